What follows belongs to an exercise in optimizing a design on an open flow for small area and a short achievable clock period; a production flow would make more cautious choices. At most, simulation tests tie the RTL to the original design; equivalence was not proved. Runs are listed by start time; runs that overlapped did not see each other's results, and the first one shown may already differ from the original design. The series may have gaps, and a smaller design here may also do less where the tests do not look. The RTL of runs 2 to 6, 8, 12 to 16, 26 to 30, 37, 40, 48 to 50 and 52 was laid out without a check of its function. Power is estimated from default activity; no workload was simulated.

**design/flow/design.v**
```verilog
`timescale 1ns / 1ps
module fulladder(input wire a,b,c, output wire sum,carry);
    assign sum = a ^ b ^ c;
    assign carry = (a & b) | (b & c) | (c & a);
endmodule
module compressor_7_to_3(
    input  wire w0,w1,w2,w3,w4,w5,w6,
    output wire sum, c0, c1
);
    wire s1,s2,s3,s4,d1,d2,d3,d4;
    fulladder fa1(.a(w0), .b(w1), .c(w2), .sum(s1), .carry(d1));
    fulladder fa2(.a(w3), .b(w4), .c(w5), .sum(s2), .carry(d2));
    fulladder fa3(.a(s1), .b(s2), .c(w6), .sum(s3), .carry(d3));
    fulladder fa4(.a(d1), .b(d2), .c(d3), .sum(s4), .carry(d4));
    assign sum = s3;
    assign c0  = s4;
    assign c1  = d4;
endmodule
module array_7_to_3_compressor(
    input  wire [31:0] p0,p1,p2,p3,p4,p5,p6,
    output wire [31:0] psum, pc0, pc1
);
    genvar j;
    generate
        for(j=0; j<32; j=j+1) begin
            compressor_7_to_3 C(
                p0[j], p1[j], p2[j], p3[j], p4[j], p5[j], p6[j],
                psum[j], pc0[j], pc1[j]
            );
        end
    endgenerate
endmodule
module array_3_to_2_compressor(
    input  wire [31:0] a,b,c,
    output wire [31:0] sum, carry
);
    assign sum   = a ^ b ^ c;
    assign carry = ((a & b) | (b & c) | (c & a)) << 1;
endmodule
module han_carlson_adder(
    input  wire [31:0] a,
    input  wire [31:0] b,
    output wire [31:0] sum,
    output wire carry_out
);
    wire [31:0] g, p;
    assign g = a & b;
    assign p = a ^ b;
    wire [31:0] g1, p1;
    assign g1[0] = g[0];
    assign p1[0] = p[0];
    genvar i;
    generate
        for(i=1;i<32;i=i+1) begin
            assign g1[i] = g[i] | (p[i] & g[i-1]);
            assign p1[i] = p[i] & p[i-1];
        end
    endgenerate
    wire [31:0] g2, p2;
    assign g2[0] = g1[0];
    assign p2[0] = p1[0];
    assign g2[1] = g1[1];
    assign p2[1] = p1[1];
    generate
        for(i=2;i<32;i=i+1) begin
            assign g2[i] = g1[i] | (p1[i] & g1[i-2]);
            assign p2[i] = p1[i] & p1[i-2];
        end
    endgenerate
    wire [31:0] g3, p3;
    assign g3[0] = g2[0];
    assign p3[0] = p2[0];
    assign g3[1] = g2[1];
    assign p3[1] = p2[1];
    assign g3[2] = g2[2];
    assign p3[2] = p2[2];
    assign g3[3] = g2[3];
    assign p3[3] = p2[3];
    generate
        for(i=4;i<32;i=i+1) begin
            assign g3[i] = g2[i] | (p2[i] & g2[i-4]);
            assign p3[i] = p2[i] & p2[i-4];
        end
    endgenerate
    wire [31:0] g4, p4;
    assign g4[0] = g3[0];
    assign p4[0] = p3[0];
    assign g4[1] = g3[1];
    assign p4[1] = p3[1];
    assign g4[2] = g3[2];
    assign p4[2] = p3[2];
    assign g4[3] = g3[3];
    assign p4[3] = p3[3];
    assign g4[4] = g3[4];
    assign p4[4] = p3[4];
    assign g4[5] = g3[5];
    assign p4[5] = p3[5];
    assign g4[6] = g3[6];
    assign p4[6] = p3[6];
    assign g4[7] = g3[7];
    assign p4[7] = p3[7];
    generate
        for(i=8;i<32;i=i+1) begin
            assign g4[i] = g3[i] | (p3[i] & g3[i-8]);
            assign p4[i] = p3[i] & p3[i-8];
        end
    endgenerate
    wire [31:0] g5, p5;
    assign g5[0]  = g4[0];  assign p5[0]  = p4[0];
    assign g5[1]  = g4[1];  assign p5[1]  = p4[1];
    assign g5[2]  = g4[2];  assign p5[2]  = p4[2];
    assign g5[3]  = g4[3];  assign p5[3]  = p4[3];
    assign g5[4]  = g4[4];  assign p5[4]  = p4[4];
    assign g5[5]  = g4[5];  assign p5[5]  = p4[5];
    assign g5[6]  = g4[6];  assign p5[6]  = p4[6];
    assign g5[7]  = g4[7];  assign p5[7]  = p4[7];
    assign g5[8]  = g4[8];  assign p5[8]  = p4[8];
    assign g5[9]  = g4[9];  assign p5[9]  = p4[9];
    assign g5[10] = g4[10]; assign p5[10] = p4[10];
    assign g5[11] = g4[11]; assign p5[11] = p4[11];
    assign g5[12] = g4[12]; assign p5[12] = p4[12];
    assign g5[13] = g4[13]; assign p5[13] = p4[13];
    assign g5[14] = g4[14]; assign p5[14] = p4[14];
    assign g5[15] = g4[15]; assign p5[15] = p4[15];
    generate
        for(i=16;i<32;i=i+1) begin
            assign g5[i] = g4[i] | (p4[i] & g4[i-16]);
            assign p5[i] = p4[i] & p4[i-16];
        end
    endgenerate
    wire [31:0] carry_in; 
    assign carry_in[0] = 1'b0;
    assign carry_in[1]  = g[0];
    assign carry_in[2]  = g1[1];
    assign carry_in[3]  = g2[2];
    assign carry_in[4]  = g3[3];
    generate
        for(i=5;i<32;i=i+1) begin
            assign carry_in[i] = g5[i-1];
        end
    endgenerate
    generate
        for(i=0;i<32;i=i+1) begin
            assign sum[i] = p[i] ^ carry_in[i];
        end
    endgenerate
    assign carry_out = g5[31];
endmodule
module piped_wallace_mult(
    input wire clock, reset,
    input wire [15:0] x,y,
    output reg [31:0] prod
);
    genvar i,j;
    wire [31:0] pp[0:15];
    generate
        for(i=0; i<16; i=i+1) begin : PP_GEN
            for(j=0; j<32; j=j+1) begin : COL
                assign pp[i][j] = (j>=i && j<i+16) ? (x[j-i] & y[i]) : 1'b0;
            end
        end
    endgenerate
    wire [31:0] s0,s1,c0_0,c1_0,c02_0,c12_0;
    array_7_to_3_compressor A0(pp[0],pp[1],pp[2],pp[3],pp[4],pp[5],pp[6], s0, c0_0, c02_0);
    array_7_to_3_compressor A1(pp[7],pp[8],pp[9],pp[10],pp[11],pp[12],pp[13], s1, c1_0, c12_0);
    wire [31:0] c0  = c0_0  << 1;
    wire [31:0] c1  = c1_0  << 1;
    wire [31:0] c02 = c02_0 << 2;
    wire [31:0] c12 = c12_0 << 2;
    reg [31:0] rs0,rs1,rc0,rc1,rc02,rc12, rpp14,rpp15;
    always @(posedge clock or posedge reset)
        if(reset) begin
            rs0<=0; rs1<=0; rc0<=0; rc1<=0; rc02<=0; rc12<=0;
            rpp14<=0; rpp15<=0;
        end else begin
            rs0<=s0; rs1<=s1; rc0<=c0; rc1<=c1; rc02<=c02; rc12<=c12;
            rpp14<=pp[14]; rpp15<=pp[15];
        end
    wire [31:0] sum1,carry_1,carry_2;
    array_7_to_3_compressor A2(
        rs0,rs1,rc0,rc1,rc02,rc12,rpp14,
        sum1, carry_1, carry_2
    );
    wire [31:0] carry1 = carry_1 << 1;
    wire [31:0] carry2 = carry_2 << 2;
    reg [31:0] rsum1,rcarry1,rcarry2,rlast;
    always @(posedge clock or posedge reset)
        if(reset) begin
            rsum1<=0; rcarry1<=0; rcarry2<=0; rlast<=0;
        end else begin
            rsum1<=sum1; rcarry1<=carry1; rcarry2<=carry2;
            rlast<=rpp15;
        end
    wire [31:0] psum_1, pcarry_1, final_sum_pre, final_carry_pre;
    array_3_to_2_compressor C0(rsum1, rcarry1, rcarry2, psum_1, pcarry_1);
    array_3_to_2_compressor C1(rlast, psum_1, pcarry_1, final_sum_pre, final_carry_pre);
    reg [31:0] rsum, rcarry;
    always @(posedge clock or posedge reset)
        if(reset) begin
            rsum<=0; rcarry<=0;
        end else begin
            rsum<=final_sum_pre;
            rcarry<=final_carry_pre;
        end
    wire [31:0] final_sum;
    wire cout;
    han_carlson_adder HC(rsum, rcarry, final_sum, cout);
    always @(posedge clock or posedge reset)
        if(reset)
            prod <= 0;
        else
            prod <= final_sum;
endmodule
```
**design/flow/run.sh**
```bash
#!/bin/bash
# synth_recipe.tcl (not shown) runs the flow's synth.tcl, then flattens the netlist and writes it again
# the make line also repeats each setting of config.mk as NAME=value (left out here)
make -C /OpenROAD-flow-scripts/flow DESIGN_CONFIG=/design/flow/config.mk WORK_HOME=/design/flow/orfs CLKGATE_MAP_FILE= SYNTH_SCRIPT=/design/flow/synth_recipe.tcl finish
```
**design/flow/config.mk**
```make
export PLATFORM = sky130hd
export DESIGN_NAME = piped_wallace_mult
export DESIGN_NICKNAME = piped_wallace_mult
export VERILOG_FILES = /design/flow/design.v
export SDC_FILE = /design/flow/constraint.sdc
export NUM_CORES = 4
export LEC_CHECK = 0
export CAP_MARGIN = 20
export CORE_MARGIN = 2
export CORE_UTILIZATION = 40
export SLEW_MARGIN = 20
```
**design/flow/constraint.sdc**
```tcl
create_clock -name core_clock -period 2.8 [get_ports {clock}]
set_input_delay 0.5600 -clock core_clock [delete_from_list [all_inputs] [get_ports {clock}]]
set_output_delay 0.5600 -clock core_clock [all_outputs]
set_load 0.01 [all_outputs]
```
==> impl_metrics.yaml, run 1 <==
sta:
  worst_pin_slew_ns: 0.720
  period_minus_slack_ns: 2.56
  drv_slew: 0
  max_freq_mhz: 390
  hold_viol_final: 0
  setup_viol: 0
  min_period_over_period: 0.915
  relSlewSlack: 0.518
  rsz0062_at_grt: "no"
  fin_skew_ns: 0.0242
  tns_ns: 0
worst_setup_path:
  critPathRequiredTime_ns: 3.20
  crit_arrival_ns: 2.96
  crit_fanout: 4
  startpoint: "rcarry[5]"
  crit_type: "reg2reg"
  startpoint_type: "flop"
  critPathCaptureType: "flop"
  reg2reg_from: "rcarry[5]"
layout:
  multiInputGateArea_um2: 8040
  seq_area_um2: 8430
  fillCellCount: 3750
  layout_commonest_cell: "dfrtp_1"
  num_antenna_cells: 0
  fin_nets: 1796
  drive_above_1_share: 0.100
  syn_to_final_growth_pct: 18.8
  final_cell_mix: "337 x dfrtp_1, 211 x and2_1, 211 x inv_1"
synthesis:
  ys_seq_area_frac: 0.484
  synth-main-ff-cell: "dfrtp_1"
  ys_warn_count: 1
  ys_types: 56
  avgSynthCellArea_um2: 13.2
  synthArstFlopShare: 1.00
  synth_nets: 1665
  synth_edf_count: 0
  ys_ff_latch: 337
  syn-instance-count: 1324
  syn_area_um2: 17400
clocking:
  hold_buffers: 0
  cts_sinks: 337
  cts_max_level: 2
  cts_buffers: 36
  post_cts_buffers: 0
  path_clk_slew_ns: 0.06
  clockBufferDepth: 3
  cts_resized: 0
  clk_root_buffer_cell: "clkbuf_16"
  clk_latency_ns: 0.53
  cts_tree: "done"
outcome:
  status: "complete, no violations"
floorplan:
  rows: 76
  die_x_um: 213
  start_util: 0.404
  dieArea_um2: 45200
  die_h_um: 213
  io_pins: 66
  fp.coreArea_um2: 43100
global_routing:
  antenna_found_initial: 0
  grtUsageTotal: 0.166
  grt_pass1_wl_um: 57800
  grt_pass1_vias: 10600
  grt_max_degree: 65
  overflow: 0
hold_path:
  hp-class: "reg2reg"
  hp-start: "rpp15[25]"
pwr:
  p_per_area_nw_per_um2: 881
  power.switching_mw: 6.06
  power.share.switching: 0.332
  leakage_nw: 10.4
  combPwrFrac: 0.357
  finalPower_mw: 18.2
  p_seq_frac: 0.372
  max-vdd-ir-drop_mv: 0.396
  clkPwrFrac: 0.271
  internal_power_mw: 12.2
route:
  drc: 0
  wl_per_cell_um: 16.7
  antenna_left: 0
  via_count: 9375
  vias_per_cell: 4.54
  wl_um: 34400
  drt_iter0_markers: 590
  drtPass1Iterations: 5
placed_design:
  io_buffers: 65
  post-dp-hpwl_um: 26000
  gp_congestion: 0.834
run:
  cap_violations: 0
[stage by stage]
step,hold WS (ns),area [um2],instances,utilization,worst slack (ns)
2_1_floorplan,0.331,17400,1324,-,-2.26
3_3_place_gp,0.333,19500,2002,0.452,-0.161
3_5_place_dp,0.335,19500,2002,0.452,-0.210
4_1_cts,0.348,20700,2064,0.481,0.178
5_1_grt,0.356,20700,2064,0.481,0.0923
6_report,0.344,20700,2064,0.481,0.238
[path summary, 6_finish.rpt]
path | to | slack [ns] | cells past startpoint
max | prod[27] | 0.24 | 8
min | C1.a[25] | 0.34 | 0
max reg2reg | prod[27] | 0.24 | 8
min reg2reg | C1.a[25] | 0.34 | 0
max in group asynchronous | prod[24] | 1.56 | 3
min in group asynchronous | C0.b[5] | 0.49 | 2
[power by group through the flow]
stage                     logic [mW]  registers, mW  clock network (mW)
final                           6.51           6.79                4.93
after global routing            7.47           6.92                5.30
after CTS                       6.66           6.80                5.07
after detailed placement        6.59           6.89                   0
after global placement          6.43           6.87                   0
after floorplan                 4.28           6.84                   0
[cells in the mapped netlist, types with 3 or more instances]
cell type | number | area share
a21o_1 | 7 | 0.0030
a21oi_1 | 22 | 0.0063
a31oi_1 | 3 | 0.0011
and2_1 | 211 | 0.076
clkbuf_1 | 35 | 0.0075
dfrtp_1 | 337 | 0.48
fa_1 | 203 | 0.23
ha_1 | 104 | 0.075
inv_1 | 212 | 0.046
nand2_1 | 61 | 0.013
nand3_1 | 11 | 0.0032
nor2_1 | 20 | 0.0043
nor2b_1 | 5 | 0.0018
nor3_1 | 4 | 0.0011
o211ai_1 | 5 | 0.0022
o21ai_0 | 10 | 0.0029
o21bai_1 | 4 | 0.0017
o31ai_1 | 3 | 0.0013
xnor2_1 | 17 | 0.0085
xor2_1 | 4 | 0.0020
[worst max-delay path: stages, from the launching register on]
cell and delay (ns):
dfrtp_1 0.37, ha_1 0.24, fa_1 0.47, a21o_1 0.21
a221oi_2 0.37, nor3_4 0.13, o211ai_4 0.26, nand2_2 0.09
o311ai_2 0.29
[cell families (layout without fill, tap and decap cells)]
kind of cell    count (synthesis)  in the layout  synth area share
compound gates                 79             79            0.0345
xor+xnor                       21             21            0.0106
fa+ha+maj                     307            307             0.308
buf+inv                       251            406            0.0544
flops                         337            337             0.484
mux                             2              2           0.00122
simple gates                  327            327             0.107
[area by class of cell]
class | count | share of cell area
clock buffers | 48 | 0.0496
clock inverters | 14 | 0.0103
inverters | 212 | 0.0386
multi-input cells | 736 | 0.389
flip-flops and latches | 337 | 0.407
well taps | 585 | 0.0354
repair buffers | 132 | 0.0702
[registers in the layout (all words and copies together) (netlist names)]
name,flops
rcarry,27
prod,32
rsum1,30
A2.genblk1.C.fa1.b,22
C1.a,16
A2.genblk1.C.fa2.b,17
C0.b,27
rpp15,16
rs0,22
C0.c,24
A2.genblk1.C.fa2.a,20
A2.genblk1.C.fa1.c,20
A2.genblk1.C.fa2.c,17
A2.genblk1.C.fa3.c,16
rsum,31
[per-layer routing]
layer,up-vias,global-route usage,wire length (um)
li1,4281,-,-
met1,4860,0.246,16800
met2,174,0.256,15600
met3,60,0.0240,1240
met4,0,0.0497,741
met5,-,0,0
## Run 2: large edit since run 1, in outline
design/flow/design.v: 213 -> 449 lines; modules unchanged: 0
  piped_wallace_mult: edited, 65 -> 449 lines, shown in part
  removed: fulladder, compressor_7_to_3, array_7_to_3_compressor, array_3_to_2_compressor, han_carlson_adder
  code outside the modules changed too, not shown
==> module piped_wallace_mult, changes in run 2, first 39 of 509 lines <==
@@ -1,65 +1,449 @@
 module piped_wallace_mult(
     input wire clock, reset,
-    input wire [15:0] x,y,
+    input wire [15:0] x, y,
     output reg [31:0] prod
 );
-    genvar i,j;
-    wire [31:0] pp[0:15];
-    generate
-        for(i=0; i<16; i=i+1) begin : PP_GEN
-            for(j=0; j<32; j=j+1) begin : COL
-                assign pp[i][j] = (j>=i && j<i+16) ? (x[j-i] & y[i]) : 1'b0;
-            end
+    reg [40:0] r1;
+    reg [114:0] r2;
+    reg [62:0] r3;
+    reg v1, v2, v3;
+    wire p1 = ((r1[0] & r1[16])) ^ r1[18];
+    wire p2 = ((r1[1] & r1[16]) | (r1[0] & r1[17])) ^ r1[18];
+    wire p3 = ((r1[2] & r1[16]) | (r1[1] & r1[17])) ^ r1[18];
+    wire p4 = ((r1[3] & r1[16]) | (r1[2] & r1[17])) ^ r1[18];
+    wire p5 = ((r1[4] & r1[16]) | (r1[3] & r1[17])) ^ r1[18];
+    wire p6 = ((r1[5] & r1[16]) | (r1[4] & r1[17])) ^ r1[18];
+    wire p7 = ((r1[6] & r1[16]) | (r1[5] & r1[17])) ^ r1[18];
+    wire p8 = ((r1[7] & r1[16]) | (r1[6] & r1[17])) ^ r1[18];
+    wire p9 = ((r1[8] & r1[16]) | (r1[7] & r1[17])) ^ r1[18];
+    wire p10 = ((r1[9] & r1[16]) | (r1[8] & r1[17])) ^ r1[18];
+    wire p11 = ((r1[10] & r1[16]) | (r1[9] & r1[17])) ^ r1[18];
+    wire p12 = ((r1[11] & r1[16]) | (r1[10] & r1[17])) ^ r1[18];
+    wire p13 = ((r1[12] & r1[16]) | (r1[11] & r1[17])) ^ r1[18];
+    wire p14 = ((r1[13] & r1[16]) | (r1[12] & r1[17])) ^ r1[18];
+    wire p15 = ((r1[14] & r1[16]) | (r1[13] & r1[17])) ^ r1[18];
+    wire p16 = ((r1[15] & r1[16]) | (r1[14] & r1[17])) ^ r1[18];
+    wire p17 = ((r1[15] & r1[17])) ^ r1[18];
+    wire p18 = ~r1[18];
+    wire p19 = ((r1[0] & r1[19])) ^ r1[21];
+    wire p20 = ((r1[1] & r1[19]) | (r1[0] & r1[20])) ^ r1[21];
+    wire p21 = ((r1[2] & r1[19]) | (r1[1] & r1[20])) ^ r1[21];
==> impl_metrics.yaml, run 2 <==
sta:
  fin_skew_ns: 0.0184
  rsz0062_at_grt: "yes"
  hold_viol_final: 0
  relSlewSlack: 0.573
  period_minus_slack_ns: 2.67
  max_freq_mhz: 374
  min_period_over_period: 0.955
  hold_ws_ns: 0.325
  setup_viol: 0
  worst_pin_slew_ns: 0.639
  drv_slew: 0
global_routing:
  met1_usage: 0.228
  grt_pass1_vias: 7923
  grt_max_degree: 36
  met3_usage: 0.0280
  antenna_found_initial: 0
  grtUsageTotal: 0.160
  overflow: 0
  grt_pass1_wl_um: 42300
  busiest_layer: "met2"
  grt_use_met2: 0.251
clocking:
  cts_buffers: 27
  clockBufferDepth: 3
  clk_latency_ns: 0.52
  post_cts_buffers: 0
  clk_root_buffer_cell: "clkbuf_16"
  cts_max_level: 1
  cts_tree: "done"
  path_clk_slew_ns: 0.06
  cts_sinks: 253
route:
  drtPass1Iterations: 5
  vias_per_cell: 4.88
  drc: 0
  antenna_left: 0
  drt_iter0_markers: 402
  wl_per_cell_um: 16.4
  via_count: 7631
  wl_um: 25600
layout:
  layout_commonest_cell: "dfxtp_1"
  drive_above_1_share: 0.0950
  final_cell_mix: "218 x dfxtp_1, 127 x xnor2_1, 120 x a22oi_1"
  largest-register: "r2"
  largest_reg_flops: 115
  num_antenna_cells: 0
  reg.largest.list: "r2: 115 flops, r3: 63 flops, r1: 40 flops"
  fillCellCount: 2792
  fin_nets: 1342
  syn_to_final_growth_pct: 17.0
  final_core_util: 0.475
worst_setup_path:
  reg2reg_slack_ns: 0.13
  crit_arrival_ns: 3.12
  crit_type: "reg2reg"
  reg2reg_from: "r3[1]"
  critPathRequiredTime_ns: 3.25
  startpoint: "r3[1]"
  crit_fanout: 4
  critPathCaptureType: "flop"
  cp_top_family: "compound AO/OA/AOI/OAI gates"
  critPathBufInv: 0
  startpoint_type: "flop"
  slowest_delay_ns: 0.36
  cp_cell_sequence: "ha_1 > fa_2 > a21o_1 > a31oi_2 > o31a_2 > a21oi_2 > a31oi_4 > o21ai_2 > a31o_1 > a311oi_2 > mux2i_1"
  cpMaxStageDelayCell: "fa_2"
floorplan:
  fp.coreArea_um2: 30500
  die_x_um: 180
  io_pins: 66
  die_h_um: 180
  start_util: 0.406
  dieArea_um2: 32400
  rows: 64
synthesis:
  avgSynthCellArea_um2: 11.4
  syn_area_um2: 12400
  ys_warn_count: 1
  synth-main-ff-cell: "dfxtp_1"
  synth_xor_area_frac: 0.118
  synth_edf_count: 0
  yosys.area.top_type: "dfxtp_1"
  synthTopCellsByCount: "218 x dfxtp_1, 127 x xnor2_1, 120 x a22oi_1, 109 x fa_1, 88 x clkbuf_1"
  synthArstFlopShare: 0.138
  synthMuxAreaShare: 0.00242
  synth-simple-area-share: 0.0646
  synth_top_area_frac: 0.352
  syn-instance-count: 1090
  synth_nets: 1284
  synth_area_leaders: "dfxtp_1 35%, fa_1 18%, xnor2_1 9.0%"
  synth_top_family_by_area: "adder cells"
  ys_types: 52
  yosysMostFrequentCell: "dfxtp_1"
  ys_ff_latch: 253
  synth_fa_ha_area_frac: 0.228
  ys_seq_area_frac: 0.423
  synth_compound_area_frac: 0.117
outcome:
  status: "complete, no violations"
pwr:
  p_per_area_nw_per_um2: 1060
  max-vdd-ir-drop_mv: 0.516
  leakage_nw: 6.07
placed_design:
  gp_congestion: 0.859
  io_buffers: 65
  post-dp-hpwl_um: 19600
hold_path:
  hp-class: "reg2reg"
  hp-start: "r2[5]"
run:
  cap_violations: 0
-- run 2: worst register-to-register path: stages (launching register included) --
cell      delay (ns)
dfxtp_1         0.30
ha_1            0.22
fa_2            0.36
a21o_1          0.22
a31oi_2         0.23
o31a_2          0.19
a21oi_2         0.11
a31oi_4         0.20
o21ai_2         0.11
a31o_1          0.24
a311oi_2        0.22
mux2i_1         0.21
-- run 2: area by class of cell --
class	instances	area, um2	share of cell area
Clock inverter	14	126	0.00872
Tap cell	396	495	0.0342
Inverter	65	244	0.0168
Clock buffer	35	757	0.0522
Timing Repair Buffer	118	1050	0.0723
Multi-Input combinational cell	683	6580	0.454
Sequential cell	253	5240	0.362
-- run 2: through the flow --
step / cell area (um2) / setup slack (ns) / std cells / total power [mW] / TNS [ns]
detailed placement: 13600 / -0.0428 / 1515 / 12.0 / -0.0436
global route: 14500 / -0.0390 / 1564 / 16.7 / -0.0627
floorplan: 12400 / 0.235 / 1090 / 9.96 / 0
CTS: 14500 / 0.0381 / 1564 / 15.5 / 0
global placement: 13600 / -0.000595 / 1515 / 11.9 / -0.000595
finish: 14500 / 0.127 / 1564 / 15.4 / 0
-- run 2: logic make-up after synthesis --
family	after synthesis
flip-flops	253
AO/OA/AOI/OAI	203
XOR/XNOR	167
adder cells (fa/ha/maj)	160
buffers and inverters	154
AND/OR/NAND/NOR	149
multiplexers	3
other	1
-- run 2: metal layers --
metal / part of all wire / wire [um]
met2: 0.43 / 11100
met1: 0.48 / 12400
met4: 0.025 / 629
met3: 0.059 / 1530
met5: 0 / 0
-- run 2: where the power goes --
group / internal [mW] / switching [mW]
combinational: 3.14 / 3.45
sequential: 4.83 / 0.530
clock: 2.01 / 1.41
total: 9.99 / 5.39
-- run 2: repair_timing --
action                     in CTS  in global routing
gates resized for setup         3                  1
setup endpoints to repair       2                  4
cloned                          0                  0
hold buffers                    0                  0
pin swaps                       1                  2
-- run 2: final timing paths --
| kind | endpoint | cells past startpoint |
|---|---|---|
| max in group asynchronous | v3 | 3 |
| worst max-delay path | prod[29] | 11 |
| worst min register to register | r3[4] | 0 |
| worst min-delay path | r3[4] | 0 |
| worst max register to register | prod[29] | 11 |
| min in group asynchronous | prod[5] | 3 |
--- run 3: outline of the changes from run 2 ---
design/flow/design.v: 449 -> 465 lines; modules unchanged: 0
  piped_wallace_mult: edited, 449 -> 465 lines, shown in part
==> module piped_wallace_mult as of run 3, first 39 of 465 lines <==
module piped_wallace_mult(
    input wire clock, reset,
    input wire [15:0] x, y,
    output reg [31:0] prod
);
    reg [31:0] r1;
    reg [148:0] r2;
    reg [91:0] r3;
    reg v1, v2, v3;
    wire e1 = r1[16] ^ 1'b0;
    wire e2 = (r1[17] & ~r1[16] & ~1'b0) | (~r1[17] & r1[16] & 1'b0);
    wire e3 = r1[18] ^ r1[17];
    wire e4 = (r1[19] & ~r1[18] & ~r1[17]) | (~r1[19] & r1[18] & r1[17]);
    wire e5 = r1[20] ^ r1[19];
    wire e6 = (r1[21] & ~r1[20] & ~r1[19]) | (~r1[21] & r1[20] & r1[19]);
    wire e7 = r1[22] ^ r1[21];
    wire e8 = (r1[23] & ~r1[22] & ~r1[21]) | (~r1[23] & r1[22] & r1[21]);
    wire e9 = r1[24] ^ r1[23];
    wire e10 = (r1[25] & ~r1[24] & ~r1[23]) | (~r1[25] & r1[24] & r1[23]);
    wire e11 = r1[26] ^ r1[25];
    wire e12 = (r1[27] & ~r1[26] & ~r1[25]) | (~r1[27] & r1[26] & r1[25]);
    wire e13 = r1[28] ^ r1[27];
    wire e14 = (r1[29] & ~r1[28] & ~r1[27]) | (~r1[29] & r1[28] & r1[27]);
    wire e15 = r1[30] ^ r1[29];
    wire e16 = (r1[31] & ~r1[30] & ~r1[29]) | (~r1[31] & r1[30] & r1[29]);
    wire e17 = 1'b0 ^ r1[31];
    wire p18 = ((r1[0] & e1)) ^ r1[17];
    wire p19 = ((r1[1] & e1) | (r1[0] & e2)) ^ r1[17];
    wire p20 = ((r1[2] & e1) | (r1[1] & e2)) ^ r1[17];
    wire p21 = ((r1[3] & e1) | (r1[2] & e2)) ^ r1[17];
    wire p22 = ((r1[4] & e1) | (r1[3] & e2)) ^ r1[17];
    wire p23 = ((r1[5] & e1) | (r1[4] & e2)) ^ r1[17];
    wire p24 = ((r1[6] & e1) | (r1[5] & e2)) ^ r1[17];
    wire p25 = ((r1[7] & e1) | (r1[6] & e2)) ^ r1[17];
    wire p26 = ((r1[8] & e1) | (r1[7] & e2)) ^ r1[17];
    wire p27 = ((r1[9] & e1) | (r1[8] & e2)) ^ r1[17];
    wire p28 = ((r1[10] & e1) | (r1[9] & e2)) ^ r1[17];
    wire p29 = ((r1[11] & e1) | (r1[10] & e2)) ^ r1[17];
    wire p30 = ((r1[12] & e1) | (r1[11] & e2)) ^ r1[17];
==> impl_metrics.yaml, run 3 <==
layout:
  largest_reg_flops: 149
  fillCellCount: 3675
  num_antenna_cells: 0
  final_cell_mix: "272 x dfxtp_1, 219 x nand2_1, 216 x inv_1"
  largest-register: "r2"
  fin_nets: 2002
  syn_to_final_growth_pct: 17.2
  drive_above_1_share: 0.0944
  layout_commonest_cell: "dfxtp_1"
  reg.largest.list: "r2: 149 flops, r3: 92 flops"
run:
  cap_violations: 0
synthesis:
  ys_warn_count: 1
  synth_nets: 1959
  avgSynthCellArea_um2: 8.90
  yosys.area.top_type: "dfxtp_1"
  synth_area_leaders: "dfxtp_1 35%, fa_1 14%, dfrtp_1 5.6%"
  synth_top_area_frac: 0.348
  syn_area_um2: 15700
  ys_types: 66
  synth_edf_count: 0
  yosysMostFrequentCell: "dfxtp_1"
  syn-instance-count: 1766
  ys_seq_area_frac: 0.403
  synthTopCellsByCount: "273 x dfxtp_1, 219 x nand2_1, 216 x inv_1, 168 x nor2_1, 142 x a21oi_1"
  synth-main-ff-cell: "dfxtp_1"
  ys_ff_latch: 308
  synthArstFlopShare: 0.114
sta:
  period_minus_slack_ns: 2.68
  relSlewSlack: 0.315
  min_period_over_period: 0.957
  drv_slew: 0
  tns_ns: 0
  worst_pin_slew_ns: 1.02
  setup_viol: 0
  max_freq_mhz: 373
  hold_viol_final: 0
  fin_skew_ns: 0.0275
  rsz0062_at_grt: "yes"
floorplan:
  dieArea_um2: 40900
  start_util: 0.406
  die_h_um: 202
  die_x_um: 202
  fp.coreArea_um2: 38700
  rows: 72
  io_pins: 66
pwr:
  internal_power_mw: 13.0
  power.switching_mw: 8.55
  power.share.switching: 0.397
  max-vdd-ir-drop_mv: 0.600
  combPwrFrac: 0.508
  p_seq_frac: 0.275
  finalPower_mw: 21.6
  p_per_area_nw_per_um2: 1170
  leakage_nw: 8.19
  clkPwrFrac: 0.217
outcome:
  status: "complete, no violations"
worst_setup_path:
  startpoint_type: "flop"
  critPathRequiredTime_ns: 3.19
  reg2reg_slack_ns: 0.12
  critPathBufInv: 0
  slowest_delay_ns: 0.52
  startpoint: "r3[8]"
  crit_fanout: 4
  critPathCaptureType: "flop"
  cpMaxStageDelayCell: "fa_1"
  cp_top_family: "simple AND/OR/NAND/NOR gates"
  reg2reg_from: "r3[8]"
  cp_cell_sequence: "fa_1 > ha_4 > o21ai_1 > o21bai_2 > nand4_2 > a21oi_4 > or2_4 > nor2_1 > or4_1"
  crit_arrival_ns: 3.07
  crit_type: "reg2reg"
clocking:
  cts_max_level: 2
  cts_sinks: 308
  path_clk_slew_ns: 0.06
  cts_buffers: 35
  clockBufferDepth: 3
  clk_latency_ns: 0.54
  clk_root_buffer_cell: "clkbuf_16"
  cts_tree: "done"
  hold_buffers: 0
hold_path:
  hp-class: "reg2reg"
  hp-start: "r2[4]"
route:
  wl_um: 41500
  via_count: 12100
  drc: 0
  antenna_left: 0
  drtPass1Iterations: 5
  wl_per_cell_um: 17.7
  vias_per_cell: 5.16
  drt_iter0_markers: 842
placed_design:
  io_buffers: 65
  gp_congestion: 0.904
  post-dp-hpwl_um: 31200
global_routing:
  grt_pass1_wl_um: 66300
  grt_pass1_vias: 12100
  overflow: 0
  antenna_found_initial: 0
  grt_max_degree: 42
  grtUsageTotal: 0.205
run 3: metal layers:
layer / track usage / wire length, um
met2: 0.330 / 18700
met1: 0.282 / 19100
met3: 0.0268 / 2300
met5: 0 / 0
met4: 0.0751 / 1360
run 3: final timing paths:
path	to	cells after the start
max reg2reg	prod[25]	9
max in group asynchronous	prod[23]	3
min reg2reg	r3[4]	0
max	prod[25]	9
min in group asynchronous	prod[0]	3
min	r3[4]	0
run 3: repair_timing:
| action | CTS | global route |
|---|---|---|
| setup endpoints to repair | 0 | 11 |
| gates resized for setup | 0 | 27 |
| setup buffers | 0 | 1 |
run 3: worst register-to-register path: stages, from the launching register on:
cell      delay (ns)
dfxtp_1         0.32
fa_1            0.52
ha_4            0.30
o21ai_1         0.07
o21bai_2        0.19
nand4_2         0.19
a21oi_4         0.26
or2_4           0.17
nor2_1          0.04
or4_1           0.49
run 3: through the flow:
stage                     hold slack, ns  utilization  setup WS, ns  cell area [um2]  cells
final                              0.321        0.476         0.121            18400   2351
after global routing               0.323        0.476       -0.0204            18400   2351
after CTS                          0.321        0.472        0.0145            18300   2350
after detailed placement           0.312        0.441        0.0290            17100   2289
after global placement             0.314        0.441        0.0555            17100   2289
after floorplan                    0.310            -         0.251            15700   1766
run 3: cell type report:
cell class | instances | area (um2) | area share
sequential | 308 | 6340 | 0.344
clock inverter | 14 | 190 | 0.0103
inverter | 217 | 815 | 0.0442
clock buffer | 47 | 1000 | 0.0544
timing repair buffer | 145 | 1250 | 0.0679
multi-input combinational | 1102 | 8180 | 0.444
tap | 518 | 648 | 0.0352
run 3: kinds of logic (layout without fill, tap and decap cells):
logic type | Yosys count | after routing | share of synthesized area
XOR/XNOR | 55 | 55 | 0.0306
AO/OA/AOI/OAI | 389 | 389 | 0.162
AND/OR/NAND/NOR | 482 | 482 | 0.130
buffers and inverters | 356 | 423 | 0.0859
other | 1 | 1 | 0.000238
multiplexers | 1 | 1 | 0.000637
adder cells (fa/ha/maj) | 174 | 174 | 0.188
flip-flops | 308 | 308 | 0.403
run 3: power groups by stage:
stage          Sequential (mW)  Combinational (mW)  Clock (mW)
2_1_floorplan             5.93                7.16           0
3_3_place_gp              6.00                10.5           0
3_5_place_dp              6.03                10.5           0
4_1_cts                   5.94                10.5        4.78
5_1_grt                   6.03                12.3        4.97
6_report                  5.92                11.0        4.68
==> run 4, diff against run 3 <==
==> design/flow/design.v: back to that of run 2 <==
--- a/design/flow/config.mk
+++ b/design/flow/config.mk
@@ -6,6 +6,8 @@
 export NUM_CORES = 4
 export LEC_CHECK = 0
+export ABC_CLOCK_PERIOD_IN_PS = 1500
 export CAP_MARGIN = 20
 export CORE_MARGIN = 2
 export CORE_UTILIZATION = 40
+export SETUP_SLACK_MARGIN = 1.2
 export SLEW_MARGIN = 20
==> impl_metrics.yaml, run 4 <==
global_routing:
  met1_usage: 0.260
  antenna_found_initial: 0
  grt_max_degree: 40
  grt_pass1_vias: 8116
  grtUsageTotal: 0.175
  grt_use_met2: 0.268
  met3_usage: 0.0276
  overflow: 0
  busiest_layer: "met2"
  grt_pass1_wl_um: 45500
synthesis:
  synth_top_area_frac: 0.352
  syn_area_um2: 12400
  yosys.area.top_type: "dfxtp_1"
  avgSynthCellArea_um2: 11.4
  ys_warn_count: 1
  yosysMostFrequentCell: "dfxtp_1"
  synth_nets: 1284
  ys_types: 52
  synthTopCellsByCount: "218 x dfxtp_1, 127 x xnor2_1, 120 x a22oi_1, 109 x fa_1, 88 x clkbuf_1"
  syn-instance-count: 1090
  synthArstFlopShare: 0.138
  synth_area_leaders: "dfxtp_1 35%, fa_1 18%, xnor2_1 9.0%"
  ys_ff_latch: 253
  synth-main-ff-cell: "dfxtp_1"
  ys_seq_area_frac: 0.423
  synth_edf_count: 0
layout:
  multiInputGateArea_um2: 7600
  reg.largest.list: "r2: 115 flops, r3: 63 flops, r1: 40 flops"
  syn_to_final_growth_pct: 33.8
  layout_commonest_cell: "dfxtp_1"
  fin_nets: 1416
  seq_area_um2: 5360
  num_antenna_cells: 0
  largest-register: "r2"
  final_core_util: 0.543
  final_cell_mix: "177 x dfxtp_1, 101 x xnor2_1, 82 x a22oi_2"
  stdcell_area_um2: 16600
  fillCellCount: 2544
  drive_above_1_share: 0.386
  largest_reg_flops: 115
sta:
  max_freq_mhz: 408
  hold_viol_final: 0
  setup_viol: 0
  hold_ws_ns: 0.341
  tns_ns: 0
  period_minus_slack_ns: 2.45
  fin_skew_ns: 0.0116
  drv_slew: 0
  min_period_over_period: 0.875
  rsz0062_at_grt: "yes"
clocking:
  clk_root_buffer_cell: "clkbuf_16"
  clk_latency_ns: 0.53
  clockBufferDepth: 3
  cts_max_level: 1
  cts_buffers: 27
  cts_tree: "done"
  cts_sinks: 253
  path_clk_slew_ns: 0.06
pwr:
  leakage_nw: 6.81
  p_per_area_nw_per_um2: 1030
  max-vdd-ir-drop_mv: 0.549
route:
  drtPass1Iterations: 4
  antenna_left: 0
  wl_per_cell_um: 17.4
  drc: 0
  wl_um: 28600
  drt_iter0_markers: 550
  vias_per_cell: 4.85
  via_count: 7938
run:
  cap_violations: 0
placed_design:
  placed_area_um2: 14200
  io_buffers: 65
  post-dp-hpwl_um: 20100
  gp_congestion: 0.820
worst_setup_path:
  critPathCaptureType: "flop"
  crit_type: "reg2reg"
  critPathRequiredTime_ns: 3.24
  cp_cell_sequence: "ha_1 > or2_2 > a21oi_2 > o31a_4 > a21oi_4 > a31oi_4 > o21ai_2 > a31o_1 > a311oi_2 > mux2i_1"
  startpoint_type: "flop"
  crit_arrival_ns: 2.89
  reg2reg_from: "r3[11]"
  startpoint: "r3[11]"
  crit_fanout: 5
  slowest_delay_ns: 0.37
  cpMaxStageDelayCell: "ha_1"
floorplan:
  die_h_um: 180
  die_x_um: 180
  rows: 64
  dieArea_um2: 32400
  fp.coreArea_um2: 30500
  io_pins: 66
  start_util: 0.406
hold_path:
  hp-class: "reg2reg"
  hp-start: "r2[5]"
outcome:
  status: "complete, no violations"
[run 4: cell types whose count changed after synthesis, moves of 86 or more]
| cell | delta |
|---|---|
| a22oi_1 | +111 |
| nand2_1 | -178 |
| inv_1 | -153 |
| nor2_1 | -152 |
| xnor2_1 | +86 |
| a21oi_1 | -116 |
[run 4: kinds of logic after synthesis]
| family | after synthesis | synth area share |
|---|---|---|
| XOR/XNOR | 167 | 0.118 |
| buffers and inverters | 154 | 0.0467 |
| flip-flops | 253 | 0.423 |
| AO/OA/AOI/OAI | 203 | 0.117 |
| adder cells (fa/ha/maj) | 160 | 0.228 |
| AND/OR/NAND/NOR | 149 | 0.0646 |
| multiplexers | 3 | 0.00242 |
| other | 1 | 0.000303 |
[run 4: what timing repair did]
item,CTS,global route
cloned,4,0
setup buffers,45,24
endpoints found under the hold margin,0,0
setup endpoints to repair,129,125
pin swaps,94,96
resized for setup,292,92
hold buffers,0,0
[run 4: layer usage]
layer  wire [um]  part of all wire
met5           0                 0
met2       12700              0.45
met1       13900              0.49
met3        1420             0.050
met4         536             0.019
[run 4: layout make-up]
type,count,share of cell area
Clock buffer,38,0.0489
Clock inverter,11,0.00868
Timing Repair Buffer,192,0.116
Multi-Input combinational cell,683,0.459
Inverter,65,0.0149
Sequential cell,253,0.323
Tap cell,396,0.0299
[run 4: path summary, 6_finish.rpt]
check                                end  slack, ns  depth (start not counted)
worst max register to register  prod[29]       0.35                         10
max in group asynchronous       prod[26]       2.06                          3
min in group asynchronous       prod[15]       0.43                          3
worst max-delay path            prod[29]       0.35                         10
worst min-delay path               r3[4]       0.34                          0
worst min register to register     r3[4]       0.34                          0
[run 4: metrics by stage]
stage | setup slack (ns) | std cells | power (mW)
floorplan | 0.455 | 1090 | 10.5
global placement | 0.250 | 1516 | 12.4
detailed placement | 0.204 | 1516 | 12.5
CTS | 0.345 | 1614 | 16.5
global route | 0.264 | 1638 | 18.5
finish | 0.351 | 1638 | 17.1
[run 4: report_power, final]
group          leakage, nW  switching (mW)  total, mW  internal [mW]
Clock                0.462            1.41       3.70           2.29
Sequential            2.29           0.606       5.44           4.84
Combinational         4.06            3.94       7.92           3.99
Total                 6.81            5.95       17.1           11.1
[run 4: critical path: cells and delay by family (launching register included)]
family          cells  cell delay [ns]
fa+ha+maj           1             0.37
simple gates        1             0.33
mux                 1             0.21
flops               1             0.30
compound gates      7             1.16
==> run 5, diff against run 4 <==
--- a/design/flow/config.mk
+++ b/design/flow/config.mk
@@ -10,4 +10,4 @@
 export CORE_MARGIN = 2
 export CORE_UTILIZATION = 40
-export SETUP_SLACK_MARGIN = 1.2
+export SETUP_SLACK_MARGIN = 0.8
 export SLEW_MARGIN = 20
==> impl_metrics.yaml, run 5 <==
outcome:
  status: "complete, no violations"
layout:
  num_antenna_cells: 0
  stdcell_area_um2: 15700
  reg.largest.list: "r2: 115 flops, r3: 63 flops, r1: 40 flops"
  finalNonFillerCells: 1613
  final_cell_mix: "177 x dfxtp_1, 117 x xnor2_1, 107 x fa_1"
  layout_commonest_cell: "dfxtp_1"
  largest_reg_flops: 115
  drive_above_1_share: 0.235
  final_core_util: 0.513
  syn_to_final_growth_pct: 26.5
  fin_nets: 1392
  fillCellCount: 2625
  largest-register: "r2"
placed_design:
  io_buffers: 65
  post-dp-hpwl_um: 19700
  placed_area_um2: 13700
  place_ws_ns: 0.175
  place_inst: 1515
  gp_congestion: 0.841
clocking:
  clockBufferDepth: 3
  clk_root_buffer_cell: "clkbuf_16"
  clk_latency_ns: 0.53
  cts_tree: "done"
  hold_buffers: 0
  cts_buffers: 26
  cts_sinks: 253
  path_clk_slew_ns: 0.06
  cts_max_level: 1
route:
  antenna_left: 0
  drc: 0
  via_count: 7891
  wl_um: 27200
  vias_per_cell: 4.89
  drtPass1Iterations: 6
  wl_per_cell_um: 16.9
  drt_iter0_markers: 533
worst_setup_path:
  cpMaxStageDelayCell: "fa_2"
  crit_fanout: 3
  endpoint: "prod[9]"
  reg2reg_slack_ns: 0.28
  cp_common_cell: "buf_4"
  critPathCaptureType: "flop"
  critPathRequiredTime_ns: 3.20
  critPathBufInv: 8
  reg2reg_from: "r3[1]"
  cp_top_family: "buffers and inverters"
  startpoint_type: "flop"
  cp_cell_sequence: "ha_4 > fa_2 > a21o_1 > a31oi_2 > buf_4 > buf_4 > buf_4 > buf_4 > buf_4 > buf_4 > buf_4 > buf_4 > nor2_2 > a21o_1 > xnor2_1 > nor2b_1"
  r2r_end: "prod[9]"
  crit_type: "reg2reg"
  cp.depth: 16
  crit_arrival_ns: 2.91
  slowest_delay_ns: 0.34
  startpoint: "r3[1]"
  rr_worst_depth: 16
sta:
  rsz0062_at_grt: "yes"
  max_freq_mhz: 397
  period_minus_slack_ns: 2.52
  tns_ns: 0
  setup_viol: 0
  worst_pin_slew_ns: 0.672
  fin_skew_ns: 0.0217
  drv_slew: 0
  hold_ws_ns: 0.326
  min_period_over_period: 0.899
  hold_viol_final: 0
  relSlewSlack: 0.552
  setup_ws_ns: 0.284
pwr:
  clkPwrFrac: 0.210
  internal_power_mw: 11.0
  power.share.switching: 0.348
  leakage_nw: 6.52
  finalPower_mw: 16.9
  p_seq_frac: 0.321
  power.switching_mw: 5.90
  p_per_area_nw_per_um2: 1080
  combPwrFrac: 0.469
  max-vdd-ir-drop_mv: 0.526
synthesis:
  synth-main-ff-cell: "dfxtp_1"
  synth_area_leaders: "dfxtp_1 35%, fa_1 18%, xnor2_1 9.0%"
  syn-instance-count: 1090
  ys_seq_area_frac: 0.423
  synth_nets: 1284
  synthTopCellsByCount: "218 x dfxtp_1, 127 x xnor2_1, 120 x a22oi_1, 109 x fa_1, 88 x clkbuf_1"
  syn_area_um2: 12400
  avgSynthCellArea_um2: 11.4
  yosysMostFrequentCell: "dfxtp_1"
  synth_edf_count: 0
  ys_types: 52
  yosys.area.top_type: "dfxtp_1"
  synth_top_area_frac: 0.352
  ys_warn_count: 1
  synthArstFlopShare: 0.138
  ys_ff_latch: 253
floorplan:
  dieArea_um2: 32400
  io_pins: 66
  die_h_um: 180
  start_util: 0.406
  fp.coreArea_um2: 30500
  rows: 64
  die_x_um: 180
global_routing:
  antenna_found_initial: 0
  grt_pass1_wl_um: 43500
  grtUsageTotal: 0.165
  grt_pass1_vias: 7988
  overflow: 0
  grt_max_degree: 36
hold_path:
  hold_depth: 0
  hp-class: "reg2reg"
run:
  cap_violations: 0
## run 5: cell type report
type	instances	area [um2]	area share
inverters	65	248	0.0158
clock buffers	37	764	0.0488
well taps	396	495	0.0316
repair buffers	169	1570	0.100
multi-input cells	683	7120	0.455
clock inverters	10	133	0.00847
flip-flops and latches	253	5330	0.340
## run 5: power groups by stage
stage	clock network [mW]	logic, mW	registers (mW)
floorplan	0	4.85	5.39
global placement	0	6.70	5.44
detailed placement	0	6.75	5.48
CTS	3.64	7.22	5.43
global route	3.82	8.83	5.57
finish	3.56	7.94	5.44
## run 5: worst min path at each step
stage	startpoint	to	slack [ns]
2_1_floorplan	r2[2]	r3[2]	0.31
3_3_place_gp	r2[5]	r3[4]	0.32
3_5_place_dp	r2[5]	r3[4]	0.31
4_1_cts	r2[5]	r3[4]	0.33
5_1_grt	r2[5]	r3[4]	0.34
6_report	r2[5]	r3[4]	0.33
## run 5: kinds of logic (layout without fill, tap and decap cells)
logic type | count (synthesis) | count (layout) | synth area share
flip-flops | 253 | 253 | 0.423
AO/OA/AOI/OAI | 203 | 203 | 0.117
XOR/XNOR | 167 | 167 | 0.118
adder cells (fa/ha/maj) | 160 | 160 | 0.228
buffers and inverters | 154 | 281 | 0.0467
AND/OR/NAND/NOR | 149 | 149 | 0.0646
multiplexers | 3 | 3 | 0.00242
other | 1 | 1 | 0.000303
## run 5: timing repair
| action | CTS | global route |
|---|---|---|
| buffers inserted | 27 | 24 |
| setup endpoints to repair | 59 | 50 |
| pin swaps | 25 | 69 |
| gates resized for setup | 78 | 92 |
## run 5: metal layers
| layer | track usage | part of all wire | vias up |
|---|---|---|---|
| li1 | - | - | 3818 |
| met5 | 0 | 0 | - |
| met1 | 0.240 | 0.48 | 3824 |
| met2 | 0.258 | 0.45 | 217 |
| met4 | 0.0377 | 0.015 | 0 |
| met3 | 0.0267 | 0.058 | 32 |
==> run 6, diff against run 5 <==
--- a/design/flow/design.v
+++ b/design/flow/design.v
@@ -432,11 +432,328 @@
     wire s423 = r2[113] ^ r2[114] ^ c364;
     wire c424 = (r2[113] & r2[114]) | (r2[113] & c364) | (r2[114] & c364);
-    wire [1:0] lo425 = {r2[0]} + {r2[1]};
-    wire [30:0] hi426 = {r3[61], r3[59], r3[57], r3[55], r3[53], r3[51], r3[49], r3[47], r3[45], r3[43], r3[41], r3[39], r3[37], r3[35], r3[33], r3[31], r3[29], r3[27], r3[25], r3[23], r3[21], r3[19], r3[17], r3[15], r3[13], r3[11], r3[9], r3[7], r3[5], r3[3], r3[2]} + {r3[62], r3[60], r3[58], r3[56], r3[54], r3[52], r3[50], r3[48], r3[46], r3[44], r3[42], r3[40], r3[38], r3[36], r3[34], r3[32], r3[30], r3[28], r3[26], r3[24], r3[22], r3[20], r3[18], r3[16], r3[14], r3[12], r3[10], r3[8], r3[6], r3[4], 1'b0} + r3[1];
-    wire [31:0] result = {hi426, r3[0]};
+    wire g425 = r2[0] & r2[1];
+    wire q426 = r2[0] ^ r2[1];
+    wire g427 = r3[3] & r3[4];
+    wire q428 = r3[3] ^ r3[4];
+    wire g429 = r3[5] & r3[6];
+    wire q430 = r3[5] ^ r3[6];
+    wire g431 = r3[7] & r3[8];
+    wire q432 = r3[7] ^ r3[8];
+    wire g433 = r3[9] & r3[10];
+    wire q434 = r3[9] ^ r3[10];
+    wire g435 = r3[11] & r3[12];
+    wire q436 = r3[11] ^ r3[12];
+    wire g437 = r3[13] & r3[14];
+    wire q438 = r3[13] ^ r3[14];
+    wire g439 = r3[15] & r3[16];
+    wire q440 = r3[15] ^ r3[16];
+    wire g441 = r3[17] & r3[18];
+    wire q442 = r3[17] ^ r3[18];
+    wire g443 = r3[19] & r3[20];
+    wire q444 = r3[19] ^ r3[20];
+    wire g445 = r3[21] & r3[22];
+    wire q446 = r3[21] ^ r3[22];
+    wire g447 = r3[23] & r3[24];
+    wire q448 = r3[23] ^ r3[24];
+    wire g449 = r3[25] & r3[26];
+    wire q450 = r3[25] ^ r3[26];
+    wire g451 = r3[27] & r3[28];
+    wire q452 = r3[27] ^ r3[28];
+    wire g453 = r3[29] & r3[30];
+    wire q454 = r3[29] ^ r3[30];
+    wire g455 = r3[31] & r3[32];
+    wire q456 = r3[31] ^ r3[32];
+    wire g457 = r3[33] & r3[34];
+    wire q458 = r3[33] ^ r3[34];
+    wire g459 = r3[35] & r3[36];
+    wire q460 = r3[35] ^ r3[36];
+    wire g461 = r3[37] & r3[38];
+    wire q462 = r3[37] ^ r3[38];
+    wire g463 = r3[39] & r3[40];
+    wire q464 = r3[39] ^ r3[40];
+    wire g465 = r3[41] & r3[42];
+    wire q466 = r3[41] ^ r3[42];
+    wire g467 = r3[43] & r3[44];
+    wire q468 = r3[43] ^ r3[44];
+    wire g469 = r3[45] & r3[46];
+    wire q470 = r3[45] ^ r3[46];
+    wire g471 = r3[47] & r3[48];
+    wire q472 = r3[47] ^ r3[48];
+    wire g473 = r3[49] & r3[50];
+    wire q474 = r3[49] ^ r3[50];
+    wire g475 = r3[51] & r3[52];
+    wire q476 = r3[51] ^ r3[52];
+    wire g477 = r3[53] & r3[54];
+    wire q478 = r3[53] ^ r3[54];
+    wire g479 = r3[55] & r3[56];
+    wire q480 = r3[55] ^ r3[56];
+    wire g481 = r3[57] & r3[58];
+    wire q482 = r3[57] ^ r3[58];
+    wire g483 = r3[59] & r3[60];
+    wire q484 = r3[59] ^ r3[60];
+    wire g485 = r3[61] & r3[62];
+    wire q486 = r3[61] ^ r3[62];
+    wire t487 = r3[2] & r3[1];
+    wire u488 = q428 & r3[2];
+    wire t489 = g429 | (q430 & g427);
+    wire u490 = q430 & q428;
+    wire t491 = g431 | (q432 & g429);
+    wire u492 = q432 & q430;
+    wire t493 = g433 | (q434 & g431);
+    wire u494 = q434 & q432;
+    wire t495 = g435 | (q436 & g433);
+    wire u496 = q436 & q434;
+    wire t497 = g437 | (q438 & g435);
+    wire u498 = q438 & q436;
+    wire t499 = g439 | (q440 & g437);
+    wire u500 = q440 & q438;
+    wire t501 = g441 | (q442 & g439);
+    wire u502 = q442 & q440;
+    wire t503 = g443 | (q444 & g441);
+    wire u504 = q444 & q442;
+    wire t505 = g445 | (q446 & g443);
+    wire u506 = q446 & q444;
+    wire t507 = g447 | (q448 & g445);
+    wire u508 = q448 & q446;
+    wire t509 = g449 | (q450 & g447);
+    wire u510 = q450 & q448;
+    wire t511 = g451 | (q452 & g449);
+    wire u512 = q452 & q450;
+    wire t513 = g453 | (q454 & g451);
+    wire u514 = q454 & q452;
+    wire t515 = g455 | (q456 & g453);
+    wire u516 = q456 & q454;
+    wire t517 = g457 | (q458 & g455);
+    wire u518 = q458 & q456;
+    wire t519 = g459 | (q460 & g457);
+    wire u520 = q460 & q458;
+    wire t521 = g461 | (q462 & g459);
+    wire u522 = q462 & q460;
+    wire t523 = g463 | (q464 & g461);
+    wire u524 = q464 & q462;
+    wire t525 = g465 | (q466 & g463);
+    wire u526 = q466 & q464;
+    wire t527 = g467 | (q468 & g465);
+    wire u528 = q468 & q466;
+    wire t529 = g469 | (q470 & g467);
+    wire u530 = q470 & q468;
+    wire t531 = g471 | (q472 & g469);
+    wire u532 = q472 & q470;
+    wire t533 = g473 | (q474 & g471);
+    wire u534 = q474 & q472;
+    wire t535 = g475 | (q476 & g473);
+    wire u536 = q476 & q474;
+    wire t537 = g477 | (q478 & g475);
+    wire u538 = q478 & q476;
+    wire t539 = g479 | (q480 & g477);
+    wire u540 = q480 & q478;
+    wire t541 = g481 | (q482 & g479);
+    wire u542 = q482 & q480;
+    wire t543 = g483 | (q484 & g481);
+    wire u544 = q484 & q482;
+    wire t545 = g485 | (q486 & g483);
+    wire u546 = q486 & q484;
+    wire t547 = g427 | (u488 & r3[1]);
+    wire t548 = t489 | (u490 & t487);
+    wire t549 = t491 | (u492 & g427);
+    wire u550 = u492 & u488;
+    wire t551 = t493 | (u494 & t489);
+    wire u552 = u494 & u490;
+    wire t553 = t495 | (u496 & t491);
+    wire u554 = u496 & u492;
+    wire t555 = t497 | (u498 & t493);
+    wire u556 = u498 & u494;
+    wire t557 = t499 | (u500 & t495);
+    wire u558 = u500 & u496;
+    wire t559 = t501 | (u502 & t497);
+    wire u560 = u502 & u498;
+    wire t561 = t503 | (u504 & t499);
+    wire u562 = u504 & u500;
+    wire t563 = t505 | (u506 & t501);
+    wire u564 = u506 & u502;
+    wire t565 = t507 | (u508 & t503);
+    wire u566 = u508 & u504;
+    wire t567 = t509 | (u510 & t505);
+    wire u568 = u510 & u506;
+    wire t569 = t511 | (u512 & t507);
+    wire u570 = u512 & u508;
+    wire t571 = t513 | (u514 & t509);
+    wire u572 = u514 & u510;
+    wire t573 = t515 | (u516 & t511);
+    wire u574 = u516 & u512;
+    wire t575 = t517 | (u518 & t513);
+    wire u576 = u518 & u514;
+    wire t577 = t519 | (u520 & t515);
+    wire u578 = u520 & u516;
+    wire t579 = t521 | (u522 & t517);
+    wire u580 = u522 & u518;
+    wire t581 = t523 | (u524 & t519);
+    wire u582 = u524 & u520;
+    wire t583 = t525 | (u526 & t521);
+    wire u584 = u526 & u522;
+    wire t585 = t527 | (u528 & t523);
+    wire u586 = u528 & u524;
+    wire t587 = t529 | (u530 & t525);
+    wire u588 = u530 & u526;
+    wire t589 = t531 | (u532 & t527);
+    wire u590 = u532 & u528;
+    wire t591 = t533 | (u534 & t529);
+    wire u592 = u534 & u530;
+    wire t593 = t535 | (u536 & t531);
+    wire u594 = u536 & u532;
+    wire t595 = t537 | (u538 & t533);
+    wire u596 = u538 & u534;
+    wire t597 = t539 | (u540 & t535);
+    wire u598 = u540 & u536;
+    wire t599 = t541 | (u542 & t537);
+    wire u600 = u542 & u538;
+    wire t601 = t543 | (u544 & t539);
+    wire u602 = u544 & u540;
+    wire t603 = t545 | (u546 & t541);
+    wire u604 = u546 & u542;
+    wire t605 = t549 | (u550 & r3[1]);
+    wire t606 = t551 | (u552 & t487);
+    wire t607 = t553 | (u554 & t547);
+    wire t608 = t555 | (u556 & t548);
+    wire t609 = t557 | (u558 & t549);
+    wire u610 = u558 & u550;
+    wire t611 = t559 | (u560 & t551);
+    wire u612 = u560 & u552;
+    wire t613 = t561 | (u562 & t553);
+    wire u614 = u562 & u554;
+    wire t615 = t563 | (u564 & t555);
+    wire u616 = u564 & u556;
+    wire t617 = t565 | (u566 & t557);
+    wire u618 = u566 & u558;
+    wire t619 = t567 | (u568 & t559);
+    wire u620 = u568 & u560;
+    wire t621 = t569 | (u570 & t561);
+    wire u622 = u570 & u562;
+    wire t623 = t571 | (u572 & t563);
+    wire u624 = u572 & u564;
+    wire t625 = t573 | (u574 & t565);
+    wire u626 = u574 & u566;
+    wire t627 = t575 | (u576 & t567);
+    wire u628 = u576 & u568;
+    wire t629 = t577 | (u578 & t569);
+    wire u630 = u578 & u570;
+    wire t631 = t579 | (u580 & t571);
+    wire u632 = u580 & u572;
+    wire t633 = t581 | (u582 & t573);
+    wire u634 = u582 & u574;
+    wire t635 = t583 | (u584 & t575);
+    wire u636 = u584 & u576;
+    wire t637 = t585 | (u586 & t577);
+    wire u638 = u586 & u578;
+    wire t639 = t587 | (u588 & t579);
+    wire u640 = u588 & u580;
+    wire t641 = t589 | (u590 & t581);
+    wire u642 = u590 & u582;
+    wire t643 = t591 | (u592 & t583);
+    wire u644 = u592 & u584;
+    wire t645 = t593 | (u594 & t585);
+    wire u646 = u594 & u586;
+    wire t647 = t595 | (u596 & t587);
+    wire u648 = u596 & u588;
+    wire t649 = t597 | (u598 & t589);
+    wire u650 = u598 & u590;
+    wire t651 = t599 | (u600 & t591);
+    wire u652 = u600 & u592;
+    wire t653 = t601 | (u602 & t593);
+    wire u654 = u602 & u594;
+    wire t655 = t603 | (u604 & t595);
+    wire u656 = u604 & u596;
+    wire t657 = t609 | (u610 & r3[1]);
+    wire t658 = t611 | (u612 & t487);
+    wire t659 = t613 | (u614 & t547);
+    wire t660 = t615 | (u616 & t548);
+    wire t661 = t617 | (u618 & t605);
+    wire t662 = t619 | (u620 & t606);
+    wire t663 = t621 | (u622 & t607);
+    wire t664 = t623 | (u624 & t608);
+    wire t665 = t625 | (u626 & t609);
+    wire u666 = u626 & u610;
+    wire t667 = t627 | (u628 & t611);
+    wire u668 = u628 & u612;
+    wire t669 = t629 | (u630 & t613);
+    wire u670 = u630 & u614;
+    wire t671 = t631 | (u632 & t615);
+    wire u672 = u632 & u616;
+    wire t673 = t633 | (u634 & t617);
+    wire u674 = u634 & u618;
+    wire t675 = t635 | (u636 & t619);
+    wire u676 = u636 & u620;
+    wire t677 = t637 | (u638 & t621);
+    wire u678 = u638 & u622;
+    wire t679 = t639 | (u640 & t623);
+    wire u680 = u640 & u624;
+    wire t681 = t641 | (u642 & t625);
+    wire u682 = u642 & u626;
+    wire t683 = t643 | (u644 & t627);
+    wire u684 = u644 & u628;
+    wire t685 = t645 | (u646 & t629);
+    wire u686 = u646 & u630;
+    wire t687 = t647 | (u648 & t631);
+    wire u688 = u648 & u632;
+    wire t689 = t649 | (u650 & t633);
+    wire u690 = u650 & u634;
+    wire t691 = t651 | (u652 & t635);
+    wire u692 = u652 & u636;
+    wire t693 = t653 | (u654 & t637);
+    wire u694 = u654 & u638;
+    wire t695 = t655 | (u656 & t639);
+    wire u696 = u656 & u640;
+    wire t697 = t665 | (u666 & r3[1]);
+    wire t698 = t667 | (u668 & t487);
+    wire t699 = t669 | (u670 & t547);
+    wire t700 = t671 | (u672 & t548);
+    wire t701 = t673 | (u674 & t605);
+    wire t702 = t675 | (u676 & t606);
+    wire t703 = t677 | (u678 & t607);
+    wire t704 = t679 | (u680 & t608);
+    wire t705 = t681 | (u682 & t657);
+    wire t706 = t683 | (u684 & t658);
+    wire t707 = t685 | (u686 & t659);
+    wire t708 = t687 | (u688 & t660);
+    wire t709 = t689 | (u690 & t661);
+    wire t710 = t691 | (u692 & t662);
+    wire t711 = t693 | (u694 & t663);
+    wire t712 = t695 | (u696 & t664);
+    wire z713 = r3[2] ^ r3[1];
+    wire z714 = q428 ^ t487;
+    wire z715 = q430 ^ t547;
+    wire z716 = q432 ^ t548;
+    wire z717 = q434 ^ t605;
+    wire z718 = q436 ^ t606;
+    wire z719 = q438 ^ t607;
+    wire z720 = q440 ^ t608;
+    wire z721 = q442 ^ t657;
+    wire z722 = q444 ^ t658;
+    wire z723 = q446 ^ t659;
+    wire z724 = q448 ^ t660;
+    wire z725 = q450 ^ t661;
+    wire z726 = q452 ^ t662;
+    wire z727 = q454 ^ t663;
+    wire z728 = q456 ^ t664;
+    wire z729 = q458 ^ t697;
+    wire z730 = q460 ^ t698;
+    wire z731 = q462 ^ t699;
+    wire z732 = q464 ^ t700;
+    wire z733 = q466 ^ t701;
+    wire z734 = q468 ^ t702;
+    wire z735 = q470 ^ t703;
+    wire z736 = q472 ^ t704;
+    wire z737 = q474 ^ t705;
+    wire z738 = q476 ^ t706;
+    wire z739 = q478 ^ t707;
+    wire z740 = q480 ^ t708;
+    wire z741 = q482 ^ t709;
+    wire z742 = q484 ^ t710;
+    wire z743 = q486 ^ t711;
+    wire [31:0] result = {z743, z742, z741, z740, z739, z738, z737, z736, z735, z734, z733, z732, z731, z730, z729, z728, z727, z726, z725, z724, z723, z722, z721, z720, z719, z718, z717, z716, z715, z714, z713, r3[0]};
     always @(posedge clock) begin
         r1 <= {(1'b0 ^ y[15]), y[15], ((y[15] & ~y[14] & ~y[13]) | (~y[15] & y[14] & y[13])), (y[14] ^ y[13]), y[13], ((y[13] & ~y[12] & ~y[11]) | (~y[13] & y[12] & y[11])), (y[12] ^ y[11]), y[11], ((y[11] & ~y[10] & ~y[9]) | (~y[11] & y[10] & y[9])), (y[10] ^ y[9]), y[9], ((y[9] & ~y[8] & ~y[7]) | (~y[9] & y[8] & y[7])), (y[8] ^ y[7]), y[7], ((y[7] & ~y[6] & ~y[5]) | (~y[7] & y[6] & y[5])), (y[6] ^ y[5]), y[5], ((y[5] & ~y[4] & ~y[3]) | (~y[5] & y[4] & y[3])), (y[4] ^ y[3]), y[3], ((y[3] & ~y[2] & ~y[1]) | (~y[3] & y[2] & y[1])), (y[2] ^ y[1]), y[1], ((y[1] & ~y[0] & ~1'b0) | (~y[1] & y[0] & 1'b0)), (y[0] ^ 1'b0), x[15], x[14], x[13], x[12], x[11], x[10], x[9], x[8], x[7], x[6], x[5], x[4], x[3], x[2], x[1], x[0]};
         r2 <= {p160, p144, p159, p143, p158, p142, p126, c310, p157, p141, s309, c308, p156, s307, c306, c304, s305, s303, c302, c300, s301, s299, c298, c296, s297, s295, c294, c292, s293, s291, c290, c288, s289, s287, c286, c284, s285, s283, c282, c280, s281, s279, c278, c276, s277, s275, c274, c272, s273, s271, c270, c268, s269, s267, c266, c264, s265, s263, c262, c260, s261, s259, c258, c256, s257, s255, c254, c252, s253, s251, c250, c248, s249, s247, c246, c244, s245, s243, c242, c240, s241, s239, c238, c236, s237, s235, c234, c232, p73, s233, s231, c230, p56, p40, s229, c228, p55, p39, p23, s227, p38, p22, p6, p37, p21, p5, r1[24], p20, p4, p19, p3, r1[21], p2, p1, r1[18]};
-        r3 <= {s423, c422, s421, c420, s419, c418, s417, c416, s415, c414, s413, c412, s411, c410, s409, c408, s407, c406, s405, c404, s403, c402, s401, c400, s399, c398, s397, c396, s395, c394, s393, c392, s391, c390, s389, c388, s387, c386, s385, c384, s383, c382, s381, c380, s379, c378, s377, c376, s375, c374, s373, c372, s371, c370, s369, c368, s367, c366, r2[5], s365, r2[2], lo425[1], lo425[0]};
+        r3 <= {s423, c422, s421, c420, s419, c418, s417, c416, s415, c414, s413, c412, s411, c410, s409, c408, s407, c406, s405, c404, s403, c402, s401, c400, s399, c398, s397, c396, s395, c394, s393, c392, s391, c390, s389, c388, s387, c386, s385, c384, s383, c382, s381, c380, s379, c378, s377, c376, s375, c374, s373, c372, s371, c370, s369, c368, s367, c366, r2[5], s365, r2[2], g425, q426};
     end
     always @(posedge clock or posedge reset)
--- a/design/flow/config.mk
+++ b/design/flow/config.mk
@@ -10,4 +10,4 @@
 export CORE_MARGIN = 2
 export CORE_UTILIZATION = 40
-export SETUP_SLACK_MARGIN = 0.8
+export SETUP_SLACK_MARGIN = 1.0
 export SLEW_MARGIN = 20
==> impl_metrics.yaml, run 6 <==
outcome:
  status: "complete, no violations"
worst_setup_path:
  critPathCaptureType: "flop"
  crit_type: "reg2reg"
  crit_fanout: 6
  reg2reg_from: "r3[26]"
  startpoint_type: "flop"
  startpoint: "r3[26]"
  critPathRequiredTime_ns: 3.22
  crit_arrival_ns: 2.62
route:
  drc: 0
  wl_met3_um: 1750
  drt_iter0_markers: 523
  wl_met1_um: 13800
  via_count: 8350
  routed.top_layer: "met4"
  antenna_left: 0
  wl_met2_um: 13400
  drtPass1Iterations: 5
  wl_um: 29900
  vias_per_cell: 5.09
  wl_per_cell_um: 18.2
layout:
  stdcell_area_um2: 16300
  syn_to_final_growth_pct: 30.2
  layout_commonest_cell: "dfxtp_1"
  reg.largest.list: "r2: 115 flops, r3: 63 flops, r1: 40 flops"
  largest-register: "r2"
  final_cell_mix: "177 x dfxtp_1, 110 x xnor2_1, 75 x fa_1"
  fin_nets: 1415
  largest_reg_flops: 115
  drive_above_1_share: 0.307
  num_antenna_cells: 0
global_routing:
  grtUsageTotal: 0.181
  antenna_found_initial: 1
  grt_max_degree: 36
  overflow: 0
  grt_pass1_vias: 8768
  grt_pass1_wl_um: 47600
floorplan:
  fp.coreArea_um2: 30700
  die_h_um: 181
  io_pins: 66
  dieArea_um2: 32800
  start_util: 0.408
  rows: 64
  die_x_um: 181
synthesis:
  yosys.area.top_type: "dfxtp_1"
  ys_warn_count: 1
  synth_top_area_frac: 0.348
  synthArstFlopShare: 0.138
  ys_seq_area_frac: 0.418
  avgSynthCellArea_um2: 11.2
  synth-main-ff-cell: "dfxtp_1"
  ys_types: 57
  syn-instance-count: 1116
  yosysMostFrequentCell: "dfxtp_1"
  synth_area_leaders: "dfxtp_1 35%, fa_1 17%, xnor2_1 8.7%"
  synthTopCellsByCount: "218 x dfxtp_1, 125 x xnor2_1, 121 x a22oi_1, 108 x fa_1, 90 x clkbuf_1"
  ys_ff_latch: 253
  synth_nets: 1309
  syn_area_um2: 12500
  synth_edf_count: 0
pwr:
  max-vdd-ir-drop_mv: 0.469
  leakage_nw: 6.63
  p_per_area_nw_per_um2: 1070
sta:
  fin_skew_ns: 0.00782
  setup_viol: 0
  hold_viol_final: 0
  min_period_over_period: 0.786
  hold_ws_ns: 0.334
  rsz0062_at_grt: "yes"
  max_freq_mhz: 455
  period_minus_slack_ns: 2.20
  drv_slew: 0
  tns_ns: 0
  setup_ws_ns: 0.600
placed_design:
  place_ws_ns: 0.403
  placed_area_um2: 14000
  gp_congestion: 0.873
  post-dp-hpwl_um: 21000
  io_buffers: 65
hold_path:
  hp-class: "reg2reg"
  hp-start: "r2[5]"
clocking:
  clk_latency_ns: 0.54
  path_clk_slew_ns: 0.06
  cts_buffers: 27
  cts_tree: "done"
  clk_root_buffer_cell: "clkbuf_16"
  clockBufferDepth: 3
  cts_max_level: 1
  cts_sinks: 253
run:
  cap_violations: 0
[run 6: changes by cell type in the layout (fill, tap and decap cells not counted), moves of 14 or more]
cell             previous run  this run
dlygate4sd2_1               1        32
a22oi_2                    33        57
fa_1                      107        75
a22oi_1                    87        64
and2_1                     35        13
buf_6                      16        30
buf_4                      82        60
clkdlybuf4s50_1            60        33
fa_2                        2        33
[run 6: area by class of cell]
cell class / count / area (um2)
flip-flops and latches: 253 / 5360
clock buffers: 34 / 753
fillers: 2642 / 14400
multi-input cells: 711 / 7660
well taps: 396 / 495
inverters: 61 / 233
clock inverters: 16 / 185
repair buffers: 168 / 1650
[run 6: logic make-up (layout without fill, tap and decap cells)]
kind of cell	Yosys count	after routing	synth area share
fa+ha+maj	159	159	0.223
mux	10	10	0.00798
flops	253	253	0.418
compound gates	226	226	0.132
other cells	1	1	0.000299
simple gates	155	155	0.0617
xor+xnor	160	160	0.112
buf+inv	152	279	0.0455
[run 6: path summary, 6_finish.rpt]
kind	to	slack, ns	depth (start not counted)
worst max-delay path	prod[24]	0.60	8
min in group asynchronous	prod[0]	0.41	3
worst max register to register	prod[24]	0.60	8
worst min-delay path	r3[4]	0.33	0
max in group asynchronous	prod[26]	2.08	3
worst min register to register	r3[4]	0.33	0
[run 6: where the power goes]
group          switching (mW)  internal (mW)  leakage [nW]
Clock                    1.47           2.20         0.454
Sequential              0.686           4.83          2.30
Combinational            4.37           4.01          3.88
[run 6: worst max-delay path, cell delays in order (launching register included)]
cell and delay (ns):
dfxtp_1 0.30, ha_2 0.41, and3_1 0.28, nand3_1 0.17, or2_1 0.33, o211ai_2 0.25
buf_4 0.16, a21oi_4 0.05, mux2i_1 0.12
[run 6: timing repair]
| item | CTS | global route |
|---|---|---|
| setup buffers | 38 | 18 |
| resized for setup | 222 | 76 |
| setup endpoints to repair | 121 | 77 |
| hold buffers | 0 | 0 |
| cloned | 0 | 2 |
| pin swaps | 83 | 58 |
[run 6: metal layers]
metal | GRT usage | vias to the layer above
met4 | 0.0592 | 0
met1 | 0.253 | 4070
li1 | - | 3964
met2 | 0.288 | 259
met3 | 0.0288 | 57
met5 | 0 | -
[run 6: metrics by stage]
stage	power [mW]	instances	utilization
after detailed placement	12.6	1531	0.454
after global routing	18.9	1639	0.531
after CTS	16.9	1619	0.513
after floorplan	10.6	1116	-
final	17.6	1639	0.531
after global placement	12.5	1531	0.454
==> run 7, diff against run 6 <==
--- a/design/flow/design.v
+++ b/design/flow/design.v
@@ -495,261 +495,164 @@
     wire q486 = r3[61] ^ r3[62];
     wire t487 = r3[2] & r3[1];
-    wire u488 = q428 & r3[2];
-    wire t489 = g429 | (q430 & g427);
-    wire u490 = q430 & q428;
-    wire t491 = g431 | (q432 & g429);
-    wire u492 = q432 & q430;
-    wire t493 = g433 | (q434 & g431);
-    wire u494 = q434 & q432;
-    wire t495 = g435 | (q436 & g433);
-    wire u496 = q436 & q434;
-    wire t497 = g437 | (q438 & g435);
-    wire u498 = q438 & q436;
-    wire t499 = g439 | (q440 & g437);
-    wire u500 = q440 & q438;
-    wire t501 = g441 | (q442 & g439);
-    wire u502 = q442 & q440;
-    wire t503 = g443 | (q444 & g441);
-    wire u504 = q444 & q442;
-    wire t505 = g445 | (q446 & g443);
-    wire u506 = q446 & q444;
-    wire t507 = g447 | (q448 & g445);
-    wire u508 = q448 & q446;
-    wire t509 = g449 | (q450 & g447);
-    wire u510 = q450 & q448;
-    wire t511 = g451 | (q452 & g449);
-    wire u512 = q452 & q450;
-    wire t513 = g453 | (q454 & g451);
-    wire u514 = q454 & q452;
-    wire t515 = g455 | (q456 & g453);
-    wire u516 = q456 & q454;
-    wire t517 = g457 | (q458 & g455);
-    wire u518 = q458 & q456;
-    wire t519 = g459 | (q460 & g457);
-    wire u520 = q460 & q458;
-    wire t521 = g461 | (q462 & g459);
-    wire u522 = q462 & q460;
-    wire t523 = g463 | (q464 & g461);
-    wire u524 = q464 & q462;
-    wire t525 = g465 | (q466 & g463);
-    wire u526 = q466 & q464;
-    wire t527 = g467 | (q468 & g465);
-    wire u528 = q468 & q466;
-    wire t529 = g469 | (q470 & g467);
-    wire u530 = q470 & q468;
-    wire t531 = g471 | (q472 & g469);
-    wire u532 = q472 & q470;
-    wire t533 = g473 | (q474 & g471);
-    wire u534 = q474 & q472;
-    wire t535 = g475 | (q476 & g473);
-    wire u536 = q476 & q474;
-    wire t537 = g477 | (q478 & g475);
-    wire u538 = q478 & q476;
-    wire t539 = g479 | (q480 & g477);
-    wire u540 = q480 & q478;
-    wire t541 = g481 | (q482 & g479);
-    wire u542 = q482 & q480;
-    wire t543 = g483 | (q484 & g481);
-    wire u544 = q484 & q482;
-    wire t545 = g485 | (q486 & g483);
-    wire u546 = q486 & q484;
-    wire t547 = g427 | (u488 & r3[1]);
-    wire t548 = t489 | (u490 & t487);
-    wire t549 = t491 | (u492 & g427);
-    wire u550 = u492 & u488;
-    wire t551 = t493 | (u494 & t489);
-    wire u552 = u494 & u490;
-    wire t553 = t495 | (u496 & t491);
-    wire u554 = u496 & u492;
-    wire t555 = t497 | (u498 & t493);
-    wire u556 = u498 & u494;
-    wire t557 = t499 | (u500 & t495);
-    wire u558 = u500 & u496;
-    wire t559 = t501 | (u502 & t497);
-    wire u560 = u502 & u498;
-    wire t561 = t503 | (u504 & t499);
-    wire u562 = u504 & u500;
-    wire t563 = t505 | (u506 & t501);
-    wire u564 = u506 & u502;
-    wire t565 = t507 | (u508 & t503);
-    wire u566 = u508 & u504;
-    wire t567 = t509 | (u510 & t505);
-    wire u568 = u510 & u506;
-    wire t569 = t511 | (u512 & t507);
-    wire u570 = u512 & u508;
-    wire t571 = t513 | (u514 & t509);
-    wire u572 = u514 & u510;
-    wire t573 = t515 | (u516 & t511);
-    wire u574 = u516 & u512;
-    wire t575 = t517 | (u518 & t513);
-    wire u576 = u518 & u514;
-    wire t577 = t519 | (u520 & t515);
-    wire u578 = u520 & u516;
-    wire t579 = t521 | (u522 & t517);
-    wire u580 = u522 & u518;
-    wire t581 = t523 | (u524 & t519);
-    wire u582 = u524 & u520;
-    wire t583 = t525 | (u526 & t521);
-    wire u584 = u526 & u522;
-    wire t585 = t527 | (u528 & t523);
-    wire u586 = u528 & u524;
-    wire t587 = t529 | (u530 & t525);
-    wire u588 = u530 & u526;
-    wire t589 = t531 | (u532 & t527);
-    wire u590 = u532 & u528;
-    wire t591 = t533 | (u534 & t529);
-    wire u592 = u534 & u530;
-    wire t593 = t535 | (u536 & t531);
-    wire u594 = u536 & u532;
-    wire t595 = t537 | (u538 & t533);
-    wire u596 = u538 & u534;
-    wire t597 = t539 | (u540 & t535);
-    wire u598 = u540 & u536;
-    wire t599 = t541 | (u542 & t537);
-    wire u600 = u542 & u538;
-    wire t601 = t543 | (u544 & t539);
-    wire u602 = u544 & u540;
-    wire t603 = t545 | (u546 & t541);
-    wire u604 = u546 & u542;
-    wire t605 = t549 | (u550 & r3[1]);
-    wire t606 = t551 | (u552 & t487);
-    wire t607 = t553 | (u554 & t547);
-    wire t608 = t555 | (u556 & t548);
-    wire t609 = t557 | (u558 & t549);
-    wire u610 = u558 & u550;
-    wire t611 = t559 | (u560 & t551);
-    wire u612 = u560 & u552;
-    wire t613 = t561 | (u562 & t553);
-    wire u614 = u562 & u554;
-    wire t615 = t563 | (u564 & t555);
-    wire u616 = u564 & u556;
-    wire t617 = t565 | (u566 & t557);
-    wire u618 = u566 & u558;
-    wire t619 = t567 | (u568 & t559);
-    wire u620 = u568 & u560;
-    wire t621 = t569 | (u570 & t561);
-    wire u622 = u570 & u562;
-    wire t623 = t571 | (u572 & t563);
-    wire u624 = u572 & u564;
-    wire t625 = t573 | (u574 & t565);
-    wire u626 = u574 & u566;
-    wire t627 = t575 | (u576 & t567);
-    wire u628 = u576 & u568;
-    wire t629 = t577 | (u578 & t569);
-    wire u630 = u578 & u570;
-    wire t631 = t579 | (u580 & t571);
-    wire u632 = u580 & u572;
-    wire t633 = t581 | (u582 & t573);
-    wire u634 = u582 & u574;
-    wire t635 = t583 | (u584 & t575);
-    wire u636 = u584 & u576;
-    wire t637 = t585 | (u586 & t577);
-    wire u638 = u586 & u578;
-    wire t639 = t587 | (u588 & t579);
-    wire u640 = u588 & u580;
-    wire t641 = t589 | (u590 & t581);
-    wire u642 = u590 & u582;
-    wire t643 = t591 | (u592 & t583);
-    wire u644 = u592 & u584;
-    wire t645 = t593 | (u594 & t585);
-    wire u646 = u594 & u586;
-    wire t647 = t595 | (u596 & t587);
-    wire u648 = u596 & u588;
-    wire t649 = t597 | (u598 & t589);
-    wire u650 = u598 & u590;
-    wire t651 = t599 | (u600 & t591);
-    wire u652 = u600 & u592;
-    wire t653 = t601 | (u602 & t593);
-    wire u654 = u602 & u594;
-    wire t655 = t603 | (u604 & t595);
-    wire u656 = u604 & u596;
-    wire t657 = t609 | (u610 & r3[1]);
-    wire t658 = t611 | (u612 & t487);
-    wire t659 = t613 | (u614 & t547);
-    wire t660 = t615 | (u616 & t548);
-    wire t661 = t617 | (u618 & t605);
-    wire t662 = t619 | (u620 & t606);
-    wire t663 = t621 | (u622 & t607);
-    wire t664 = t623 | (u624 & t608);
-    wire t665 = t625 | (u626 & t609);
-    wire u666 = u626 & u610;
-    wire t667 = t627 | (u628 & t611);
-    wire u668 = u628 & u612;
-    wire t669 = t629 | (u630 & t613);
-    wire u670 = u630 & u614;
-    wire t671 = t631 | (u632 & t615);
-    wire u672 = u632 & u616;
-    wire t673 = t633 | (u634 & t617);
-    wire u674 = u634 & u618;
-    wire t675 = t635 | (u636 & t619);
-    wire u676 = u636 & u620;
-    wire t677 = t637 | (u638 & t621);
-    wire u678 = u638 & u622;
-    wire t679 = t639 | (u640 & t623);
-    wire u680 = u640 & u624;
-    wire t681 = t641 | (u642 & t625);
-    wire u682 = u642 & u626;
-    wire t683 = t643 | (u644 & t627);
-    wire u684 = u644 & u628;
-    wire t685 = t645 | (u646 & t629);
-    wire u686 = u646 & u630;
-    wire t687 = t647 | (u648 & t631);
-    wire u688 = u648 & u632;
-    wire t689 = t649 | (u650 & t633);
-    wire u690 = u650 & u634;
-    wire t691 = t651 | (u652 & t635);
-    wire u692 = u652 & u636;
-    wire t693 = t653 | (u654 & t637);
-    wire u694 = u654 & u638;
-    wire t695 = t655 | (u656 & t639);
-    wire u696 = u656 & u640;
-    wire t697 = t665 | (u666 & r3[1]);
-    wire t698 = t667 | (u668 & t487);
-    wire t699 = t669 | (u670 & t547);
-    wire t700 = t671 | (u672 & t548);
-    wire t701 = t673 | (u674 & t605);
-    wire t702 = t675 | (u676 & t606);
-    wire t703 = t677 | (u678 & t607);
-    wire t704 = t679 | (u680 & t608);
-    wire t705 = t681 | (u682 & t657);
-    wire t706 = t683 | (u684 & t658);
-    wire t707 = t685 | (u686 & t659);
-    wire t708 = t687 | (u688 & t660);
-    wire t709 = t689 | (u690 & t661);
-    wire t710 = t691 | (u692 & t662);
-    wire t711 = t693 | (u694 & t663);
-    wire t712 = t695 | (u696 & t664);
-    wire z713 = r3[2] ^ r3[1];
-    wire z714 = q428 ^ t487;
-    wire z715 = q430 ^ t547;
-    wire z716 = q432 ^ t548;
-    wire z717 = q434 ^ t605;
-    wire z718 = q436 ^ t606;
-    wire z719 = q438 ^ t607;
-    wire z720 = q440 ^ t608;
-    wire z721 = q442 ^ t657;
-    wire z722 = q444 ^ t658;
-    wire z723 = q446 ^ t659;
-    wire z724 = q448 ^ t660;
-    wire z725 = q450 ^ t661;
-    wire z726 = q452 ^ t662;
-    wire z727 = q454 ^ t663;
-    wire z728 = q456 ^ t664;
-    wire z729 = q458 ^ t697;
-    wire z730 = q460 ^ t698;
-    wire z731 = q462 ^ t699;
-    wire z732 = q464 ^ t700;
-    wire z733 = q466 ^ t701;
-    wire z734 = q468 ^ t702;
-    wire z735 = q470 ^ t703;
-    wire z736 = q472 ^ t704;
-    wire z737 = q474 ^ t705;
-    wire z738 = q476 ^ t706;
-    wire z739 = q478 ^ t707;
-    wire z740 = q480 ^ t708;
-    wire z741 = q482 ^ t709;
-    wire z742 = q484 ^ t710;
-    wire z743 = q486 ^ t711;
-    wire [31:0] result = {z743, z742, z741, z740, z739, z738, z737, z736, z735, z734, z733, z732, z731, z730, z729, z728, z727, z726, z725, z724, z723, z722, z721, z720, z719, z718, z717, z716, z715, z714, z713, r3[0]};
+    wire t488 = g429 | (q430 & g427);
+    wire u489 = q430 & q428;
+    wire t490 = g433 | (q434 & g431);
+    wire u491 = q434 & q432;
+    wire t492 = g437 | (q438 & g435);
+    wire u493 = q438 & q436;
+    wire t494 = g441 | (q442 & g439);
+    wire u495 = q442 & q440;
+    wire t496 = g445 | (q446 & g443);
+    wire u497 = q446 & q444;
+    wire t498 = g449 | (q450 & g447);
+    wire u499 = q450 & q448;
+    wire t500 = g453 | (q454 & g451);
+    wire u501 = q454 & q452;
+    wire t502 = g457 | (q458 & g455);
+    wire u503 = q458 & q456;
+    wire t504 = g461 | (q462 & g459);
+    wire u505 = q462 & q460;
+    wire t506 = g465 | (q466 & g463);
+    wire u507 = q466 & q464;
+    wire t508 = g469 | (q470 & g467);
+    wire u509 = q470 & q468;
+    wire t510 = g473 | (q474 & g471);
+    wire u511 = q474 & q472;
+    wire t512 = g477 | (q478 & g475);
+    wire u513 = q478 & q476;
+    wire t514 = g481 | (q482 & g479);
+    wire u515 = q482 & q480;
+    wire t516 = g485 | (q486 & g483);
+    wire u517 = q486 & q484;
+    wire t518 = g427 | (q428 & t487);
+    wire t519 = t488 | (u489 & t487);
+    wire t520 = g435 | (q436 & t490);
+    wire u521 = q436 & u491;
+    wire t522 = t492 | (u493 & t490);
+    wire u523 = u493 & u491;
+    wire t524 = g443 | (q444 & t494);
+    wire u525 = q444 & u495;
+    wire t526 = t496 | (u497 & t494);
+    wire u527 = u497 & u495;
+    wire t528 = g451 | (q452 & t498);
+    wire u529 = q452 & u499;
+    wire t530 = t500 | (u501 & t498);
+    wire u531 = u501 & u499;
+    wire t532 = g459 | (q460 & t502);
+    wire u533 = q460 & u503;
+    wire t534 = t504 | (u505 & t502);
+    wire u535 = u505 & u503;
+    wire t536 = g467 | (q468 & t506);
+    wire u537 = q468 & u507;
+    wire t538 = t508 | (u509 & t506);
+    wire u539 = u509 & u507;
+    wire t540 = g475 | (q476 & t510);
+    wire u541 = q476 & u511;
+    wire t542 = t512 | (u513 & t510);
+    wire u543 = u513 & u511;
+    wire t544 = g483 | (q484 & t514);
+    wire u545 = q484 & u515;
+    wire t546 = t516 | (u517 & t514);
+    wire u547 = u517 & u515;
+    wire t548 = g431 | (q432 & t519);
+    wire t549 = t490 | (u491 & t519);
+    wire t550 = t520 | (u521 & t519);
+    wire t551 = t522 | (u523 & t519);
+    wire t552 = g447 | (q448 & t526);
+    wire u553 = q448 & u527;
+    wire t554 = t498 | (u499 & t526);
+    wire u555 = u499 & u527;
+    wire t556 = t528 | (u529 & t526);
+    wire u557 = u529 & u527;
+    wire t558 = t530 | (u531 & t526);
+    wire u559 = u531 & u527;
+    wire t560 = g463 | (q464 & t534);
+    wire u561 = q464 & u535;
+    wire t562 = t506 | (u507 & t534);
+    wire u563 = u507 & u535;
+    wire t564 = t536 | (u537 & t534);
+    wire u565 = u537 & u535;
+    wire t566 = t538 | (u539 & t534);
+    wire u567 = u539 & u535;
+    wire t568 = g479 | (q480 & t542);
+    wire u569 = q480 & u543;
+    wire t570 = t514 | (u515 & t542);
+    wire u571 = u515 & u543;
+    wire t572 = t544 | (u545 & t542);
+    wire u573 = u545 & u543;
+    wire t574 = t546 | (u547 & t542);
+    wire u575 = u547 & u543;
+    wire t576 = g439 | (q440 & t551);
+    wire t577 = t494 | (u495 & t551);
+    wire t578 = t524 | (u525 & t551);
+    wire t579 = t526 | (u527 & t551);
+    wire t580 = t552 | (u553 & t551);
+    wire t581 = t554 | (u555 & t551);
+    wire t582 = t556 | (u557 & t551);
+    wire t583 = t558 | (u559 & t551);
+    wire t584 = g471 | (q472 & t566);
+    wire u585 = q472 & u567;
+    wire t586 = t510 | (u511 & t566);
+    wire u587 = u511 & u567;
+    wire t588 = t540 | (u541 & t566);
+    wire u589 = u541 & u567;
+    wire t590 = t542 | (u543 & t566);
+    wire u591 = u543 & u567;
+    wire t592 = t568 | (u569 & t566);
+    wire u593 = u569 & u567;
+    wire t594 = t570 | (u571 & t566);
+    wire u595 = u571 & u567;
+    wire t596 = t572 | (u573 & t566);
+    wire u597 = u573 & u567;
+    wire t598 = t574 | (u575 & t566);
+    wire u599 = u575 & u567;
+    wire t600 = g455 | (q456 & t583);
+    wire t601 = t502 | (u503 & t583);
+    wire t602 = t532 | (u533 & t583);
+    wire t603 = t534 | (u535 & t583);
+    wire t604 = t560 | (u561 & t583);
+    wire t605 = t562 | (u563 & t583);
+    wire t606 = t564 | (u565 & t583);
+    wire t607 = t566 | (u567 & t583);
+    wire t608 = t584 | (u585 & t583);
+    wire t609 = t586 | (u587 & t583);
+    wire t610 = t588 | (u589 & t583);
+    wire t611 = t590 | (u591 & t583);
+    wire t612 = t592 | (u593 & t583);
+    wire t613 = t594 | (u595 & t583);
+    wire t614 = t596 | (u597 & t583);
+    wire t615 = t598 | (u599 & t583);
+    wire z616 = r3[2] ^ r3[1];
+    wire z617 = q428 ^ t487;
+    wire z618 = q430 ^ t518;
+    wire z619 = q432 ^ t519;
+    wire z620 = q434 ^ t548;
+    wire z621 = q436 ^ t549;
+    wire z622 = q438 ^ t550;
+    wire z623 = q440 ^ t551;
+    wire z624 = q442 ^ t576;
+    wire z625 = q444 ^ t577;
+    wire z626 = q446 ^ t578;
+    wire z627 = q448 ^ t579;
+    wire z628 = q450 ^ t580;
+    wire z629 = q452 ^ t581;
+    wire z630 = q454 ^ t582;
+    wire z631 = q456 ^ t583;
+    wire z632 = q458 ^ t600;
+    wire z633 = q460 ^ t601;
+    wire z634 = q462 ^ t602;
+    wire z635 = q464 ^ t603;
+    wire z636 = q466 ^ t604;
+    wire z637 = q468 ^ t605;
+    wire z638 = q470 ^ t606;
+    wire z639 = q472 ^ t607;
+    wire z640 = q474 ^ t608;
+    wire z641 = q476 ^ t609;
+    wire z642 = q478 ^ t610;
+    wire z643 = q480 ^ t611;
+    wire z644 = q482 ^ t612;
+    wire z645 = q484 ^ t613;
+    wire z646 = q486 ^ t614;
+    wire [31:0] result = {z646, z645, z644, z643, z642, z641, z640, z639, z638, z637, z636, z635, z634, z633, z632, z631, z630, z629, z628, z627, z626, z625, z624, z623, z622, z621, z620, z619, z618, z617, z616, r3[0]};
     always @(posedge clock) begin
         r1 <= {(1'b0 ^ y[15]), y[15], ((y[15] & ~y[14] & ~y[13]) | (~y[15] & y[14] & y[13])), (y[14] ^ y[13]), y[13], ((y[13] & ~y[12] & ~y[11]) | (~y[13] & y[12] & y[11])), (y[12] ^ y[11]), y[11], ((y[11] & ~y[10] & ~y[9]) | (~y[11] & y[10] & y[9])), (y[10] ^ y[9]), y[9], ((y[9] & ~y[8] & ~y[7]) | (~y[9] & y[8] & y[7])), (y[8] ^ y[7]), y[7], ((y[7] & ~y[6] & ~y[5]) | (~y[7] & y[6] & y[5])), (y[6] ^ y[5]), y[5], ((y[5] & ~y[4] & ~y[3]) | (~y[5] & y[4] & y[3])), (y[4] ^ y[3]), y[3], ((y[3] & ~y[2] & ~y[1]) | (~y[3] & y[2] & y[1])), (y[2] ^ y[1]), y[1], ((y[1] & ~y[0] & ~1'b0) | (~y[1] & y[0] & 1'b0)), (y[0] ^ 1'b0), x[15], x[14], x[13], x[12], x[11], x[10], x[9], x[8], x[7], x[6], x[5], x[4], x[3], x[2], x[1], x[0]};
==> impl_metrics.yaml, run 7 <==
sta:
  hold_viol_final: 0
  drv_slew: 0
  fin_skew_ns: 0.0108
  hold_ws_ns: 0.334
  rsz0062_at_grt: "yes"
  period_minus_slack_ns: 2.07
  setup_viol: 0
  min_period_over_period: 0.740
  max_freq_mhz: 482
  tns_ns: 0
global_routing:
  grtUsageTotal: 0.180
  antenna_found_initial: 0
  grt_pass1_wl_um: 45200
  overflow: 0
  grt_max_degree: 36
  grt_pass1_vias: 8178
synthesis:
  synth_top_area_frac: 0.356
  avgSynthCellArea_um2: 11.7
  synthArstFlopShare: 0.138
  yosysMostFrequentCell: "dfxtp_1"
  yosys.area.top_type: "dfxtp_1"
  ys_warn_count: 1
  ys_types: 59
  ys_seq_area_frac: 0.428
  synth_area_leaders: "dfxtp_1 36%, fa_1 18%, xnor2_1 8.7%"
  syn-instance-count: 1049
  synth-main-ff-cell: "dfxtp_1"
  syn_area_um2: 12200
  synth_edf_count: 0
  synthTopCellsByCount: "218 x dfxtp_1, 122 x xnor2_1, 120 x a22oi_1, 112 x fa_1, 75 x clkbuf_1"
  synth_nets: 1246
  ys_ff_latch: 253
clocking:
  clk_root_buffer_cell: "clkbuf_16"
  cts_tree: "done"
  cts_max_level: 1
  clockBufferDepth: 3
  cts_buffers: 27
  cts_sinks: 253
  hold_buffers: 0
  path_clk_slew_ns: 0.06
  clk_latency_ns: 0.52
route:
  antenna_left: 0
  drc: 0
  drt_iter0_markers: 430
  drtPass1Iterations: 4
  vias_per_cell: 4.86
  wl_per_cell_um: 17.4
  wl_um: 27800
  via_count: 7744
worst_setup_path:
  crit_arrival_ns: 2.47
  startpoint: "r1[12]"
  endpoint: "r2[70]"
  startpoint_type: "flop"
  reg2reg_from: "r1[12]"
  critPathRequiredTime_ns: 3.20
  critPathCaptureType: "flop"
  crit_fanout: 12
  r2r_end: "r2[70]"
  reg2reg_slack_ns: 0.73
  crit_type: "reg2reg"
  rr_worst_depth: 6
layout:
  layout_commonest_cell: "dfxtp_1"
  final_core_util: 0.533
  largest-register: "r2"
  reg.largest.list: "r2: 115 flops, r3: 63 flops, r1: 40 flops"
  fillCellCount: 2548
  num_antenna_cells: 0
  largest_reg_flops: 115
  finalNonFillerCells: 1592
  fin_nets: 1374
  final_cell_mix: "162 x dfxtp_1, 101 x xnor2_1, 80 x fa_1"
  syn_to_final_growth_pct: 32.0
  stdcell_area_um2: 16200
  drive_above_1_share: 0.347
floorplan:
  start_util: 0.403
  die_h_um: 179
  die_x_um: 179
  rows: 64
  dieArea_um2: 32000
  io_pins: 66
  fp.coreArea_um2: 30300
pwr:
  p_per_area_nw_per_um2: 1020
  leakage_nw: 6.61
  max-vdd-ir-drop_mv: 0.499
hold_path:
  hold_end: "r3[2]"
  hp-start: "r2[2]"
  hold_depth: 0
  hp-class: "reg2reg"
placed_design:
  placed_area_um2: 13800
  place_inst: 1478
  io_buffers: 65
  post-dp-hpwl_um: 20200
  gp_congestion: 0.857
run:
  cap_violations: 0
outcome:
  status: "complete, no violations"
==> run 7: cell types whose count changed in the layout (fill, tap and decap cells not counted), moves of 7 or more <==
cell and change:
and3_1 -7, buf_4 +10, dfxtp_1 -15, dfxtp_2 +13, ha_2 -9, inv_1 +10, mux2i_1 -8, nand2_1 -18
nand2b_1 -8, xnor2_1 -9
==> run 7: metrics by stage <==
| stage | power (mW) | worst slack [ns] |
|---|---|---|
| 2_1_floorplan | 10.1 | 0.821 |
| 3_3_place_gp | 11.7 | 0.481 |
| 3_5_place_dp | 11.8 | 0.425 |
| 4_1_cts | 16.1 | 0.707 |
| 5_1_grt | 17.9 | 0.643 |
| 6_report | 16.5 | 0.727 |
==> run 7: logic make-up (layout without fill, tap and decap cells) <==
logic type      count (synthesis)  count (layout)  share of synthesized area
flops                         253             253                      0.428
other cells                     1               1                   0.000306
mux                             3               3                    0.00286
compound gates                190             190                      0.119
simple gates                  123             123                     0.0513
fa+ha+maj                     163             163                      0.235
buf+inv                       155             302                     0.0481
xor+xnor                      161             161                      0.115
==> run 7: critical path, cell delays in order (launching register included) <==
cell     delay, ns
dfxtp_2       0.33
buf_12        0.15
a22oi_2       0.15
xor2_1        0.30
fa_2          0.52
inv_2         0.07
fa_2          0.43
==> run 7: layout make-up <==
cell class              instances  area (um2)  share of cell area
multi-input cells             641        7380               0.456
flip-flops and latches        253        5390               0.333
repair buffers                182        1750               0.108
clock buffers                  37         773              0.0478
well taps                     396         495              0.0307
inverters                      72         270              0.0167
clock inverters                11         115             0.00712
==> run 7: timing repair <==
item	4_1_cts	5_1_grt
buffers inserted	49	16
gates resized for setup	229	74
gates cloned	1	0
pin swaps	103	67
endpoints found under the setup margin	120	71
==> run 7: layer usage <==
layer / global-route usage / wire length (um) / share of wire / vias up
met3: 0.0282 / 1500 / 0.054 / 44
met1: 0.262 / 13300 / 0.48 / 3784
met5: 0 / 0 / 0 / -
met4: 0.0400 / 511 / 0.018 / 0
li1: - / - / - / 3729
met2: 0.282 / 12500 / 0.45 / 187
==> run 7: power breakdown <==
group | total, mW | switching (mW) | internal (mW)
combinational | 7.46 | 3.67 | 3.79
clock | 3.48 | 1.37 | 2.11
sequential | 5.57 | 0.710 | 4.86
total | 16.5 | 5.75 | 10.8
--- run 8: outline of the changes from run 7 ---
design/flow/design.v: 669 -> 665 lines; modules unchanged: 0
  piped_wallace_mult: edited, 669 -> 665 lines, not shown
--- a/design/flow/config.mk
+++ b/design/flow/config.mk
@@ -10,4 +10,4 @@
 export CORE_MARGIN = 2
 export CORE_UTILIZATION = 40
-export SETUP_SLACK_MARGIN = 1.0
+export SETUP_SLACK_MARGIN = 1.2
 export SLEW_MARGIN = 20
==> impl_metrics.yaml, run 8 <==
pwr:
  leakage_nw: 9.86
  p_per_area_nw_per_um2: 844
  max-vdd-ir-drop_mv: 0.419
hold_path:
  hp-class: "in2reg"
route:
  antenna_left: 0
  drc: 0
  wl_per_cell_um: 19.3
  drt_iter0_markers: 1020
  wl_um: 47600
  via_count: 13100
  drtPass1Iterations: 6
  vias_per_cell: 5.28
layout:
  largest-register: "r1"
  largest_reg_flops: 149
  finalNonFillerCells: 2474
  final_cell_mix: "276 x dfxtp_1, 222 x inv_1, 183 x buf_4"
  fin_nets: 2123
  reg.largest.list: "r1: 149 flops, r2: 92 flops, r3: 57 flops"
  stdcell_area_um2: 22200
  syn_to_final_growth_pct: 37.3
  layout_commonest_cell: "dfxtp_1"
  drive_above_1_share: 0.328
  num_antenna_cells: 0
  final_core_util: 0.557
worst_setup_path:
  crit_type: "reg2reg"
  endpoint: "prod[23]"
  r2r_end: "prod[23]"
  crit_fanout: 2
  startpoint_type: "flop"
  critPathRequiredTime_ns: 3.24
  reg2reg_slack_ns: 0.69
  cp_common_cell: "fa_2"
  crit_arrival_ns: 2.55
  critPathCaptureType: "flop"
  reg2reg_from: "r3[8]"
  startpoint: "r3[8]"
  cp_cell_sequence: "fa_2 > a211oi_4 > o211ai_4 > a2bb2oi_4 > nand2_2 > inv_2 > fa_2 > nor2_1"
  rr_worst_depth: 8
  cpMaxStageDelayCell: "fa_2"
  slowest_delay_ns: 0.43
floorplan:
  io_pins: 66
  die_x_um: 205
  rows: 73
  die_h_um: 205
  dieArea_um2: 42000
  fp.coreArea_um2: 39800
  start_util: 0.406
sta:
  max_freq_mhz: 473
  setup_viol: 0
  period_minus_slack_ns: 2.11
  setup_ws_ns: 0.687
  fin_skew_ns: 0.0222
  worst_pin_slew_ns: 0.516
  hold_ws_ns: 0.236
  min_period_over_period: 0.754
  relSlewSlack: 0.654
  rsz0062_at_grt: "yes"
  drv_slew: 0
  hold_viol_final: 0
synthesis:
  synth_area_leaders: "dfxtp_1 37%, fa_1 14%, inv_1 5.5%"
  synthTopCellsByCount: "298 x dfxtp_1, 238 x inv_1, 171 x nor2_1, 133 x a21oi_1, 115 x fa_1"
  synth_top_area_frac: 0.369
  syn_area_um2: 16200
  synth_edf_count: 0
  ys_warn_count: 1
  synth-main-ff-cell: "dfxtp_1"
  synth_nets: 1904
  ys_seq_area_frac: 0.423
  yosysMostFrequentCell: "dfxtp_1"
  syn-instance-count: 1705
  synthArstFlopShare: 0.105
  avgSynthCellArea_um2: 9.48
  ys_ff_latch: 333
  ys_types: 52
  yosys.area.top_type: "dfxtp_1"
clocking:
  cts_max_level: 2
  clk_root_buffer_cell: "clkbuf_16"
  clockBufferDepth: 3
  clk_latency_ns: 0.54
  cts_buffers: 37
  hold_buffers: 0
  path_clk_slew_ns: 0.06
  cts_tree: "done"
  cts_sinks: 333
placed_design:
  post-dp-hpwl_um: 32000
  place_ws_ns: -0.0570
  gp_congestion: 0.887
  placed_area_um2: 18400
  place_inst: 2267
  io_buffers: 65
global_routing:
  overflow: 0
  grt_pass1_wl_um: 71900
  grt_max_degree: 38
  grt_pass1_vias: 12500
  grtUsageTotal: 0.224
  antenna_found_initial: 2
outcome:
  status: "complete, no violations"
run:
  cap_violations: 0
==> run 8: changes by cell type after synthesis, sizes merged, moves of 29 or more <==
cell,previous run,this run
o21ai,14,47
maj3,0,29
dfxtp,218,298
nor2,29,171
xnor2,122,29
a21oi,24,137
inv,71,238
o22ai,0,52
a211oi,3,49
nand2,32,89
a22oi,121,10
buf,8,42
a221oi,0,61
==> run 8: power breakdown <==
part | total (mW) | internal [mW] | switching, mW | leakage (nW)
clock network | 4.81 | 2.85 | 1.97 | 0.593
registers | 6.80 | 6.17 | 0.633 | 2.96
logic | 7.11 | 3.42 | 3.69 | 6.31
total | 18.7 | 12.4 | 6.29 | 9.86
==> run 8: cell type report <==
cell class,instances,area (um2)
repair buffers,317,3270
fillers,3444,17600
well taps,525,657
clock buffers,47,1000
flip-flops and latches,333,6880
multi-input cells,992,9250
inverters,243,932
clock inverters,17,199
==> run 8: per-stage QoR <==
stage	total power, mW	TNS, ns
2_1_floorplan	10.8	0
3_3_place_gp	12.6	-0.0765
3_5_place_dp	12.7	-0.122
4_1_cts	18.3	0
5_1_grt	20.0	0
6_report	18.7	0
==> run 8: layer usage <==
metal  part of all wire  GRT usage
met5            0.00019          0
met4              0.037     0.0868
met3              0.085     0.0493
met2               0.43      0.336
met1               0.44      0.313
==> run 8: worst min-delay path by stage <==
stage	start	end	slack (ns)	cells after the start
floorplan	r1[0]	r2[0]	0.31	0
global placement	r1[11]	r2[10]	0.31	0
detailed placement	r1[1]	r2[1]	0.31	0
CTS	y[3]	r1[3]	0.22	1
global route	y[3]	r1[3]	0.22	1
finish	y[3]	r1[3]	0.24	1
==> run 8: what timing repair did <==
action / in CTS / in global routing
gates cloned: 13 / 7
hold endpoints to repair: 0 / 0
buffers inserted: 72 / 51
gates resized for setup: 408 / 145
pin swaps: 74 / 72
endpoints found under the setup margin: 174 / 109
==> run 8: cell families after synthesis <==
| kind of cell | synth area share |
|---|---|
| flops | 0.423 |
| fa+ha+maj | 0.199 |
| simple gates | 0.0853 |
| compound gates | 0.173 |
| xor+xnor | 0.0244 |
| mux | 0.00372 |
| other cells | 0.000232 |
| buf+inv | 0.0904 |
==> run 8: worst max-delay path: cells and delay by family, from the launching register on <==
family	cells	cell delay, ns
and+or+nand+nor	2	0.19
adders and majority gates	2	0.84
DFF	1	0.32
AOI/OAI and AO/OA	3	0.62
buffers and inverters	1	0.06
==> run 9, diff against run 8 <==
==> design/flow/design.v: back to that of run 7 <==
--- a/design/flow/config.mk
+++ b/design/flow/config.mk
@@ -9,5 +9,5 @@
 export CAP_MARGIN = 20
 export CORE_MARGIN = 2
-export CORE_UTILIZATION = 40
-export SETUP_SLACK_MARGIN = 1.2
+export CORE_UTILIZATION = 65
+export SETUP_SLACK_MARGIN = 1.0
 export SLEW_MARGIN = 20
==> impl_metrics.yaml, run 9 <==
synthesis:
  synthArstFlopShare: 0.138
  synth_edf_count: 0
  synthTopCellsByCount: "218 x dfxtp_1, 122 x xnor2_1, 120 x a22oi_1, 112 x fa_1, 75 x clkbuf_1"
  ys_ff_latch: 253
  syn-instance-count: 1049
  syn_area_um2: 12200
  ys_warn_count: 1
  yosysMostFrequentCell: "dfxtp_1"
  yosys.area.top_type: "dfxtp_1"
  synth_area_leaders: "dfxtp_1 36%, fa_1 18%, xnor2_1 8.7%"
  avgSynthCellArea_um2: 11.7
  synth_top_area_frac: 0.356
  synth-main-ff-cell: "dfxtp_1"
  synth_nets: 1246
  ys_seq_area_frac: 0.428
  ys_types: 59
global_routing:
  grtUsageTotal: 0.297
  grt_pass1_vias: 8423
  grt_max_degree: 36
  antenna_found_initial: 0
  overflow: 0
  grt_pass1_wl_um: 46100
placed_design:
  io_buffers: 65
  gp_congestion: 0.898
  post-dp-hpwl_um: 19200
  place_ws_ns: 0.480
layout:
  reg.largest.list: "r2: 115 flops, r3: 63 flops, r1: 40 flops"
  final_cell_mix: "164 x dfxtp_1, 102 x xnor2_1, 89 x buf_4"
  largest-register: "r2"
  layout_commonest_cell: "dfxtp_1"
  largest_reg_flops: 115
  drive_above_1_share: 0.361
  final_core_util: 0.869
  num_antenna_cells: 0
  syn_to_final_growth_pct: 31.9
  fin_nets: 1386
run:
  cap_violations: 0
sta:
  max_freq_mhz: 471
  drv_slew: 0
  setup_ws_ns: 0.676
  tns_ns: 0
  min_period_over_period: 0.759
  hold_viol_final: 0
  setup_viol: 0
  fin_skew_ns: 0.0280
  period_minus_slack_ns: 2.12
  rsz0062_at_grt: "yes"
route:
  antenna_left: 0
  drc: 0
  vias_per_cell: 5.85
  wl_per_cell_um: 22.2
  drtPass1Iterations: 5
  drt_iter0_markers: 606
  wl_um: 32000
  via_count: 8427
worst_setup_path:
  crit_fanout: 4
  crit_type: "reg2reg"
  cp_cell_sequence: "ha_4 > o211ai_1 > buf_4 > o211ai_4 > nand3_4 > a21oi_4 > o2111ai_2 > a21o_1 > a21oi_2"
  critPathRequiredTime_ns: 3.25
  critPathBufInv: 1
  critPathCaptureType: "flop"
  reg2reg_slack_ns: 0.68
  crit_arrival_ns: 2.58
  cpMaxStageDelayCell: "dfxtp_2"
  startpoint_type: "flop"
  slowest_delay_ns: 0.33
  cp_top_family: "compound AO/OA/AOI/OAI gates"
pwr:
  p_per_area_nw_per_um2: 1080
  leakage_nw: 6.66
  max-vdd-ir-drop_mv: 0.643
clocking:
  clk_root_buffer_cell: "clkbuf_16"
  cts_buffers: 26
  cts_max_level: 1
  cts_sinks: 253
  cts_tree: "done"
  path_clk_slew_ns: 0.06
  clk_latency_ns: 0.54
  clockBufferDepth: 3
floorplan:
  dieArea_um2: 20000
  die_x_um: 141
  start_util: 0.659
  rows: 50
  fp.coreArea_um2: 18600
  io_pins: 66
  die_h_um: 141
hold_path:
  hp-class: "reg2reg"
outcome:
  status: "complete, no violations"
[run 9: layout make-up]
cell class	count	area, um2
clock inverters	8	106
inverters	72	270
fillers	847	2430
multi-input cells	641	7510
clock buffers	37	754
well taps	234	293
repair buffers	195	1820
flip-flops and latches	253	5400
[run 9: logic make-up after synthesis]
logic type / synth area share
buffers and inverters: 0.0481
xor gates and xnor gates: 0.115
and+or+nand+nor: 0.0513
muxes: 0.00286
DFF: 0.428
adders and majority gates: 0.235
AOI/OAI and AO/OA: 0.119
other: 0.000306
[run 9: path summary, 6_finish.rpt]
| kind | startpoint | end | cells after the start |
|---|---|---|---|
| max | r3[9] | prod[27] | 9 |
| min | r2[5] | r3[4] | 0 |
| max reg2reg | r3[9] | prod[27] | 9 |
| min reg2reg | r2[5] | r3[4] | 0 |
| max in group asynchronous | reset | prod[26] | 3 |
| min in group asynchronous | reset | prod[4] | 3 |
[run 9: timing repair]
action,4_1_cts,5_1_grt
buffers inserted,50,25
pin swaps,86,95
endpoints found under the hold margin,0,0
cloned,1,1
hold buffers,0,0
endpoints found under the setup margin,118,71
gates resized for setup,225,91
[run 9: where the power goes]
group	switching (mW)	total (mW)	leakage, nW	internal (mW)
Clock	1.39	3.45	0.415	2.06
Sequential	0.862	5.72	2.30	4.86
Combinational	4.16	8.35	3.95	4.18
Total	6.42	17.5	6.66	11.1
[run 9: through the flow]
| step | area [um2] | total power [mW] | hold slack (ns) | instances |
|---|---|---|---|---|
| 3_5_place_dp | 13600 | 11.8 | 0.321 | 1318 |
| 6_report | 16100 | 17.5 | 0.336 | 1440 |
| 4_1_cts | 15500 | 16.2 | 0.327 | 1414 |
| 5_1_grt | 16100 | 18.5 | 0.340 | 1440 |
| 2_1_floorplan | 13200 | 10.1 | 0.310 | 1049 |
| 3_3_place_gp | 13600 | 11.6 | 0.312 | 1318 |
[run 9: metal layers]
layer | vias up | track usage | wire length, um
met2 | 407 | 0.489 | 15600
met3 | 81 | 0.0476 | 2330
met4 | 0 | 0.0742 | 906
met1 | 4190 | 0.419 | 13200
li1 | 3749 | - | -
met5 | - | 0 | 0
==> run 10, diff against run 9 <==
--- a/design/flow/config.mk
+++ b/design/flow/config.mk
@@ -6,8 +6,7 @@
 export NUM_CORES = 4
 export LEC_CHECK = 0
-export ABC_CLOCK_PERIOD_IN_PS = 1500
 export CAP_MARGIN = 20
 export CORE_MARGIN = 2
 export CORE_UTILIZATION = 65
-export SETUP_SLACK_MARGIN = 1.0
+export PLACE_DENSITY = 0.75
 export SLEW_MARGIN = 20
==> impl_metrics.yaml, run 10 <==
synthesis:
  yosys.area.top_type: "dfxtp_1"
  synth_area_leaders: "dfxtp_1 36%, fa_1 18%, xnor2_1 8.7%"
  avgSynthCellArea_um2: 11.7
  synth_top_area_frac: 0.356
  ys_seq_area_frac: 0.428
  synth_nets: 1246
  synthArstFlopShare: 0.138
  synth-main-ff-cell: "dfxtp_1"
  syn-instance-count: 1049
  synthTopCellsByCount: "218 x dfxtp_1, 122 x xnor2_1, 120 x a22oi_1, 112 x fa_1, 75 x clkbuf_1"
  ys_warn_count: 1
  synth_edf_count: 0
  ys_types: 59
  ys_ff_latch: 253
  syn_area_um2: 12200
  yosysMostFrequentCell: "dfxtp_1"
hold_path:
  hp-class: "reg2reg"
floorplan:
  fp.coreArea_um2: 18600
  rows: 50
  die_x_um: 141
  die_h_um: 141
  start_util: 0.659
  io_pins: 66
  dieArea_um2: 20000
pwr:
  clkPwrFrac: 0.223
  max-vdd-ir-drop_mv: 0.510
  power.share.switching: 0.349
  p_per_area_nw_per_um2: 1040
  power.switching_mw: 5.13
  internal_power_mw: 9.56
  p_seq_frac: 0.374
  combPwrFrac: 0.403
  leakage_nw: 5.93
worst_setup_path:
  cpMaxStageDelayCell: "dfxtp_1"
  crit_arrival_ns: 2.75
  crit_fanout: 15
  cp_top_family: "adder cells"
  slowest_delay_ns: 0.75
  cp_cell_sequence: "a22oi_1 > xnor2_1 > fa_1 > fa_1"
  reg2reg_slack_ns: 0.44
  startpoint_type: "flop"
  critPathBufInv: 0
  critPathCaptureType: "flop"
  critPathRequiredTime_ns: 3.20
  crit_type: "reg2reg"
  cp_common_cell: "fa_1"
layout:
  layout_commonest_cell: "dfxtp_1"
  syn_to_final_growth_pct: 14.9
  drive_above_1_share: 0.105
  largest-register: "r2"
  largest_reg_flops: 115
  fin_nets: 1305
  stdcell_area_um2: 14100
  fillCellCount: 1259
  final_core_util: 0.758
  num_antenna_cells: 0
  finalNonFillerCells: 1361
  final_cell_mix: "218 x dfxtp_1, 122 x xnor2_1, 120 x a22oi_1"
  reg.largest.list: "r2: 115 flops, r3: 63 flops, r1: 40 flops"
sta:
  max_freq_mhz: 424
  tns_ns: 0
  relSlewSlack: 0.536
  setup_ws_ns: 0.442
  min_period_over_period: 0.842
  period_minus_slack_ns: 2.36
  hold_viol_final: 0
  drv_slew: 0
  setup_viol: 0
  rsz0062_at_grt: "no"
  worst_pin_slew_ns: 0.695
  fin_skew_ns: 0.0176
placed_design:
  io_buffers: 65
  post-dp-hpwl_um: 18500
  gp_congestion: 0.957
  placed_area_um2: 13200
  place_ws_ns: 0.493
  place_inst: 1314
clocking:
  clk_latency_ns: 0.53
  clk_root_buffer_cell: "clkbuf_16"
  cts_tree: "done"
  cts_resized: 0
  path_clk_slew_ns: 0.06
  cts_max_level: 1
  cts_buffers: 26
  cts_sinks: 253
  post_cts_buffers: 0
  clockBufferDepth: 3
  hold_buffers: 0
route:
  wl_um: 25300
  wl_met3_um: 2140
  antenna_left: 0
  via_count: 7701
  vias_per_cell: 5.66
  drt_iter0_markers: 640
  wl_met2_um: 11200
  drc: 0
  routed.top_layer: "met4"
  wl_met1_um: 11200
  wl_per_cell_um: 18.6
  drtPass1Iterations: 5
global_routing:
  busiest_layer: "met2"
  grt_pass1_vias: 7755
  met3_usage: 0.0493
  met1_usage: 0.391
  grtUsageTotal: 0.265
  grt_use_met2: 0.404
  antenna_found_initial: 0
  grt_pass1_wl_um: 41400
  grt_max_degree: 36
  overflow: 0
run:
  cap_violations: 0
outcome:
  status: "complete, no violations"
==> run 10: worst register-to-register path: cells and delay by family, from the launching register on <==
| family | cells | cell delay [ns] |
|---|---|---|
| fa+ha+maj | 2 | 1.04 |
| flops | 1 | 0.75 |
| xor+xnor | 1 | 0.22 |
| compound gates | 1 | 0.21 |
==> run 10: logic make-up (layout without fill, tap and decap cells) <==
kind of cell / count (synthesis) / in the layout / share of synthesized area
DFF: 253 / 253 / 0.428
muxes: 3 / 3 / 0.00286
other: 1 / 1 / 0.000306
and+or+nand+nor: 123 / 123 / 0.0513
xor gates and xnor gates: 161 / 161 / 0.115
AOI/OAI and AO/OA: 190 / 190 / 0.119
buffers and inverters: 155 / 233 / 0.0481
adders and majority gates: 163 / 163 / 0.235
==> run 10: path summary, 6_finish.rpt <==
| kind | depth (start not counted) | startpoint | endpoint |
|---|---|---|---|
| setup / recovery | 4 | r1[8] | r2[50] |
| hold / removal | 0 | r2[5] | r3[4] |
| min in group asynchronous | 3 | reset | prod[7] |
| hold reg to reg | 0 | r2[5] | r3[4] |
| max in group asynchronous | 3 | reset | prod[27] |
| setup reg to reg | 4 | r1[8] | r2[50] |
==> run 10: stage by stage <==
| stage | total power, mW | hold slack [ns] |
|---|---|---|
| final | 14.7 | 0.326 |
| after CTS | 14.8 | 0.329 |
| after global placement | 11.2 | 0.312 |
| after global routing | 15.8 | 0.332 |
| after detailed placement | 11.4 | 0.312 |
| after floorplan | 9.58 | 0.310 |
==> run 10: layout make-up <==
cell class / count / area (um2) / share of cell area
Clock inverter: 12 / 82.6 / 0.00587
Multi-Input combinational cell: 641 / 6420 / 0.456
Clock buffer: 35 / 754 / 0.0536
Tap cell: 234 / 293 / 0.0208
Inverter: 72 / 270 / 0.0192
Timing Repair Buffer: 114 / 1020 / 0.0724
Sequential cell: 253 / 5240 / 0.372
==> run 10: power groups by stage <==
stage | Sequential (mW) | Clock [mW] | Combinational (mW)
floorplan | 5.37 | 0 | 4.21
global placement | 5.51 | 0 | 5.64
detailed placement | 5.55 | 0 | 5.85
CTS | 5.49 | 3.33 | 5.95
global route | 5.60 | 3.49 | 6.75
finish | 5.49 | 3.28 | 5.91
==> run 11, diff against run 10 <==
--- a/design/flow/config.mk
+++ b/design/flow/config.mk
@@ -6,7 +6,10 @@
 export NUM_CORES = 4
 export LEC_CHECK = 0
+export ABC_CLOCK_PERIOD_IN_PS = 800
 export CAP_MARGIN = 20
 export CORE_MARGIN = 2
 export CORE_UTILIZATION = 65
-export PLACE_DENSITY = 0.75
+export CTS_BUF_LIST = sky130_fd_sc_hd__clkbuf_4
+export CTS_CLUSTER_SIZE = 20
+export SETUP_SLACK_MARGIN = 1.0
 export SLEW_MARGIN = 20
==> impl_metrics.yaml, run 11 <==
outcome:
  status: "complete, no violations"
global_routing:
  overflow: 0
  antenna_found_initial: 1
  grt_pass1_vias: 8462
  grt_pass1_wl_um: 45200
  grt_max_degree: 36
  grtUsageTotal: 0.293
synthesis:
  ys_ff_latch: 253
  syn_area_um2: 12200
  ys_types: 59
  ys_seq_area_frac: 0.428
  syn-instance-count: 1049
  synth_area_leaders: "dfxtp_1 36%, fa_1 18%, xnor2_1 8.7%"
  yosys.area.top_type: "dfxtp_1"
  synth-main-ff-cell: "dfxtp_1"
  yosysMostFrequentCell: "dfxtp_1"
  synth_edf_count: 0
  ys_warn_count: 1
  synth_top_area_frac: 0.356
  avgSynthCellArea_um2: 11.7
  synthArstFlopShare: 0.138
  synth_nets: 1246
  synthTopCellsByCount: "218 x dfxtp_1, 122 x xnor2_1, 120 x a22oi_1, 112 x fa_1, 75 x clkbuf_1"
route:
  drc: 0
  vias_per_cell: 5.56
  wl_um: 29600
  drt_iter0_markers: 521
  drtPass1Iterations: 5
  antenna_left: 0
  via_count: 8380
  wl_per_cell_um: 19.6
worst_setup_path:
  reg2reg_slack_ns: 0.63
  endpoint: "prod[26]"
  critPathRequiredTime_ns: 3.38
  startpoint: "r3[29]"
  rr_worst_depth: 9
  startpoint_type: "flop"
  crit_fanout: 3
  critPathCaptureType: "flop"
  crit_arrival_ns: 2.75
  r2r_end: "prod[26]"
  reg2reg_from: "r3[29]"
  crit_type: "reg2reg"
placed_design:
  post-dp-hpwl_um: 19200
  place_ws_ns: 0.480
  gp_congestion: 0.898
  io_buffers: 65
clocking:
  path_clk_slew_ns: 0.07
  clockBufferDepth: 3
  clk_latency_ns: 0.70
  clk_root_buffer_cell: "clkbuf_4"
  cts_buffers: 61
  hold_buffers: 0
  cts_max_level: 2
  cts_sinks: 253
  cts_tree: "done"
floorplan:
  io_pins: 66
  dieArea_um2: 20000
  fp.coreArea_um2: 18600
  rows: 50
  die_x_um: 141
  start_util: 0.659
  die_h_um: 141
sta:
  setup_ws_ns: 0.630
  hold_viol_final: 0
  rsz0062_at_grt: "yes"
  max_freq_mhz: 461
  setup_viol: 0
  tns_ns: 0
  fin_skew_ns: 0.0477
  drv_slew: 0
  period_minus_slack_ns: 2.17
  min_period_over_period: 0.775
  hold_ws_ns: 0.252
layout:
  layout_commonest_cell: "dfxtp_1"
  largest-register: "r2"
  reg.largest.list: "r2: 115 flops, r3: 63 flops, r1: 40 flops"
  final_cell_mix: "166 x dfxtp_1, 106 x xnor2_1, 96 x buf_4"
  fin_nets: 1426
  drive_above_1_share: 0.395
  final_core_util: 0.851
  syn_to_final_growth_pct: 29.1
  largest_reg_flops: 115
pwr:
  finalPower_mw: 16.4
  max-vdd-ir-drop_mv: 0.523
  leakage_nw: 6.62
  p_per_area_nw_per_um2: 1040
hold_path:
  hp-class: "in2async"
run:
  cap_violations: 0
==> run 11: cell type report <==
cell class	instances	area (um2)
Sequential cell	253	5380
Multi-Input combinational cell	641	7390
Clock inverter	25	160
Fill cell	971	2780
Antenna cell	1	2.50
Clock buffer	82	616
Tap cell	234	293
Timing Repair Buffer	200	1690
Inverter	72	270
==> run 11: power breakdown <==
| part | switching, mW | internal, mW |
|---|---|---|
| registers | 0.743 | 4.85 |
| logic | 3.94 | 3.87 |
| clock network | 1.43 | 1.55 |
==> run 11: timing repair <==
item | CTS | global route
gates resized for setup | 322 | 65
pin swaps | 101 | 57
setup buffers | 62 | 20
endpoints found under the setup margin | 113 | 96
==> run 11: worst min path at each step <==
stage                     to  slack, ns  cells past startpoint
finish               prod[4]       0.25                      3
global route         prod[0]       0.27                      3
CTS                 prod[10]       0.21                      3
detailed placement     r3[4]       0.32                      0
global placement       r3[4]       0.31                      0
floorplan              r3[4]       0.31                      0
==> run 11: cells by family after synthesis <==
family / synth area share
compound gates: 0.119
xor+xnor: 0.115
fa+ha+maj: 0.235
buf+inv: 0.0481
flops: 0.428
mux: 0.00286
other cells: 0.000306
simple gates: 0.0513
==> run 11: critical path, stage by stage, from the launching register on <==
cell and delay, ns:
dfxtp_1 0.33, ha_4 0.28, nand4_1 0.15, nor3_4 0.31
a32oi_2 0.09, buf_6 0.15, a21oi_4 0.23, o21ai_4 0.11
buf_4 0.16, o311ai_2 0.23
==> run 11: routing by layer <==
metal	track usage	vias up	routed length [um]
met1	0.410	4108	12700
met2	0.452	341	14100
met3	0.0665	67	2040
li1	-	3864	-
met5	0	-	0
met4	0.113	0	762
==> run 11: metrics by stage <==
step                      cells  area, um2
after global placement     1318      13600
after global routing       1508      15800
final                      1508      15800
after detailed placement   1318      13600
after CTS                  1487      15400
after floorplan            1049      13200
--- run 12: outline of the changes from run 11 ---
design/flow/design.v: 669 -> 661 lines; modules unchanged: 0
  piped_wallace_mult: edited, 669 -> 661 lines, shown in part
==> module piped_wallace_mult as of run 12, first 55 of 661 lines <==
module piped_wallace_mult(
    input wire clock, reset,
    input wire [15:0] x, y,
    output reg [31:0] prod
);
    reg [59:0] r1;
    reg [101:0] r2;
    reg [61:0] r3;
    reg v1, v2;
    wire g1 = x[1] & x[0];
    wire q2 = x[1] ^ x[0];
    wire g3 = x[2] & x[1];
    wire q4 = x[2] ^ x[1];
    wire g5 = x[3] & x[2];
    wire q6 = x[3] ^ x[2];
    wire g7 = x[4] & x[3];
    wire q8 = x[4] ^ x[3];
    wire g9 = x[5] & x[4];
    wire q10 = x[5] ^ x[4];
    wire g11 = x[6] & x[5];
    wire q12 = x[6] ^ x[5];
    wire g13 = x[7] & x[6];
    wire q14 = x[7] ^ x[6];
    wire g15 = x[8] & x[7];
    wire q16 = x[8] ^ x[7];
    wire g17 = x[9] & x[8];
    wire q18 = x[9] ^ x[8];
    wire g19 = x[10] & x[9];
    wire q20 = x[10] ^ x[9];
    wire g21 = x[11] & x[10];
    wire q22 = x[11] ^ x[10];
    wire g23 = x[12] & x[11];
    wire q24 = x[12] ^ x[11];
    wire g25 = x[13] & x[12];
    wire q26 = x[13] ^ x[12];
    wire g27 = x[14] & x[13];
    wire q28 = x[14] ^ x[13];
    wire g29 = x[15] & x[14];
    wire q30 = x[15] ^ x[14];
    wire u31 = q2 & x[0];
    wire t32 = g5 | (q6 & g3);
    wire u33 = q6 & q4;
    wire t34 = g9 | (q10 & g7);
    wire u35 = q10 & q8;
    wire t36 = g13 | (q14 & g11);
    wire u37 = q14 & q12;
    wire t38 = g17 | (q18 & g15);
    wire u39 = q18 & q16;
    wire t40 = g21 | (q22 & g19);
    wire u41 = q22 & q20;
    wire t42 = g25 | (q26 & g23);
    wire u43 = q26 & q24;
    wire t44 = g29 | (q30 & g27);
    wire u45 = q30 & q28;
    wire t46 = g3 | (q4 & g1);
==> design/flow/config.mk (replaced) <==
export PLATFORM = sky130hd
export DESIGN_NAME = piped_wallace_mult
export DESIGN_NICKNAME = piped_wallace_mult
export VERILOG_FILES = /design/flow/design.v
export SDC_FILE = /design/flow/constraint.sdc
export NUM_CORES = 4
export LEC_CHECK = 0
export ABC_CLOCK_PERIOD_IN_PS = 1500
export CAP_MARGIN = 20
export CORE_MARGIN = 2
export CORE_UTILIZATION = 40
export SETUP_SLACK_MARGIN = 1.1
export SLEW_MARGIN = 20
==> impl_metrics.yaml, run 12 <==
hold_path:
  hold_depth: 1
  hold_end: "r1[0]"
  hp-start: "x[0]"
  hp-class: "in2reg"
worst_setup_path:
  critPathCaptureType: "flop"
  crit_fanout: 3
  slowest_delay_ns: 0.40
  critPathBufInv: 0
  startpoint_type: "flop"
  cp_cell_sequence: "ha_4 > a21o_1 > a21o_1 > a211o_1 > o21a_1 > or3_4 > o31a_1 > a211o_1 > a21oi_2 > xnor2_1"
  crit_type: "reg2reg"
  critPathRequiredTime_ns: 3.25
  cpMaxStageDelayCell: "dfrtp_1"
  reg2reg_from: "r3[41]"
  crit_arrival_ns: 3.21
  reg2reg_slack_ns: 0.04
  cp_top_family: "compound AO/OA/AOI/OAI gates"
  rr_worst_depth: 10
  r2r_end: "prod[31]"
pwr:
  power.share.switching: 0.314
  leakage_nw: 6.88
  p_seq_frac: 0.395
  clkPwrFrac: 0.260
  max-vdd-ir-drop_mv: 0.472
  power.switching_mw: 4.28
  internal_power_mw: 9.36
  combPwrFrac: 0.344
  finalPower_mw: 13.6
  p_per_area_nw_per_um2: 849
global_routing:
  overflow: 0
  grt_max_degree: 63
  grt_pass1_vias: 8274
  grt_pass1_wl_um: 44100
  grtUsageTotal: 0.172
  antenna_found_initial: 1
synthesis:
  ys_types: 47
  syn-instance-count: 1061
  synth_area_leaders: "dfxtp_1 26%, dfrtp_1 20%, fa_1 11%"
  synthArstFlopShare: 0.372
  synthTopCellsByCount: "162 x dfxtp_1, 119 x xnor2_1, 96 x dfrtp_1, 81 x a22o_1, 78 x clkbuf_1"
  syn_area_um2: 12300
  avgSynthCellArea_um2: 11.6
  synth_top_area_frac: 0.264
  ys_seq_area_frac: 0.459
  ys_warn_count: 1
  yosys.area.top_type: "dfxtp_1"
  yosysMostFrequentCell: "dfxtp_1"
  synth_nets: 1229
  synth_edf_count: 0
  ys_ff_latch: 258
  synth-main-ff-cell: "dfxtp_1"
clocking:
  cts_tree: "done"
  clk_root_buffer_cell: "clkbuf_16"
  clockBufferDepth: 3
  cts_max_level: 1
  cts_sinks: 258
  clk_latency_ns: 0.53
  hold_buffers: 0
  cts_buffers: 27
  path_clk_slew_ns: 0.06
route:
  via_count: 8510
  drc: 0
  vias_per_cell: 5.21
  drtPass1Iterations: 8
  wl_um: 28300
  drt_iter0_markers: 711
  antenna_left: 0
  wl_per_cell_um: 17.3
layout:
  layout_commonest_cell: "dfxtp_1"
  fin_nets: 1384
  final_core_util: 0.528
  stdcell_area_um2: 16100
  finalNonFillerCells: 1632
  reg.largest.list: "r2: 102 flops, r3: 62 flops, r1: 60 flops"
  num_antenna_cells: 0
  fillCellCount: 2613
  largest-register: "r2"
  drive_above_1_share: 0.312
  syn_to_final_growth_pct: 30.7
  largest_reg_flops: 102
  final_cell_mix: "118 x dfxtp_1, 114 x buf_4, 111 x xnor2_1"
floorplan:
  start_util: 0.404
  io_pins: 66
  rows: 64
  dieArea_um2: 32200
  fp.coreArea_um2: 30400
  die_x_um: 179
  die_h_um: 179
sta:
  hold_viol_final: 0
  relSlewSlack: 0.493
  hold_ws_ns: 0.180
  drv_slew: 0
  tns_ns: 0
  period_minus_slack_ns: 2.76
  min_period_over_period: 0.986
  rsz0062_at_grt: "yes"
  fin_skew_ns: 0.00993
  max_freq_mhz: 362
  setup_ws_ns: 0.0398
  worst_pin_slew_ns: 0.759
  setup_viol: 0
placed_design:
  placed_area_um2: 13900
  io_buffers: 65
  place_inst: 1484
  post-dp-hpwl_um: 19100
  place_ws_ns: -0.188
  gp_congestion: 0.910
outcome:
  status: "complete, no violations"
run:
  cap_violations: 0
[run 12: cell count changes after synthesis, moves of 10 or more]
cell and delta:
and2_1 +32, a222oi_1 +10, ha_1 +17, dfxtp_1 -56
a22oi_1 -111, xor2_1 -26, inv_1 -17, dfrtp_1 +61
a221oi_1 +70, fa_1 -46, a22o_1 +81, nor2b_1 +25
[run 12: worst register-to-register path: stages (launching register included)]
cell,delay (ns)
dfrtp_1,0.40
ha_4,0.26
a21o_1,0.15
a21o_1,0.15
a211o_1,0.28
o21a_1,0.19
or3_4,0.38
o31a_1,0.29
a211o_1,0.31
a21oi_2,0.16
xnor2_1,0.12
[run 12: cell families after synthesis]
group / Yosys count / synth area share
AO/OA/AOI/OAI: 238 / 0.156
XOR/XNOR: 132 / 0.0940
adder cells (fa/ha/maj): 134 / 0.177
buffers and inverters: 140 / 0.0427
flip-flops: 258 / 0.459
other: 1 / 0.000305
AND/OR/NAND/NOR: 158 / 0.0712
[run 12: power groups by stage]
stage          logic [mW]  registers, mW  clock network, mW
6_report             4.70           5.39               3.55
3_5_place_dp         4.44           5.48                  0
2_1_floorplan        2.98           5.27                  0
3_3_place_gp         4.38           5.45                  0
5_1_grt              5.39           5.50               3.81
4_1_cts              4.52           5.41               3.66
[run 12: layer usage]
layer,routed length (um),share of wire,GRT usage,up-vias
met5,0,0,0,-
met4,829,0.029,0.0558,0
met3,1900,0.067,0.0321,69
met2,12800,0.45,0.270,327
met1,12700,0.45,0.242,4092
li1,-,-,-,4022
[run 12: worst max-delay path by stage]
stage | from | end | slack [ns] | depth (start not counted)
after global placement | x[1] | r1[31] | -0.14 | 11
after global routing | r3[41] | prod[31] | -0.06 | 10
final | r3[41] | prod[31] | 0.04 | 10
after floorplan | r3[41] | prod[31] | 0.09 | 10
after detailed placement | x[1] | r1[31] | -0.19 | 11
after CTS | r3[41] | prod[31] | 0.04 | 10
[run 12: layout make-up]
type / count / area [um2] / area share
inverters: 52 / 199 / 0.0124
clock buffers: 43 / 851 / 0.0529
well taps: 396 / 495 / 0.0308
repair buffers: 214 / 1770 / 0.110
multi-input cells: 663 / 6930 / 0.431
flip-flops and latches: 258 / 5770 / 0.359
clock inverters: 6 / 61.3 / 0.00381
[run 12: repair_timing]
action                     in CTS  in global routing
resized for setup             192                127
hold endpoints to repair        0                  0
setup buffers                  36                 63
pin swaps                      44                 88
setup endpoints to repair     118                 95
gates cloned                    0                  0
==> run 13, diff against run 12 <==
--- a/design/flow/config.mk
+++ b/design/flow/config.mk
@@ -6,8 +6,7 @@
 export NUM_CORES = 4
 export LEC_CHECK = 0
-export ABC_CLOCK_PERIOD_IN_PS = 1500
 export CAP_MARGIN = 20
 export CORE_MARGIN = 2
 export CORE_UTILIZATION = 40
-export SETUP_SLACK_MARGIN = 1.1
+export SETUP_SLACK_MARGIN = 0.6
 export SLEW_MARGIN = 20
==> impl_metrics.yaml, run 13 <==
outcome:
  status: "complete, no violations"
clocking:
  cts_max_level: 1
  clk_latency_ns: 0.53
  cts_tree: "done"
  cts_buffers: 27
  clk_root_buffer_cell: "clkbuf_16"
  path_clk_slew_ns: 0.06
  cts_sinks: 258
  hold_buffers: 0
  clockBufferDepth: 3
global_routing:
  grtUsageTotal: 0.167
  overflow: 0
  busiest_layer: "met2"
  grt_use_met2: 0.261
  antenna_found_initial: 0
  grt_max_degree: 63
  grt_pass1_vias: 8126
  met1_usage: 0.237
  grt_pass1_wl_um: 42800
  met3_usage: 0.0289
route:
  vias_per_cell: 5.18
  drc: 0
  routed.top_layer: "met4"
  wl_um: 26300
  antenna_left: 0
  drtPass1Iterations: 6
  wl_met2_um: 11600
  wl_met3_um: 1770
  wl_per_cell_um: 17.1
  wl_met1_um: 12300
  drt_iter0_markers: 754
  via_count: 7977
worst_setup_path:
  critPathRequiredTime_ns: 3.24
  crit_type: "reg2reg"
  critPathCaptureType: "flop"
  crit_fanout: 3
  crit_arrival_ns: 3.19
  startpoint_type: "flop"
layout:
  fin_nets: 1292
  drive_above_1_share: 0.145
  finalNonFillerCells: 1540
  syn_to_final_growth_pct: 21.2
  layout_commonest_cell: "dfxtp_1"
  num_antenna_cells: 0
  largest-register: "r2"
  reg.largest.list: "r2: 102 flops, r3: 62 flops, r1: 60 flops"
  largest_reg_flops: 102
  final_cell_mix: "162 x dfxtp_1, 118 x xnor2_1, 96 x dfrtp_1"
pwr:
  combPwrFrac: 0.338
  max-vdd-ir-drop_mv: 0.548
  power.share.switching: 0.311
  leakage_nw: 6.29
  power.switching_mw: 4.23
  finalPower_mw: 13.6
  p_seq_frac: 0.396
  p_per_area_nw_per_um2: 914
  internal_power_mw: 9.39
  clkPwrFrac: 0.266
synthesis:
  syn-instance-count: 1061
  synthTopCellsByCount: "162 x dfxtp_1, 119 x xnor2_1, 96 x dfrtp_1, 81 x a22o_1, 78 x clkbuf_1"
  synthArstFlopShare: 0.372
  synth_nets: 1229
  ys_warn_count: 1
  ys_ff_latch: 258
  syn_area_um2: 12300
  synth_top_area_frac: 0.264
  ys_seq_area_frac: 0.459
  yosysMostFrequentCell: "dfxtp_1"
  avgSynthCellArea_um2: 11.6
  synth_edf_count: 0
  synth-main-ff-cell: "dfxtp_1"
  yosys.area.top_type: "dfxtp_1"
  ys_types: 47
  synth_area_leaders: "dfxtp_1 26%, dfrtp_1 20%, fa_1 11%"
sta:
  period_minus_slack_ns: 2.75
  drv_slew: 0
  fin_skew_ns: 0.0151
  min_period_over_period: 0.982
  rsz0062_at_grt: "yes"
  max_freq_mhz: 364
  hold_viol_final: 0
  relSlewSlack: 0.398
  worst_pin_slew_ns: 0.902
  setup_viol: 0
floorplan:
  die_x_um: 179
  start_util: 0.404
  dieArea_um2: 32200
  die_h_um: 179
  rows: 64
  fp.coreArea_um2: 30400
  io_pins: 66
placed_design:
  gp_congestion: 0.886
  place_inst: 1473
  io_buffers: 65
  post-dp-hpwl_um: 18700
hold_path:
  hp-class: "in2reg"
run:
  cap_violations: 0
[run 13: power by group through the flow]
| stage | Clock (mW) | Sequential, mW | Combinational, mW |
|---|---|---|---|
| after detailed placement | 0 | 5.47 | 4.33 |
| after CTS | 3.73 | 5.40 | 4.45 |
| after floorplan | 0 | 5.27 | 2.88 |
| after global routing | 3.87 | 5.50 | 5.28 |
| final | 3.62 | 5.40 | 4.61 |
| after global placement | 0 | 5.44 | 4.28 |
[run 13: area by class of cell]
cell class | instances | area [um2]
flip-flops and latches | 258 | 5650
fillers | 2735 | 15500
well taps | 396 | 495
clock buffers | 35 | 790
inverters | 52 | 199
repair buffers | 122 | 1110
clock inverters | 14 | 134
multi-input cells | 663 | 6540
[run 13: cell families (layout without fill, tap and decap cells)]
family          Yosys count  count (layout)  synth area share
flops                   258             258             0.459
compound gates          238             238             0.156
simple gates            158             158            0.0712
buf+inv                 140             223            0.0427
fa+ha+maj               134             134             0.177
xor+xnor                132             132            0.0940
other cells               1               1          0.000305
[run 13: worst paths after layout]
check	start	endpoint	slack (ns)	cells after the start
setup / recovery	r3[41]	prod[31]	0.05	10
hold / removal	x[0]	r1[0]	0.27	1
setup reg to reg	r3[41]	prod[31]	0.05	10
hold reg to reg	v1	v2	0.35	0
max in group asynchronous	reset	prod[1]	1.79	3
min in group asynchronous	reset	prod[23]	0.40	2
[run 13: timing repair]
action | 4_1_cts | 5_1_grt
pin swaps | 27 | 23
gates resized for setup | 29 | 43
cloned | 0 | 0
endpoints found under the setup margin | 20 | 26
setup buffers | 11 | 7
[run 13: critical path, stage by stage (launching register included)]
cell and delay, ns:
dfrtp_1 0.40, ha_4 0.25, a21o_1 0.15, a21o_1 0.15
a211o_1 0.27, o21a_1 0.19, or3_4 0.39, o31a_1 0.30
a211o_1 0.31, a21oi_2 0.16, xnor2_1 0.12
[run 13: stage by stage]
step | setup WS (ns) | setup TNS, ns | instance area (um2) | utilization | hold slack, ns
after global routing | -0.0594 | -0.106 | 14900 | 0.490 | 0.261
after detailed placement | -0.238 | -0.740 | 13600 | 0.446 | 0.337
after CTS | 0.0394 | 0 | 14600 | 0.481 | 0.248
after floorplan | 0.0932 | 0 | 12400 | - | 0.329
final | 0.0508 | 0 | 14900 | 0.490 | 0.267
after global placement | -0.177 | -0.388 | 13600 | 0.446 | 0.332
==> run 14, diff against run 13 <==
--- a/design/flow/config.mk
+++ b/design/flow/config.mk
@@ -6,7 +6,8 @@
 export NUM_CORES = 4
 export LEC_CHECK = 0
+export ABC_CLOCK_PERIOD_IN_PS = 600
 export CAP_MARGIN = 20
 export CORE_MARGIN = 2
 export CORE_UTILIZATION = 40
-export SETUP_SLACK_MARGIN = 0.6
+export SETUP_SLACK_MARGIN = 1.1
 export SLEW_MARGIN = 20
==> impl_metrics.yaml, run 14 <==
outcome:
  status: "complete, no violations"
sta:
  hold_viol_final: 0
  drv_slew: 0
  tns_ns: 0
  hold_ws_ns: 0.180
  period_minus_slack_ns: 2.76
  rsz0062_at_grt: "yes"
  min_period_over_period: 0.986
  worst_pin_slew_ns: 0.759
  fin_skew_ns: 0.00993
  relSlewSlack: 0.493
  max_freq_mhz: 362
  setup_viol: 0
global_routing:
  grt_max_degree: 63
  overflow: 0
  grt_pass1_vias: 8274
  antenna_found_initial: 1
  grtUsageTotal: 0.172
  grt_pass1_wl_um: 44100
worst_setup_path:
  reg2reg_slack_ns: 0.04
  crit_fanout: 3
  startpoint_type: "flop"
  startpoint: "r3[41]"
  r2r_end: "prod[31]"
  reg2reg_from: "r3[41]"
  endpoint: "prod[31]"
  crit_arrival_ns: 3.21
  critPathRequiredTime_ns: 3.25
  critPathCaptureType: "flop"
  crit_type: "reg2reg"
  rr_worst_depth: 10
clocking:
  clockBufferDepth: 3
  clk_root_buffer_cell: "clkbuf_16"
  cts_buffers: 27
  hold_buffers: 0
  cts_tree: "done"
  cts_max_level: 1
  path_clk_slew_ns: 0.06
  cts_sinks: 258
  clk_latency_ns: 0.53
floorplan:
  die_x_um: 179
  fp.coreArea_um2: 30400
  start_util: 0.404
  dieArea_um2: 32200
  io_pins: 66
  die_h_um: 179
  rows: 64
route:
  wl_um: 28300
  drt_iter0_markers: 711
  via_count: 8510
  antenna_left: 0
  drc: 0
  wl_per_cell_um: 17.3
  vias_per_cell: 5.21
  drtPass1Iterations: 8
synthesis:
  avgSynthCellArea_um2: 11.6
  syn_area_um2: 12300
  synth-main-ff-cell: "dfxtp_1"
  synth_top_area_frac: 0.264
  ys_seq_area_frac: 0.459
  syn-instance-count: 1061
  synth_nets: 1229
  synthTopCellsByCount: "162 x dfxtp_1, 119 x xnor2_1, 96 x dfrtp_1, 81 x a22o_1, 78 x clkbuf_1"
  ys_ff_latch: 258
  synthArstFlopShare: 0.372
  ys_warn_count: 1
  yosys.area.top_type: "dfxtp_1"
  ys_types: 47
  yosysMostFrequentCell: "dfxtp_1"
  synth_edf_count: 0
  synth_area_leaders: "dfxtp_1 26%, dfrtp_1 20%, fa_1 11%"
pwr:
  finalPower_mw: 13.6
  leakage_nw: 6.88
  max-vdd-ir-drop_mv: 0.472
  p_per_area_nw_per_um2: 849
layout:
  largest_reg_flops: 102
  final_core_util: 0.528
  largest-register: "r2"
  reg.largest.list: "r2: 102 flops, r3: 62 flops, r1: 60 flops"
  drive_above_1_share: 0.312
  syn_to_final_growth_pct: 30.7
  finalNonFillerCells: 1632
  fin_nets: 1384
  num_antenna_cells: 0
  fillCellCount: 2613
  final_cell_mix: "118 x dfxtp_1, 114 x buf_4, 111 x xnor2_1"
  layout_commonest_cell: "dfxtp_1"
placed_design:
  post-dp-hpwl_um: 19100
  gp_congestion: 0.910
  io_buffers: 65
  place_inst: 1484
run:
  cap_violations: 0
hold_path:
  hp-class: "in2reg"
run 14: cell counts after synthesis:
No cell type changed its count.
run 14: metal layers:
| metal | GRT usage | wire [um] |
|---|---|---|
| met3 | 0.0321 | 1900 |
| met5 | 0 | 0 |
| met1 | 0.242 | 12700 |
| met2 | 0.270 | 12800 |
| met4 | 0.0558 | 829 |
run 14: worst max-delay path: stages, from the launching register on:
cell     delay (ns)
dfrtp_1        0.40
ha_4           0.26
a21o_1         0.15
a21o_1         0.15
a211o_1        0.28
o21a_1         0.19
or3_4          0.38
o31a_1         0.29
a211o_1        0.31
a21oi_2        0.16
xnor2_1        0.12
run 14: how the worst min path moves through the flow:
stage | start | to | cells past startpoint
after floorplan | r1[57] | r2[36] | 0
after global placement | v1 | v2 | 0
after detailed placement | v1 | v2 | 0
after CTS | x[0] | r1[0] | 1
after global routing | x[0] | r1[0] | 1
final | x[0] | r1[0] | 1
run 14: stage by stage:
step | instance area [um2] | setup slack [ns]
floorplan | 12700 | 0.0943
global placement | 13900 | -0.145
detailed placement | 13900 | -0.188
CTS | 15400 | 0.0401
global route | 16100 | -0.0577
finish | 16100 | 0.0398
run 14: where the power goes:
group / internal, mW / leakage [nW] / switching [mW] / total [mW]
Sequential: 4.71 / 2.59 / 0.684 / 5.39
Clock: 2.17 / 0.444 / 1.38 / 3.55
Combinational: 2.49 / 3.84 / 2.21 / 4.70
run 14: layout make-up:
cell class                 instances  area [um2]  area share
clock inverter                     6        61.3     0.00381
multi-input combinational        663        6930       0.431
timing repair buffer             214        1770       0.110
tap                              396         495      0.0308
sequential                       258        5770       0.359
inverter                          52         199      0.0124
clock buffer                      43         851      0.0529
run 14: what timing repair did:
action                     in CTS  in global routing
pin swaps                      44                 88
buffers inserted               36                 63
resized for setup             192                127
setup endpoints to repair     118                 95
run 14: cell families after synthesis:
kind of cell / count (synthesis) / share of synthesized area
adders and majority gates: 134 / 0.177
DFF: 258 / 0.459
and+or+nand+nor: 158 / 0.0712
AOI/OAI and AO/OA: 238 / 0.156
buffers and inverters: 140 / 0.0427
xor gates and xnor gates: 132 / 0.0940
other: 1 / 0.000305
==> run 15, diff against run 14 <==
--- a/design/flow/config.mk
+++ b/design/flow/config.mk
@@ -6,5 +6,5 @@
 export NUM_CORES = 4
 export LEC_CHECK = 0
-export ABC_CLOCK_PERIOD_IN_PS = 600
+export ABC_CLOCK_PERIOD_IN_PS = 1000
 export CAP_MARGIN = 20
 export CORE_MARGIN = 2
==> impl_metrics.yaml, run 15 <==
synthesis:
  yosys.area.top_type: "dfxtp_1"
  synth-main-ff-cell: "dfxtp_1"
  ys_types: 47
  ys_seq_area_frac: 0.459
  ys_warn_count: 1
  synth_top_area_frac: 0.264
  synth_area_leaders: "dfxtp_1 26%, dfrtp_1 20%, fa_1 11%"
  syn-instance-count: 1061
  ys_ff_latch: 258
  synthTopCellsByCount: "162 x dfxtp_1, 119 x xnor2_1, 96 x dfrtp_1, 81 x a22o_1, 78 x clkbuf_1"
  avgSynthCellArea_um2: 11.6
  synth_edf_count: 0
  synthArstFlopShare: 0.372
  yosysMostFrequentCell: "dfxtp_1"
  syn_area_um2: 12300
  synth_nets: 1229
pwr:
  leakage_nw: 6.88
  finalPower_mw: 13.6
  p_per_area_nw_per_um2: 849
  max-vdd-ir-drop_mv: 0.472
layout:
  layout_commonest_cell: "dfxtp_1"
  final_core_util: 0.528
  multiInputGateArea_um2: 6930
  stdcell_area_um2: 16100
  drive_above_1_share: 0.312
  num_antenna_cells: 0
  seq_area_um2: 5770
  largest_reg_flops: 102
  fin_nets: 1384
  final_cell_mix: "118 x dfxtp_1, 114 x buf_4, 111 x xnor2_1"
  largest-register: "r2"
  syn_to_final_growth_pct: 30.7
  fillCellCount: 2613
  reg.largest.list: "r2: 102 flops, r3: 62 flops, r1: 60 flops"
global_routing:
  antenna_found_initial: 1
  grt_pass1_vias: 8274
  overflow: 0
  grtUsageTotal: 0.172
  grt_pass1_wl_um: 44100
  grt_max_degree: 63
hold_path:
  hp-class: "in2reg"
clocking:
  clk_root_buffer_cell: "clkbuf_16"
  path_clk_slew_ns: 0.06
  clk_latency_ns: 0.53
  cts_max_level: 1
  clockBufferDepth: 3
  cts_sinks: 258
  cts_buffers: 27
  cts_tree: "done"
worst_setup_path:
  crit_arrival_ns: 3.21
  startpoint_type: "flop"
  startpoint: "r3[41]"
  critPathBufInv: 0
  endpoint: "prod[31]"
  critPathCaptureType: "flop"
  reg2reg_slack_ns: 0.04
  cpMaxStageDelayCell: "dfrtp_1"
  cp.depth: 10
  crit_type: "reg2reg"
  crit_fanout: 3
  reg2reg_from: "r3[41]"
  rr_worst_depth: 10
  critPathRequiredTime_ns: 3.25
  r2r_end: "prod[31]"
  cp_top_family: "compound AO/OA/AOI/OAI gates"
  slowest_delay_ns: 0.40
  cp_cell_sequence: "ha_4 > a21o_1 > a21o_1 > a211o_1 > o21a_1 > or3_4 > o31a_1 > a211o_1 > a21oi_2 > xnor2_1"
floorplan:
  fp.coreArea_um2: 30400
  die_x_um: 179
  die_h_um: 179
  dieArea_um2: 32200
  io_pins: 66
  rows: 64
  start_util: 0.404
route:
  drc: 0
  wl_per_cell_um: 17.3
  drt_iter0_markers: 711
  wl_um: 28300
  via_count: 8510
  antenna_left: 0
  drtPass1Iterations: 8
  vias_per_cell: 5.21
sta:
  period_minus_slack_ns: 2.76
  fin_skew_ns: 0.00993
  relSlewSlack: 0.493
  rsz0062_at_grt: "yes"
  hold_viol_final: 0
  min_period_over_period: 0.986
  setup_viol: 0
  worst_pin_slew_ns: 0.759
  drv_slew: 0
  max_freq_mhz: 362
run:
  cap_violations: 0
outcome:
  status: "complete, no violations"
placed_design:
  post-dp-hpwl_um: 19100
  placed_area_um2: 13900
  io_buffers: 65
  gp_congestion: 0.910
[run 15: cell counts after synthesis]
Identical to the previous run, type by type.
[run 15: worst min path at each step]
stage / startpoint / depth (start not counted) / slack, ns / end
finish: x[0] / 1 / 0.18 / r1[0]
global route: x[0] / 1 / 0.16 / r1[0]
CTS: x[0] / 1 / 0.16 / r1[0]
detailed placement: v1 / 0 / 0.33 / v2
global placement: v1 / 0 / 0.33 / v2
floorplan: r1[57] / 0 / 0.33 / r2[36]
[run 15: cell families (layout without fill, tap and decap cells)]
logic type                 after synthesis  after routing  synth area share
other                                    1              1          0.000305
xor gates and xnor gates               132            132            0.0940
DFF                                    258            258             0.459
and+or+nand+nor                        158            158            0.0712
buffers and inverters                  140            315            0.0427
adders and majority gates              134            134             0.177
AOI/OAI and AO/OA                      238            238             0.156
[run 15: per-stage QoR]
step | instances | TNS, ns | worst slack, ns | hold slack [ns]
detailed placement | 1484 | -0.475 | -0.188 | 0.335
finish | 1632 | 0 | 0.0398 | 0.180
global route | 1632 | -0.0577 | -0.0577 | 0.163
global placement | 1484 | -0.244 | -0.145 | 0.334
floorplan | 1061 | 0 | 0.0943 | 0.329
CTS | 1569 | 0 | 0.0401 | 0.158
[run 15: cell type report]
| class | instances | area share |
|---|---|---|
| inverters | 52 | 0.0124 |
| clock buffers | 43 | 0.0529 |
| repair buffers | 214 | 0.110 |
| multi-input cells | 663 | 0.431 |
| flip-flops and latches | 258 | 0.359 |
| clock inverters | 6 | 0.00381 |
| well taps | 396 | 0.0308 |
[run 15: metal layers]
layer,vias up,track usage,part of all wire
li1,4022,-,-
met1,4092,0.242,0.45
met2,327,0.270,0.45
met3,69,0.0321,0.067
met4,0,0.0558,0.029
met5,-,0,0
[run 15: timing repair]
action,in CTS,in global routing
resized for setup,192,127
setup buffers,36,63
hold endpoints to repair,0,0
setup endpoints to repair,118,95
hold buffers,0,0
cloned,0,0
pin swaps,44,88
[run 15: where the power goes]
part / switching (mW) / internal [mW]
registers: 0.684 / 4.71
logic: 2.21 / 2.49
clock network: 1.38 / 2.17
==> run 16: too many edits to list; what changed since run 15 <==
design/flow/design.v: 661 -> 725 lines; modules unchanged: 0
  piped_wallace_mult: edited, 661 -> 718 lines, shown in part
  pfx: new, 4 lines
  pfx_g: new, 3 lines
==> module piped_wallace_mult as of run 16, first 44 of 718 lines <==
module piped_wallace_mult(
    input wire clock, reset,
    input wire [15:0] x, y,
    output reg [31:0] prod
);
    reg [59:0] r1;
    reg [101:0] r2;
    reg [61:0] r3;
    reg v1, v2;
    wire g1 = x[1] & x[0];
    wire q2 = x[1] ^ x[0];
    wire g3 = x[2] & x[1];
    wire q4 = x[2] ^ x[1];
    wire g5 = x[3] & x[2];
    wire q6 = x[3] ^ x[2];
    wire g7 = x[4] & x[3];
    wire q8 = x[4] ^ x[3];
    wire g9 = x[5] & x[4];
    wire q10 = x[5] ^ x[4];
    wire g11 = x[6] & x[5];
    wire q12 = x[6] ^ x[5];
    wire g13 = x[7] & x[6];
    wire q14 = x[7] ^ x[6];
    wire g15 = x[8] & x[7];
    wire q16 = x[8] ^ x[7];
    wire g17 = x[9] & x[8];
    wire q18 = x[9] ^ x[8];
    wire g19 = x[10] & x[9];
    wire q20 = x[10] ^ x[9];
    wire g21 = x[11] & x[10];
    wire q22 = x[11] ^ x[10];
    wire g23 = x[12] & x[11];
    wire q24 = x[12] ^ x[11];
    wire g25 = x[13] & x[12];
    wire q26 = x[13] ^ x[12];
    wire g27 = x[14] & x[13];
    wire q28 = x[14] ^ x[13];
    wire g29 = x[15] & x[14];
    wire q30 = x[15] ^ x[14];
    wire t31, u32;
    pfx i33 (.gh(g3), .ph(q4), .gl(g1), .pl(q2), .g(t31), .p(u32));
    wire t34, u35;
    pfx i36 (.gh(g5), .ph(q6), .gl(g3), .pl(q4), .g(t34), .p(u35));
    wire t37, u38;
==> module pfx as of run 16 <==
module pfx(input wire gh, ph, gl, pl, output wire g, p);
    assign g = gh | (ph & gl);
    assign p = ph & pl;
endmodule
==> module pfx_g as of run 16 <==
module pfx_g(input wire gh, ph, gl, output wire g);
    assign g = gh | (ph & gl);
endmodule
--- a/design/flow/config.mk
+++ b/design/flow/config.mk
@@ -6,5 +6,4 @@
 export NUM_CORES = 4
 export LEC_CHECK = 0
-export ABC_CLOCK_PERIOD_IN_PS = 1000
 export CAP_MARGIN = 20
 export CORE_MARGIN = 2
@@ -12,2 +11,4 @@
 export SETUP_SLACK_MARGIN = 1.1
 export SLEW_MARGIN = 20
+export SYNTH_HIERARCHICAL = 1
+export SYNTH_MINIMUM_KEEP_SIZE = 0
==> impl_metrics.yaml, run 16 <==
global_routing:
  grt_pass1_vias: 9635
  overflow: 0
  grt_max_degree: 96
  antenna_found_initial: 0
  grt_pass1_wl_um: 53100
  grtUsageTotal: 0.182
pwr:
  max-vdd-ir-drop_mv: 0.589
  finalPower_mw: 14.7
  leakage_nw: 8.43
  p_per_area_nw_per_um2: 859
floorplan:
  start_util: 0.404
  io_pins: 66
  die_h_um: 193
  fp.coreArea_um2: 35400
  rows: 69
  die_x_um: 193
  dieArea_um2: 37300
synthesis:
  ys_warn_count: 7
  synth_nets: 1404
  syn-instance-count: 1243
  avgSynthCellArea_um2: 11.5
  syn_area_um2: 14300
hold_path:
  hold_end: "r1[2]"
  hp-start: "x[2]"
  hold_depth: 1
  hp-class: "in2reg"
layout:
  syn_to_final_growth_pct: 20.0
  drive_above_1_share: 0.290
  num_antenna_cells: 0
  final_cell_mix: "183 x and2_1, 167 x a21o_1, 100 x buf_4"
  largest_reg_flops: 102
  largest-register: "r2"
  reg.largest.list: "r2: 102 flops, r3: 61 flops, r1: 60 flops"
  fin_nets: 1522
  layout_commonest_cell: "and2_1"
  fillCellCount: 3283
sta:
  max_freq_mhz: 518
  tns_ns: 0
  worst_pin_slew_ns: 0.591
  fin_skew_ns: 0.0124
  relSlewSlack: 0.606
  drv_slew: 0
  rsz0062_at_grt: "yes"
  period_minus_slack_ns: 1.93
  hold_viol_final: 0
  setup_viol: 0
  min_period_over_period: 0.689
route:
  antenna_left: 0
  wl_per_cell_um: 18.6
  via_count: 9616
  vias_per_cell: 5.21
  drtPass1Iterations: 5
  drc: 0
  wl_um: 34300
  drt_iter0_markers: 658
placed_design:
  post-dp-hpwl_um: 25600
  io_buffers: 65
  gp_congestion: 0.886
worst_setup_path:
  reg2reg_from: "r2[91]"
  reg2reg_slack_ns: 0.87
  rr_worst_depth: 6
  critPathCaptureType: "flop"
  critPathRequiredTime_ns: 3.25
  r2r_end: "r3[53]"
  crit_type: "reg2reg"
  crit_arrival_ns: 2.38
  crit_fanout: 1
  startpoint_type: "flop"
clocking:
  cts_buffers: 29
  cts_tree: "done"
  clockBufferDepth: 3
  hold_buffers: 0
  clk_root_buffer_cell: "clkbuf_16"
  clk_latency_ns: 0.56
  path_clk_slew_ns: 0.06
  cts_max_level: 1
  cts_sinks: 257
outcome:
  status: "complete, no violations"
run:
  cap_violations: 0
## run 16: cell count changes in the layout (fill, tap and decap cells not counted), moves of 27 or more
cell,change
a21o_1,+160
and2_1,+135
dfxtp_2,+35
xor2_1,+31
dfxtp_1,-29
clkbuf_2,-27
## run 16: where the power goes
part / switching [mW] / leakage (nW) / internal (mW)
Combinational: 2.64 / 5.38 / 2.90
Sequential: 0.786 / 2.60 / 4.72
Clock: 1.54 / 0.453 / 2.16
## run 16: final cells by class
type | instances | area [um2] | share of cell area
clock inverters | 21 | 196 | 0.0114
inverters | 53 | 203 | 0.0118
clock buffers | 33 | 761 | 0.0443
repair buffers | 175 | 1350 | 0.0786
well taps | 461 | 577 | 0.0336
flip-flops and latches | 257 | 5770 | 0.336
multi-input cells | 845 | 8320 | 0.484
## run 16: critical path, stage by stage (launching register included)
cell	delay [ns]
dfxtp_2	0.32
fa_1	0.52
inv_1	0.05
fa_2	0.55
inv_2	0.05
ha_4	0.20
and2_1	0.13
## run 16: metrics by stage
step / std cells / instance area [um2] / hold slack (ns) / worst slack, ns / utilization
after floorplan: 1243 / 14500 / 0.326 / 0.962 / -
after global placement: 1714 / 15400 / 0.334 / 0.348 / 0.434
after detailed placement: 1714 / 15400 / 0.340 / 0.306 / 0.434
after CTS: 1781 / 16400 / 0.350 / 0.879 / 0.464
after global routing: 1845 / 17200 / 0.196 / 0.847 / 0.485
final: 1845 / 17200 / 0.202 / 0.870 / 0.485
## run 16: worst max path at each step
stage,from,endpoint,slack [ns],depth (start not counted)
after global routing,r2[91],r3[53],0.85,6
after global placement,x[2],r1[31],0.35,7
after CTS,r2[91],r3[53],0.88,6
after detailed placement,x[2],r1[31],0.31,7
final,r2[91],r3[53],0.87,6
after floorplan,r2[93],r3[53],0.96,6
## run 16: layer usage
layer / vias up / track usage / wire length (um)
met4: 0 / 0.0691 / 1440
met5: - / 0 / 0
met2: 336 / 0.300 / 15600
met3: 89 / 0.0259 / 1870
li1: 4584 / - / -
met1: 4607 / 0.242 / 15400
## run 16: what timing repair did
action                     in CTS  in global routing
gates resized for setup       220                 83
pin swaps                      20                 83
setup endpoints to repair     138                 83
buffers inserted               13                 64
cloned                          0                  0
--- run 17: outline of the changes from run 16 ---
design/flow/design.v: 725 -> 594 lines; modules unchanged: 2
  piped_wallace_mult: edited, 718 -> 587 lines, shown in part
==> module piped_wallace_mult, changes in run 17, first 37 of 1193 lines <==
@@ -39,672 +39,541 @@
     wire q30 = x[15] ^ x[14];
     wire t31, u32;
-    pfx i33 (.gh(g3), .ph(q4), .gl(g1), .pl(q2), .g(t31), .p(u32));
+    pfx i33 (.gh(g5), .ph(q6), .gl(g3), .pl(q4), .g(t31), .p(u32));
     wire t34, u35;
-    pfx i36 (.gh(g5), .ph(q6), .gl(g3), .pl(q4), .g(t34), .p(u35));
+    pfx i36 (.gh(g9), .ph(q10), .gl(g7), .pl(q8), .g(t34), .p(u35));
     wire t37, u38;
-    pfx i39 (.gh(g7), .ph(q8), .gl(g5), .pl(q6), .g(t37), .p(u38));
+    pfx i39 (.gh(g13), .ph(q14), .gl(g11), .pl(q12), .g(t37), .p(u38));
     wire t40, u41;
-    pfx i42 (.gh(g9), .ph(q10), .gl(g7), .pl(q8), .g(t40), .p(u41));
+    pfx i42 (.gh(g17), .ph(q18), .gl(g15), .pl(q16), .g(t40), .p(u41));
     wire t43, u44;
-    pfx i45 (.gh(g11), .ph(q12), .gl(g9), .pl(q10), .g(t43), .p(u44));
+    pfx i45 (.gh(g21), .ph(q22), .gl(g19), .pl(q20), .g(t43), .p(u44));
     wire t46, u47;
-    pfx i48 (.gh(g13), .ph(q14), .gl(g11), .pl(q12), .g(t46), .p(u47));
+    pfx i48 (.gh(g25), .ph(q26), .gl(g23), .pl(q24), .g(t46), .p(u47));
     wire t49, u50;
-    pfx i51 (.gh(g15), .ph(q16), .gl(g13), .pl(q14), .g(t49), .p(u50));
-    wire t52, u53;
-    pfx i54 (.gh(g17), .ph(q18), .gl(g15), .pl(q16), .g(t52), .p(u53));
-    wire t55, u56;
-    pfx i57 (.gh(g19), .ph(q20), .gl(g17), .pl(q18), .g(t55), .p(u56));
-    wire t58, u59;
-    pfx i60 (.gh(g21), .ph(q22), .gl(g19), .pl(q20), .g(t58), .p(u59));
-    wire t61, u62;
-    pfx i63 (.gh(g23), .ph(q24), .gl(g21), .pl(q22), .g(t61), .p(u62));
-    wire t64, u65;
-    pfx i66 (.gh(g25), .ph(q26), .gl(g23), .pl(q24), .g(t64), .p(u65));
-    wire t67, u68;
-    pfx i69 (.gh(g27), .ph(q28), .gl(g25), .pl(q26), .g(t67), .p(u68));
-    wire t70, u71;
-    pfx i72 (.gh(g29), .ph(q30), .gl(g27), .pl(q28), .g(t70), .p(u71));
-    wire t73 = x[15] & g29;
==> impl_metrics.yaml, run 17 <==
worst_setup_path:
  cp_common_cell: "fa_1"
  critPathRequiredTime_ns: 3.21
  startpoint_type: "flop"
  cp_cell_sequence: "inv_2 > fa_1 > inv_1 > fa_1 > ha_2 > and2_1"
  cpMaxStageDelayCell: "fa_1"
  crit_type: "reg2reg"
  rr_worst_depth: 6
  slowest_delay_ns: 0.52
  crit_fanout: 1
  critPathCaptureType: "flop"
  crit_arrival_ns: 2.33
sta:
  period_minus_slack_ns: 1.92
  tns_ns: 0
  fin_skew_ns: 0.00919
  rsz0062_at_grt: "yes"
  hold_viol_final: 0
  max_freq_mhz: 522
  setup_viol: 0
  worst_pin_slew_ns: 0.623
  setup_ws_ns: 0.883
  drv_slew: 0
  relSlewSlack: 0.585
  min_period_over_period: 0.685
synthesis:
  syn-instance-count: 1111
  synth_area_leaders: "dfxtp_1 24%, dfrtp_1 18%, fa_1 8.9%"
  syn_area_um2: 13400
  synth-main-ff-cell: "dfxtp_1"
  ys_warn_count: 7
  avgSynthCellArea_um2: 12.1
  ys_ff_latch: 257
  yosys.area.top_type: "dfxtp_1"
  synth_edf_count: 0
  synthArstFlopShare: 0.370
  synth_nets: 1273
  ys_seq_area_frac: 0.418
  ys_types: 29
  synthTopCellsByCount: "162 x dfxtp_1, 126 x and2_1, 103 x a21o_1, 100 x xnor2_1, 95 x dfrtp_1"
  yosysMostFrequentCell: "dfxtp_1"
  synth_top_area_frac: 0.241
layout:
  reg.largest.list: "r2: 102 flops, r3: 61 flops, r1: 60 flops"
  layout_commonest_cell: "and2_1"
  final_cell_mix: "121 x and2_1, 98 x a21o_1, 95 x dfrtp_1"
  final_core_util: 0.490
  syn_to_final_growth_pct: 21.5
  largest-register: "r2"
  stdcell_area_um2: 16300
  fillCellCount: 2946
  fin_nets: 1386
  drive_above_1_share: 0.317
  largest_reg_flops: 102
  num_antenna_cells: 0
placed_design:
  post-dp-hpwl_um: 20700
  io_buffers: 65
  gp_congestion: 0.839
  placed_area_um2: 14400
  place_ws_ns: 0.111
route:
  drtPass1Iterations: 8
  vias_per_cell: 5.05
  drt_iter0_markers: 678
  wl_per_cell_um: 17.6
  drc: 0
  wl_um: 29800
  antenna_left: 0
  via_count: 8544
floorplan:
  die_h_um: 187
  dieArea_um2: 35100
  io_pins: 66
  start_util: 0.404
  fp.coreArea_um2: 33300
  rows: 67
  die_x_um: 187
outcome:
  status: "complete, no violations"
global_routing:
  antenna_found_initial: 0
  grtUsageTotal: 0.165
  grt_pass1_vias: 8528
  overflow: 0
  grt_pass1_wl_um: 47100
  grt_max_degree: 62
clocking:
  clk_latency_ns: 0.53
  cts_tree: "done"
  hold_buffers: 0
  cts_max_level: 1
  path_clk_slew_ns: 0.06
  cts_buffers: 27
  clk_root_buffer_cell: "clkbuf_16"
  cts_sinks: 257
  clockBufferDepth: 3
hold_path:
  hold_depth: 1
  hp-class: "in2reg"
pwr:
  p_per_area_nw_per_um2: 860
  leakage_nw: 7.64
  max-vdd-ir-drop_mv: 0.469
run:
  cap_violations: 0
-- run 17: metrics by stage --
stage               std cells  power, mW  hold WS (ns)
floorplan                1111       8.59         0.326
global route             1692       15.3         0.191
finish                   1692       14.0         0.200
CTS                      1643       14.0         0.340
global placement         1574       10.1         0.334
detailed placement       1574       10.2         0.342
-- run 17: worst paths after layout --
check                        from       end  slack (ns)
hold reg to reg             r3[1]   prod[0]        0.34
setup / recovery           r2[79]    r3[45]        0.88
setup reg to reg           r2[79]    r3[45]        0.88
hold / removal               x[3]     r1[3]        0.20
max in group asynchronous   reset  prod[27]        1.69
min in group asynchronous   reset   prod[8]        0.45
-- run 17: final cells by class --
cell class                 count  area, um2  area share
multi-input combinational    717       7600       0.466
sequential                   257       5770       0.353
timing repair buffer         170       1310      0.0800
clock buffer                  38        758      0.0465
tap                          448        561      0.0343
inverter                      51        195      0.0120
clock inverter                11        134     0.00820
-- run 17: worst max-delay path: cells and delay by family, from the launching register on --
| kind | cells | cell delay [ns] |
|---|---|---|
| adders and majority gates | 3 | 1.27 |
| DFF | 1 | 0.32 |
| and+or+nand+nor | 1 | 0.13 |
| buffers and inverters | 2 | 0.09 |
-- run 17: what timing repair did --
action | CTS | global route
cloned | 1 | 1
setup endpoints to repair | 141 | 118
buffers inserted | 19 | 48
gates resized for setup | 196 | 116
pin swaps | 28 | 77
-- run 17: power breakdown --
group / internal (mW) / total (mW) / switching, mW
Clock: 2.16 / 3.55 / 1.40
Combinational: 2.64 / 5.01 / 2.37
Sequential: 4.71 / 5.46 / 0.748
Total: 9.51 / 14.0 / 4.52
-- run 17: kinds of logic after synthesis --
family                     after synthesis  share of synthesized area
buffers and inverters                  139                     0.0606
adders and majority gates              128                      0.153
AOI/OAI and AO/OA                      282                      0.202
other                                    1                   0.000279
DFF                                    257                      0.418
and+or+nand+nor                        161                     0.0732
xor gates and xnor gates               143                     0.0932
-- run 17: layer usage --
layer  vias up  wire, um  GRT usage
met2       262     12800      0.250
met3        61      1570     0.0253
li1       4116         -          -
met4         0       955     0.0531
met1      4105     14500      0.241
met5         -         0          0
-- run 17: modules after synthesis (local to each module, per instance) --
module              copies in the design  flip-flops and latches  cells inside  area, um2
piped_wallace_mult                     1                     257           947      12300
pfx_g                                 42                       0             1       7.51
pfx                                   61                       0             2       13.8
==> run 18, diff against run 17 <==
--- a/design/flow/config.mk
+++ b/design/flow/config.mk
@@ -9,5 +9,5 @@
 export CORE_MARGIN = 2
 export CORE_UTILIZATION = 40
-export SETUP_SLACK_MARGIN = 1.1
+export SETUP_SLACK_MARGIN = 0.8
 export SLEW_MARGIN = 20
 export SYNTH_HIERARCHICAL = 1
==> impl_metrics.yaml, run 18 <==
outcome:
  status: "complete, no violations"
worst_setup_path:
  reg2reg_from: "r1[47]"
  startpoint: "x[11]"
  critPathCaptureType: "flop"
  startpoint_type: "primary input"
  crit_type: "in2reg"
  crit_arrival_ns: 2.37
  r2r_end: "r2[43]"
  reg2reg_slack_ns: 0.85
  crit_fanout: 5
  endpoint: "r1[31]"
  rr_worst_depth: 2
  critPathRequiredTime_ns: 3.21
global_routing:
  antenna_found_initial: 0
  grtUsageTotal: 0.159
  overflow: 0
  grt_max_degree: 96
  grt_pass1_vias: 8300
  grt_pass1_wl_um: 45500
sta:
  period_minus_slack_ns: 1.96
  setup_ws_ns: 0.844
  hold_ws_ns: 0.257
  setup_viol: 0
  drv_slew: 0
  tns_ns: 0
  hold_viol_final: 0
  fin_skew_ns: 0.00703
  rsz0062_at_grt: "yes"
  worst_pin_slew_ns: 0.995
  max_freq_mhz: 511
  relSlewSlack: 0.336
  min_period_over_period: 0.699
synthesis:
  synth_area_leaders: "dfxtp_1 24%, dfrtp_1 18%, fa_1 8.9%"
  yosys.area.top_type: "dfxtp_1"
  ys_ff_latch: 257
  ys_warn_count: 7
  syn_area_um2: 13400
  syn-instance-count: 1111
  synth_edf_count: 0
  synthArstFlopShare: 0.370
  synth-main-ff-cell: "dfxtp_1"
  ys_seq_area_frac: 0.418
  synthTopCellsByCount: "162 x dfxtp_1, 126 x and2_1, 103 x a21o_1, 100 x xnor2_1, 95 x dfrtp_1"
  synth_top_area_frac: 0.241
  avgSynthCellArea_um2: 12.1
  yosysMostFrequentCell: "dfxtp_1"
  ys_types: 29
  synth_nets: 1273
clocking:
  clk_latency_ns: 0.53
  cts_sinks: 257
  clk_root_buffer_cell: "clkbuf_16"
  clockBufferDepth: 3
  post_cts_buffers: 0
  cts_buffers: 26
  cts_max_level: 1
  path_clk_slew_ns: 0.06
  cts_tree: "done"
  hold_buffers: 0
layout:
  fillCellCount: 3039
  fin_nets: 1317
  drive_above_1_share: 0.156
  layout_commonest_cell: "dfxtp_1"
  largest_reg_flops: 102
  final_cell_mix: "147 x dfxtp_1, 125 x and2_1, 100 x xnor2_1, 100 x a21o_1, 95 x dfrtp_1"
  largest-register: "r2"
  syn_to_final_growth_pct: 14.8
  num_antenna_cells: 0
  finalNonFillerCells: 1623
  reg.largest.list: "r2: 102 flops, r3: 61 flops, r1: 60 flops"
floorplan:
  die_x_um: 187
  dieArea_um2: 35100
  die_h_um: 187
  rows: 67
  fp.coreArea_um2: 33300
  io_pins: 66
  start_util: 0.404
route:
  via_count: 8048
  antenna_left: 0
  drc: 0
  drtPass1Iterations: 8
  wl_um: 27500
  drt_iter0_markers: 558
  wl_per_cell_um: 17.0
  vias_per_cell: 4.96
run:
  cap_violations: 0
pwr:
  p_per_area_nw_per_um2: 887
  max-vdd-ir-drop_mv: 0.488
  leakage_nw: 7.38
placed_design:
  place_ws_ns: 0.0622
  place_inst: 1575
  gp_congestion: 0.860
  post-dp-hpwl_um: 20600
  io_buffers: 65
hold_path:
  hp-class: "in2reg"
## run 18: cell types whose count changed in the layout (fill, tap and decap cells not counted), moves of 24 or more
cell             change
clkdlybuf4s50_1     +30
clkbuf_2            -27
buf_4               -54
dfxtp_1             +56
dfxtp_4             -24
ha_1                +27
dfxtp_2             -32
## run 18: layer usage
layer	wire length, um	global-route usage	vias to the layer above
met4	611	0.0458	0
met2	11600	0.241	226
met5	0	0	-
li1	-	-	3963
met3	1930	0.0360	46
met1	13400	0.227	3813
## run 18: logic make-up after synthesis
family | Yosys count | synth area share
other cells | 1 | 0.000279
fa+ha+maj | 128 | 0.153
buf+inv | 139 | 0.0606
simple gates | 161 | 0.0732
flops | 257 | 0.418
compound gates | 282 | 0.202
xor+xnor | 143 | 0.0932
## run 18: layout make-up
cell class	count	area [um2]	share of cell area
clock buffer	33	739	0.0479
clock inverter	15	194	0.0126
inverter	51	195	0.0127
multi-input combinational	715	7110	0.461
sequential	257	5640	0.366
tap	448	561	0.0363
timing repair buffer	104	993	0.0644
## run 18: power by group
part | leakage (nW) | switching, mW | internal [mW]
combinational | 4.33 | 2.12 | 2.47
sequential | 2.59 | 0.733 | 4.68
clock | 0.457 | 1.42 | 2.25
## run 18: metrics by stage
| stage | power, mW | util | instance area, um2 |
|---|---|---|---|
| after floorplan | 8.58 | - | 13500 |
| after global placement | 10.1 | 0.432 | 14400 |
| after detailed placement | 10.1 | 0.432 | 14400 |
| after CTS | 13.9 | 0.460 | 15300 |
| after global routing | 14.9 | 0.464 | 15400 |
| final | 13.7 | 0.464 | 15400 |
## run 18: worst min-delay path by stage
stage	cells after the start	start	end
3_3_place_gp	0	v1	v2
3_5_place_dp	0	r3[1]	prod[0]
6_report	1	x[10]	r1[10]
2_1_floorplan	0	r1[47]	r2[14]
4_1_cts	0	v1	v2
5_1_grt	1	x[10]	r1[10]
## run 18: critical path, stage by stage
cell             delay [ns]
clkdlybuf4s50_1        0.45
ha_1                   0.35
and2_1                 0.18
a21o_1                 0.21
a21o_1                 0.20
a21o_1                 0.15
ha_1                   0.27
## run 18: what timing repair did
item | CTS | global route
gates resized for setup | 8 | 36
pin swaps | 0 | 6
setup endpoints to repair | 33 | 44
==> run 19, diff against run 18 <==
--- a/design/flow/config.mk
+++ b/design/flow/config.mk
@@ -9,5 +9,5 @@
 export CORE_MARGIN = 2
 export CORE_UTILIZATION = 40
-export SETUP_SLACK_MARGIN = 0.8
+export SETUP_SLACK_MARGIN = 1.4
 export SLEW_MARGIN = 20
 export SYNTH_HIERARCHICAL = 1
==> impl_metrics.yaml, run 19 <==
layout:
  fillCellCount: 2810
  seq_area_um2: 5780
  drive_above_1_share: 0.407
  largest_reg_flops: 102
  syn_to_final_growth_pct: 29.2
  final_core_util: 0.522
  num_antenna_cells: 0
  multiInputGateArea_um2: 8120
  finalNonFillerCells: 1722
  largest-register: "r2"
  fin_nets: 1416
  reg.largest.list: "r2: 102 flops, r3: 61 flops, r1: 60 flops"
  final_cell_mix: "117 x and2_1, 96 x a21o_1, 95 x dfrtp_1"
  layout_commonest_cell: "and2_1"
floorplan:
  start_util: 0.404
  die_h_um: 187
  dieArea_um2: 35100
  die_x_um: 187
  rows: 67
  io_pins: 66
  fp.coreArea_um2: 33300
clocking:
  clk_root_buffer_cell: "clkbuf_16"
  hold_buffers: 0
  path_clk_slew_ns: 0.06
  cts_max_level: 1
  cts_tree: "done"
  clockBufferDepth: 3
  clk_latency_ns: 0.53
  cts_buffers: 27
  cts_resized: 408
  cts_sinks: 257
  post_cts_buffers: 69
synthesis:
  synth_top_area_frac: 0.241
  synth_fa_ha_area_frac: 0.153
  ys_seq_area_frac: 0.418
  synth_compound_area_frac: 0.202
  synth_edf_count: 0
  synth_nets: 1273
  ys_warn_count: 7
  synthTopCellsByCount: "162 x dfxtp_1, 126 x and2_1, 103 x a21o_1, 100 x xnor2_1, 95 x dfrtp_1"
  synthArstFlopShare: 0.370
  synth_top_family_by_area: "compound AO/OA/AOI/OAI gates"
  synth-simple-area-share: 0.0732
  yosys.area.top_type: "dfxtp_1"
  synth_xor_area_frac: 0.0932
  ys_ff_latch: 257
  yosysMostFrequentCell: "dfxtp_1"
  syn_area_um2: 13400
  syn-instance-count: 1111
  synth_area_leaders: "dfxtp_1 24%, dfrtp_1 18%, fa_1 8.9%"
  ys_types: 29
  avgSynthCellArea_um2: 12.1
  synthMuxAreaShare: 0
  synth-main-ff-cell: "dfxtp_1"
pwr:
  finalPower_mw: 14.7
  internal_power_mw: 9.90
  max-vdd-ir-drop_mv: 0.414
  power.switching_mw: 4.75
  leakage_nw: 7.97
  p_per_area_nw_per_um2: 844
  seq_power_mw: 5.45
  maxPowerGroup: "combinational cells"
  power.share.switching: 0.324
  pg_clk_mw: 3.55
  combPwrFrac: 0.386
  clkPwrFrac: 0.242
  comb-power_mw: 5.65
  p_seq_frac: 0.372
sta:
  drv_slew: 0
  period_minus_slack_ns: 1.92
  min_period_over_period: 0.685
  max_freq_mhz: 522
  worst_pin_slew_ns: 0.692
  hold_viol_final: 0
  setup_viol: 0
  relSlewSlack: 0.539
  rsz0062_at_grt: "yes"
  fin_skew_ns: 0.0100
  setup_ws_ns: 0.883
  tns_ns: 0
placed_design:
  place_ws_ns: 0.113
  place_inst: 1572
  io_buffers: 65
  post-dp-hpwl_um: 20900
  gp_congestion: 0.847
worst_setup_path:
  crit_fanout: 1
  crit_type: "reg2reg"
  startpoint_type: "flop"
  cpMaxStageDelayCell: "fa_2"
  critPathRequiredTime_ns: 3.22
  critPathCaptureType: "flop"
  crit_arrival_ns: 2.33
  slowest_delay_ns: 0.56
  cp_cell_sequence: "fa_2 > inv_2 > fa_2 > inv_2 > ha_4 > and2_4"
global_routing:
  grt_max_degree: 62
  antenna_found_initial: 0
  grt_pass1_wl_um: 49400
  grtUsageTotal: 0.174
  grt_pass1_vias: 8990
  overflow: 0
route:
  drtPass1Iterations: 6
  vias_per_cell: 5.07
  drt_iter0_markers: 779
  via_count: 8732
  wl_per_cell_um: 18.0
  antenna_left: 0
  wl_um: 30900
  drc: 0
hold_path:
  hp-class: "in2reg"
run:
  cap_violations: 0
outcome:
  status: "complete, no violations"
[run 19: cell count changes in the layout (fill, tap and decap cells not counted), moves of 24 or more]
| cell | previous run | this run |
|---|---|---|
| buf_4 | 38 | 89 |
| dfxtp_1 | 147 | 86 |
| buf_2 | 0 | 32 |
| fa_2 | 0 | 28 |
| buf_6 | 0 | 50 |
| clkdlybuf4s50_1 | 47 | 16 |
| dfxtp_2 | 15 | 49 |
| fa_1 | 60 | 32 |
| dfxtp_4 | 0 | 27 |
| ha_2 | 0 | 24 |
| ha_1 | 61 | 14 |
[run 19: through the flow]
stage	hold slack [ns]	cell area, um2
final	0.165	17400
after global placement	0.334	14600
after floorplan	0.326	13700
after detailed placement	0.339	14600
after global routing	0.148	17400
after CTS	0.140	16700
[run 19: worst paths after layout]
kind | from | to | slack [ns] | cells past startpoint
hold reg to reg | v1 | v2 | 0.35 | 0
hold / removal | x[5] | r1[5] | 0.16 | 1
max in group asynchronous | reset | prod[31] | 1.68 | 3
setup reg to reg | r2[91] | r3[53] | 0.88 | 6
min in group asynchronous | reset | prod[7] | 0.47 | 2
setup / recovery | r2[91] | r3[53] | 0.88 | 6
[run 19: final cells by class]
class                           instances  share of cell area
Sequential cell                       257               0.333
Multi-Input combinational cell        717               0.468
Clock inverter                          7             0.00216
Inverter                               51              0.0112
Clock buffer                           42              0.0505
Timing Repair Buffer                  200               0.103
Tap cell                              448              0.0323
[run 19: cell families after synthesis]
group,Yosys count
compound gates,282
fa+ha+maj,128
xor+xnor,143
simple gates,161
other cells,1
flops,257
buf+inv,139
[run 19: layer usage]
metal  GRT usage  routed length [um]  vias up
li1            -                   -     4168
met3      0.0276                1750       68
met1       0.244               14500     4224
met2       0.276               13900      272
met5           0                   0        -
met4      0.0546                 801        0
[run 19: modules after synthesis, one instance, submodules excluded]
| module | area (um2) | times used | cells | flops+latches |
|---|---|---|---|---|
| piped_wallace_mult | 12300 | 1 | 947 | 257 |
| pfx_g | 7.51 | 42 | 1 | 0 |
| pfx | 13.8 | 61 | 2 | 0 |
[run 19: worst max-delay path, delay by kind of cell (launching register included)]
family,cells,cell delay (ns)
AND/OR/NAND/NOR,1,0.13
buffers and inverters,2,0.08
flip-flops,1,0.33
adder cells (fa/ha/maj),3,1.28
==> run 20, diff against run 19 <==
--- a/design/flow/config.mk
+++ b/design/flow/config.mk
@@ -9,5 +9,5 @@
 export CORE_MARGIN = 2
 export CORE_UTILIZATION = 40
-export SETUP_SLACK_MARGIN = 1.4
+export SETUP_SLACK_MARGIN = 0.2
 export SLEW_MARGIN = 20
 export SYNTH_HIERARCHICAL = 1
==> impl_metrics.yaml, run 20 <==
synthesis:
  ys_ff_latch: 257
  ys_seq_area_frac: 0.418
  syn_area_um2: 13400
  yosys.area.top_type: "dfxtp_1"
  synthArstFlopShare: 0.370
  yosysMostFrequentCell: "dfxtp_1"
  synth_edf_count: 0
  avgSynthCellArea_um2: 12.1
  ys_warn_count: 7
  synthTopCellsByCount: "162 x dfxtp_1, 126 x and2_1, 103 x a21o_1, 100 x xnor2_1, 95 x dfrtp_1"
  ys_types: 29
  synth_top_area_frac: 0.241
  synth_nets: 1273
  synth-main-ff-cell: "dfxtp_1"
  syn-instance-count: 1111
  synth_area_leaders: "dfxtp_1 24%, dfrtp_1 18%, fa_1 8.9%"
route:
  wl_per_cell_um: 16.7
  drc: 0
  drtPass1Iterations: 6
  wl_met3_um: 1470
  wl_met1_um: 13700
  vias_per_cell: 4.96
  via_count: 8047
  routed.top_layer: "met4"
  antenna_left: 0
  wl_met2_um: 11600
  drt_iter0_markers: 623
  wl_um: 27200
placed_design:
  io_buffers: 65
  placed_area_um2: 14300
  gp_congestion: 0.854
  post-dp-hpwl_um: 20500
  place_inst: 1575
hold_path:
  hold_end: "v2"
  hold_depth: 0
  hp-start: "v1"
  hp-class: "reg2reg"
floorplan:
  start_util: 0.404
  dieArea_um2: 35100
  io_pins: 66
  fp.coreArea_um2: 33300
  die_h_um: 187
  rows: 67
  die_x_um: 187
sta:
  worst_pin_slew_ns: 0.955
  hold_ws_ns: 0.347
  drv_slew: 0
  fin_skew_ns: 0.0210
  hold_viol_final: 0
  period_minus_slack_ns: 2.10
  setup_viol: 0
  rsz0062_at_grt: "no"
  tns_ns: 0
  max_freq_mhz: 476
  relSlewSlack: 0.363
  min_period_over_period: 0.750
global_routing:
  grtUsageTotal: 0.159
  overflow: 0
  antenna_found_initial: 0
  grt_pass1_wl_um: 45600
  met3_usage: 0.0251
  grt_max_degree: 62
  busiest_layer: "met1"
  met1_usage: 0.238
  grt_use_met2: 0.238
  grt_pass1_vias: 8202
worst_setup_path:
  reg2reg_from: "r1[7]"
  cp_top_family: "compound AO/OA/AOI/OAI gates"
  crit_type: "in2reg"
  crit_arrival_ns: 2.51
  startpoint_type: "primary input"
  reg2reg_slack_ns: 0.76
  crit_fanout: 9
  r2r_end: "r2[43]"
  rr_worst_depth: 4
  cp_cell_sequence: "clkdlybuf4s50_1 > ha_1 > and2_1 > a21o_1 > a21o_1 > a21o_1 > ha_1"
  slowest_delay_ns: 0.46
  critPathRequiredTime_ns: 3.21
  cp_common_cell: "a21o_1"
  critPathCaptureType: "flop"
  cpMaxStageDelayCell: "clkdlybuf4s50_1"
  critPathBufInv: 1
clocking:
  clk_latency_ns: 0.53
  clockBufferDepth: 3
  hold_buffers: 0
  path_clk_slew_ns: 0.06
  cts_sinks: 257
  post_cts_buffers: 0
  cts_tree: "done"
  clk_root_buffer_cell: "clkbuf_16"
  cts_buffers: 27
  cts_resized: 0
  cts_max_level: 1
pwr:
  max-vdd-ir-drop_mv: 0.428
  leakage_nw: 7.21
  p_per_area_nw_per_um2: 894
layout:
  final_cell_mix: "162 x dfxtp_1, 126 x and2_1, 103 x a21o_1"
  drive_above_1_share: 0.133
  syn_to_final_growth_pct: 13.7
  layout_commonest_cell: "dfxtp_1"
  largest_reg_flops: 102
  stdcell_area_um2: 15300
  fillCellCount: 3044
  reg.largest.list: "r2: 102 flops, r3: 61 flops, r1: 60 flops"
  num_antenna_cells: 0
  largest-register: "r2"
  finalNonFillerCells: 1624
  fin_nets: 1318
outcome:
  status: "complete, no violations"
run:
  cap_violations: 0
-- run 20: cell count changes in the layout (fill, tap and decap cells not counted), moves of 22 or more --
cell / change
dfxtp_2: -49
fa_2: -28
buf_4: -51
ha_4: -30
buf_2: -32
a221oi_4: -22
buf_6: -50
dfxtp_1: +76
clkdlybuf4s50_1: +49
dfxtp_4: -27
ha_2: -24
fa_1: +28
ha_1: +54
-- run 20: cell type report --
class | count | area (um2) | area share
Multi-Input combinational cell | 715 | 7000 | 0.458
Clock buffer | 41 | 862 | 0.0565
Timing Repair Buffer | 104 | 956 | 0.0626
Inverter | 51 | 195 | 0.0128
Sequential cell | 257 | 5620 | 0.368
Clock inverter | 8 | 77.6 | 0.00508
Tap cell | 448 | 561 | 0.0367
-- run 20: metrics by stage --
step / util / setup slack [ns] / total power, mW
3_5_place_dp: 0.431 / 0.158 / 10.2
4_1_cts: 0.459 / 0.702 / 13.9
3_3_place_gp: 0.431 / 0.172 / 10.1
6_report: 0.459 / 0.699 / 13.7
5_1_grt: 0.459 / 0.568 / 14.8
2_1_floorplan: - / 0.773 / 8.57
-- run 20: power by group --
group          total (mW)  internal, mW  switching, mW
Combinational        4.63          2.48           2.14
Sequential           5.42          4.68          0.742
Clock                3.61          2.22           1.39
-- run 20: per-module statistics from Yosys (local to each module, per instance) --
module | times used | cell area, um2 | flip-flops and latches
piped_wallace_mult | 1 | 12300 | 257
pfx_g | 42 | 7.51 | 0
pfx | 61 | 13.8 | 0
-- run 20: cell families after synthesis --
logic type / Yosys count / synth area share
AO/OA/AOI/OAI: 282 / 0.202
flip-flops: 257 / 0.418
AND/OR/NAND/NOR: 161 / 0.0732
XOR/XNOR: 143 / 0.0932
buffers and inverters: 139 / 0.0606
adder cells (fa/ha/maj): 128 / 0.153
other: 1 / 0.000279
-- run 20: worst max path at each step --
stage,from,endpoint,slack [ns],cells past startpoint
6_report,x[1],r1[31],0.70,7
5_1_grt,r3[2],prod[31],0.57,6
4_1_cts,r3[0],prod[31],0.70,6
3_5_place_dp,x[2],r1[31],0.16,7
3_3_place_gp,x[2],r1[31],0.17,7
2_1_floorplan,x[2],r1[31],0.77,6
-- run 20: worst register-to-register path: cells and delay by family (launching register included) --
kind            cells  cell delay (ns)
flops               1             0.82
buf+inv             1             0.28
fa+ha+maj           1             0.46
compound gates      1             0.07
xor+xnor            1             0.29
==> run 21, diff against run 20 <==
--- a/design/flow/config.mk
+++ b/design/flow/config.mk
@@ -9,5 +9,5 @@
 export CORE_MARGIN = 2
 export CORE_UTILIZATION = 40
-export SETUP_SLACK_MARGIN = 0.2
+export SETUP_SLACK_MARGIN = 0.5
 export SLEW_MARGIN = 20
 export SYNTH_HIERARCHICAL = 1
==> impl_metrics.yaml, run 21 <==
outcome:
  status: "complete, no violations"
pwr:
  leakage_nw: 7.21
  p_per_area_nw_per_um2: 894
  max-vdd-ir-drop_mv: 0.428
  finalPower_mw: 13.7
worst_setup_path:
  crit_fanout: 9
  reg2reg_from: "r1[7]"
  cp_cell_sequence: "clkdlybuf4s50_1 > ha_1 > and2_1 > a21o_1 > a21o_1 > a21o_1 > ha_1"
  cp_common_cell: "a21o_1"
  critPathRequiredTime_ns: 3.21
  critPathBufInv: 1
  startpoint_type: "primary input"
  rr_worst_depth: 4
  reg2reg_slack_ns: 0.76
  r2r_end: "r2[43]"
  cpMaxStageDelayCell: "clkdlybuf4s50_1"
  critPathCaptureType: "flop"
  cp_top_family: "compound AO/OA/AOI/OAI gates"
  crit_arrival_ns: 2.51
  crit_type: "in2reg"
  cp.depth: 7
  slowest_delay_ns: 0.46
hold_path:
  hold_depth: 0
  hold_end: "v2"
  hp-start: "v1"
  hp-class: "reg2reg"
synthesis:
  synth_top_family_by_area: "compound AO/OA/AOI/OAI gates"
  synth_area_leaders: "dfxtp_1 24%, dfrtp_1 18%, fa_1 8.9%"
  synth_xor_area_frac: 0.0932
  ys_types: 29
  synthMuxAreaShare: 0
  synth-simple-area-share: 0.0732
  synth_compound_area_frac: 0.202
  ys_seq_area_frac: 0.418
  synthTopCellsByCount: "162 x dfxtp_1, 126 x and2_1, 103 x a21o_1, 100 x xnor2_1, 95 x dfrtp_1"
  yosys.area.top_type: "dfxtp_1"
  ys_warn_count: 7
  ys_ff_latch: 257
  syn_area_um2: 13400
  avgSynthCellArea_um2: 12.1
  synth_top_area_frac: 0.241
  syn-instance-count: 1111
  synth_edf_count: 0
  synth_nets: 1273
  yosysMostFrequentCell: "dfxtp_1"
  synth_fa_ha_area_frac: 0.153
  synth-main-ff-cell: "dfxtp_1"
  synthArstFlopShare: 0.370
route:
  wl_um: 27200
  antenna_left: 0
  via_count: 8047
  wl_per_cell_um: 16.7
  drc: 0
  drt_iter0_markers: 623
  drtPass1Iterations: 6
  vias_per_cell: 4.96
floorplan:
  io_pins: 66
  start_util: 0.404
  die_x_um: 187
  fp.coreArea_um2: 33300
  rows: 67
  die_h_um: 187
  dieArea_um2: 35100
clocking:
  cts_max_level: 1
  cts_resized: 0
  cts_sinks: 257
  hold_buffers: 0
  clk_root_buffer_cell: "clkbuf_16"
  path_clk_slew_ns: 0.06
  clockBufferDepth: 3
  clk_latency_ns: 0.53
  cts_tree: "done"
  post_cts_buffers: 0
  cts_buffers: 27
placed_design:
  post-dp-hpwl_um: 20500
  place_ws_ns: 0.158
  gp_congestion: 0.854
  place_inst: 1575
  io_buffers: 65
sta:
  worst_pin_slew_ns: 0.955
  hold_ws_ns: 0.347
  rsz0062_at_grt: "no"
  drv_slew: 0
  fin_skew_ns: 0.0210
  period_minus_slack_ns: 2.10
  hold_viol_final: 0
  tns_ns: 0
  relSlewSlack: 0.363
  setup_ws_ns: 0.699
  min_period_over_period: 0.750
  setup_viol: 0
  max_freq_mhz: 476
layout:
  finalNonFillerCells: 1624
  reg.largest.list: "r2: 102 flops, r3: 61 flops, r1: 60 flops"
  syn_to_final_growth_pct: 13.7
  fin_nets: 1318
  drive_above_1_share: 0.133
  fillCellCount: 3044
  num_antenna_cells: 0
  layout_commonest_cell: "dfxtp_1"
  largest_reg_flops: 102
  final_cell_mix: "162 x dfxtp_1, 126 x and2_1, 103 x a21o_1"
  largest-register: "r2"
run:
  cap_violations: 0
global_routing:
  grt_pass1_vias: 8202
  grt_max_degree: 62
  grt_pass1_wl_um: 45600
  antenna_found_initial: 0
  grtUsageTotal: 0.159
  overflow: 0
run 21: cell counts in the layout (fill, tap and decap cells not counted):
No cell type changed its count.
run 21: final cells by class:
class,instances,area (um2),share of cell area
multi-input cells,715,7000,0.458
flip-flops and latches,257,5620,0.368
repair buffers,104,956,0.0626
clock buffers,41,862,0.0565
well taps,448,561,0.0367
inverters,51,195,0.0128
clock inverters,8,77.6,0.00508
run 21: logic make-up after synthesis:
family,count (synthesis)
flip-flops,257
adder cells (fa/ha/maj),128
buffers and inverters,139
XOR/XNOR,143
AND/OR/NAND/NOR,161
other,1
AO/OA/AOI/OAI,282
run 21: routing by layer:
layer / part of all wire / wire length (um) / track usage / vias up
li1: - / - / - / 3964
met1: 0.50 / 13700 / 0.238 / 3835
met2: 0.43 / 11600 / 0.238 / 214
met3: 0.054 / 1470 / 0.0251 / 34
met4: 0.018 / 491 / 0.0406 / 0
met5: 0 / 0 / 0 / -
run 21: how the worst max path moves through the flow:
| stage | startpoint | endpoint | slack [ns] |
|---|---|---|---|
| after floorplan | x[2] | r1[31] | 0.77 |
| after global placement | x[2] | r1[31] | 0.17 |
| after detailed placement | x[2] | r1[31] | 0.16 |
| after CTS | r3[0] | prod[31] | 0.70 |
| after global routing | r3[2] | prod[31] | 0.57 |
| final | x[1] | r1[31] | 0.70 |
run 21: per-stage QoR:
| step | util | area, um2 |
|---|---|---|
| floorplan | - | 13400 |
| global placement | 0.431 | 14300 |
| detailed placement | 0.431 | 14300 |
| CTS | 0.459 | 15300 |
| global route | 0.459 | 15300 |
| finish | 0.459 | 15300 |
run 21: Yosys stat by module, one instance, submodules excluded:
module              area, um2  cells inside
pfx                      13.8             2
pfx_g                    7.51             1
piped_wallace_mult      12300           947
run 21: power breakdown:
group          internal, mW  leakage (nW)  switching [mW]
clock network          2.22         0.468            1.39
registers              4.68          2.59           0.742
logic                  2.48          4.15            2.14
==> run 22, diff against run 21 <==
--- a/design/flow/config.mk
+++ b/design/flow/config.mk
@@ -9,5 +9,5 @@
 export CORE_MARGIN = 2
 export CORE_UTILIZATION = 40
-export SETUP_SLACK_MARGIN = 0.5
+export SETUP_SLACK_MARGIN = 0.7
 export SLEW_MARGIN = 20
 export SYNTH_HIERARCHICAL = 1
==> impl_metrics.yaml, run 22 <==
worst_setup_path:
  critPathBufInv: 1
  critPathCaptureType: "flop"
  crit_arrival_ns: 2.46
  cp.depth: 7
  r2r_end: "r2[43]"
  crit_fanout: 9
  endpoint: "r1[31]"
  cp_top_family: "compound AO/OA/AOI/OAI gates"
  crit_type: "in2reg"
  startpoint_type: "primary input"
  slowest_delay_ns: 0.45
  reg2reg_from: "r1[7]"
  cp_cell_sequence: "clkdlybuf4s50_1 > ha_1 > and2_1 > a21o_1 > a21o_4 > a21o_1 > ha_1"
  critPathRequiredTime_ns: 3.21
  cpMaxStageDelayCell: "clkdlybuf4s50_1"
  reg2reg_slack_ns: 0.76
  rr_worst_depth: 4
  startpoint: "x[3]"
clocking:
  cts_buffers: 27
  clockBufferDepth: 3
  cts_sinks: 257
  path_clk_slew_ns: 0.06
  cts_resized: 0
  clk_latency_ns: 0.53
  hold_buffers: 0
  cts_max_level: 1
  post_cts_buffers: 0
  cts_tree: "done"
  clk_root_buffer_cell: "clkbuf_16"
route:
  wl_um: 27300
  drc: 0
  wl_per_cell_um: 16.8
  via_count: 8073
  drtPass1Iterations: 6
  drt_iter0_markers: 669
  vias_per_cell: 4.97
  antenna_left: 0
synthesis:
  ys_warn_count: 7
  yosysMostFrequentCell: "dfxtp_1"
  synth_nets: 1273
  synth-main-ff-cell: "dfxtp_1"
  synthTopCellsByCount: "162 x dfxtp_1, 126 x and2_1, 103 x a21o_1, 100 x xnor2_1, 95 x dfrtp_1"
  avgSynthCellArea_um2: 12.1
  synthArstFlopShare: 0.370
  yosys.area.top_type: "dfxtp_1"
  syn_area_um2: 13400
  synth_top_area_frac: 0.241
  ys_types: 29
  synth_area_leaders: "dfxtp_1 24%, dfrtp_1 18%, fa_1 8.9%"
  syn-instance-count: 1111
  synth_edf_count: 0
  ys_ff_latch: 257
  ys_seq_area_frac: 0.418
placed_design:
  gp_congestion: 0.854
  place_ws_ns: 0.158
  io_buffers: 65
  post-dp-hpwl_um: 20500
  place_inst: 1575
  placed_area_um2: 14300
floorplan:
  start_util: 0.404
  rows: 67
  die_h_um: 187
  die_x_um: 187
  io_pins: 66
  fp.coreArea_um2: 33300
  dieArea_um2: 35100
pwr:
  p_per_area_nw_per_um2: 894
  leakage_nw: 7.21
  combPwrFrac: 0.339
  power.share.switching: 0.313
  p_seq_frac: 0.397
  finalPower_mw: 13.7
  internal_power_mw: 9.38
  clkPwrFrac: 0.264
  power.switching_mw: 4.28
  max-vdd-ir-drop_mv: 0.427
sta:
  tns_ns: 0
  setup_ws_ns: 0.752
  setup_viol: 0
  fin_skew_ns: 0.0209
  drv_slew: 0
  relSlewSlack: 0.345
  hold_viol_final: 0
  period_minus_slack_ns: 2.05
  max_freq_mhz: 488
  rsz0062_at_grt: "no"
  min_period_over_period: 0.731
  hold_ws_ns: 0.347
  worst_pin_slew_ns: 0.981
global_routing:
  grt_pass1_vias: 8202
  met3_usage: 0.0251
  antenna_found_initial: 0
  grt_max_degree: 62
  overflow: 0
  grt_pass1_wl_um: 45600
  grtUsageTotal: 0.159
  grt_use_met2: 0.238
  met1_usage: 0.238
  busiest_layer: "met1"
layout:
  drive_above_1_share: 0.134
  largest_reg_flops: 102
  fin_nets: 1318
  layout_commonest_cell: "dfxtp_1"
  largest-register: "r2"
  finalNonFillerCells: 1624
  num_antenna_cells: 0
  stdcell_area_um2: 15300
  final_cell_mix: "162 x dfxtp_1, 126 x and2_1, 101 x a21o_1"
  syn_to_final_growth_pct: 13.7
  reg.largest.list: "r2: 102 flops, r3: 61 flops, r1: 60 flops"
  final_core_util: 0.459
hold_path:
  hp-class: "reg2reg"
outcome:
  status: "complete, no violations"
run:
  cap_violations: 0
run 22: cell types whose count changed in the layout (fill, tap and decap cells not counted):
| cell | before | now |
|---|---|---|
| a21o_1 | 103 | 101 |
| a21o_2 | 0 | 1 |
| a21o_4 | 0 | 1 |
run 22: logic make-up (layout without fill, tap and decap cells):
| group | Yosys count | after routing | share of synthesized area |
|---|---|---|---|
| compound gates | 282 | 282 | 0.202 |
| xor+xnor | 143 | 143 | 0.0932 |
| fa+ha+maj | 128 | 128 | 0.153 |
| buf+inv | 139 | 204 | 0.0606 |
| flops | 257 | 257 | 0.418 |
| other cells | 1 | 1 | 0.000279 |
| simple gates | 161 | 161 | 0.0732 |
run 22: final cells by class:
| type | instances | area (um2) |
|---|---|---|
| Fill cell | 3044 | 18000 |
| Multi-Input combinational cell | 715 | 7010 |
| Sequential cell | 257 | 5620 |
| Timing Repair Buffer | 104 | 956 |
| Clock buffer | 41 | 862 |
| Tap cell | 448 | 561 |
| Inverter | 51 | 195 |
| Clock inverter | 8 | 77.6 |
run 22: how the worst min path moves through the flow:
stage / startpoint / to / slack [ns] / depth (start not counted)
5_1_grt: v1 / v2 / 0.37 / 0
6_report: v1 / v2 / 0.35 / 0
3_5_place_dp: v1 / v2 / 0.33 / 0
2_1_floorplan: r1[47] / r2[14] / 0.33 / 0
3_3_place_gp: v1 / v2 / 0.33 / 0
4_1_cts: v1 / v2 / 0.35 / 0
run 22: power groups by stage:
stage / Sequential, mW / Combinational, mW / Clock (mW)
3_3_place_gp: 5.49 / 4.59 / 0
2_1_floorplan: 5.28 / 3.29 / 0
5_1_grt: 5.54 / 5.39 / 3.90
4_1_cts: 5.42 / 4.71 / 3.74
3_5_place_dp: 5.50 / 4.67 / 0
6_report: 5.42 / 4.63 / 3.61
run 22: per-layer routing:
| layer | vias to the layer above | share of wire |
|---|---|---|
| met3 | 39 | 0.062 |
| met2 | 225 | 0.42 |
| met5 | - | 0 |
| met4 | 0 | 0.019 |
| met1 | 3850 | 0.50 |
| li1 | 3959 | - |
run 22: per-module statistics from Yosys (local to each module, per instance):
| module | area [um2] | copies in the design | cells | flops+latches |
|---|---|---|---|---|
| piped_wallace_mult | 12300 | 1 | 947 | 257 |
| pfx | 13.8 | 61 | 2 | 0 |
| pfx_g | 7.51 | 42 | 1 | 0 |
==> run 23, diff against run 22 <==
--- a/design/flow/config.mk
+++ b/design/flow/config.mk
@@ -9,5 +9,5 @@
 export CORE_MARGIN = 2
 export CORE_UTILIZATION = 40
-export SETUP_SLACK_MARGIN = 0.7
+export SETUP_SLACK_MARGIN = 0.95
 export SLEW_MARGIN = 20
 export SYNTH_HIERARCHICAL = 1
==> impl_metrics.yaml, run 23 <==
run:
  cap_violations: 0
synthesis:
  ys_seq_area_frac: 0.418
  yosys.area.top_type: "dfxtp_1"
  ys_ff_latch: 257
  yosysMostFrequentCell: "dfxtp_1"
  synth_top_area_frac: 0.241
  synthArstFlopShare: 0.370
  syn-instance-count: 1111
  synth-main-ff-cell: "dfxtp_1"
  synth_area_leaders: "dfxtp_1 24%, dfrtp_1 18%, fa_1 8.9%"
  synthTopCellsByCount: "162 x dfxtp_1, 126 x and2_1, 103 x a21o_1, 100 x xnor2_1, 95 x dfrtp_1"
  avgSynthCellArea_um2: 12.1
  synth_nets: 1273
  ys_types: 29
  synth_edf_count: 0
  syn_area_um2: 13400
  ys_warn_count: 7
layout:
  syn_to_final_growth_pct: 15.7
  layout_commonest_cell: "and2_1"
  largest-register: "r2"
  num_antenna_cells: 0
  fin_nets: 1321
  largest_reg_flops: 102
  reg.largest.list: "r2: 102 flops, r3: 61 flops, r1: 60 flops"
  drive_above_1_share: 0.190
  final_cell_mix: "126 x and2_1, 121 x dfxtp_1, 100 x xnor2_1"
worst_setup_path:
  startpoint_type: "flop"
  r2r_end: "r3[45]"
  slowest_delay_ns: 0.52
  crit_type: "reg2reg"
  critPathCaptureType: "flop"
  cpMaxStageDelayCell: "fa_1"
  critPathRequiredTime_ns: 3.22
  cp_top_family: "adder cells"
  rr_worst_depth: 6
  crit_arrival_ns: 2.30
  reg2reg_from: "r2[77]"
  reg2reg_slack_ns: 0.91
  cp_cell_sequence: "inv_2 > fa_1 > inv_1 > fa_1 > ha_1 > and2_1"
  cp_common_cell: "fa_1"
  critPathBufInv: 2
  crit_fanout: 1
global_routing:
  antenna_found_initial: 0
  grtUsageTotal: 0.162
  overflow: 0
  grt_pass1_vias: 8321
  grt_max_degree: 71
  grt_pass1_wl_um: 46300
pwr:
  max-vdd-ir-drop_mv: 0.473
  leakage_nw: 7.36
  p_per_area_nw_per_um2: 886
  finalPower_mw: 13.8
floorplan:
  fp.coreArea_um2: 33300
  dieArea_um2: 35100
  start_util: 0.404
  die_h_um: 187
  rows: 67
  die_x_um: 187
  io_pins: 66
sta:
  hold_viol_final: 0
  hold_ws_ns: 0.238
  min_period_over_period: 0.674
  rsz0062_at_grt: "yes"
  max_freq_mhz: 530
  fin_skew_ns: 0.0101
  period_minus_slack_ns: 1.89
  worst_pin_slew_ns: 0.753
  drv_slew: 0
  tns_ns: 0
  relSlewSlack: 0.497
  setup_viol: 0
route:
  wl_met1_um: 13900
  wl_um: 28000
  vias_per_cell: 5.03
  wl_per_cell_um: 17.2
  drtPass1Iterations: 5
  drt_iter0_markers: 648
  wl_met3_um: 1590
  via_count: 8179
  antenna_left: 0
  routed.top_layer: "met4"
  drc: 0
  wl_met2_um: 11900
placed_design:
  gp_congestion: 0.837
  io_buffers: 65
  post-dp-hpwl_um: 20500
clocking:
  cts_buffers: 27
  cts_max_level: 1
  clockBufferDepth: 3
  clk_latency_ns: 0.53
  path_clk_slew_ns: 0.06
  cts_tree: "done"
  cts_sinks: 257
  clk_root_buffer_cell: "clkbuf_16"
hold_path:
  hp-start: "x[2]"
  hold_depth: 1
  hp-class: "in2reg"
  hold_end: "r1[2]"
outcome:
  status: "complete, no violations"
## run 23: cell counts after synthesis
No cell type changed its count.
## run 23: power breakdown
part	switching, mW	internal [mW]
Clock	1.44	2.33
Sequential	0.753	4.70
Combinational	2.15	2.39
Total	4.34	9.42
## run 23: how the worst max path moves through the flow
stage            from      to  depth (start not counted)
2_1_floorplan    x[1]  r1[31]                          6
3_3_place_gp     x[2]  r1[31]                          7
3_5_place_dp     x[2]  r1[31]                          7
4_1_cts        r2[93]  r3[53]                          6
5_1_grt        r2[77]  r3[45]                          6
6_report       r2[77]  r3[45]                          6
## run 23: layout make-up
cell class | instances | area, um2
fillers | 2996 | 17700
multi-input cells | 716 | 7210
flip-flops and latches | 257 | 5680
repair buffers | 106 | 923
clock buffers | 37 | 818
well taps | 448 | 561
inverters | 51 | 195
clock inverters | 12 | 155
## run 23: metal layers
metal,track usage,vias to the layer above
met1,0.240,3927
li1,-,3971
met3,0.0270,43
met2,0.245,238
met5,0,-
met4,0.0433,0
## run 23: cell families (layout without fill, tap and decap cells)
logic type / after synthesis / after routing / synth area share
adder cells (fa/ha/maj): 128 / 128 / 0.153
buffers and inverters: 139 / 206 / 0.0606
other: 1 / 1 / 0.000279
AO/OA/AOI/OAI: 282 / 283 / 0.202
XOR/XNOR: 143 / 143 / 0.0932
AND/OR/NAND/NOR: 161 / 161 / 0.0732
flip-flops: 257 / 257 / 0.418
## run 23: per-module statistics from Yosys (local to each module, per instance)
module | cells | area, um2
piped_wallace_mult | 947 | 12300
pfx | 2 | 13.8
pfx_g | 1 | 7.51
## run 23: repair_timing
action	CTS	global route
resized for setup	79	33
hold buffers	0	0
gates cloned	1	0
buffers inserted	2	2
endpoints found under the hold margin	0	0
pin swaps	44	20
setup endpoints to repair	105	55
## run 23: stage by stage
step,instances,instance area [um2],util,worst slack (ns)
after floorplan,1111,13500,-,0.866
after global placement,1573,14400,0.432,0.156
after detailed placement,1573,14400,0.432,0.0979
after CTS,1625,15400,0.464,0.889
after global routing,1627,15500,0.467,0.842
final,1627,15500,0.467,0.912
==> run 24, diff against run 23 <==
--- a/design/flow/config.mk
+++ b/design/flow/config.mk
@@ -8,5 +8,5 @@
 export CAP_MARGIN = 20
 export CORE_MARGIN = 2
-export CORE_UTILIZATION = 40
+export CORE_UTILIZATION = 55
 export SETUP_SLACK_MARGIN = 0.95
 export SLEW_MARGIN = 20
==> impl_metrics.yaml, run 24 <==
synthesis:
  avgSynthCellArea_um2: 12.1
  synth-main-ff-cell: "dfxtp_1"
  synth_top_family_by_area: "compound AO/OA/AOI/OAI gates"
  ys_warn_count: 7
  synth_compound_area_frac: 0.202
  synthMuxAreaShare: 0
  yosysMostFrequentCell: "dfxtp_1"
  synth_fa_ha_area_frac: 0.153
  synth_nets: 1273
  synthArstFlopShare: 0.370
  synth_xor_area_frac: 0.0932
  synth_area_leaders: "dfxtp_1 24%, dfrtp_1 18%, fa_1 8.9%"
  syn_area_um2: 13400
  synth_top_area_frac: 0.241
  syn-instance-count: 1111
  yosys.area.top_type: "dfxtp_1"
  ys_ff_latch: 257
  synth_edf_count: 0
  ys_seq_area_frac: 0.418
  ys_types: 29
  synth-simple-area-share: 0.0732
  synthTopCellsByCount: "162 x dfxtp_1, 126 x and2_1, 103 x a21o_1, 100 x xnor2_1, 95 x dfrtp_1"
worst_setup_path:
  crit_fanout: 1
  crit_arrival_ns: 2.40
  crit_type: "reg2reg"
  critPathCaptureType: "flop"
  startpoint_type: "flop"
  r2r_end: "r3[53]"
  reg2reg_slack_ns: 0.87
  reg2reg_from: "r2[91]"
  critPathRequiredTime_ns: 3.27
  rr_worst_depth: 6
placed_design:
  io_buffers: 65
  post-dp-hpwl_um: 19500
  gp_congestion: 0.872
  place_ws_ns: 0.0912
  place_inst: 1451
  placed_area_um2: 14200
layout:
  final_core_util: 0.633
  fin_nets: 1321
  reg.largest.list: "r2: 102 flops, r3: 61 flops, r1: 60 flops"
  stdcell_area_um2: 15300
  largest-register: "r2"
  finalNonFillerCells: 1504
  syn_to_final_growth_pct: 14.0
  final_cell_mix: "125 x and2_1, 123 x dfxtp_1, 100 x xnor2_1"
  layout_commonest_cell: "and2_1"
  num_antenna_cells: 0
  drive_above_1_share: 0.186
  largest_reg_flops: 102
hold_path:
  hold_depth: 1
  hold_end: "r1[8]"
  hp-class: "in2reg"
  hp-start: "x[8]"
global_routing:
  grt_max_degree: 62
  overflow: 0
  grt_pass1_vias: 8155
  grt_pass1_wl_um: 44400
  antenna_found_initial: 0
  grtUsageTotal: 0.213
clocking:
  hold_buffers: 0
  cts_buffers: 28
  path_clk_slew_ns: 0.06
  cts_sinks: 257
  clk_latency_ns: 0.53
  clockBufferDepth: 3
  cts_tree: "done"
  cts_max_level: 1
  clk_root_buffer_cell: "clkbuf_16"
sta:
  min_period_over_period: 0.689
  relSlewSlack: 0.414
  drv_slew: 0
  period_minus_slack_ns: 1.93
  worst_pin_slew_ns: 0.878
  hold_ws_ns: 0.257
  tns_ns: 0
  max_freq_mhz: 518
  setup_ws_ns: 0.871
  setup_viol: 0
  rsz0062_at_grt: "yes"
  fin_skew_ns: 0.0109
  hold_viol_final: 0
floorplan:
  io_pins: 66
  fp.coreArea_um2: 24200
  die_x_um: 160
  start_util: 0.556
  die_h_um: 160
  dieArea_um2: 25700
  rows: 57
pwr:
  leakage_nw: 7.34
  finalPower_mw: 13.4
  p_per_area_nw_per_um2: 875
  max-vdd-ir-drop_mv: 0.406
route:
  drt_iter0_markers: 826
  drtPass1Iterations: 8
  wl_um: 26700
  via_count: 8110
  drc: 0
  vias_per_cell: 5.39
  wl_per_cell_um: 17.7
  antenna_left: 0
run:
  cap_violations: 0
outcome:
  status: "complete, no violations"
-- run 24: cell counts after synthesis --
Identical to the previous run, type by type.
-- run 24: worst max path at each step --
stage	start	endpoint	slack (ns)	cells after the start
6_report	r2[91]	r3[53]	0.87	6
5_1_grt	r2[91]	r3[53]	0.81	6
4_1_cts	r2[91]	r3[53]	0.86	6
3_5_place_dp	x[2]	r1[31]	0.09	7
3_3_place_gp	x[2]	r1[31]	0.12	7
2_1_floorplan	x[1]	r1[31]	0.87	6
-- run 24: Yosys stat by module (local to each module, per instance) --
module              flops+latches  copies in the design  area, um2
pfx                             0                    61       13.8
pfx_g                           0                    42       7.51
piped_wallace_mult            257                     1      12300
-- run 24: area by class of cell --
class	count	area (um2)
Clock buffer	42	835
Clock inverter	9	55.1
Fill cell	1930	8860
Inverter	51	195
Multi-Input combinational cell	716	7210
Sequential cell	257	5680
Tap cell	324	405
Timing Repair Buffer	105	935
-- run 24: cell families (layout without fill, tap and decap cells) --
group | after synthesis | in the layout
XOR/XNOR | 143 | 143
flip-flops | 257 | 257
AO/OA/AOI/OAI | 282 | 283
adder cells (fa/ha/maj) | 128 | 128
other | 1 | 1
buffers and inverters | 139 | 207
AND/OR/NAND/NOR | 161 | 161
-- run 24: repair_timing --
action                                  4_1_cts  5_1_grt
buffers inserted                              0        1
endpoints found under the setup margin      112       54
gates cloned                                  0        1
resized for setup                            75       33
pin swaps                                    33       15
-- run 24: power breakdown --
group	internal [mW]	switching (mW)	total [mW]
Sequential	4.69	0.740	5.43
Combinational	2.40	2.13	4.53
Clock	2.05	1.39	3.44
-- run 24: routing by layer --
layer / GRT usage / routed length, um / vias to the layer above
met5: 0 / 0 / -
li1: - / - / 3981
met4: 0.0602 / 721 / 0
met3: 0.0309 / 1480 / 57
met2: 0.318 / 11100 / 278
met1: 0.323 / 13400 / 3794
-- run 24: critical path, cell delays in order (launching register included) --
cell and delay (ns):
dfxtp_2 0.32, fa_1 0.53, inv_1 0.05, fa_1 0.48, inv_1 0.05, ha_2 0.31
and2_4 0.12
==> run 25, diff against run 24 <==
--- a/design/flow/config.mk
+++ b/design/flow/config.mk
@@ -8,5 +8,6 @@
 export CAP_MARGIN = 20
 export CORE_MARGIN = 2
-export CORE_UTILIZATION = 55
+export CORE_UTILIZATION = 40
+export CTS_BUF_LIST = sky130_fd_sc_hd__clkbuf_8
 export SETUP_SLACK_MARGIN = 0.95
 export SLEW_MARGIN = 20
==> impl_metrics.yaml, run 25 <==
worst_setup_path:
  reg2reg_from: "r2[93]"
  endpoint: "r3[53]"
  slowest_delay_ns: 0.52
  startpoint: "r2[93]"
  critPathRequiredTime_ns: 3.23
  crit_type: "reg2reg"
  critPathCaptureType: "flop"
  cp_cell_sequence: "fa_1 > inv_1 > fa_1 > inv_1 > ha_1 > and2_1"
  rr_worst_depth: 6
  crit_fanout: 1
  startpoint_type: "flop"
  r2r_end: "r3[53]"
  reg2reg_slack_ns: 0.91
  cpMaxStageDelayCell: "fa_1"
  crit_arrival_ns: 2.32
route:
  drt_iter0_markers: 634
  drtPass1Iterations: 8
  drc: 0
  wl_per_cell_um: 17.0
  via_count: 8262
  vias_per_cell: 4.99
  wl_um: 28200
  antenna_left: 0
floorplan:
  dieArea_um2: 35100
  rows: 67
  die_h_um: 187
  fp.coreArea_um2: 33300
  start_util: 0.404
  io_pins: 66
  die_x_um: 187
layout:
  layout_commonest_cell: "and2_1"
  reg.largest.list: "r2: 102 flops, r3: 61 flops, r1: 60 flops"
  fin_nets: 1336
  stdcell_area_um2: 15500
  num_antenna_cells: 0
  syn_to_final_growth_pct: 15.1
  final_cell_mix: "126 x and2_1, 119 x dfxtp_1, 100 x xnor2_1"
  largest_reg_flops: 102
  drive_above_1_share: 0.202
  largest-register: "r2"
synthesis:
  synth_top_family_by_area: "compound AO/OA/AOI/OAI gates"
  syn-instance-count: 1111
  ys_ff_latch: 257
  synth_xor_area_frac: 0.0932
  synthMuxAreaShare: 0
  synth_compound_area_frac: 0.202
  synth-simple-area-share: 0.0732
  synthTopCellsByCount: "162 x dfxtp_1, 126 x and2_1, 103 x a21o_1, 100 x xnor2_1, 95 x dfrtp_1"
  ys_types: 29
  avgSynthCellArea_um2: 12.1
  ys_seq_area_frac: 0.418
  yosys.area.top_type: "dfxtp_1"
  synth_nets: 1273
  synth_top_area_frac: 0.241
  synth-main-ff-cell: "dfxtp_1"
  yosysMostFrequentCell: "dfxtp_1"
  syn_area_um2: 13400
  ys_warn_count: 7
  synth_fa_ha_area_frac: 0.153
  synth_area_leaders: "dfxtp_1 24%, dfrtp_1 18%, fa_1 8.9%"
  synth_edf_count: 0
  synthArstFlopShare: 0.370
global_routing:
  grtUsageTotal: 0.163
  antenna_found_initial: 0
  grt_pass1_wl_um: 46400
  overflow: 0
  grt_pass1_vias: 8448
  grt_max_degree: 71
pwr:
  max-vdd-ir-drop_mv: 0.330
  clkPwrFrac: 0.251
  power.switching_mw: 4.35
  combPwrFrac: 0.339
  p_per_area_nw_per_um2: 862
  leakage_nw: 7.40
  power.share.switching: 0.326
  internal_power_mw: 8.98
  p_seq_frac: 0.409
sta:
  relSlewSlack: 0.504
  period_minus_slack_ns: 1.89
  hold_ws_ns: 0.236
  setup_ws_ns: 0.907
  fin_skew_ns: 0.0193
  setup_viol: 0
  min_period_over_period: 0.676
  tns_ns: 0
  rsz0062_at_grt: "yes"
  max_freq_mhz: 528
  drv_slew: 0
  hold_viol_final: 0
  worst_pin_slew_ns: 0.743
clocking:
  path_clk_slew_ns: 0.06
  cts_sinks: 257
  cts_max_level: 2
  cts_tree: "done"
  clk_root_buffer_cell: "clkbuf_8"
  clockBufferDepth: 3
  cts_buffers: 43
  clk_latency_ns: 0.55
placed_design:
  placed_area_um2: 14400
  post-dp-hpwl_um: 20500
  io_buffers: 65
  place_ws_ns: 0.0979
  gp_congestion: 0.837
outcome:
  status: "complete, no violations"
hold_path:
  hp-class: "in2reg"
run:
  cap_violations: 0
-- run 25: final cells by class --
class                      count  area [um2]
tap                          448         561
fill                        3023       17800
timing repair buffer         105         921
clock inverter                22         126
sequential                   257        5680
clock buffer                  56         771
multi-input combinational    716        7210
inverter                      51         195
-- run 25: per-stage QoR --
| stage | power (mW) | utilization | instances |
|---|---|---|---|
| 2_1_floorplan | 8.58 | - | 1111 |
| 3_3_place_gp | 10.1 | 0.432 | 1573 |
| 3_5_place_dp | 10.1 | 0.432 | 1573 |
| 4_1_cts | 13.5 | 0.461 | 1655 |
| 5_1_grt | 14.6 | 0.465 | 1655 |
| 6_report | 13.3 | 0.465 | 1655 |
-- run 25: logic make-up after synthesis --
group           Yosys count
compound gates          282
flops                   257
simple gates            161
xor+xnor                143
buf+inv                 139
fa+ha+maj               128
other cells               1
-- run 25: Yosys stat by module, one instance, submodules excluded --
module	area (um2)	times used	cells inside
piped_wallace_mult	12300	1	947
pfx	13.8	61	2
pfx_g	7.51	42	1
-- run 25: worst max-delay path, delay by kind of cell, from the launching register on --
| family | cells | cell delay (ns) |
|---|---|---|
| adder cells (fa/ha/maj) | 3 | 1.24 |
| buffers and inverters | 2 | 0.09 |
| flip-flops | 1 | 0.32 |
| AND/OR/NAND/NOR | 1 | 0.13 |
-- run 25: worst min path at each step --
stage	startpoint	depth (start not counted)	slack, ns	end
after floorplan	r1[47]	0	0.33	r2[14]
after global placement	v1	0	0.33	v2
after detailed placement	v1	0	0.34	v2
after CTS	x[11]	1	0.27	r1[11]
after global routing	x[12]	1	0.21	r1[12]
final	x[12]	1	0.24	r1[12]
-- run 25: timing repair --
| action | in CTS | in global routing |
|---|---|---|
| hold buffers | 0 | 0 |
| pin swaps | 36 | 27 |
| setup buffers | 3 | 0 |
| gates cloned | 1 | 0 |
| resized for setup | 76 | 36 |
| endpoints found under the setup margin | 101 | 57 |
-- run 25: power groups by stage --
stage          registers (mW)  clock network [mW]  logic [mW]
4_1_cts                  5.45                3.47        4.58
5_1_grt                  5.59                3.65        5.34
3_5_place_dp             5.52                   0        4.62
2_1_floorplan            5.28                   0        3.30
3_3_place_gp             5.50                   0        4.59
6_report                 5.46                3.35        4.52
-- run 25: per-layer routing --
layer	vias up	wire, um	global-route usage
li1	4007	-	-
met1	3970	14000	0.237
met2	233	11900	0.243
met3	52	1590	0.0319
met4	0	655	0.0546
met5	-	0	0
==> run 26, diff against run 25 <==
--- a/design/flow/design.v
+++ b/design/flow/design.v
@@ -7,5 +7,5 @@
     reg [101:0] r2;
     reg [61:0] r3;
-    reg v1, v2;
+    reg v1, v2, v3;
     wire g1 = x[1] & x[0];
     wire q2 = x[1] ^ x[0];
@@ -576,12 +576,12 @@
         r1 <= {(y[14] & y[15]), (y[14] & ~y[15]) | (~y[14] & y[15]), y[14], (y[11] & y[12] & y[13] & ~y[14]) | (~y[11] & ~y[12] & ~y[13] & y[14]), (y[11] & ~y[12] & y[13] & ~y[14]) | (~y[11] & y[12] & y[13] & ~y[14]) | (y[11] & ~y[12] & ~y[13] & y[14]) | (~y[11] & y[12] & ~y[13] & y[14]), (y[11] & y[12] & ~y[13] & ~y[14]) | (~y[11] & ~y[12] & y[13] & ~y[14]) | (y[11] & y[12] & ~y[13] & y[14]) | (~y[11] & ~y[12] & y[13] & y[14]), (y[11] & ~y[12] & ~y[13] & ~y[14]) | (~y[11] & y[12] & ~y[13] & ~y[14]) | (y[11] & ~y[12] & y[13] & y[14]) | (~y[11] & y[12] & y[13] & y[14]), y[11], (y[8] & y[9] & y[10] & ~y[11]) | (~y[8] & ~y[9] & ~y[10] & y[11]), (y[8] & ~y[9] & y[10] & ~y[11]) | (~y[8] & y[9] & y[10] & ~y[11]) | (y[8] & ~y[9] & ~y[10] & y[11]) | (~y[8] & y[9] & ~y[10] & y[11]), (y[8] & y[9] & ~y[10] & ~y[11]) | (~y[8] & ~y[9] & y[10] & ~y[11]) | (y[8] & y[9] & ~y[10] & y[11]) | (~y[8] & ~y[9] & y[10] & y[11]), (y[8] & ~y[9] & ~y[10] & ~y[11]) | (~y[8] & y[9] & ~y[10] & ~y[11]) | (y[8] & ~y[9] & y[10] & y[11]) | (~y[8] & y[9] & y[10] & y[11]), y[8], (y[5] & y[6] & y[7] & ~y[8]) | (~y[5] & ~y[6] & ~y[7] & y[8]), (y[5] & ~y[6] & y[7] & ~y[8]) | (~y[5] & y[6] & y[7] & ~y[8]) | (y[5] & ~y[6] & ~y[7] & y[8]) | (~y[5] & y[6] & ~y[7] & y[8]), (y[5] & y[6] & ~y[7] & ~y[8]) | (~y[5] & ~y[6] & y[7] & ~y[8]) | (y[5] & y[6] & ~y[7] & y[8]) | (~y[5] & ~y[6] & y[7] & y[8]), (y[5] & ~y[6] & ~y[7] & ~y[8]) | (~y[5] & y[6] & ~y[7] & ~y[8]) | (y[5] & ~y[6] & y[7] & y[8]) | (~y[5] & y[6] & y[7] & y[8]), y[5], (y[2] & y[3] & y[4] & ~y[5]) | (~y[2] & ~y[3] & ~y[4] & y[5]), (y[2] & ~y[3] & y[4] & ~y[5]) | (~y[2] & y[3] & y[4] & ~y[5]) | (y[2] & ~y[3] & ~y[4] & y[5]) | (~y[2] & y[3] & ~y[4] & y[5]), (y[2] & y[3] & ~y[4] & ~y[5]) | (~y[2] & ~y[3] & y[4] & ~y[5]) | (y[2] & y[3] & ~y[4] & y[5]) | (~y[2] & ~y[3] & y[4] & y[5]), (y[2] & ~y[3] & ~y[4] & ~y[5]) | (~y[2] & y[3] & ~y[4] & ~y[5]) | (y[2] & ~y[3] & y[4] & y[5]) | (~y[2] & y[3] & y[4] & y[5]), y[2], (~y[0] & ~y[1] & y[2]), (y[0] & y[1] & ~y[2]) | (y[0] & ~y[1] & y[2]), (~y[0] & y[1] & ~y[2]) | (~y[0] & y[1] & y[2]), (y[0] & ~y[1] & ~y[2]) | (y[0] & y[1] & y[2]), t110, z125, z124, z123, z122, z121, z120, z119, z118, z117, z116, z115, z114, z113, z112, z111, q2, x[15], x[14], x[13], x[12], x[11], x[10], x[9], x[8], x[7], x[6], x[5], x[4], x[3], x[2], x[1], x[0]};
         r2 <= {p232, p237, p231, p230, p215, p229, p214, p236, p228, p213, c297, p227, s296, c295, p226, s294, c293, p235, s292, c291, c289, s290, s288, c287, c285, s286, s284, c283, c281, s282, s280, c279, c277, s278, s276, c275, c273, s274, s272, c271, c269, s270, s268, c267, c265, s266, s264, c263, c261, s262, s260, c259, c257, s258, s256, c255, c253, s254, s252, c251, c249, s250, s248, c247, c245, r1[57], s246, s244, c243, p182, p167, s242, c241, p181, p166, s240, c239, r1[52], p180, p165, s238, p164, p149, p134, p163, p148, p133, r1[47], p162, p147, p132, p146, p131, p145, p130, r1[42], p144, p129, p128, p127, r1[37], p126};
+        r3 <= {c401 ^ s402, c401 & s402, c399 ^ s400, c399 & s400, c397 ^ s398, c397 & s398, c395 ^ s396, c395 & s396, c393 ^ s394, c393 & s394, c391 ^ s392, c391 & s392, c389 ^ s390, c389 & s390, c387 ^ s388, c387 & s388, c385 ^ s386, c385 & s386, c383 ^ s384, c383 & s384, c381 ^ s382, c381 & s382, c379 ^ s380, c379 & s380, c377 ^ s378, c377 & s378, c375 ^ s376, c375 & s376, c373 ^ s374, c373 & s374, c371 ^ s372, c371 & s372, c369 ^ s370, c369 & s370, c367 ^ s368, c367 & s368, c365 ^ s366, c365 & s366, c363 ^ s364, c363 & s364, c361 ^ s362, c361 & s362, c359 ^ s360, c359 & s360, c357 ^ s358, c357 & s358, c355 ^ s356, c355 & s356, c353 ^ s354, c353 & s354, c351 ^ s352, c351 & s352, c349 ^ s350, c349 & s350, c347 ^ s348, c347 & s348, s346 ^ r2[6], s346 & r2[6], r2[3], r2[2], r2[0] ^ r2[1], r2[0] & r2[1]};
     end
     always @(posedge clock or posedge reset)
         if (reset) begin
-            v1 <= 1'b0; v2 <= 1'b0; r3 <= 62'd0; prod <= 32'd0;
+            v1 <= 1'b0; v2 <= 1'b0; v3 <= 1'b0; prod <= 32'd0;
         end else begin
-            v1 <= 1'b1; v2 <= v1;
-            r3 <= v2 ? {c401 ^ s402, c401 & s402, c399 ^ s400, c399 & s400, c397 ^ s398, c397 & s398, c395 ^ s396, c395 & s396, c393 ^ s394, c393 & s394, c391 ^ s392, c391 & s392, c389 ^ s390, c389 & s390, c387 ^ s388, c387 & s388, c385 ^ s386, c385 & s386, c383 ^ s384, c383 & s384, c381 ^ s382, c381 & s382, c379 ^ s380, c379 & s380, c377 ^ s378, c377 & s378, c375 ^ s376, c375 & s376, c373 ^ s374, c373 & s374, c371 ^ s372, c371 & s372, c369 ^ s370, c369 & s370, c367 ^ s368, c367 & s368, c365 ^ s366, c365 & s366, c363 ^ s364, c363 & s364, c361 ^ s362, c361 & s362, c359 ^ s360, c359 & s360, c357 ^ s358, c357 & s358, c355 ^ s356, c355 & s356, c353 ^ s354, c353 & s354, c351 ^ s352, c351 & s352, c349 ^ s350, c349 & s350, c347 ^ s348, c347 & s348, s346 ^ r2[6], s346 & r2[6], r2[3], r2[2], r2[0] ^ r2[1], r2[0] & r2[1]} : 62'd0;
-            prod <= result;
+            v1 <= 1'b1; v2 <= v1; v3 <= v2;
+            prod <= v3 ? result : 32'd0;
         end
 endmodule
--- a/design/flow/config.mk
+++ b/design/flow/config.mk
@@ -10,5 +10,5 @@
 export CORE_UTILIZATION = 40
 export CTS_BUF_LIST = sky130_fd_sc_hd__clkbuf_8
-export SETUP_SLACK_MARGIN = 0.95
+export SETUP_SLACK_MARGIN = 1.1
 export SLEW_MARGIN = 20
 export SYNTH_HIERARCHICAL = 1
==> impl_metrics.yaml, run 26 <==
pwr:
  power.switching_mw: 4.64
  power.share.switching: 0.334
  combPwrFrac: 0.376
  p_seq_frac: 0.403
  internal_power_mw: 9.26
  clkPwrFrac: 0.221
  max-vdd-ir-drop_mv: 0.394
  leakage_nw: 7.16
  p_per_area_nw_per_um2: 892
layout:
  reg.largest.list: "r2: 102 flops, r3: 61 flops, r1: 60 flops"
  drive_above_1_share: 0.290
  fin_nets: 1375
  largest_reg_flops: 102
  largest-register: "r2"
  final_cell_mix: "172 x dfxtp_1, 97 x a21o_1, 94 x and2_1"
  final_core_util: 0.482
  seq_area_um2: 5460
  finalNonFillerCells: 1681
  layout_commonest_cell: "dfxtp_1"
  stdcell_area_um2: 15600
  syn_to_final_growth_pct: 19.5
  fillCellCount: 2916
  multiInputGateArea_um2: 7280
global_routing:
  grt_pass1_vias: 8401
  grt_pass1_wl_um: 44600
  overflow: 0
  busiest_layer: "met2"
  grtUsageTotal: 0.164
  antenna_found_initial: 0
  met3_usage: 0.0328
  grt_use_met2: 0.257
  grt_max_degree: 36
  met1_usage: 0.225
floorplan:
  fp.coreArea_um2: 32300
  io_pins: 66
  start_util: 0.404
  rows: 66
  dieArea_um2: 34100
  die_h_um: 185
  die_x_um: 185
placed_design:
  io_buffers: 65
  gp_congestion: 0.844
  place_inst: 1552
  post-dp-hpwl_um: 20100
  placed_area_um2: 14000
sta:
  setup_viol: 0
  hold_ws_ns: 0.190
  worst_pin_slew_ns: 0.741
  rsz0062_at_grt: "yes"
  min_period_over_period: 0.653
  fin_skew_ns: 0.0310
  max_freq_mhz: 547
  hold_viol_final: 0
  drv_slew: 0
  tns_ns: 0
  period_minus_slack_ns: 1.83
  relSlewSlack: 0.506
synthesis:
  yosysMostFrequentCell: "dfxtp_1"
  ys_warn_count: 7
  ys_seq_area_frac: 0.410
  yosys.area.top_type: "dfxtp_1"
  synth_top_area_frac: 0.342
  synthArstFlopShare: 0.136
  syn_area_um2: 13000
  synthTopCellsByCount: "223 x dfxtp_1, 103 x a21o_1, 99 x xnor2_1, 97 x and2_1, 73 x a22o_1"
  ys_types: 29
  synth_edf_count: 0
  avgSynthCellArea_um2: 11.8
  synth_area_leaders: "dfxtp_1 34%, fa_1 9.2%, a221oi_2 7.1%"
  ys_ff_latch: 258
  syn-instance-count: 1101
  synth_nets: 1263
  synth-main-ff-cell: "dfxtp_1"
route:
  drc: 0
  via_count: 8323
  antenna_left: 0
  drt_iter0_markers: 486
  wl_um: 27700
  drtPass1Iterations: 5
  vias_per_cell: 4.95
  wl_per_cell_um: 16.5
worst_setup_path:
  startpoint_type: "flop"
  endpoint: "prod[29]"
  critPathCaptureType: "flop"
  crit_arrival_ns: 2.25
  crit_fanout: 8
  crit_type: "reg2reg"
  r2r_end: "prod[29]"
  rr_worst_depth: 7
  startpoint: "r3[0]"
  reg2reg_slack_ns: 0.97
  reg2reg_from: "r3[0]"
  critPathRequiredTime_ns: 3.23
clocking:
  path_clk_slew_ns: 0.06
  cts_tree: "done"
  hold_buffers: 0
  cts_sinks: 258
  cts_buffers: 41
  clk_latency_ns: 0.55
  clk_root_buffer_cell: "clkbuf_8"
  clockBufferDepth: 3
  cts_max_level: 2
outcome:
  status: "complete, no violations"
hold_path:
  hp-class: "in2reg"
run:
  cap_violations: 0
run 26: modules after synthesis (local to each module, per instance):
module	area [um2]	copies in the design	flip-flops and latches	cells
piped_wallace_mult	11900	1	258	937
pfx	13.8	61	0	2
pfx_g	7.51	42	0	1
run 26: worst min-delay path by stage:
stage | cells after the start | start | slack (ns) | end
detailed placement | 0 | r2[2] | 0.32 | r3[2]
finish | 1 | x[7] | 0.19 | r1[7]
floorplan | 0 | r2[2] | 0.31 | r3[2]
global route | 1 | x[7] | 0.17 | r1[7]
global placement | 0 | r2[3] | 0.32 | r3[3]
CTS | 1 | x[3] | 0.30 | r1[3]
run 26: layout make-up:
class / count / share of cell area
repair buffers: 155 / 0.0785
clock buffers: 50 / 0.0442
diodes: 1 / 0.000161
clock inverters: 18 / 0.00699
inverters: 69 / 0.0166
well taps: 442 / 0.0355
flip-flops and latches: 258 / 0.350
multi-input cells: 688 / 0.468
run 26: worst max-delay path, stage by stage, from the launching register on:
cell and delay [ns]:
dfxtp_1 0.30, ha_2 0.18, a21o_4 0.22, a21o_4 0.23, a21o_4 0.25, a21o_1 0.20, xor2_1 0.16, and2_1 0.16
run 26: power groups by stage:
stage	combinational, mW	sequential (mW)	clock (mW)
after floorplan	3.68	5.45	0
after global placement	4.94	5.68	0
after detailed placement	5.02	5.70	0
after CTS	5.11	5.61	3.19
after global routing	6.09	5.74	3.37
final	5.23	5.60	3.07
run 26: per-layer routing:
metal  up-vias  share of wire
met4         0          0.033
met5         -              0
li1       4051              -
met3        71          0.059
met2       246           0.44
met1      3955           0.47
run 26: logic make-up after synthesis:
| family | Yosys count | synth area share |
|---|---|---|
| simple gates | 132 | 0.0615 |
| flops | 258 | 0.410 |
| compound gates | 282 | 0.208 |
| other cells | 1 | 0.000288 |
| xor+xnor | 143 | 0.0961 |
| fa+ha+maj | 128 | 0.157 |
| buf+inv | 157 | 0.0675 |
run 26: through the flow:
step,setup slack (ns),power [mW]
after floorplan,0.868,9.13
after global placement,0.163,10.6
after detailed placement,0.107,10.7
after CTS,0.961,13.9
after global routing,0.924,15.2
final,0.971,13.9
run 26: what timing repair did:
item / in CTS / in global routing
resized for setup: 222 / 98
buffers inserted: 28 / 30
cloned: 1 / 1
hold endpoints to repair: 0 / 0
endpoints found under the setup margin: 121 / 87
pin swaps: 69 / 66
==> run 27, diff against run 26 <==
--- a/design/flow/config.mk
+++ b/design/flow/config.mk
@@ -9,6 +9,5 @@
 export CORE_MARGIN = 2
 export CORE_UTILIZATION = 40
-export CTS_BUF_LIST = sky130_fd_sc_hd__clkbuf_8
-export SETUP_SLACK_MARGIN = 1.1
+export SETUP_SLACK_MARGIN = 0.95
 export SLEW_MARGIN = 20
 export SYNTH_HIERARCHICAL = 1
==> impl_metrics.yaml, run 27 <==
layout:
  num_antenna_cells: 0
  fin_nets: 1306
  syn_to_final_growth_pct: 15.4
  largest_reg_flops: 102
  finalNonFillerCells: 1603
  stdcell_area_um2: 15000
  drive_above_1_share: 0.179
  largest-register: "r2"
  layout_commonest_cell: "dfxtp_1"
  final_cell_mix: "187 x dfxtp_1, 99 x xnor2_1, 98 x a21o_1"
  reg.largest.list: "r2: 102 flops, r3: 61 flops, r1: 60 flops"
sta:
  fin_skew_ns: 0.0241
  max_freq_mhz: 532
  setup_viol: 0
  worst_pin_slew_ns: 0.755
  period_minus_slack_ns: 1.88
  drv_slew: 0
  rsz0062_at_grt: "yes"
  tns_ns: 0
  min_period_over_period: 0.671
  relSlewSlack: 0.496
  hold_viol_final: 0
worst_setup_path:
  startpoint_type: "primary input"
  crit_type: "in2reg"
  slowest_delay_ns: 0.60
  cp_cell_sequence: "clkdlybuf4s50_1 > ha_4 > and2_1 > and2_1 > a21o_1 > a21o_1 > ha_2"
  crit_fanout: 3
  cpMaxStageDelayCell: "clkdlybuf4s50_1"
  critPathRequiredTime_ns: 3.27
  crit_arrival_ns: 2.35
  critPathCaptureType: "flop"
placed_design:
  place_inst: 1552
  placed_area_um2: 13900
  post-dp-hpwl_um: 20200
  gp_congestion: 0.828
  io_buffers: 65
synthesis:
  synth_edf_count: 0
  ys_seq_area_frac: 0.410
  yosysMostFrequentCell: "dfxtp_1"
  avgSynthCellArea_um2: 11.8
  synthTopCellsByCount: "223 x dfxtp_1, 103 x a21o_1, 99 x xnor2_1, 97 x and2_1, 73 x a22o_1"
  ys_warn_count: 7
  syn_area_um2: 13000
  synthArstFlopShare: 0.136
  synth_area_leaders: "dfxtp_1 34%, fa_1 9.2%, a221oi_2 7.1%"
  ys_types: 29
  synth-main-ff-cell: "dfxtp_1"
  synth_nets: 1263
  ys_ff_latch: 258
  synth_top_area_frac: 0.342
  syn-instance-count: 1101
  yosys.area.top_type: "dfxtp_1"
floorplan:
  die_x_um: 185
  start_util: 0.404
  io_pins: 66
  dieArea_um2: 34100
  die_h_um: 185
  fp.coreArea_um2: 32300
  rows: 66
clocking:
  clockBufferDepth: 3
  clk_root_buffer_cell: "clkbuf_16"
  post_cts_buffers: 1
  cts_buffers: 26
  cts_sinks: 258
  path_clk_slew_ns: 0.06
  hold_buffers: 0
  cts_tree: "done"
  clk_latency_ns: 0.54
  cts_resized: 76
  cts_max_level: 1
hold_path:
  hp-class: "in2reg"
pwr:
  max-vdd-ir-drop_mv: 0.484
  finalPower_mw: 14.1
  leakage_nw: 6.89
  p_per_area_nw_per_um2: 938
global_routing:
  antenna_found_initial: 0
  grtUsageTotal: 0.159
  grt_max_degree: 36
  grt_pass1_wl_um: 43500
  overflow: 0
  grt_pass1_vias: 7972
route:
  via_count: 7855
  antenna_left: 0
  wl_per_cell_um: 16.7
  drt_iter0_markers: 440
  drtPass1Iterations: 5
  wl_um: 26700
  drc: 0
  vias_per_cell: 4.90
run:
  cap_violations: 0
outcome:
  status: "complete, no violations"
## run 27: worst max-delay path: cells and delay by family
kind,cells,cell delay [ns]
AOI/OAI and AO/OA,2,0.30
and+or+nand+nor,2,0.32
adders and majority gates,2,0.56
buffers and inverters,1,0.60
## run 27: cells by family after synthesis
group                      after synthesis  share of synthesized area
AOI/OAI and AO/OA                      282                      0.208
xor gates and xnor gates               143                     0.0961
adders and majority gates              128                      0.157
buffers and inverters                  157                     0.0675
DFF                                    258                      0.410
other                                    1                   0.000288
and+or+nand+nor                        132                     0.0615
## run 27: worst paths after layout
check	start	endpoint	slack, ns	cells past startpoint
setup / recovery	x[14]	r1[31]	0.92	7
hold / removal	x[7]	r1[7]	0.26	1
setup reg to reg	r3[17]	prod[19]	0.94	7
hold reg to reg	r2[3]	r3[3]	0.33	0
max in group asynchronous	reset	prod[30]	2.05	3
min in group asynchronous	reset	prod[10]	0.43	3
## run 27: routing by layer
| metal | vias up | track usage | routed length (um) | share of wire |
|---|---|---|---|---|
| met3 | 31 | 0.0279 | 1340 | 0.050 |
| met5 | - | 0 | 0 | 0 |
| met1 | 3746 | 0.225 | 13300 | 0.50 |
| met2 | 164 | 0.255 | 11700 | 0.44 |
| li1 | 3914 | - | - | - |
| met4 | 0 | 0.0333 | 389 | 0.015 |
## run 27: layout make-up
| cell class | instances | area (um2) |
|---|---|---|
| Clock inverter | 12 | 150 |
| Timing Repair Buffer | 102 | 913 |
| Fill cell | 2946 | 17200 |
| Multi-Input combinational cell | 687 | 7050 |
| Clock buffer | 33 | 729 |
| Inverter | 69 | 259 |
| Tap cell | 442 | 553 |
| Sequential cell | 258 | 5390 |
## run 27: power by group
group / internal [mW] / switching (mW)
Clock: 2.12 / 1.38
Sequential: 4.84 / 0.788
Combinational: 2.60 / 2.38
## run 27: modules after synthesis (local to each module, per instance)
module / cells / area [um2]
pfx: 2 / 13.8
pfx_g: 1 / 7.51
piped_wallace_mult: 937 / 11900
## run 27: stage by stage
stage          hold WS (ns)  setup WS, ns   util
6_report              0.262         0.921  0.466
5_1_grt               0.240         0.866  0.466
4_1_cts               0.333         0.852  0.461
3_5_place_dp          0.319         0.124  0.431
3_3_place_gp          0.312         0.165  0.431
2_1_floorplan         0.310         0.866      -
==> run 28: too many edits to list; what changed since run 27 <==
design/flow/design.v: 594 -> 629 lines; modules unchanged: 2
  piped_wallace_mult: edited, 587 -> 622 lines, shown in part
==> module piped_wallace_mult, changes in run 28, first 37 of 1097 lines <==
@@ -39,542 +39,577 @@
     wire q30 = x[15] ^ x[14];
     wire t31, u32;
-    pfx i33 (.gh(g5), .ph(q6), .gl(g3), .pl(q4), .g(t31), .p(u32));
+    pfx i33 (.gh(g3), .ph(q4), .gl(g1), .pl(q2), .g(t31), .p(u32));
     wire t34, u35;
-    pfx i36 (.gh(g9), .ph(q10), .gl(g7), .pl(q8), .g(t34), .p(u35));
+    pfx i36 (.gh(g5), .ph(q6), .gl(g3), .pl(q4), .g(t34), .p(u35));
     wire t37, u38;
-    pfx i39 (.gh(g13), .ph(q14), .gl(g11), .pl(q12), .g(t37), .p(u38));
+    pfx i39 (.gh(g7), .ph(q8), .gl(g5), .pl(q6), .g(t37), .p(u38));
     wire t40, u41;
-    pfx i42 (.gh(g17), .ph(q18), .gl(g15), .pl(q16), .g(t40), .p(u41));
+    pfx i42 (.gh(g9), .ph(q10), .gl(g7), .pl(q8), .g(t40), .p(u41));
     wire t43, u44;
-    pfx i45 (.gh(g21), .ph(q22), .gl(g19), .pl(q20), .g(t43), .p(u44));
+    pfx i45 (.gh(g11), .ph(q12), .gl(g9), .pl(q10), .g(t43), .p(u44));
     wire t46, u47;
-    pfx i48 (.gh(g25), .ph(q26), .gl(g23), .pl(q24), .g(t46), .p(u47));
+    pfx i48 (.gh(g13), .ph(q14), .gl(g11), .pl(q12), .g(t46), .p(u47));
     wire t49, u50;
-    pfx i51 (.gh(g29), .ph(q30), .gl(g27), .pl(q28), .g(t49), .p(u50));
-    wire t52;
-    pfx_g i53 (.gh(g3), .ph(q4), .gl(g1), .g(t52));
-    wire t54;
-    pfx_g i55 (.gh(t31), .ph(u32), .gl(g1), .g(t54));
-    wire t56, u57;
-    pfx i58 (.gh(g11), .ph(q12), .gl(t34), .pl(u35), .g(t56), .p(u57));
-    wire t59, u60;
-    pfx i61 (.gh(t37), .ph(u38), .gl(t34), .pl(u35), .g(t59), .p(u60));
-    wire t62, u63;
-    pfx i64 (.gh(g19), .ph(q20), .gl(t40), .pl(u41), .g(t62), .p(u63));
-    wire t65, u66;
-    pfx i67 (.gh(t43), .ph(u44), .gl(t40), .pl(u41), .g(t65), .p(u66));
-    wire t68, u69;
-    pfx i70 (.gh(g27), .ph(q28), .gl(t46), .pl(u47), .g(t68), .p(u69));
-    wire t71, u72;
==> impl_metrics.yaml, run 28 <==
outcome:
  status: "complete, no violations"
global_routing:
  antenna_found_initial: 0
  grt_pass1_vias: 8472
  grtUsageTotal: 0.165
  grt_max_degree: 36
  overflow: 0
  grt_pass1_wl_um: 45700
floorplan:
  rows: 66
  start_util: 0.407
  die_h_um: 186
  dieArea_um2: 34700
  io_pins: 66
  die_x_um: 186
  fp.coreArea_um2: 32600
clocking:
  clockBufferDepth: 3
  cts_tree: "done"
  cts_max_level: 1
  hold_buffers: 0
  clk_root_buffer_cell: "clkbuf_16"
  cts_buffers: 29
  clk_latency_ns: 0.54
  cts_sinks: 258
  path_clk_slew_ns: 0.06
synthesis:
  synth_nets: 1299
  ys_warn_count: 7
  avgSynthCellArea_um2: 11.7
  syn_area_um2: 13300
  syn-instance-count: 1137
run:
  cap_violations: 0
route:
  drc: 0
  wl_um: 28000
  drt_iter0_markers: 495
  wl_per_cell_um: 16.9
  vias_per_cell: 5.00
  antenna_left: 0
  via_count: 8275
  drtPass1Iterations: 6
sta:
  fin_skew_ns: 0.0187
  relSlewSlack: 0.400
  hold_ws_ns: 0.231
  period_minus_slack_ns: 1.84
  setup_viol: 0
  worst_pin_slew_ns: 0.898
  hold_viol_final: 0
  min_period_over_period: 0.657
  tns_ns: 0
  max_freq_mhz: 543
  drv_slew: 0
  setup_ws_ns: 0.960
  rsz0062_at_grt: "yes"
layout:
  num_antenna_cells: 0
  layout_commonest_cell: "dfxtp_1"
  largest-register: "r2"
  fin_nets: 1353
  multiInputGateArea_um2: 7320
  seq_area_um2: 5390
  fillCellCount: 2915
  syn_to_final_growth_pct: 16.7
  final_core_util: 0.476
  largest_reg_flops: 102
  finalNonFillerCells: 1655
  final_cell_mix: "193 x dfxtp_1, 117 x a21o_1, 111 x and2_1"
  stdcell_area_um2: 15500
  drive_above_1_share: 0.180
  reg.largest.list: "r2: 102 flops, r3: 61 flops, r1: 60 flops"
placed_design:
  placed_area_um2: 14200
  gp_congestion: 0.960
  place_ws_ns: 0.334
  post-dp-hpwl_um: 21200
  place_inst: 1595
  io_buffers: 65
worst_setup_path:
  crit_arrival_ns: 2.25
  crit_fanout: 4
  critPathCaptureType: "flop"
  critPathRequiredTime_ns: 3.21
  crit_type: "in2reg"
  startpoint_type: "primary input"
pwr:
  p_per_area_nw_per_um2: 939
  max-vdd-ir-drop_mv: 0.503
  leakage_nw: 7.24
  finalPower_mw: 14.6
hold_path:
  hp-class: "in2reg"
## run 28: cell type report
| type | count | area share |
|---|---|---|
| multi-input cells | 721 | 0.472 |
| flip-flops and latches | 258 | 0.347 |
| repair buffers | 110 | 0.0640 |
| clock buffers | 38 | 0.0529 |
| well taps | 442 | 0.0356 |
| inverters | 71 | 0.0172 |
| clock inverters | 15 | 0.0112 |
## run 28: path summary, 6_finish.rpt
| kind | from | end | slack, ns | cells past startpoint |
|---|---|---|---|---|
| worst max-delay path | x[8] | r1[31] | 0.96 | 7 |
| worst min-delay path | x[3] | r1[3] | 0.23 | 1 |
| worst max register to register | r2[21] | r3[17] | 0.97 | 5 |
| worst min register to register | r2[2] | r3[2] | 0.33 | 0 |
| max in group asynchronous | reset | prod[31] | 2.06 | 3 |
| min in group asynchronous | reset | v3 | 0.43 | 3 |
## run 28: critical path, stage by stage
cell	delay (ns)
clkdlybuf4s50_1	0.59
ha_4	0.26
a21o_1	0.17
a21o_1	0.20
a21o_1	0.17
a21o_1	0.15
xor2_1	0.15
## run 28: metal layers
metal  wire length [um]  global-route usage
met5                  0                   0
met1              13700               0.235
met4                504              0.0419
met2              12300               0.264
met3               1490              0.0269
## run 28: timing repair
action / in CTS / in global routing
endpoints found under the setup margin: 80 / 50
gates resized for setup: 68 / 46
gates cloned: 1 / 0
buffers inserted: 2 / 4
pin swaps: 12 / 16
## run 28: power breakdown
| part | leakage (nW) | total (mW) | switching (mW) | internal, mW |
|---|---|---|---|---|
| Combinational | 4.42 | 5.09 | 2.44 | 2.65 |
| Sequential | 2.33 | 5.63 | 0.791 | 4.84 |
| Clock | 0.489 | 3.84 | 1.49 | 2.35 |
==> run 29, diff against run 28 <==
==> design/flow/design.v: back to that of run 26 <==
--- a/design/flow/config.mk
+++ b/design/flow/config.mk
@@ -9,4 +9,5 @@
 export CORE_MARGIN = 2
 export CORE_UTILIZATION = 40
+export CTS_BUF_LIST = sky130_fd_sc_hd__clkbuf_8
 export SETUP_SLACK_MARGIN = 0.95
 export SLEW_MARGIN = 20
==> impl_metrics.yaml, run 29 <==
global_routing:
  grt_pass1_vias: 8152
  grtUsageTotal: 0.161
  overflow: 0
  grt_max_degree: 36
  grt_pass1_wl_um: 43900
  antenna_found_initial: 0
synthesis:
  synth_nets: 1263
  ys_types: 29
  synth-main-ff-cell: "dfxtp_1"
  yosys.area.top_type: "dfxtp_1"
  synthTopCellsByCount: "223 x dfxtp_1, 103 x a21o_1, 99 x xnor2_1, 97 x and2_1, 73 x a22o_1"
  ys_seq_area_frac: 0.410
  syn_area_um2: 13000
  yosysMostFrequentCell: "dfxtp_1"
  syn-instance-count: 1101
  synthArstFlopShare: 0.136
  ys_ff_latch: 258
  synth_top_area_frac: 0.342
  ys_warn_count: 7
  synth_edf_count: 0
  avgSynthCellArea_um2: 11.8
  synth_area_leaders: "dfxtp_1 34%, fa_1 9.2%, a221oi_2 7.1%"
worst_setup_path:
  cp_top_family: "adder cells"
  r2r_end: "prod[29]"
  critPathCaptureType: "flop"
  cpMaxStageDelayCell: "clkdlybuf4s50_1"
  startpoint_type: "primary input"
  slowest_delay_ns: 0.47
  cp.depth: 7
  critPathRequiredTime_ns: 3.29
  rr_worst_depth: 7
  crit_arrival_ns: 2.35
  startpoint: "x[11]"
  crit_type: "in2reg"
  reg2reg_slack_ns: 0.95
  reg2reg_from: "r3[17]"
  crit_fanout: 4
  cp_cell_sequence: "clkdlybuf4s50_1 > ha_1 > and2_1 > and2_1 > a21o_1 > a21o_1 > ha_2"
  critPathBufInv: 1
layout:
  largest_reg_flops: 102
  final_cell_mix: "186 x dfxtp_1, 98 x xnor2_1, 98 x a21o_1"
  largest-register: "r2"
  reg.largest.list: "r2: 102 flops, r3: 61 flops, r1: 60 flops"
  drive_above_1_share: 0.196
  syn_to_final_growth_pct: 16.1
  fin_nets: 1326
  fillCellCount: 2953
  layout_commonest_cell: "dfxtp_1"
  num_antenna_cells: 0
  seq_area_um2: 5390
  multiInputGateArea_um2: 7010
clocking:
  cts_tree: "done"
  cts_max_level: 2
  path_clk_slew_ns: 0.06
  clk_root_buffer_cell: "clkbuf_8"
  clk_latency_ns: 0.55
  cts_buffers: 44
  cts_sinks: 258
  clockBufferDepth: 3
route:
  wl_met2_um: 11600
  drc: 0
  wl_um: 26600
  via_count: 8021
  drtPass1Iterations: 5
  antenna_left: 0
  wl_per_cell_um: 16.2
  routed.top_layer: "met4"
  wl_met1_um: 13100
  vias_per_cell: 4.89
  drt_iter0_markers: 554
  wl_met3_um: 1370
sta:
  tns_ns: 0
  min_period_over_period: 0.666
  setup_viol: 0
  hold_viol_final: 0
  rsz0062_at_grt: "yes"
  setup_ws_ns: 0.936
  max_freq_mhz: 536
  worst_pin_slew_ns: 0.740
  fin_skew_ns: 0.0169
  period_minus_slack_ns: 1.86
  relSlewSlack: 0.506
  drv_slew: 0
placed_design:
  place_ws_ns: 0.124
  gp_congestion: 0.828
  io_buffers: 65
  post-dp-hpwl_um: 20200
floorplan:
  fp.coreArea_um2: 32300
  io_pins: 66
  start_util: 0.404
  die_h_um: 185
  rows: 66
  die_x_um: 185
  dieArea_um2: 34100
pwr:
  combPwrFrac: 0.348
  leakage_nw: 7.01
  power.share.switching: 0.325
  p_seq_frac: 0.395
  internal_power_mw: 9.63
  max-vdd-ir-drop_mv: 0.358
  power.switching_mw: 4.63
  p_per_area_nw_per_um2: 943
  clkPwrFrac: 0.257
hold_path:
  hold_end: "r1[8]"
  hp-class: "in2reg"
  hp-start: "x[8]"
  hold_depth: 1
run:
  cap_violations: 0
outcome:
  status: "complete, no violations"
==> run 29: per-module statistics from Yosys (local to each module, per instance) <==
module              cell area, um2  cells inside  flip-flops and latches
pfx_g                         7.51             1                       0
piped_wallace_mult           11900           937                     258
pfx                           13.8             2                       0
==> run 29: power groups by stage <==
stage                     combinational, mW  sequential (mW)  clock [mW]
after floorplan                        3.66             5.45           0
after global placement                 4.93             5.68           0
after detailed placement               4.98             5.71           0
after CTS                              5.01             5.63        3.80
after global routing                   5.77             5.77        4.00
final                                  4.97             5.63        3.66
==> run 29: worst max-delay path by stage <==
stage               end
3_3_place_gp     r1[31]
5_1_grt        prod[29]
4_1_cts          r1[31]
6_report         r1[31]
3_5_place_dp     r1[31]
2_1_floorplan    r1[31]
==> run 29: logic make-up after synthesis <==
logic type	synth area share
buf+inv	0.0675
other cells	0.000288
simple gates	0.0615
flops	0.410
compound gates	0.208
fa+ha+maj	0.157
xor+xnor	0.0961
==> run 29: per-layer routing <==
layer,up-vias,global-route usage
li1,3958,-
met1,3818,0.225
met2,206,0.254
met3,39,0.0304
met4,0,0.0458
met5,-,0
==> run 29: through the flow <==
step / std cells / util / area, um2 / hold slack [ns] / power (mW)
2_1_floorplan: 1101 / - / 13100 / 0.310 / 9.11
3_3_place_gp: 1552 / 0.431 / 13900 / 0.312 / 10.6
3_5_place_dp: 1552 / 0.431 / 13900 / 0.319 / 10.7
4_1_cts: 1634 / 0.464 / 15000 / 0.312 / 14.4
5_1_grt: 1640 / 0.469 / 15100 / 0.209 / 15.5
6_report: 1640 / 0.469 / 15100 / 0.241 / 14.3
==> run 29: final cells by class <==
type                            instances  share of cell area
Sequential cell                       258               0.356
Clock inverter                         27              0.0173
Inverter                               69              0.0171
Multi-Input combinational cell        687               0.463
Clock buffer                           53              0.0482
Tap cell                              442              0.0366
Timing Repair Buffer                  104              0.0614
==> run 29: timing repair <==
action / 4_1_cts / 5_1_grt
setup buffers: 1 / 6
gates resized for setup: 71 / 35
endpoints found under the setup margin: 86 / 49
gates cloned: 1 / 0
hold buffers: 0 / 0
pin swaps: 8 / 22
==> run 30: too many edits to list; what changed since run 29 <==
design/flow/design.v: 594 -> 631 lines; modules unchanged: 2
  piped_wallace_mult: edited, 587 -> 624 lines, not shown
--- a/design/flow/config.mk
+++ b/design/flow/config.mk
@@ -9,5 +9,4 @@
 export CORE_MARGIN = 2
 export CORE_UTILIZATION = 40
-export CTS_BUF_LIST = sky130_fd_sc_hd__clkbuf_8
 export SETUP_SLACK_MARGIN = 0.95
 export SLEW_MARGIN = 20
==> impl_metrics.yaml, run 30 <==
worst_setup_path:
  crit_type: "reg2reg"
  r2r_end: "r2[49]"
  cpMaxStageDelayCell: "fa_2"
  critPathBufInv: 1
  critPathCaptureType: "flop"
  cp_common_cell: "fa_2"
  rr_worst_depth: 5
  startpoint_type: "flop"
  critPathRequiredTime_ns: 3.22
  reg2reg_slack_ns: 0.76
  slowest_delay_ns: 0.63
  cp_cell_sequence: "buf_12 > a22oi_2 > xnor2_2 > fa_2 > fa_2"
  crit_arrival_ns: 2.46
  cp_top_family: "adder cells"
  crit_fanout: 8
  reg2reg_from: "r1[13]"
floorplan:
  io_pins: 66
  start_util: 0.409
  fp.coreArea_um2: 29800
  dieArea_um2: 31900
  die_h_um: 179
  rows: 63
  die_x_um: 179
clocking:
  clockBufferDepth: 3
  cts_tree: "done"
  hold_buffers: 0
  cts_buffers: 27
  clk_root_buffer_cell: "clkbuf_16"
  clk_latency_ns: 0.54
  cts_max_level: 1
  path_clk_slew_ns: 0.06
  cts_sinks: 238
  cts_resized: 158
  post_cts_buffers: 31
hold_path:
  hp-class: "reg2reg"
  hp-start: "r2[4]"
  hold_end: "r3[4]"
  hold_depth: 0
sta:
  worst_pin_slew_ns: 0.830
  period_minus_slack_ns: 2.04
  max_freq_mhz: 491
  rsz0062_at_grt: "yes"
  hold_viol_final: 0
  min_period_over_period: 0.728
  hold_ws_ns: 0.331
  setup_viol: 0
  relSlewSlack: 0.446
  tns_ns: 0
  fin_skew_ns: 0.0101
  drv_slew: 0
route:
  vias_per_cell: 4.86
  wl_per_cell_um: 16.8
  drc: 0
  drtPass1Iterations: 5
  via_count: 7599
  antenna_left: 0
  wl_um: 26300
  drt_iter0_markers: 380
synthesis:
  synthTopCellsByCount: "203 x dfxtp_1, 134 x xnor2_1, 117 x a22oi_1, 105 x fa_1, 82 x and2_1"
  synth-main-ff-cell: "dfxtp_1"
  syn_area_um2: 12200
  synthArstFlopShare: 0.147
  syn-instance-count: 1055
  synth_edf_count: 0
  yosys.area.top_type: "dfxtp_1"
  ys_seq_area_frac: 0.406
  ys_types: 26
  synth_top_area_frac: 0.334
  yosysMostFrequentCell: "dfxtp_1"
  ys_ff_latch: 238
  synth_nets: 1246
  avgSynthCellArea_um2: 11.5
  synth_area_leaders: "dfxtp_1 33%, fa_1 17%, xnor2_1 9.6%"
  ys_warn_count: 7
placed_design:
  io_buffers: 65
  post-dp-hpwl_um: 18900
  placed_area_um2: 13500
  gp_congestion: 0.867
layout:
  largest_reg_flops: 103
  final_cell_mix: "172 x dfxtp_1, 104 x xnor2_1, 81 x and2_1"
  fin_nets: 1347
  drive_above_1_share: 0.274
  num_antenna_cells: 0
  stdcell_area_um2: 15500
  largest-register: "r2"
  reg.largest.list: "r2: 103 flops, r3: 60 flops, r1: 40 flops"
  syn_to_final_growth_pct: 27.1
  layout_commonest_cell: "dfxtp_1"
outcome:
  status: "complete, no violations"
global_routing:
  overflow: 0
  antenna_found_initial: 0
  grt_pass1_vias: 7995
  grt_max_degree: 36
  grt_pass1_wl_um: 42500
  grtUsageTotal: 0.170
pwr:
  p_per_area_nw_per_um2: 939
  leakage_nw: 6.90
  max-vdd-ir-drop_mv: 0.501
run:
  cap_violations: 0
-- run 30: cell types whose count changed in the layout (fill, tap and decap cells not counted), sizes merged, moves of 19 or more --
cell	before	now
a22oi	9	120
a22o	81	0
a221oi	70	0
buf	39	88
fa	60	105
xnor2	99	134
a21o	104	71
dfxtp	223	203
clkbuf	53	34
-- run 30: cell families after synthesis --
family                     Yosys count  synth area share
DFF                                238             0.406
AOI/OAI and AO/OA                  198             0.123
xor gates and xnor gates           174             0.125
buffers and inverters              160            0.0582
adders and majority gates          157             0.226
and+or+nand+nor                    124            0.0595
muxes                                3           0.00277
other                                1          0.000308
-- run 30: final cells by class --
| class | instances | area [um2] |
|---|---|---|
| Fill cell | 2612 | 14300 |
| Sequential cell | 238 | 5030 |
| Clock buffer | 33 | 749 |
| Clock inverter | 12 | 115 |
| Timing Repair Buffer | 154 | 1570 |
| Tap cell | 390 | 488 |
| Inverter | 78 | 295 |
| Multi-Input combinational cell | 657 | 7240 |
-- run 30: metal layers --
metal,global-route usage,share of wire,vias up
met5,0,0,-
met4,0.0498,0.030,0
met3,0.0232,0.044,52
met2,0.289,0.47,182
met1,0.226,0.45,3736
li1,-,-,3629
-- run 30: per-stage QoR --
stage	worst slack, ns	utilization	power [mW]	cells
after floorplan	0.855	-	9.30	1055
after global placement	0.388	0.454	11.0	1475
after detailed placement	0.415	0.454	11.1	1475
after CTS	0.793	0.506	14.6	1551
after global routing	0.711	0.520	16.0	1562
final	0.763	0.520	14.5	1562
-- run 30: where the power goes --
| part | switching [mW] | internal (mW) | leakage (nW) | total [mW] |
|---|---|---|---|---|
| clock | 1.40 | 2.00 | 0.430 | 3.40 |
| combinational | 2.82 | 3.00 | 4.31 | 5.82 |
| sequential | 0.673 | 4.66 | 2.16 | 5.33 |
-- run 30: per-module statistics from Yosys, one instance, submodules excluded --
module	cells inside	times used	area [um2]
pfx_g	1	27	7.51
pfx	2	44	13.8
piped_wallace_mult	940	1	11400
-- run 30: how the worst max path moves through the flow --
stage / from / endpoint / slack [ns] / cells after the start
2_1_floorplan: r1[28] / r2[69] / 0.85 / 7
3_3_place_gp: r1[9] / r2[49] / 0.39 / 5
3_5_place_dp: r1[9] / r2[49] / 0.42 / 5
4_1_cts: r1[28] / r2[53] / 0.79 / 6
5_1_grt: r1[31] / r2[61] / 0.71 / 7
6_report: r1[13] / r2[49] / 0.76 / 5
## Run 31: large edit since run 30, in outline
design/flow/design.v: 631 -> 593 lines; modules unchanged: 2
  piped_wallace_mult: edited, 624 -> 586 lines, shown in part
==> module piped_wallace_mult as of run 31, first 56 of 586 lines <==
module piped_wallace_mult(
    input wire clock, reset,
    input wire [15:0] x, y,
    output reg [31:0] prod
);
    reg [59:0] r1;
    reg [97:0] r2;
    reg [60:0] r3;
    reg v1, v2, v3;
    wire g1 = x[1] & x[0];
    wire q2 = x[1] ^ x[0];
    wire g3 = x[2] & x[1];
    wire q4 = x[2] ^ x[1];
    wire g5 = x[3] & x[2];
    wire q6 = x[3] ^ x[2];
    wire g7 = x[4] & x[3];
    wire q8 = x[4] ^ x[3];
    wire g9 = x[5] & x[4];
    wire q10 = x[5] ^ x[4];
    wire g11 = x[6] & x[5];
    wire q12 = x[6] ^ x[5];
    wire g13 = x[7] & x[6];
    wire q14 = x[7] ^ x[6];
    wire g15 = x[8] & x[7];
    wire q16 = x[8] ^ x[7];
    wire g17 = x[9] & x[8];
    wire q18 = x[9] ^ x[8];
    wire g19 = x[10] & x[9];
    wire q20 = x[10] ^ x[9];
    wire g21 = x[11] & x[10];
    wire q22 = x[11] ^ x[10];
    wire g23 = x[12] & x[11];
    wire q24 = x[12] ^ x[11];
    wire g25 = x[13] & x[12];
    wire q26 = x[13] ^ x[12];
    wire g27 = x[14] & x[13];
    wire q28 = x[14] ^ x[13];
    wire g29 = x[15] & x[14];
    wire q30 = x[15] ^ x[14];
    wire t31, u32;
    pfx i33 (.gh(g5), .ph(q6), .gl(g3), .pl(q4), .g(t31), .p(u32));
    wire t34, u35;
    pfx i36 (.gh(g9), .ph(q10), .gl(g7), .pl(q8), .g(t34), .p(u35));
    wire t37, u38;
    pfx i39 (.gh(g13), .ph(q14), .gl(g11), .pl(q12), .g(t37), .p(u38));
    wire t40, u41;
    pfx i42 (.gh(g17), .ph(q18), .gl(g15), .pl(q16), .g(t40), .p(u41));
    wire t43, u44;
    pfx i45 (.gh(g21), .ph(q22), .gl(g19), .pl(q20), .g(t43), .p(u44));
    wire t46, u47;
    pfx i48 (.gh(g25), .ph(q26), .gl(g23), .pl(q24), .g(t46), .p(u47));
    wire t49, u50;
    pfx i51 (.gh(g29), .ph(q30), .gl(g27), .pl(q28), .g(t49), .p(u50));
    wire t52;
    pfx_g i53 (.gh(g3), .ph(q4), .gl(g1), .g(t52));
    wire t54;
==> impl_metrics.yaml, run 31 <==
worst_setup_path:
  startpoint_type: "primary input"
  crit_type: "in2reg"
  crit_fanout: 3
  critPathRequiredTime_ns: 3.27
  cp_cell_sequence: "clkdlybuf4s50_1 > ha_4 > and2_1 > and2_1 > and2_1 > a21o_1 > ha_2"
  slowest_delay_ns: 0.58
  critPathCaptureType: "flop"
  cp_top_family: "buffers and inverters"
  critPathBufInv: 1
  crit_arrival_ns: 2.33
  cp_common_cell: "and2_1"
  cpMaxStageDelayCell: "clkdlybuf4s50_1"
global_routing:
  overflow: 0
  grt_pass1_wl_um: 42800
  grt_pass1_vias: 7876
  antenna_found_initial: 0
  grt_max_degree: 36
  grtUsageTotal: 0.157
synthesis:
  ys_warn_count: 7
  synth-main-ff-cell: "dfxtp_1"
  synthTopCellsByCount: "218 x dfxtp_1, 102 x a21o_1, 99 x xnor2_1, 95 x and2_1, 73 x a22o_1"
  avgSynthCellArea_um2: 11.9
  yosysMostFrequentCell: "dfxtp_1"
  synthArstFlopShare: 0.138
  synth_area_leaders: "dfxtp_1 34%, fa_1 9.4%, dfrtp_1 6.8%"
  yosys.area.top_type: "dfxtp_1"
  ys_ff_latch: 253
  syn-instance-count: 1078
  synth_edf_count: 0
  ys_types: 36
  synth_nets: 1238
  syn_area_um2: 12800
  ys_seq_area_frac: 0.408
  synth_top_area_frac: 0.340
route:
  wl_met1_um: 12900
  drtPass1Iterations: 7
  wl_per_cell_um: 16.8
  vias_per_cell: 5.06
  drc: 0
  via_count: 7865
  antenna_left: 0
  drt_iter0_markers: 362
  routed.top_layer: "met4"
  wl_um: 26100
  wl_met2_um: 11400
  wl_met3_um: 1310
sta:
  min_period_over_period: 0.663
  fin_skew_ns: 0.0102
  drv_slew: 0
  setup_viol: 0
  tns_ns: 0
  hold_viol_final: 0
  rsz0062_at_grt: "yes"
  period_minus_slack_ns: 1.86
  max_freq_mhz: 538
  worst_pin_slew_ns: 0.771
  relSlewSlack: 0.485
outcome:
  status: "complete, no violations"
clocking:
  cts_max_level: 1
  cts_tree: "done"
  hold_buffers: 0
  post_cts_buffers: 2
  cts_resized: 75
  clk_root_buffer_cell: "clkbuf_16"
  clockBufferDepth: 3
  cts_sinks: 253
  path_clk_slew_ns: 0.06
  cts_buffers: 27
  clk_latency_ns: 0.54
pwr:
  max-vdd-ir-drop_mv: 0.514
  leakage_nw: 6.84
  p_per_area_nw_per_um2: 942
placed_design:
  io_buffers: 65
  gp_congestion: 0.845
  placed_area_um2: 13700
  post-dp-hpwl_um: 19500
floorplan:
  io_pins: 66
  start_util: 0.407
  dieArea_um2: 33600
  die_h_um: 183
  fp.coreArea_um2: 31600
  die_x_um: 183
  rows: 65
layout:
  drive_above_1_share: 0.189
  num_antenna_cells: 0
  stdcell_area_um2: 14900
  fillCellCount: 2861
  largest-register: "r2"
  largest_reg_flops: 98
  syn_to_final_growth_pct: 15.8
  multiInputGateArea_um2: 7030
  seq_area_um2: 5290
  reg.largest.list: "r2: 98 flops, r1: 60 flops, r3: 60 flops"
  fin_nets: 1291
  final_cell_mix: "183 x dfxtp_1, 98 x xnor2_1, 98 x a21o_1"
  layout_commonest_cell: "dfxtp_1"
run:
  cap_violations: 0
hold_path:
  hp-class: "in2reg"
run 31: changes by cell type after synthesis, moves of 15 or more:
| cell | delta |
|---|---|
| buf_6 | +25 |
| a21o_1 | +31 |
| xnor2_1 | -35 |
| dfxtp_1 | +15 |
| a221oi_2 | +57 |
| a22oi_1 | -106 |
| fa_1 | -45 |
| a22o_1 | +73 |
| buf_2 | -28 |
| inv_1 | -24 |
run 31: final cells by class:
cell class / instances / area share
tap: 402 / 0.0338
timing repair buffer: 111 / 0.0657
clock inverter: 16 / 0.00791
inverter: 50 / 0.0126
multi-input combinational: 688 / 0.473
clock buffer: 34 / 0.0514
sequential: 253 / 0.356
run 31: metrics by stage:
step                      power, mW  setup WS (ns)  hold slack, ns  utilization  std cells
after floorplan                9.01          0.866           0.310            -       1078
after global placement         10.5          0.132           0.315        0.434       1491
after detailed placement       10.6          0.104           0.316        0.434       1491
after CTS                      14.1          0.867           0.330        0.463       1544
after global routing           15.2          0.888           0.239        0.471       1554
final                          14.0          0.942           0.251        0.471       1554
run 31: per-module statistics from Yosys (local to each module, per instance):
| module | flip-flops and latches | cells |
|---|---|---|
| pfx | 0 | 2 |
| piped_wallace_mult | 253 | 915 |
| pfx_g | 0 | 1 |
run 31: per-layer routing:
metal | GRT usage | up-vias
li1 | - | 3884
met2 | 0.245 | 194
met1 | 0.229 | 3758
met5 | 0 | -
met3 | 0.0228 | 29
met4 | 0.0378 | 0
run 31: final timing paths:
path | from | endpoint | slack (ns) | cells past startpoint
worst max-delay path | x[14] | r1[31] | 0.94 | 7
worst min-delay path | x[8] | r1[8] | 0.25 | 1
worst max register to register | r3[16] | prod[30] | 0.97 | 7
worst min register to register | r2[2] | r3[2] | 0.33 | 0
max in group asynchronous | reset | prod[9] | 2.04 | 3
min in group asynchronous | reset | prod[21] | 0.44 | 3
run 31: kinds of logic (layout without fill, tap and decap cells):
logic type | count (synthesis) | count (layout) | share of synthesized area
compound gates | 283 | 284 | 0.209
xor+xnor | 142 | 142 | 0.0979
fa+ha+maj | 126 | 126 | 0.158
buf+inv | 138 | 211 | 0.0641
flops | 253 | 253 | 0.408
other cells | 1 | 1 | 0.000292
simple gates | 135 | 135 | 0.0634
run 31: where the power goes:
part / internal, mW / switching [mW] / total, mW
registers: 4.78 / 0.790 / 5.57
logic: 2.60 / 2.38 / 4.98
clock network: 2.03 / 1.43 / 3.46
total: 9.41 / 4.60 / 14.0
==> run 32, diff against run 31 <==
==> design/flow/flow/run.sh (new file) <==
#!/bin/bash
set -e
cp standard.sh standard.sh.orig.txt
cat "$FLOW_CONFIG" > config.orig.txt
echo 'export BUFFER_PORTS_ARGS = -buffer_cell sky130_fd_sc_hd__buf_2' >> "$FLOW_CONFIG"
bash standard.sh > standard.log 2>&1
==> design/flow/standard.sh (new file) <==
#!/bin/bash
# synth_recipe.tcl (not shown) runs the flow's synth.tcl, then flattens the netlist and writes it again
# the make line also repeats each setting of config.mk as NAME=value (left out here)
make -C /OpenROAD-flow-scripts/flow DESIGN_CONFIG=/design/flow/config.mk WORK_HOME=/design/flow/orfs CLKGATE_MAP_FILE= SYNTH_SCRIPT=/design/flow/synth_recipe.tcl "${@:-finish}"
--- a/design/flow/config.mk
+++ b/design/flow/config.mk
@@ -13,2 +13,3 @@
 export SYNTH_HIERARCHICAL = 1
 export SYNTH_MINIMUM_KEEP_SIZE = 0
+export BUFFER_PORTS_ARGS = -buffer_cell sky130_fd_sc_hd__buf_2
removed: design/flow/run.sh
==> impl_metrics.yaml, run 32 <==
clocking:
  clk_latency_ns: 0.51
  cts_sinks: 253
  hold_buffers: 0
  clk_root_buffer_cell: "clkbuf_16"
  cts_tree: "done"
  cts_buffers: 26
  clockBufferDepth: 3
  path_clk_slew_ns: 0.06
  cts_max_level: 1
floorplan:
  start_util: 0.407
  dieArea_um2: 33600
  die_x_um: 183
  fp.coreArea_um2: 31600
  rows: 65
  die_h_um: 183
  io_pins: 66
route:
  vias_per_cell: 5.04
  drtPass1Iterations: 6
  via_count: 7823
  wl_um: 25800
  antenna_left: 0
  drc: 0
  drt_iter0_markers: 517
  wl_per_cell_um: 16.7
global_routing:
  overflow: 0
  grt_pass1_wl_um: 42900
  grt_max_degree: 36
  grtUsageTotal: 0.158
  grt_pass1_vias: 7978
  antenna_found_initial: 0
layout:
  multiInputGateArea_um2: 6940
  seq_area_um2: 5290
  num_antenna_cells: 0
  final_cell_mix: "182 x dfxtp_1, 99 x a21o_1, 97 x xnor2_1"
  layout_commonest_cell: "dfxtp_1"
  syn_to_final_growth_pct: 13.4
  fillCellCount: 2922
  drive_above_1_share: 0.239
  finalNonFillerCells: 1552
  reg.largest.list: "r2: 98 flops, r1: 60 flops, r3: 60 flops"
  largest_reg_flops: 98
  fin_nets: 1290
  largest-register: "r2"
placed_design:
  post-dp-hpwl_um: 19700
  place_inst: 1494
  io_buffers: 65
  gp_congestion: 0.846
synthesis:
  synth_nets: 1238
  synthArstFlopShare: 0.138
  ys_warn_count: 7
  syn-instance-count: 1078
  ys_types: 36
  synthTopCellsByCount: "218 x dfxtp_1, 102 x a21o_1, 99 x xnor2_1, 95 x and2_1, 73 x a22o_1"
  syn_area_um2: 12800
  avgSynthCellArea_um2: 11.9
  ys_seq_area_frac: 0.408
  synth_top_area_frac: 0.340
  yosys.area.top_type: "dfxtp_1"
  ys_ff_latch: 253
  synth-main-ff-cell: "dfxtp_1"
  yosysMostFrequentCell: "dfxtp_1"
  synth_edf_count: 0
  synth_area_leaders: "dfxtp_1 34%, fa_1 9.4%, dfrtp_1 6.8%"
worst_setup_path:
  cp_top_family: "adder cells"
  startpoint_type: "flop"
  rr_worst_depth: 5
  cpMaxStageDelayCell: "fa_1"
  cp.depth: 5
  critPathRequiredTime_ns: 3.19
  critPathCaptureType: "flop"
  slowest_delay_ns: 0.49
  crit_type: "reg2reg"
  crit_arrival_ns: 2.20
  cp_cell_sequence: "buf_4 > a22o_1 > a221oi_2 > xnor2_1 > fa_1"
  crit_fanout: 13
  critPathBufInv: 1
sta:
  period_minus_slack_ns: 1.81
  hold_viol_final: 0
  fin_skew_ns: 0.00995
  relSlewSlack: 0.442
  max_freq_mhz: 552
  setup_viol: 0
  drv_slew: 0
  worst_pin_slew_ns: 0.836
  rsz0062_at_grt: "yes"
  tns_ns: 0
  min_period_over_period: 0.647
hold_path:
  hp-class: "in2async"
outcome:
  status: "complete, no violations"
pwr:
  leakage_nw: 6.73
  p_per_area_nw_per_um2: 976
  max-vdd-ir-drop_mv: 0.481
run:
  cap_violations: 0
run 32: path summary, 6_finish.rpt:
| kind | start | endpoint | slack (ns) |
|---|---|---|---|
| setup / recovery | r1[4] | r2[31] | 0.99 |
| max in group asynchronous | reset | prod[10] | 2.35 |
| setup reg to reg | r1[4] | r2[31] | 0.99 |
| hold / removal | reset | prod[25] | 0.14 |
| min in group core_clock | x[0] | r1[0] | 0.17 |
| hold reg to reg | r2[4] | r3[4] | 0.33 |
run 32: routing by layer:
layer  track usage  vias up  wire (um)
li1              -     3877          -
met1         0.226     3748      12700
met2         0.251      170      11500
met3        0.0236       28       1300
met4        0.0368        0        333
met5             0        -          0
run 32: Yosys stat by module, one instance, submodules excluded:
module / cells / times used / flip-flops and latches / area (um2)
pfx: 2 / 61 / 0 / 13.8
pfx_g: 1 / 41 / 0 / 7.51
piped_wallace_mult: 915 / 1 / 253 / 11700
run 32: cell type report:
cell class / count / area share
multi-input cells: 688 / 0.477
repair buffers: 111 / 0.0471
clock buffers: 39 / 0.0551
inverters: 50 / 0.0129
clock inverters: 9 / 0.0104
flip-flops and latches: 253 / 0.363
well taps: 402 / 0.0345
run 32: what timing repair did:
item / CTS / global route
buffers inserted: 1 / 8
gates resized for setup: 29 / 32
gates cloned: 1 / 0
pin swaps: 9 / 12
setup endpoints to repair: 44 / 46
run 32: worst register-to-register path: cells and delay by family, from the launching register on:
family,cells,cell delay [ns]
flops,1,0.41
fa+ha+maj,1,0.49
buf+inv,1,0.21
xor+xnor,1,0.13
compound gates,2,0.44
run 32: power by group:
part / switching (mW) / internal [mW] / total [mW]
logic: 2.41 / 2.57 / 4.99
registers: 0.772 / 4.78 / 5.55
clock network: 1.33 / 2.34 / 3.68
total: 4.52 / 9.70 / 14.2
run 32: logic make-up after synthesis:
logic type	count (synthesis)	synth area share
AO/OA/AOI/OAI	283	0.209
buffers and inverters	138	0.0641
XOR/XNOR	142	0.0979
other	1	0.000292
flip-flops	253	0.408
AND/OR/NAND/NOR	135	0.0634
adder cells (fa/ha/maj)	126	0.158
run 32: through the flow:
step	total power, mW	utilization	hold WS [ns]	worst slack (ns)	cell area, um2
floorplan	9.01	-	0.310	0.866	12900
global placement	10.3	0.424	0.312	0.596	13400
detailed placement	10.4	0.424	0.318	0.587	13400
CTS	14.3	0.457	0.138	0.905	14400
global route	15.5	0.462	0.145	0.915	14600
finish	14.2	0.462	0.141	0.990	14600
==> run 33, diff against run 32 <==
==> design/flow/flow/run.sh (replaced) <==
#!/bin/bash
# The standard layout (standard.sh, unchanged synthesis), except that the
# port buffers are plain buffers instead of delay cells. Tool output: standard.log
# here and ORFS's own logs under orfs/logs.
set -e
echo 'export BUFFER_PORTS_ARGS = -buffer_cell sky130_fd_sc_hd__buf_2' >> "$FLOW_CONFIG"
bash standard.sh > standard.log 2>&1
--- a/design/flow/config.mk
+++ b/design/flow/config.mk
@@ -9,4 +9,5 @@
 export CORE_MARGIN = 2
 export CORE_UTILIZATION = 40
+export CTS_BUF_LIST = sky130_fd_sc_hd__clkbuf_8
 export SETUP_SLACK_MARGIN = 0.95
 export SLEW_MARGIN = 20
==> impl_metrics.yaml, run 33 <==
outcome:
  status: "complete, no violations"
worst_setup_path:
  cpMaxStageDelayCell: "dfxtp_2"
  crit_type: "reg2reg"
  critPathRequiredTime_ns: 3.24
  cp_cell_sequence: "a21o_1 > a21o_1 > a21o_1 > a21o_4 > a21o_1 > xor2_1 > and2_1"
  rr_worst_depth: 7
  critPathBufInv: 0
  startpoint_type: "flop"
  critPathCaptureType: "flop"
  reg2reg_slack_ns: 0.98
  reg2reg_from: "r3[16]"
  cp_top_family: "compound AO/OA/AOI/OAI gates"
  crit_arrival_ns: 2.26
  cp_common_cell: "a21o_1"
  r2r_end: "prod[28]"
  crit_fanout: 8
  slowest_delay_ns: 0.33
global_routing:
  grt_pass1_vias: 8131
  grt_pass1_wl_um: 43100
  antenna_found_initial: 0
  grtUsageTotal: 0.160
  grt_max_degree: 36
  overflow: 0
floorplan:
  io_pins: 66
  fp.coreArea_um2: 31600
  dieArea_um2: 33600
  die_h_um: 183
  die_x_um: 183
  start_util: 0.407
  rows: 65
layout:
  largest_reg_flops: 98
  seq_area_um2: 5300
  finalNonFillerCells: 1576
  final_cell_mix: "180 x dfxtp_1, 99 x a21o_1, 96 x xnor2_1"
  layout_commonest_cell: "dfxtp_1"
  drive_above_1_share: 0.250
  largest-register: "r2"
  syn_to_final_growth_pct: 13.6
  num_antenna_cells: 0
  multiInputGateArea_um2: 6940
  fillCellCount: 2952
  reg.largest.list: "r2: 98 flops, r1: 60 flops, r3: 60 flops"
  fin_nets: 1303
clocking:
  clk_root_buffer_cell: "clkbuf_8"
  cts_tree: "done"
  cts_buffers: 42
  cts_max_level: 2
  path_clk_slew_ns: 0.06
  clk_latency_ns: 0.56
  hold_buffers: 0
  cts_sinks: 253
  clockBufferDepth: 3
synthesis:
  avgSynthCellArea_um2: 11.9
  synthArstFlopShare: 0.138
  ys_ff_latch: 253
  syn-instance-count: 1078
  synth_edf_count: 0
  syn_area_um2: 12800
  yosys.area.top_type: "dfxtp_1"
  synth_area_leaders: "dfxtp_1 34%, fa_1 9.4%, dfrtp_1 6.8%"
  synth_nets: 1238
  ys_warn_count: 7
  synth_top_area_frac: 0.340
  synthTopCellsByCount: "218 x dfxtp_1, 102 x a21o_1, 99 x xnor2_1, 95 x and2_1, 73 x a22o_1"
  ys_seq_area_frac: 0.408
  synth-main-ff-cell: "dfxtp_1"
  yosysMostFrequentCell: "dfxtp_1"
  ys_types: 36
route:
  drtPass1Iterations: 6
  wl_um: 26100
  antenna_left: 0
  drc: 0
  vias_per_cell: 5.04
  drt_iter0_markers: 468
  via_count: 7945
  wl_per_cell_um: 16.6
run:
  cap_violations: 0
hold_path:
  hp-class: "in2async"
placed_design:
  place_inst: 1494
  gp_congestion: 0.846
  io_buffers: 65
  post-dp-hpwl_um: 19700
sta:
  min_period_over_period: 0.650
  tns_ns: 0
  fin_skew_ns: 0.0255
  setup_viol: 0
  hold_viol_final: 0
  drv_slew: 0
  max_freq_mhz: 549
  worst_pin_slew_ns: 0.841
  rsz0062_at_grt: "yes"
  relSlewSlack: 0.439
  period_minus_slack_ns: 1.82
pwr:
  max-vdd-ir-drop_mv: 0.452
  p_per_area_nw_per_um2: 974
  leakage_nw: 6.80
[run 33: cell counts after synthesis]
Identical to the previous run, type by type.
[run 33: tightest hold or removal path, stage by stage]
cell	delay, ns
buf_2	0.10
inv_1	0.04
buf_4	0.38
[run 33: routing by layer]
metal  track usage  share of wire  vias up
met1         0.222           0.49     3788
met4        0.0502          0.025        0
met2         0.251           0.43      188
met3        0.0320          0.057       61
li1              -              -     3908
met5             0              0        -
[run 33: per-stage QoR]
step                      cell area, um2  setup WS [ns]   util  total power, mW  hold WS [ns]
after global placement             13400          0.596  0.424             10.3         0.312
after CTS                          14400          0.901  0.458             14.4        0.0934
after floorplan                    12900          0.866      -             9.01         0.310
final                              14600          0.980  0.462             14.2         0.106
after global routing               14600          0.890  0.462             15.5        0.0893
after detailed placement           13400          0.587  0.424             10.4         0.318
[run 33: cell families (layout without fill, tap and decap cells)]
logic type / Yosys count / in the layout / share of synthesized area
other: 1 / 1 / 0.000292
and+or+nand+nor: 135 / 135 / 0.0634
buffers and inverters: 138 / 233 / 0.0641
DFF: 253 / 253 / 0.408
xor gates and xnor gates: 142 / 142 / 0.0979
AOI/OAI and AO/OA: 283 / 284 / 0.209
adders and majority gates: 126 / 126 / 0.158
[run 33: timing repair]
| action | in CTS | in global routing |
|---|---|---|
| pin swaps | 8 | 16 |
| endpoints found under the setup margin | 44 | 53 |
| gates cloned | 1 | 0 |
| endpoints found under the hold margin | 0 | 0 |
| buffers inserted | 1 | 5 |
| resized for setup | 27 | 36 |
[run 33: area by class of cell]
cell class              count  area share
multi-input cells         688       0.476
repair buffers            108      0.0455
clock buffers              53      0.0500
inverters                  50      0.0129
flip-flops and latches    253       0.363
well taps                 402      0.0345
clock inverters            22      0.0183
[run 33: where the power goes]
group / total [mW] / leakage [nW] / switching, mW / internal [mW]
logic: 4.95 / 3.96 / 2.41 / 2.54
registers: 5.55 / 2.29 / 0.772 / 4.78
clock network: 3.71 / 0.545 / 1.44 / 2.27
[run 33: worst max path at each step]
stage                     slack (ns)  cells after the start  endpoint  startpoint
after floorplan                 0.87                      6    r1[31]        x[1]
after global placement          0.60                      7    r1[31]        x[2]
after detailed placement        0.59                      7    r1[31]        x[2]
after CTS                       0.90                      5    r2[31]       r1[4]
after global routing            0.89                      7  prod[31]      r3[16]
final                           0.98                      7  prod[28]      r3[16]
==> run 34, diff against run 33 <==
==> design/flow/flow/run.sh (replaced) <==
#!/bin/bash
# The standard layout (standard.sh, unchanged synthesis), except that the
# port buffers are plain buffers instead of delay cells. Tool output: standard.log
# here and ORFS's own logs under orfs/logs.
set -e
echo 'export BUFFER_PORTS_ARGS = -buffer_cell sky130_fd_sc_hd__buf_1' >> "$FLOW_CONFIG"
bash standard.sh > standard.log 2>&1
--- a/design/flow/config.mk
+++ b/design/flow/config.mk
@@ -9,8 +9,7 @@
 export CORE_MARGIN = 2
 export CORE_UTILIZATION = 40
-export CTS_BUF_LIST = sky130_fd_sc_hd__clkbuf_8
 export SETUP_SLACK_MARGIN = 0.95
 export SLEW_MARGIN = 20
 export SYNTH_HIERARCHICAL = 1
 export SYNTH_MINIMUM_KEEP_SIZE = 0
-export BUFFER_PORTS_ARGS = -buffer_cell sky130_fd_sc_hd__buf_2
+export BUFFER_PORTS_ARGS = -buffer_cell sky130_fd_sc_hd__buf_1
==> impl_metrics.yaml, run 34 <==
clocking:
  cts_max_level: 1
  clk_latency_ns: 0.54
  cts_buffers: 27
  clockBufferDepth: 3
  path_clk_slew_ns: 0.06
  hold_buffers: 0
  cts_sinks: 253
  cts_tree: "done"
  clk_root_buffer_cell: "clkbuf_16"
layout:
  drive_above_1_share: 0.177
  reg.largest.list: "r2: 98 flops, r1: 60 flops, r3: 60 flops"
  largest-register: "r2"
  fin_nets: 1285
  syn_to_final_growth_pct: 11.5
  num_antenna_cells: 0
  final_cell_mix: "183 x dfxtp_1, 98 x a21o_1, 97 x xnor2_1"
  largest_reg_flops: 98
  layout_commonest_cell: "dfxtp_1"
  finalNonFillerCells: 1545
worst_setup_path:
  cpMaxStageDelayCell: "fa_1"
  slowest_delay_ns: 0.55
  critPathRequiredTime_ns: 3.23
  critPathBufInv: 2
  reg2reg_slack_ns: 0.97
  cp.depth: 5
  cp_top_family: "adder cells"
  r2r_end: "r3[16]"
  rr_worst_depth: 5
  startpoint: "r2[20]"
  crit_type: "reg2reg"
  cp_cell_sequence: "fa_1 > inv_1 > fa_1 > inv_1 > ha_1"
  startpoint_type: "flop"
  endpoint: "r3[16]"
  crit_arrival_ns: 2.26
  reg2reg_from: "r2[20]"
  critPathCaptureType: "flop"
  crit_fanout: 1
synthesis:
  ys_types: 36
  syn_area_um2: 12800
  ys_warn_count: 7
  yosysMostFrequentCell: "dfxtp_1"
  synthArstFlopShare: 0.138
  synth_fa_ha_area_frac: 0.158
  synthTopCellsByCount: "218 x dfxtp_1, 102 x a21o_1, 99 x xnor2_1, 95 x and2_1, 73 x a22o_1"
  synth_top_family_by_area: "compound AO/OA/AOI/OAI gates"
  synth_nets: 1238
  synth_top_area_frac: 0.340
  ys_seq_area_frac: 0.408
  synth_xor_area_frac: 0.0979
  synth_area_leaders: "dfxtp_1 34%, fa_1 9.4%, dfrtp_1 6.8%"
  avgSynthCellArea_um2: 11.9
  synth-simple-area-share: 0.0634
  ys_ff_latch: 253
  synth_edf_count: 0
  yosys.area.top_type: "dfxtp_1"
  synth_compound_area_frac: 0.209
  synth-main-ff-cell: "dfxtp_1"
  synthMuxAreaShare: 0
  syn-instance-count: 1078
route:
  vias_per_cell: 5.07
  routed.top_layer: "met4"
  antenna_left: 0
  via_count: 7833
  wl_met3_um: 1320
  wl_met1_um: 13000
  drt_iter0_markers: 425
  drc: 0
  wl_met2_um: 11400
  wl_per_cell_um: 16.8
  wl_um: 26000
  drtPass1Iterations: 5
placed_design:
  place_ws_ns: 0.485
  gp_congestion: 0.847
  io_buffers: 65
  place_inst: 1492
  post-dp-hpwl_um: 19600
sta:
  worst_pin_slew_ns: 0.827
  hold_viol_final: 0
  tns_ns: 0
  setup_viol: 0
  setup_ws_ns: 0.970
  fin_skew_ns: 0.0181
  min_period_over_period: 0.654
  max_freq_mhz: 546
  relSlewSlack: 0.448
  drv_slew: 0
  period_minus_slack_ns: 1.83
  rsz0062_at_grt: "yes"
global_routing:
  grtUsageTotal: 0.158
  grt_max_degree: 33
  grt_pass1_vias: 8001
  grt_pass1_wl_um: 43100
  overflow: 0
  antenna_found_initial: 0
outcome:
  status: "complete, no violations"
floorplan:
  fp.coreArea_um2: 31600
  rows: 65
  dieArea_um2: 33600
  io_pins: 66
  die_h_um: 183
  start_util: 0.407
  die_x_um: 183
hold_path:
  hp-class: "in2async"
run:
  cap_violations: 0
pwr:
  p_per_area_nw_per_um2: 962
  max-vdd-ir-drop_mv: 0.447
  finalPower_mw: 13.8
  leakage_nw: 6.45
[run 34: final cells by class]
cell class / count / area, um2
timing repair buffer: 105 / 552
inverter: 50 / 188
sequential: 253 / 5290
fill: 2906 / 17200
tap: 402 / 503
clock inverter: 9 / 67.6
clock buffer: 38 / 787
multi-input combinational: 688 / 6930
[run 34: power breakdown]
group | switching, mW | leakage, nW | total [mW] | internal, mW
combinational | 2.39 | 3.74 | 4.86 | 2.47
sequential | 0.799 | 2.29 | 5.58 | 4.78
clock | 1.38 | 0.426 | 3.34 | 1.96
[run 34: metal layers]
layer | vias to the layer above | GRT usage
li1 | 3873 | -
met1 | 3751 | 0.229
met2 | 173 | 0.250
met3 | 36 | 0.0220
met4 | 0 | 0.0339
met5 | - | 0
[run 34: stage by stage]
step                      utilization  hold WS [ns]  area (um2)
after floorplan                     -         0.310       12900
after global placement          0.421         0.314       13300
after detailed placement        0.421         0.318       13300
after CTS                       0.452         0.139       14200
after global routing            0.454         0.134       14300
final                           0.454         0.145       14300
[run 34: how the worst min path moves through the flow]
stage	cells after the start	endpoint	slack (ns)	from
global placement	0	r3[2]	0.31	r2[2]
detailed placement	0	r3[2]	0.32	r2[2]
CTS	1	r1[0]	0.14	x[0]
floorplan	0	r3[2]	0.31	r2[2]
global route	1	r1[0]	0.13	x[0]
finish	2	prod[15]	0.15	reset
[run 34: kinds of logic (layout without fill, tap and decap cells)]
| group | Yosys count | in the layout |
|---|---|---|
| AO/OA/AOI/OAI | 283 | 284 |
| flip-flops | 253 | 253 |
| XOR/XNOR | 142 | 142 |
| buffers and inverters | 138 | 202 |
| AND/OR/NAND/NOR | 135 | 135 |
| adder cells (fa/ha/maj) | 126 | 126 |
| other | 1 | 1 |
[run 34: what timing repair did]
item | in CTS | in global routing
pin swaps | 7 | 14
endpoints found under the setup margin | 46 | 41
gates cloned | 1 | 0
gates resized for setup | 37 | 21
setup buffers | 3 | 2
[run 34: Yosys stat by module, one instance, submodules excluded]
module              cells  area (um2)
pfx                     2        13.8
pfx_g                   1        7.51
piped_wallace_mult    915       11700
==> run 35, diff against run 34 <==
--- a/design/flow/config.mk
+++ b/design/flow/config.mk
@@ -8,5 +8,5 @@
 export CAP_MARGIN = 20
 export CORE_MARGIN = 2
-export CORE_UTILIZATION = 40
+export CORE_UTILIZATION = 58
 export SETUP_SLACK_MARGIN = 0.95
 export SLEW_MARGIN = 20
==> impl_metrics.yaml, run 35 <==
outcome:
  status: "complete, no violations"
route:
  via_count: 7876
  drtPass1Iterations: 5
  antenna_left: 0
  wl_um: 25900
  vias_per_cell: 5.51
  drc: 0
  drt_iter0_markers: 590
  wl_per_cell_um: 18.1
layout:
  fillCellCount: 1736
  reg.largest.list: "r2: 98 flops, r1: 60 flops, r3: 60 flops"
  layout_commonest_cell: "dfxtp_1"
  finalNonFillerCells: 1429
  seq_area_um2: 5290
  num_antenna_cells: 0
  fin_nets: 1289
  final_core_util: 0.657
  multiInputGateArea_um2: 6900
  drive_above_1_share: 0.183
  largest_reg_flops: 98
  syn_to_final_growth_pct: 11.3
  largest-register: "r2"
  final_cell_mix: "180 x dfxtp_1, 99 x xnor2_1, 98 x a21o_1"
synthesis:
  syn-instance-count: 1078
  syn_area_um2: 12800
  ys_seq_area_frac: 0.408
  ys_warn_count: 7
  synthArstFlopShare: 0.138
  synth_nets: 1238
  synth_area_leaders: "dfxtp_1 34%, fa_1 9.4%, dfrtp_1 6.8%"
  synthTopCellsByCount: "218 x dfxtp_1, 102 x a21o_1, 99 x xnor2_1, 95 x and2_1, 73 x a22o_1"
  synth_edf_count: 0
  avgSynthCellArea_um2: 11.9
  synth_top_area_frac: 0.340
  yosys.area.top_type: "dfxtp_1"
  ys_types: 36
  synth-main-ff-cell: "dfxtp_1"
  yosysMostFrequentCell: "dfxtp_1"
  ys_ff_latch: 253
sta:
  hold_ws_ns: 0.0721
  rsz0062_at_grt: "yes"
  max_freq_mhz: 542
  fin_skew_ns: 0.0213
  hold_viol_final: 0
  setup_ws_ns: 0.956
  relSlewSlack: 0.439
  tns_ns: 0
  period_minus_slack_ns: 1.84
  setup_viol: 0
  drv_slew: 0
  worst_pin_slew_ns: 0.840
  min_period_over_period: 0.658
run:
  cap_violations: 0
worst_setup_path:
  critPathRequiredTime_ns: 3.19
  crit_type: "reg2reg"
  critPathBufInv: 0
  reg2reg_slack_ns: 0.96
  rr_worst_depth: 3
  reg2reg_from: "r1[34]"
  crit_fanout: 12
  cpMaxStageDelayCell: "dfxtp_1"
  slowest_delay_ns: 0.77
  cp_cell_sequence: "a221oi_2 > xnor2_1 > fa_1"
  crit_arrival_ns: 2.23
  critPathCaptureType: "flop"
  cp_top_family: "flip-flops"
  startpoint_type: "flop"
  r2r_end: "r2[13]"
clocking:
  hold_buffers: 0
  clk_latency_ns: 0.54
  cts_buffers: 26
  cts_sinks: 253
  cts_max_level: 1
  clockBufferDepth: 3
  clk_root_buffer_cell: "clkbuf_16"
  path_clk_slew_ns: 0.06
  cts_tree: "done"
global_routing:
  overflow: 0
  grt_max_degree: 36
  grtUsageTotal: 0.225
  antenna_found_initial: 0
  grt_pass1_wl_um: 43100
  grt_pass1_vias: 7989
floorplan:
  die_h_um: 153
  start_util: 0.590
  dieArea_um2: 23400
  fp.coreArea_um2: 21800
  die_x_um: 153
  rows: 54
  io_pins: 66
placed_design:
  post-dp-hpwl_um: 18800
  place_inst: 1372
  gp_congestion: 0.892
  io_buffers: 65
  place_ws_ns: 0.446
pwr:
  p_per_area_nw_per_um2: 999
  max-vdd-ir-drop_mv: 0.514
  leakage_nw: 6.50
hold_path:
  hp-class: "in2async"
==> run 35: changes by cell type in the layout (fill, tap and decap cells not counted), moves of 3 or more <==
cell / change
clkbuf_8: -4
bufinv_16: +5
clkinvlp_4: +3
dfxtp_2: +5
dfxtp_1: -3
buf_4: +6
==> run 35: per-module statistics from Yosys (local to each module, per instance) <==
module              cells  flops+latches  area [um2]
piped_wallace_mult    915            253       11700
pfx                     2              0        13.8
pfx_g                   1              0        7.51
==> run 35: where the power goes <==
group	total, mW	leakage [nW]	switching, mW	internal (mW)
clock network	3.78	0.468	1.41	2.37
logic	4.91	3.75	2.38	2.53
registers	5.59	2.28	0.806	4.78
==> run 35: worst max path at each step <==
stage	start	to	slack (ns)	depth (start not counted)
after global routing	r1[41]	r2[13]	0.91	4
after floorplan	x[1]	r1[31]	0.87	6
after global placement	x[2]	r1[31]	0.48	7
after CTS	r3[32]	prod[28]	0.95	7
final	r1[34]	r2[13]	0.96	3
after detailed placement	x[2]	r1[31]	0.45	7
==> run 35: worst min-delay path, stage by stage <==
cell and delay (ns):
buf_1 0.07, inv_1 0.04, buf_4 0.35
==> run 35: final cells by class <==
class,count,area share
Timing Repair Buffer,110,0.0410
Inverter,50,0.0131
Multi-Input combinational cell,688,0.483
Clock inverter,15,0.0160
Tap cell,280,0.0245
Sequential cell,253,0.370
Clock buffer,33,0.0524
==> run 35: cell families after synthesis <==
logic type	Yosys count	share of synthesized area
AO/OA/AOI/OAI	283	0.209
XOR/XNOR	142	0.0979
adder cells (fa/ha/maj)	126	0.158
buffers and inverters	138	0.0641
flip-flops	253	0.408
other	1	0.000292
AND/OR/NAND/NOR	135	0.0634
==> run 35: routing by layer <==
metal / vias up / wire (um) / track usage
li1: 3878 / - / -
met1: 3710 / 12900 / 0.338
met2: 247 / 11000 / 0.338
met3: 41 / 1460 / 0.0369
met4: 0 / 501 / 0.0622
met5: - / 0 / 0
==> run 35: through the flow <==
step	cell area [um2]	total power [mW]
finish	14300	14.3
CTS	14200	14.3
detailed placement	13100	10.4
floorplan	12900	9.01
global route	14300	15.5
global placement	13100	10.3
==> run 35: timing repair <==
action | CTS | global route
resized for setup | 34 | 20
gates cloned | 1 | 0
pin swaps | 7 | 16
setup buffers | 2 | 6
endpoints found under the setup margin | 59 | 35
==> run 36, diff against run 35 <==
--- a/design/flow/config.mk
+++ b/design/flow/config.mk
@@ -6,9 +6,9 @@
 export NUM_CORES = 4
 export LEC_CHECK = 0
-export CAP_MARGIN = 20
+export CAP_MARGIN = 0
 export CORE_MARGIN = 2
-export CORE_UTILIZATION = 58
+export CORE_UTILIZATION = 40
 export SETUP_SLACK_MARGIN = 0.95
-export SLEW_MARGIN = 20
+export SLEW_MARGIN = 0
 export SYNTH_HIERARCHICAL = 1
 export SYNTH_MINIMUM_KEEP_SIZE = 0
==> impl_metrics.yaml, run 36 <==
synthesis:
  synthArstFlopShare: 0.138
  synth_edf_count: 0
  synth_nets: 1238
  synth_top_area_frac: 0.340
  yosys.area.top_type: "dfxtp_1"
  avgSynthCellArea_um2: 11.9
  synth_area_leaders: "dfxtp_1 34%, fa_1 9.4%, dfrtp_1 6.8%"
  synthTopCellsByCount: "218 x dfxtp_1, 102 x a21o_1, 99 x xnor2_1, 95 x and2_1, 73 x a22o_1"
  yosysMostFrequentCell: "dfxtp_1"
  synth-main-ff-cell: "dfxtp_1"
  ys_ff_latch: 253
  syn-instance-count: 1078
  ys_warn_count: 7
  syn_area_um2: 12800
  ys_seq_area_frac: 0.408
  ys_types: 36
route:
  wl_met2_um: 11400
  drt_iter0_markers: 425
  drtPass1Iterations: 5
  via_count: 7833
  wl_per_cell_um: 16.8
  vias_per_cell: 5.07
  wl_um: 26000
  wl_met1_um: 13000
  drc: 0
  antenna_left: 0
  routed.top_layer: "met4"
  wl_met3_um: 1320
floorplan:
  fp.coreArea_um2: 31600
  start_util: 0.407
  io_pins: 66
  die_x_um: 183
  rows: 65
  die_h_um: 183
  dieArea_um2: 33600
worst_setup_path:
  critPathCaptureType: "flop"
  startpoint_type: "flop"
  reg2reg_from: "r2[20]"
  crit_arrival_ns: 2.26
  r2r_end: "r3[16]"
  reg2reg_slack_ns: 0.97
  crit_type: "reg2reg"
  critPathRequiredTime_ns: 3.23
  rr_worst_depth: 5
  crit_fanout: 1
placed_design:
  post-dp-hpwl_um: 19600
  gp_congestion: 0.847
  place_inst: 1492
  io_buffers: 65
clocking:
  cts_max_level: 1
  clk_root_buffer_cell: "clkbuf_16"
  clockBufferDepth: 3
  cts_sinks: 253
  hold_buffers: 0
  cts_tree: "done"
  cts_buffers: 27
  clk_latency_ns: 0.54
  path_clk_slew_ns: 0.06
global_routing:
  met3_usage: 0.0220
  grt_pass1_wl_um: 43100
  grtUsageTotal: 0.158
  grt_use_met2: 0.250
  grt_max_degree: 33
  grt_pass1_vias: 8001
  met1_usage: 0.229
  antenna_found_initial: 0
  overflow: 0
  busiest_layer: "met2"
pwr:
  leakage_nw: 6.45
  p_per_area_nw_per_um2: 962
  max-vdd-ir-drop_mv: 0.447
layout:
  fillCellCount: 2906
  num_antenna_cells: 0
  largest_reg_flops: 98
  drive_above_1_share: 0.177
  syn_to_final_growth_pct: 11.5
  seq_area_um2: 5290
  layout_commonest_cell: "dfxtp_1"
  reg.largest.list: "r2: 98 flops, r1: 60 flops, r3: 60 flops"
  fin_nets: 1285
  finalNonFillerCells: 1545
  multiInputGateArea_um2: 6930
  final_cell_mix: "183 x dfxtp_1, 98 x a21o_1, 97 x xnor2_1"
  largest-register: "r2"
sta:
  tns_ns: 0
  setup_viol: 0
  drv_slew: 0
  worst_pin_slew_ns: 0.827
  rsz0062_at_grt: "yes"
  max_freq_mhz: 546
  relSlewSlack: 0.448
  fin_skew_ns: 0.0181
  period_minus_slack_ns: 1.83
  min_period_over_period: 0.654
  hold_viol_final: 0
hold_path:
  hp-class: "in2async"
outcome:
  status: "complete, no violations"
run:
  cap_violations: 0
==> run 36: cell counts after synthesis <==
No cell type changed its count.
==> run 36: metrics by stage <==
stage | util | area [um2] | hold slack [ns] | worst slack [ns] | power, mW
floorplan | - | 12900 | 0.310 | 0.866 | 9.01
global placement | 0.421 | 13300 | 0.314 | 0.513 | 10.3
global route | 0.454 | 14300 | 0.134 | 0.906 | 15.0
CTS | 0.452 | 14200 | 0.139 | 0.949 | 13.9
detailed placement | 0.421 | 13300 | 0.318 | 0.485 | 10.4
finish | 0.454 | 14300 | 0.145 | 0.970 | 13.8
==> run 36: power by group <==
part	switching [mW]	internal [mW]
clock network	1.38	1.96
logic	2.39	2.47
registers	0.799	4.78
total	4.57	9.21
==> run 36: repair_timing <==
action / 4_1_cts / 5_1_grt
resized for setup: 37 / 21
setup buffers: 3 / 2
setup endpoints to repair: 46 / 41
cloned: 1 / 0
pin swaps: 7 / 14
==> run 36: how the worst max path moves through the flow <==
| stage | start | endpoint | slack (ns) | depth (start not counted) |
|---|---|---|---|---|
| 6_report | r2[20] | r3[16] | 0.97 | 5 |
| 5_1_grt | r2[20] | r3[16] | 0.91 | 5 |
| 4_1_cts | r3[0] | prod[30] | 0.95 | 7 |
| 3_5_place_dp | x[2] | r1[31] | 0.49 | 7 |
| 3_3_place_gp | x[2] | r1[31] | 0.51 | 7 |
| 2_1_floorplan | x[1] | r1[31] | 0.87 | 6 |
==> run 36: worst max-delay path, cell delays in order (launching register included) <==
cell	delay [ns]
dfxtp_2	0.32
fa_1	0.55
inv_1	0.06
fa_1	0.47
inv_1	0.04
ha_1	0.28
==> run 36: layout make-up <==
cell class,instances,share of cell area
sequential,253,0.370
inverter,50,0.0131
clock inverter,9,0.00472
clock buffer,38,0.0550
tap,402,0.0351
multi-input combinational,688,0.484
timing repair buffer,105,0.0385
==> run 36: cell families after synthesis <==
| group | synth area share |
|---|---|
| AOI/OAI and AO/OA | 0.209 |
| DFF | 0.408 |
| xor gates and xnor gates | 0.0979 |
| buffers and inverters | 0.0641 |
| and+or+nand+nor | 0.0634 |
| adders and majority gates | 0.158 |
| other | 0.000292 |
==> run 36: modules after synthesis, one instance, submodules excluded <==
| module | cells inside | flip-flops and latches | copies in the design |
|---|---|---|---|
| pfx | 2 | 0 | 61 |
| piped_wallace_mult | 915 | 253 | 1 |
| pfx_g | 1 | 0 | 41 |
## Run 37: large edit since run 36, in outline
design/flow/design.v: 593 -> 687 lines; modules unchanged: 2
  piped_wallace_mult: edited, 586 -> 680 lines, shown in part
==> module piped_wallace_mult as of run 37, first 50 of 680 lines <==
module piped_wallace_mult(
    input wire clock, reset,
    input wire [15:0] x, y,
    output reg [31:0] prod
);
    reg [59:0] r1;
    reg [90:0] r2;
    reg [60:0] r3;
    reg v1, v2, v3;
    wire g1 = x[1] & x[0];
    wire q2 = x[1] ^ x[0];
    wire g3 = x[2] & x[1];
    wire q4 = x[2] ^ x[1];
    wire g5 = x[3] & x[2];
    wire q6 = x[3] ^ x[2];
    wire g7 = x[4] & x[3];
    wire q8 = x[4] ^ x[3];
    wire g9 = x[5] & x[4];
    wire q10 = x[5] ^ x[4];
    wire g11 = x[6] & x[5];
    wire q12 = x[6] ^ x[5];
    wire g13 = x[7] & x[6];
    wire q14 = x[7] ^ x[6];
    wire g15 = x[8] & x[7];
    wire q16 = x[8] ^ x[7];
    wire g17 = x[9] & x[8];
    wire q18 = x[9] ^ x[8];
    wire g19 = x[10] & x[9];
    wire q20 = x[10] ^ x[9];
    wire g21 = x[11] & x[10];
    wire q22 = x[11] ^ x[10];
    wire g23 = x[12] & x[11];
    wire q24 = x[12] ^ x[11];
    wire g25 = x[13] & x[12];
    wire q26 = x[13] ^ x[12];
    wire g27 = x[14] & x[13];
    wire q28 = x[14] ^ x[13];
    wire g29 = x[15] & x[14];
    wire q30 = x[15] ^ x[14];
    wire t31, u32;
    pfx i33 (.gh(g5), .ph(q6), .gl(g3), .pl(q4), .g(t31), .p(u32));
    wire t34, u35;
    pfx i36 (.gh(g9), .ph(q10), .gl(g7), .pl(q8), .g(t34), .p(u35));
    wire t37, u38;
    pfx i39 (.gh(g13), .ph(q14), .gl(g11), .pl(q12), .g(t37), .p(u38));
    wire t40, u41;
    pfx i42 (.gh(g17), .ph(q18), .gl(g15), .pl(q16), .g(t40), .p(u41));
    wire t43, u44;
    pfx i45 (.gh(g21), .ph(q22), .gl(g19), .pl(q20), .g(t43), .p(u44));
    wire t46, u47;
--- a/design/flow/config.mk
+++ b/design/flow/config.mk
@@ -6,9 +6,9 @@
 export NUM_CORES = 4
 export LEC_CHECK = 0
-export CAP_MARGIN = 0
+export CAP_MARGIN = 20
 export CORE_MARGIN = 2
 export CORE_UTILIZATION = 40
 export SETUP_SLACK_MARGIN = 0.95
-export SLEW_MARGIN = 0
+export SLEW_MARGIN = 20
 export SYNTH_HIERARCHICAL = 1
 export SYNTH_MINIMUM_KEEP_SIZE = 0
==> impl_metrics.yaml, run 37 <==
layout:
  num_antenna_cells: 0
  stdcell_area_um2: 15000
  seq_area_um2: 5140
  fillCellCount: 3194
  drive_above_1_share: 0.158
  syn_to_final_growth_pct: 11.3
  largest_reg_flops: 91
  reg.largest.list: "r2: 91 flops, r1: 60 flops, r3: 60 flops"
  final_cell_mix: "177 x dfxtp_1, 147 x a21o_1, 140 x and2_1"
  fin_nets: 1382
  layout_commonest_cell: "dfxtp_1"
  multiInputGateArea_um2: 7570
  largest-register: "r2"
floorplan:
  rows: 67
  die_x_um: 187
  dieArea_um2: 35100
  die_h_um: 187
  io_pins: 66
  fp.coreArea_um2: 33300
  start_util: 0.404
clocking:
  cts_tree: "done"
  cts_max_level: 1
  path_clk_slew_ns: 0.06
  clk_latency_ns: 0.53
  hold_buffers: 0
  cts_sinks: 246
  clk_root_buffer_cell: "clkbuf_16"
  cts_buffers: 26
  clockBufferDepth: 3
synthesis:
  avgSynthCellArea_um2: 11.4
  yosysMostFrequentCell: "dfxtp_1"
  syn_area_um2: 13400
  synth-main-ff-cell: "dfxtp_1"
  ys_seq_area_frac: 0.379
  ys_warn_count: 7
  synth_area_leaders: "dfxtp_1 31%, fa_1 8.8%, a21o_1 8.2%"
  synthTopCellsByCount: "211 x dfxtp_1, 147 x a21o_1, 140 x and2_1, 98 x xnor2_1, 76 x a22o_1"
  ys_types: 35
  synth_top_area_frac: 0.314
  synth_nets: 1340
  yosys.area.top_type: "dfxtp_1"
  ys_ff_latch: 246
  syn-instance-count: 1182
  synth_edf_count: 0
  synthArstFlopShare: 0.142
route:
  wl_um: 30200
  drt_iter0_markers: 644
  antenna_left: 0
  drtPass1Iterations: 8
  vias_per_cell: 5.05
  wl_per_cell_um: 17.9
  drc: 0
  via_count: 8534
run:
  cap_violations: 0
global_routing:
  grt_max_degree: 36
  grt_pass1_wl_um: 49500
  grtUsageTotal: 0.175
  antenna_found_initial: 0
  overflow: 0
  grt_pass1_vias: 9080
sta:
  rsz0062_at_grt: "yes"
  hold_viol_final: 0
  worst_pin_slew_ns: 0.681
  drv_slew: 0
  min_period_over_period: 0.644
  tns_ns: 0
  setup_viol: 0
  max_freq_mhz: 554
  period_minus_slack_ns: 1.80
  relSlewSlack: 0.546
  fin_skew_ns: 0.00979
placed_design:
  io_buffers: 65
  post-dp-hpwl_um: 22800
  gp_congestion: 0.843
  placed_area_um2: 14000
pwr:
  p_seq_frac: 0.376
  comb-power_mw: 5.65
  clkPwrFrac: 0.243
  maxPowerGroup: "combinational cells"
  pg_clk_mw: 3.61
  seq_power_mw: 5.58
  p_per_area_nw_per_um2: 992
  power.switching_mw: 5.16
  internal_power_mw: 9.68
  max-vdd-ir-drop_mv: 0.575
  power.share.switching: 0.348
  combPwrFrac: 0.381
  leakage_nw: 6.99
worst_setup_path:
  crit_arrival_ns: 2.22
  crit_fanout: 1
  crit_type: "reg2reg"
  critPathCaptureType: "flop"
  critPathRequiredTime_ns: 3.22
  startpoint_type: "flop"
hold_path:
  hp-class: "in2async"
outcome:
  status: "complete, no violations"
==> run 37: area by class of cell <==
| cell class | count | share of cell area |
|---|---|---|
| clock buffer | 33 | 0.0487 |
| clock inverter | 13 | 0.0128 |
| tap | 448 | 0.0375 |
| inverter | 65 | 0.0163 |
| timing repair buffer | 101 | 0.0346 |
| sequential | 246 | 0.344 |
| multi-input combinational | 784 | 0.506 |
==> run 37: kinds of logic after synthesis <==
logic type / Yosys count / synth area share
other cells: 1 / 0.000279
buf+inv: 152 / 0.0623
fa+ha+maj: 124 / 0.148
simple gates: 187 / 0.0845
xor+xnor: 142 / 0.0946
flops: 246 / 0.379
compound gates: 330 / 0.230
==> run 37: path summary, 6_finish.rpt <==
| path | depth (start not counted) | startpoint | slack [ns] | to |
|---|---|---|---|---|
| setup / recovery | 5 | r2[71] | 1.0 | r3[44] |
| hold / removal | 3 | reset | 0.08 | prod[30] |
| setup reg to reg | 5 | r2[71] | 1.0 | r3[44] |
| hold reg to reg | 0 | r2[3] | 0.33 | r3[3] |
| min in group core_clock | 1 | x[0] | 0.17 | r1[0] |
| max in group asynchronous | 3 | reset | 2.42 | prod[7] |
==> run 37: per-layer routing <==
layer	track usage	routed length, um
met5	0	0
met4	0.0559	884
met3	0.0246	1380
met2	0.279	13400
met1	0.244	14600
==> run 37: per-module statistics from Yosys, one instance, submodules excluded <==
module / copies in the design / flops+latches / cells inside / area, um2
piped_wallace_mult: 1 / 246 / 929 / 11700
pfx: 106 / 0 / 2 / 13.8
pfx_g: 41 / 0 / 1 / 7.51
==> run 37: per-stage QoR <==
step / total power, mW / setup slack (ns) / util / hold slack, ns / instances
finish: 14.8 / 0.996 / 0.449 / 0.0826 / 1690
global route: 16.1 / 0.937 / 0.449 / 0.144 / 1690
CTS: 15.0 / 0.966 / 0.448 / 0.0735 / 1687
detailed placement: 11.3 / 0.477 / 0.420 / 0.320 / 1641
global placement: 11.2 / 0.522 / 0.420 / 0.319 / 1641
floorplan: 9.50 / 0.866 / - / 0.310 / 1182
==> run 37: repair_timing <==
item                                    in CTS  in global routing
gates resized for setup                     27                 11
pin swaps                                    0                 10
endpoints found under the setup margin      48                 18
cloned                                       0                  0
buffers inserted                             0                  3
==> run 37: worst max-delay path: stages (launching register included) <==
cell	delay [ns]
dfxtp_2	0.32
inv_2	0.03
fa_1	0.55
inv_2	0.04
fa_1	0.53
ha_1	0.22
--- run 38: outline of the changes from run 37 ---
design/flow/design.v: 687 -> 593 lines; modules unchanged: 2
  piped_wallace_mult: edited, 680 -> 586 lines, not shown
--- a/design/flow/config.mk
+++ b/design/flow/config.mk
@@ -9,4 +9,6 @@
 export CORE_MARGIN = 2
 export CORE_UTILIZATION = 40
+export CTS_CLUSTER_DIAMETER = 80
+export CTS_CLUSTER_SIZE = 30
 export SETUP_SLACK_MARGIN = 0.95
 export SLEW_MARGIN = 20
==> impl_metrics.yaml, run 38 <==
hold_path:
  hp-class: "in2async"
worst_setup_path:
  reg2reg_from: "r3[0]"
  reg2reg_slack_ns: 0.98
  startpoint: "r3[0]"
  rr_worst_depth: 7
  startpoint_type: "flop"
  critPathRequiredTime_ns: 3.17
  crit_type: "reg2reg"
  critPathCaptureType: "flop"
  crit_arrival_ns: 2.19
  r2r_end: "prod[26]"
  crit_fanout: 8
synthesis:
  syn_area_um2: 12800
  avgSynthCellArea_um2: 11.8
  syn-instance-count: 1088
  yosysMostFrequentCell: "dfxtp_1"
  ys_ff_latch: 246
  ys_seq_area_frac: 0.399
  synth_area_leaders: "dfxtp_1 33%, fa_1 9.2%, a221oi_2 8.0%"
  ys_warn_count: 7
  yosys.area.top_type: "dfxtp_1"
  synth_edf_count: 0
  synth_top_area_frac: 0.330
  synthArstFlopShare: 0.142
  synth_nets: 1247
  synthTopCellsByCount: "211 x dfxtp_1, 102 x a21o_1, 97 x xnor2_1, 95 x and2_1, 80 x a22o_1"
  ys_types: 34
  synth-main-ff-cell: "dfxtp_1"
layout:
  syn_to_final_growth_pct: 9.23
  largest-register: "r2"
  reg.largest.list: "r2: 91 flops, r1: 60 flops, r3: 60 flops"
  num_antenna_cells: 0
  largest_reg_flops: 91
  final_core_util: 0.443
  layout_commonest_cell: "dfxtp_1"
  final_cell_mix: "179 x dfxtp_1, 98 x a21o_1, 97 x xnor2_1"
  fin_nets: 1284
  drive_above_1_share: 0.161
floorplan:
  rows: 65
  dieArea_um2: 33400
  fp.coreArea_um2: 31600
  io_pins: 66
  die_h_um: 183
  start_util: 0.406
  die_x_um: 183
pwr:
  p_per_area_nw_per_um2: 914
  leakage_nw: 6.33
  internal_power_mw: 8.33
  finalPower_mw: 12.8
  clkPwrFrac: 0.188
  p_seq_frac: 0.423
  power.switching_mw: 4.44
  max-vdd-ir-drop_mv: 0.393
  power.share.switching: 0.348
  combPwrFrac: 0.389
placed_design:
  gp_congestion: 0.842
  place_ws_ns: 0.461
  io_buffers: 65
  post-dp-hpwl_um: 19400
route:
  antenna_left: 0
  via_count: 7773
  drtPass1Iterations: 6
  wl_um: 25600
  drc: 0
  vias_per_cell: 5.06
  wl_per_cell_um: 16.7
  drt_iter0_markers: 524
sta:
  max_freq_mhz: 551
  relSlewSlack: 0.547
  setup_viol: 0
  rsz0062_at_grt: "yes"
  hold_ws_ns: 0.0893
  fin_skew_ns: 0.0281
  min_period_over_period: 0.649
  period_minus_slack_ns: 1.82
  hold_viol_final: 0
  tns_ns: 0
  drv_slew: 0
  setup_ws_ns: 0.984
  worst_pin_slew_ns: 0.680
global_routing:
  grt_pass1_vias: 7984
  grt_max_degree: 33
  grtUsageTotal: 0.156
  overflow: 0
  met1_usage: 0.219
  grt_pass1_wl_um: 42700
  antenna_found_initial: 0
  met3_usage: 0.0228
  busiest_layer: "met2"
  grt_use_met2: 0.258
outcome:
  status: "complete, no violations"
clocking:
  cts_sinks: 246
  cts_max_level: 1
  path_clk_slew_ns: 0.10
  cts_tree: "done"
  cts_buffers: 14
  hold_buffers: 0
  clk_root_buffer_cell: "clkbuf_16"
  clk_latency_ns: 0.50
  clockBufferDepth: 3
run:
  cap_violations: 0
-- run 38: cell count changes after synthesis, sizes merged --
cell,before,now
and4,1,0
ha,65,66
buf,74,75
and2,140,95
clkbuf,13,12
a21o,147,102
and3,3,1
nor2b,8,7
xnor2,98,97
-- run 38: cell families after synthesis --
group,after synthesis,synth area share
other cells,1,0.000293
simple gates,138,0.0646
buf+inv,152,0.0658
compound gates,285,0.215
fa+ha+maj,125,0.157
xor+xnor,141,0.0986
flops,246,0.399
-- run 38: per-stage QoR --
step	cells	instance area [um2]
after floorplan	1088	12900
after global placement	1505	13300
after detailed placement	1505	13300
after CTS	1532	13900
after global routing	1535	14000
final	1535	14000
-- run 38: power by group through the flow --
stage | Clock, mW | Sequential [mW] | Combinational [mW]
3_5_place_dp | 0 | 5.49 | 4.83
2_1_floorplan | 0 | 5.27 | 3.67
3_3_place_gp | 0 | 5.48 | 4.74
5_1_grt | 2.63 | 5.54 | 5.85
4_1_cts | 2.49 | 5.41 | 4.99
6_report | 2.40 | 5.41 | 4.96
-- run 38: modules after synthesis (local to each module, per instance) --
module	times used	cells	flip-flops and latches	area, um2
pfx_g	41	1	0	7.51
piped_wallace_mult	1	925	246	11600
pfx	61	2	0	13.8
-- run 38: final cells by class --
cell class | instances | area, um2
tap | 402 | 503
clock inverter | 7 | 114
inverter | 65 | 244
sequential | 246 | 5150
fill | 2942 | 17600
clock buffer | 17 | 393
multi-input combinational | 691 | 6980
timing repair buffer | 107 | 589
-- run 38: what timing repair did --
item                                    in CTS  in global routing
setup buffers                                2                  3
cloned                                       1                  0
endpoints found under the setup margin      68                 43
resized for setup                           33                 20
pin swaps                                    5                 10
-- run 38: worst max path at each step --
stage                           to  cells past startpoint  slack (ns)
after global placement      r1[31]                      7        0.53
after global routing      prod[25]                      7        0.90
final                     prod[26]                      7        0.98
after CTS                 prod[30]                      7        0.95
after floorplan             r1[31]                      6        0.87
after detailed placement    r1[31]                      7        0.46
-- run 38: worst max-delay path: stages (launching register included) --
cell	delay, ns
dfxtp_1	0.32
ha_1	0.20
and3_4	0.17
a21o_4	0.25
a21o_4	0.26
a21o_1	0.17
xor2_1	0.15
and2_1	0.16
-- run 38: per-layer routing --
metal  vias up  part of all wire
li1       3856                 -
met1      3726              0.49
met2       167              0.45
met3        24             0.047
met4         0             0.013
met5         -                 0
==> run 39, diff against run 38 <==
--- a/design/flow/config.mk
+++ b/design/flow/config.mk
@@ -9,6 +9,4 @@
 export CORE_MARGIN = 2
 export CORE_UTILIZATION = 40
-export CTS_CLUSTER_DIAMETER = 80
-export CTS_CLUSTER_SIZE = 30
 export SETUP_SLACK_MARGIN = 0.95
 export SLEW_MARGIN = 20
==> impl_metrics.yaml, run 39 <==
worst_setup_path:
  startpoint_type: "flop"
  cp_common_cell: "a21o_1"
  cp_cell_sequence: "a21o_1 > a21o_1 > a21o_1 > a21o_4 > a21o_1 > xor2_1 > and2_1"
  cpMaxStageDelayCell: "dfxtp_1"
  critPathCaptureType: "flop"
  crit_type: "reg2reg"
  crit_arrival_ns: 2.24
  critPathRequiredTime_ns: 3.21
  slowest_delay_ns: 0.31
  reg2reg_slack_ns: 0.98
  crit_fanout: 8
synthesis:
  ys_warn_count: 7
  yosys.area.top_type: "dfxtp_1"
  syn-instance-count: 1088
  yosysMostFrequentCell: "dfxtp_1"
  ys_types: 34
  synth_nets: 1247
  synthTopCellsByCount: "211 x dfxtp_1, 102 x a21o_1, 97 x xnor2_1, 95 x and2_1, 80 x a22o_1"
  ys_seq_area_frac: 0.399
  synth_top_area_frac: 0.330
  avgSynthCellArea_um2: 11.8
  syn_area_um2: 12800
  synth-main-ff-cell: "dfxtp_1"
  synth_edf_count: 0
  ys_ff_latch: 246
  synthArstFlopShare: 0.142
  synth_area_leaders: "dfxtp_1 33%, fa_1 9.2%, a221oi_2 8.0%"
placed_design:
  placed_area_um2: 13300
  io_buffers: 65
  place_ws_ns: 0.461
  post-dp-hpwl_um: 19400
  gp_congestion: 0.842
sta:
  worst_pin_slew_ns: 0.687
  setup_viol: 0
  min_period_over_period: 0.652
  period_minus_slack_ns: 1.82
  rsz0062_at_grt: "yes"
  hold_viol_final: 0
  setup_ws_ns: 0.975
  drv_slew: 0
  max_freq_mhz: 548
  tns_ns: 0
  relSlewSlack: 0.542
  fin_skew_ns: 0.0212
global_routing:
  grt_pass1_vias: 8152
  grt_pass1_wl_um: 43100
  grtUsageTotal: 0.158
  overflow: 0
  grt_max_degree: 33
  antenna_found_initial: 0
layout:
  final_cell_mix: "181 x dfxtp_1, 99 x a21o_1, 97 x xnor2_1"
  num_antenna_cells: 0
  syn_to_final_growth_pct: 12.2
  reg.largest.list: "r2: 91 flops, r1: 60 flops, r3: 60 flops"
  fin_nets: 1298
  largest_reg_flops: 91
  largest-register: "r2"
  stdcell_area_um2: 14400
  fillCellCount: 2913
  drive_above_1_share: 0.175
  layout_commonest_cell: "dfxtp_1"
floorplan:
  die_x_um: 183
  dieArea_um2: 33400
  fp.coreArea_um2: 31600
  rows: 65
  start_util: 0.406
  io_pins: 66
  die_h_um: 183
clocking:
  path_clk_slew_ns: 0.06
  cts_sinks: 246
  cts_max_level: 1
  cts_tree: "done"
  clk_root_buffer_cell: "clkbuf_16"
  cts_buffers: 27
  clockBufferDepth: 3
  clk_latency_ns: 0.54
route:
  antenna_left: 0
  drt_iter0_markers: 497
  drc: 0
  vias_per_cell: 5.08
  wl_per_cell_um: 16.6
  wl_um: 25900
  drtPass1Iterations: 6
  via_count: 7915
pwr:
  finalPower_mw: 13.8
  leakage_nw: 6.53
  p_per_area_nw_per_um2: 964
  max-vdd-ir-drop_mv: 0.527
hold_path:
  hp-class: "in2async"
run:
  cap_violations: 0
outcome:
  status: "complete, no violations"
run 39: timing repair:
item	CTS	global route
resized for setup	33	19
setup endpoints to repair	65	42
cloned	1	0
hold buffers	0	0
pin swaps	5	11
buffers inserted	2	4
run 39: path summary, 6_finish.rpt:
check	start	endpoint	cells after the start
min in group core_clock	x[0]	r1[0]	1
worst max-delay path	r3[13]	prod[30]	7
worst max register to register	r3[13]	prod[30]	7
worst min-delay path	reset	prod[17]	2
max in group asynchronous	reset	prod[8]	3
worst min register to register	r2[4]	r3[4]	0
run 39: report_power, final:
group | internal [mW] | switching, mW | leakage [nW]
Sequential | 4.67 | 0.746 | 2.23
Clock | 2.10 | 1.35 | 0.439
Combinational | 2.50 | 2.47 | 3.86
run 39: cell type report:
type,instances,area (um2),area share
clock buffer,35,766,0.0533
clock inverter,12,120,0.00837
inverter,65,244,0.0170
multi-input combinational,691,6980,0.486
sequential,246,5150,0.359
tap,402,503,0.0350
timing repair buffer,108,597,0.0416
run 39: per-module statistics from Yosys (local to each module, per instance):
module / area [um2] / times used / flip-flops and latches / cells inside
pfx: 13.8 / 61 / 0 / 2
pfx_g: 7.51 / 41 / 0 / 1
piped_wallace_mult: 11600 / 1 / 246 / 925
run 39: metal layers:
layer | vias up | global-route usage | wire length, um | share of wire
li1 | 3899 | - | - | -
met1 | 3802 | 0.219 | 12700 | 0.49
met2 | 175 | 0.257 | 11500 | 0.44
met3 | 39 | 0.0266 | 1240 | 0.048
met4 | 0 | 0.0413 | 498 | 0.019
met5 | - | 0 | 0 | 0
run 39: through the flow:
stage	cells	hold slack, ns	utilization
4_1_cts	1555	0.0654	0.452
3_3_place_gp	1505	0.316	0.422
3_5_place_dp	1505	0.320	0.422
2_1_floorplan	1088	0.310	-
6_report	1559	0.0618	0.455
5_1_grt	1559	0.111	0.455
run 39: cell families after synthesis:
family,synth area share
DFF,0.399
and+or+nand+nor,0.0646
AOI/OAI and AO/OA,0.215
adders and majority gates,0.157
other,0.000293
xor gates and xnor gates,0.0986
buffers and inverters,0.0658
run 39: worst max-delay path: cells and delay by family, from the launching register on:
kind / cells / cell delay, ns
AOI/OAI and AO/OA: 5 / 1.08
DFF: 1 / 0.31
xor gates and xnor gates: 1 / 0.16
and+or+nand+nor: 1 / 0.16
--- run 40: outline of the changes from run 39 ---
design/flow/design.v: 593 -> 673 lines; modules unchanged: 0
  piped_wallace_mult: edited, 586 -> 659 lines, not shown
  pfxn: new, 4 lines
  pfxn_g: new, 3 lines
  pfxp: new, 4 lines
  pfxp_g: new, 3 lines
  removed: pfx, pfx_g
==> module pfxn as of run 40 <==
module pfxn(input wire gh, ph, gl, pl, output wire g, p);
    assign g = ~(gh | (ph & gl));
    assign p = ~(ph & pl);
endmodule
==> module pfxn_g as of run 40 <==
module pfxn_g(input wire gh, ph, gl, output wire g);
    assign g = ~(gh | (ph & gl));
endmodule
==> module pfxp as of run 40 <==
module pfxp(input wire gh, ph, gl, pl, output wire g, p);
    assign g = ~(gh & (ph | gl));
    assign p = ~(ph | pl);
endmodule
==> module pfxp_g as of run 40 <==
module pfxp_g(input wire gh, ph, gl, output wire g);
    assign g = ~(gh & (ph | gl));
endmodule
==> impl_metrics.yaml, run 40 <==
worst_setup_path:
  cp_cell_sequence: "inv_2 > fa_1 > inv_2 > fa_2 > ha_1"
  cp_top_family: "adder cells"
  slowest_delay_ns: 0.55
  critPathBufInv: 2
  startpoint_type: "flop"
  cp_common_cell: "inv_2"
  crit_arrival_ns: 2.22
  crit_type: "reg2reg"
  cpMaxStageDelayCell: "fa_1"
  critPathRequiredTime_ns: 3.20
  reg2reg_slack_ns: 0.98
  critPathCaptureType: "flop"
  crit_fanout: 1
clocking:
  cts_sinks: 246
  clockBufferDepth: 3
  cts_tree: "done"
  cts_max_level: 1
  path_clk_slew_ns: 0.06
  cts_buffers: 26
  clk_latency_ns: 0.52
  clk_root_buffer_cell: "clkbuf_16"
floorplan:
  fp.coreArea_um2: 31800
  start_util: 0.409
  die_h_um: 184
  dieArea_um2: 33900
  rows: 65
  die_x_um: 184
  io_pins: 66
synthesis:
  synth_edf_count: 0
  yosys.area.top_type: "dfxtp_1"
  ys_warn_count: 7
  syn-instance-count: 1159
  avgSynthCellArea_um2: 11.2
  syn_area_um2: 13000
  synth_area_leaders: "dfxtp_1 33%, fa_1 9.1%, xnor2_1 8.4%"
  synth_top_area_frac: 0.325
  ys_types: 35
  ys_seq_area_frac: 0.392
  synth-main-ff-cell: "dfxtp_1"
  synthTopCellsByCount: "211 x dfxtp_1, 135 x inv_1, 125 x xnor2_1, 80 x a22o_1, 68 x a221oi_2"
  synth_nets: 1318
  synthArstFlopShare: 0.142
  ys_ff_latch: 246
  yosysMostFrequentCell: "dfxtp_1"
sta:
  setup_viol: 0
  period_minus_slack_ns: 1.82
  hold_viol_final: 0
  hold_ws_ns: 0.112
  setup_ws_ns: 0.982
  tns_ns: 0
  worst_pin_slew_ns: 0.725
  fin_skew_ns: 0.0105
  min_period_over_period: 0.649
  drv_slew: 0
  relSlewSlack: 0.517
  rsz0062_at_grt: "yes"
  max_freq_mhz: 550
layout:
  finalNonFillerCells: 1664
  stdcell_area_um2: 14700
  syn_to_final_growth_pct: 13.0
  largest_reg_flops: 91
  reg.largest.list: "r2: 91 flops, r1: 60 flops, r3: 60 flops"
  fin_nets: 1368
  layout_commonest_cell: "dfxtp_1"
  num_antenna_cells: 0
  final_core_util: 0.462
  largest-register: "r2"
  final_cell_mix: "177 x dfxtp_1, 133 x inv_1, 125 x xnor2_1"
  drive_above_1_share: 0.244
global_routing:
  overflow: 0
  grt_max_degree: 36
  grtUsageTotal: 0.162
  grt_pass1_wl_um: 44800
  grt_pass1_vias: 8451
  antenna_found_initial: 0
placed_design:
  gp_congestion: 0.876
  place_ws_ns: 0.581
  place_inst: 1614
  post-dp-hpwl_um: 20100
  placed_area_um2: 13600
  io_buffers: 65
pwr:
  max-vdd-ir-drop_mv: 0.468
  finalPower_mw: 14.4
  leakage_nw: 6.14
  p_per_area_nw_per_um2: 977
route:
  drtPass1Iterations: 8
  wl_um: 26200
  drc: 0
  via_count: 8119
  drt_iter0_markers: 590
  vias_per_cell: 4.88
  antenna_left: 0
  wl_per_cell_um: 15.8
run:
  cap_violations: 0
outcome:
  status: "complete, no violations"
hold_path:
  hp-class: "in2async"
-- run 40: path summary, 6_finish.rpt --
kind,from,to,cells after the start
max in group asynchronous,reset,prod[11],3
setup reg to reg,r2[71],r3[44],5
min in group core_clock,x[12],r1[12],1
hold / removal,reset,prod[23],3
setup / recovery,r2[71],r3[44],5
hold reg to reg,r2[4],r3[4],0
-- run 40: modules after synthesis, one instance, submodules excluded --
module              times used  cells
pfxn_g                      29      1
piped_wallace_mult           1    996
pfxp                        26      2
pfxn                        35      2
pfxp_g                      12      1
-- run 40: final cells by class --
cell class	count	area [um2]
Multi-Input combinational cell	690	6960
Clock buffer	32	724
Fill cell	2921	17100
Sequential cell	246	5150
Clock inverter	16	198
Inverter	136	510
Tap cell	435	544
Timing Repair Buffer	109	607
-- run 40: where the power goes --
part / internal, mW / leakage, nW / switching [mW] / total, mW
Sequential: 4.68 / 2.23 / 0.823 / 5.50
Clock: 2.21 / 0.450 / 1.37 / 3.58
Combinational: 2.51 / 3.46 / 2.76 / 5.27
Total: 9.40 / 6.14 / 4.95 / 14.4
-- run 40: layer usage --
layer / wire [um] / vias up / GRT usage
met4: 307 / 0 / 0.0346
li1: - / 4039 / -
met1: 12800 / 3859 / 0.232
met2: 11500 / 193 / 0.256
met5: 0 / - / 0
met3: 1540 / 28 / 0.0275
-- run 40: logic make-up after synthesis --
kind of cell / synth area share
compound gates: 0.218
xor+xnor: 0.0972
fa+ha+maj: 0.154
buf+inv: 0.0853
flops: 0.392
other cells: 0.000289
simple gates: 0.0519
-- run 40: timing repair --
| item | in CTS | in global routing |
|---|---|---|
| gates resized for setup | 28 | 20 |
| buffers inserted | 1 | 1 |
| hold buffers | 0 | 0 |
| setup endpoints to repair | 53 | 43 |
| pin swaps | 1 | 11 |
| hold endpoints to repair | 0 | 0 |
-- run 40: worst min-delay path, delay by kind of cell --
family   cells  cell delay [ns]
buf+inv      3             0.48
==> run 41, diff against run 40 <==
==> design/flow/design.v: back to that of run 38 <==
--- a/design/flow/config.mk
+++ b/design/flow/config.mk
@@ -9,4 +9,6 @@
 export CORE_MARGIN = 2
 export CORE_UTILIZATION = 40
+export CTS_CLUSTER_DIAMETER = 150
+export CTS_CLUSTER_SIZE = 30
 export SETUP_SLACK_MARGIN = 0.95
 export SLEW_MARGIN = 20
==> impl_metrics.yaml, run 41 <==
synthesis:
  avgSynthCellArea_um2: 11.8
  synth-main-ff-cell: "dfxtp_1"
  synth-simple-area-share: 0.0646
  synth_nets: 1247
  ys_ff_latch: 246
  synth_area_leaders: "dfxtp_1 33%, fa_1 9.2%, a221oi_2 8.0%"
  ys_types: 34
  synthTopCellsByCount: "211 x dfxtp_1, 102 x a21o_1, 97 x xnor2_1, 95 x and2_1, 80 x a22o_1"
  yosys.area.top_type: "dfxtp_1"
  syn_area_um2: 12800
  synth_compound_area_frac: 0.215
  synthMuxAreaShare: 0
  ys_warn_count: 7
  yosysMostFrequentCell: "dfxtp_1"
  syn-instance-count: 1088
  synth_xor_area_frac: 0.0987
  synth_fa_ha_area_frac: 0.157
  synth_top_area_frac: 0.330
  synth_edf_count: 0
  synth_top_family_by_area: "compound AO/OA/AOI/OAI gates"
  ys_seq_area_frac: 0.399
  synthArstFlopShare: 0.142
worst_setup_path:
  critPathCaptureType: "flop"
  critPathRequiredTime_ns: 3.17
  startpoint_type: "flop"
  crit_arrival_ns: 2.18
  crit_type: "reg2reg"
  crit_fanout: 8
  reg2reg_from: "r3[16]"
  reg2reg_slack_ns: 0.99
  rr_worst_depth: 7
  r2r_end: "prod[26]"
global_routing:
  antenna_found_initial: 0
  grt_pass1_wl_um: 42800
  grt_max_degree: 33
  grt_pass1_vias: 8003
  overflow: 0
  grtUsageTotal: 0.157
placed_design:
  post-dp-hpwl_um: 19400
  place_ws_ns: 0.461
  gp_congestion: 0.842
  place_inst: 1505
  placed_area_um2: 13300
  io_buffers: 65
pwr:
  p_seq_frac: 0.439
  clkPwrFrac: 0.158
  internal_power_mw: 8.03
  max-vdd-ir-drop_mv: 0.377
  power.switching_mw: 4.29
  finalPower_mw: 12.3
  p_per_area_nw_per_um2: 891
  leakage_nw: 6.26
  power.share.switching: 0.348
  combPwrFrac: 0.403
sta:
  hold_viol_final: 0
  worst_pin_slew_ns: 0.702
  setup_ws_ns: 0.992
  hold_ws_ns: 0.0974
  rsz0062_at_grt: "yes"
  max_freq_mhz: 553
  relSlewSlack: 0.532
  min_period_over_period: 0.646
  period_minus_slack_ns: 1.81
  fin_skew_ns: 0.0312
  drv_slew: 0
  tns_ns: 0
  setup_viol: 0
clocking:
  path_clk_slew_ns: 0.11
  cts_max_level: 1
  cts_tree: "done"
  clk_latency_ns: 0.49
  cts_sinks: 246
  cts_buffers: 12
  hold_buffers: 0
  clockBufferDepth: 3
  clk_root_buffer_cell: "clkbuf_16"
floorplan:
  dieArea_um2: 33400
  die_x_um: 183
  start_util: 0.406
  rows: 65
  die_h_um: 183
  fp.coreArea_um2: 31600
  io_pins: 66
layout:
  finalNonFillerCells: 1529
  syn_to_final_growth_pct: 8.15
  stdcell_area_um2: 13800
  final_cell_mix: "177 x dfxtp_1, 98 x a21o_1, 97 x xnor2_1"
  fillCellCount: 2956
  layout_commonest_cell: "dfxtp_1"
  largest-register: "r2"
  drive_above_1_share: 0.157
  reg.largest.list: "r2: 91 flops, r1: 60 flops, r3: 60 flops"
  num_antenna_cells: 0
  fin_nets: 1283
  final_core_util: 0.439
  largest_reg_flops: 91
route:
  wl_per_cell_um: 16.8
  wl_um: 25700
  drt_iter0_markers: 568
  antenna_left: 0
  drtPass1Iterations: 7
  drc: 0
  via_count: 7806
  vias_per_cell: 5.11
outcome:
  status: "complete, no violations"
run:
  cap_violations: 0
hold_path:
  hp-class: "in2async"
## run 41: kinds of logic after synthesis
group / Yosys count
AOI/OAI and AO/OA: 285
xor gates and xnor gates: 141
adders and majority gates: 125
buffers and inverters: 152
DFF: 246
other: 1
and+or+nand+nor: 138
## run 41: routing by layer
metal | up-vias | routed length [um] | global-route usage
li1 | 3837 | - | -
met1 | 3770 | 12500 | 0.218
met2 | 170 | 11700 | 0.261
met3 | 29 | 1150 | 0.0199
met4 | 0 | 392 | 0.0342
met5 | - | 0 | 0
## run 41: how the worst max path moves through the flow
| stage | from | end | slack [ns] | cells after the start |
|---|---|---|---|---|
| 2_1_floorplan | x[1] | r1[31] | 0.87 | 6 |
| 3_3_place_gp | x[2] | r1[31] | 0.53 | 7 |
| 3_5_place_dp | x[2] | r1[31] | 0.46 | 7 |
| 4_1_cts | r1[9] | r2[47] | 0.95 | 5 |
| 5_1_grt | r3[16] | prod[25] | 0.91 | 7 |
| 6_report | r3[16] | prod[26] | 0.99 | 7 |
## run 41: worst max-delay path, cell delays in order, from the launching register on
cell	delay [ns]
dfxtp_2	0.34
a21o_1	0.18
a21o_1	0.22
a21o_1	0.22
a21o_4	0.24
a21o_1	0.17
xor2_1	0.15
and2_1	0.16
## run 41: final cells by class
| class | count | area, um2 | share of cell area |
|---|---|---|---|
| clock buffer | 16 | 337 | 0.0243 |
| multi-input combinational | 691 | 6980 | 0.505 |
| timing repair buffer | 108 | 589 | 0.0426 |
| tap | 402 | 503 | 0.0363 |
| sequential | 246 | 5150 | 0.372 |
| clock inverter | 1 | 30.0 | 0.00217 |
| inverter | 65 | 244 | 0.0176 |
## run 41: power groups by stage
stage / Combinational, mW / Clock (mW) / Sequential (mW)
floorplan: 3.67 / 0 / 5.27
global route: 5.85 / 2.15 / 5.54
global placement: 4.74 / 0 / 5.48
CTS: 4.99 / 2.05 / 5.41
finish: 4.96 / 1.95 / 5.41
detailed placement: 4.83 / 0 / 5.49
## run 41: repair_timing
action	CTS	global route
cloned	1	0
pin swaps	8	10
setup buffers	3	3
resized for setup	38	16
setup endpoints to repair	69	28
## run 41: Yosys stat by module (local to each module, per instance)
module	copies in the design	cells inside	cell area, um2
pfx_g	41	1	7.51
pfx	61	2	13.8
piped_wallace_mult	1	925	11600
==> run 42, diff against run 41 <==
--- a/design/flow/config.mk
+++ b/design/flow/config.mk
@@ -11,5 +11,5 @@
 export CTS_CLUSTER_DIAMETER = 150
 export CTS_CLUSTER_SIZE = 30
-export SETUP_SLACK_MARGIN = 0.95
+export SETUP_SLACK_MARGIN = 0.85
 export SLEW_MARGIN = 20
 export SYNTH_HIERARCHICAL = 1
==> impl_metrics.yaml, run 42 <==
placed_design:
  io_buffers: 65
  place_ws_ns: 0.479
  gp_congestion: 0.848
  post-dp-hpwl_um: 19300
  place_inst: 1504
clocking:
  cts_tree: "done"
  cts_max_level: 1
  hold_buffers: 0
  clk_latency_ns: 0.50
  cts_sinks: 246
  path_clk_slew_ns: 0.10
  cts_buffers: 12
  clockBufferDepth: 3
  clk_root_buffer_cell: "clkbuf_16"
worst_setup_path:
  crit_fanout: 10
  crit_type: "reg2reg"
  reg2reg_slack_ns: 0.90
  crit_arrival_ns: 2.24
  r2r_end: "r2[47]"
  cp_top_family: "adder cells"
  critPathRequiredTime_ns: 3.15
  slowest_delay_ns: 0.51
  startpoint: "r1[9]"
  critPathBufInv: 1
  startpoint_type: "flop"
  reg2reg_from: "r1[9]"
  cpMaxStageDelayCell: "fa_1"
  critPathCaptureType: "flop"
  cp_cell_sequence: "buf_4 > a22o_1 > a221oi_2 > xnor2_1 > fa_1"
  rr_worst_depth: 5
floorplan:
  dieArea_um2: 33400
  rows: 65
  io_pins: 66
  start_util: 0.406
  die_h_um: 183
  fp.coreArea_um2: 31600
  die_x_um: 183
sta:
  relSlewSlack: 0.527
  max_freq_mhz: 528
  tns_ns: 0
  setup_viol: 0
  fin_skew_ns: 0.0401
  min_period_over_period: 0.677
  rsz0062_at_grt: "no"
  period_minus_slack_ns: 1.90
  drv_slew: 0
  worst_pin_slew_ns: 0.709
  hold_viol_final: 0
  setup_ws_ns: 0.905
synthesis:
  ys_types: 34
  yosysMostFrequentCell: "dfxtp_1"
  ys_ff_latch: 246
  ys_warn_count: 7
  synth_nets: 1247
  synth_top_area_frac: 0.330
  synth_area_leaders: "dfxtp_1 33%, fa_1 9.2%, a221oi_2 8.0%"
  syn_area_um2: 12800
  avgSynthCellArea_um2: 11.8
  ys_seq_area_frac: 0.399
  syn-instance-count: 1088
  synthTopCellsByCount: "211 x dfxtp_1, 102 x a21o_1, 97 x xnor2_1, 95 x and2_1, 80 x a22o_1"
  synth_edf_count: 0
  yosys.area.top_type: "dfxtp_1"
  synthArstFlopShare: 0.142
  synth-main-ff-cell: "dfxtp_1"
global_routing:
  antenna_found_initial: 0
  overflow: 0
  grt_pass1_vias: 7877
  grt_max_degree: 33
  grt_pass1_wl_um: 42300
  grtUsageTotal: 0.154
pwr:
  internal_power_mw: 7.98
  power.share.switching: 0.349
  p_per_area_nw_per_um2: 891
  max-vdd-ir-drop_mv: 0.439
  p_seq_frac: 0.443
  finalPower_mw: 12.2
  clkPwrFrac: 0.161
  leakage_nw: 6.22
  power.switching_mw: 4.27
  combPwrFrac: 0.396
layout:
  fin_nets: 1277
  drive_above_1_share: 0.142
  num_antenna_cells: 0
  finalNonFillerCells: 1523
  final_cell_mix: "183 x dfxtp_1, 99 x a21o_1, 97 x xnor2_1"
  reg.largest.list: "r2: 91 flops, r1: 60 flops, r3: 60 flops"
  syn_to_final_growth_pct: 7.41
  largest-register: "r2"
  fillCellCount: 2972
  largest_reg_flops: 91
  layout_commonest_cell: "dfxtp_1"
route:
  via_count: 7673
  drtPass1Iterations: 6
  vias_per_cell: 5.04
  drc: 0
  wl_per_cell_um: 16.8
  wl_um: 25600
  wl_met1_um: 12600
  wl_met3_um: 1050
  drt_iter0_markers: 404
  antenna_left: 0
  wl_met2_um: 11600
  routed.top_layer: "met4"
outcome:
  status: "complete, no violations"
hold_path:
  hp-class: "in2async"
run:
  cap_violations: 0
run 42: cell counts after synthesis:
Identical to the previous run, type by type.
run 42: cell families after synthesis:
logic type / synth area share
adders and majority gates: 0.157
DFF: 0.399
xor gates and xnor gates: 0.0986
buffers and inverters: 0.0658
AOI/OAI and AO/OA: 0.215
and+or+nand+nor: 0.0646
other: 0.000293
run 42: per-stage QoR:
step / utilization / hold slack (ns) / area, um2
2_1_floorplan: - / 0.310 / 12900
3_3_place_gp: 0.421 / 0.314 / 13300
3_5_place_dp: 0.421 / 0.316 / 13300
4_1_cts: 0.433 / 0.0932 / 13700
5_1_grt: 0.436 / 0.130 / 13700
6_report: 0.436 / 0.0825 / 13700
run 42: modules after synthesis, one instance, submodules excluded:
| module | copies in the design | cell area, um2 |
|---|---|---|
| pfx | 61 | 13.8 |
| pfx_g | 41 | 7.51 |
| piped_wallace_mult | 1 | 11600 |
run 42: worst reg2reg max path, delay by kind of cell, from the launching register on:
kind / cells / cell delay (ns)
xor+xnor: 1 / 0.14
flops: 1 / 0.41
compound gates: 2 / 0.49
buf+inv: 1 / 0.20
fa+ha+maj: 1 / 0.51
run 42: how the worst max path moves through the flow:
stage	endpoint	slack (ns)	cells past startpoint
finish	r2[47]	0.90	5
global route	r2[47]	0.85	5
CTS	r2[39]	0.85	4
detailed placement	r1[31]	0.48	7
global placement	r1[31]	0.51	7
floorplan	r1[31]	0.85	6
run 42: layout make-up:
type	count	area, um2	share of cell area
clock buffers	16	337	0.0245
clock inverters	1	30.0	0.00218
inverters	65	244	0.0177
multi-input cells	691	6960	0.506
flip-flops and latches	246	5140	0.374
well taps	402	503	0.0366
repair buffers	102	534	0.0389
run 42: layer usage:
layer	global-route usage	up-vias
li1	-	3845
met1	0.220	3648
met2	0.250	153
met3	0.0214	27
met4	0.0339	0
met5	0	-
run 42: power by group through the flow:
stage / clock (mW) / combinational [mW] / sequential (mW)
finish: 1.97 / 4.86 / 5.42
global route: 2.18 / 5.75 / 5.56
CTS: 2.07 / 4.89 / 5.42
detailed placement: 0 / 4.81 / 5.51
global placement: 0 / 4.75 / 5.49
floorplan: 0 / 3.67 / 5.27
run 42: timing repair:
| item | CTS | global route |
|---|---|---|
| gates resized for setup | 11 | 27 |
| pin swaps | 0 | 3 |
| buffers inserted | 0 | 1 |
| cloned | 0 | 1 |
| endpoints found under the setup margin | 39 | 45 |
| hold endpoints to repair | 0 | 0 |
==> run 43, diff against run 42 <==
--- a/design/flow/config.mk
+++ b/design/flow/config.mk
@@ -11,5 +11,5 @@
 export CTS_CLUSTER_DIAMETER = 150
 export CTS_CLUSTER_SIZE = 30
-export SETUP_SLACK_MARGIN = 0.85
+export SETUP_SLACK_MARGIN = 1.05
 export SLEW_MARGIN = 20
 export SYNTH_HIERARCHICAL = 1
==> impl_metrics.yaml, run 43 <==
synthesis:
  synthTopCellsByCount: "211 x dfxtp_1, 102 x a21o_1, 97 x xnor2_1, 95 x and2_1, 80 x a22o_1"
  synth_edf_count: 0
  ys_types: 34
  ys_ff_latch: 246
  syn_area_um2: 12800
  avgSynthCellArea_um2: 11.8
  synth_top_area_frac: 0.330
  ys_seq_area_frac: 0.399
  syn-instance-count: 1088
  synth-main-ff-cell: "dfxtp_1"
  yosys.area.top_type: "dfxtp_1"
  ys_warn_count: 7
  synth_nets: 1247
  synth_area_leaders: "dfxtp_1 33%, fa_1 9.2%, a221oi_2 8.0%"
  synthArstFlopShare: 0.142
  yosysMostFrequentCell: "dfxtp_1"
layout:
  largest-register: "r2"
  largest_reg_flops: 91
  fillCellCount: 2952
  final_cell_mix: "154 x dfxtp_1, 98 x a21o_1, 94 x and2_1"
  syn_to_final_growth_pct: 13.2
  final_core_util: 0.459
  num_antenna_cells: 0
  drive_above_1_share: 0.221
  layout_commonest_cell: "dfxtp_1"
  fin_nets: 1332
  reg.largest.list: "r2: 91 flops, r1: 60 flops, r3: 60 flops"
outcome:
  status: "complete, no violations"
worst_setup_path:
  crit_type: "reg2reg"
  cpMaxStageDelayCell: "fa_2"
  endpoint: "r3[44]"
  critPathCaptureType: "flop"
  crit_fanout: 1
  cp_cell_sequence: "inv_2 > fa_1 > inv_2 > fa_2 > ha_4"
  reg2reg_slack_ns: 0.99
  crit_arrival_ns: 2.19
  critPathRequiredTime_ns: 3.18
  reg2reg_from: "r2[71]"
  r2r_end: "r3[44]"
  cp_common_cell: "inv_2"
  slowest_delay_ns: 0.58
  cp_top_family: "adder cells"
  cp.depth: 5
  startpoint_type: "flop"
  critPathBufInv: 2
  startpoint: "r2[71]"
  rr_worst_depth: 5
route:
  drtPass1Iterations: 5
  wl_um: 26500
  antenna_left: 0
  wl_per_cell_um: 16.8
  via_count: 7981
  drc: 0
  drt_iter0_markers: 541
  vias_per_cell: 5.06
floorplan:
  dieArea_um2: 33400
  rows: 65
  io_pins: 66
  start_util: 0.406
  fp.coreArea_um2: 31600
  die_x_um: 183
  die_h_um: 183
placed_design:
  place_ws_ns: 0.490
  io_buffers: 65
  gp_congestion: 0.892
  post-dp-hpwl_um: 19500
clocking:
  clk_root_buffer_cell: "clkbuf_16"
  path_clk_slew_ns: 0.11
  cts_tree: "done"
  clk_latency_ns: 0.49
  cts_sinks: 246
  clockBufferDepth: 3
  hold_buffers: 0
  cts_buffers: 12
  cts_max_level: 1
sta:
  worst_pin_slew_ns: 0.692
  tns_ns: 0
  min_period_over_period: 0.648
  relSlewSlack: 0.539
  period_minus_slack_ns: 1.81
  max_freq_mhz: 551
  hold_viol_final: 0
  setup_viol: 0
  rsz0062_at_grt: "yes"
  fin_skew_ns: 0.0339
  drv_slew: 0
  setup_ws_ns: 0.986
pwr:
  leakage_nw: 6.57
  max-vdd-ir-drop_mv: 0.397
  p_per_area_nw_per_um2: 864
global_routing:
  antenna_found_initial: 0
  grtUsageTotal: 0.158
  grt_pass1_wl_um: 43200
  grt_max_degree: 33
  overflow: 0
  grt_pass1_vias: 8051
hold_path:
  hp-class: "in2async"
run:
  cap_violations: 0
run 43: cell counts after synthesis:
Identical to the previous run, type by type.
run 43: how the worst min path moves through the flow:
stage                     start  endpoint  slack [ns]
after global placement    r2[3]     r3[3]        0.31
after floorplan           r2[2]     r3[2]        0.31
after global routing      reset  prod[18]        0.14
after detailed placement  r2[3]     r3[3]        0.31
final                     reset  prod[18]        0.09
after CTS                 reset  prod[18]         0.1
run 43: where the power goes:
part | switching, mW | internal (mW)
clock network | 1.08 | 0.874
registers | 0.735 | 4.68
logic | 2.53 | 2.63
run 43: area by class of cell:
cell class                 instances  area, um2  area share
inverter                          65        244      0.0168
tap                              402        503      0.0347
clock buffer                      16        337      0.0232
timing repair buffer             157       1040      0.0721
multi-input combinational        691       7100       0.490
sequential                       246       5230       0.361
clock inverter                     1       30.0     0.00207
run 43: per-module statistics from Yosys, one instance, submodules excluded:
module	times used	cells
pfx	61	2
pfx_g	41	1
piped_wallace_mult	1	925
run 43: metal layers:
metal	wire (um)	vias to the layer above	global-route usage	share of wire
met2	11900	205	0.257	0.45
met1	12900	3800	0.228	0.49
met5	0	-	0	0
met3	1260	36	0.0173	0.047
met4	464	0	0.0339	0.017
li1	-	3940	-	-
run 43: worst register-to-register path, stage by stage, from the launching register on:
cell and delay [ns]:
dfxtp_2 0.34, inv_2 0.03, fa_1 0.54, inv_2 0.05, fa_2 0.58, ha_4 0.19
run 43: logic make-up after synthesis:
| group | synth area share |
|---|---|
| compound gates | 0.215 |
| flops | 0.399 |
| buf+inv | 0.0658 |
| xor+xnor | 0.0986 |
| simple gates | 0.0646 |
| fa+ha+maj | 0.157 |
| other cells | 0.000293 |
run 43: metrics by stage:
step	hold slack, ns	area (um2)	power [mW]	std cells
4_1_cts	0.0959	14000	12.5	1548
3_5_place_dp	0.313	13400	10.3	1512
3_3_place_gp	0.314	13400	10.3	1512
6_report	0.0883	14500	12.5	1578
2_1_floorplan	0.310	12900	8.97	1088
5_1_grt	0.140	14500	13.7	1578
run 43: repair_timing:
item | CTS | global route
resized for setup | 57 | 67
pin swaps | 19 | 66
endpoints found under the setup margin | 80 | 62
cloned | 1 | 0
setup buffers | 18 | 30
==> run 44, diff against run 43 <==
--- a/design/flow/config.mk
+++ b/design/flow/config.mk
@@ -8,8 +8,8 @@
 export CAP_MARGIN = 20
 export CORE_MARGIN = 2
-export CORE_UTILIZATION = 40
+export CORE_UTILIZATION = 48
 export CTS_CLUSTER_DIAMETER = 150
 export CTS_CLUSTER_SIZE = 30
-export SETUP_SLACK_MARGIN = 1.05
+export SETUP_SLACK_MARGIN = 0.95
 export SLEW_MARGIN = 20
 export SYNTH_HIERARCHICAL = 1
==> impl_metrics.yaml, run 44 <==
pwr:
  power.share.switching: 0.345
  max-vdd-ir-drop_mv: 0.387
  p_seq_frac: 0.439
  power.switching_mw: 4.26
  leakage_nw: 6.32
  finalPower_mw: 12.3
  clkPwrFrac: 0.158
  combPwrFrac: 0.403
  p_per_area_nw_per_um2: 893
  internal_power_mw: 8.09
sta:
  setup_viol: 0
  drv_slew: 0
  setup_ws_ns: 0.991
  max_freq_mhz: 553
  hold_viol_final: 0
  worst_pin_slew_ns: 0.700
  rsz0062_at_grt: "yes"
  relSlewSlack: 0.533
  period_minus_slack_ns: 1.81
  fin_skew_ns: 0.0298
  min_period_over_period: 0.646
  tns_ns: 0
worst_setup_path:
  slowest_delay_ns: 0.53
  crit_type: "reg2reg"
  crit_fanout: 8
  rr_worst_depth: 5
  r2r_end: "r2[51]"
  critPathRequiredTime_ns: 3.17
  startpoint_type: "flop"
  reg2reg_from: "r1[7]"
  cpMaxStageDelayCell: "fa_1"
  critPathCaptureType: "flop"
  crit_arrival_ns: 2.18
  cp_cell_sequence: "buf_4 > a22o_1 > a221oi_2 > xnor2_1 > fa_1"
  reg2reg_slack_ns: 0.99
  endpoint: "r2[51]"
  startpoint: "r1[7]"
placed_design:
  place_ws_ns: 0.463
  gp_congestion: 0.870
  placed_area_um2: 13200
  io_buffers: 65
  post-dp-hpwl_um: 18800
route:
  drt_iter0_markers: 569
  drtPass1Iterations: 16
  wl_per_cell_um: 17.1
  wl_um: 25300
  via_count: 7827
  vias_per_cell: 5.31
  drc: 0
  antenna_left: 0
layout:
  largest_reg_flops: 91
  num_antenna_cells: 0
  syn_to_final_growth_pct: 8.11
  final_core_util: 0.529
  drive_above_1_share: 0.179
  fin_nets: 1296
  reg.largest.list: "r2: 91 flops, r1: 60 flops, r3: 60 flops"
  stdcell_area_um2: 13800
  layout_commonest_cell: "dfxtp_1"
  largest-register: "r2"
  final_cell_mix: "165 x dfxtp_1, 98 x a21o_1, 97 x xnor2_1"
global_routing:
  grt_pass1_vias: 7657
  overflow: 0
  grt_pass1_wl_um: 41600
  grt_max_degree: 36
  antenna_found_initial: 0
  grtUsageTotal: 0.181
floorplan:
  dieArea_um2: 28000
  die_x_um: 167
  start_util: 0.490
  io_pins: 66
  fp.coreArea_um2: 26100
  rows: 59
  die_h_um: 167
synthesis:
  ys_seq_area_frac: 0.399
  ys_warn_count: 7
  synth_area_leaders: "dfxtp_1 33%, fa_1 9.2%, a221oi_2 8.0%"
  synthArstFlopShare: 0.142
  ys_ff_latch: 246
  ys_types: 34
  synth_edf_count: 0
  synth-main-ff-cell: "dfxtp_1"
  synth_top_area_frac: 0.330
  synthTopCellsByCount: "211 x dfxtp_1, 102 x a21o_1, 97 x xnor2_1, 95 x and2_1, 80 x a22o_1"
  syn-instance-count: 1088
  synth_nets: 1247
  syn_area_um2: 12800
  yosysMostFrequentCell: "dfxtp_1"
  avgSynthCellArea_um2: 11.8
  yosys.area.top_type: "dfxtp_1"
outcome:
  status: "complete, no violations"
clocking:
  cts_tree: "done"
  cts_buffers: 12
  clockBufferDepth: 3
  path_clk_slew_ns: 0.11
  clk_root_buffer_cell: "clkbuf_16"
  clk_latency_ns: 0.49
  cts_max_level: 1
  cts_sinks: 246
hold_path:
  hp-class: "in2async"
run:
  cap_violations: 0
-- run 44: kinds of logic (layout without fill, tap and decap cells) --
family | Yosys count | in the layout | share of synthesized area
compound gates | 285 | 286 | 0.215
flops | 246 | 246 | 0.399
buf+inv | 152 | 203 | 0.0658
xor+xnor | 141 | 141 | 0.0986
simple gates | 138 | 138 | 0.0646
fa+ha+maj | 125 | 125 | 0.157
other cells | 1 | 1 | 0.000293
-- run 44: critical path, delay by kind of cell (launching register included) --
kind / cells / cell delay (ns)
AOI/OAI and AO/OA: 2 / 0.44
xor gates and xnor gates: 1 / 0.13
adders and majority gates: 1 / 0.53
buffers and inverters: 1 / 0.19
DFF: 1 / 0.40
-- run 44: modules after synthesis, one instance, submodules excluded --
| module | times used | cells | flops+latches |
|---|---|---|---|
| piped_wallace_mult | 1 | 925 | 246 |
| pfx | 61 | 2 | 0 |
| pfx_g | 41 | 1 | 0 |
-- run 44: what timing repair did --
item,4_1_cts,5_1_grt
hold buffers,0,0
pin swaps,2,21
setup buffers,1,17
cloned,1,0
resized for setup,28,38
endpoints found under the setup margin,57,45
-- run 44: per-layer routing --
| layer | share of wire | vias up | track usage |
|---|---|---|---|
| met5 | 0 | - | 0 |
| li1 | - | 3874 | - |
| met2 | 0.45 | 174 | 0.291 |
| met4 | 0.014 | 0 | 0.0355 |
| met1 | 0.50 | 3756 | 0.269 |
| met3 | 0.039 | 23 | 0.0175 |
-- run 44: power groups by stage --
| stage | Combinational [mW] | Sequential [mW] | Clock, mW |
|---|---|---|---|
| finish | 4.97 | 5.43 | 1.95 |
| global route | 5.80 | 5.56 | 2.17 |
| CTS | 4.94 | 5.41 | 2.04 |
| detailed placement | 4.81 | 5.50 | 0 |
| global placement | 4.77 | 5.48 | 0 |
| floorplan | 3.67 | 5.27 | 0 |
-- run 44: cell type report --
class / count / area [um2]
Fill cell: 2338 / 12300
Multi-Input combinational cell: 691 / 6970
Sequential cell: 246 / 5170
Timing Repair Buffer: 121 / 671
Tap cell: 335 / 419
Clock buffer: 16 / 337
Inverter: 65 / 244
Clock inverter: 1 / 30.0
-- run 44: metrics by stage --
stage               cells  hold slack [ns]
global placement     1439            0.313
floorplan            1088            0.310
CTS                  1458            0.127
detailed placement   1439            0.312
global route         1475            0.154
finish               1475            0.134
==> run 45, diff against run 44 <==
--- a/design/flow/config.mk
+++ b/design/flow/config.mk
@@ -8,7 +8,8 @@
 export CAP_MARGIN = 20
 export CORE_MARGIN = 2
-export CORE_UTILIZATION = 48
+export CORE_UTILIZATION = 40
 export CTS_CLUSTER_DIAMETER = 150
 export CTS_CLUSTER_SIZE = 30
+export PLACE_DENSITY = 0.8
 export SETUP_SLACK_MARGIN = 0.95
 export SLEW_MARGIN = 20
==> impl_metrics.yaml, run 45 <==
worst_setup_path:
  critPathBufInv: 0
  rr_worst_depth: 7
  crit_fanout: 8
  reg2reg_slack_ns: 0.96
  slowest_delay_ns: 0.34
  critPathCaptureType: "flop"
  cp_common_cell: "a21o_1"
  crit_arrival_ns: 2.23
  cp_top_family: "compound AO/OA/AOI/OAI gates"
  cpMaxStageDelayCell: "dfxtp_2"
  critPathRequiredTime_ns: 3.19
  r2r_end: "prod[30]"
  cp.depth: 7
  reg2reg_from: "r3[13]"
  startpoint_type: "flop"
  cp_cell_sequence: "a21o_1 > a21o_1 > a21o_1 > a21o_4 > a21o_1 > xor2_1 > and2_1"
  crit_type: "reg2reg"
synthesis:
  synth_area_leaders: "dfxtp_1 33%, fa_1 9.2%, a221oi_2 8.0%"
  syn-instance-count: 1088
  ys_types: 34
  yosys.area.top_type: "dfxtp_1"
  synthTopCellsByCount: "211 x dfxtp_1, 102 x a21o_1, 97 x xnor2_1, 95 x and2_1, 80 x a22o_1"
  synth_fa_ha_area_frac: 0.157
  synth-simple-area-share: 0.0646
  ys_ff_latch: 246
  ys_seq_area_frac: 0.399
  synthMuxAreaShare: 0
  avgSynthCellArea_um2: 11.8
  synth_compound_area_frac: 0.215
  syn_area_um2: 12800
  synth-main-ff-cell: "dfxtp_1"
  synthArstFlopShare: 0.142
  synth_nets: 1247
  yosysMostFrequentCell: "dfxtp_1"
  synth_top_area_frac: 0.330
  synth_xor_area_frac: 0.0987
  synth_top_family_by_area: "compound AO/OA/AOI/OAI gates"
  synth_edf_count: 0
  ys_warn_count: 7
global_routing:
  met3_usage: 0.0240
  busiest_layer: "met2"
  overflow: 0
  grt_pass1_vias: 8355
  grt_use_met2: 0.280
  grt_pass1_wl_um: 43600
  grt_max_degree: 36
  met1_usage: 0.209
  antenna_found_initial: 0
  grtUsageTotal: 0.160
sta:
  fin_skew_ns: 0.0330
  relSlewSlack: 0.523
  rsz0062_at_grt: "yes"
  drv_slew: 0
  period_minus_slack_ns: 1.84
  hold_viol_final: 0
  setup_viol: 0
  worst_pin_slew_ns: 0.715
  tns_ns: 0
  max_freq_mhz: 543
  min_period_over_period: 0.658
floorplan:
  fp.coreArea_um2: 31600
  dieArea_um2: 33400
  die_h_um: 183
  die_x_um: 183
  rows: 65
  start_util: 0.406
  io_pins: 66
clocking:
  cts_sinks: 246
  path_clk_slew_ns: 0.11
  clockBufferDepth: 3
  cts_buffers: 12
  clk_latency_ns: 0.49
  cts_tree: "done"
  hold_buffers: 0
  clk_root_buffer_cell: "clkbuf_16"
  cts_max_level: 1
layout:
  drive_above_1_share: 0.153
  final_cell_mix: "174 x dfxtp_1, 98 x a21o_1, 97 x xnor2_1"
  final_core_util: 0.436
  fin_nets: 1277
  syn_to_final_growth_pct: 7.43
  num_antenna_cells: 0
  reg.largest.list: "r2: 91 flops, r1: 60 flops, r3: 60 flops"
  stdcell_area_um2: 13700
  largest-register: "r2"
  layout_commonest_cell: "dfxtp_1"
  largest_reg_flops: 91
route:
  wl_per_cell_um: 17.4
  drt_iter0_markers: 653
  antenna_left: 0
  wl_met2_um: 12700
  routed.top_layer: "met4"
  wl_met1_um: 11600
  vias_per_cell: 5.26
  wl_um: 26500
  via_count: 8005
  drtPass1Iterations: 8
  wl_met3_um: 1710
  drc: 0
run:
  cap_violations: 0
placed_design:
  gp_congestion: 0.882
  io_buffers: 65
  placed_area_um2: 13300
  post-dp-hpwl_um: 19700
outcome:
  status: "complete, no violations"
pwr:
  finalPower_mw: 12.5
  leakage_nw: 6.21
  p_per_area_nw_per_um2: 910
  max-vdd-ir-drop_mv: 0.432
hold_path:
  hp-class: "in2async"
-- run 45: cell counts after synthesis --
Identical to the previous run, type by type.
-- run 45: how the worst max path moves through the flow --
stage,start,end,slack [ns]
4_1_cts,r3[16],prod[20],0.96
6_report,r3[13],prod[30],0.96
3_3_place_gp,x[2],r1[31],0.54
2_1_floorplan,x[1],r1[31],0.87
3_5_place_dp,x[2],r1[31],0.51
5_1_grt,r3[13],prod[23],0.91
-- run 45: cell type report --
| cell class | instances | area [um2] |
|---|---|---|
| fillers | 2880 | 17800 |
| multi-input cells | 691 | 6960 |
| flip-flops and latches | 246 | 5150 |
| repair buffers | 102 | 526 |
| well taps | 402 | 503 |
| clock buffers | 15 | 333 |
| inverters | 65 | 244 |
| clock inverters | 1 | 30.0 |
-- run 45: through the flow --
step                cells  worst slack, ns  hold slack [ns]
detailed placement   1501            0.508            0.316
floorplan            1088            0.866            0.310
CTS                  1519            0.958            0.123
finish               1522            0.958            0.113
global route         1522            0.912            0.143
global placement     1501            0.541            0.316
-- run 45: per-module statistics from Yosys (local to each module, per instance) --
module / cell area [um2] / flops+latches
pfx_g: 7.51 / 0
piped_wallace_mult: 11600 / 246
pfx: 13.8 / 0
-- run 45: kinds of logic after synthesis --
| group | Yosys count |
|---|---|
| and+or+nand+nor | 138 |
| DFF | 246 |
| other | 1 |
| buffers and inverters | 152 |
| adders and majority gates | 125 |
| xor gates and xnor gates | 141 |
| AOI/OAI and AO/OA | 285 |
-- run 45: worst reg2reg max path, cell delays in order (launching register included) --
cell and delay (ns):
dfxtp_2 0.34, a21o_1 0.20, a21o_1 0.22, a21o_1 0.25, a21o_4 0.24, a21o_1 0.20
xor2_1 0.16, and2_1 0.15
-- run 45: timing repair --
action	in CTS	in global routing
buffers inserted	1	3
endpoints found under the setup margin	62	27
gates resized for setup	35	14
gates cloned	1	0
pin swaps	6	13
endpoints found under the hold margin	0	0
-- run 45: power by group --
| part | internal, mW | leakage, nW | switching (mW) | total (mW) |
|---|---|---|---|---|
| Combinational | 2.54 | 3.81 | 2.57 | 5.12 |
| Sequential | 4.67 | 2.23 | 0.788 | 5.46 |
| Clock | 0.869 | 0.174 | 1.07 | 1.94 |
| Total | 8.08 | 6.21 | 4.43 | 12.5 |
==> run 46, diff against run 45 <==
--- a/design/flow/config.mk
+++ b/design/flow/config.mk
@@ -11,6 +11,5 @@
 export CTS_CLUSTER_DIAMETER = 150
 export CTS_CLUSTER_SIZE = 30
-export PLACE_DENSITY = 0.8
-export SETUP_SLACK_MARGIN = 0.95
+export SETUP_SLACK_MARGIN = 0.9
 export SLEW_MARGIN = 20
 export SYNTH_HIERARCHICAL = 1
==> impl_metrics.yaml, run 46 <==
sta:
  min_period_over_period: 0.664
  setup_viol: 0
  tns_ns: 0
  relSlewSlack: 0.525
  worst_pin_slew_ns: 0.712
  max_freq_mhz: 538
  setup_ws_ns: 0.941
  rsz0062_at_grt: "yes"
  hold_viol_final: 0
  period_minus_slack_ns: 1.86
  drv_slew: 0
  fin_skew_ns: 0.0401
  hold_ws_ns: 0.0872
clocking:
  clockBufferDepth: 3
  cts_sinks: 246
  path_clk_slew_ns: 0.10
  clk_root_buffer_cell: "clkbuf_16"
  cts_tree: "done"
  clk_latency_ns: 0.50
  cts_buffers: 12
  cts_max_level: 1
  hold_buffers: 0
placed_design:
  io_buffers: 65
  place_ws_ns: 0.479
  gp_congestion: 0.848
  post-dp-hpwl_um: 19300
  place_inst: 1504
synthesis:
  synth_top_area_frac: 0.330
  ys_warn_count: 7
  yosys.area.top_type: "dfxtp_1"
  synthTopCellsByCount: "211 x dfxtp_1, 102 x a21o_1, 97 x xnor2_1, 95 x and2_1, 80 x a22o_1"
  synth-main-ff-cell: "dfxtp_1"
  ys_ff_latch: 246
  synth_edf_count: 0
  synth_area_leaders: "dfxtp_1 33%, fa_1 9.2%, a221oi_2 8.0%"
  synth_nets: 1247
  yosysMostFrequentCell: "dfxtp_1"
  syn-instance-count: 1088
  syn_area_um2: 12800
  ys_seq_area_frac: 0.399
  synthArstFlopShare: 0.142
  avgSynthCellArea_um2: 11.8
  ys_types: 34
worst_setup_path:
  critPathRequiredTime_ns: 3.15
  startpoint_type: "flop"
  reg2reg_from: "r1[9]"
  crit_type: "reg2reg"
  reg2reg_slack_ns: 0.94
  startpoint: "r1[9]"
  cp_top_family: "compound AO/OA/AOI/OAI gates"
  critPathBufInv: 1
  slowest_delay_ns: 0.46
  cp_cell_sequence: "buf_4 > a22o_1 > a221oi_2 > xnor2_1 > fa_1"
  critPathCaptureType: "flop"
  cpMaxStageDelayCell: "fa_1"
  crit_fanout: 10
  crit_arrival_ns: 2.21
layout:
  largest-register: "r2"
  fillCellCount: 2971
  fin_nets: 1285
  drive_above_1_share: 0.155
  largest_reg_flops: 91
  final_cell_mix: "177 x dfxtp_1, 99 x a21o_1, 97 x xnor2_1"
  num_antenna_cells: 0
  reg.largest.list: "r2: 91 flops, r1: 60 flops, r3: 60 flops"
  layout_commonest_cell: "dfxtp_1"
  syn_to_final_growth_pct: 8.00
  finalNonFillerCells: 1531
floorplan:
  io_pins: 66
  die_x_um: 183
  rows: 65
  fp.coreArea_um2: 31600
  start_util: 0.406
  dieArea_um2: 33400
  die_h_um: 183
global_routing:
  grt_pass1_vias: 7908
  grt_pass1_wl_um: 42700
  overflow: 0
  grtUsageTotal: 0.156
  grt_max_degree: 33
  antenna_found_initial: 0
pwr:
  clkPwrFrac: 0.159
  combPwrFrac: 0.400
  internal_power_mw: 8.04
  power.switching_mw: 4.28
  max-vdd-ir-drop_mv: 0.437
  power.share.switching: 0.347
  p_seq_frac: 0.441
  p_per_area_nw_per_um2: 891
  leakage_nw: 6.27
route:
  drtPass1Iterations: 6
  via_count: 7743
  wl_per_cell_um: 16.8
  antenna_left: 0
  vias_per_cell: 5.06
  wl_um: 25700
  drc: 0
  drt_iter0_markers: 442
hold_path:
  hp-class: "in2async"
run:
  cap_violations: 0
outcome:
  status: "complete, no violations"
[run 46: cell counts after synthesis]
No cell type changed its count.
[run 46: cell families after synthesis]
| group | Yosys count | share of synthesized area |
|---|---|---|
| AO/OA/AOI/OAI | 285 | 0.215 |
| XOR/XNOR | 141 | 0.0986 |
| adder cells (fa/ha/maj) | 125 | 0.157 |
| buffers and inverters | 152 | 0.0658 |
| flip-flops | 246 | 0.399 |
| other | 1 | 0.000293 |
| AND/OR/NAND/NOR | 138 | 0.0646 |
[run 46: stage by stage]
step / utilization / instance area [um2] / total power [mW]
CTS: 0.435 / 13700 / 12.4
global route: 0.438 / 13800 / 13.6
detailed placement: 0.421 / 13300 / 10.3
global placement: 0.421 / 13300 / 10.2
floorplan: - / 12900 / 8.94
finish: 0.438 / 13800 / 12.3
[run 46: area by class of cell]
type / count / area [um2] / area share
clock inverters: 1 / 30.0 / 0.00217
repair buffers: 110 / 598 / 0.0433
clock buffers: 16 / 337 / 0.0244
well taps: 402 / 503 / 0.0364
inverters: 65 / 244 / 0.0177
flip-flops and latches: 246 / 5140 / 0.372
multi-input cells: 691 / 6960 / 0.504
[run 46: modules after synthesis (local to each module, per instance)]
module | cells inside | area (um2)
pfx | 2 | 13.8
pfx_g | 1 | 7.51
piped_wallace_mult | 925 | 11600
[run 46: path summary, 6_finish.rpt]
kind / end / cells past startpoint
worst max-delay path: r2[47] / 5
worst min register to register: r3[4] / 0
min in group core_clock: r1[12] / 1
worst min-delay path: prod[18] / 2
max in group asynchronous: prod[5] / 3
worst max register to register: r2[47] / 5
[run 46: per-layer routing]
layer  part of all wire  vias to the layer above  GRT usage
li1                   -                     3853          -
met1               0.49                     3713      0.220
met2               0.46                      149      0.256
met3              0.043                       28     0.0207
met4              0.015                        0     0.0352
met5                  0                        -          0
[run 46: what timing repair did]
action | 4_1_cts | 5_1_grt
endpoints found under the setup margin | 56 | 41
gates cloned | 1 | 0
buffers inserted | 0 | 9
pin swaps | 1 | 11
resized for setup | 25 | 21
[run 46: power by group through the flow]
stage	clock network [mW]	logic (mW)	registers, mW
after global placement	0	4.75	5.49
after detailed placement	0	4.81	5.51
after CTS	2.07	4.95	5.43
after global routing	2.18	5.82	5.57
after floorplan	0	3.67	5.27
final	1.96	4.92	5.43
==> run 47, diff against run 46 <==
--- a/design/flow/config.mk
+++ b/design/flow/config.mk
@@ -11,5 +11,5 @@
 export CTS_CLUSTER_DIAMETER = 150
 export CTS_CLUSTER_SIZE = 30
-export SETUP_SLACK_MARGIN = 0.9
+export SETUP_SLACK_MARGIN = 1.0
 export SLEW_MARGIN = 20
 export SYNTH_HIERARCHICAL = 1
==> impl_metrics.yaml, run 47 <==
outcome:
  status: "complete, no violations"
synthesis:
  synth_top_area_frac: 0.330
  syn_area_um2: 12800
  ys_seq_area_frac: 0.399
  ys_warn_count: 7
  synth-main-ff-cell: "dfxtp_1"
  ys_ff_latch: 246
  yosysMostFrequentCell: "dfxtp_1"
  synthTopCellsByCount: "211 x dfxtp_1, 102 x a21o_1, 97 x xnor2_1, 95 x and2_1, 80 x a22o_1"
  yosys.area.top_type: "dfxtp_1"
  synth_nets: 1247
  synthArstFlopShare: 0.142
  ys_types: 34
  synth_edf_count: 0
  synth_area_leaders: "dfxtp_1 33%, fa_1 9.2%, a221oi_2 8.0%"
  syn-instance-count: 1088
  avgSynthCellArea_um2: 11.8
route:
  wl_per_cell_um: 16.8
  via_count: 7826
  vias_per_cell: 5.10
  drc: 0
  antenna_left: 0
  drtPass1Iterations: 6
  drt_iter0_markers: 563
  wl_um: 25800
placed_design:
  gp_congestion: 0.866
  place_ws_ns: 0.489
  io_buffers: 65
  placed_area_um2: 13300
  post-dp-hpwl_um: 19400
  place_inst: 1508
pwr:
  clkPwrFrac: 0.160
  internal_power_mw: 8.02
  p_seq_frac: 0.439
  p_per_area_nw_per_um2: 883
  power.switching_mw: 4.25
  power.share.switching: 0.347
  leakage_nw: 6.29
  max-vdd-ir-drop_mv: 0.392
  combPwrFrac: 0.401
floorplan:
  rows: 65
  io_pins: 66
  die_h_um: 183
  start_util: 0.406
  die_x_um: 183
  fp.coreArea_um2: 31600
  dieArea_um2: 33400
clocking:
  cts_max_level: 1
  cts_tree: "done"
  clockBufferDepth: 3
  clk_latency_ns: 0.49
  clk_root_buffer_cell: "clkbuf_16"
  path_clk_slew_ns: 0.11
  cts_buffers: 12
  hold_buffers: 0
  cts_sinks: 246
worst_setup_path:
  startpoint_type: "flop"
  reg2reg_from: "r2[29]"
  rr_worst_depth: 5
  crit_fanout: 1
  critPathRequiredTime_ns: 3.19
  slowest_delay_ns: 0.54
  r2r_end: "r3[24]"
  critPathCaptureType: "flop"
  crit_type: "reg2reg"
  reg2reg_slack_ns: 1.02
  cp_cell_sequence: "fa_1 > inv_2 > fa_1 > inv_1 > ha_1"
  cpMaxStageDelayCell: "fa_1"
  cp_common_cell: "fa_1"
  crit_arrival_ns: 2.18
layout:
  syn_to_final_growth_pct: 8.53
  reg.largest.list: "r2: 91 flops, r1: 60 flops, r3: 60 flops"
  largest-register: "r2"
  stdcell_area_um2: 13900
  finalNonFillerCells: 1535
  num_antenna_cells: 0
  fin_nets: 1289
  final_cell_mix: "176 x dfxtp_1, 98 x a21o_1, 97 x xnor2_1"
  drive_above_1_share: 0.163
  largest_reg_flops: 91
  layout_commonest_cell: "dfxtp_1"
hold_path:
  hp-class: "in2async"
sta:
  setup_ws_ns: 1.02
  rsz0062_at_grt: "yes"
  hold_viol_final: 0
  period_minus_slack_ns: 1.78
  setup_viol: 0
  worst_pin_slew_ns: 0.729
  relSlewSlack: 0.514
  min_period_over_period: 0.637
  fin_skew_ns: 0.0288
  drv_slew: 0
  max_freq_mhz: 561
  tns_ns: 0
global_routing:
  grtUsageTotal: 0.158
  overflow: 0
  grt_max_degree: 33
  antenna_found_initial: 0
  grt_pass1_vias: 8102
  grt_pass1_wl_um: 43300
run:
  cap_violations: 0
-- run 47: cell counts after synthesis --
Identical to the previous run, type by type.
-- run 47: critical path: cells and delay by family, from the launching register on --
kind	cells	cell delay (ns)
buf+inv	2	0.08
fa+ha+maj	3	1.26
flops	1	0.34
-- run 47: cell type report --
type                            instances  area (um2)
Clock buffer                           16         337
Timing Repair Buffer                  114         614
Tap cell                              402         503
Fill cell                            2969       17700
Sequential cell                       246        5180
Multi-Input combinational cell        691        6980
Inverter                               65         244
Clock inverter                          1        30.0
-- run 47: timing repair --
action,CTS,global route
pin swaps,11,12
endpoints found under the setup margin,72,40
gates cloned,1,0
setup buffers,3,6
gates resized for setup,36,26
-- run 47: power by group through the flow --
stage | combinational, mW | clock [mW] | sequential [mW]
2_1_floorplan | 3.69 | 0 | 5.27
3_3_place_gp | 4.78 | 0 | 5.46
3_5_place_dp | 4.83 | 0 | 5.47
4_1_cts | 5.00 | 2.06 | 5.40
5_1_grt | 5.74 | 2.19 | 5.53
6_report | 4.92 | 1.97 | 5.38
-- run 47: routing by layer --
layer | part of all wire | global-route usage
met1 | 0.49 | 0.225
met2 | 0.45 | 0.257
met3 | 0.051 | 0.0226
met4 | 0.015 | 0.0310
met5 | 0 | 0
-- run 47: cells by family after synthesis --
kind of cell	Yosys count	synth area share
simple gates	138	0.0646
buf+inv	152	0.0658
fa+ha+maj	125	0.157
compound gates	285	0.215
flops	246	0.399
other cells	1	0.000293
xor+xnor	141	0.0986
-- run 47: worst max-delay path by stage --
stage           start        to  slack, ns  depth (start not counted)
4_1_cts         r3[8]  prod[26]       1.00                          7
3_5_place_dp     x[5]    r1[31]       0.49                          7
5_1_grt         r3[5]  prod[22]       0.93                          7
3_3_place_gp     x[2]    r1[31]       0.53                          7
2_1_floorplan    x[1]    r1[31]       0.87                          6
6_report       r2[29]    r3[24]       1.02                          5
-- run 47: metrics by stage --
| stage | hold WS [ns] | utilization | power [mW] |
|---|---|---|---|
| 2_1_floorplan | 0.310 | - | 8.96 |
| 3_3_place_gp | 0.318 | 0.422 | 10.2 |
| 3_5_place_dp | 0.314 | 0.422 | 10.3 |
| 4_1_cts | 0.0754 | 0.437 | 12.5 |
| 6_report | 0.0688 | 0.440 | 12.3 |
| 5_1_grt | 0.125 | 0.440 | 13.5 |
## Run 48: large edit since run 47, in outline
design/flow/design.v: 593 -> 601 lines; modules unchanged: 2
  piped_wallace_mult: edited, 586 -> 586 lines, shown in part
  fa_m: new, 4 lines
  ha_m: new, 4 lines
==> module piped_wallace_mult as of run 48, first 52 of 586 lines <==
module piped_wallace_mult(
    input wire clock, reset,
    input wire [15:0] x, y,
    output reg [31:0] prod
);
    reg [59:0] r1;
    reg [90:0] r2;
    reg [60:0] r3;
    reg v1, v2, v3;
    wire g1 = x[1] & x[0];
    wire q2 = x[1] ^ x[0];
    wire g3 = x[2] & x[1];
    wire q4 = x[2] ^ x[1];
    wire g5 = x[3] & x[2];
    wire q6 = x[3] ^ x[2];
    wire g7 = x[4] & x[3];
    wire q8 = x[4] ^ x[3];
    wire g9 = x[5] & x[4];
    wire q10 = x[5] ^ x[4];
    wire g11 = x[6] & x[5];
    wire q12 = x[6] ^ x[5];
    wire g13 = x[7] & x[6];
    wire q14 = x[7] ^ x[6];
    wire g15 = x[8] & x[7];
    wire q16 = x[8] ^ x[7];
    wire g17 = x[9] & x[8];
    wire q18 = x[9] ^ x[8];
    wire g19 = x[10] & x[9];
    wire q20 = x[10] ^ x[9];
    wire g21 = x[11] & x[10];
    wire q22 = x[11] ^ x[10];
    wire g23 = x[12] & x[11];
    wire q24 = x[12] ^ x[11];
    wire g25 = x[13] & x[12];
    wire q26 = x[13] ^ x[12];
    wire g27 = x[14] & x[13];
    wire q28 = x[14] ^ x[13];
    wire g29 = x[15] & x[14];
    wire q30 = x[15] ^ x[14];
    wire t31, u32;
    pfx i33 (.gh(g5), .ph(q6), .gl(g3), .pl(q4), .g(t31), .p(u32));
    wire t34, u35;
    pfx i36 (.gh(g9), .ph(q10), .gl(g7), .pl(q8), .g(t34), .p(u35));
    wire t37, u38;
    pfx i39 (.gh(g13), .ph(q14), .gl(g11), .pl(q12), .g(t37), .p(u38));
    wire t40, u41;
    pfx i42 (.gh(g17), .ph(q18), .gl(g15), .pl(q16), .g(t40), .p(u41));
    wire t43, u44;
    pfx i45 (.gh(g21), .ph(q22), .gl(g19), .pl(q20), .g(t43), .p(u44));
    wire t46, u47;
    pfx i48 (.gh(g25), .ph(q26), .gl(g23), .pl(q24), .g(t46), .p(u47));
    wire t49, u50;
==> module fa_m as of run 48 <==
module fa_m(input wire a, b, c, output wire s, co);
    assign s = a ^ b ^ c;
    assign co = (a & b) | (a & c) | (b & c);
endmodule
==> module ha_m as of run 48 <==
module ha_m(input wire a, b, output wire s, co);
    assign s = a ^ b;
    assign co = a & b;
endmodule
==> impl_metrics.yaml, run 48 <==
outcome:
  status: "complete, no violations"
pwr:
  comb-power_mw: 4.98
  p_seq_frac: 0.440
  pg_clk_mw: 1.95
  internal_power_mw: 8.12
  power.switching_mw: 4.26
  combPwrFrac: 0.402
  max-vdd-ir-drop_mv: 0.390
  maxPowerGroup: "registers"
  clkPwrFrac: 0.158
  power.share.switching: 0.344
  leakage_nw: 6.13
  p_per_area_nw_per_um2: 888
  seq_power_mw: 5.45
synthesis:
  ys_seq_area_frac: 0.404
  ys_types: 30
  yosys.area.top_type: "dfxtp_1"
  synthArstFlopShare: 0.142
  synth_top_area_frac: 0.334
  ys_warn_count: 7
  ys_ff_latch: 246
  synth-main-ff-cell: "dfxtp_1"
  syn-instance-count: 1038
  syn_area_um2: 12600
  synth_area_leaders: "dfxtp_1 33%, fa_1 9.7%, a221oi_2 7.4%"
  synth_edf_count: 0
  avgSynthCellArea_um2: 12.2
  yosysMostFrequentCell: "dfxtp_1"
  synth_nets: 1199
  synthTopCellsByCount: "211 x dfxtp_1, 102 x a21o_1, 101 x xnor2_1, 95 x and2_1, 66 x ha_1"
clocking:
  hold_buffers: 0
  cts_buffers: 12
  cts_max_level: 1
  path_clk_slew_ns: 0.11
  cts_tree: "done"
  cts_sinks: 246
  clk_latency_ns: 0.49
  clk_root_buffer_cell: "clkbuf_16"
  clockBufferDepth: 3
floorplan:
  io_pins: 66
  dieArea_um2: 33000
  start_util: 0.404
  rows: 65
  die_x_um: 182
  die_h_um: 182
  fp.coreArea_um2: 31300
route:
  antenna_left: 0
  via_count: 7771
  vias_per_cell: 5.19
  wl_met2_um: 11700
  drt_iter0_markers: 596
  wl_met3_um: 1360
  wl_met1_um: 12700
  wl_per_cell_um: 17.5
  drc: 0
  wl_um: 26200
  routed.top_layer: "met4"
  drtPass1Iterations: 7
global_routing:
  antenna_found_initial: 0
  grtUsageTotal: 0.160
  grt_pass1_wl_um: 43300
  grt_max_degree: 36
  grt_pass1_vias: 7994
  overflow: 0
sta:
  fin_skew_ns: 0.0268
  min_period_over_period: 0.639
  setup_viol: 0
  max_freq_mhz: 559
  hold_viol_final: 0
  drv_slew: 0
  relSlewSlack: 0.497
  hold_ws_ns: 0.108
  period_minus_slack_ns: 1.79
  rsz0062_at_grt: "yes"
  worst_pin_slew_ns: 0.755
  tns_ns: 0
layout:
  num_antenna_cells: 0
  largest-register: "r2"
  fillCellCount: 2895
  largest_reg_flops: 91
  reg.largest.list: "r2: 91 flops, r1: 60 flops, r3: 60 flops"
  final_cell_mix: "170 x dfxtp_1, 99 x xnor2_1, 98 x a21o_1"
  layout_commonest_cell: "dfxtp_1"
  final_core_util: 0.445
  syn_to_final_growth_pct: 10.3
  fin_nets: 1253
  drive_above_1_share: 0.208
worst_setup_path:
  cp_top_family: "compound AO/OA/AOI/OAI gates"
  critPathRequiredTime_ns: 3.18
  crit_fanout: 8
  cpMaxStageDelayCell: "dfxtp_2"
  crit_type: "reg2reg"
  cp_common_cell: "a21o_1"
  startpoint_type: "flop"
  crit_arrival_ns: 2.17
  critPathBufInv: 0
  critPathCaptureType: "flop"
  slowest_delay_ns: 0.34
  cp_cell_sequence: "a21o_1 > a21o_1 > a21o_1 > a21o_4 > a21o_1 > xor2_1 > and2_1"
hold_path:
  hp-class: "in2async"
placed_design:
  post-dp-hpwl_um: 19100
  io_buffers: 65
  gp_congestion: 0.835
run:
  cap_violations: 0
## run 48: cell types whose count changed after synthesis, sizes merged, moves of 4 or more
| cell | change |
|---|---|
| clkbuf | +8 |
| buf | -7 |
| inv | -45 |
| a22oi | -4 |
| xnor2 | +4 |
## run 48: path summary, 6_finish.rpt
path	startpoint	end	slack, ns	depth (start not counted)
min in group core_clock	x[0]	r1[0]	0.19	1
max in group asynchronous	reset	prod[29]	2.36	3
worst min-delay path	reset	prod[4]	0.11	3
worst max-delay path	r3[16]	prod[28]	1.01	7
worst min register to register	r2[4]	r3[4]	0.33	0
worst max register to register	r3[16]	prod[28]	1.01	7
## run 48: timing repair
action                                  in CTS  in global routing
cloned                                       1                  0
pin swaps                                   18                 32
hold endpoints to repair                     0                  0
setup buffers                               13                 15
resized for setup                           56                 34
endpoints found under the setup margin      77                 47
## run 48: layout make-up
type	instances	area, um2	share of cell area
Multi-Input combinational cell	685	7050	0.506
Sequential cell	246	5190	0.372
Timing Repair Buffer	127	759	0.0545
Tap cell	402	503	0.0361
Clock buffer	15	333	0.0239
Inverter	20	75.1	0.00539
Clock inverter	1	30.0	0.00215
## run 48: through the flow
stage / cells / power [mW] / worst slack, ns / instance area [um2]
2_1_floorplan: 1038 / 8.91 / 0.868 / 12700
3_3_place_gp: 1451 / 10.2 / 0.482 / 13100
3_5_place_dp: 1451 / 10.3 / 0.456 / 13100
4_1_cts: 1481 / 12.5 / 0.997 / 13700
5_1_grt: 1496 / 13.6 / 0.947 / 13900
6_report: 1496 / 12.4 / 1.01 / 13900
## run 48: logic make-up (layout without fill, tap and decap cells)
group / count (synthesis) / in the layout / synth area share
AO/OA/AOI/OAI: 281 / 282 / 0.215
AND/OR/NAND/NOR: 132 / 132 / 0.0635
other: 1 / 1 / 0.000297
XOR/XNOR: 143 / 143 / 0.0991
adder cells (fa/ha/maj): 127 / 127 / 0.162
flip-flops: 246 / 246 / 0.404
buffers and inverters: 108 / 163 / 0.0562
## run 48: worst min-delay path, cell delays in order
cell and delay [ns]:
buf_1 0.07, inv_1 0.04, buf_4 0.37
## run 48: layer usage
layer	track usage	up-vias
met5	0	-
met2	0.263	214
met4	0.0328	0
met1	0.227	3742
met3	0.0199	39
li1	-	3776
==> run 49, diff against run 48 <==
--- a/design/flow/config.mk
+++ b/design/flow/config.mk
@@ -11,5 +11,5 @@
 export CTS_CLUSTER_DIAMETER = 150
 export CTS_CLUSTER_SIZE = 30
-export SETUP_SLACK_MARGIN = 1.0
+export SETUP_SLACK_MARGIN = 0.95
 export SLEW_MARGIN = 20
 export SYNTH_HIERARCHICAL = 1
==> impl_metrics.yaml, run 49 <==
sta:
  rsz0062_at_grt: "yes"
  drv_slew: 0
  max_freq_mhz: 547
  fin_skew_ns: 0.0343
  worst_pin_slew_ns: 0.726
  setup_viol: 0
  period_minus_slack_ns: 1.83
  relSlewSlack: 0.516
  tns_ns: 0
  min_period_over_period: 0.653
  hold_viol_final: 0
  setup_ws_ns: 0.971
  hold_ws_ns: 0.124
layout:
  largest-register: "r2"
  reg.largest.list: "r2: 91 flops, r1: 60 flops, r3: 60 flops"
  seq_share: 0.378
  multi_input_area_share: 0.511
  fillCellCount: 2902
  final_cell_mix: "174 x dfxtp_1, 100 x xnor2_1, 98 x a21o_1"
  num-multi-input-gates: 685
  largest_reg_flops: 91
  num_antenna_cells: 0
  finalNonFillerCells: 1475
  multiInputGateArea_um2: 6980
  syn_to_final_growth_pct: 8.04
  clock_area_frac: 0.0269
  seq_cells: 246
  drive_above_1_share: 0.185
  dominant-cell-class: "multi-input combinational cells"
  fin_nets: 1231
  nClkBuffers: 16
  seq_area_um2: 5170
  nonClkBufAreaFrac: 0.0411
  layout_commonest_cell: "dfxtp_1"
  buffers_excl_clock: 105
  inverters: 20
floorplan:
  die_h_um: 182
  rows: 65
  die_x_um: 182
  taps: 402
  fp.coreArea_um2: 31300
  dieArea_um2: 33000
  start_util: 0.404
  io_pins: 66
clocking:
  cts_tree: "done"
  cts_sinks: 246
  path_clk_slew_ns: 0.11
  clk_root_buffer_cell: "clkbuf_16"
  cts_buffers: 12
  clockBufferDepth: 3
  hold_buffers: 0
  cts_max_level: 1
  clk_latency_ns: 0.48
synthesis:
  syn-instance-count: 1038
  synthTopCellsByCount: "211 x dfxtp_1, 102 x a21o_1, 101 x xnor2_1, 95 x and2_1, 66 x ha_1"
  synthArstFlopShare: 0.142
  synth_top_area_frac: 0.334
  yosysMostFrequentCell: "dfxtp_1"
  ys_types: 30
  synth_nets: 1199
  yosys.area.top_type: "dfxtp_1"
  synth-main-ff-cell: "dfxtp_1"
  ys_warn_count: 7
  synth_area_leaders: "dfxtp_1 33%, fa_1 9.7%, a221oi_2 7.4%"
  syn_area_um2: 12600
  ys_ff_latch: 246
  ys_seq_area_frac: 0.404
  avgSynthCellArea_um2: 12.2
  synth_edf_count: 0
placed_design:
  place_ws_ns: 0.443
  place_inst: 1450
  gp_congestion: 0.834
  io_buffers: 65
  post-dp-hpwl_um: 19200
global_routing:
  grtUsageTotal: 0.155
  antenna_found_initial: 0
  grt_pass1_vias: 7747
  grt_pass1_wl_um: 42100
  overflow: 0
  grt_max_degree: 36
pwr:
  internal_power_mw: 8.03
  max-vdd-ir-drop_mv: 0.345
  p_per_area_nw_per_um2: 897
  power.share.switching: 0.344
  clkPwrFrac: 0.161
  leakage_nw: 6.00
  comb-power_mw: 4.83
  seq_power_mw: 5.44
  pg_clk_mw: 1.96
  combPwrFrac: 0.395
  p_seq_frac: 0.445
  maxPowerGroup: "registers"
  power.switching_mw: 4.21
worst_setup_path:
  critPathRequiredTime_ns: 3.18
  startpoint_type: "flop"
  crit_fanout: 8
  critPathCaptureType: "flop"
  crit_arrival_ns: 2.21
  crit_type: "reg2reg"
route:
  antenna_left: 0
  drt_iter0_markers: 454
  drtPass1Iterations: 5
  wl_um: 25500
  vias_per_cell: 5.14
  wl_per_cell_um: 17.3
  drc: 0
  via_count: 7585
hold_path:
  hp-class: "in2async"
run:
  cap_violations: 0
outcome:
  status: "complete, no violations"
run 49: cell counts after synthesis:
No cell type changed its count.
run 49: final timing paths:
| check | startpoint | endpoint | slack (ns) | cells past startpoint |
|---|---|---|---|---|
| hold / removal | reset | prod[4] | 0.12 | 3 |
| setup / recovery | r3[16] | prod[28] | 0.97 | 7 |
| hold reg to reg | r2[3] | r3[3] | 0.34 | 0 |
| max in group asynchronous | reset | prod[16] | 2.37 | 3 |
| setup reg to reg | r3[16] | prod[28] | 0.97 | 7 |
| min in group core_clock | x[0] | r1[0] | 0.20 | 1 |
run 49: kinds of logic (layout without fill, tap and decap cells):
logic type / Yosys count / after routing / share of synthesized area
buffers and inverters: 108 / 142 / 0.0562
other: 1 / 1 / 0.000297
DFF: 246 / 246 / 0.404
and+or+nand+nor: 132 / 132 / 0.0635
adders and majority gates: 127 / 127 / 0.162
xor gates and xnor gates: 143 / 143 / 0.0991
AOI/OAI and AO/OA: 281 / 282 / 0.215
run 49: repair_timing:
action                                  4_1_cts  5_1_grt
setup buffers                                 1        6
resized for setup                            43       24
endpoints found under the setup margin       64       39
pin swaps                                     7       13
cloned                                        1        0
run 49: critical path, stage by stage (launching register included):
cell and delay [ns]:
dfxtp_2 0.35, a21o_1 0.18, a21o_1 0.22, a21o_1 0.25
a21o_4 0.24, a21o_1 0.18, xor2_1 0.15, and2_1 0.15
run 49: layer usage:
| metal | global-route usage | part of all wire | wire length, um |
|---|---|---|---|
| met5 | 0 | 0 | 0 |
| met4 | 0.0299 | 0.012 | 315 |
| met3 | 0.0209 | 0.043 | 1100 |
| met2 | 0.248 | 0.44 | 11300 |
| met1 | 0.226 | 0.50 | 12800 |
run 49: stage by stage:
step	util	instance area, um2	power [mW]
after floorplan	-	12700	8.90
after global placement	0.417	13100	10.2
after detailed placement	0.417	13100	10.3
after CTS	0.432	13500	12.4
after global routing	0.436	13700	13.4
final	0.436	13700	12.2
run 49: per-module statistics from Yosys (local to each module, per instance):
module	area (um2)	cells	flip-flops and latches	copies in the design
fa_m	20.0	1	0	61
pfx_g	7.51	1	0	41
piped_wallace_mult	10100	799	246	1
pfx	13.8	2	0	61
ha_m	12.5	1	0	15
==> run 50, diff against run 49 <==
--- a/design/flow/config.mk
+++ b/design/flow/config.mk
@@ -11,5 +11,5 @@
 export CTS_CLUSTER_DIAMETER = 150
 export CTS_CLUSTER_SIZE = 30
-export SETUP_SLACK_MARGIN = 0.95
+export SETUP_SLACK_MARGIN = 1.1
 export SLEW_MARGIN = 20
 export SYNTH_HIERARCHICAL = 1
==> impl_metrics.yaml, run 50 <==
worst_setup_path:
  crit_type: "reg2reg"
  crit_fanout: 8
  crit_arrival_ns: 2.15
  startpoint_type: "flop"
  critPathRequiredTime_ns: 3.17
  critPathCaptureType: "flop"
synthesis:
  syn-instance-count: 1038
  synth_top_area_frac: 0.334
  yosys.area.top_type: "dfxtp_1"
  synth_compound_area_frac: 0.215
  synth_edf_count: 0
  avgSynthCellArea_um2: 12.2
  synth-main-ff-cell: "dfxtp_1"
  synth_nets: 1199
  ys_ff_latch: 246
  synth_xor_area_frac: 0.0991
  synth-simple-area-share: 0.0635
  synth_top_family_by_area: "compound AO/OA/AOI/OAI gates"
  ys_seq_area_frac: 0.404
  synthArstFlopShare: 0.142
  ys_types: 30
  yosysMostFrequentCell: "dfxtp_1"
  synth_fa_ha_area_frac: 0.162
  ys_warn_count: 7
  synthMuxAreaShare: 0
  synth_area_leaders: "dfxtp_1 33%, fa_1 9.7%, a221oi_2 7.4%"
  syn_area_um2: 12600
  synthTopCellsByCount: "211 x dfxtp_1, 102 x a21o_1, 101 x xnor2_1, 95 x and2_1, 66 x ha_1"
floorplan:
  dieArea_um2: 33000
  io_pins: 66
  die_h_um: 182
  die_x_um: 182
  fp.coreArea_um2: 31300
  start_util: 0.404
  rows: 65
clocking:
  cts_tree: "done"
  cts_sinks: 246
  clk_root_buffer_cell: "clkbuf_16"
  cts_max_level: 1
  cts_buffers: 12
  hold_buffers: 0
  clk_latency_ns: 0.48
  path_clk_slew_ns: 0.11
  clockBufferDepth: 3
placed_design:
  place_inst: 1451
  gp_congestion: 0.824
  io_buffers: 65
  placed_area_um2: 13100
  post-dp-hpwl_um: 19000
route:
  via_count: 7868
  vias_per_cell: 5.16
  antenna_left: 0
  drc: 0
  wl_per_cell_um: 17.5
  drt_iter0_markers: 434
  wl_um: 26700
  drtPass1Iterations: 6
sta:
  max_freq_mhz: 562
  min_period_over_period: 0.636
  setup_viol: 0
  drv_slew: 0
  worst_pin_slew_ns: 0.702
  rsz0062_at_grt: "yes"
  tns_ns: 0
  hold_ws_ns: 0.125
  relSlewSlack: 0.532
  period_minus_slack_ns: 1.78
  fin_skew_ns: 0.0265
  hold_viol_final: 0
global_routing:
  antenna_found_initial: 0
  grt_pass1_vias: 7998
  grtUsageTotal: 0.161
  grt_pass1_wl_um: 43600
  grt_max_degree: 36
  overflow: 0
run:
  cap_violations: 0
layout:
  reg.largest.list: "r2: 91 flops, r1: 60 flops, r3: 60 flops"
  num_antenna_cells: 0
  finalNonFillerCells: 1525
  fin_nets: 1282
  fillCellCount: 2785
  final_core_util: 0.463
  drive_above_1_share: 0.276
  stdcell_area_um2: 14500
  seq_area_um2: 5250
  layout_commonest_cell: "dfxtp_1"
  final_cell_mix: "144 x dfxtp_1, 97 x a21o_1, 92 x xnor2_1, 92 x and2_1, 76 x buf_4"
  largest-register: "r2"
  largest_reg_flops: 91
  multiInputGateArea_um2: 7280
  syn_to_final_growth_pct: 14.7
pwr:
  p_per_area_nw_per_um2: 867
  leakage_nw: 6.39
  max-vdd-ir-drop_mv: 0.440
hold_path:
  hp-class: "in2async"
outcome:
  status: "complete, no violations"
==> run 50: cell count changes in the layout (fill, tap and decap cells not counted), moves of 5 or more <==
cell,change
xnor2_1,-8
dfxtp_4,+18
buf_8,+5
buf_1,-6
dfxtp_2,+12
xnor2_2,+8
fa_1,-10
a22o_2,-8
buf_4,+40
dfxtp_1,-30
a22o_4,+8
a221oi_2,-10
a221oi_4,+10
fa_2,+10
==> run 50: cell type report <==
cell class                 count  area share
timing repair buffer         156      0.0708
clock inverter                 1     0.00207
inverter                      20     0.00518
sequential                   246       0.362
clock buffer                  15      0.0230
multi-input combinational    685       0.502
tap                          402      0.0347
==> run 50: modules after synthesis, one instance, submodules excluded <==
module / copies in the design / cells inside
piped_wallace_mult: 1 / 799
fa_m: 61 / 1
pfx: 61 / 2
ha_m: 15 / 1
pfx_g: 41 / 1
==> run 50: worst max-delay path, cell delays in order, from the launching register on <==
cell and delay (ns):
dfxtp_4 0.41, buf_8 0.15, a22o_4 0.24, a221oi_2 0.19, xnor2_1 0.19, fa_2 0.49
==> run 50: repair_timing <==
item,in CTS,in global routing
setup buffers,29,28
setup endpoints to repair,97,79
resized for setup,102,71
cloned,1,0
pin swaps,58,61
==> run 50: path summary, 6_finish.rpt <==
kind	from	endpoint	slack (ns)	depth (start not counted)
worst max-delay path	r1[40]	r2[24]	1.02	5
worst min-delay path	reset	prod[0]	0.13	3
worst max register to register	r1[40]	r2[24]	1.02	5
worst min register to register	r2[2]	r3[2]	0.34	0
max in group asynchronous	reset	prod[28]	2.37	3
min in group core_clock	x[0]	r1[0]	0.19	1
==> run 50: metrics by stage <==
stage / total power, mW / worst slack, ns
3_3_place_gp: 10.2 / 0.484
5_1_grt: 13.7 / 0.971
4_1_cts: 12.6 / 1.03
2_1_floorplan: 8.93 / 0.868
3_5_place_dp: 10.3 / 0.450
6_report: 12.6 / 1.02
==> run 50: power by group <==
group | switching, mW | internal, mW
logic | 2.42 | 2.67
registers | 0.804 | 4.71
clock network | 1.09 | 0.869
==> run 50: routing by layer <==
layer / wire [um] / GRT usage / share of wire / up-vias
li1: - / - / - / 3837
met1: 12900 / 0.233 / 0.48 / 3805
met2: 12000 / 0.252 / 0.45 / 195
met3: 1500 / 0.0279 / 0.056 / 31
met4: 327 / 0.0335 / 0.012 / 0
met5: 0 / 0 / 0 / -
==> run 51, diff against run 50 <==
==> design/flow/design.v: back to that of run 38 <==
--- a/design/flow/config.mk
+++ b/design/flow/config.mk
@@ -6,4 +6,5 @@
 export NUM_CORES = 4
 export LEC_CHECK = 0
+export ABC_AREA = 1
 export CAP_MARGIN = 20
 export CORE_MARGIN = 2
@@ -11,5 +12,5 @@
 export CTS_CLUSTER_DIAMETER = 150
 export CTS_CLUSTER_SIZE = 30
-export SETUP_SLACK_MARGIN = 1.1
+export SETUP_SLACK_MARGIN = 1.0
 export SLEW_MARGIN = 20
 export SYNTH_HIERARCHICAL = 1
==> impl_metrics.yaml, run 51 <==
sta:
  rsz0062_at_grt: "yes"
  period_minus_slack_ns: 1.80
  hold_viol_final: 0
  drv_slew: 0
  max_freq_mhz: 557
  setup_viol: 0
  worst_pin_slew_ns: 0.997
  fin_skew_ns: 0.0372
  min_period_over_period: 0.641
  tns_ns: 0
  relSlewSlack: 0.335
clocking:
  hold_buffers: 0
  post_cts_buffers: 2
  cts_buffers: 12
  clk_root_buffer_cell: "clkbuf_16"
  cts_tree: "done"
  path_clk_slew_ns: 0.11
  cts_sinks: 246
  cts_max_level: 1
  clk_latency_ns: 0.50
  clockBufferDepth: 3
  cts_resized: 46
placed_design:
  post-dp-hpwl_um: 26200
  gp_congestion: 1.02
  io_buffers: 65
synthesis:
  yosys.area.top_type: "dfxtp_1"
  yosysMostFrequentCell: "nand2_1"
  synth_edf_count: 0
  synth_area_leaders: "dfxtp_1 32%, nand2_1 15%, fa_1 9.0%"
  syn-instance-count: 1668
  syn_area_um2: 13100
  synthMuxAreaShare: 0
  ys_types: 22
  synth_fa_ha_area_frac: 0.153
  synth_top_family_by_area: "simple AND/OR/NAND/NOR gates"
  ys_warn_count: 7
  synth_nets: 1827
  synth-main-ff-cell: "dfxtp_1"
  synthTopCellsByCount: "518 x nand2_1, 287 x inv_1, 211 x dfxtp_1, 113 x o21ai_0, 100 x xor2_1"
  synth_xor_area_frac: 0.0682
  synthArstFlopShare: 0.142
  synth-simple-area-share: 0.178
  ys_seq_area_frac: 0.390
  synth_top_area_frac: 0.323
  synth_compound_area_frac: 0.0898
  ys_ff_latch: 246
  avgSynthCellArea_um2: 7.85
run:
  cap_violations: 0
floorplan:
  start_util: 0.404
  io_pins: 66
  rows: 66
  fp.coreArea_um2: 32400
  die_x_um: 185
  dieArea_um2: 34200
  die_h_um: 185
global_routing:
  grtUsageTotal: 0.206
  grt_pass1_vias: 9654
  grt_pass1_wl_um: 54400
  grt_max_degree: 36
  overflow: 0
  antenna_found_initial: 0
worst_setup_path:
  cp_common_cell: "fa_1"
  critPathRequiredTime_ns: 3.19
  cpMaxStageDelayCell: "fa_1"
  cp_cell_sequence: "inv_2 > fa_1 > inv_1 > fa_1 > ha_1"
  crit_arrival_ns: 2.19
  startpoint_type: "flop"
  crit_fanout: 1
  crit_type: "reg2reg"
  slowest_delay_ns: 0.55
  critPathCaptureType: "flop"
route:
  wl_met3_um: 2470
  drtPass1Iterations: 5
  routed.top_layer: "met4"
  antenna_left: 0
  wl_um: 34000
  via_count: 9919
  wl_met1_um: 15800
  drt_iter0_markers: 846
  wl_per_cell_um: 15.7
  drc: 0
  wl_met2_um: 14800
  vias_per_cell: 4.56
hold_path:
  hp-class: "in2async"
pwr:
  p_per_area_nw_per_um2: 828
  leakage_nw: 7.25
  max-vdd-ir-drop_mv: 0.430
  finalPower_mw: 11.9
layout:
  reg.largest.list: "r2: 91 flops, r1: 60 flops, r3: 60 flops"
  syn_to_final_growth_pct: 9.41
  fin_nets: 1886
  largest-register: "r2"
  fillCellCount: 3319
  final_cell_mix: "510 x nand2_1, 273 x inv_1, 176 x dfxtp_1"
  drive_above_1_share: 0.0826
  seq_area_um2: 5170
  multiInputGateArea_um2: 6490
  layout_commonest_cell: "nand2_1"
  num_antenna_cells: 0
  largest_reg_flops: 91
outcome:
  status: "complete, no violations"
-- run 51: kinds of logic after synthesis --
logic type,Yosys count
other,1
AND/OR/NAND/NOR,617
buffers and inverters,359
flip-flops,246
XOR/XNOR,102
adder cells (fa/ha/maj),125
AO/OA/AOI/OAI,218
-- run 51: area by class of cell --
class / count / area share
multi-input combinational: 1064 / 0.453
clock inverter: 1 / 0.00210
inverter: 303 / 0.0831
tap: 442 / 0.0386
timing repair inverter: 1 / 0.000524
clock buffer: 17 / 0.0238
sequential: 246 / 0.361
timing repair buffer: 99 / 0.0377
-- run 51: worst paths after layout --
| kind | startpoint | endpoint | slack [ns] | cells after the start |
|---|---|---|---|---|
| min in group core_clock | x[0] | r1[0] | 0.18 | 1 |
| worst max-delay path | r2[75] | r3[46] | 1.00 | 5 |
| worst max register to register | r2[75] | r3[46] | 1.00 | 5 |
| worst min register to register | r2[2] | r3[2] | 0.34 | 0 |
| max in group asynchronous | reset | prod[2] | 2.33 | 3 |
| worst min-delay path | reset | prod[18] | 0.13 | 3 |
-- run 51: Yosys stat by module, one instance, submodules excluded --
module | flops+latches | times used
pfx | 0 | 61
pfx_g | 0 | 41
piped_wallace_mult | 246 | 1
-- run 51: metal layers --
metal | GRT usage | vias to the layer above
li1 | - | 5102
met1 | 0.287 | 4431
met2 | 0.331 | 333
met3 | 0.0301 | 53
met4 | 0.0603 | 0
met5 | 0 | -
-- run 51: metrics by stage --
| step | hold WS [ns] | std cells | setup slack, ns | cell area, um2 | util |
|---|---|---|---|---|---|
| global route | 0.166 | 2173 | 0.945 | 14300 | 0.442 |
| floorplan | 0.310 | 1668 | 1.01 | 13100 | - |
| detailed placement | 0.314 | 2140 | 0.648 | 13600 | 0.420 |
| global placement | 0.314 | 2140 | 0.650 | 13600 | 0.420 |
| CTS | 0.141 | 2161 | 0.993 | 14100 | 0.435 |
| finish | 0.133 | 2173 | 1.00 | 14300 | 0.442 |
-- run 51: critical path, delay by kind of cell (launching register included) --
kind                     cells  cell delay [ns]
adder cells (fa/ha/maj)      3             1.26
buffers and inverters        2             0.09
flip-flops                   1             0.34
-- run 51: report_power, final --
group          internal (mW)  leakage [nW]  switching [mW]
Sequential              4.65          2.22           0.661
Combinational           1.78          4.85            2.76
Clock                  0.881         0.176            1.12
==> run 52, diff against run 51 <==
==> design/flow/design.v: back to that of run 48 <==
==> impl_metrics.yaml, run 52 <==
layout:
  layout_commonest_cell: "nand2_1"
  seq_area_um2: 5150
  reg.largest.list: "r2: 91 flops, r1: 60 flops, r3: 60 flops"
  largest-register: "r2"
  num_antenna_cells: 0
  drive_above_1_share: 0.0873
  final_cell_mix: "916 x nand2_1, 208 x inv_1, 174 x dfxtp_1"
  largest_reg_flops: 91
  stdcell_area_um2: 14700
  syn_to_final_growth_pct: 2.91
  fillCellCount: 3609
  fin_nets: 2117
  multiInputGateArea_um2: 7420
pwr:
  leakage_nw: 8.00
  max-vdd-ir-drop_mv: 0.379
  p_per_area_nw_per_um2: 778
clocking:
  cts_sinks: 246
  path_clk_slew_ns: 0.11
  clk_latency_ns: 0.49
  clk_root_buffer_cell: "clkbuf_16"
  hold_buffers: 0
  cts_tree: "done"
  clockBufferDepth: 3
  cts_buffers: 12
  cts_max_level: 1
global_routing:
  grt_max_degree: 33
  grt_pass1_vias: 10700
  antenna_found_initial: 0
  overflow: 0
  grt_pass1_wl_um: 53200
  grtUsageTotal: 0.176
placed_design:
  placed_area_um2: 14200
  io_buffers: 65
  post-dp-hpwl_um: 23600
  gp_congestion: 0.880
floorplan:
  dieArea_um2: 37200
  die_h_um: 193
  start_util: 0.403
  fp.coreArea_um2: 35400
  io_pins: 66
  die_x_um: 193
  rows: 69
run:
  cap_violations: 0
synthesis:
  synthArstFlopShare: 0.142
  synthTopCellsByCount: "920 x nand2_1, 211 x dfxtp_1, 210 x inv_1, 112 x nor2_1, 71 x o21ai_1"
  yosys.area.top_type: "dfxtp_1"
  synth_compound_area_frac: 0.0394
  yosysMostFrequentCell: "nand2_1"
  ys_types: 31
  synth_area_leaders: "dfxtp_1 30%, nand2_1 24%, fa_1 8.6%"
  synth-simple-area-share: 0.318
  syn-instance-count: 1953
  synth_edf_count: 0
  synth_fa_ha_area_frac: 0.143
  synth_xor_area_frac: 0.0159
  synth_nets: 2114
  syn_area_um2: 14300
  synth-main-ff-cell: "dfxtp_1"
  synth_top_family_by_area: "simple AND/OR/NAND/NOR gates"
  synthMuxAreaShare: 0
  avgSynthCellArea_um2: 7.31
  ys_ff_latch: 246
  ys_warn_count: 7
  synth_top_area_frac: 0.296
  ys_seq_area_frac: 0.357
route:
  wl_um: 31700
  antenna_left: 0
  vias_per_cell: 4.59
  wl_per_cell_um: 13.1
  via_count: 11100
  drc: 0
  drt_iter0_markers: 793
  drtPass1Iterations: 6
worst_setup_path:
  cp_cell_sequence: "fa_1 > fa_1 > ha_1"
  slowest_delay_ns: 0.58
  r2r_end: "r3[24]"
  reg2reg_slack_ns: 1.04
  critPathRequiredTime_ns: 3.18
  startpoint_type: "flop"
  cp_common_cell: "fa_1"
  crit_type: "reg2reg"
  rr_worst_depth: 3
  critPathCaptureType: "flop"
  crit_arrival_ns: 2.14
  startpoint: "r2[29]"
  cpMaxStageDelayCell: "fa_1"
  reg2reg_from: "r2[29]"
  crit_fanout: 1
sta:
  tns_ns: 0
  drv_slew: 0
  period_minus_slack_ns: 1.76
  hold_viol_final: 0
  min_period_over_period: 0.627
  fin_skew_ns: 0.0297
  rsz0062_at_grt: "no"
  worst_pin_slew_ns: 0.581
  relSlewSlack: 0.612
  setup_viol: 0
  max_freq_mhz: 570
hold_path:
  hp-class: "in2async"
outcome:
  status: "complete, no violations"
-- run 52: cell count changes after synthesis, sizes merged, moves of 37 or more --
cell	delta
inv	-85
nand2	+458
xor2	-76
o21ai	-83
nor2	+49
buf	+37
-- run 52: per-stage QoR --
step | util | hold WS (ns) | worst slack (ns) | power (mW) | instances
after floorplan | - | 0.310 | 1.01 | 8.32 | 1953
after global placement | 0.402 | 0.317 | 0.738 | 9.39 | 2400
after detailed placement | 0.402 | 0.312 | 0.706 | 9.51 | 2400
after CTS | 0.414 | 0.0629 | 1.00 | 11.6 | 2417
after global routing | 0.415 | 0.0804 | 1.00 | 12.7 | 2420
final | 0.415 | 0.0465 | 1.04 | 11.4 | 2420
-- run 52: kinds of logic (layout without fill, tap and decap cells) --
logic type,after synthesis,in the layout
buffers and inverters,310,314
AND/OR/NAND/NOR,1141,1143
AO/OA/AOI/OAI,102,102
flip-flops,246,246
adder cells (fa/ha/maj),127,127
XOR/XNOR,26,26
other,1,1
-- run 52: worst max-delay path: cells and delay by family, from the launching register on --
kind / cells / cell delay [ns]
adder cells (fa/ha/maj): 3 / 1.29
flip-flops: 1 / 0.36
-- run 52: layout make-up --
type	instances	share of cell area
Clock buffer	16	0.0229
Clock inverter	1	0.00204
Inverter	218	0.0560
Multi-Input combinational cell	1399	0.505
Sequential cell	246	0.350
Tap cell	461	0.0393
Timing Repair Buffer	79	0.0243
-- run 52: how the worst max path moves through the flow --
stage,end,depth (start not counted)
6_report,r3[24],3
5_1_grt,prod[31],12
4_1_cts,r2[27],7
3_5_place_dp,prod[21],12
3_3_place_gp,r1[31],11
2_1_floorplan,r1[31],10
-- run 52: metal layers --
| metal | routed length (um) | share of wire | track usage |
|---|---|---|---|
| met5 | 0 | 0 | 0 |
| met3 | 1890 | 0.060 | 0.0222 |
| met2 | 13900 | 0.44 | 0.287 |
| met4 | 731 | 0.023 | 0.0469 |
| met1 | 15100 | 0.48 | 0.247 |
-- run 52: power breakdown --
part | switching [mW] | internal (mW)
combinational | 2.44 | 1.66
clock | 1.11 | 0.875
sequential | 0.795 | 4.55
-- run 52: what timing repair did --
item	CTS	global route
endpoints found under the setup margin	62	59
buffers inserted	0	0
pin swaps	0	1
gates resized for setup	32	16
cloned	0	2
hold endpoints to repair	0	0
==> run 53: too many edits to list; what changed since run 52 <==
design/flow/design.v: 601 -> 585 lines; modules unchanged: 4
  piped_wallace_mult: edited, 586 -> 570 lines, shown in part
==> module piped_wallace_mult, changes in run 53, first 40 of 349 lines <==
@@ -6,5 +6,5 @@
     reg [59:0] r1;
     reg [90:0] r2;
-    reg [60:0] r3;
+    reg [55:0] r3;
     reg v1, v2, v3;
     wire g1 = x[1] & x[0];
@@ -394,186 +394,170 @@
     wire s478 = r2[90] ^ 1'b1;
     wire c479 = r2[90] & 1'b1;
-    wire t480 = r3[2] & r3[0];
-    wire u481 = r3[4] & r3[3];
-    wire t482, u483;
-    pfx i484 (.gh(r3[7]), .ph(r3[8]), .gl(r3[5]), .pl(r3[6]), .g(t482), .p(u483));
-    wire t485, u486;
-    pfx i487 (.gh(r3[11]), .ph(r3[12]), .gl(r3[9]), .pl(r3[10]), .g(t485), .p(u486));
-    wire t488, u489;
-    pfx i490 (.gh(r3[15]), .ph(r3[16]), .gl(r3[13]), .pl(r3[14]), .g(t488), .p(u489));
-    wire t491, u492;
-    pfx i493 (.gh(r3[19]), .ph(r3[20]), .gl(r3[17]), .pl(r3[18]), .g(t491), .p(u492));
+    wire g480 = r2[0] & r2[1];
+    wire q481 = r2[0] ^ r2[1];
+    wire g482 = s399 & r2[7];
+    wire q483 = s399 ^ r2[7];
+    wire g484 = c400 & s402;
+    wire q485 = c400 ^ s402;
+    wire g486 = c403 & s405;
+    wire q487 = c403 ^ s405;
+    wire g488 = c406 & s408;
+    wire q489 = c406 ^ s408;
+    wire g490 = c409 & s411;
+    wire q491 = c409 ^ s411;
+    wire t492 = r2[2] & g480;
+    wire u493 = r2[4] & r2[3];
     wire t494, u495;
-    pfx i496 (.gh(r3[23]), .ph(r3[24]), .gl(r3[21]), .pl(r3[22]), .g(t494), .p(u495));
+    pfx i496 (.gh(g484), .ph(q485), .gl(g482), .pl(q483), .g(t494), .p(u495));
     wire t497, u498;
-    pfx i499 (.gh(r3[27]), .ph(r3[28]), .gl(r3[25]), .pl(r3[26]), .g(t497), .p(u498));
-    wire t500, u501;
--- a/design/flow/config.mk
+++ b/design/flow/config.mk
@@ -6,5 +6,4 @@
 export NUM_CORES = 4
 export LEC_CHECK = 0
-export ABC_AREA = 1
 export CAP_MARGIN = 20
 export CORE_MARGIN = 2
@@ -12,5 +11,5 @@
 export CTS_CLUSTER_DIAMETER = 150
 export CTS_CLUSTER_SIZE = 30
-export SETUP_SLACK_MARGIN = 1.0
+export SETUP_SLACK_MARGIN = 0.95
 export SLEW_MARGIN = 20
 export SYNTH_HIERARCHICAL = 1
==> impl_metrics.yaml, run 53 <==
worst_setup_path:
  cpMaxStageDelayCell: "fa_1"
  cp.depth: 5
  critPathBufInv: 1
  crit_type: "reg2reg"
  critPathRequiredTime_ns: 3.16
  crit_arrival_ns: 2.22
  reg2reg_slack_ns: 0.94
  reg2reg_from: "r1[11]"
  cp_top_family: "compound AO/OA/AOI/OAI gates"
  crit_fanout: 10
  r2r_end: "r2[67]"
  critPathCaptureType: "flop"
  startpoint_type: "flop"
  rr_worst_depth: 5
  cp_cell_sequence: "buf_4 > a22o_2 > a221oi_2 > xnor2_1 > fa_1"
  slowest_delay_ns: 0.45
synthesis:
  yosysMostFrequentCell: "dfxtp_1"
  synth_edf_count: 0
  ys_types: 30
  synth_nets: 1166
  ys_ff_latch: 241
  synth-main-ff-cell: "dfxtp_1"
  syn-instance-count: 1005
  ys_warn_count: 7
  avgSynthCellArea_um2: 12.3
  synthArstFlopShare: 0.145
  yosys.area.top_type: "dfxtp_1"
  synth_top_area_frac: 0.334
  synth_area_leaders: "dfxtp_1 33%, fa_1 9.9%, a221oi_2 7.5%"
  ys_seq_area_frac: 0.405
  syn_area_um2: 12300
  synthTopCellsByCount: "206 x dfxtp_1, 100 x xnor2_1, 88 x a21o_1, 82 x and2_1, 66 x ha_1"
sta:
  period_minus_slack_ns: 1.86
  drv_slew: 0
  max_freq_mhz: 538
  relSlewSlack: 0.504
  tns_ns: 0
  setup_ws_ns: 0.941
  setup_viol: 0
  worst_pin_slew_ns: 0.744
  rsz0062_at_grt: "yes"
  hold_ws_ns: 0.128
  hold_viol_final: 0
  fin_skew_ns: 0.0383
  min_period_over_period: 0.664
placed_design:
  gp_congestion: 0.841
  place_inst: 1417
  placed_area_um2: 12800
  post-dp-hpwl_um: 18400
  place_ws_ns: 0.440
  io_buffers: 65
route:
  wl_met3_um: 993
  routed.top_layer: "met4"
  wl_met2_um: 10900
  wl_um: 24700
  via_count: 7406
  drtPass1Iterations: 5
  wl_per_cell_um: 17.1
  drt_iter0_markers: 503
  vias_per_cell: 5.13
  antenna_left: 0
  drc: 0
  wl_met1_um: 12500
global_routing:
  overflow: 0
  grt_pass1_wl_um: 41700
  antenna_found_initial: 0
  grt_max_degree: 36
  grtUsageTotal: 0.155
  grt_pass1_vias: 7596
layout:
  reg.largest.list: "r2: 91 flops, r1: 60 flops, r3: 55 flops"
  finalNonFillerCells: 1444
  fin_nets: 1205
  largest-register: "r2"
  layout_commonest_cell: "dfxtp_1"
  final_core_util: 0.439
  drive_above_1_share: 0.188
  final_cell_mix: "172 x dfxtp_1, 99 x xnor2_1, 85 x a21o_1"
  largest_reg_flops: 91
  syn_to_final_growth_pct: 8.54
  stdcell_area_um2: 13400
  num_antenna_cells: 0
floorplan:
  rows: 64
  fp.coreArea_um2: 30500
  die_x_um: 180
  die_h_um: 180
  dieArea_um2: 32300
  start_util: 0.405
  io_pins: 66
pwr:
  power.share.switching: 0.340
  finalPower_mw: 11.9
  p_seq_frac: 0.444
  power.switching_mw: 4.05
  combPwrFrac: 0.392
  internal_power_mw: 7.88
  clkPwrFrac: 0.164
  max-vdd-ir-drop_mv: 0.412
  p_per_area_nw_per_um2: 890
  leakage_nw: 5.84
hold_path:
  hp-class: "in2async"
clocking:
  cts_tree: "done"
  cts_buffers: 12
  path_clk_slew_ns: 0.11
  clk_root_buffer_cell: "clkbuf_16"
  cts_max_level: 1
  clk_latency_ns: 0.49
  clockBufferDepth: 3
  hold_buffers: 0
  cts_sinks: 241
outcome:
  status: "complete, no violations"
run:
  cap_violations: 0
-- run 53: layout make-up --
class                   instances  area [um2]
inverters                      20        75.1
repair buffers                113         627
clock buffers                  17         340
flip-flops and latches        241        5060
clock inverters                 1        30.0
multi-input cells             656        6770
well taps                     396         495
fillers                      2850       17100
-- run 53: worst max-delay path by stage --
stage / slack [ns] / startpoint / end
after floorplan: 0.87 / x[1] / r1[31]
after global placement: 0.47 / x[3] / r1[31]
after detailed placement: 0.44 / x[3] / r1[31]
after CTS: 0.95 / r1[10] / r2[51]
after global routing: 0.88 / r1[11] / r2[78]
final: 0.94 / r1[11] / r2[67]
-- run 53: logic make-up after synthesis --
group	after synthesis	synth area share
compound gates	267	0.212
buf+inv	108	0.0576
other cells	1	0.000304
simple gates	118	0.0579
flops	241	0.405
xor+xnor	143	0.101
fa+ha+maj	127	0.166
-- run 53: Yosys stat by module, one instance, submodules excluded --
module,times used,flip-flops and latches,area (um2)
ha_m,15,0,12.5
fa_m,61,0,20.0
pfx,47,0,13.8
piped_wallace_mult,1,241,9980
pfx_g,41,0,7.51
-- run 53: power by group through the flow --
stage	Sequential (mW)	Combinational, mW	Clock, mW
finish	5.29	4.68	1.96
global route	5.42	5.52	2.19
CTS	5.29	4.73	2.06
detailed placement	5.38	4.60	0
global placement	5.37	4.52	0
floorplan	5.16	3.51	0
-- run 53: layer usage --
layer | global-route usage | vias up
li1 | - | 3624
met1 | 0.229 | 3589
met2 | 0.241 | 167
met3 | 0.0217 | 26
met4 | 0.0348 | 0
met5 | 0 | -
-- run 53: worst register-to-register path, stage by stage (launching register included) --
cell and delay (ns):
dfxtp_2 0.42, buf_4 0.21, a22o_2 0.24, a221oi_2 0.23, xnor2_1 0.19, fa_1 0.45
-- run 53: timing repair --
item,in CTS,in global routing
buffers inserted,4,5
resized for setup,37,20
pin swaps,8,11
endpoints found under the setup margin,58,29
==> run 54, diff against run 53 <==
--- a/design/flow/config.mk
+++ b/design/flow/config.mk
@@ -11,5 +11,5 @@
 export CTS_CLUSTER_DIAMETER = 150
 export CTS_CLUSTER_SIZE = 30
-export SETUP_SLACK_MARGIN = 0.95
+export SETUP_SLACK_MARGIN = 1.0
 export SLEW_MARGIN = 20
 export SYNTH_HIERARCHICAL = 1
==> impl_metrics.yaml, run 54 <==
synthesis:
  synth_top_area_frac: 0.334
  synth_xor_area_frac: 0.101
  synthTopCellsByCount: "206 x dfxtp_1, 100 x xnor2_1, 88 x a21o_1, 82 x and2_1, 66 x ha_1"
  avgSynthCellArea_um2: 12.3
  syn_area_um2: 12300
  synth_fa_ha_area_frac: 0.166
  ys_types: 30
  synth_compound_area_frac: 0.212
  synth-main-ff-cell: "dfxtp_1"
  ys_ff_latch: 241
  synthMuxAreaShare: 0
  synth_top_family_by_area: "compound AO/OA/AOI/OAI gates"
  synth_edf_count: 0
  synth_nets: 1166
  ys_warn_count: 7
  yosys.area.top_type: "dfxtp_1"
  synth_area_leaders: "dfxtp_1 33%, fa_1 9.9%, a221oi_2 7.5%"
  yosysMostFrequentCell: "dfxtp_1"
  synthArstFlopShare: 0.145
  synth-simple-area-share: 0.0579
  syn-instance-count: 1005
  ys_seq_area_frac: 0.405
worst_setup_path:
  crit_fanout: 11
  critPathRequiredTime_ns: 3.15
  reg2reg_from: "r1[11]"
  crit_type: "reg2reg"
  cpMaxStageDelayCell: "fa_1"
  endpoint: "r2[55]"
  reg2reg_slack_ns: 1.0
  crit_arrival_ns: 2.15
  startpoint_type: "flop"
  startpoint: "r1[11]"
  critPathBufInv: 1
  r2r_end: "r2[55]"
  rr_worst_depth: 5
  cp_top_family: "adder cells"
  slowest_delay_ns: 0.48
  cp_cell_sequence: "buf_12 > a22o_4 > a221oi_4 > xnor2_2 > fa_1"
  cp.depth: 5
  critPathCaptureType: "flop"
global_routing:
  overflow: 0
  grt_max_degree: 36
  grt_pass1_vias: 7775
  antenna_found_initial: 0
  grt_pass1_wl_um: 41800
  grtUsageTotal: 0.156
route:
  vias_per_cell: 5.10
  wl_per_cell_um: 17.3
  drtPass1Iterations: 5
  antenna_left: 0
  via_count: 7430
  drt_iter0_markers: 634
  drc: 0
  wl_um: 25200
pwr:
  p_per_area_nw_per_um2: 884
  max-vdd-ir-drop_mv: 0.576
  leakage_nw: 5.97
  finalPower_mw: 12.1
clocking:
  clk_root_buffer_cell: "clkbuf_16"
  cts_tree: "done"
  cts_buffers: 12
  cts_sinks: 241
  path_clk_slew_ns: 0.11
  cts_max_level: 1
  clk_latency_ns: 0.49
  clockBufferDepth: 3
floorplan:
  fp.coreArea_um2: 30500
  die_h_um: 180
  rows: 64
  dieArea_um2: 32300
  die_x_um: 180
  start_util: 0.405
  io_pins: 66
layout:
  layout_commonest_cell: "dfxtp_1"
  syn_to_final_growth_pct: 10.9
  num_antenna_cells: 0
  largest-register: "r2"
  finalNonFillerCells: 1458
  final_cell_mix: "171 x dfxtp_1, 97 x xnor2_1, 85 x a21o_1"
  reg.largest.list: "r2: 91 flops, r1: 60 flops, r3: 55 flops"
  largest_reg_flops: 91
  fin_nets: 1220
  drive_above_1_share: 0.207
  final_core_util: 0.449
sta:
  relSlewSlack: 0.482
  rsz0062_at_grt: "yes"
  period_minus_slack_ns: 1.80
  setup_viol: 0
  drv_slew: 0
  max_freq_mhz: 555
  tns_ns: 0
  min_period_over_period: 0.644
  hold_viol_final: 0
  fin_skew_ns: 0.0370
  worst_pin_slew_ns: 0.777
placed_design:
  gp_congestion: 0.844
  place_inst: 1417
  io_buffers: 65
  post-dp-hpwl_um: 18500
hold_path:
  hp-class: "in2async"
run:
  cap_violations: 0
outcome:
  status: "complete, no violations"
[run 54: cell counts after synthesis]
Identical to the previous run, type by type.
[run 54: report_power, final]
group,leakage [nW],internal (mW),total (mW),switching (mW)
sequential,2.19,4.58,5.30,0.725
clock,0.175,0.876,1.98,1.10
combinational,3.61,2.51,4.81,2.30
[run 54: worst min path at each step]
| stage | to | cells after the start | slack (ns) |
|---|---|---|---|
| after CTS | prod[16] | 3 | 0.13 |
| final | prod[18] | 3 | 0.13 |
| after floorplan | r2[11] | 0 | 0.33 |
| after detailed placement | v3 | 0 | 0.34 |
| after global routing | prod[18] | 3 | 0.16 |
| after global placement | v2 | 0 | 0.33 |
[run 54: layout make-up]
class	count	area, um2
Sequential cell	241	5080
Tap cell	396	495
Fill cell	2768	16800
Inverter	20	75.1
Multi-Input combinational cell	656	6880
Clock buffer	16	337
Clock inverter	1	30.0
Timing Repair Buffer	128	796
[run 54: worst register-to-register path, stage by stage (launching register included)]
cell and delay, ns:
dfxtp_4 0.40, buf_12 0.16, a22o_4 0.23, a221oi_4 0.23, xnor2_2 0.17, fa_1 0.48
[run 54: per-module statistics from Yosys, one instance, submodules excluded]
module	cells	flip-flops and latches	times used	area, um2
pfx_g	1	0	41	7.51
piped_wallace_mult	794	241	1	9980
pfx	2	0	47	13.8
ha_m	1	0	15	12.5
fa_m	1	0	61	20.0
[run 54: per-stage QoR]
| step | setup WS [ns] | hold WS, ns | cell area [um2] |
|---|---|---|---|
| after floorplan | 0.868 | 0.326 | 12400 |
| after global placement | 0.478 | 0.332 | 12800 |
| after detailed placement | 0.444 | 0.336 | 12800 |
| after CTS | 0.969 | 0.126 | 13300 |
| after global routing | 0.947 | 0.163 | 13700 |
| final | 0.997 | 0.134 | 13700 |
[run 54: per-layer routing]
layer  up-vias  track usage  wire length (um)
met4         0       0.0358               421
met1      3551        0.227             12500
met3        32       0.0245              1180
met2       191        0.243             11100
met5         -            0                 0
li1       3656            -                 -
[run 54: repair_timing]
action,4_1_cts,5_1_grt
gates resized for setup,46,40
pin swaps,9,36
endpoints found under the setup margin,67,45
hold buffers,0,0
setup buffers,8,15
cloned,0,1

## what the ideal ports hide
The results above use ideal ports. As a check the final layouts listed here were re-extracted and re-timed, cells and wires unchanged.
Step 1 sets driving cells, clkbuf_16 on the clock port and buf_2 on the other inputs (assumed; they add their load-dependent delay and slew).
Step 2, shift: input delay + t, output delay - t, t = (earliest + latest rising clock arrival at the registers) / 2. This alone moves slack from input paths to output paths.
a / b / c = ideal ports / drivers / drivers and shift; a / b = the first two.
| run | t, ns | setup WS [ns] | worst hold slack (ns) | worst register clock-pin slew, ns | pins driven straight from the clock port |
|---|---|---|---|---|---|
| run 1 | 0.575 | 0.238 / 0.238 / -0.206 | 0.344 / 0.344 / 0.344 | 0.06 / 0.06 | 1 |
| run 2 | 0.564 | 0.127 / 0.127 / 0.127 | 0.325 / 0.325 / 0.325 | 0.06 / 0.06 | 1 |
| run 3 | 0.579 | 0.121 / 0.121 / 0.121 | 0.321 / 0.321 / 0.321 | 0.06 / 0.06 | 1 |
| run 4 | 0.567 | 0.351 / 0.351 / 0.351 | 0.341 / 0.341 / 0.341 | 0.06 / 0.06 | 1 |
| run 5 | 0.563 | 0.284 / 0.284 / 0.284 | 0.326 / 0.326 / 0.326 | 0.07 / 0.07 | 1 |
| run 6 | 0.586 | 0.600 / 0.600 / 0.600 | 0.334 / 0.334 / 0.334 | 0.06 / 0.06 | 1 |
| run 7 | 0.564 | 0.727 / 0.727 / 0.727 | 0.334 / 0.334 / 0.334 | 0.06 / 0.06 | 1 |
| run 8 | 0.576 | 0.687 / 0.687 / 0.484 | 0.236 / 0.222 / 0.326 | 0.07 / 0.07 | 1 |
| run 9 | 0.570 | 0.676 / 0.676 / 0.676 | 0.336 / 0.336 / 0.336 | 0.07 / 0.07 | 1 |
| run 10 | 0.570 | 0.442 / 0.442 / 0.442 | 0.326 / 0.326 / 0.326 | 0.06 / 0.06 | 1 |
| run 11 | 0.714 | 0.630 / 0.630 / 0.630 | 0.252 / 0.236 / 0.331 | 0.07 / 0.07 | 1 |
| run 12 | 0.571 | 0.040 / 0.040 / 0.040 | 0.180 / 0.154 / 0.346 | 0.06 / 0.06 | 1 |
| run 13 | 0.566 | 0.051 / 0.051 / 0.051 | 0.267 / 0.245 / 0.349 | 0.07 / 0.07 | 1 |
| run 14 | 0.571 | 0.040 / 0.040 / 0.040 | 0.180 / 0.154 / 0.346 | 0.06 / 0.06 | 1 |
| run 15 | 0.571 | 0.040 / 0.040 / 0.040 | 0.180 / 0.154 / 0.346 | 0.06 / 0.06 | 1 |
| run 16 | 0.603 | 0.870 / 0.870 / 0.569 | 0.202 / 0.174 / 0.353 | 0.06 / 0.06 | 1 |
| run 17 | 0.573 | 0.883 / 0.883 / 0.583 | 0.200 / 0.171 / 0.344 | 0.06 / 0.06 | 1 |
| run 18 | 0.575 | 0.844 / 0.803 / 0.301 | 0.257 / 0.223 / 0.346 | 0.06 / 0.06 | 1 |
| run 19 | 0.577 | 0.883 / 0.883 / 0.723 | 0.165 / 0.148 / 0.353 | 0.06 / 0.06 | 1 |
| run 20 | 0.570 | 0.699 / 0.731 / 0.162 | 0.347 / 0.347 / 0.347 | 0.06 / 0.06 | 1 |
| run 21 | 0.570 | 0.699 / 0.731 / 0.162 | 0.347 / 0.347 / 0.347 | 0.06 / 0.06 | 1 |
| run 22 | 0.570 | 0.752 / 0.759 / 0.215 | 0.347 / 0.347 / 0.347 | 0.06 / 0.06 | 1 |
| run 23 | 0.577 | 0.912 / 0.912 / 0.469 | 0.238 / 0.210 / 0.352 | 0.06 / 0.06 | 1 |
| run 24 | 0.577 | 0.871 / 0.871 / 0.383 | 0.257 / 0.227 / 0.347 | 0.06 / 0.06 | 1 |
| run 25 | 0.587 | 0.907 / 0.907 / 0.424 | 0.236 / 0.211 / 0.352 | 0.06 / 0.06 | 1 |
| run 26 | 0.575 | 0.971 / 0.971 / 0.590 | 0.190 / 0.170 / 0.337 | 0.06 / 0.06 | 1 |
| run 27 | 0.575 | 0.921 / 0.937 / 0.371 | 0.262 / 0.232 / 0.333 | 0.06 / 0.06 | 1 |
| run 28 | 0.583 | 0.960 / 0.971 / 0.402 | 0.231 / 0.204 / 0.327 | 0.07 / 0.07 | 1 |
| run 29 | 0.581 | 0.936 / 0.953 / 0.377 | 0.241 / 0.221 / 0.317 | 0.06 / 0.06 | 1 |
| run 30 | 0.583 | 0.763 / 0.763 / 0.763 | 0.331 / 0.331 / 0.331 | 0.06 / 0.06 | 1 |
| run 31 | 0.575 | 0.942 / 0.965 / 0.390 | 0.251 / 0.226 / 0.328 | 0.06 / 0.06 | 1 |
| run 32 | 0.556 | 0.990 / 0.990 / 0.582 | 0.141 / 0.111 / 0.330 | 0.06 / 0.06 | 1 |
| run 33 | 0.587 | 0.980 / 0.980 / 0.580 | 0.106 / 0.085 / 0.330 | 0.07 / 0.07 | 1 |
| run 34 | 0.579 | 0.970 / 0.970 / 0.444 | 0.145 / 0.122 / 0.329 | 0.06 / 0.06 | 1 |
| run 35 | 0.573 | 0.956 / 0.956 / 0.468 | 0.072 / 0.047 / 0.329 | 0.07 / 0.07 | 1 |
| run 36 | 0.579 | 0.970 / 0.970 / 0.444 | 0.145 / 0.122 / 0.329 | 0.06 / 0.06 | 1 |
| run 37 | 0.576 | 0.996 / 0.996 / 0.481 | 0.083 / 0.053 / 0.332 | 0.06 / 0.06 | 1 |
| run 38 | 0.533 | 0.984 / 0.984 / 0.534 | 0.089 / 0.068 / 0.325 | 0.10 / 0.10 | 1 |
| run 39 | 0.578 | 0.975 / 0.975 / 0.533 | 0.062 / 0.041 / 0.333 | 0.06 / 0.06 | 1 |
| run 40 | 0.559 | 0.982 / 0.982 / 0.591 | 0.112 / 0.087 / 0.326 | 0.06 / 0.06 | 1 |
| run 41 | 0.524 | 0.992 / 0.992 / 0.562 | 0.097 / 0.077 / 0.350 | 0.12 / 0.12 | 1 |
| run 42 | 0.528 | 0.905 / 0.905 / 0.488 | 0.082 / 0.061 / 0.345 | 0.12 / 0.12 | 1 |
| run 43 | 0.517 | 0.986 / 0.986 / 0.612 | 0.088 / 0.078 / 0.338 | 0.11 / 0.11 | 1 |
| run 44 | 0.521 | 0.991 / 0.991 / 0.575 | 0.134 / 0.109 / 0.337 | 0.11 / 0.11 | 1 |
| run 45 | 0.521 | 0.958 / 0.958 / 0.528 | 0.113 / 0.085 / 0.339 | 0.11 / 0.11 | 1 |
| run 46 | 0.528 | 0.941 / 0.941 / 0.488 | 0.087 / 0.065 / 0.345 | 0.12 / 0.12 | 1 |
| run 47 | 0.518 | 1.017 / 1.017 / 0.594 | 0.069 / 0.055 / 0.345 | 0.12 / 0.12 | 1 |
| run 48 | 0.528 | 1.010 / 1.010 / 0.602 | 0.108 / 0.081 / 0.329 | 0.11 / 0.11 | 1 |
| run 49 | 0.511 | 0.971 / 0.971 / 0.555 | 0.124 / 0.101 / 0.342 | 0.11 / 0.11 | 1 |
| run 50 | 0.522 | 1.020 / 1.020 / 0.660 | 0.125 / 0.098 / 0.339 | 0.11 / 0.11 | 1 |
| run 51 | 0.534 | 1.004 / 1.004 / 0.711 | 0.133 / 0.105 / 0.340 | 0.12 / 0.12 | 1 |
| run 52 | 0.528 | 1.044 / 1.044 / 0.740 | 0.046 / 0.017 / 0.338 | 0.11 / 0.11 | 1 |
| run 53 | 0.520 | 0.941 / 0.941 / 0.533 | 0.128 / 0.100 / 0.361 | 0.11 / 0.11 | 1 |
| run 54 | 0.527 | 0.997 / 0.997 / 0.561 | 0.134 / 0.106 / 0.360 | 0.12 / 0.12 | 1 |
Met with ideal ports but missed after step 2: setup timing in run 1. For run 29, which loses most, drivers alone change the setup slack by +0.017 ns; drivers and shift together by -0.559 ns.
